Context: an optimization exercise on an open-source flow, tuned for small area. The choices shown serve that exercise and are no tape-out recipe. At most, simulation tests tie the RTL to the original design; equivalence was not proved. Order is by start time. A run may have started before the one above it ended, and the first run may already hold edits. The series may have gaps, and a smaller design here may also do less where the tests do not look. Function not checked in runs 1, 4 to 6, 8 and 9: the RTL went through the layout flow alone. No activity file was given, so power comes from the tool's default toggle rates.

<file path="design/flow/run.sh">
#!/bin/bash
# synth_recipe.tcl (not shown) runs the flow's synth.tcl, then flattens the netlist and writes it again
# the make line also repeats each setting of config.mk as NAME=value (left out here)
make -C /OpenROAD-flow-scripts/flow DESIGN_CONFIG=/design/flow/config.mk WORK_HOME=/design/flow/orfs CLKGATE_MAP_FILE= SYNTH_SCRIPT=/design/flow/synth_recipe.tcl finish
</file>
<file path="design/flow/config.mk">
export PLATFORM = sky130hd
export DESIGN_NAME = dk_core
export DESIGN_NICKNAME = dk_core
export VERILOG_FILES = /design/flow/design.v
export SDC_FILE = /design/flow/constraint.sdc
export NUM_CORES = 4
export LEC_CHECK = 0
export CAP_MARGIN = 20
export CORE_MARGIN = 2
export CORE_UTILIZATION = 40
export SLEW_MARGIN = 20
</file>
<file path="design/flow/constraint.sdc">
create_clock -name core_clock -period 30.0 [get_ports {clk}]
set_input_delay 6.0000 -clock core_clock [delete_from_list [all_inputs] [get_ports {clk}]]
set_output_delay 6.0000 -clock core_clock [all_outputs]
set_load 0.01 [all_outputs]
</file>
<file path="design/flow/design.v">
`timescale 1ns / 1ps
module rand_gen(
    input wire clk,
    input wire reset,
    input wire en,
    output reg [31:0] rand_out
    );
    always @ (posedge clk) begin 
        if (reset) rand_out <= 1;
        else if (en) rand_out <= (rand_out * 32'h41C6_4E6D + 32'h0000_3039) & 32'h7fff_ffff;
    end
endmodule
`timescale 1ns / 1ps
module barrel(
    input wire clk,   
    input wire reset,   
    input wire en,   
    input wire rst,   
    input wire start, 
    input wire over,  
    output reg [9:0] x,   
    output reg [8:0] y,   
    output reg [1:0] state,   
    output reg [2:0] animation_state   
    );
    localparam BARREL_INITIAL = 2'b00,   
               BARREL_ROLLING = 2'b01,   
               BARREL_FALLING = 2'b10;   
    localparam BARREL_ROLL1 = 3'b000,    
               BARREL_ROLL2 = 3'b001,
               BARREL_ROLL3 = 3'b010,
               BARREL_ROLL4 = 3'b011,
               BARREL_FALL1 = 3'b100,    
               BARREL_FALL2 = 3'b101;
    localparam TOP_BOARD = 9'd5,         
               BOTTOM_BOARD = 9'd461,
               LEFT_BOARD = 10'd5,
               RIGHT_BOARD = 10'd640;
    localparam land0lx = 10'd250,    
               land0ly =  9'd53,
               land0rx = 10'd388,
               land0ry =  9'd70,
               land1lx = 10'd0,
               land1ly =  9'd115,
               land1rx = 10'd591,
               land1ry =  9'd131,
               land2lx = 10'd49,
               land2ly =  9'd197,
               land2rx = 10'd640,
               land2ry =  9'd213,
               land3lx = 10'd0,
               land3ly =  9'd286,
               land3rx = 10'd591,
               land3ry =  9'd302,
               land4lx = 10'd49,
               land4ly =  9'd376,
               land4rx = 10'd640,
               land4ry =  9'd393,
               land5lx = 10'd0,
               land5ly =  9'd461,
               land5rx = 10'd640,
               land5ry =  9'd479;
    localparam ladder0lx = 10'd337,   
               ladder0ly =  9'd27,
               ladder0rx = 10'd347,
               ladder0ry =  9'd48,
               ladder1lx = 10'd539,
               ladder1ly =  9'd89,
               ladder1rx = 10'd549,
               ladder1ry =  9'd109,
               ladder2lx = 10'd46,
               ladder2ly =  9'd171,
               ladder2rx = 10'd56,
               ladder2ry =  9'd191,
               ladder3lx = 10'd544,
               ladder3ly =  9'd260,
               ladder3rx = 10'd554,
               ladder3ry =  9'd280,
               ladder4lx = 10'd51,
               ladder4ly =  9'd350,
               ladder4rx = 10'd61,
               ladder4ry =  9'd371;
    localparam BARREL_INITIAL_X = 10'd203,   
               BARREL_INITIAL_Y =  9'd90;
    localparam BARREL_FALL_WIDTH  = 10'd42,   
               BARREL_FALL_HEIGHT = 9'd24,
               BARREL_ROLL_WIDTH  = 10'd32,
               BARREL_ROLL_HEIGHT = 9'd24;
    localparam MOVSPEED_X = 3'd1,   
               MOVSPEED_Y = 3'd1,
               accumulate_Y = 1'b0;
    wire COLLATION_DOWN;
    wire EN_FALL;
    wire [31:0] randnumber;
    wire RAND_MATCH;
    assign COLLATION_DOWN = (y + BARREL_FALL_HEIGHT >= BOTTOM_BOARD) | 
                            ((x < land0rx & x + BARREL_FALL_WIDTH > land0lx) & (y + BARREL_FALL_HEIGHT >= land0ly & y + BARREL_FALL_HEIGHT <= land0ry)) |
                            ((x < land1rx & x + BARREL_FALL_WIDTH > land1lx) & (y + BARREL_FALL_HEIGHT >= land1ly & y + BARREL_FALL_HEIGHT <= land1ry)) |
                            ((x < land2rx & x + BARREL_FALL_WIDTH > land2lx) & (y + BARREL_FALL_HEIGHT >= land2ly & y + BARREL_FALL_HEIGHT <= land2ry)) |
                            ((x < land3rx & x + BARREL_FALL_WIDTH > land3lx) & (y + BARREL_FALL_HEIGHT >= land3ly & y + BARREL_FALL_HEIGHT <= land3ry)) |
                            ((x < land4rx & x + BARREL_FALL_WIDTH > land4lx) & (y + BARREL_FALL_HEIGHT >= land4ly & y + BARREL_FALL_HEIGHT <= land4ry)) |
                            ((x < land5rx & x + BARREL_FALL_WIDTH > land5lx) & (y + BARREL_FALL_HEIGHT >= land5ly & y + BARREL_FALL_HEIGHT <= land5ry));
    assign EN_FALL = (x >= ladder0lx & x <= ladder0rx & y >= ladder0ly & y <= ladder0ry) |
                     (x >= ladder1lx & x <= ladder1rx & y >= ladder1ly & y <= ladder1ry) |
                     (x >= ladder2lx & x <= ladder2rx & y >= ladder2ly & y <= ladder2ry) |
                     (x >= ladder3lx & x <= ladder3rx & y >= ladder3ly & y <= ladder3ry) |
                     (x >= ladder4lx & x <= ladder4rx & y >= ladder4ly & y <= ladder4ry);
    rand_gen m20(.clk(clk), .reset(reset), .en(en), .rand_out(randnumber));
    assign RAND_MATCH = randnumber[3:2] == 2'b10;
    reg signed [10:0] SPEED_X;
	reg signed [9:0] SPEED_Y;
    reg [1:0] next_state;
    reg [4:0] animation_counter;
    always@ (posedge clk) begin
      if (reset) begin   
        x <= BARREL_INITIAL_X;
        y <= BARREL_INITIAL_Y;
        SPEED_X <= MOVSPEED_X;
        SPEED_Y <= 0;
        state <= BARREL_INITIAL;
        animation_counter <= 0;
      end
      else if (en) begin
        state <= next_state;
        case (state)
            BARREL_INITIAL: begin
                x <= BARREL_INITIAL_X;
                y <= BARREL_INITIAL_Y;
                SPEED_X <= MOVSPEED_X;
                SPEED_Y <= 0;
            end
            BARREL_ROLLING: begin   
                if(x + BARREL_ROLL_WIDTH + SPEED_X > RIGHT_BOARD) begin
                    x <= RIGHT_BOARD - BARREL_ROLL_WIDTH;
                    SPEED_X <= -MOVSPEED_X;
                end
                else if(x + SPEED_X < LEFT_BOARD) begin
                    x <= LEFT_BOARD;
                    SPEED_X <= MOVSPEED_X;
                end
                else begin
                    x <= x + SPEED_X;
                end
                SPEED_Y <= 0;
                animation_counter <= animation_counter + 1'b1;
            end
            BARREL_FALLING: begin   
                if(y + BARREL_FALL_HEIGHT + SPEED_Y > BOTTOM_BOARD) begin
                    y <= BOTTOM_BOARD - BARREL_FALL_HEIGHT;
                    SPEED_Y <= 0;
                end
                else if((y + BARREL_FALL_HEIGHT + SPEED_Y > land0ly & y + BARREL_FALL_HEIGHT + SPEED_Y < land0ry) & (x + SPEED_X < land0rx & x + SPEED_X + BARREL_ROLL_WIDTH > land0lx) & (~EN_FALL)) begin
                    y <= land0ly - BARREL_FALL_HEIGHT;
                    SPEED_Y <= 0;
                end
                else if((y + BARREL_FALL_HEIGHT + SPEED_Y > land1ly & y + BARREL_FALL_HEIGHT + SPEED_Y < land1ry) & (x + SPEED_X < land1rx & x + SPEED_X + BARREL_ROLL_WIDTH > land1lx) & (~EN_FALL)) begin
                    y <= land1ly - BARREL_FALL_HEIGHT;
                    SPEED_Y <= 0;
                end
                else if((y + BARREL_FALL_HEIGHT + SPEED_Y > land2ly & y + BARREL_FALL_HEIGHT + SPEED_Y < land2ry) & (x + SPEED_X < land2rx & x + SPEED_X + BARREL_ROLL_WIDTH > land2lx) & (~EN_FALL)) begin
                    y <= land2ly - BARREL_FALL_HEIGHT;
                    SPEED_Y <= 0;
                end
                else if((y + BARREL_FALL_HEIGHT + SPEED_Y > land3ly & y + BARREL_FALL_HEIGHT + SPEED_Y < land3ry) & (x + SPEED_X < land3rx & x + SPEED_X + BARREL_ROLL_WIDTH > land3lx) & (~EN_FALL)) begin
                    y <= land3ly - BARREL_FALL_HEIGHT;
                    SPEED_Y <= 0;
                end
                else if((y + BARREL_FALL_HEIGHT + SPEED_Y > land4ly & y + BARREL_FALL_HEIGHT + SPEED_Y < land4ry) & (x + SPEED_X < land4rx & x + SPEED_X + BARREL_ROLL_WIDTH > land4lx) & (~EN_FALL)) begin
                    y <= land4ly - BARREL_FALL_HEIGHT;
                    SPEED_Y <= 0;
                end
                else if((y + BARREL_FALL_HEIGHT + SPEED_Y > land5ly & y + BARREL_FALL_HEIGHT + SPEED_Y < land5ry) & (x + SPEED_X < land5rx & x + SPEED_X + BARREL_ROLL_WIDTH > land5lx) & (~EN_FALL)) begin
                    y <= land5ly - BARREL_FALL_HEIGHT;
                    SPEED_Y <= 0;
                end
                else begin   
                    y <= y + SPEED_Y;
                end
                SPEED_Y <= MOVSPEED_Y;   
                animation_counter <= animation_counter + 1'b1;
            end
        endcase
      end
    end
    always@ (*) begin   
        case(state)
            BARREL_FALLING: begin
                case (animation_counter[4])
                    1'b1: animation_state = BARREL_FALL1;
                    1'b0: animation_state = BARREL_FALL2;
                endcase
            end
            default: begin
                case (animation_counter[4:3])
                    2'b00: animation_state = BARREL_ROLL1;
                    2'b01: animation_state = BARREL_ROLL2;
                    2'b10: animation_state = BARREL_ROLL3;
                    2'b11: animation_state = BARREL_ROLL4;
                endcase
            end
        endcase
    end
    always@ (*) begin   
        next_state = state;
        case(state)
            BARREL_INITIAL: begin
                if(start & (~rst)) next_state = BARREL_ROLLING;
                else next_state = BARREL_INITIAL;
            end
            BARREL_ROLLING: begin
                if(rst) next_state = BARREL_INITIAL;
                else if(over) next_state = BARREL_INITIAL;
                else if(~COLLATION_DOWN) next_state = BARREL_FALLING;
                else if(EN_FALL & RAND_MATCH) next_state = BARREL_FALLING;
                else next_state = BARREL_ROLLING;
            end
            BARREL_FALLING: begin
                if(rst) next_state = BARREL_INITIAL;
                else if(over) next_state = BARREL_INITIAL;
                else if(EN_FALL) next_state = BARREL_FALLING;
                else if(COLLATION_DOWN) next_state = BARREL_ROLLING;
                else next_state = BARREL_FALLING;
            end
        endcase
    end
endmodule
`timescale 1ns / 1ps
module mario(
    input wire clk,   
    input wire reset,   
    input wire en,   
    input wire rst,   
    input wire start, 
    input wire over,  
    input wire [4:0] keydown,   
    output reg [9:0] x,   
    output reg [8:0] y,   
    output reg [2:0] state,   
    output reg [3:0] animation_state   
    );
    localparam MARIO_INITIAL  = 3'b000,   
               MARIO_FLYING   = 3'b001,
               MARIO_JUMPING  = 3'b010,
               MARIO_WALKING  = 3'b011,
               MARIO_STANDING = 3'b100,
               MARIO_DYING    = 3'b101,
               MARIO_CLAMPING = 3'b110;
    localparam MARIO_STAND       = 4'b0000,   
               MARIO_WALK_LEFT1  = 4'b0001,
               MARIO_WALK_LEFT2  = 4'b0010,
               MARIO_WALK_LEFT3  = 4'b0011,
               MARIO_WALK_RIGHT1 = 4'b0100,
               MARIO_WALK_RIGHT2 = 4'b0101,
               MARIO_WALK_RIGHT3 = 4'b1110,
               MARIO_FLY_LEFT    = 4'b0110,
               MARIO_FLY_RIGHT   = 4'b0111,
               MARIO_CLAMP1      = 4'b1000,
               MARIO_CLAMP2      = 4'b1001,
               MARIO_DIE1        = 4'b1010,
               MARIO_DIE2        = 4'b1011,
               MARIO_DIE3        = 4'b1100,
               MARIO_DIE4        = 4'b1101;
    localparam TOP_BOARD = 9'd5,   
               BOTTOM_BOARD = 9'd461,
               LEFT_BOARD = 10'd5,
               RIGHT_BOARD = 10'd640;
    localparam land0lx = 10'd250,   
               land0ly =  9'd53,
               land0rx = 10'd388,
               land0ry =  9'd70,
               land1lx = 10'd0,
               land1ly =  9'd115,
               land1rx = 10'd591,
               land1ry =  9'd131,
               land2lx = 10'd49,
               land2ly =  9'd197,
               land2rx = 10'd640,
               land2ry =  9'd213,
               land3lx = 10'd0,
               land3ly =  9'd286,
               land3rx = 10'd591,
               land3ry =  9'd302,
               land4lx = 10'd49,
               land4ly =  9'd376,
               land4rx = 10'd640,
               land4ry =  9'd393,
               land5lx = 10'd0,
               land5ly =  9'd461,
               land5rx = 10'd640,
               land5ry =  9'd479;
    localparam ladder0lx = 10'd339,   
               ladder0ly =  9'd15,
               ladder0rx = 10'd353,
               ladder0ry =  9'd81,
               ladder1lx = 10'd541,
               ladder1ly =  9'd77,
               ladder1rx = 10'd555,
               ladder1ry =  9'd163,
               ladder2lx = 10'd48,
               ladder2ly =  9'd159,
               ladder2rx = 10'd62,
               ladder2ry =  9'd252,
               ladder3lx = 10'd546,
               ladder3ly =  9'd248,
               ladder3rx = 10'd560,
               ladder3ry =  9'd342,
               ladder4lx = 10'd53,
               ladder4ly =  9'd338,
               ladder4rx = 10'd67,
               ladder4ry =  9'd427;
    localparam MARIO_INITIAL_X = 10'd450,   
               MARIO_INITIAL_Y = 9'd425;
    localparam MARIO_HEIGHT = 9'd36,   
	           MARIO_WIDTH  = 10'd34;
    localparam MOVSPEED_X = 3'd4,   
               MOVSPEED_Y = 6'd50,
               CLAMPSPEED = 3'd3,
               ACCELERATION_Y = 3'd3;
    wire COLLATION_LEFT, COLLATION_RIGHT, COLLATION_DOWN, COLLATION_UP;
    wire KEYUP, KEYDOWN, KEYLEFT, KEYRIGHT, KEYJUMP;
    wire EN_CLAMP_DOWN, EN_CLAMP_UP;
    assign COLLATION_RIGHT = (x + MARIO_WIDTH  >= RIGHT_BOARD) |
                             (y < land0ry & y + MARIO_HEIGHT > land0ly) & (x + MARIO_WIDTH >= land0lx & x + MARIO_WIDTH <= land0rx) |
                             (y < land1ry & y + MARIO_HEIGHT > land1ly) & (x + MARIO_WIDTH >= land1lx & x + MARIO_WIDTH <= land1rx) |
                             (y < land2ry & y + MARIO_HEIGHT > land2ly) & (x + MARIO_WIDTH >= land2lx & x + MARIO_WIDTH <= land2rx) |
                             (y < land3ry & y + MARIO_HEIGHT > land3ly) & (x + MARIO_WIDTH >= land3lx & x + MARIO_WIDTH <= land3rx) |
                             (y < land4ry & y + MARIO_HEIGHT > land4ly) & (x + MARIO_WIDTH >= land4lx & x + MARIO_WIDTH <= land4rx) |
                             (y < land5ry & y + MARIO_HEIGHT > land5ly) & (x + MARIO_WIDTH >= land5lx & x + MARIO_WIDTH <= land5rx);
    assign COLLATION_LEFT  = (x <= LEFT_BOARD) |
                             ((y < land0ry & y + MARIO_HEIGHT > land0ly) & (x >= land0lx & x <= land0rx)) |
                             ((y < land1ry & y + MARIO_HEIGHT > land1ly) & (x >= land1lx & x <= land1rx)) |
                             ((y < land2ry & y + MARIO_HEIGHT > land2ly) & (x >= land2lx & x <= land2rx)) |
                             ((y < land3ry & y + MARIO_HEIGHT > land3ly) & (x >= land3lx & x <= land3rx)) |
                             ((y < land4ry & y + MARIO_HEIGHT > land4ly) & (x >= land4lx & x <= land4rx)) |
                             ((y < land5ry & y + MARIO_HEIGHT > land5ly) & (x >= land5lx & x <= land5rx));
    assign COLLATION_DOWN  = (y + MARIO_HEIGHT >= BOTTOM_BOARD) | 
                             ((x < land0rx & x + MARIO_WIDTH > land0lx) & (y + MARIO_HEIGHT >= land0ly & y + MARIO_HEIGHT <= land0ry)) |
                             ((x < land1rx & x + MARIO_WIDTH > land1lx) & (y + MARIO_HEIGHT >= land1ly & y + MARIO_HEIGHT <= land1ry)) |
                             ((x < land2rx & x + MARIO_WIDTH > land2lx) & (y + MARIO_HEIGHT >= land2ly & y + MARIO_HEIGHT <= land2ry)) |
                             ((x < land3rx & x + MARIO_WIDTH > land3lx) & (y + MARIO_HEIGHT >= land3ly & y + MARIO_HEIGHT <= land3ry)) |
                             ((x < land4rx & x + MARIO_WIDTH > land4lx) & (y + MARIO_HEIGHT >= land4ly & y + MARIO_HEIGHT <= land4ry)) |
                             ((x < land5rx & x + MARIO_WIDTH > land5lx) & (y + MARIO_HEIGHT >= land5ly & y + MARIO_HEIGHT <= land5ry));
    assign COLLATION_UP    = (y <= TOP_BOARD) |
                             ((x < land0rx & x + MARIO_WIDTH > land0lx) & (y >= land0ly & y <= land0ry)) |
                             ((x < land1rx & x + MARIO_WIDTH > land1lx) & (y >= land1ly & y <= land1ry)) |
                             ((x < land2rx & x + MARIO_WIDTH > land2lx) & (y >= land2ly & y <= land2ry)) |
                             ((x < land3rx & x + MARIO_WIDTH > land3lx) & (y >= land3ly & y <= land3ry)) |
                             ((x < land4rx & x + MARIO_WIDTH > land4lx) & (y >= land4ly & y <= land4ry)) |
                             ((x < land5rx & x + MARIO_WIDTH > land5lx) & (y >= land5ly & y <= land5ry));
    assign KEYUP    = keydown[0];
    assign KEYLEFT  = keydown[1];
    assign KEYRIGHT = keydown[2];
    assign KEYDOWN  = keydown[3];
    assign KEYJUMP  = keydown[4];
    assign EN_CLAMP_UP   = (x > 300 && x < 400) | 
                           (x >= ladder0lx & x <= ladder0rx & y > ladder0ly & y < ladder0ry) |
                           (x >= ladder1lx & x <= ladder1rx & y > ladder1ly & y < ladder1ry) |
                           (x >= ladder2lx & x <= ladder2rx & y > ladder2ly & y < ladder2ry) |
                           (x >= ladder3lx & x <= ladder3rx & y > ladder3ly & y < ladder3ry) |
                           (x >= ladder4lx & x <= ladder4rx & y > ladder4ly & y < ladder4ry);
    assign EN_CLAMP_DOWN = (x > 300 && x < 400) |
                           (x >= ladder0lx & x <= ladder0rx & y > ladder0ly & y < ladder0ry) |
                           (x >= ladder1lx & x <= ladder1rx & y > ladder1ly & y < ladder1ry) |
                           (x >= ladder2lx & x <= ladder2rx & y > ladder2ly & y < ladder2ry) |
                           (x >= ladder3lx & x <= ladder3rx & y > ladder3ly & y < ladder3ry) |
                           (x >= ladder4lx & x <= ladder4rx & y > ladder4ly & y < ladder4ry);
    reg signed [9:0] SPEED_X;
    wire signed [12:0] SPEED_Y;
    reg signed [12:0] SPEED_Y10x;   
    assign SPEED_Y = SPEED_Y10x / 10;
    reg [2:0] next_state;
    reg [4:0] animation_counter;
    reg last_direction;
    always@ (posedge clk) begin   
      if (reset) begin   
        x <= MARIO_INITIAL_X;
        y <= MARIO_INITIAL_Y;
        SPEED_X <= 0;
        SPEED_Y10x <= 0;
        state <= MARIO_INITIAL;
        animation_counter <= 0;
        last_direction <= 1'b1;
      end
      else if (en) begin
        state <= next_state;
        case (state)
            MARIO_INITIAL: begin   
                x <= MARIO_INITIAL_X;
                y <= MARIO_INITIAL_Y;
            end
            MARIO_JUMPING: begin   
                SPEED_Y10x <= -MOVSPEED_Y;
            end
            MARIO_FLYING: begin   
                animation_counter <= animation_counter + 1'b1;
                if(y + SPEED_Y < TOP_BOARD) begin   
                    y <= TOP_BOARD;
                    SPEED_Y10x <= 0;
                end 
                else if((y + SPEED_Y > land0ly & y + SPEED_Y < land0ry) & (x + SPEED_X < land0rx & x + SPEED_X + MARIO_WIDTH > land0lx)) begin
                    y <= land0ry;
                    SPEED_Y10x <= 0;
                end
                else if((y + SPEED_Y > land1ly & y + SPEED_Y < land1ry) & (x + SPEED_X < land1rx & x + SPEED_X + MARIO_WIDTH > land1lx)) begin
                    y <= land1ry;
                    SPEED_Y10x <= 0;
                end
                else if((y + SPEED_Y > land2ly & y + SPEED_Y < land2ry) & (x + SPEED_X < land2rx & x + SPEED_X + MARIO_WIDTH > land2lx)) begin
                    y <= land2ry;
                    SPEED_Y10x <= 0;
                end
                else if((y + SPEED_Y > land3ly & y + SPEED_Y < land3ry) & (x + SPEED_X < land3rx & x + SPEED_X + MARIO_WIDTH > land3lx)) begin
                    y <= land3ry;
                    SPEED_Y10x <= 0;
                end
                else if((y + SPEED_Y > land4ly & y + SPEED_Y < land4ry) & (x + SPEED_X < land4rx & x + SPEED_X + MARIO_WIDTH > land4lx)) begin
                    y <= land4ry;
                    SPEED_Y10x <= 0;
                end
                else if((y + SPEED_Y > land5ly & y + SPEED_Y < land5ry) & (x + SPEED_X < land5rx & x + SPEED_X + MARIO_WIDTH > land5lx)) begin
                    y <= land5ry;
                    SPEED_Y10x <= 0;
                end 
                else if(y + MARIO_HEIGHT + SPEED_Y > BOTTOM_BOARD) begin
                    y <= BOTTOM_BOARD - MARIO_HEIGHT;
                    SPEED_Y10x <= 0;
                end
                else if((y + MARIO_HEIGHT + SPEED_Y > land0ly & y + MARIO_HEIGHT + SPEED_Y < land0ry) & (x + SPEED_X < land0rx & x + SPEED_X + MARIO_WIDTH > land0lx)) begin
                    y <= land0ly - MARIO_HEIGHT;
                    SPEED_Y10x <= 0;
                end
                else if((y + MARIO_HEIGHT + SPEED_Y > land1ly & y + MARIO_HEIGHT + SPEED_Y < land1ry) & (x + SPEED_X < land1rx & x + SPEED_X + MARIO_WIDTH > land1lx)) begin
                    y <= land1ly - MARIO_HEIGHT;
                    SPEED_Y10x <= 0;
                end
                else if((y + MARIO_HEIGHT + SPEED_Y > land2ly & y + MARIO_HEIGHT + SPEED_Y < land2ry) & (x + SPEED_X < land2rx & x + SPEED_X + MARIO_WIDTH > land2lx)) begin
                    y <= land2ly - MARIO_HEIGHT;
                    SPEED_Y10x <= 0;
                end
                else if((y + MARIO_HEIGHT + SPEED_Y > land3ly & y + MARIO_HEIGHT + SPEED_Y < land3ry) & (x + SPEED_X < land3rx & x + SPEED_X + MARIO_WIDTH > land3lx)) begin
                    y <= land3ly - MARIO_HEIGHT;
                    SPEED_Y10x <= 0;
                end
                else if((y + MARIO_HEIGHT + SPEED_Y > land4ly & y + MARIO_HEIGHT + SPEED_Y < land4ry) & (x + SPEED_X < land4rx & x + SPEED_X + MARIO_WIDTH > land4lx)) begin
                    y <= land4ly - MARIO_HEIGHT;
                    SPEED_Y10x <= 0;
                end
                else if((y + MARIO_HEIGHT + SPEED_Y > land5ly & y + MARIO_HEIGHT + SPEED_Y < land5ry) & (x + SPEED_X < land5rx & x + SPEED_X + MARIO_WIDTH > land5lx)) begin
                    y <= land5ly - MARIO_HEIGHT;
                    SPEED_Y10x <= 0;
                end
                else y <= y + SPEED_Y;
                if(x + SPEED_X < LEFT_BOARD) begin
                    x <= LEFT_BOARD;
                    SPEED_X <= 0;
                end
                else if(x + MARIO_WIDTH + SPEED_X > RIGHT_BOARD) begin
                    x <= RIGHT_BOARD - MARIO_WIDTH;
                    SPEED_X <= 0;
                end
                else x <= x + SPEED_X;   
                SPEED_Y10x <= SPEED_Y10x + ACCELERATION_Y;
            end
            MARIO_WALKING: begin   
                animation_counter <= animation_counter + 1'b1;
                SPEED_Y10x <= 0;
                if(KEYLEFT) begin   
                    SPEED_X <= -MOVSPEED_X;
                    last_direction <= 1;
                end
                else if(KEYRIGHT) begin   
                    SPEED_X <= MOVSPEED_X;
                    last_direction <= 0;
                end
                else begin
                    SPEED_X <= MOVSPEED_X;   
                end
                if(x + SPEED_X < LEFT_BOARD)  
                    x <= LEFT_BOARD;
                else if(x + MARIO_WIDTH + SPEED_X > RIGHT_BOARD)   
                    x <= RIGHT_BOARD - MARIO_WIDTH;
                else x <= x + SPEED_X;   
            end
            MARIO_STANDING: begin   
                SPEED_X <= 0;
                SPEED_Y10x <= 0;
            end
            MARIO_DYING: begin   
                animation_counter <= animation_counter + 1'b1;
                SPEED_X <= 0;
                SPEED_Y10x <= 0;
            end
            MARIO_CLAMPING: begin   
                SPEED_X <= 0;
                SPEED_Y10x <= 0;
                if(KEYUP | KEYDOWN) begin
                    animation_counter <= animation_counter + 1'b1;
                    if(KEYUP) begin   
                        if(y - CLAMPSPEED < TOP_BOARD)
                            y <= TOP_BOARD;
                        else y <= y - CLAMPSPEED;
                    end
                    else begin   
                        if(y + MARIO_HEIGHT + CLAMPSPEED > BOTTOM_BOARD)
                            y <= BOTTOM_BOARD - MARIO_HEIGHT;
                        else y <= y + CLAMPSPEED;
                    end
                end
            end
        endcase
      end
    end
    always@ (*) begin   
        case(state)
            MARIO_FLYING: begin   
                if(last_direction) animation_state = MARIO_FLY_LEFT;
                else animation_state = MARIO_FLY_RIGHT;
            end
            MARIO_WALKING: begin   
                if(SPEED_X > 0) begin
                    case (animation_counter[3:2])
                        2'b00: animation_state = MARIO_WALK_RIGHT1;
                        2'b01: animation_state = MARIO_WALK_RIGHT3;
                        2'b10: animation_state = MARIO_WALK_RIGHT2;
                        2'b11: animation_state = MARIO_WALK_RIGHT3;
                    endcase
                end
                else begin
                    case (animation_counter[3:2])
                        2'b00: animation_state = MARIO_WALK_LEFT1;
                        2'b01: animation_state = MARIO_WALK_LEFT3;
                        2'b10: animation_state = MARIO_WALK_LEFT2;
                        2'b11: animation_state = MARIO_WALK_LEFT3;
                    endcase
                end
            end
            MARIO_DYING: begin   
                case (animation_counter[4:3])
                    2'b00: animation_state = MARIO_DIE1;
                    2'b01: animation_state = MARIO_DIE2;
                    2'b10: animation_state = MARIO_DIE3;
                    2'b11: animation_state = MARIO_DIE4;
                endcase
            end
            MARIO_CLAMPING: begin   
                if(KEYDOWN | KEYUP) begin
                    case (animation_counter[2:1])
                        2'b00: animation_state = MARIO_CLAMP1;
                        2'b01: animation_state = MARIO_CLAMP1;
                        2'b10: animation_state = MARIO_CLAMP2;
                        2'b11: animation_state = MARIO_CLAMP2;
                    endcase
                end
                else animation_state = MARIO_CLAMP1;
            end
            default: animation_state = last_direction ? MARIO_WALK_LEFT3 : MARIO_WALK_RIGHT3;
        endcase
    end
    always@ (*) begin  
        next_state = state;
        case(state)
            MARIO_INITIAL: begin
                if(start & (~rst)) next_state = MARIO_STANDING;
                else next_state = MARIO_INITIAL;
            end
            MARIO_JUMPING: begin
                if(rst) next_state = MARIO_INITIAL;
                else if(over) next_state = MARIO_DYING;
                else next_state = MARIO_FLYING;
            end
            MARIO_FLYING: begin
                if(rst) next_state = MARIO_INITIAL;
                else if(over) next_state = MARIO_DYING;
                else if(COLLATION_DOWN & (SPEED_Y10x >= 0)) next_state = MARIO_STANDING;   
                else next_state = MARIO_FLYING;
            end
            MARIO_WALKING: begin
                if(rst) next_state = MARIO_INITIAL;
                else if(over) next_state = MARIO_DYING;
                else if(~COLLATION_DOWN) next_state = MARIO_FLYING;
                else if(KEYJUMP) next_state = MARIO_JUMPING;   
                else if(KEYUP & EN_CLAMP_UP) next_state = MARIO_CLAMPING;
                else if(KEYDOWN & EN_CLAMP_DOWN) next_state = MARIO_CLAMPING;
                else if((~KEYLEFT) & (~KEYRIGHT)) next_state = MARIO_STANDING;
                else next_state = MARIO_WALKING;
            end
            MARIO_STANDING: begin
                if(rst) begin
                    next_state = MARIO_INITIAL;
                end
                else if(over) begin
                    next_state = MARIO_DYING;
                end
                else if(~COLLATION_DOWN) begin
                    next_state = MARIO_FLYING;
                end
                else if(KEYJUMP) begin   
                    next_state = MARIO_JUMPING;
                end
                else if(KEYUP & EN_CLAMP_UP) begin
                    next_state = MARIO_CLAMPING;
                end
                else if(KEYDOWN & EN_CLAMP_DOWN) begin
                    next_state = MARIO_CLAMPING;
                end
                else if(KEYLEFT | KEYRIGHT) begin
                    next_state = MARIO_WALKING;
                end
                else next_state = MARIO_STANDING;
            end
            MARIO_DYING: begin
                if(rst) begin
                    next_state = MARIO_INITIAL;
                end
                else next_state = MARIO_DYING;
            end
            MARIO_CLAMPING: begin
                if(rst) begin
                    next_state = MARIO_INITIAL;
                end
                else if(over) begin
                    next_state = MARIO_DYING;
                end
                else if(COLLATION_DOWN & KEYJUMP) begin
                    next_state = MARIO_JUMPING;
                end
                else if(KEYLEFT & (~COLLATION_LEFT)) begin   
                    next_state = MARIO_WALKING;
                end
                else if(KEYRIGHT & (~COLLATION_RIGHT)) begin   
                    next_state = MARIO_WALKING;
                end
                else if(EN_CLAMP_UP | EN_CLAMP_DOWN) begin
                    next_state = MARIO_CLAMPING;
                end
                else begin
                    next_state = MARIO_STANDING;
                end
            end
        endcase
    end
endmodule
`timescale 1ns / 1ps
module kong(
    input wire clk,   
    input wire reset,   
    input wire en,   
    input wire rst,   
    input wire start, 
    input wire over,  
    output wire [9:0] x,   
    output wire [8:0] y,   
    output reg [3:0] drop_count,   
    output reg state,    
    output reg [1:0] animation_state   
    );
    localparam KONG_INITIAL = 1'b0,   
               KONG_PLAYING = 1'b1;
    localparam KONG_NORMAL = 2'b00,   
               KONG_GET    = 2'b01,
               KONG_HOLD   = 2'b10,
               KONG_DROP   = 2'b11;
    localparam KONG_INITIAL_X = 127,   
               KONG_INITIAL_Y = 79;
    reg next_state;
    reg [7:0] animation_counter;
    reg [10:0] clk_div;
    assign x = KONG_INITIAL_X;
    assign y = KONG_INITIAL_Y;
    always@ (posedge clk) begin
      if (reset) begin   
        state <= KONG_INITIAL;
        clk_div <= 0;
      end
      else if (en) begin
        state <= next_state;
        clk_div <= clk_div + 1'b1;   
      end
    end
    always@ (posedge clk) begin
      if (reset) begin
        animation_state <= KONG_NORMAL;
        drop_count <= 0;
        animation_counter <= 0;
      end
      else if (en && clk_div[5:0] == 6'b011111) begin
        case(state)
            KONG_INITIAL: begin
                animation_state <= KONG_NORMAL;
            end
            KONG_PLAYING: begin
                case(animation_state)
                    KONG_GET: begin
                        animation_state <= KONG_HOLD;
                    end
                    KONG_HOLD: begin
                        animation_state <= KONG_DROP;
                    end
                    KONG_DROP: begin
                        animation_state <= KONG_NORMAL;
                        drop_count <= drop_count + 1'b1;   
                    end
                    KONG_NORMAL: begin
                        if(animation_counter[2:0] == 3'b101) begin
                            animation_counter <= 0;
                            animation_state <= KONG_GET;
                        end
                        else begin
                            animation_counter <= animation_counter + 1'b1;
                        end
                    end
                endcase
            end
        endcase
      end
    end
    always@ (*) begin   
        next_state = state;
        case(state)
            KONG_INITIAL: begin
                if(start & (~rst)) next_state = KONG_PLAYING;
                else next_state = KONG_INITIAL;
            end
            KONG_PLAYING: begin
                if(rst | over) next_state = KONG_INITIAL;
                else next_state = KONG_PLAYING;
            end
        endcase
    end
endmodule
`timescale 1ns / 1ps
module queue(
    input wire clk,   
    input wire reset,   
    input wire en,   
    input wire rst,   
    input wire start, 
    input wire over,  
    output wire [9:0] x,  
    output wire [8:0] y,   
    output reg state,   
    output reg animation_state   
    );
    localparam QUEUE_INITIAL = 1'b0,   
               QUEUE_PLAYING = 1'b1;
    localparam QUEUE_LEFT  = 1'b0,  
               QUEUE_RIGHT = 1'b1;
    localparam QUEUE_INITIAL_X = 280,   
               QUEUE_INITIAL_Y = 27;
    reg next_state;
    reg [4:0] animation_counter;
    assign x = QUEUE_INITIAL_X;
    assign y = QUEUE_INITIAL_Y;
    always@ (posedge clk) begin
        if (reset) state <= QUEUE_INITIAL;
        else if (en) state <= next_state;
    end
    always@ (posedge clk) begin   
      if (reset) begin
        animation_state <= QUEUE_RIGHT;
        animation_counter <= 0;
      end
      else if (en) begin
        case(state)
            QUEUE_INITIAL: begin
                animation_state <= QUEUE_RIGHT;
            end
            QUEUE_PLAYING: begin
                case (animation_counter[4])
                    1'b0: animation_state <= QUEUE_RIGHT;
                    1'b1: animation_state <= QUEUE_LEFT;
                endcase
                animation_counter <= animation_counter + 1'b1;
            end
        endcase
      end
    end
    always@ (*) begin   
        next_state = state;
        case(state)
            QUEUE_INITIAL: begin
                if(start & (~rst)) next_state = QUEUE_PLAYING;
                else next_state = QUEUE_INITIAL;
            end
            QUEUE_PLAYING: begin
                if(rst | over) next_state = QUEUE_INITIAL;
                else next_state = QUEUE_PLAYING;
            end
        endcase
    end
endmodule
`timescale 1ns / 1ps
module state_fsm(
    input wire clk,
    input wire reset,
    input wire start,
    input wire restart,
    input wire over,
    input wire success,
    output reg [1:0] state
    );
    localparam GAME_INITIAL = 2'b00,   
               GAME_RUNNING = 2'b01,
               GAME_OVER    = 2'b10,
               GAME_SUCCESS = 2'b11;
    reg [1:0] next_state;
    always @ (posedge clk) begin
        if (reset) state <= GAME_INITIAL;   
        else state <= next_state;
    end
    always@ (*) begin   
        next_state = state;
        case (state)
            GAME_INITIAL: begin
                if (start & ~restart)
                    next_state = GAME_RUNNING;
            end
            GAME_RUNNING: begin
                if (over) begin
                    next_state = GAME_OVER;
                end
                else if (restart) begin
                    next_state = GAME_INITIAL;
                end
                else if (success) begin
                    next_state = GAME_SUCCESS;
                end
            end
            GAME_OVER: begin
                if (restart) begin
                    next_state = GAME_INITIAL;
                end
            end
            GAME_SUCCESS: begin
                if(restart) begin
                    next_state = GAME_INITIAL;
                end
            end
        endcase
    end
endmodule
`timescale 1ns / 1ps
module WelStateControl(
	 input wire clk,
	 input wire reset,
	 input wire start,
	 input wire [4:0] movement,
    output reg [1:0] state
    );
	localparam Welcome_choice1 = 2'b00,
              Welcome_choice2 = 2'b01,
              Acknowledge   =   2'b10,
				  StartRunning  =   2'b11; 
	reg [1:0] next_state;
	always @ (posedge clk) begin
        if (reset) state <= 2'b00;
        else state <= next_state;
   end
	always@ (*) begin
		if(start == 1)begin 
			  next_state = state;
			  case (state)
					Welcome_choice1: 
					begin
						 if (movement[4]) next_state = StartRunning;
						 else if(movement[3]) next_state = Welcome_choice2; 
					end
					Welcome_choice2:
					begin
						 if (movement[4]) next_state = Acknowledge;
						 else if (movement[0]) next_state = Welcome_choice1;
					end
					Acknowledge: 
					begin
						 if (movement[1]) next_state = Welcome_choice2;
					end
			  endcase
		 end
		 else next_state = Welcome_choice1;
    end
endmodule
module score(
    input wire clk,   
    input wire rst,   
    input wire[9:0] mario_posx, barrel_posx,   
    input wire[8:0] mario_posy, barrel_posy,
    input wire barrel_fall,   
    input wire mario_jumping,   
    output reg[10:0] count
);
    localparam[2:0] same_floor_no_intersection = 3'b001, start = 3'b000,
        different_floor = 3'b010, same_floor_with_intersection = 3'b011, goal = 3'b100;   
    localparam[9:0] mario_width = 34, barrel_fall_width = 42, barrel_roll_width = 32;   
    localparam[8:0] mario_height = 36, barrel_height = 24, jump_height = 60;
    wire same_floor;   
    wire intersection;   
    wire[9:0] barrel_posx1,barrel_posx2,mario_posx1,mario_posx2;
    wire[8:0] barrel_bottom, mario_bottom;
    reg[10:0] count_next;
    reg[2:0] state, state_next;
    assign barrel_posx1 = barrel_posx;
    assign barrel_posx2 = barrel_posx + (barrel_fall ? barrel_fall_width : barrel_roll_width);   
    assign mario_posx1 = mario_posx;
    assign mario_posx2 = mario_posx + mario_width;   
    assign barrel_bottom = barrel_posy + barrel_height;
    assign mario_bottom = mario_posy + mario_height;
    assign same_floor = mario_bottom <= barrel_bottom + 4 & mario_bottom >= barrel_bottom - jump_height;   
    assign intersection = (mario_posx2 > barrel_posx1 & barrel_posx2 > mario_posx1)   
    | (mario_posx2 < barrel_posx1 & barrel_posx2 < mario_posx1);
    always @(posedge clk)   
    begin
        if(rst)
        begin
            count <= 0;
            state <= start;
        end
        else begin
            count <= count_next;
            state <= state_next;
        end
    end
    always @(*) begin   
        case (state)
			 start:
			 begin
				count_next <= 0;
				if(same_floor)
                state_next <= intersection ? same_floor_with_intersection : same_floor_no_intersection;
            else
                state_next <= different_floor;
			 end
          different_floor:   
			 begin
				count_next <= count;
            if(same_floor)
                state_next <= intersection ? same_floor_with_intersection : same_floor_no_intersection;
            else
                state_next <= different_floor;
			 end
          same_floor_no_intersection:   
			 begin
				count_next <= count;
            if(same_floor)
                state_next <= intersection ? same_floor_with_intersection : same_floor_no_intersection;
            else
                state_next <= different_floor;
			 end
          same_floor_with_intersection:   
			 begin
				count_next <= count;
            if(same_floor)
                state_next <=  intersection ? same_floor_with_intersection :   
                 (mario_jumping ? goal : same_floor_no_intersection);
            else
                state_next <= different_floor;
			 end
          goal: 
            begin
                count_next <= count + 1;   
                state_next <= same_floor_no_intersection;   
            end
          default:
            begin
                count_next <= count;
                state_next <= start;
            end
        endcase
    end
endmodule
`timescale 1ns / 1ps
module dk_core(
	input wire clk,
	input wire reset,   
	input wire tick_fast,   
	input wire tick_slow,   
	input wire [4:0] keys,   
	input wire [1:0] SW,   
	output wire [1:0] game_state,
	output wire [1:0] menu_state,
	output wire [9:0] mario_x,
	output wire [8:0] mario_y,
	output wire [2:0] mario_state,
	output wire [3:0] mario_anim,
	output wire kong_state,
	output wire [1:0] kong_anim,
	output wire queue_state,
	output wire queue_anim,
	output wire [159:0] barrel_x_all,   
	output wire [143:0] barrel_y_all,   
	output wire [31:0] barrel_state_all,   
	output wire [47:0] barrel_anim_all,   
	output wire collision,
	output wire [23:0] score_bcd   
    );
	wire [31:0] total_count;
	wire [4:0] movement;
	assign movement = keys;
	localparam GAME_INITIAL = 2'b00,   
               GAME_RUNNING = 2'b01,
               GAME_OVER    = 2'b10,
               GAME_SUCCESS = 2'b11;
	wire start, over, restart, success;
	wire [1:0] cur_state;
	wire [1:0] W_state;   
	assign start = W_state[0] & W_state[1];   
	assign restart = SW[1];   
	assign success = mario_y < 30 && (mario_x > 250 && mario_x < 350) && mario_state == 3'b100;  
	state_fsm StateControl(.clk(clk), .reset(reset), .start(start), .restart(restart), .over(over), .success(success), .state(cur_state));
	WelStateControl Wel00(.clk(clk), .reset(reset), .start(cur_state == GAME_INITIAL), .movement(movement), .state(W_state));
	assign game_state = cur_state;
	assign menu_state = W_state;
	localparam mario_height 	  = 36,
	           mario_width        = 34,
			   BARREL_FALL_WIDTH  = 42,
               BARREL_FALL_HEIGHT = 24,
               BARREL_ROLL_WIDTH  = 32,
               BARREL_ROLL_HEIGHT = 24;
	mario myMario(.clk(clk), .reset(reset), .en(tick_slow),   
				  .rst(cur_state == GAME_INITIAL),
				  .start(cur_state == GAME_RUNNING),
				  .over(cur_state == GAME_OVER),
				  .keydown(movement),
				  .x(mario_x), .y(mario_y),
				  .state(mario_state),
				  .animation_state(mario_animation));
	wire [3:0] mario_animation;
	assign mario_anim = mario_animation;
	wire [9:0] kong_x;   
	wire [8:0] kong_y;
	wire [3:0] drop_count;   
	kong myKong(.clk(clk), .reset(reset), .en(tick_slow),
				.rst(cur_state == GAME_INITIAL),
				.start(cur_state == GAME_RUNNING),
				.over(cur_state == GAME_OVER),
				.x(kong_x), .y(kong_y),
				.drop_count(drop_count),
				.state(kong_state),
				.animation_state(kong_anim));
	wire [9:0] queue_x;  
	wire [8:0] queue_y;
	queue myQueue(.clk(clk), .reset(reset), .en(tick_slow),
				  .rst(cur_state == GAME_INITIAL),
				  .start(cur_state == GAME_RUNNING),
				  .over(cur_state == GAME_OVER),
				  .x(queue_x), .y(queue_y),
				  .state(queue_state),
				  .animation_state(queue_anim));
	localparam BARREL_NUM_MAX = 16;   
	localparam BARREL_INITIAL = 2'b00,
               BARREL_ROLLING = 2'b01,
               BARREL_FALLING = 2'b10;
	wire [9:0] barrel_x [0:BARREL_NUM_MAX - 1];   
	wire [8:0] barrel_y [0:BARREL_NUM_MAX - 1];
	wire [1:0] barrel_state [0:BARREL_NUM_MAX - 1];   
	wire [2:0] barrel_animation [0:BARREL_NUM_MAX - 1];   
	wire [9:0] barrel_curwidth [0:BARREL_NUM_MAX - 1];   
	wire [8:0] barrel_curheight [0:BARREL_NUM_MAX - 1];
	wire [10:0] barrel_count [0:BARREL_NUM_MAX - 1];   
	generate   
		genvar target_index;
		for(target_index = 0; target_index < BARREL_NUM_MAX; target_index = target_index + 1) begin: barrel_generator
			barrel myBarrel(.clk(clk), .reset(reset), .en(tick_fast),
							.rst(cur_state == GAME_INITIAL),
							.start((cur_state == GAME_RUNNING) & (target_index == drop_count)),
							.over((cur_state == GAME_OVER) | (barrel_x[target_index] > 560 & barrel_y[target_index] > 410)),
							.x(barrel_x[target_index]), .y(barrel_y[target_index]),
							.state(barrel_state[target_index]),
							.animation_state(barrel_animation[target_index]));
			assign barrel_curwidth[target_index] = barrel_state[target_index] == BARREL_FALLING ? BARREL_FALL_WIDTH : (barrel_state[target_index] == BARREL_ROLLING ? BARREL_ROLL_WIDTH : 0);   
			assign barrel_curheight[target_index] = barrel_state[target_index] == BARREL_FALLING ? BARREL_FALL_HEIGHT : (barrel_state[target_index] == BARREL_ROLLING ? BARREL_ROLL_HEIGHT : 0);
			score myScore(.clk(clk),   
						  .rst(reset | (cur_state == GAME_INITIAL)),
						  .mario_posx(mario_x), .mario_posy(mario_y),
						  .barrel_posx(barrel_x[target_index]), .barrel_posy(barrel_y[target_index]),
						  .barrel_fall(barrel_animation[target_index][2] == 1'b1),
						  .mario_jumping(mario_state == 3'b001),
						  .count(barrel_count[target_index]));
			assign barrel_x_all[10*target_index +: 10] = barrel_x[target_index];
			assign barrel_y_all[9*target_index +: 9] = barrel_y[target_index];
			assign barrel_state_all[2*target_index +: 2] = barrel_state[target_index];
			assign barrel_anim_all[3*target_index +: 3] = barrel_animation[target_index];
		end
	endgenerate
	assign total_count = (barrel_count[0] + barrel_count[1] + barrel_count[2] + barrel_count[3] + barrel_count[4] + barrel_count[5] + barrel_count[6] + barrel_count[7] + barrel_count[8] + barrel_count[9] + barrel_count[10] + barrel_count[11] + barrel_count[12] + barrel_count[13] + barrel_count[14] + barrel_count[15]);   
	assign
        score_bcd[ 3: 0] = total_count % 10,
        score_bcd[ 7: 4] = total_count/     10 % 10,
        score_bcd[11: 8] = total_count/    100 % 10,
        score_bcd[15:12] = total_count/   1000 % 10,
        score_bcd[19:16] = total_count/  10000 % 10,
        score_bcd[23:20] = total_count/ 100000 % 10;   
	reg [BARREL_NUM_MAX - 1 : 0] mario_collision;   
	generate
		genvar coltarget_index;
		for(coltarget_index = 0; coltarget_index < BARREL_NUM_MAX; coltarget_index = coltarget_index + 1) begin: barrel_collision_check
			always@ (*) begin   
				mario_collision[coltarget_index] = ((barrel_state[coltarget_index] == BARREL_ROLLING) ||
				(barrel_state[coltarget_index] == BARREL_FALLING)) &&
				((barrel_x[coltarget_index] > mario_x &&
				barrel_x[coltarget_index] < mario_x + mario_width &&
				barrel_y[coltarget_index] > mario_y &&
				barrel_y[coltarget_index] < mario_y + mario_height) ||
				(barrel_x[coltarget_index] + barrel_curwidth[coltarget_index] > mario_x &&
				barrel_x[coltarget_index] + barrel_curwidth[coltarget_index] < mario_x + mario_width &&
				barrel_y[coltarget_index] > mario_y &&
				barrel_y[coltarget_index] < mario_y + mario_height) ||
				(barrel_x[coltarget_index] > mario_x &&
				barrel_x[coltarget_index] < mario_x + mario_width &&
				barrel_y[coltarget_index] + barrel_curheight[coltarget_index] > mario_y &&
				barrel_y[coltarget_index] + barrel_curheight[coltarget_index] < mario_y + mario_height) ||
				(barrel_x[coltarget_index] + barrel_curwidth[coltarget_index] > mario_x &&
				barrel_x[coltarget_index] + barrel_curwidth[coltarget_index] < mario_x + mario_width &&
				barrel_y[coltarget_index] + barrel_curheight[coltarget_index] > mario_y &&
				barrel_y[coltarget_index] + barrel_curheight[coltarget_index] < mario_y + mario_height));
			end
		end
	endgenerate
	reg[127:0] collision_sampler;   
	assign collision = |mario_collision;
	assign over = (~SW[0]) & ((&collision_sampler) | (mario_x < 183 && mario_y < 114));
	always @(posedge clk)
	begin
		if (reset) collision_sampler <= 128'b0;
		else if (tick_slow) collision_sampler <= {collision_sampler[126:0], collision};
	end
endmodule
</file>
==> results by group, run 1 <==
Run status
  – Status: no timing/DRC/antenna violations

Cells and area
  – Final Cell Area: about 160000 um^2
  – Area growth from synthesis to layout: 10.7%
  – Layout cells sized above 1: ~4.9%
  – Fillers: about 37000
  – Fin nets: 22400

Synthesis
  – Post-synthesis sequential area ratio: between 10 and 15%
  – Mapped cell area: 146000 um^2
  – Register bit total from synthesis: 934
  – Yosys cell types: between 100 and 150
  – Synth area leader: ha_1
  – Top cells by count, synth: 2502 x ha_1, 1869 x nor2_1, 1718 x a21oi_1
  – Dominant cells by area after synthesis: ha_1 22%, dfxtp_1 13%, a21oi_1 5.9%
  – Number of synthesized flops with an enable pin: 0
  – Async SR Flop Fraction: 0%
  – Count leader, synth: ha_1
  – Syn Inst Count: between 15000 and 20000
  – Main synth FF type: dfxtp_1
  – Avg Inst Size Synth: approximately 7.5 um^2
  – Share of the synthesized area in the top cell type: approximately 22%
  – Ys Warns: 9

Power
  – PwrDens: roughly 23 nW/um^2
  – Worst-case vdd ir drop: around 0.00005 V
  – Leakage: 68.4 nW

Job
  – MaxCap Viol Count: 0

Critical path
  – CP Data Arrival Time: roughly 18 ns
  – Critical path endpoint category: primary output
  – Setup crit start kind: flop
  – Worst-path maximum fanout: 18
  – Worst path slowest cell: o31ai_2
  – WS Path Type: reg -> out
  – Req. time, crit path: approximately 24 ns
  – Critical path's largest stage delay: a little under 0.9 ns
  – Cell repeated most along the worst path: fa_1

Timing
  – Slew @ Worst Pin: 1.37 ns
  – F_max: approximately 0.042 GHz
  – Worst hold-check slack: approximately 0.48 ns
  – Tcrit/Tclk final: between 70% and 80%
  – Setup violators final: 0
  – RSZ-0062 raised after global routing: false
  – Setup WS post-layout: about 6.3 ns
  – Final setup TNS: 0 ns
  – Final hold violations: 0
  – Slew headroom: roughly 9%
  – Post-route minimum period: 23.73 ns
  – Setup Skew: between 0.07 and 0.08 ns
  – Pins Over Slew Limit: 0

CTS
  – Post-CTS Setup Inserts: 0
  – Clk root buf: clkbuf_16
  – Num Clock Sinks: about 930
  – Clk latency of the worst-skew pair: about 0.84 ns
  – CTS buffer count: about 110
  – CTS tree: done
  – Post-CTS resize count: 0
  – Quantity of hold-fixing buffers added after cts: 0
  – H-tree levels: 3
  – Worst-path clk slew: roughly 0.06 ns
  – Worst-case clock buffer depth: 3

GRT
  – Vias in the first global route: 139000
  – Gr usage total: ~30%
  – Initial antenna violation count: 37
  – GR Overflow Total: 0
  – Global-route wire length before repair: approximately 860000 um
  – Largest net degree at the start of global routing: ~130

Placed design
  – Placed Area: between 150000 and 200000 um^2
  – GPL Wtd Cong: between 0.9 and 1
  – Buffers on Ports: ~450
  – DPL Wire Length: about 420000 um
  – Setup WS pre-CTS: 7.31 ns

Routing
  – Final ANT Viol Nets: 0
  – Vias post-DR: 148000
  – DRT Wirelength: 567000 um
  – Remaining DRCs: 0
  – DR iter-0 viols: between 10000 and 15000
  – Drt first pass iters: 6
  – Routed WL per cell: ~23 um
  – Number of vias per cell: roughly 6.1

Floorplanning
  – Die area: ~370000 um^2
  – Die Y: between 600 and 700 um
  – Die width: ~610 um
  – Core outline area: 362000 um^2
  – Num rows: between 200 and 250
  – Num ports: around 460
  – Starting density of the core: approximately 40%

Hold path
  – HP Class: reg -> reg
-- logic make-up (layout without fill, tap and decap cells) --
logic type | Yosys count | count (layout) | share of synthesized area (%)
muxes | 288 | 288 | 2.00
DFF | 934 | 934 | 12.8
adders and majority gates | 2824 | 2824 | 25.9
xor gates and xnor gates | 1404 | 1404 | 8.45
AOI/OAI and AO/OA | 5383 | 5383 | 23.4
buffers and inverters | 1731 | 2074 | 4.58
other | 1 | 23 | 0.00258
and+or+nand+nor | 6761 | 6761 | 22.9
-- layout make-up --
class / instances / area (um^2) / share of cell area, %
Sequential cell: 934 / 18700 / 11.6
Timing Repair Buffer: 915 / 8030 / 4.99
Clock inverter: 61 / 977 / 0.607
Clock buffer: 151 / 3170 / 1.97
Tap cell: 4794 / 6000 / 3.72
Antenna cell: 18 / 45.0 / 0.0280
Multi-Input combinational cell: 16700 / 121000 / 74.8
Inverter: 947 / 3600 / 2.24
-- worst paths after layout --
check	startpoint	to	slack, ns	depth (start not counted)
max	barrel_generator[6].myScore.count[6]	score_bcd[7]	6.27	47
min	flop	flop	0.48	2
max reg2reg	myMario.SPEED_Y10x[0]	myMario.y[1]	17.47	45
min reg2reg	flop	flop	0.48	2
-- power by group --
part	internal [mW]	switching, mW
Combinational	0.343	0.564
Sequential	1.27	0.0363
Clock	0.904	0.666
Total	2.52	1.27
-- registers in the layout, summed over array words and instances (netlist names), 16 cells and up --
signal,cells
barrel_generator.myBarrel.SPEED_X,16
barrel_generator.myBarrel.SPEED_Y,16
barrel_generator.myBarrel.animation_counter,80
barrel_generator.myBarrel.m20.rand_out,64
barrel_generator.myBarrel.state,32
barrel_generator.myBarrel.x,160
barrel_generator.myBarrel.y,144
barrel_generator.myScore.count,176
barrel_generator.myScore.state,48
collision_sampler,128
-- cell usage in the layout (no fill, tap or decap), types with 433 or more instances in the layout --
master / instances
a21oi_1: 1718
buf_4: 464
clkdlybuf4s50_1: 446
dfxtp_1: 928
ha_1: 2500
inv_1: 846
nand2_1: 1457
nand2b_1: 495
nand3_1: 610
nand4_1: 433
nor2_1: 1866
nor2b_1: 476
nor3_1: 442
o21ai_0: 1183
xnor2_1: 874
xor2_1: 511
-- worst max-delay path: cells and delay by family (launching register included) --
kind / cells / cell delay, ns
AO/OA/AOI/OAI: 17 / 6.16
XOR/XNOR: 2 / 0.56
adder cells (fa/ha/maj): 9 / 4.37
buffers and inverters: 5 / 1.28
flip-flops: 1 / 0.36
multiplexers: 2 / 0.53
AND/OR/NAND/NOR: 12 / 3.58
-- metrics by stage --
stage | instances | power, mW | utilization (%)
2_1_floorplan | 19300 | 1.95 | -
3_3_place_gp | 24300 | 2.21 | 43.3
3_5_place_dp | 24300 | 2.22 | 43.3
4_1_cts | 24500 | 3.80 | 44.5
5_1_grt | 24500 | 3.96 | 44.5
6_report | 24500 | 3.78 | 44.5
-- layer usage --
layer / vias up / GRT usage (%) / share of wire (%)
li1: 70700 / - / -
met2: 5974 / 47.0 / 44
met5: - / 0 / 0.033
met4: 26 / 14.4 / 5.6
met1: 70300 / 37.8 / 42
met3: 1239 / 4.92 / 8.0
==> run 2: changes to the inputs <==
==> design/flow/design.v (replaced) <==
`timescale 1ns / 1ps
module rand_gen(
    input wire clk,
    input wire reset,
    input wire en,
    output reg [3:0] rand_out
    );
    always @ (posedge clk) begin
        if (reset) rand_out <= 4'd1;
        else if (en) rand_out <= rand_out * 4'd13 + 4'd9;
    end
endmodule
`timescale 1ns / 1ps
module barrel(
    input wire clk,
    input wire reset,
    input wire en,
    input wire rst,
    input wire start,
    input wire game_over,
    input wire rand_match,
    output reg [9:0] x,
    output reg [8:0] y,
    output reg [1:0] state,
    output wire [2:0] animation_state
    );
    localparam BARREL_INITIAL = 2'b00,
               BARREL_ROLLING = 2'b01,
               BARREL_FALLING = 2'b10;
    reg sx;          
    reg sy;          
    reg [4:0] animation_counter;
    reg [1:0] next_state;
    wire y90  = y == 9'd90;
    wire y91  = y == 9'd91;
    wire y173 = y == 9'd173;
    wire y262 = y == 9'd262;
    wire y352 = y == 9'd352;
    wire y437 = y == 9'd437;
    wire x_right = x >= 10'd591;
    wire x_left  = x <= 10'd7;
    wire lad1 = x >= 10'd539 & x <= 10'd549;
    wire lad2 = x >= 10'd46  & x <= 10'd56;
    wire lad3 = x >= 10'd544 & x <= 10'd554;
    wire lad4 = x >= 10'd51  & x <= 10'd61;
    wire COLLATION_DOWN = y437 | ((y91 | y262) & ~x_right) | ((y173 | y352) & ~x_left);
    wire EN_FALL = (y91 & lad1) | (y173 & lad2) | (y262 & lad3) | (y352 & lad4);
    wire land = COLLATION_DOWN & ~EN_FALL;
    wire over = game_over | (y437 & x == 10'd561);
    wire turn = sx ? (x <= 10'd5) : (x >= 10'd608);
    always @(posedge clk) begin
        if (reset) begin
            x <= 10'd203;
            y <= 9'd90;
            sx <= 1'b0;
            sy <= 1'b0;
            state <= BARREL_INITIAL;
            animation_counter <= 5'd0;
        end
        else if (en) begin
            state <= next_state;
            sy <= state == BARREL_FALLING;
            case (state)
                BARREL_INITIAL: begin
                    x <= 10'd203;
                    y <= 9'd90;
                    sx <= 1'b0;
                end
                BARREL_ROLLING: begin
                    if (turn) sx <= ~sx;
                    else x <= sx ? x - 10'd1 : x + 10'd1;
                    animation_counter <= animation_counter + 1'b1;
                end
                BARREL_FALLING: begin
                    y <= y + {8'd0, sy & ~land};
                    animation_counter <= animation_counter + 1'b1;
                end
                default: ;
            endcase
        end
    end
    assign animation_state = (state == BARREL_FALLING) ? {2'b10, ~animation_counter[4]}
                                                       : {1'b0, animation_counter[4:3]};
    always @(*) begin
        next_state = state;
        case (state)
            BARREL_INITIAL: if (start & ~rst) next_state = BARREL_ROLLING;
            BARREL_ROLLING: begin
                if (rst | over) next_state = BARREL_INITIAL;
                else if (~COLLATION_DOWN | (EN_FALL & rand_match)) next_state = BARREL_FALLING;
            end
            BARREL_FALLING: begin
                if (rst | over) next_state = BARREL_INITIAL;
                else if (land) next_state = BARREL_ROLLING;
            end
            default: ;
        endcase
    end
endmodule
`timescale 1ns / 1ps
module mario(
    input wire clk,   
    input wire reset,   
    input wire en,   
    input wire rst,   
    input wire start, 
    input wire over,  
    input wire [4:0] keydown,   
    output reg [9:0] x,   
    output reg [8:0] y,   
    output reg [2:0] state,   
    output reg [3:0] animation_state   
    );
    localparam MARIO_INITIAL  = 3'b000,   
               MARIO_FLYING   = 3'b001,
               MARIO_JUMPING  = 3'b010,
               MARIO_WALKING  = 3'b011,
               MARIO_STANDING = 3'b100,
               MARIO_DYING    = 3'b101,
               MARIO_CLAMPING = 3'b110;
    localparam MARIO_STAND       = 4'b0000,   
               MARIO_WALK_LEFT1  = 4'b0001,
               MARIO_WALK_LEFT2  = 4'b0010,
               MARIO_WALK_LEFT3  = 4'b0011,
               MARIO_WALK_RIGHT1 = 4'b0100,
               MARIO_WALK_RIGHT2 = 4'b0101,
               MARIO_WALK_RIGHT3 = 4'b1110,
               MARIO_FLY_LEFT    = 4'b0110,
               MARIO_FLY_RIGHT   = 4'b0111,
               MARIO_CLAMP1      = 4'b1000,
               MARIO_CLAMP2      = 4'b1001,
               MARIO_DIE1        = 4'b1010,
               MARIO_DIE2        = 4'b1011,
               MARIO_DIE3        = 4'b1100,
               MARIO_DIE4        = 4'b1101;
    localparam TOP_BOARD = 9'd5,   
               BOTTOM_BOARD = 9'd461,
               LEFT_BOARD = 10'd5,
               RIGHT_BOARD = 10'd640;
    localparam land0lx = 10'd250,   
               land0ly =  9'd53,
               land0rx = 10'd388,
               land0ry =  9'd70,
               land1lx = 10'd0,
               land1ly =  9'd115,
               land1rx = 10'd591,
               land1ry =  9'd131,
               land2lx = 10'd49,
               land2ly =  9'd197,
               land2rx = 10'd640,
               land2ry =  9'd213,
               land3lx = 10'd0,
               land3ly =  9'd286,
               land3rx = 10'd591,
               land3ry =  9'd302,
               land4lx = 10'd49,
               land4ly =  9'd376,
               land4rx = 10'd640,
               land4ry =  9'd393,
               land5lx = 10'd0,
               land5ly =  9'd461,
               land5rx = 10'd640,
               land5ry =  9'd479;
    localparam ladder0lx = 10'd339,   
               ladder0ly =  9'd15,
               ladder0rx = 10'd353,
               ladder0ry =  9'd81,
               ladder1lx = 10'd541,
               ladder1ly =  9'd77,
               ladder1rx = 10'd555,
               ladder1ry =  9'd163,
               ladder2lx = 10'd48,
               ladder2ly =  9'd159,
               ladder2rx = 10'd62,
               ladder2ry =  9'd252,
               ladder3lx = 10'd546,
               ladder3ly =  9'd248,
               ladder3rx = 10'd560,
               ladder3ry =  9'd342,
               ladder4lx = 10'd53,
               ladder4ly =  9'd338,
               ladder4rx = 10'd67,
               ladder4ry =  9'd427;
    localparam MARIO_INITIAL_X = 10'd450,   
               MARIO_INITIAL_Y = 9'd425;
    localparam MARIO_HEIGHT = 9'd36,   
	           MARIO_WIDTH  = 10'd34;
    localparam MOVSPEED_X = 3'd4,   
               MOVSPEED_Y = 6'd50,
               CLAMPSPEED = 3'd3,
               ACCELERATION_Y = 3'd3;
    wire COLLATION_LEFT, COLLATION_RIGHT, COLLATION_DOWN, COLLATION_UP;
    wire KEYUP, KEYDOWN, KEYLEFT, KEYRIGHT, KEYJUMP;
    wire EN_CLAMP_DOWN, EN_CLAMP_UP;
    assign COLLATION_RIGHT = (x + MARIO_WIDTH  >= RIGHT_BOARD) |
                             (y < land0ry & y + MARIO_HEIGHT > land0ly) & (x + MARIO_WIDTH >= land0lx & x + MARIO_WIDTH <= land0rx) |
                             (y < land1ry & y + MARIO_HEIGHT > land1ly) & (x + MARIO_WIDTH >= land1lx & x + MARIO_WIDTH <= land1rx) |
                             (y < land2ry & y + MARIO_HEIGHT > land2ly) & (x + MARIO_WIDTH >= land2lx & x + MARIO_WIDTH <= land2rx) |
                             (y < land3ry & y + MARIO_HEIGHT > land3ly) & (x + MARIO_WIDTH >= land3lx & x + MARIO_WIDTH <= land3rx) |
                             (y < land4ry & y + MARIO_HEIGHT > land4ly) & (x + MARIO_WIDTH >= land4lx & x + MARIO_WIDTH <= land4rx) |
                             (y < land5ry & y + MARIO_HEIGHT > land5ly) & (x + MARIO_WIDTH >= land5lx & x + MARIO_WIDTH <= land5rx);
    assign COLLATION_LEFT  = (x <= LEFT_BOARD) |
                             ((y < land0ry & y + MARIO_HEIGHT > land0ly) & (x >= land0lx & x <= land0rx)) |
                             ((y < land1ry & y + MARIO_HEIGHT > land1ly) & (x >= land1lx & x <= land1rx)) |
                             ((y < land2ry & y + MARIO_HEIGHT > land2ly) & (x >= land2lx & x <= land2rx)) |
                             ((y < land3ry & y + MARIO_HEIGHT > land3ly) & (x >= land3lx & x <= land3rx)) |
                             ((y < land4ry & y + MARIO_HEIGHT > land4ly) & (x >= land4lx & x <= land4rx)) |
                             ((y < land5ry & y + MARIO_HEIGHT > land5ly) & (x >= land5lx & x <= land5rx));
    assign COLLATION_DOWN  = (y + MARIO_HEIGHT >= BOTTOM_BOARD) | 
                             ((x < land0rx & x + MARIO_WIDTH > land0lx) & (y + MARIO_HEIGHT >= land0ly & y + MARIO_HEIGHT <= land0ry)) |
                             ((x < land1rx & x + MARIO_WIDTH > land1lx) & (y + MARIO_HEIGHT >= land1ly & y + MARIO_HEIGHT <= land1ry)) |
                             ((x < land2rx & x + MARIO_WIDTH > land2lx) & (y + MARIO_HEIGHT >= land2ly & y + MARIO_HEIGHT <= land2ry)) |
                             ((x < land3rx & x + MARIO_WIDTH > land3lx) & (y + MARIO_HEIGHT >= land3ly & y + MARIO_HEIGHT <= land3ry)) |
                             ((x < land4rx & x + MARIO_WIDTH > land4lx) & (y + MARIO_HEIGHT >= land4ly & y + MARIO_HEIGHT <= land4ry)) |
                             ((x < land5rx & x + MARIO_WIDTH > land5lx) & (y + MARIO_HEIGHT >= land5ly & y + MARIO_HEIGHT <= land5ry));
    assign COLLATION_UP    = (y <= TOP_BOARD) |
                             ((x < land0rx & x + MARIO_WIDTH > land0lx) & (y >= land0ly & y <= land0ry)) |
                             ((x < land1rx & x + MARIO_WIDTH > land1lx) & (y >= land1ly & y <= land1ry)) |
                             ((x < land2rx & x + MARIO_WIDTH > land2lx) & (y >= land2ly & y <= land2ry)) |
                             ((x < land3rx & x + MARIO_WIDTH > land3lx) & (y >= land3ly & y <= land3ry)) |
                             ((x < land4rx & x + MARIO_WIDTH > land4lx) & (y >= land4ly & y <= land4ry)) |
                             ((x < land5rx & x + MARIO_WIDTH > land5lx) & (y >= land5ly & y <= land5ry));
    assign KEYUP    = keydown[0];
    assign KEYLEFT  = keydown[1];
    assign KEYRIGHT = keydown[2];
    assign KEYDOWN  = keydown[3];
    assign KEYJUMP  = keydown[4];
    assign EN_CLAMP_UP   = (x > 300 && x < 400) | 
                           (x >= ladder0lx & x <= ladder0rx & y > ladder0ly & y < ladder0ry) |
                           (x >= ladder1lx & x <= ladder1rx & y > ladder1ly & y < ladder1ry) |
                           (x >= ladder2lx & x <= ladder2rx & y > ladder2ly & y < ladder2ry) |
                           (x >= ladder3lx & x <= ladder3rx & y > ladder3ly & y < ladder3ry) |
                           (x >= ladder4lx & x <= ladder4rx & y > ladder4ly & y < ladder4ry);
    assign EN_CLAMP_DOWN = (x > 300 && x < 400) |
                           (x >= ladder0lx & x <= ladder0rx & y > ladder0ly & y < ladder0ry) |
                           (x >= ladder1lx & x <= ladder1rx & y > ladder1ly & y < ladder1ry) |
                           (x >= ladder2lx & x <= ladder2rx & y > ladder2ly & y < ladder2ry) |
                           (x >= ladder3lx & x <= ladder3rx & y > ladder3ly & y < ladder3ry) |
                           (x >= ladder4lx & x <= ladder4rx & y > ladder4ly & y < ladder4ry);
    reg sx_nz, sx_neg;
    wire signed [9:0] SPEED_X = sx_nz ? (sx_neg ? -10'sd4 : 10'sd4) : 10'sd0;
    reg signed [9:0] vq;
    reg signed [4:0] vr;
    wire signed [12:0] SPEED_Y = {{3{vq[9]}}, vq};
    wire v_neg = vq[9] | vr[4];
    wire v_wrap = (vq == 10'sd409) & (vr >= 5'sd3);                        
    wire v_carry = v_neg ? (vq[9] & (vr >= -5'sd2) & (vr <= 5'sd0)) : (vr >= 5'sd7);
    wire signed [9:0] vq_acc = v_wrap ? -10'sd409 : (v_carry ? vq + 10'sd1 : vq);
    wire signed [4:0] vr_acc = v_wrap ? vr - 5'sd9 : (v_carry ? vr - 5'sd7 : vr + 5'sd3);
    reg [2:0] next_state;
    reg [4:0] animation_counter;
    reg last_direction;
    always@ (posedge clk) begin   
      if (reset) begin   
        x <= MARIO_INITIAL_X;
        y <= MARIO_INITIAL_Y;
        sx_nz <= 1'b0;
        sx_neg <= 1'b0;
        vq <= 10'sd0;
        vr <= 5'sd0;
        state <= MARIO_INITIAL;
        animation_counter <= 0;
        last_direction <= 1'b1;
      end
      else if (en) begin
        state <= next_state;
        case (state)
            MARIO_INITIAL: begin   
                x <= MARIO_INITIAL_X;
                y <= MARIO_INITIAL_Y;
            end
            MARIO_JUMPING: begin   
                vq <= -10'sd5;
                vr <= 5'sd0;
            end
            MARIO_FLYING: begin   
                animation_counter <= animation_counter + 1'b1;
                if(y + SPEED_Y < TOP_BOARD) begin   
                    y <= TOP_BOARD;
                end 
                else if((y + SPEED_Y > land0ly & y + SPEED_Y < land0ry) & (x + SPEED_X < land0rx & x + SPEED_X + MARIO_WIDTH > land0lx)) begin
                    y <= land0ry;
                end
                else if((y + SPEED_Y > land1ly & y + SPEED_Y < land1ry) & (x + SPEED_X < land1rx & x + SPEED_X + MARIO_WIDTH > land1lx)) begin
                    y <= land1ry;
                end
                else if((y + SPEED_Y > land2ly & y + SPEED_Y < land2ry) & (x + SPEED_X < land2rx & x + SPEED_X + MARIO_WIDTH > land2lx)) begin
                    y <= land2ry;
                end
                else if((y + SPEED_Y > land3ly & y + SPEED_Y < land3ry) & (x + SPEED_X < land3rx & x + SPEED_X + MARIO_WIDTH > land3lx)) begin
                    y <= land3ry;
                end
                else if((y + SPEED_Y > land4ly & y + SPEED_Y < land4ry) & (x + SPEED_X < land4rx & x + SPEED_X + MARIO_WIDTH > land4lx)) begin
                    y <= land4ry;
                end
                else if((y + SPEED_Y > land5ly & y + SPEED_Y < land5ry) & (x + SPEED_X < land5rx & x + SPEED_X + MARIO_WIDTH > land5lx)) begin
                    y <= land5ry;
                end 
                else if(y + MARIO_HEIGHT + SPEED_Y > BOTTOM_BOARD) begin
                    y <= BOTTOM_BOARD - MARIO_HEIGHT;
                end
                else if((y + MARIO_HEIGHT + SPEED_Y > land0ly & y + MARIO_HEIGHT + SPEED_Y < land0ry) & (x + SPEED_X < land0rx & x + SPEED_X + MARIO_WIDTH > land0lx)) begin
                    y <= land0ly - MARIO_HEIGHT;
                end
                else if((y + MARIO_HEIGHT + SPEED_Y > land1ly & y + MARIO_HEIGHT + SPEED_Y < land1ry) & (x + SPEED_X < land1rx & x + SPEED_X + MARIO_WIDTH > land1lx)) begin
                    y <= land1ly - MARIO_HEIGHT;
                end
                else if((y + MARIO_HEIGHT + SPEED_Y > land2ly & y + MARIO_HEIGHT + SPEED_Y < land2ry) & (x + SPEED_X < land2rx & x + SPEED_X + MARIO_WIDTH > land2lx)) begin
                    y <= land2ly - MARIO_HEIGHT;
                end
                else if((y + MARIO_HEIGHT + SPEED_Y > land3ly & y + MARIO_HEIGHT + SPEED_Y < land3ry) & (x + SPEED_X < land3rx & x + SPEED_X + MARIO_WIDTH > land3lx)) begin
                    y <= land3ly - MARIO_HEIGHT;
                end
                else if((y + MARIO_HEIGHT + SPEED_Y > land4ly & y + MARIO_HEIGHT + SPEED_Y < land4ry) & (x + SPEED_X < land4rx & x + SPEED_X + MARIO_WIDTH > land4lx)) begin
                    y <= land4ly - MARIO_HEIGHT;
                end
                else if((y + MARIO_HEIGHT + SPEED_Y > land5ly & y + MARIO_HEIGHT + SPEED_Y < land5ry) & (x + SPEED_X < land5rx & x + SPEED_X + MARIO_WIDTH > land5lx)) begin
                    y <= land5ly - MARIO_HEIGHT;
                end
                else y <= y + SPEED_Y;
                if(x + SPEED_X < LEFT_BOARD) begin
                    x <= LEFT_BOARD;
                    sx_nz <= 1'b0;
                end
                else if(x + MARIO_WIDTH + SPEED_X > RIGHT_BOARD) begin
                    x <= RIGHT_BOARD - MARIO_WIDTH;
                    sx_nz <= 1'b0;
                end
                else x <= x + SPEED_X;   
                vq <= vq_acc;
                vr <= vr_acc;
            end
            MARIO_WALKING: begin   
                animation_counter <= animation_counter + 1'b1;
                vq <= 10'sd0;
                vr <= 5'sd0;
                sx_nz <= 1'b1;
                sx_neg <= KEYLEFT;
                if(KEYLEFT) last_direction <= 1;
                else if(KEYRIGHT) last_direction <= 0;
                if(x + SPEED_X < LEFT_BOARD)  
                    x <= LEFT_BOARD;
                else if(x + MARIO_WIDTH + SPEED_X > RIGHT_BOARD)   
                    x <= RIGHT_BOARD - MARIO_WIDTH;
                else x <= x + SPEED_X;   
            end
            MARIO_STANDING: begin   
                sx_nz <= 1'b0;
                vq <= 10'sd0;
                vr <= 5'sd0;
            end
            MARIO_DYING: begin   
                animation_counter <= animation_counter + 1'b1;
                sx_nz <= 1'b0;
                vq <= 10'sd0;
                vr <= 5'sd0;
            end
            MARIO_CLAMPING: begin   
                sx_nz <= 1'b0;
                vq <= 10'sd0;
                vr <= 5'sd0;
                if(KEYUP | KEYDOWN) begin
                    animation_counter <= animation_counter + 1'b1;
                    if(KEYUP) begin   
                        if(y - CLAMPSPEED < TOP_BOARD)
                            y <= TOP_BOARD;
                        else y <= y - CLAMPSPEED;
                    end
                    else begin   
                        if(y + MARIO_HEIGHT + CLAMPSPEED > BOTTOM_BOARD)
                            y <= BOTTOM_BOARD - MARIO_HEIGHT;
                        else y <= y + CLAMPSPEED;
                    end
                end
            end
        endcase
      end
    end
    always@ (*) begin   
        case(state)
            MARIO_FLYING: begin   
                if(last_direction) animation_state = MARIO_FLY_LEFT;
                else animation_state = MARIO_FLY_RIGHT;
            end
            MARIO_WALKING: begin   
                if(SPEED_X > 0) begin
                    case (animation_counter[3:2])
                        2'b00: animation_state = MARIO_WALK_RIGHT1;
                        2'b01: animation_state = MARIO_WALK_RIGHT3;
                        2'b10: animation_state = MARIO_WALK_RIGHT2;
                        2'b11: animation_state = MARIO_WALK_RIGHT3;
                    endcase
                end
                else begin
                    case (animation_counter[3:2])
                        2'b00: animation_state = MARIO_WALK_LEFT1;
                        2'b01: animation_state = MARIO_WALK_LEFT3;
                        2'b10: animation_state = MARIO_WALK_LEFT2;
                        2'b11: animation_state = MARIO_WALK_LEFT3;
                    endcase
                end
            end
            MARIO_DYING: begin   
                case (animation_counter[4:3])
                    2'b00: animation_state = MARIO_DIE1;
                    2'b01: animation_state = MARIO_DIE2;
                    2'b10: animation_state = MARIO_DIE3;
                    2'b11: animation_state = MARIO_DIE4;
                endcase
            end
            MARIO_CLAMPING: begin   
                if(KEYDOWN | KEYUP) begin
                    case (animation_counter[2:1])
                        2'b00: animation_state = MARIO_CLAMP1;
                        2'b01: animation_state = MARIO_CLAMP1;
                        2'b10: animation_state = MARIO_CLAMP2;
                        2'b11: animation_state = MARIO_CLAMP2;
                    endcase
                end
                else animation_state = MARIO_CLAMP1;
            end
            default: animation_state = last_direction ? MARIO_WALK_LEFT3 : MARIO_WALK_RIGHT3;
        endcase
    end
    always@ (*) begin  
        next_state = state;
        case(state)
            MARIO_INITIAL: begin
                if(start & (~rst)) next_state = MARIO_STANDING;
                else next_state = MARIO_INITIAL;
            end
            MARIO_JUMPING: begin
                if(rst) next_state = MARIO_INITIAL;
                else if(over) next_state = MARIO_DYING;
                else next_state = MARIO_FLYING;
            end
            MARIO_FLYING: begin
                if(rst) next_state = MARIO_INITIAL;
                else if(over) next_state = MARIO_DYING;
                else if(COLLATION_DOWN & ~v_neg) next_state = MARIO_STANDING;   
                else next_state = MARIO_FLYING;
            end
            MARIO_WALKING: begin
                if(rst) next_state = MARIO_INITIAL;
                else if(over) next_state = MARIO_DYING;
                else if(~COLLATION_DOWN) next_state = MARIO_FLYING;
                else if(KEYJUMP) next_state = MARIO_JUMPING;   
                else if(KEYUP & EN_CLAMP_UP) next_state = MARIO_CLAMPING;
                else if(KEYDOWN & EN_CLAMP_DOWN) next_state = MARIO_CLAMPING;
                else if((~KEYLEFT) & (~KEYRIGHT)) next_state = MARIO_STANDING;
                else next_state = MARIO_WALKING;
            end
            MARIO_STANDING: begin
                if(rst) begin
                    next_state = MARIO_INITIAL;
                end
                else if(over) begin
                    next_state = MARIO_DYING;
                end
                else if(~COLLATION_DOWN) begin
                    next_state = MARIO_FLYING;
                end
                else if(KEYJUMP) begin   
                    next_state = MARIO_JUMPING;
                end
                else if(KEYUP & EN_CLAMP_UP) begin
                    next_state = MARIO_CLAMPING;
                end
                else if(KEYDOWN & EN_CLAMP_DOWN) begin
                    next_state = MARIO_CLAMPING;
                end
                else if(KEYLEFT | KEYRIGHT) begin
                    next_state = MARIO_WALKING;
                end
                else next_state = MARIO_STANDING;
            end
            MARIO_DYING: begin
                if(rst) begin
                    next_state = MARIO_INITIAL;
                end
                else next_state = MARIO_DYING;
            end
            MARIO_CLAMPING: begin
                if(rst) begin
                    next_state = MARIO_INITIAL;
                end
                else if(over) begin
                    next_state = MARIO_DYING;
                end
                else if(COLLATION_DOWN & KEYJUMP) begin
                    next_state = MARIO_JUMPING;
                end
                else if(KEYLEFT & (~COLLATION_LEFT)) begin   
                    next_state = MARIO_WALKING;
                end
                else if(KEYRIGHT & (~COLLATION_RIGHT)) begin   
                    next_state = MARIO_WALKING;
                end
                else if(EN_CLAMP_UP | EN_CLAMP_DOWN) begin
                    next_state = MARIO_CLAMPING;
                end
                else begin
                    next_state = MARIO_STANDING;
                end
            end
        endcase
    end
endmodule
`timescale 1ns / 1ps
module kong(
    input wire clk,
    input wire reset,
    input wire en,
    input wire rst,
    input wire start,
    input wire over,
    output reg [3:0] drop_count,   
    output reg state,
    output reg [1:0] animation_state
    );
    localparam KONG_INITIAL = 1'b0,
               KONG_PLAYING = 1'b1;
    localparam KONG_NORMAL = 2'b00,
               KONG_GET    = 2'b01,
               KONG_HOLD   = 2'b10,
               KONG_DROP   = 2'b11;
    reg [2:0] animation_counter;   
    reg [5:0] clk_div;             
    always @(posedge clk) begin
      if (reset) begin
        state <= KONG_INITIAL;
        clk_div <= 6'd0;
      end
      else if (en) begin
        state <= state ? ~(rst | over) : (start & ~rst);
        clk_div <= clk_div + 1'b1;
      end
    end
    always @(posedge clk) begin
      if (reset) begin
        animation_state <= KONG_NORMAL;
        drop_count <= 4'd0;
        animation_counter <= 3'd0;
      end
      else if (en && clk_div == 6'b011111) begin
        if (state == KONG_INITIAL) animation_state <= KONG_NORMAL;
        else begin
            case (animation_state)
                KONG_GET: animation_state <= KONG_HOLD;
                KONG_HOLD: animation_state <= KONG_DROP;
                KONG_DROP: begin
                    animation_state <= KONG_NORMAL;
                    drop_count <= drop_count + 1'b1;
                end
                KONG_NORMAL: begin
                    if (animation_counter == 3'b101) begin
                        animation_counter <= 3'd0;
                        animation_state <= KONG_GET;
                    end
                    else animation_counter <= animation_counter + 1'b1;
                end
            endcase
        end
      end
    end
endmodule
`timescale 1ns / 1ps
module queue(
    input wire clk,
    input wire reset,
    input wire en,
    input wire state,
    output reg animation_state
    );
    reg [4:0] animation_counter;
    always @(posedge clk) begin
      if (reset) begin
        animation_state <= 1'b1;
        animation_counter <= 5'd0;
      end
      else if (en) begin
        if (state) begin
            animation_state <= ~animation_counter[4];
            animation_counter <= animation_counter + 1'b1;
        end
        else animation_state <= 1'b1;
      end
    end
endmodule
`timescale 1ns / 1ps
module state_fsm(
    input wire clk,
    input wire reset,
    input wire start,
    input wire restart,
    input wire over,
    input wire success,
    output reg [1:0] state
    );
    localparam GAME_INITIAL = 2'b00,   
               GAME_RUNNING = 2'b01,
               GAME_OVER    = 2'b10,
               GAME_SUCCESS = 2'b11;
    reg [1:0] next_state;
    always @ (posedge clk) begin
        if (reset) state <= GAME_INITIAL;   
        else state <= next_state;
    end
    always@ (*) begin   
        next_state = state;
        case (state)
            GAME_INITIAL: begin
                if (start & ~restart)
                    next_state = GAME_RUNNING;
            end
            GAME_RUNNING: begin
                if (over) begin
                    next_state = GAME_OVER;
                end
                else if (restart) begin
                    next_state = GAME_INITIAL;
                end
                else if (success) begin
                    next_state = GAME_SUCCESS;
                end
            end
            GAME_OVER: begin
                if (restart) begin
                    next_state = GAME_INITIAL;
                end
            end
            GAME_SUCCESS: begin
                if(restart) begin
                    next_state = GAME_INITIAL;
                end
            end
        endcase
    end
endmodule
`timescale 1ns / 1ps
module WelStateControl(
	 input wire clk,
	 input wire reset,
	 input wire start,
	 input wire [4:0] movement,
    output reg [1:0] state
    );
	localparam Welcome_choice1 = 2'b00,
              Welcome_choice2 = 2'b01,
              Acknowledge   =   2'b10,
				  StartRunning  =   2'b11; 
	reg [1:0] next_state;
	always @ (posedge clk) begin
        if (reset) state <= 2'b00;
        else state <= next_state;
   end
	always@ (*) begin
		if(start == 1)begin 
			  next_state = state;
			  case (state)
					Welcome_choice1: 
					begin
						 if (movement[4]) next_state = StartRunning;
						 else if(movement[3]) next_state = Welcome_choice2; 
					end
					Welcome_choice2:
					begin
						 if (movement[4]) next_state = Acknowledge;
						 else if (movement[0]) next_state = Welcome_choice1;
					end
					Acknowledge: 
					begin
						 if (movement[1]) next_state = Welcome_choice2;
					end
			  endcase
		 end
		 else next_state = Welcome_choice1;
    end
endmodule
`timescale 1ns / 1ps
module score(
    input wire clk,
    input wire rst,             
    input wire same_floor,
    input wire intersection,
    input wire mario_jumping,
    output wire goal,           
    output wire wrap            
);
    localparam [1:0] S_IDLE = 2'd0, S_OVER = 2'd1, S_GOAL = 2'd2;
    reg [1:0] state;
    reg [10:0] cnt;             
    wire fb = cnt[10] ^ cnt[8] ^ (cnt[9:0] == 10'd0);
    wire [10:0] cnt_next = {cnt[9:0], fb};
    assign goal = state == S_GOAL;
    assign wrap = goal & (cnt == 11'b10000000000);
    always @(posedge clk) begin
        if (rst) begin
            state <= S_IDLE;
            cnt <= 11'd0;
        end
        else begin
            if (goal) cnt <= cnt_next;
            case (state)
                S_OVER: state <= ~same_floor ? S_IDLE :
                                 intersection ? S_OVER :
                                 mario_jumping ? S_GOAL : S_IDLE;
                S_GOAL: state <= S_IDLE;
                default: state <= (same_floor & intersection) ? S_OVER : S_IDLE;
            endcase
        end
    end
endmodule
`timescale 1ns / 1ps
module dk_core(
	input wire clk,
	input wire reset,
	input wire tick_fast,
	input wire tick_slow,
	input wire [4:0] keys,
	input wire [1:0] SW,
	output wire [1:0] game_state,
	output wire [1:0] menu_state,
	output wire [9:0] mario_x,
	output wire [8:0] mario_y,
	output wire [2:0] mario_state,
	output wire [3:0] mario_anim,
	output wire kong_state,
	output wire [1:0] kong_anim,
	output wire queue_state,
	output wire queue_anim,
	output wire [159:0] barrel_x_all,
	output wire [143:0] barrel_y_all,
	output wire [31:0] barrel_state_all,
	output wire [47:0] barrel_anim_all,
	output wire collision,
	output wire [23:0] score_bcd
    );
	localparam GAME_INITIAL = 2'b00,
	           GAME_RUNNING = 2'b01,
	           GAME_OVER    = 2'b10,
	           GAME_SUCCESS = 2'b11;
	wire over, success;
	wire [1:0] cur_state;
	wire [1:0] W_state;
	wire g_init = cur_state == GAME_INITIAL;
	wire g_run  = cur_state == GAME_RUNNING;
	wire g_over = cur_state == GAME_OVER;
	assign success = mario_y < 30 && (mario_x > 250 && mario_x < 350) && mario_state == 3'b100;
	state_fsm StateControl(.clk(clk), .reset(reset), .start(W_state[0] & W_state[1]), .restart(SW[1]),
	                       .over(over), .success(success), .state(cur_state));
	WelStateControl Wel00(.clk(clk), .reset(reset), .start(g_init), .movement(keys), .state(W_state));
	assign game_state = cur_state;
	assign menu_state = W_state;
	mario myMario(.clk(clk), .reset(reset), .en(tick_slow),
	              .rst(g_init), .start(g_run), .over(g_over),
	              .keydown(keys),
	              .x(mario_x), .y(mario_y),
	              .state(mario_state),
	              .animation_state(mario_anim));
	wire [3:0] drop_count;
	kong myKong(.clk(clk), .reset(reset), .en(tick_slow),
	            .rst(g_init), .start(g_run), .over(g_over),
	            .drop_count(drop_count),
	            .state(kong_state),
	            .animation_state(kong_anim));
	assign queue_state = kong_state;
	queue myQueue(.clk(clk), .reset(reset), .en(tick_slow),
	              .state(kong_state),
	              .animation_state(queue_anim));
	wire [3:0] rnd;
	rand_gen rg(.clk(clk), .reset(reset), .en(tick_fast), .rand_out(rnd));
	wire rand_match = rnd[3:2] == 2'b10;
	localparam BARREL_NUM_MAX = 16;
	wire score_rst = reset | g_init;
	wire mario_jumping = mario_state == 3'b001;
	wire mario_low_ok = mario_y < 9'd476;
	wire [15:0] barrel_collision;
	wire [15:0] goal;
	wire [15:0] wrap;
	generate
		genvar i;
		for (i = 0; i < BARREL_NUM_MAX; i = i + 1) begin: barrel_generator
			wire [9:0] bx;
			wire [8:0] by;
			wire [1:0] bs;
			wire [2:0] ba;
			barrel myBarrel(.clk(clk), .reset(reset), .en(tick_fast),
			                .rst(g_init),
			                .start(g_run & (drop_count == i)),
			                .game_over(g_over),
			                .rand_match(rand_match),
			                .x(bx), .y(by), .state(bs), .animation_state(ba));
			wire signed [10:0] dx = {1'b0, bx} - {1'b0, mario_x};
			wire signed [9:0]  dy = {1'b0, by} - {1'b0, mario_y};
			wire falling = bs == 2'b10;
			wire rolling = bs == 2'b01;
			wire y_hit = dy >= -10'sd23 && dy <= 10'sd35;
			wire x_roll = dx >= -11'sd31 && dx <= 11'sd33;
			wire x_fall = (dx >= -11'sd41 && dx <= -11'sd9) || (dx >= 11'sd1 && dx <= 11'sd33);
			assign barrel_collision[i] = y_hit & ((rolling & x_roll) | (falling & x_fall));
			wire same_floor = mario_low_ok && dy >= 10'sd8 && dy <= 10'sd72;
			wire intersection = dx <= 11'sd33 && (falling ? dx >= -11'sd41 : dx >= -11'sd31);
			score myScore(.clk(clk), .rst(score_rst),
			              .same_floor(same_floor), .intersection(intersection),
			              .mario_jumping(mario_jumping),
			              .goal(goal[i]), .wrap(wrap[i]));
			assign barrel_x_all[10*i +: 10] = bx;
			assign barrel_y_all[9*i +: 9] = by;
			assign barrel_state_all[2*i +: 2] = bs;
			assign barrel_anim_all[3*i +: 3] = ba;
		end
	endgenerate
	reg [14:0] total;
	reg [4:0] n_goal, n_wrap;
	integer k;
	always @(*) begin
		n_goal = 5'd0;
		n_wrap = 5'd0;
		for (k = 0; k < BARREL_NUM_MAX; k = k + 1) begin
			n_goal = n_goal + goal[k];
			n_wrap = n_wrap + wrap[k];
		end
	end
	always @(posedge clk) begin
		if (score_rst) total <= 15'd0;
		else total <= total + {10'd0, n_goal} - {n_wrap[3:0], 11'd0};
	end
	reg [19:0] bcd;
	integer b, d;
	always @(*) begin
		bcd = 20'd0;
		for (b = 14; b >= 0; b = b - 1) begin
			for (d = 0; d < 5; d = d + 1)
				if (bcd[4*d +: 4] >= 4'd5) bcd[4*d +: 4] = bcd[4*d +: 4] + 4'd3;
			bcd = {bcd[18:0], total[b]};
		end
	end
	assign score_bcd = {4'd0, bcd};
	assign collision = |barrel_collision;
	reg [7:0] coll_run;
	always @(posedge clk) begin
		if (reset) coll_run <= 8'd0;
		else if (tick_slow) coll_run <= ~collision ? 8'd0 : (coll_run[7] ? coll_run : coll_run + 8'd1);
	end
	assign over = (~SW[0]) & (coll_run[7] | (mario_x < 183 && mario_y < 114));
endmodule
==> results by group, run 2 <==
Run status
  – Status: no timing/DRC/antenna violations

Cells and area
  – Fin nets: 10200 (-54%)
  – Most frequent cells in the layout: 1051 x nor2_1, 751 x dfxtp_1, 741 x ha_1
  – Area growth from synthesis to layout: 14.1%
  – Commonest non-fill, non-tap cell in the layout: nor2_1
  – Final Cell Area: 79200 um^2 (-51%)
  – Largest Register: barrel_generator.myScore.cnt
  – Layout cells sized above 1: 4.30% (-0.63 points)
  – Max FFs per register: 176 (unchanged)
  – Leading registers by flop count: barrel_generator.myScore.cnt x176, barrel_generator.myBarrel.x x160, barrel_generator.myBarrel.y x144

CTS
  – Num Clock Sinks: 754 (-19%)
  – Post-CTS resize count: 0 (unchanged)
  – Worst-path clk slew: 0.06 ns (about the same)
  – CTS tree: done
  – Clk latency of the worst-skew pair: 0.76 ns (-0.08 ns)
  – H-tree levels: 3 (unchanged)
  – Clk root buf: clkbuf_16
  – Post-CTS Setup Inserts: 0 (unchanged)
  – Quantity of hold-fixing buffers added after cts: 0 (unchanged)
  – CTS buffer count: 97 (-15%)
  – Worst-case clock buffer depth: 3 (unchanged)

GRT
  – Global-route wire length before repair: 366000 um (-57%)
  – GR Overflow Total: 0 (unchanged)
  – Initial antenna violation count: 4 (-89%)
  – Largest net degree at the start of global routing: 176 (+32%)
  – Vias in the first global route: 64500 (-54%)
  – Gr usage total: 26.0% (-3.3 points)

Placed design
  – Buffers on Ports: 449 (unchanged)
  – Placed Area: 75800 um^2 (-52%)
  – GPL Wtd Cong: 0.931 (-3.0%)
  – DPL Wire Length: 175000 um (-59%)
  – Setup WS pre-CTS: 12.48 ns (+5.18 ns)

Floorplanning
  – Die width: 421 um (-31%)
  – Num rows: 152 (-31%)
  – Starting density of the core: 40.4% (+0.18 points)
  – Core outline area: 172000 um^2 (-53%)
  – Die Y: 421 um (-31%)
  – Num ports: 455 (unchanged)
  – Die area: 177000 um^2 (-52%)

Critical path
  – Critical path endpoint category: primary output
  – Buf+Inv Stages, Crit Path: 7 (+2)
  – Setup crit start kind: flop
  – Cell repeated most along the worst path: ha_1
  – CP Data Arrival Time: 12.43 ns (-5.30 ns)
  – Critical path's largest stage delay: 0.57 ns (-0.32 ns)
  – Worst-path maximum fanout: 10 (-8)
  – Worst path slowest cell: clkdlybuf4s50_1
  – WS Path Type: reg -> out
  – Req. time, crit path: 24.00 ns (about the same)
  – Largest delay share family, worst path: compound AO/OA/AOI/OAI gates

Synthesis
  – Async SR Flop Fraction: 0% (unchanged)
  – Synth area leader: dfxtp_1
  – Register bit total from synthesis: 754 (-19%)
  – Mapped cell area: 69400 um^2 (-52%)
  – Count leader, synth: nor2_1
  – Main synth FF type: dfxtp_1
  – Share of the synthesized area in the top cell type: 21.7% (+0.25 points)
  – Avg Inst Size Synth: 7.58 um^2 (+0.56%)
  – Yosys cell types: 127 (-3.8%)
  – Number of synthesized flops with an enable pin: 0 (unchanged)
  – Syn Inst Count: 9161 (-53%)
  – Ys Warns: 9 (unchanged)
  – Post-synthesis sequential area ratio: 21.7% (+8.9 points)
  – Top cells by count, synth: 1052 x nor2_1, 754 x dfxtp_1, 741 x ha_1
  – Dominant cells by area after synthesis: dfxtp_1 22%, ha_1 13%, nor2_1 5.7%

Power
  – P_int: 1.79 mW (-29%)
  – Worst-case vdd ir drop: 0.0000550 V (+6.7%)
  – Clock Power Share: 51.1% (+9.6 points)
  – Design Power: 2.44 mW (-36%)
  – Switching power: 651 uW (-49%)
  – Combinational power share: 7.5% (-16 points)
  – PwrDens: 30.8 nW/um^2 (+31%)
  – Leakage: 30.9 nW (-55%)
  – Sw Ratio: 26.7% (-6.8 points)
  – Power share of the sequential group: 41.4% (+6.9 points)

Timing
  – Slew @ Worst Pin: 1.16 ns (-0.203 ns)
  – Pins Over Slew Limit: 0 (unchanged)
  – Worst hold-check slack: 0.456 ns (-0.0211 ns)
  – Tcrit/Tclk final: 61.4% (-18 points)
  – Final setup TNS: 0 ns (unchanged)
  – RSZ-0062 raised after global routing: false
  – Setup violators final: 0 (unchanged)
  – Final hold violations: 0 (unchanged)
  – Slew headroom: 20.5% (+12 points)
  – Post-route minimum period: 18.43 ns (-5.30 ns)
  – Setup Skew: 0.0441 ns (-0.0287 ns)
  – F_max: 0.0543 GHz (+29%)
  – Setup WS post-layout: 11.57 ns (+5.30 ns)

Routing
  – Final ANT Viol Nets: 0 (unchanged)
  – Number of vias per cell: 5.80 (-4.2%)
  – Routed WL per cell: 20.2 um (-13%)
  – Drt first pass iters: 6 (unchanged)
  – Remaining DRCs: 0 (unchanged)
  – DR iter-0 viols: 5229 (-65%)
  – DRT Wirelength: 238000 um (-58%)
  – Vias post-DR: 68300 (-54%)

Hold path
  – HP Class: reg -> reg

Job
  – MaxCap Viol Count: 0 (unchanged)
==> run 2: cell count changes in the layout (fill, tap and decap cells not counted), sizes merged, moves of 253 or more <==
cell    before   now
ha        2502   741
a21oi     1727   730
o21ai     1227   534
nand2b     495   221
nand4      433   129
xnor2      889   305
a31oi      348    87
xor2       515   192
nor3       447   173
nand2     1459   613
buf        468    79
inv        873   620
nor2b      476   138
nor2      1873  1054
==> run 2: metal layers <==
metal	routed length, um	GRT usage (%)
met1	100000	31.8
met2	109000	43.1
met3	14400	4.29
met4	14600	14.8
met5	0	0
==> run 2: worst min-delay path: stages (launching register included) <==
cell and delay, ns:
dfxtp_1 0.30, nand2_1 0.05, a21oi_1 0.05
==> run 2: area by class of cell <==
type | instances | area (um^2)
Clock buffer | 134 | 2740
Timing Repair Buffer | 526 | 5090
Fill cell | 17100 | 92700
Sequential cell | 754 | 15100
Antenna cell | 3 | 7.51
Multi-Input combinational cell | 7374 | 50300
Clock inverter | 46 | 668
Tap cell | 2310 | 2890
Inverter | 635 | 2390
==> run 2: worst paths after layout <==
kind / endpoint / slack [ns] / startpoint / cells past startpoint
setup / recovery: score_bcd[9] / 11.57 / total[13] / 44
hold / removal: barrel_generator[1].myBarrel.sy / 0.46 / barrel_generator[1].myBarrel.sy / 2
setup reg to reg: coll_run[3] / 22.75 / myMario.x[2] / 21
hold reg to reg: barrel_generator[1].myBarrel.sy / 0.46 / barrel_generator[1].myBarrel.sy / 2
==> run 2: cells by family after synthesis <==
| family | count (synthesis) | synth area share (%) |
|---|---|---|
| multiplexers | 273 | 4.02 |
| adder cells (fa/ha/maj) | 815 | 15.5 |
| AO/OA/AOI/OAI | 2422 | 22.4 |
| other | 1 | 0.00540 |
| buffers and inverters | 1037 | 5.77 |
| XOR/XNOR | 498 | 6.37 |
| AND/OR/NAND/NOR | 3361 | 24.2 |
| flip-flops | 754 | 21.7 |
==> run 2: stage by stage <==
step	cells	utilization, %
CTS	11800	46.1
finish	11800	46.1
global placement	11600	44.1
detailed placement	11600	44.1
global route	11800	46.1
floorplan	9165	-
==> run 2: power by group through the flow <==
stage          registers [mW]  clock network (mW)  logic [mW]
2_1_floorplan            1.03                   0       0.121
3_3_place_gp             1.03                   0       0.177
3_5_place_dp             1.03                   0       0.179
4_1_cts                  1.01                1.28       0.180
5_1_grt                  1.01                1.32       0.199
6_report                 1.01                1.25       0.182
==> run 3: changes to the inputs <==
==> design/flow/design.v (replaced) <==
`timescale 1ns / 1ps
module rand_gen(
    input wire clk,
    input wire reset,
    input wire en,
    output reg [3:0] rand_out
    );
    function [3:0] lcg4(input [3:0] r);
        case (r)
            4'd0: lcg4 = 4'd9;    4'd1: lcg4 = 4'd6;    4'd2: lcg4 = 4'd3;    4'd3: lcg4 = 4'd0;
            4'd4: lcg4 = 4'd13;   4'd5: lcg4 = 4'd10;   4'd6: lcg4 = 4'd7;    4'd7: lcg4 = 4'd4;
            4'd8: lcg4 = 4'd1;    4'd9: lcg4 = 4'd14;   4'd10: lcg4 = 4'd11;  4'd11: lcg4 = 4'd8;
            4'd12: lcg4 = 4'd5;   4'd13: lcg4 = 4'd2;   4'd14: lcg4 = 4'd15;  default: lcg4 = 4'd12;
        endcase
    endfunction
    always @ (posedge clk) begin
        if (reset) rand_out <= 4'd1;
        else if (en) rand_out <= lcg4(rand_out);
    end
endmodule
`timescale 1ns / 1ps
module barrel(
    input wire clk,
    input wire reset,
    input wire en,
    input wire rst,
    input wire start,
    input wire game_over,
    input wire rand_match,
    output reg [9:0] x,
    output reg [8:0] y,
    output reg [1:0] state,
    output wire [2:0] animation_state
    );
    localparam BARREL_INITIAL = 2'b00,
               BARREL_ROLLING = 2'b01,
               BARREL_FALLING = 2'b10;
    reg sx;          
    reg sy;          
    reg [4:0] animation_counter;
    reg [1:0] next_state;
    wire y90  = y == 9'd90;
    wire y91  = y == 9'd91;
    wire y173 = y == 9'd173;
    wire y262 = y == 9'd262;
    wire y352 = y == 9'd352;
    wire y437 = y == 9'd437;
    wire x_right = x >= 10'd591;
    wire x_left  = x <= 10'd7;
    wire lad1 = x >= 10'd539 & x <= 10'd549;
    wire lad2 = x >= 10'd46  & x <= 10'd56;
    wire lad3 = x >= 10'd544 & x <= 10'd554;
    wire lad4 = x >= 10'd51  & x <= 10'd61;
    wire COLLATION_DOWN = y437 | ((y91 | y262) & ~x_right) | ((y173 | y352) & ~x_left);
    wire EN_FALL = (y91 & lad1) | (y173 & lad2) | (y262 & lad3) | (y352 & lad4);
    wire land = COLLATION_DOWN & ~EN_FALL;
    wire over = game_over | (y437 & x == 10'd561);
    function [9:0] step10(input [9:0] v, input dir);
        integer i;
        reg c;
        begin
            c = 1'b1;
            for (i = 0; i < 10; i = i + 1) begin
                step10[i] = v[i] ^ c;
                c = c & (v[i] ^ dir);
            end
        end
    endfunction
    function [8:0] inc9(input [8:0] v, input ci);
        integer i;
        reg c;
        begin
            c = ci;
            for (i = 0; i < 9; i = i + 1) begin
                inc9[i] = v[i] ^ c;
                c = c & v[i];
            end
        end
    endfunction
    function [4:0] inc5(input [4:0] v);
        integer i;
        reg c;
        begin
            c = 1'b1;
            for (i = 0; i < 5; i = i + 1) begin
                inc5[i] = v[i] ^ c;
                c = c & v[i];
            end
        end
    endfunction
    wire turn = sx ? (x <= 10'd5) : (x >= 10'd608);
    always @(posedge clk) begin
        if (reset) begin
            x <= 10'd203;
            y <= 9'd90;
            sx <= 1'b0;
            sy <= 1'b0;
            state <= BARREL_INITIAL;
            animation_counter <= 5'd0;
        end
        else if (en) begin
            state <= next_state;
            sy <= state == BARREL_FALLING;
            case (state)
                BARREL_INITIAL: begin
                    x <= 10'd203;
                    y <= 9'd90;
                    sx <= 1'b0;
                end
                BARREL_ROLLING: begin
                    if (turn) sx <= ~sx;
                    else x <= step10(x, sx);
                    animation_counter <= inc5(animation_counter);
                end
                BARREL_FALLING: begin
                    y <= inc9(y, sy & ~land);
                    animation_counter <= inc5(animation_counter);
                end
                default: ;
            endcase
        end
    end
    assign animation_state = (state == BARREL_FALLING) ? {2'b10, ~animation_counter[4]}
                                                       : {1'b0, animation_counter[4:3]};
    always @(*) begin
        next_state = state;
        case (state)
            BARREL_INITIAL: if (start & ~rst) next_state = BARREL_ROLLING;
            BARREL_ROLLING: begin
                if (rst | over) next_state = BARREL_INITIAL;
                else if (~COLLATION_DOWN | (EN_FALL & rand_match)) next_state = BARREL_FALLING;
            end
            BARREL_FALLING: begin
                if (rst | over) next_state = BARREL_INITIAL;
                else if (land) next_state = BARREL_ROLLING;
            end
            default: ;
        endcase
    end
endmodule
`timescale 1ns / 1ps
module mario(
    input wire clk,
    input wire reset,
    input wire en,
    input wire rst,
    input wire start,
    input wire over,
    input wire [4:0] keydown,   
    output reg [9:0] x,
    output reg [8:0] y,
    output reg [2:0] state,
    output reg [3:0] animation_state
    );
    localparam MARIO_INITIAL  = 3'b000,
               MARIO_FLYING   = 3'b001,
               MARIO_JUMPING  = 3'b010,
               MARIO_WALKING  = 3'b011,
               MARIO_STANDING = 3'b100,
               MARIO_DYING    = 3'b101,
               MARIO_CLAMPING = 3'b110;
    localparam MARIO_STAND       = 4'b0000,
               MARIO_WALK_LEFT1  = 4'b0001,
               MARIO_WALK_LEFT2  = 4'b0010,
               MARIO_WALK_LEFT3  = 4'b0011,
               MARIO_WALK_RIGHT1 = 4'b0100,
               MARIO_WALK_RIGHT2 = 4'b0101,
               MARIO_WALK_RIGHT3 = 4'b1110,
               MARIO_FLY_LEFT    = 4'b0110,
               MARIO_FLY_RIGHT   = 4'b0111,
               MARIO_CLAMP1      = 4'b1000,
               MARIO_CLAMP2      = 4'b1001,
               MARIO_DIE1        = 4'b1010,
               MARIO_DIE2        = 4'b1011,
               MARIO_DIE3        = 4'b1100,
               MARIO_DIE4        = 4'b1101;
    wire KEYUP    = keydown[0];
    wire KEYLEFT  = keydown[1];
    wire KEYRIGHT = keydown[2];
    wire KEYDOWN  = keydown[3];
    wire KEYJUMP  = keydown[4];
    function [12:0] add13(input [12:0] a, input [12:0] b);
        integer i;
        reg c;
        begin
            c = 1'b0;
            for (i = 0; i < 13; i = i + 1) begin
                add13[i] = a[i] ^ b[i] ^ c;
                c = (a[i] & b[i]) | (c & (a[i] ^ b[i]));
            end
        end
    endfunction
    function [9:0] add10(input [9:0] a, input [9:0] b);
        integer i;
        reg c;
        begin
            c = 1'b0;
            for (i = 0; i < 10; i = i + 1) begin
                add10[i] = a[i] ^ b[i] ^ c;
                c = (a[i] & b[i]) | (c & (a[i] ^ b[i]));
            end
        end
    endfunction
    function [4:0] inc5(input [4:0] v);
        integer i;
        reg c;
        begin
            c = 1'b1;
            for (i = 0; i < 5; i = i + 1) begin
                inc5[i] = v[i] ^ c;
                c = c & v[i];
            end
        end
    endfunction
    reg sx_nz, sx_neg;
    wire [9:0] SPEED_X = sx_nz ? (sx_neg ? 10'h3fc : 10'd4) : 10'd0;
    wire speed_x_pos = sx_nz & ~sx_neg;
    reg signed [9:0] vq;
    reg signed [4:0] vr;
    wire v_neg = vq[9] | vr[4];
    wire v_wrap = (vq == 10'sd409) & (vr >= 5'sd3);                        
    wire v_carry = v_neg ? (vq[9] & (vr >= -5'sd2) & (vr <= 5'sd0)) : (vr >= 5'sd7);
    wire [9:0] vq_inc = add10(vq, 10'd1);
    wire signed [9:0] vq_acc = v_wrap ? -10'sd409 : (v_carry ? vq_inc : vq);
    wire signed [4:0] vr_acc = v_wrap ? vr - 5'sd9 : (v_carry ? vr - 5'sd7 : vr + 5'sd3);
    wire [12:0] ys = add13({4'd0, y}, {{3{vq[9]}}, vq});
    wire [9:0]  xs = add10(x, SPEED_X);
    wire ys_hi0 = ys[12:9] == 4'd0;
    wire [8:0] ysl = ys[8:0];
    wire xs_l0 = xs >= 10'd217 && xs <= 10'd387;
    wire xs_l1 = xs < 10'd591;    
    wire xs_l2 = xs >= 10'd16;    
    wire COLLATION_DOWN = (y >= 9'd425 && y <= 9'd475) |
                          (x >= 10'd217 && x <= 10'd387 && y >= 9'd17 && y <= 9'd34) |
                          (x <= 10'd590 && y >= 9'd79  && y <= 9'd95) |
                          (x >= 10'd16  && y >= 9'd161 && y <= 9'd177) |
                          (x <= 10'd590 && y >= 9'd250 && y <= 9'd266) |
                          (x >= 10'd16  && y >= 9'd340 && y <= 9'd357);
    wire COLLATION_LEFT  = (x <= 10'd5) |
                           (x >= 10'd250 && x <= 10'd388 && y >= 9'd18  && y <= 9'd69) |
                           (x <= 10'd591 && y >= 9'd80  && y <= 9'd130) |
                           (x >= 10'd49  && y >= 9'd162 && y <= 9'd212) |
                           (x <= 10'd591 && y >= 9'd251 && y <= 9'd301) |
                           (x >= 10'd49  && y >= 9'd341 && y <= 9'd392) |
                           (y >= 9'd426 && y <= 9'd475);
    wire COLLATION_RIGHT = (x >= 10'd606) |
                           (x >= 10'd216 && x <= 10'd354 && y >= 9'd18  && y <= 9'd69) |
                           (x <= 10'd557 && y >= 9'd80  && y <= 9'd130) |
                           (x >= 10'd15  && y >= 9'd162 && y <= 9'd212) |
                           (x <= 10'd557 && y >= 9'd251 && y <= 9'd301) |
                           (x >= 10'd15  && y >= 9'd341 && y <= 9'd392) |
                           (y >= 9'd426 && y <= 9'd475);
    wire EN_CLAMP = (x >= 10'd301 && x <= 10'd399) |
                    (x >= 10'd541 && x <= 10'd555 && y >= 9'd78  && y <= 9'd162) |
                    (x >= 10'd48  && x <= 10'd62  && y >= 9'd160 && y <= 9'd251) |
                    (x >= 10'd546 && x <= 10'd560 && y >= 9'd249 && y <= 9'd341) |
                    (x >= 10'd53  && x <= 10'd67  && y >= 9'd339 && y <= 9'd426);
    wire [9:0] x_move = (xs < 10'd5) ? 10'd5 : (xs > 10'd606) ? 10'd606 : xs;
    wire x_stop = (xs < 10'd5) | (xs > 10'd606);
    reg [8:0] y_fly;
    always @(*) begin
        if (ys < 13'd5) y_fly = 9'd5;
        else if (ys_hi0 && ysl > 9'd53  && ysl < 9'd70  && xs_l0) y_fly = 9'd70;
        else if (ys_hi0 && ysl > 9'd115 && ysl < 9'd131 && xs_l1) y_fly = 9'd131;
        else if (ys_hi0 && ysl > 9'd197 && ysl < 9'd213 && xs_l2) y_fly = 9'd213;
        else if (ys_hi0 && ysl > 9'd286 && ysl < 9'd302 && xs_l1) y_fly = 9'd302;
        else if (ys_hi0 && ysl > 9'd376 && ysl < 9'd393 && xs_l2) y_fly = 9'd393;
        else if (ys_hi0 && ysl > 9'd461 && ysl < 9'd479) y_fly = 9'd479;
        else if (ys > 13'd425 && ys < 13'd8156) y_fly = 9'd425;
        else if (ys_hi0 && ysl > 9'd17  && ysl < 9'd34  && xs_l0) y_fly = 9'd17;
        else if (ys_hi0 && ysl > 9'd79  && ysl < 9'd95  && xs_l1) y_fly = 9'd79;
        else if (ys_hi0 && ysl > 9'd161 && ysl < 9'd177 && xs_l2) y_fly = 9'd161;
        else if (ys_hi0 && ysl > 9'd250 && ysl < 9'd266 && xs_l1) y_fly = 9'd250;
        else if (ys_hi0 && ysl > 9'd340 && ysl < 9'd357 && xs_l2) y_fly = 9'd340;
        else y_fly = ysl;
    end
    wire [8:0] y_up   = (y >= 9'd3 && y <= 9'd7) ? 9'd5 : y - 9'd3;
    wire [8:0] y_down = (y >= 9'd423 && y <= 9'd472) ? 9'd425 : y + 9'd3;
    reg [2:0] next_state;
    reg [4:0] animation_counter;
    reg last_direction;
    always @(posedge clk) begin
      if (reset) begin
        x <= 10'd450;
        y <= 9'd425;
        sx_nz <= 1'b0;
        sx_neg <= 1'b0;
        vq <= 10'sd0;
        vr <= 5'sd0;
        state <= MARIO_INITIAL;
        animation_counter <= 5'd0;
        last_direction <= 1'b1;
      end
      else if (en) begin
        state <= next_state;
        case (state)
            MARIO_INITIAL: begin
                x <= 10'd450;
                y <= 9'd425;
            end
            MARIO_JUMPING: begin
                vq <= -10'sd5;
                vr <= 5'sd0;
            end
            MARIO_FLYING: begin
                animation_counter <= inc5(animation_counter);
                y <= y_fly;
                x <= x_move;
                if (x_stop) sx_nz <= 1'b0;
                vq <= vq_acc;
                vr <= vr_acc;
            end
            MARIO_WALKING: begin
                animation_counter <= inc5(animation_counter);
                vq <= 10'sd0;
                vr <= 5'sd0;
                sx_nz <= 1'b1;
                sx_neg <= KEYLEFT;
                if (KEYLEFT) last_direction <= 1'b1;
                else if (KEYRIGHT) last_direction <= 1'b0;
                x <= x_move;
            end
            MARIO_STANDING: begin
                sx_nz <= 1'b0;
                vq <= 10'sd0;
                vr <= 5'sd0;
            end
            MARIO_DYING: begin
                animation_counter <= inc5(animation_counter);
                sx_nz <= 1'b0;
                vq <= 10'sd0;
                vr <= 5'sd0;
            end
            MARIO_CLAMPING: begin
                sx_nz <= 1'b0;
                vq <= 10'sd0;
                vr <= 5'sd0;
                if (KEYUP | KEYDOWN) begin
                    animation_counter <= inc5(animation_counter);
                    y <= KEYUP ? y_up : y_down;
                end
            end
            default: ;
        endcase
      end
    end
    always @(*) begin
        case (state)
            MARIO_FLYING: animation_state = last_direction ? MARIO_FLY_LEFT : MARIO_FLY_RIGHT;
            MARIO_WALKING: begin
                if (speed_x_pos) animation_state = animation_counter[2] ? MARIO_WALK_RIGHT3 :
                                                   animation_counter[3] ? MARIO_WALK_RIGHT2 : MARIO_WALK_RIGHT1;
                else animation_state = animation_counter[2] ? MARIO_WALK_LEFT3 :
                                       animation_counter[3] ? MARIO_WALK_LEFT2 : MARIO_WALK_LEFT1;
            end
            MARIO_DYING: case (animation_counter[4:3])
                2'b00: animation_state = MARIO_DIE1;
                2'b01: animation_state = MARIO_DIE2;
                2'b10: animation_state = MARIO_DIE3;
                default: animation_state = MARIO_DIE4;
            endcase
            MARIO_CLAMPING: animation_state = ((KEYDOWN | KEYUP) & animation_counter[2]) ? MARIO_CLAMP2 : MARIO_CLAMP1;
            default: animation_state = last_direction ? MARIO_WALK_LEFT3 : MARIO_WALK_RIGHT3;
        endcase
    end
    always @(*) begin
        next_state = state;
        case (state)
            MARIO_INITIAL: next_state = (start & ~rst) ? MARIO_STANDING : MARIO_INITIAL;
            MARIO_JUMPING: next_state = rst ? MARIO_INITIAL : over ? MARIO_DYING : MARIO_FLYING;
            MARIO_FLYING: begin
                if (rst) next_state = MARIO_INITIAL;
                else if (over) next_state = MARIO_DYING;
                else if (COLLATION_DOWN & ~v_neg) next_state = MARIO_STANDING;
            end
            MARIO_WALKING: begin
                if (rst) next_state = MARIO_INITIAL;
                else if (over) next_state = MARIO_DYING;
                else if (~COLLATION_DOWN) next_state = MARIO_FLYING;
                else if (KEYJUMP) next_state = MARIO_JUMPING;
                else if ((KEYUP | KEYDOWN) & EN_CLAMP) next_state = MARIO_CLAMPING;
                else if (~KEYLEFT & ~KEYRIGHT) next_state = MARIO_STANDING;
            end
            MARIO_STANDING: begin
                if (rst) next_state = MARIO_INITIAL;
                else if (over) next_state = MARIO_DYING;
                else if (~COLLATION_DOWN) next_state = MARIO_FLYING;
                else if (KEYJUMP) next_state = MARIO_JUMPING;
                else if ((KEYUP | KEYDOWN) & EN_CLAMP) next_state = MARIO_CLAMPING;
                else if (KEYLEFT | KEYRIGHT) next_state = MARIO_WALKING;
            end
            MARIO_DYING: if (rst) next_state = MARIO_INITIAL;
            MARIO_CLAMPING: begin
                if (rst) next_state = MARIO_INITIAL;
                else if (over) next_state = MARIO_DYING;
                else if (COLLATION_DOWN & KEYJUMP) next_state = MARIO_JUMPING;
                else if (KEYLEFT & ~COLLATION_LEFT) next_state = MARIO_WALKING;
                else if (KEYRIGHT & ~COLLATION_RIGHT) next_state = MARIO_WALKING;
                else if (~EN_CLAMP) next_state = MARIO_STANDING;
            end
            default: ;
        endcase
    end
endmodule
`timescale 1ns / 1ps
module kong(
    input wire clk,
    input wire reset,
    input wire en,
    input wire rst,
    input wire start,
    input wire over,
    output reg [3:0] drop_count,   
    output reg state,
    output reg [1:0] animation_state
    );
    localparam KONG_INITIAL = 1'b0,
               KONG_PLAYING = 1'b1;
    localparam KONG_NORMAL = 2'b00,
               KONG_GET    = 2'b01,
               KONG_HOLD   = 2'b10,
               KONG_DROP   = 2'b11;
    reg [2:0] animation_counter;   
    reg [5:0] clk_div;             
    always @(posedge clk) begin
      if (reset) begin
        state <= KONG_INITIAL;
        clk_div <= 6'd0;
      end
      else if (en) begin
        state <= state ? ~(rst | over) : (start & ~rst);
        clk_div <= clk_div + 1'b1;
      end
    end
    always @(posedge clk) begin
      if (reset) begin
        animation_state <= KONG_NORMAL;
        drop_count <= 4'd0;
        animation_counter <= 3'd0;
      end
      else if (en && clk_div == 6'b011111) begin
        if (state == KONG_INITIAL) animation_state <= KONG_NORMAL;
        else begin
            case (animation_state)
                KONG_GET: animation_state <= KONG_HOLD;
                KONG_HOLD: animation_state <= KONG_DROP;
                KONG_DROP: begin
                    animation_state <= KONG_NORMAL;
                    drop_count <= drop_count + 1'b1;
                end
                KONG_NORMAL: begin
                    if (animation_counter == 3'b101) begin
                        animation_counter <= 3'd0;
                        animation_state <= KONG_GET;
                    end
                    else animation_counter <= animation_counter + 1'b1;
                end
            endcase
        end
      end
    end
endmodule
`timescale 1ns / 1ps
module queue(
    input wire clk,
    input wire reset,
    input wire en,
    input wire state,
    output reg animation_state
    );
    reg [4:0] animation_counter;
    always @(posedge clk) begin
      if (reset) begin
        animation_state <= 1'b1;
        animation_counter <= 5'd0;
      end
      else if (en) begin
        if (state) begin
            animation_state <= ~animation_counter[4];
            animation_counter <= animation_counter + 1'b1;
        end
        else animation_state <= 1'b1;
      end
    end
endmodule
`timescale 1ns / 1ps
module state_fsm(
    input wire clk,
    input wire reset,
    input wire start,
    input wire restart,
    input wire over,
    input wire success,
    output reg [1:0] state
    );
    localparam GAME_INITIAL = 2'b00,   
               GAME_RUNNING = 2'b01,
               GAME_OVER    = 2'b10,
               GAME_SUCCESS = 2'b11;
    reg [1:0] next_state;
    always @ (posedge clk) begin
        if (reset) state <= GAME_INITIAL;   
        else state <= next_state;
    end
    always@ (*) begin   
        next_state = state;
        case (state)
            GAME_INITIAL: begin
                if (start & ~restart)
                    next_state = GAME_RUNNING;
            end
            GAME_RUNNING: begin
                if (over) begin
                    next_state = GAME_OVER;
                end
                else if (restart) begin
                    next_state = GAME_INITIAL;
                end
                else if (success) begin
                    next_state = GAME_SUCCESS;
                end
            end
            GAME_OVER: begin
                if (restart) begin
                    next_state = GAME_INITIAL;
                end
            end
            GAME_SUCCESS: begin
                if(restart) begin
                    next_state = GAME_INITIAL;
                end
            end
        endcase
    end
endmodule
`timescale 1ns / 1ps
module WelStateControl(
	 input wire clk,
	 input wire reset,
	 input wire start,
	 input wire [4:0] movement,
    output reg [1:0] state
    );
	localparam Welcome_choice1 = 2'b00,
              Welcome_choice2 = 2'b01,
              Acknowledge   =   2'b10,
				  StartRunning  =   2'b11; 
	reg [1:0] next_state;
	always @ (posedge clk) begin
        if (reset) state <= 2'b00;
        else state <= next_state;
   end
	always@ (*) begin
		if(start == 1)begin 
			  next_state = state;
			  case (state)
					Welcome_choice1: 
					begin
						 if (movement[4]) next_state = StartRunning;
						 else if(movement[3]) next_state = Welcome_choice2; 
					end
					Welcome_choice2:
					begin
						 if (movement[4]) next_state = Acknowledge;
						 else if (movement[0]) next_state = Welcome_choice1;
					end
					Acknowledge: 
					begin
						 if (movement[1]) next_state = Welcome_choice2;
					end
			  endcase
		 end
		 else next_state = Welcome_choice1;
    end
endmodule
`timescale 1ns / 1ps
module score(
    input wire clk,
    input wire rst,             
    input wire same_floor,
    input wire intersection,
    input wire mario_jumping,
    output wire goal,           
    output wire wrap            
);
    localparam [1:0] S_IDLE = 2'd0, S_OVER = 2'd1, S_GOAL = 2'd2;
    reg [1:0] state;
    reg [10:0] cnt;             
    wire fb = cnt[10] ^ cnt[8] ^ (cnt[9:0] == 10'd0);
    wire [10:0] cnt_next = {cnt[9:0], fb};
    assign goal = state == S_GOAL;
    assign wrap = goal & (cnt == 11'b10000000000);
    always @(posedge clk) begin
        if (rst) begin
            state <= S_IDLE;
            cnt <= 11'd0;
        end
        else begin
            if (goal) cnt <= cnt_next;
            case (state)
                S_OVER: state <= ~same_floor ? S_IDLE :
                                 intersection ? S_OVER :
                                 mario_jumping ? S_GOAL : S_IDLE;
                S_GOAL: state <= S_IDLE;
                default: state <= (same_floor & intersection) ? S_OVER : S_IDLE;
            endcase
        end
    end
endmodule
module score_total(
    input wire clk,
    input wire rst,
    input wire [15:0] goal,
    input wire [15:0] wrap,
    output reg [19:0] score_dec     
);
    function [4:0] add5(input [4:0] a, input [4:0] b);
        integer j;
        reg c;
        begin
            c = 1'b0;
            for (j = 0; j < 5; j = j + 1) begin
                add5[j] = a[j] ^ b[j] ^ c;
                c = (a[j] & b[j]) | (c & (a[j] ^ b[j]));
            end
        end
    endfunction
    function [4:0] pop16(input [15:0] v);
        reg [4:0] p0, p1, p2, p3, p4, p5, p6, p7, q0, q1, q2, q3;
        begin
            p0 = add5({4'd0, v[0]}, {4'd0, v[1]});   p1 = add5({4'd0, v[2]}, {4'd0, v[3]});
            p2 = add5({4'd0, v[4]}, {4'd0, v[5]});   p3 = add5({4'd0, v[6]}, {4'd0, v[7]});
            p4 = add5({4'd0, v[8]}, {4'd0, v[9]});   p5 = add5({4'd0, v[10]}, {4'd0, v[11]});
            p6 = add5({4'd0, v[12]}, {4'd0, v[13]}); p7 = add5({4'd0, v[14]}, {4'd0, v[15]});
            q0 = add5(p0, p1); q1 = add5(p2, p3); q2 = add5(p4, p5); q3 = add5(p6, p7);
            pop16 = add5(add5(q0, q1), add5(q2, q3));
        end
    endfunction
    function [19:0] wrap_nines(input [4:0] w);
        case (w)
            5'd0:  wrap_nines = 20'h99999; 5'd1:  wrap_nines = 20'h97951; 5'd2:  wrap_nines = 20'h95903; 5'd3:  wrap_nines = 20'h93855;
            5'd4:  wrap_nines = 20'h91807; 5'd5:  wrap_nines = 20'h89759; 5'd6:  wrap_nines = 20'h87711; 5'd7:  wrap_nines = 20'h85663;
            5'd8:  wrap_nines = 20'h83615; 5'd9:  wrap_nines = 20'h81567; 5'd10: wrap_nines = 20'h79519; 5'd11: wrap_nines = 20'h77471;
            5'd12: wrap_nines = 20'h75423; 5'd13: wrap_nines = 20'h73375; 5'd14: wrap_nines = 20'h71327; 5'd15: wrap_nines = 20'h69279;
            default: wrap_nines = 20'h67231;
        endcase
    endfunction
    wire [4:0] n_goal = pop16(goal);
    wire [4:0] n_wrap = pop16(wrap);
    wire [19:0] wk = wrap_nines(n_wrap);
    reg [19:0] sum_dec, next_dec;
    reg [4:0] ds;
    reg dc;
    reg [3:0] ng_u;
    reg ng_t;
    integer k;
    always @(*) begin
        ng_t = n_goal >= 5'd10;
        ng_u = ng_t ? n_goal[3:0] - 4'd10 : n_goal[3:0];
        ds = add5({1'b0, score_dec[3:0]}, {1'b0, ng_u});
        dc = ds >= 5'd10;
        sum_dec[3:0] = dc ? ds[3:0] - 4'd10 : ds[3:0];
        ds = add5(add5({1'b0, score_dec[7:4]}, {4'd0, ng_t}), {4'd0, dc});
        dc = ds >= 5'd10;
        sum_dec[7:4] = dc ? ds[3:0] - 4'd10 : ds[3:0];
        for (k = 2; k < 5; k = k + 1) begin
            ds = add5({1'b0, score_dec[4*k +: 4]}, {4'd0, dc});
            dc = ds >= 5'd10;
            sum_dec[4*k +: 4] = dc ? 4'd0 : ds[3:0];
        end
        dc = 1'b1;
        for (k = 0; k < 5; k = k + 1) begin
            ds = add5(add5({1'b0, sum_dec[4*k +: 4]}, {1'b0, wk[4*k +: 4]}), {4'd0, dc});
            dc = ds >= 5'd10;
            next_dec[4*k +: 4] = dc ? ds[3:0] - 4'd10 : ds[3:0];
        end
    end
    always @(posedge clk) begin
        if (rst) score_dec <= 20'd0;
        else score_dec <= next_dec;
    end
endmodule
`timescale 1ns / 1ps
module dk_core(
	input wire clk,
	input wire reset,
	input wire tick_fast,
	input wire tick_slow,
	input wire [4:0] keys,
	input wire [1:0] SW,
	output wire [1:0] game_state,
	output wire [1:0] menu_state,
	output wire [9:0] mario_x,
	output wire [8:0] mario_y,
	output wire [2:0] mario_state,
	output wire [3:0] mario_anim,
	output wire kong_state,
	output wire [1:0] kong_anim,
	output wire queue_state,
	output wire queue_anim,
	output wire [159:0] barrel_x_all,
	output wire [143:0] barrel_y_all,
	output wire [31:0] barrel_state_all,
	output wire [47:0] barrel_anim_all,
	output wire collision,
	output wire [23:0] score_bcd
    );
	localparam GAME_INITIAL = 2'b00,
	           GAME_RUNNING = 2'b01,
	           GAME_OVER    = 2'b10,
	           GAME_SUCCESS = 2'b11;
	wire over, success;
	wire [1:0] cur_state;
	wire [1:0] W_state;
	wire g_init = cur_state == GAME_INITIAL;
	wire g_run  = cur_state == GAME_RUNNING;
	wire g_over = cur_state == GAME_OVER;
	assign success = mario_y < 30 && (mario_x > 250 && mario_x < 350) && mario_state == 3'b100;
	state_fsm StateControl(.clk(clk), .reset(reset), .start(W_state[0] & W_state[1]), .restart(SW[1]),
	                       .over(over), .success(success), .state(cur_state));
	WelStateControl Wel00(.clk(clk), .reset(reset), .start(g_init), .movement(keys), .state(W_state));
	assign game_state = cur_state;
	assign menu_state = W_state;
	mario myMario(.clk(clk), .reset(reset), .en(tick_slow),
	              .rst(g_init), .start(g_run), .over(g_over),
	              .keydown(keys),
	              .x(mario_x), .y(mario_y),
	              .state(mario_state),
	              .animation_state(mario_anim));
	wire [3:0] drop_count;
	kong myKong(.clk(clk), .reset(reset), .en(tick_slow),
	            .rst(g_init), .start(g_run), .over(g_over),
	            .drop_count(drop_count),
	            .state(kong_state),
	            .animation_state(kong_anim));
	assign queue_state = kong_state;
	queue myQueue(.clk(clk), .reset(reset), .en(tick_slow),
	              .state(kong_state),
	              .animation_state(queue_anim));
	wire [3:0] rnd;
	rand_gen rg(.clk(clk), .reset(reset), .en(tick_fast), .rand_out(rnd));
	wire rand_match = rnd[3:2] == 2'b10;
	localparam BARREL_NUM_MAX = 16;
	wire score_rst = reset | g_init;
	wire mario_jumping = mario_state == 3'b001;
	wire mario_low_ok = mario_y < 9'd476;
	function [10:0] add11(input [10:0] a, input [10:0] b);
		integer j;
		reg c;
		begin
			c = 1'b0;
			for (j = 0; j < 11; j = j + 1) begin
				add11[j] = a[j] ^ b[j] ^ c;
				c = (a[j] & b[j]) | (c & (a[j] ^ b[j]));
			end
		end
	endfunction
	wire [10:0] mx_off = 11'd41 - {1'b0, mario_x};
	wire [9:0]  my_off = 10'd23 - {1'b0, mario_y};
	wire [15:0] barrel_collision;
	wire [15:0] goal;
	wire [15:0] wrap;
	generate
		genvar i;
		for (i = 0; i < BARREL_NUM_MAX; i = i + 1) begin: barrel_generator
			wire [9:0] bx;
			wire [8:0] by;
			wire [1:0] bs;
			wire [2:0] ba;
			barrel myBarrel(.clk(clk), .reset(reset), .en(tick_fast),
			                .rst(g_init),
			                .start(g_run & (drop_count == i)),
			                .game_over(g_over),
			                .rand_match(rand_match),
			                .x(bx), .y(by), .state(bs), .animation_state(ba));
			wire [10:0] ex = add11({1'b0, bx}, mx_off);
			wire [10:0] ey11 = add11({2'b0, by}, {my_off[9], my_off});
			wire [9:0]  ey = ey11[9:0];
			wire ex_in = ex[10:7] == 4'd0;      
			wire ey_in = ey[9:7] == 3'd0;       
			wire falling = bs == 2'b10;
			wire rolling = bs == 2'b01;
			wire y_hit = ey_in && ey[6:0] <= 7'd58;
			wire x_roll = ex_in && ex[6:0] >= 7'd10 && ex[6:0] <= 7'd74;
			wire x_fall = ex_in && (ex[6:0] <= 7'd32 || (ex[6:0] >= 7'd42 && ex[6:0] <= 7'd74));
			assign barrel_collision[i] = y_hit & ((rolling & x_roll) | (falling & x_fall));
			wire same_floor = mario_low_ok && ey_in && ey[6:0] >= 7'd31 && ey[6:0] <= 7'd95;
			wire intersection = ex_in && ex[6:0] <= 7'd74 && (falling || ex[6:0] >= 7'd10);
			score myScore(.clk(clk), .rst(score_rst),
			              .same_floor(same_floor), .intersection(intersection),
			              .mario_jumping(mario_jumping),
			              .goal(goal[i]), .wrap(wrap[i]));
			assign barrel_x_all[10*i +: 10] = bx;
			assign barrel_y_all[9*i +: 9] = by;
			assign barrel_state_all[2*i +: 2] = bs;
			assign barrel_anim_all[3*i +: 3] = ba;
		end
	endgenerate
	wire [19:0] score_dec;
	score_total myTotal(.clk(clk), .rst(score_rst), .goal(goal), .wrap(wrap), .score_dec(score_dec));
	assign score_bcd = {4'd0, score_dec};
	assign collision = |barrel_collision;
	reg [6:0] coll_run;
	reg coll_full;
	always @(posedge clk) begin
		if (reset) begin
			coll_run <= 7'd0;
			coll_full <= 1'b0;
		end
		else if (tick_slow) begin
			if (~collision) begin
				coll_run <= 7'd0;
				coll_full <= 1'b0;
			end
			else begin
				coll_run <= {coll_run[5:0], coll_run[6] ^ coll_run[5] ^ (coll_run[5:0] == 6'd0)};
				if (coll_run == 7'b1000000) coll_full <= 1'b1;   
			end
		end
	end
	assign over = (~SW[0]) & (coll_full | (mario_x < 183 && mario_y < 114));
endmodule
==> results by group, run 3 <==
Run status
  – Status: no timing/DRC/antenna violations

GRT
  – Gr usage total: 26.5% (+0.48 points)
  – Vias in the first global route: 50600 (-22%)
  – GR Overflow Total: 0 (unchanged)
  – Initial antenna violation count: 2 (-2)
  – Global-route wire length before repair: 306000 um (-16%)
  – Largest net degree at the start of global routing: 106 (-40%)

Routing
  – Routed WL per cell: 21.6 um (+7.0%)
  – Vias post-DR: 53800 (-21%)
  – Number of vias per cell: 5.77 (-0.42%)
  – DR iter-0 viols: 4649 (-11%)
  – DRT Wirelength: 202000 um (-15%)
  – Remaining DRCs: 0 (unchanged)
  – Final ANT Viol Nets: 0 (unchanged)
  – Drt first pass iters: 8 (+2)

Power
  – Clock Power Share: 51.3% (+0.2 points)
  – Power share of the sequential group: 42.6% (+1.2 points)
  – PwrDens: 35.7 nW/um^2 (+16%)
  – Worst-case vdd ir drop: 0.0000377 V (-31%)
  – Leakage: 26.1 nW (-15%)
  – Switching power: 611 uW (-6.1%)
  – Combinational power share: 6.1% (-1.4 points)
  – Sw Ratio: 25.3% (-1.4 points)
  – P_int: 1.80 mW (+0.87%)

Cells and area
  – Largest Register: barrel_generator.myScore.cnt
  – Max FFs per register: 176 (unchanged)
  – Most frequent cells in the layout: 759 x dfxtp_1, 733 x nor2_1, 676 x nand2_1
  – Layout cells sized above 1: 4.47% (+0.17 points)
  – Commonest non-fill, non-tap cell in the layout: dfxtp_1
  – Leading registers by flop count: barrel_generator.myScore.cnt x176, barrel_generator.myBarrel.x x160, barrel_generator.myBarrel.y x144
  – N_diodes: 0 (-3)
  – Fin nets: 8115 (-21%)
  – Area growth from synthesis to layout: 16.4%

Timing
  – Slew @ Worst Pin: 1.08 ns (-0.0810 ns)
  – Setup violators final: 0 (unchanged)
  – Worst hold-check slack: 0.457 ns (+0.00115 ns)
  – Final setup TNS: 0 ns (unchanged)
  – Post-route minimum period: 14.47 ns (-3.96 ns)
  – F_max: 0.0691 GHz (+27%)
  – Slew headroom: 27.9% (+7.4 points)
  – RSZ-0062 raised after global routing: false
  – Tcrit/Tclk final: 48.2% (-13 points)
  – Setup Skew: 0.0428 ns (-0.00139 ns)
  – Setup WS post-layout: 15.53 ns (+3.96 ns)
  – Pins Over Slew Limit: 0 (unchanged)
  – Final hold violations: 0 (unchanged)

Synthesis
  – Main synth FF type: dfxtp_1
  – Number of synthesized flops with an enable pin: 0 (unchanged)
  – Ys Warns: 10 (+1)
  – Top cells by count, synth: 759 x dfxtp_1, 734 x nor2_1, 677 x nand2_1
  – Mapped cell area: 58100 um^2 (-16%)
  – Async SR Flop Fraction: 0% (unchanged)
  – Dominant cells by area after synthesis: dfxtp_1 26%, fa_1 11%, ha_1 9.6%
  – Register bit total from synthesis: 759 (+0.66%)
  – Yosys cell types: 100 (-21%)
  – Post-synthesis sequential area ratio: 26.2% (+4.4 points)
  – Syn Inst Count: 7076 (-23%)
  – Avg Inst Size Synth: 8.21 um^2 (+8.3%)
  – Share of the synthesized area in the top cell type: 26.2% (+4.4 points)
  – Synth area leader: dfxtp_1
  – Count leader, synth: dfxtp_1

Floorplanning
  – Die width: 385 um (-8.5%)
  – Starting density of the core: 40.4% (about the same)
  – Die Y: 385 um (-8.5%)
  – Num rows: 139 (-8.6%)
  – Core outline area: 144000 um^2 (-16%)
  – Num ports: 455 (unchanged)
  – Die area: 148000 um^2 (-16%)

CTS
  – H-tree levels: 3 (unchanged)
  – Worst-case clock buffer depth: 3 (unchanged)
  – CTS buffer count: 95 (-2.1%)
  – Post-CTS Setup Inserts: 0 (unchanged)
  – Quantity of hold-fixing buffers added after cts: 0 (unchanged)
  – Post-CTS resize count: 0 (unchanged)
  – Clk latency of the worst-skew pair: 0.72 ns (-0.04 ns)
  – Num Clock Sinks: 759 (+0.66%)
  – CTS tree: done
  – Clk root buf: clkbuf_16
  – Worst-path clk slew: 0.06 ns (about the same)

Job
  – MaxCap Viol Count: 0 (unchanged)

Placed design
  – Buffers on Ports: 450 (+0.22%)
  – GPL Wtd Cong: 0.926 (-0.54%)
  – Setup WS pre-CTS: 15.66 ns (+3.18 ns)
  – DPL Wire Length: 149000 um (-15%)

Critical path
  – WS Path Type: reg -> out
  – RR Startpoint: barrel_generator[2].myScore.state[0]
  – Critical path's largest stage delay: 0.76 ns (+0.19 ns)
  – Worst path slowest cell: xor2_4
  – Critical path endpoint category: primary output
  – Cell repeated most along the worst path: fa_1
  – CP Data Arrival Time: 8.47 ns (-3.96 ns)
  – Setup crit start kind: flop
  – Buf+Inv Stages, Crit Path: 7 (unchanged)
  – Worst-path maximum fanout: 18 (+8)
  – Crit path cell chain: inv_2 > buf_4 > ha_1 > xor2_4 > buf_4 > fa_1 > inv_1 > fa_1 > inv_1 > fa_1 > inv_1 > fa_1 > fa_1 > fa_1 > fa_1 > a21boi_0 > or4_1 > nor4_1 > nor4_1 > nand4_1 > clkdlybuf4s50_1
  – Largest delay share family, worst path: adder cells
  – Setup crit start: myMario.x[1]
  – Req. time, crit path: 24.00 ns (about the same)

Hold path
  – HP Class: reg -> reg
-- run 3: cell count changes after synthesis, sizes merged, moves of 116 or more --
cell and delta:
a21oi -381, ha -296, nand3 -116, o21ai -174
nor2 -319, fa +254, nand2b -137, a21o -157
o21bai -120
-- run 3: layout make-up --
type / count / area [um^2]
Inverter: 585 / 2200
Timing Repair Buffer: 532 / 5130
Clock inverter: 46 / 607
Fill cell: 13900 / 76200
Multi-Input combinational cell: 5359 / 39300
Tap cell: 1903 / 2380
Sequential cell: 759 / 15200
Clock buffer: 131 / 2760
-- run 3: logic make-up (layout without fill, tap and decap cells) --
kind of cell / Yosys count / count (layout) / share of synthesized area (%)
other cells: 1 / 4 / 0.00646
xor+xnor: 285 / 285 / 4.30
simple gates: 2661 / 2661 / 22.7
buf+inv: 961 / 1294 / 6.37
fa+ha+maj: 773 / 773 / 20.9
compound gates: 1410 / 1410 / 15.7
flops: 759 / 759 / 26.2
mux: 226 / 226 / 3.94
-- run 3: final timing paths --
kind	cells past startpoint	to	slack, ns
setup / recovery	21	collision	15.53
hold / removal	2	flop	0.46
setup reg to reg	62	myTotal.score_dec[17]	16.22
hold reg to reg	2	flop	0.46
-- run 3: metrics by stage --
| step | util (%) | cells | area, um^2 | total power, mW |
|---|---|---|---|---|
| 6_report | 47.0 | 9315 | 67600 | 2.41 |
| 2_1_floorplan | - | 7079 | 58100 | 1.14 |
| 5_1_grt | 47.0 | 9315 | 67600 | 2.49 |
| 4_1_cts | 47.0 | 9315 | 67600 | 2.44 |
| 3_5_place_dp | 44.7 | 9138 | 64200 | 1.19 |
| 3_3_place_gp | 44.6 | 9138 | 64200 | 1.19 |
-- run 3: power by group through the flow --
stage	clock network (mW)	registers (mW)	logic, mW
5_1_grt	1.30	1.03	0.161
2_1_floorplan	0	1.04	0.0973
4_1_cts	1.26	1.03	0.145
3_5_place_dp	0	1.05	0.144
6_report	1.24	1.03	0.146
3_3_place_gp	0	1.05	0.142
-- run 3: tightest hold or removal path: cells and delay by family, from the launching register on --
kind / cells / cell delay [ns]
simple gates: 1 / 0.05
flops: 1 / 0.31
compound gates: 1 / 0.05
-- run 3: routing by layer --
layer  part of all wire [%]  track usage (%)  vias to the layer above
met5                      0                0                        -
met4                    3.3             8.32                        0
met3                    8.0             5.17                      307
met2                     45             42.2                     2004
met1                     44             35.9                    26200
li1                       -                -                    25300
==> run 4: changes to the inputs <==
--- a/design/flow/design.v
+++ b/design/flow/design.v
@@ -55,69 +55,50 @@
     wire EN_FALL = (y91 & lad1) | (y173 & lad2) | (y262 & lad3) | (y352 & lad4);
     wire land = COLLATION_DOWN & ~EN_FALL;
     wire over = game_over | (y437 & x == 10'd561);
-    function [9:0] step10(input [9:0] v, input dir);
-        integer i;
-        reg c;
-        begin
-            c = 1'b1;
-            for (i = 0; i < 10; i = i + 1) begin
-                step10[i] = v[i] ^ c;
-                c = c & (v[i] ^ dir);
-            end
+    wire turn = sx ? (x <= 10'd5) : (x >= 10'd608);
+    wire st_init = state == BARREL_INITIAL;
+    wire st_roll = state == BARREL_ROLLING;
+    wire st_fall = state == BARREL_FALLING;
+    wire load = reset | (en & st_init);
+    wire x_step = en & st_roll & ~turn;
+    wire y_step = en & st_fall & sy & ~land;
+    wire a_step = en & (st_roll | st_fall);
+    reg [9:0] x_next;
+    reg [8:0] y_next;
+    reg [4:0] a_next;
+    reg c;
+    integer i;
+    always @(*) begin
+        c = x_step;
+        for (i = 0; i < 10; i = i + 1) begin
+            x_next[i] = x[i] ^ c;
+            c = c & (x[i] ^ sx);
         end
-    endfunction
-    function [8:0] inc9(input [8:0] v, input ci);
-        integer i;
-        reg c;
-        begin
-            c = ci;
-            for (i = 0; i < 9; i = i + 1) begin
-                inc9[i] = v[i] ^ c;
-                c = c & v[i];
-            end
+        c = y_step;
+        for (i = 0; i < 9; i = i + 1) begin
+            y_next[i] = y[i] ^ c;
+            c = c & y[i];
         end
-    endfunction
-    function [4:0] inc5(input [4:0] v);
-        integer i;
-        reg c;
-        begin
-            c = 1'b1;
-            for (i = 0; i < 5; i = i + 1) begin
-                inc5[i] = v[i] ^ c;
-                c = c & v[i];
-            end
+        c = a_step;
+        for (i = 0; i < 5; i = i + 1) begin
+            a_next[i] = animation_counter[i] ^ c;
+            c = c & animation_counter[i];
         end
-    endfunction
-    wire turn = sx ? (x <= 10'd5) : (x >= 10'd608);
+    end
     always @(posedge clk) begin
+        x <= load ? 10'd203 : x_next;
+        y <= load ? 9'd90 : y_next;
+        animation_counter <= reset ? 5'd0 : a_next;
         if (reset) begin
-            x <= 10'd203;
-            y <= 9'd90;
             sx <= 1'b0;
             sy <= 1'b0;
             state <= BARREL_INITIAL;
-            animation_counter <= 5'd0;
         end
         else if (en) begin
             state <= next_state;
-            sy <= state == BARREL_FALLING;
-            case (state)
-                BARREL_INITIAL: begin
-                    x <= 10'd203;
-                    y <= 9'd90;
-                    sx <= 1'b0;
-                end
-                BARREL_ROLLING: begin
-                    if (turn) sx <= ~sx;
-                    else x <= step10(x, sx);
-                    animation_counter <= inc5(animation_counter);
-                end
-                BARREL_FALLING: begin
-                    y <= inc9(y, sy & ~land);
-                    animation_counter <= inc5(animation_counter);
-                end
-                default: ;
-            endcase
+            sy <= st_fall;
+            if (st_init) sx <= 1'b0;
+            else if (st_roll & turn) sx <= ~sx;
         end
     end
     assign animation_state = (state == BARREL_FALLING) ? {2'b10, ~animation_counter[4]}
==> design/flow/flow/run.sh (new file) <==
#!/bin/bash
# Layout flow: the standard flow (standard synthesis unchanged), with the
# port buffers made from the smallest buffer cell instead of the one
# buffer_ports picks by default. The make output goes to flow_make.log here.
set -euo pipefail
bash standard.sh "BUFFER_PORTS_ARGS=-buffer_cell sky130_fd_sc_hd__buf_1" finish > flow_make.log 2>&1
==> design/flow/standard.sh (new file) <==
#!/bin/bash
# synth_recipe.tcl (not shown) runs the flow's synth.tcl, then flattens the netlist and writes it again
# the make line also repeats each setting of config.mk as NAME=value (left out here)
make -C /OpenROAD-flow-scripts/flow DESIGN_CONFIG=/design/flow/config.mk WORK_HOME=/design/flow/orfs CLKGATE_MAP_FILE= SYNTH_SCRIPT=/design/flow/synth_recipe.tcl "${@:-finish}"
--- a/design/flow/config.mk
+++ b/design/flow/config.mk
@@ -7,5 +7,5 @@
 export LEC_CHECK = 0
 export CAP_MARGIN = 20
 export CORE_MARGIN = 2
-export CORE_UTILIZATION = 40
+export CORE_UTILIZATION = 65
 export SLEW_MARGIN = 20
removed: design/flow/run.sh
==> results by group, run 4 <==
CTS
  – Clk root buf: clkbuf_16
  – Clk latency of the worst-skew pair: 0.70 ns (-0.02 ns)
  – CTS tree: done
  – Worst-case clock buffer depth: 3 (unchanged)
  – Post-CTS resize count: 0 (unchanged)
  – Worst-path clk slew: 0.06 ns (about the same)
  – CTS buffer count: 86 (-9.5%)
  – Quantity of hold-fixing buffers added after cts: 0 (unchanged)
  – Post-CTS Setup Inserts: 0 (unchanged)
  – Num Clock Sinks: 759 (unchanged)
  – H-tree levels: 3 (unchanged)

Synthesis
  – Post-synthesis sequential area ratio: 26.9% (+0.70 points)
  – Syn Inst Count: 6676 (-5.7%)
  – Yosys cell types: 98 (-2.0%)
  – Count leader, synth: dfxtp_1
  – Register bit total from synthesis: 759 (unchanged)
  – Top cells by count, synth: 759 x dfxtp_1, 662 x nor2_1, 566 x inv_1
  – Number of synthesized flops with an enable pin: 0 (unchanged)
  – Share of the synthesized area in the top cell type: 26.9% (+0.70 points)
  – Synth area leader: dfxtp_1
  – Dominant cells by area after synthesis: dfxtp_1 27%, fa_1 12%, ha_1 10%
  – Async SR Flop Fraction: 0% (unchanged)
  – Ys Warns: 10 (unchanged)
  – Avg Inst Size Synth: 8.47 um^2 (+3.2%)
  – Mapped cell area: 56500 um^2 (-2.6%)
  – Main synth FF type: dfxtp_1

Cells and area
  – Largest Register: barrel_generator.myScore.cnt
  – Cell Count, Final, Fillers Out: 8157 (-12%)
  – Area growth from synthesis to layout: 9.41%
  – Commonest non-fill, non-tap cell in the layout: dfxtp_1
  – Max FFs per register: 176 (unchanged)
  – Fillers: 7013 (-49%)
  – Layout cells sized above 1: 4.31% (-0.15 points)
  – Most frequent cells in the layout: 758 x dfxtp_1, 660 x nor2_1, 559 x inv_1
  – Leading registers by flop count: barrel_generator.myScore.cnt x176, barrel_generator.myBarrel.x x160, barrel_generator.myBarrel.y x144
  – Fin nets: 7737 (-4.7%)
  – Register area: 15200 um^2 (about the same)
  – Multi-input gate area: 38000 um^2 (-3.4%)

GRT
  – GR Overflow Total: 0 (unchanged)
  – Layer with the highest usage: met2
  – Vias in the first global route: 48100 (-4.9%)
  – Largest net degree at the start of global routing: 106 (unchanged)
  – Gr usage total: 39.2% (+13 points)
  – GR Layer Usage met1: 50.8% (+15 points)
  – Met2 usage: 61.1% (+19 points)
  – Initial antenna violation count: 4 (+2)
  – Global-route wire length before repair: 276000 um (-9.8%)
  – Met3 usage: 10.1% (+4.9 points)

Timing
  – Final setup TNS: 0 ns (unchanged)
  – RSZ-0062 raised after global routing: false
  – Setup Skew: 0.0346 ns (-0.00814 ns)
  – Setup violators final: 0 (unchanged)
  – Final hold violations: 0 (unchanged)
  – Post-route minimum period: 13.94 ns (-0.537 ns)
  – Slew headroom: 24.0% (-3.9 points)
  – Slew @ Worst Pin: 1.14 ns (+0.0583 ns)
  – F_max: 0.0717 GHz (+3.9%)
  – Pins Over Slew Limit: 0 (unchanged)
  – Tcrit/Tclk final: 46.5% (-1.8 points)

Floorplanning
  – Num rows: 108 (-22%)
  – Core outline area: 86500 um^2 (-40%)
  – Die width: 299 um (-22%)
  – Starting density of the core: 65.4% (+25 points)
  – Die area: 89400 um^2 (-40%)
  – Num ports: 455 (unchanged)
  – Die Y: 299 um (-22%)

Critical path
  – RR Endpoint: myTotal.score_dec[18]
  – Req. time, crit path: 30.53 ns (+6.53 ns)
  – Cell repeated most along the worst path: ha_1
  – Critical path endpoint category: flop
  – RR Startpoint: barrel_generator[7].myScore.state[0]
  – R2R cell count: 62 (unchanged)
  – Setup crit start kind: flop
  – CP Data Arrival Time: 14.47 ns (+6.00 ns)
  – Worst-path maximum fanout: 13 (-5)
  – Critical path's largest stage delay: 0.65 ns (-0.11 ns)
  – WS Path Type: reg -> reg
  – FF-to-FF setup slack: 16.06 ns (-0.16 ns)
  – Worst path slowest cell: ha_1

Routing
  – Final ANT Viol Nets: 0 (unchanged)
  – DR iter-0 viols: 4937 (+6.2%)
  – Drt first pass iters: 16 (+8)
  – Remaining DRCs: 0 (unchanged)
  – Number of vias per cell: 6.29 (+8.9%)
  – Vias post-DR: 51300 (-4.6%)
  – DRT Wirelength: 180000 um (-11%)
  – Routed WL per cell: 22.0 um (+1.9%)

Power
  – Leakage: 24.6 nW (-5.7%)
  – P_int: 1.69 mW (-6.3%)
  – Sw Ratio: 24.4% (-0.96 points)
  – Clock Power Share: 49.7% (-1.6 points)
  – Combinational power share: 4.9% (-1.2 points)
  – Switching power: 544 uW (-11%)
  – Power share of the sequential group: 45.5% (+2.9 points)
  – PwrDens: 36.1 nW/um^2 (+1.1%)
  – Worst-case vdd ir drop: 0.0000543 V (+44%)

Placed design
  – GPL Wtd Cong: 0.978 (+5.5%)
  – DP Cell Count: 8000 (-12%)
  – Buffers on Ports: 450 (unchanged)
  – DPL Wire Length: 132000 um (-12%)

Hold path
  – Min-Delay Endpoint: myQueue.animation_counter[1]
  – Beginning of the worst hold path: myQueue.animation_counter[1]
  – WHS Path Cells: 2 (unchanged)
  – HP Class: reg -> reg

Run status
  – Status: no timing/DRC/antenna violations

Job
  – MaxCap Viol Count: 0 (unchanged)
==> run 4: changes by cell type in the layout (fill, tap and decap cells not counted), moves of 27 or more <==
| cell | before | now |
|---|---|---|
| nand3_1 | 250 | 207 |
| nand2_1 | 676 | 526 |
| a32oi_1 | 71 | 7 |
| nand2b_1 | 83 | 130 |
| o22ai_1 | 82 | 17 |
| nor2_1 | 733 | 660 |
| o21ai_0 | 353 | 302 |
| xor2_1 | 93 | 57 |
| clkdlybuf4s50_1 | 448 | 0 |
| nor2b_1 | 134 | 161 |
| buf_1 | 0 | 448 |
| and2_1 | 28 | 104 |
| a21oi_1 | 348 | 314 |
==> run 4: per-stage QoR <==
stage          instance area (um^2)  power (mW)  hold slack (ns)  util (%)  worst slack (ns)
2_1_floorplan                 56600        1.10            0.444         -             17.22
3_3_place_gp                  58900        1.14            0.464      68.1             16.64
3_5_place_dp                  58900        1.14            0.469      68.1             16.19
4_1_cts                       61800        2.24            0.477      71.5             16.16
5_1_grt                       61900        2.29            0.504      71.5             15.16
6_report                      61900        2.23            0.477      71.5             16.06
==> run 4: critical path, delay by kind of cell (launching register included) <==
family | cells | cell delay [ns]
DFF | 1 | 0.31
adders and majority gates | 31 | 9.89
AOI/OAI and AO/OA | 9 | 1.61
buffers and inverters | 13 | 0.94
xor gates and xnor gates | 2 | 0.35
and+or+nand+nor | 7 | 0.69
==> run 4: power groups by stage <==
stage | clock (mW) | sequential, mW | combinational (mW)
floorplan | 0 | 1.04 | 0.0682
global placement | 0 | 1.04 | 0.103
CTS | 1.12 | 1.02 | 0.106
detailed placement | 0 | 1.04 | 0.105
global route | 1.16 | 1.02 | 0.117
finish | 1.11 | 1.02 | 0.109
==> run 4: cell families (layout without fill, tap and decap cells) <==
logic type / count (synthesis) / count (layout) / synth area share [%]
muxes: 247 / 247 / 4.42
AOI/OAI and AO/OA: 1160 / 1160 / 13.3
adders and majority gates: 791 / 791 / 21.8
buffers and inverters: 915 / 1237 / 6.32
xor gates and xnor gates: 274 / 274 / 4.28
and+or+nand+nor: 2529 / 2529 / 22.9
other: 1 / 5 / 0.00663
DFF: 759 / 759 / 26.9
==> run 4: final cells by class <==
| cell class | instances | area share [%] |
|---|---|---|
| multi-input cells | 5005 | 61.4 |
| flip-flops and latches | 759 | 24.6 |
| clock buffers | 119 | 4.05 |
| repair buffers | 511 | 3.49 |
| inverters | 572 | 3.47 |
| well taps | 1155 | 2.34 |
| clock inverters | 35 | 0.698 |
| diodes | 1 | 0.00404 |
==> run 4: routing by layer <==
metal | vias to the layer above | share of wire (%)
met5 | - | 0.029
li1 | 23700 | -
met2 | 2406 | 44
met4 | 8 | 5.2
met1 | 24700 | 40
met3 | 516 | 11
==> run 4: worst max-delay path by stage <==
stage                                          from               endpoint  cells past startpoint  slack, ns
6_report       barrel_generator[7].myScore.state[0]  myTotal.score_dec[18]                     62      16.06
5_1_grt        barrel_generator[7].myScore.state[0]  myTotal.score_dec[18]                     60      15.16
4_1_cts        barrel_generator[7].myScore.state[0]  myTotal.score_dec[18]                     60      16.16
3_5_place_dp   barrel_generator[7].myScore.state[0]  myTotal.score_dec[18]                     60      16.19
3_3_place_gp   barrel_generator[7].myScore.state[0]  myTotal.score_dec[17]                     62      16.64
2_1_floorplan                          myMario.x[1]              collision                     19      17.22
==> run 5: changes to the inputs <==
--- a/design/flow/design.v
+++ b/design/flow/design.v
@@ -69,10 +69,10 @@
     reg c;
     integer i;
     always @(*) begin
-        c = x_step;
+        c = 1'b0;
         for (i = 0; i < 10; i = i + 1) begin
-            x_next[i] = x[i] ^ c;
-            c = c & (x[i] ^ sx);
+            x_next[i] = x[i] ^ ((i == 0) ? x_step : (x_step & sx)) ^ c;
+            c = (x[i] & ((i == 0) ? x_step : (x_step & sx))) | (c & (x[i] ^ ((i == 0) ? x_step : (x_step & sx))));
         end
         c = y_step;
         for (i = 0; i < 9; i = i + 1) begin
@@ -595,26 +595,46 @@
     input wire [15:0] wrap,
     output reg [19:0] score_dec     
 );
-    function [4:0] add5(input [4:0] a, input [4:0] b);
-        integer j;
-        reg c;
+    function [1:0] fa(input a, input b, input c);
+        fa = {(a & b) | (c & (a ^ b)), a ^ b ^ c};
+    endfunction
+    function [4:0] pop16(input [15:0] v);
+        reg [1:0] a0, a1, a2, a3, a4, b0, b1, b2, d0, d1, d2, e0, e1, e2;
         begin
-            c = 1'b0;
-            for (j = 0; j < 5; j = j + 1) begin
-                add5[j] = a[j] ^ b[j] ^ c;
-                c = (a[j] & b[j]) | (c & (a[j] ^ b[j]));
-            end
+            a0 = fa(v[0], v[1], v[2]);     a1 = fa(v[3], v[4], v[5]);
+            a2 = fa(v[6], v[7], v[8]);     a3 = fa(v[9], v[10], v[11]);
+            a4 = fa(v[12], v[13], v[14]);
+            b0 = fa(a0[0], a1[0], a2[0]);  b1 = fa(a3[0], a4[0], v[15]);
+            b2 = fa(a0[1], a1[1], a2[1]);
+            d0 = fa(b0[0], b1[0], 1'b0);
+            d1 = fa(b0[1], b1[1], b2[0]);
+            d2 = fa(a3[1], a4[1], d0[1]);
+            e0 = fa(d1[0], d2[0], 1'b0);
+            e1 = fa(b2[1], d1[1], d2[1]);
+            e2 = fa(e1[0], e0[1], 1'b0);
+            pop16 = {e1[1] & e2[1], e1[1] ^ e2[1], e2[0], e0[0], d0[0]};
         end
     endfunction
-    function [4:0] pop16(input [15:0] v);
-        reg [4:0] p0, p1, p2, p3, p4, p5, p6, p7, q0, q1, q2, q3;
+    function [4:0] dadd(input [3:0] a, input [3:0] b, input ci);
+        reg [1:0] f0, f1, f2, f3;
+        reg [3:0] s;
+        reg z;
+        begin
+            f0 = fa(a[0], b[0], ci);
+            f1 = fa(a[1], b[1], f0[1]);
+            f2 = fa(a[2], b[2], f1[1]);
+            f3 = fa(a[3], b[3], f2[1]);
+            s = {f3[0], f2[0], f1[0], f0[0]};
+            z = f3[1] | (s[3] & (s[2] | s[1]));    
+            dadd = {z, s[3] ^ (z & (s[2] | s[1])), s[2] ^ (z & ~s[1]), s[1] ^ z, s[0]};
+        end
+    endfunction
+    function [4:0] dinc(input [3:0] a, input ci);
+        reg nine;
         begin
-            p0 = add5({4'd0, v[0]}, {4'd0, v[1]});   p1 = add5({4'd0, v[2]}, {4'd0, v[3]});
-            p2 = add5({4'd0, v[4]}, {4'd0, v[5]});   p3 = add5({4'd0, v[6]}, {4'd0, v[7]});
-            p4 = add5({4'd0, v[8]}, {4'd0, v[9]});   p5 = add5({4'd0, v[10]}, {4'd0, v[11]});
-            p6 = add5({4'd0, v[12]}, {4'd0, v[13]}); p7 = add5({4'd0, v[14]}, {4'd0, v[15]});
-            q0 = add5(p0, p1); q1 = add5(p2, p3); q2 = add5(p4, p5); q3 = add5(p6, p7);
-            pop16 = add5(add5(q0, q1), add5(q2, q3));
+            nine = a[3] & a[0];    
+            if (ci & nine) dinc = 5'b10000;
+            else dinc = {1'b0, a[3] ^ (ci & a[2] & a[1] & a[0]), a[2] ^ (ci & a[1] & a[0]), a[1] ^ (ci & a[0]), a[0] ^ ci};
         end
     endfunction
     function [19:0] wrap_nines(input [4:0] w);
@@ -626,39 +646,30 @@
             default: wrap_nines = 20'h67231;
         endcase
     endfunction
+    function [4:0] bin_dec(input [4:0] n);
+        case (n)
+            5'd10: bin_dec = 5'h10; 5'd11: bin_dec = 5'h11; 5'd12: bin_dec = 5'h12; 5'd13: bin_dec = 5'h13;
+            5'd14: bin_dec = 5'h14; 5'd15: bin_dec = 5'h15; 5'd16: bin_dec = 5'h16;
+            default: bin_dec = n;
+        endcase
+    endfunction
     wire [4:0] n_goal = pop16(goal);
     wire [4:0] n_wrap = pop16(wrap);
     wire [19:0] wk = wrap_nines(n_wrap);
-    reg [19:0] sum_dec, next_dec;
-    reg [4:0] ds;
-    reg dc;
-    reg [3:0] ng_u;
-    reg ng_t;
-    integer k;
-    always @(*) begin
-        ng_t = n_goal >= 5'd10;
-        ng_u = ng_t ? n_goal[3:0] - 4'd10 : n_goal[3:0];
-        ds = add5({1'b0, score_dec[3:0]}, {1'b0, ng_u});
-        dc = ds >= 5'd10;
-        sum_dec[3:0] = dc ? ds[3:0] - 4'd10 : ds[3:0];
-        ds = add5(add5({1'b0, score_dec[7:4]}, {4'd0, ng_t}), {4'd0, dc});
-        dc = ds >= 5'd10;
-        sum_dec[7:4] = dc ? ds[3:0] - 4'd10 : ds[3:0];
-        for (k = 2; k < 5; k = k + 1) begin
-            ds = add5({1'b0, score_dec[4*k +: 4]}, {4'd0, dc});
-            dc = ds >= 5'd10;
-            sum_dec[4*k +: 4] = dc ? 4'd0 : ds[3:0];
-        end
-        dc = 1'b1;
-        for (k = 0; k < 5; k = k + 1) begin
-            ds = add5(add5({1'b0, sum_dec[4*k +: 4]}, {1'b0, wk[4*k +: 4]}), {4'd0, dc});
-            dc = ds >= 5'd10;
-            next_dec[4*k +: 4] = dc ? ds[3:0] - 4'd10 : ds[3:0];
-        end
-    end
+    wire [4:0] ng = bin_dec(n_goal);
+    wire [4:0] s0 = dadd(score_dec[3:0], ng[3:0], 1'b0);
+    wire [4:0] s1 = dadd(score_dec[7:4], {3'd0, ng[4]}, s0[4]);
+    wire [4:0] s2 = dinc(score_dec[11:8], s1[4]);
+    wire [4:0] s3 = dinc(score_dec[15:12], s2[4]);
+    wire [4:0] s4 = dinc(score_dec[19:16], s3[4]);
+    wire [4:0] t0 = dadd(s0[3:0], wk[3:0], 1'b1);
+    wire [4:0] t1 = dadd(s1[3:0], wk[7:4], t0[4]);
+    wire [4:0] t2 = dadd(s2[3:0], wk[11:8], t1[4]);
+    wire [4:0] t3 = dadd(s3[3:0], wk[15:12], t2[4]);
+    wire [4:0] t4 = dadd(s4[3:0], wk[19:16], t3[4]);
     always @(posedge clk) begin
         if (rst) score_dec <= 20'd0;
-        else score_dec <= next_dec;
+        else score_dec <= {t4[3:0], t3[3:0], t2[3:0], t1[3:0], t0[3:0]};
     end
 endmodule
 `timescale 1ns / 1ps
==> design/flow/flow/run.sh (replaced) <==
#!/bin/bash
# Layout flow: the standard flow (standard synthesis unchanged), with
#  - the port buffers made from the smallest buffer cell instead of the one
#    buffer_ports picks by default;
#  - a clock tree of smaller clock buffers in larger clusters, without dummy
#    loads.
# The make output goes to flow_make.log here.
set -euo pipefail
bash standard.sh \
  "BUFFER_PORTS_ARGS=-buffer_cell sky130_fd_sc_hd__buf_1" \
  "CTS_ARGS=-sink_clustering_enable -repair_clock_nets -dont_use_dummy_load -buf_list {sky130_fd_sc_hd__clkbuf_8} -sink_clustering_size 20 -sink_clustering_max_diameter 60" \
  finish > flow_make.log 2>&1
--- a/design/flow/config.mk
+++ b/design/flow/config.mk
@@ -7,5 +7,5 @@
 export LEC_CHECK = 0
 export CAP_MARGIN = 20
 export CORE_MARGIN = 2
-export CORE_UTILIZATION = 65
+export CORE_UTILIZATION = 55
 export SLEW_MARGIN = 20
==> results by group, run 5 <==
Run status
  – Status: no timing/DRC/antenna violations

CTS
  – CTS tree: done
  – Quantity of hold-fixing buffers added after cts: 0 (unchanged)
  – Post-CTS Setup Inserts: 0 (unchanged)
  – Clk latency of the worst-skew pair: 0.79 ns (+0.09 ns)
  – Post-CTS resize count: 0 (unchanged)
  – CTS buffer count: 81 (-5.8%)
  – Num Clock Sinks: 759 (unchanged)
  – H-tree levels: 3 (unchanged)
  – Worst-case clock buffer depth: 3 (unchanged)
  – Clk root buf: clkbuf_8
  – Worst-path clk slew: 0.12 ns (+0.06 ns)

Routing
  – DR iter-0 viols: 3812 (-23%)
  – Final ANT Viol Nets: 0 (unchanged)
  – Vias post-DR: 46500 (-9.4%)
  – DRT Wirelength: 172000 um (-4.1%)
  – Number of vias per cell: 5.91 (-6.0%)
  – Routed WL per cell: 21.9 um (-0.51%)
  – Remaining DRCs: 0 (unchanged)
  – Drt first pass iters: 6 (-10)

GRT
  – GR Overflow Total: 0 (unchanged)
  – Gr usage total: 32.9% (-6.3 points)
  – Largest net degree at the start of global routing: 103 (-2.8%)
  – Vias in the first global route: 43700 (-9.1%)
  – Global-route wire length before repair: 263000 um (-4.7%)
  – Initial antenna violation count: 7 (+3)

Synthesis
  – Post-Synth Adder-Cell Area: 25.8% (+4.0 points)
  – Post-synthesis sequential area ratio: 27.3% (+0.39 points)
  – Main synth FF type: dfxtp_1
  – Largest family of logic cells by synthesized area: adder cells
  – Synth Area in XOR/XNOR: 2.18% (-2.1 points)
  – Simple-Gate Fraction of Synth Area: 22.1% (-0.87 points)
  – Synth area leader: dfxtp_1
  – Mapped cell area: 55700 um^2 (-1.4%)
  – Syn Inst Count: 6147 (-7.9%)
  – Yosys cell types: 94 (-4.1%)
  – Register bit total from synthesis: 759 (unchanged)
  – Compound-cell area share of the yosys netlist: 11.9% (-1.4 points)
  – Count leader, synth: dfxtp_1
  – Number of synthesized flops with an enable pin: 0 (unchanged)
  – Avg Inst Size Synth: 9.07 um^2 (+7.1%)
  – Async SR Flop Fraction: 0% (unchanged)
  – Top cells by count, synth: 759 x dfxtp_1, 611 x inv_1, 509 x nor2_1
  – Mux cell area share after synthesis: 4.66% (+0.23 points)
  – Ys Warns: 10 (unchanged)
  – Dominant cells by area after synthesis: dfxtp_1 27%, fa_1 16%, ha_1 9.4%
  – Share of the synthesized area in the top cell type: 27.3% (+0.39 points)

Critical path
  – R2R cell count: 58 (-6.5%)
  – Worst path slowest cell: or4b_2
  – WS Path Type: reg -> reg
  – Setup crit start kind: flop
  – RR Endpoint: myTotal.score_dec[18]
  – RR Startpoint: barrel_generator[3].myScore.state[0]
  – Cell repeated most along the worst path: fa_1
  – CP Data Arrival Time: 15.64 ns (+1.17 ns)
  – Critical path endpoint category: flop
  – Worst-path maximum fanout: 13 (unchanged)
  – Req. time, crit path: 30.59 ns (+0.06 ns)
  – Critical path's largest stage delay: 0.62 ns (-0.03 ns)
  – FF-to-FF setup slack: 14.94 ns (-1.12 ns)

Hold path
  – WHS Path Cells: 2 (unchanged)
  – Min-Delay Endpoint: barrel_generator[11].myScore.cnt[3]
  – Beginning of the worst hold path: barrel_generator[11].myScore.cnt[2]
  – HP Class: reg -> reg

Floorplanning
  – Num rows: 116 (+7.4%)
  – Core outline area: 100000 um^2 (+16%)
  – Die area: 104000 um^2 (+16%)
  – Die Y: 322 um (+7.8%)
  – Starting density of the core: 55.6% (-9.8 points)
  – Num ports: 455 (unchanged)
  – Die width: 322 um (+7.8%)

Timing
  – Post-route minimum period: 15.06 ns (+1.12 ns)
  – Pins Over Slew Limit: 0 (unchanged)
  – Slew @ Worst Pin: 1.10 ns (-0.0448 ns)
  – RSZ-0062 raised after global routing: false
  – Slew headroom: 26.3% (+2.3 points)
  – Final setup TNS: 0 ns (unchanged)
  – Setup violators final: 0 (unchanged)
  – Final hold violations: 0 (unchanged)
  – Setup Skew: 0.106 ns (+0.0709 ns)
  – Tcrit/Tclk final: 50.2% (+3.7 points)
  – F_max: 0.0664 GHz (-7.4%)

Placed design
  – GPL Wtd Cong: 0.954 (-2.4%)
  – Buffers on Ports: 450 (unchanged)
  – DPL Wire Length: 128000 um (-2.6%)
  – Placed Area: 58800 um^2 (-0.11%)

Cells and area
  – Fillers: 9130 (+30%)
  – Leading registers by flop count: barrel_generator.myScore.cnt x176, barrel_generator.myBarrel.x x160, barrel_generator.myBarrel.y x144
  – Layout cells sized above 1: 3.83% (-0.48 points)
  – Commonest non-fill, non-tap cell in the layout: dfxtp_1
  – Most frequent cells in the layout: 758 x dfxtp_1, 602 x inv_1, 506 x nor2_1
  – Fin nets: 7388 (-4.5%)
  – Max FFs per register: 176 (unchanged)
  – Final Cell Area: 60000 um^2 (-3.1%)
  – Finished Core Util: 59.8% (-12 points)
  – Largest Register: barrel_generator.myScore.cnt
  – Area growth from synthesis to layout: 7.58%

Power
  – PwrDens: 28.7 nW/um^2 (-21%)
  – Leakage: 24.1 nW (-2.3%)
  – Worst-case vdd ir drop: 0.0000307 V (-43%)
  – Design Power: 1.72 mW (-23%)

Job
  – MaxCap Viol Count: 0 (unchanged)
## run 5: power by group
part	switching (mW)	internal (mW)	leakage (nW)
clock network	0.362	0.239	0.582
logic	0.0700	0.0294	17.3
registers	0.00690	1.01	6.12
## run 5: layout make-up
cell class | instances | area (um^2) | share of cell area (%)
multi-input cells | 4515 | 37300 | 62.3
flip-flops and latches | 759 | 15200 | 25.3
repair buffers | 531 | 2300 | 3.84
inverters | 613 | 2300 | 3.84
well taps | 1357 | 1700 | 2.83
clock buffers | 81 | 1110 | 1.86
diodes | 3 | 7.51 | 0.0125
## run 5: layer usage
layer | global-route usage [%] | vias to the layer above | share of wire (%)
met5 | 0 | - | 0.020
met4 | 12.2 | 4 | 3.9
met3 | 6.72 | 300 | 7.8
met2 | 52.2 | 1677 | 45
met1 | 44.3 | 22600 | 43
li1 | - | 21900 | -
## run 5: how the worst max path moves through the flow
stage                                                    start               endpoint  slack (ns)  cells past startpoint
after floorplan           barrel_generator[3].myScore.state[0]  myTotal.score_dec[18]       15.67                     61
after global placement    barrel_generator[3].myScore.state[0]  myTotal.score_dec[18]       15.24                     58
after detailed placement  barrel_generator[3].myScore.state[0]  myTotal.score_dec[18]       14.96                     58
after CTS                 barrel_generator[3].myScore.state[0]  myTotal.score_dec[18]       14.91                     58
after global routing      barrel_generator[3].myScore.state[0]  myTotal.score_dec[18]       13.89                     58
final                     barrel_generator[3].myScore.state[0]  myTotal.score_dec[18]       14.94                     58
## run 5: kinds of logic (layout without fill, tap and decap cells)
logic type	after synthesis	after routing
adders and majority gates	876	876
buffers and inverters	876	1225
muxes	256	256
DFF	759	759
and+or+nand+nor	2256	2256
AOI/OAI and AO/OA	984	984
xor gates and xnor gates	139	139
other	1	7
## run 5: metrics by stage
stage	hold slack (ns)	setup WS, ns	std cells
floorplan	0.452	15.67	6150
detailed placement	0.472	14.96	7775
global route	0.448	13.89	7857
CTS	0.453	14.91	7856
global placement	0.464	15.24	7775
finish	0.449	14.94	7859
## run 5: critical path, delay by kind of cell, from the launching register on
kind	cells	cell delay, ns
XOR/XNOR	2	0.20
buffers and inverters	16	1.11
AND/OR/NAND/NOR	2	0.67
adder cells (fa/ha/maj)	31	11.04
AO/OA/AOI/OAI	7	1.50
flip-flops	1	0.32
==> run 6: changes to the inputs <==
--- a/design/flow/flow/run.sh
+++ b/design/flow/flow/run.sh
@@ -8,5 +8,5 @@
 set -euo pipefail
 bash standard.sh \
   "BUFFER_PORTS_ARGS=-buffer_cell sky130_fd_sc_hd__buf_1" \
-  "CTS_ARGS=-sink_clustering_enable -repair_clock_nets -dont_use_dummy_load -buf_list {sky130_fd_sc_hd__clkbuf_8} -sink_clustering_size 20 -sink_clustering_max_diameter 60" \
+  "CTS_ARGS=-sink_clustering_enable -repair_clock_nets -dont_use_dummy_load -buf_list {sky130_fd_sc_hd__clkbuf_4 sky130_fd_sc_hd__clkbuf_8} -sink_clustering_size 12 -sink_clustering_max_diameter 50" \
   finish > flow_make.log 2>&1
==> results by group, run 6 <==
Power
  – Leakage: 24.2 nW (+0.66%)
  – Switching power: 449 uW (+2.5%)
  – Worst-case vdd ir drop: 0.0000342 V (+11%)
  – Design Power: 1.79 mW (+4.2%)
  – Clock Power Share: 37.6% (+2.6 points)
  – Power share of the sequential group: 56.9% (-2.3 points)
  – Combinational power share: 5.6% (-0.2 points)
  – P_int: 1.34 mW (+4.8%)
  – PwrDens: 29.7 nW/um^2 (+3.7%)
  – Sw Ratio: 25.1% (-0.43 points)

Timing
  – F_max: 0.0667 GHz (+0.38%)
  – Slew @ Worst Pin: 1.06 ns (-0.0315 ns)
  – Post-route minimum period: 15.00 ns (-0.0576 ns)
  – Setup Skew: 0.0767 ns (-0.0288 ns)
  – Final setup TNS: 0 ns (unchanged)
  – Pins Over Slew Limit: 0 (unchanged)
  – RSZ-0062 raised after global routing: false
  – Final hold violations: 0 (unchanged)
  – Slew headroom: 28.4% (+2.1 points)
  – Setup violators final: 0 (unchanged)
  – Tcrit/Tclk final: 50.0% (-0.19 points)
  – Worst hold-check slack: 0.479 ns (+0.0300 ns)

CTS
  – Post-CTS Setup Inserts: 0 (unchanged)
  – Post-CTS resize count: 0 (unchanged)
  – Quantity of hold-fixing buffers added after cts: 0 (unchanged)
  – Clk root buf: clkbuf_8
  – Worst-case clock buffer depth: 3 (unchanged)
  – Clk latency of the worst-skew pair: 0.80 ns (about the same)
  – H-tree levels: 3 (unchanged)
  – CTS tree: done
  – Worst-path clk slew: 0.08 ns (-0.04 ns)
  – Num Clock Sinks: 759 (unchanged)
  – CTS buffer count: 103 (+27%)

Synthesis
  – Main synth FF type: dfxtp_1
  – Post-synthesis sequential area ratio: 27.3% (unchanged)
  – Synth area leader: dfxtp_1
  – Mapped cell area: 55700 um^2 (unchanged)
  – Dominant cells by area after synthesis: dfxtp_1 27%, fa_1 16%, ha_1 9.4%
  – Avg Inst Size Synth: 9.07 um^2 (unchanged)
  – Register bit total from synthesis: 759 (unchanged)
  – Top cells by count, synth: 759 x dfxtp_1, 611 x inv_1, 509 x nor2_1
  – Async SR Flop Fraction: 0% (unchanged)
  – Syn Inst Count: 6147 (unchanged)
  – Ys Warns: 10 (unchanged)
  – Share of the synthesized area in the top cell type: 27.3% (unchanged)
  – Number of synthesized flops with an enable pin: 0 (unchanged)
  – Yosys cell types: 94 (unchanged)
  – Count leader, synth: dfxtp_1

Job
  – MaxCap Viol Count: 0 (unchanged)

Cells and area
  – Leading registers by flop count: barrel_generator.myScore.cnt x176, barrel_generator.myBarrel.x x160, barrel_generator.myBarrel.y x144
  – Layout cells sized above 1: 4.16% (+0.32 points)
  – Largest Register: barrel_generator.myScore.cnt
  – Commonest non-fill, non-tap cell in the layout: dfxtp_1
  – Fin nets: 7410 (+0.30%)
  – Most frequent cells in the layout: 758 x dfxtp_1, 602 x inv_1, 506 x nor2_1
  – Max FFs per register: 176 (unchanged)
  – Fillers: 9114 (-0.18%)
  – Area growth from synthesis to layout: 8.12%

Critical path
  – R2R cell count: 58 (unchanged)
  – RR Endpoint: myTotal.score_dec[18]
  – WS Path Type: reg -> reg
  – Req. time, crit path: 30.65 ns (+0.06 ns)
  – Critical path's largest stage delay: 0.62 ns (about the same)
  – Worst-path maximum fanout: 13 (unchanged)
  – RR Startpoint: barrel_generator[3].myScore.state[0]
  – CP Data Arrival Time: 15.65 ns (about the same)
  – Critical path endpoint category: flop
  – Setup crit start kind: flop
  – FF-to-FF setup slack: 15.00 ns (+0.06 ns)
  – Worst path slowest cell: or4b_2
  – Cell repeated most along the worst path: fa_1

Routing
  – Remaining DRCs: 0 (unchanged)
  – Final ANT Viol Nets: 0 (unchanged)
  – Number of vias per cell: 5.92 (+0.18%)
  – DR iter-0 viols: 3711 (-2.6%)
  – Vias post-DR: 46700 (+0.46%)
  – Routed WL per cell: 21.9 um (about the same)
  – Drt first pass iters: 6 (unchanged)
  – DRT Wirelength: 173000 um (+0.28%)

GRT
  – Largest net degree at the start of global routing: 103 (unchanged)
  – Initial antenna violation count: 8 (+1)
  – Vias in the first global route: 44000 (+0.52%)
  – Gr usage total: 33.0% (+0.084 points)
  – Global-route wire length before repair: 263000 um (+0.19%)
  – GR Overflow Total: 0 (unchanged)

Hold path
  – Min-Delay Endpoint: myKong.animation_counter[2]
  – HP Class: reg -> reg
  – Beginning of the worst hold path: myKong.animation_counter[1]
  – WHS Path Cells: 2 (unchanged)

Placed design
  – DPL Wire Length: 128000 um (unchanged)
  – GPL Wtd Cong: 0.954 (unchanged)
  – Buffers on Ports: 450 (unchanged)

Floorplanning
  – Num rows: 116 (unchanged)
  – Core outline area: 100000 um^2 (unchanged)
  – Starting density of the core: 55.6% (unchanged)
  – Die area: 104000 um^2 (unchanged)
  – Num ports: 455 (unchanged)
  – Die Y: 322 um (unchanged)
  – Die width: 322 um (unchanged)

Run status
  – Status: no timing/DRC/antenna violations
run 6: cell counts after synthesis:
Identical to the previous run, type by type.
run 6: how the worst max path moves through the flow:
stage | endpoint | startpoint | slack, ns
2_1_floorplan | myTotal.score_dec[18] | barrel_generator[3].myScore.state[0] | 15.67
3_3_place_gp | myTotal.score_dec[18] | barrel_generator[3].myScore.state[0] | 15.24
3_5_place_dp | myTotal.score_dec[18] | barrel_generator[3].myScore.state[0] | 14.96
4_1_cts | myTotal.score_dec[18] | barrel_generator[3].myScore.state[0] | 14.97
5_1_grt | myTotal.score_dec[18] | barrel_generator[3].myScore.state[0] | 13.96
6_report | myTotal.score_dec[18] | barrel_generator[3].myScore.state[0] | 15.00
run 6: final cells by class:
cell class	instances	area [um^2]	share of cell area, %
Multi-Input combinational cell	4515	37300	62.0
Sequential cell	759	15200	25.2
Timing Repair Buffer	531	2300	3.82
Inverter	613	2300	3.82
Tap cell	1357	1700	2.82
Clock buffer	103	1420	2.35
Antenna cell	3	7.51	0.0125
run 6: routing by layer:
| layer | vias to the layer above | track usage [%] | routed length, um | part of all wire (%) |
|---|---|---|---|---|
| met1 | 22700 | 44.0 | 73500 | 42 |
| li1 | 22000 | - | - | - |
| met5 | - | 0 | 27 | 0.016 |
| met2 | 1714 | 52.8 | 78900 | 46 |
| met4 | 4 | 11.6 | 6570 | 3.8 |
| met3 | 331 | 7.21 | 13900 | 8.1 |
run 6: power groups by stage:
stage / clock, mW / combinational (mW) / sequential (mW)
2_1_floorplan: 0 / 0.0630 / 1.04
3_3_place_gp: 0 / 0.0967 / 1.04
3_5_place_dp: 0 / 0.0976 / 1.04
4_1_cts: 0.696 / 0.0982 / 1.02
5_1_grt: 0.733 / 0.109 / 1.02
6_report: 0.673 / 0.0995 / 1.02
run 6: critical path, delay by kind of cell (launching register included):
family          cells  cell delay (ns)
fa+ha+maj          31            11.03
compound gates      7             1.49
buf+inv            16             1.11
simple gates        2             0.67
flops               1             0.32
xor+xnor            2             0.20
run 6: cell families (layout without fill, tap and decap cells):
| group | Yosys count | in the layout | synth area share (%) |
|---|---|---|---|
| AOI/OAI and AO/OA | 984 | 984 | 11.9 |
| xor gates and xnor gates | 139 | 139 | 2.18 |
| adders and majority gates | 876 | 876 | 25.8 |
| buffers and inverters | 876 | 1247 | 6.06 |
| DFF | 759 | 759 | 27.3 |
| muxes | 256 | 256 | 4.66 |
| other | 1 | 7 | 0.00673 |
| and+or+nand+nor | 2256 | 2256 | 22.1 |
run 6: through the flow:
stage | setup WS (ns) | utilization, % | std cells | instance area [um^2]
3_5_place_dp | 14.96 | 58.7 | 7775 | 58800
4_1_cts | 14.97 | 60.1 | 7878 | 60200
3_3_place_gp | 15.24 | 58.6 | 7775 | 58800
5_1_grt | 13.96 | 60.1 | 7879 | 60300
6_report | 15.00 | 60.1 | 7881 | 60300
2_1_floorplan | 15.67 | - | 6150 | 55800
==> run 7: changes to the inputs <==
--- a/design/flow/design.v
+++ b/design/flow/design.v
@@ -128,8 +128,10 @@
     input wire start,
     input wire over,
     input wire [4:0] keydown,   
-    output reg [9:0] x,
-    output reg [8:0] y,
+    output wire [9:0] x,
+    output wire [8:0] y,
+    output reg [9:0] xn,        
+    output reg [8:0] yn,
     output reg [2:0] state,
     output reg [3:0] animation_state
     );
@@ -257,13 +259,15 @@
     end
     wire [8:0] y_up   = (y >= 9'd3 && y <= 9'd7) ? 9'd5 : y - 9'd3;
     wire [8:0] y_down = (y >= 9'd423 && y <= 9'd472) ? 9'd425 : y + 9'd3;
+    assign x = ~xn;
+    assign y = ~yn;
     reg [2:0] next_state;
     reg [4:0] animation_counter;
     reg last_direction;
     always @(posedge clk) begin
       if (reset) begin
-        x <= 10'd450;
-        y <= 9'd425;
+        xn <= ~(10'd450);
+        yn <= ~(9'd425);
         sx_nz <= 1'b0;
         sx_neg <= 1'b0;
         vq <= 10'sd0;
@@ -276,8 +280,8 @@
         state <= next_state;
         case (state)
             MARIO_INITIAL: begin
-                x <= 10'd450;
-                y <= 9'd425;
+                xn <= ~(10'd450);
+                yn <= ~(9'd425);
             end
             MARIO_JUMPING: begin
                 vq <= -10'sd5;
@@ -285,8 +289,8 @@
             end
             MARIO_FLYING: begin
                 animation_counter <= inc5(animation_counter);
-                y <= y_fly;
-                x <= x_move;
+                yn <= ~(y_fly);
+                xn <= ~(x_move);
                 if (x_stop) sx_nz <= 1'b0;
                 vq <= vq_acc;
                 vr <= vr_acc;
@@ -299,7 +303,7 @@
                 sx_neg <= KEYLEFT;
                 if (KEYLEFT) last_direction <= 1'b1;
                 else if (KEYRIGHT) last_direction <= 1'b0;
-                x <= x_move;
+                xn <= ~(x_move);
             end
             MARIO_STANDING: begin
                 sx_nz <= 1'b0;
@@ -318,7 +322,7 @@
                 vr <= 5'sd0;
                 if (KEYUP | KEYDOWN) begin
                     animation_counter <= inc5(animation_counter);
-                    y <= KEYUP ? y_up : y_down;
+                    yn <= ~(KEYUP ? y_up : y_down);
                 end
             end
             default: ;
@@ -713,10 +717,12 @@
 	WelStateControl Wel00(.clk(clk), .reset(reset), .start(g_init), .movement(keys), .state(W_state));
 	assign game_state = cur_state;
 	assign menu_state = W_state;
+	wire [9:0] mario_xn;   
+	wire [8:0] mario_yn;   
 	mario myMario(.clk(clk), .reset(reset), .en(tick_slow),
 	              .rst(g_init), .start(g_run), .over(g_over),
 	              .keydown(keys),
-	              .x(mario_x), .y(mario_y),
+	              .x(mario_x), .y(mario_y), .xn(mario_xn), .yn(mario_yn),
 	              .state(mario_state),
 	              .animation_state(mario_anim));
 	wire [3:0] drop_count;
@@ -747,8 +753,6 @@
 			end
 		end
 	endfunction
-	wire [10:0] mx_off = 11'd41 - {1'b0, mario_x};
-	wire [9:0]  my_off = 10'd23 - {1'b0, mario_y};
 	wire [15:0] barrel_collision;
 	wire [15:0] goal;
 	wire [15:0] wrap;
@@ -765,19 +769,25 @@
 			                .game_over(g_over),
 			                .rand_match(rand_match),
 			                .x(bx), .y(by), .state(bs), .animation_state(ba));
-			wire [10:0] ex = add11({1'b0, bx}, mx_off);
-			wire [10:0] ey11 = add11({2'b0, by}, {my_off[9], my_off});
+			wire [10:0] ex = add11({1'b0, bx}, {1'b1, mario_xn});
+			wire [10:0] ey11 = add11({2'b0, by}, {2'b11, mario_yn});
 			wire [9:0]  ey = ey11[9:0];
-			wire ex_in = ex[10:7] == 4'd0;      
-			wire ey_in = ey[9:7] == 3'd0;       
+			wire ex_pos = ex[10:6] == 5'b00000;    
+			wire ex_neg = ex[10:6] == 5'b11111;    
+			wire ey_pos = ey[9:7] == 3'b000;       
+			wire ey_neg = ey[9:7] == 3'b111;       
 			wire falling = bs == 2'b10;
 			wire rolling = bs == 2'b01;
-			wire y_hit = ey_in && ey[6:0] <= 7'd58;
-			wire x_roll = ex_in && ex[6:0] >= 7'd10 && ex[6:0] <= 7'd74;
-			wire x_fall = ex_in && (ex[6:0] <= 7'd32 || (ex[6:0] >= 7'd42 && ex[6:0] <= 7'd74));
+			wire ex_0_32  = ex_pos && ex[5:0] <= 6'd32;                     
+			wire ex_m32_m1 = ex_neg && ex[5:0] >= 6'd32;                    
+			wire ex_m42_m1 = ex_neg && ex[5:0] >= 6'd22;                    
+			wire ex_m42_m10 = ex_neg && ex[5:0] >= 6'd22 && ex[5:0] <= 6'd54;   
+			wire y_hit = (ey_pos && ey[6:0] <= 7'd34) || (ey_neg && ey[6:0] >= 7'd104);
+			wire x_roll = ex_0_32 | ex_m32_m1;
+			wire x_fall = ex_0_32 | ex_m42_m10;
 			assign barrel_collision[i] = y_hit & ((rolling & x_roll) | (falling & x_fall));
-			wire same_floor = mario_low_ok && ey_in && ey[6:0] >= 7'd31 && ey[6:0] <= 7'd95;
-			wire intersection = ex_in && ex[6:0] <= 7'd74 && (falling || ex[6:0] >= 7'd10);
+			wire same_floor = mario_low_ok && ey_pos && ey[6:0] >= 7'd7 && ey[6:0] <= 7'd71;
+			wire intersection = ex_0_32 | (falling ? ex_m42_m1 : ex_m32_m1);
 			score myScore(.clk(clk), .rst(score_rst),
 			              .same_floor(same_floor), .intersection(intersection),
 			              .mario_jumping(mario_jumping),
==> results by group, run 7 <==
Run status
  – Status: no timing/DRC/antenna violations

Floorplanning
  – Num rows: 116 (unchanged)
  – Die Y: 320 um (-0.60%)
  – Starting density of the core: 55.2% (-0.35 points)
  – Die area: 103000 um^2 (-1.2%)
  – Core outline area: 99700 um^2 (-0.58%)
  – Num ports: 455 (unchanged)
  – Die width: 320 um (-0.60%)

Routing
  – DR iter-0 viols: 4305 (+16%)
  – Routed WL per cell: 21.5 um (-2.1%)
  – Vias post-DR: 46000 (-1.5%)
  – Number of vias per cell: 5.90 (-0.39%)
  – Drt first pass iters: 7 (+1)
  – Remaining DRCs: 0 (unchanged)
  – DRT Wirelength: 167000 um (-3.2%)
  – Final ANT Viol Nets: 0 (unchanged)

GRT
  – Vias in the first global route: 43300 (-1.4%)
  – Global-route wire length before repair: 257000 um (-2.4%)
  – Gr usage total: 32.3% (-0.70 points)
  – Initial antenna violation count: 6 (-2)
  – Largest net degree at the start of global routing: 129 (+25%)
  – GR Overflow Total: 0 (unchanged)

Critical path
  – Critical path's largest stage delay: 0.60 ns (-0.02 ns)
  – CP Data Arrival Time: 15.53 ns (-0.12 ns)
  – Critical path endpoint category: flop
  – Worst-path maximum fanout: 13 (unchanged)
  – Setup crit start kind: flop
  – Worst path slowest cell: ha_1
  – FF-to-FF setup slack: 15.08 ns (+0.08 ns)
  – Cell repeated most along the worst path: fa_1
  – Req. time, crit path: 30.61 ns (-0.04 ns)
  – R2R cell count: 60 (+3.4%)
  – WS Path Type: reg -> reg

Timing
  – Slew @ Worst Pin: 1.11 ns (+0.0436 ns)
  – Final setup TNS: 0 ns (unchanged)
  – Setup Skew: 0.0629 ns (-0.0138 ns)
  – Tcrit/Tclk final: 49.7% (-0.27 points)
  – RSZ-0062 raised after global routing: false
  – F_max: 0.0670 GHz (+0.55%)
  – Final hold violations: 0 (unchanged)
  – Pins Over Slew Limit: 0 (unchanged)
  – Slew headroom: 26.2% (-2.2 points)
  – Setup violators final: 0 (unchanged)
  – Post-route minimum period: 14.92 ns (-0.0817 ns)

CTS
  – Num Clock Sinks: 759 (unchanged)
  – Post-CTS resize count: 0 (unchanged)
  – CTS buffer count: 100 (-2.9%)
  – Quantity of hold-fixing buffers added after cts: 0 (unchanged)
  – H-tree levels: 3 (unchanged)
  – Clk latency of the worst-skew pair: 0.78 ns (-0.02 ns)
  – Clk root buf: clkbuf_8
  – CTS tree: done
  – Post-CTS Setup Inserts: 0 (unchanged)
  – Worst-case clock buffer depth: 3 (unchanged)
  – Worst-path clk slew: 0.07 ns (about the same)

Cells and area
  – Area growth from synthesis to layout: 7.87%
  – Most frequent cells in the layout: 752 x dfxtp_1, 638 x inv_1, 557 x nor2_1
  – Fin nets: 7370 (-0.54%)
  – Fillers: 9088 (-0.29%)
  – Layout cells sized above 1: 3.79% (-0.37 points)
  – Largest Register: barrel_generator.myScore.cnt
  – Max FFs per register: 176 (unchanged)
  – Leading registers by flop count: barrel_generator.myScore.cnt x176, barrel_generator.myBarrel.x x160, barrel_generator.myBarrel.y x144
  – Commonest non-fill, non-tap cell in the layout: dfxtp_1

Synthesis
  – Number of synthesized flops with an enable pin: 0 (unchanged)
  – Synth area leader: dfxtp_1
  – Async SR Flop Fraction: 0% (unchanged)
  – Yosys cell types: 101 (+7.4%)
  – Syn Inst Count: 6105 (-0.68%)
  – Avg Inst Size Synth: 9.02 um^2 (-0.53%)
  – Main synth FF type: dfxtp_1
  – Post-synthesis sequential area ratio: 27.6% (+0.33 points)
  – Ys Warns: 10 (unchanged)
  – Share of the synthesized area in the top cell type: 27.6% (+0.33 points)
  – Count leader, synth: dfxtp_1
  – Top cells by count, synth: 759 x dfxtp_1, 649 x inv_1, 559 x nor2_1
  – Dominant cells by area after synthesis: dfxtp_1 28%, fa_1 17%, ha_1 9.3%
  – Mapped cell area: 55100 um^2 (-1.2%)
  – Register bit total from synthesis: 759 (unchanged)

Job
  – MaxCap Viol Count: 0 (unchanged)

Hold path
  – WHS Path Cells: 2 (unchanged)
  – HP Class: reg -> reg

Power
  – Design Power: 1.77 mW (-0.96%)
  – PwrDens: 29.9 nW/um^2 (+0.49%)
  – Leakage: 23.8 nW (-1.8%)
  – Worst-case vdd ir drop: 0.0000294 V (-14%)

Placed design
  – DPL Wire Length: 124000 um (-3.5%)
  – Buffers on Ports: 450 (unchanged)
  – GPL Wtd Cong: 0.924 (-3.2%)
[run 7: cell types whose count changed in the layout (fill, tap and decap cells not counted), moves of 15 or more]
cell	change
a21oi_1	+17
inv_1	+36
a211o_1	+15
mux2i_1	-22
nor2b_1	-38
nand4b_1	-16
nor2_1	+51
o21ai_0	+26
[run 7: final cells by class]
type | count | area (um^2) | area share (%)
timing repair buffer | 519 | 2220 | 3.74
tap | 1298 | 1620 | 2.73
inverter | 655 | 2460 | 4.14
sequential | 759 | 15200 | 25.6
multi-input combinational | 4459 | 36500 | 61.5
clock buffer | 100 | 1380 | 2.32
antenna | 2 | 5.00 | 0.00843
[run 7: worst max-delay path: cells and delay by family (launching register included)]
| family | cells | cell delay, ns |
|---|---|---|
| xor+xnor | 1 | 0.11 |
| fa+ha+maj | 32 | 11.42 |
| flops | 1 | 0.31 |
| compound gates | 8 | 1.39 |
| simple gates | 2 | 0.37 |
| buf+inv | 17 | 1.16 |
[run 7: metal layers]
metal | track usage, % | vias up | routed length (um)
li1 | - | 21800 | -
met1 | 44.0 | 22200 | 72700
met2 | 51.8 | 1616 | 76500
met3 | 5.95 | 313 | 12100
met4 | 10.6 | 2 | 6020
met5 | 0 | - | 13
[run 7: path summary, 6_finish.rpt]
kind / startpoint / to
setup / recovery: barrel_generator[3].myScore.state[0] / myTotal.score_dec[18]
hold / removal: myMario.sx_neg / myMario.sx_neg
setup reg to reg: barrel_generator[3].myScore.state[0] / myTotal.score_dec[18]
hold reg to reg: myMario.sx_neg / myMario.sx_neg
[run 7: per-stage QoR]
| stage | instances | setup WS [ns] | area [um^2] | hold WS [ns] | utilization [%] |
|---|---|---|---|---|---|
| final | 7792 | 15.08 | 59400 | 0.475 | 59.6 |
| after global routing | 7791 | 14.23 | 59400 | 0.490 | 59.6 |
| after CTS | 7790 | 15.15 | 59400 | 0.474 | 59.6 |
| after detailed placement | 7690 | 15.15 | 58000 | 0.468 | 58.2 |
| after global placement | 7689 | 15.44 | 58000 | 0.456 | 58.2 |
| after floorplan | 6108 | 15.86 | 55100 | 0.439 | - |
[run 7: cells by family (layout without fill, tap and decap cells)]
logic type | Yosys count | after routing | synth area share (%)
AOI/OAI and AO/OA | 1024 | 1024 | 12.5
other | 1 | 6 | 0.00681
muxes | 233 | 233 | 4.29
xor gates and xnor gates | 114 | 114 | 1.81
adders and majority gates | 866 | 866 | 25.9
buffers and inverters | 890 | 1274 | 6.23
and+or+nand+nor | 2218 | 2218 | 21.6
DFF | 759 | 759 | 27.6
[run 7: where the power goes]
part | internal (mW) | switching (mW) | total [mW]
Clock | 0.292 | 0.371 | 0.663
Combinational | 0.0297 | 0.0675 | 0.0972
Sequential | 1.01 | 0.00372 | 1.01
==> run 8: changes to the inputs <==
--- a/design/flow/design.v
+++ b/design/flow/design.v
@@ -29,16 +29,17 @@
     input wire rand_match,
     output reg [9:0] x,
     output reg [8:0] y,
-    output reg [1:0] state,
+    output wire [1:0] state,
     output wire [2:0] animation_state
     );
     localparam BARREL_INITIAL = 2'b00,
                BARREL_ROLLING = 2'b01,
                BARREL_FALLING = 2'b10;
     reg sx;          
-    reg sy;          
     reg [4:0] animation_counter;
+    reg [1:0] st;
     reg [1:0] next_state;
+    assign state = {st[1], st[0] & ~st[1]};
     wire y90  = y == 9'd90;
     wire y91  = y == 9'd91;
     wire y173 = y == 9'd173;
@@ -56,9 +57,10 @@
     wire land = COLLATION_DOWN & ~EN_FALL;
     wire over = game_over | (y437 & x == 10'd561);
     wire turn = sx ? (x <= 10'd5) : (x >= 10'd608);
-    wire st_init = state == BARREL_INITIAL;
-    wire st_roll = state == BARREL_ROLLING;
-    wire st_fall = state == BARREL_FALLING;
+    wire st_init = st == 2'b00;
+    wire st_roll = st == 2'b01;
+    wire st_fall = st[1];
+    wire sy = ~st[0];    
     wire load = reset | (en & st_init);
     wire x_step = en & st_roll & ~turn;
     wire y_step = en & st_fall & sy & ~land;
@@ -91,32 +93,26 @@
         animation_counter <= reset ? 5'd0 : a_next;
         if (reset) begin
             sx <= 1'b0;
-            sy <= 1'b0;
-            state <= BARREL_INITIAL;
+            st <= 2'b00;
         end
         else if (en) begin
-            state <= next_state;
-            sy <= st_fall;
+            st <= next_state;
             if (st_init) sx <= 1'b0;
             else if (st_roll & turn) sx <= ~sx;
         end
     end
-    assign animation_state = (state == BARREL_FALLING) ? {2'b10, ~animation_counter[4]}
+    assign animation_state = st_fall ? {2'b10, ~animation_counter[4]}
                                                        : {1'b0, animation_counter[4:3]};
     always @(*) begin
-        next_state = state;
-        case (state)
-            BARREL_INITIAL: if (start & ~rst) next_state = BARREL_ROLLING;
-            BARREL_ROLLING: begin
-                if (rst | over) next_state = BARREL_INITIAL;
-                else if (~COLLATION_DOWN | (EN_FALL & rand_match)) next_state = BARREL_FALLING;
-            end
-            BARREL_FALLING: begin
-                if (rst | over) next_state = BARREL_INITIAL;
-                else if (land) next_state = BARREL_ROLLING;
-            end
-            default: ;
-        endcase
+        next_state = st;
+        if (st_init) begin
+            if (start & ~rst) next_state = 2'b01;
+        end
+        else if (rst | over) next_state = 2'b00;
+        else if (st_roll) begin
+            if (~COLLATION_DOWN | (EN_FALL & rand_match)) next_state = 2'b11;
+        end
+        else next_state = land ? 2'b01 : 2'b10;
     end
 endmodule
 `timescale 1ns / 1ps
@@ -748,8 +744,7 @@
 		begin
 			c = 1'b0;
 			for (j = 0; j < 11; j = j + 1) begin
-				add11[j] = a[j] ^ b[j] ^ c;
-				c = (a[j] & b[j]) | (c & (a[j] ^ b[j]));
+				{c, add11[j]} = {1'b0, a[j]} + {1'b0, b[j]} + {1'b0, c};
 			end
 		end
 	endfunction
==> design/flow/flow/run.sh (replaced) <==
#!/bin/bash
# Layout flow: the standard flow (standard synthesis unchanged), with
#  - the port buffers made from the smallest buffer cell instead of the one
#    buffer_ports picks by default;
#  - a clock tree of clkbuf_8 buffers in clusters of up to 16 sinks, without
#    dummy loads.
# The make output goes to flow_make.log here.
set -euo pipefail
bash standard.sh \
  "BUFFER_PORTS_ARGS=-buffer_cell sky130_fd_sc_hd__buf_1" \
  "CTS_ARGS=-sink_clustering_enable -repair_clock_nets -dont_use_dummy_load -buf_list {sky130_fd_sc_hd__clkbuf_8} -sink_clustering_size 16 -sink_clustering_max_diameter 50" \
  finish > flow_make.log 2>&1
--- a/design/flow/config.mk
+++ b/design/flow/config.mk
@@ -5,7 +5,7 @@
 export SDC_FILE = /design/flow/constraint.sdc
 export NUM_CORES = 4
 export LEC_CHECK = 0
-export CAP_MARGIN = 20
+export CAP_MARGIN = 5
 export CORE_MARGIN = 2
 export CORE_UTILIZATION = 55
-export SLEW_MARGIN = 20
+export SLEW_MARGIN = 5
==> results by group, run 8 <==
GRT
  – GR Overflow Total: 0 (unchanged)
  – Initial antenna violation count: 6 (unchanged)
  – Global-route wire length before repair: 255000 um (-0.85%)
  – Vias in the first global route: 42800 (-1.2%)
  – Gr usage total: 33.0% (+0.73 points)
  – Largest net degree at the start of global routing: 197 (+53%)

Hold path
  – Beginning of the worst hold path: coll_run[3]
  – Min-Delay Endpoint: coll_run[3]
  – WHS Path Cells: 2 (unchanged)
  – HP Class: reg -> reg

Critical path
  – CP Data Arrival Time: 15.50 ns (-0.03 ns)
  – Cell repeated most along the worst path: fa_1
  – Setup crit start: barrel_generator[0].myScore.state[0]
  – WS Path Type: reg -> reg
  – Setup crit start kind: flop
  – RR Startpoint: barrel_generator[0].myScore.state[0]
  – FF-to-FF setup slack: 15.12 ns (+0.04 ns)
  – Buf+Inv Stages, Crit Path: 17 (unchanged)
  – Critical path's largest stage delay: 0.59 ns (about the same)
  – Worst-path maximum fanout: 13 (unchanged)
  – RR Endpoint: myTotal.score_dec[18]
  – Critical path endpoint category: flop
  – Req. time, crit path: 30.62 ns (about the same)
  – R2R cell count: 60 (unchanged)
  – Largest delay share family, worst path: adder cells
  – Worst path slowest cell: ha_1

Cells and area
  – Most frequent cells in the layout: 736 x dfxtp_1, 586 x nor2_1, 527 x inv_1
  – Fillers: 8808 (-3.1%)
  – Fin nets: 7062 (-4.2%)
  – Leading registers by flop count: barrel_generator.myScore.cnt x176, barrel_generator.myBarrel.x x160, barrel_generator.myBarrel.y x144
  – Layout cells sized above 1: 3.97% (+0.18 points)
  – Largest Register: barrel_generator.myScore.cnt
  – Area growth from synthesis to layout: 7.40%
  – Cell Count, Final, Fillers Out: 7525 (-3.4%)
  – Max FFs per register: 176 (unchanged)
  – Final Cell Area: 57400 um^2 (-3.4%)
  – Commonest non-fill, non-tap cell in the layout: dfxtp_1
  – Finished Core Util: 59.5% (-0.085 points)

Routing
  – Routed WL per cell: 22.0 um (+2.3%)
  – Remaining DRCs: 0 (unchanged)
  – DRT Wirelength: 165000 um (-1.2%)
  – DR iter-0 viols: 4005 (-7.0%)
  – Final ANT Viol Nets: 0 (unchanged)
  – Number of vias per cell: 6.02 (+2.1%)
  – Vias post-DR: 45300 (-1.4%)
  – Drt first pass iters: 6 (-1)

Placed design
  – DPL Wire Length: 122000 um (-1.4%)
  – Buffers on Ports: 450 (unchanged)
  – Placed Area: 56000 um^2 (-3.5%)
  – DP Cell Count: 7422 (-3.5%)
  – Setup WS pre-CTS: 15.11 ns (-0.0429 ns)
  – GPL Wtd Cong: 0.946 (+2.4%)

Timing
  – Final setup TNS: 0 ns (unchanged)
  – Pins Over Slew Limit: 0 (unchanged)
  – Final hold violations: 0 (unchanged)
  – Setup Skew: 0.0852 ns (+0.0222 ns)
  – Post-route minimum period: 14.88 ns (-0.0366 ns)
  – Slew headroom: 30.0% (+3.8 points)
  – Tcrit/Tclk final: 49.6% (-0.12 points)
  – Setup WS post-layout: 15.12 ns (+0.0366 ns)
  – Worst hold-check slack: 0.475 ns (+0.000140 ns)
  – RSZ-0062 raised after global routing: false
  – F_max: 0.0672 GHz (+0.25%)
  – Setup violators final: 0 (unchanged)
  – Slew @ Worst Pin: 1.04 ns (-0.0624 ns)

Synthesis
  – Avg Inst Size Synth: 9.04 um^2 (+0.17%)
  – Dominant cells by area after synthesis: dfxtp_1 28%, fa_1 17%, ha_1 8.1%
  – Share of the synthesized area in the top cell type: 27.9% (+0.26 points)
  – Yosys cell types: 103 (+2.0%)
  – Syn Inst Count: 5911 (-3.2%)
  – Top cells by count, synth: 743 x dfxtp_1, 589 x nor2_1, 541 x inv_1
  – Count leader, synth: dfxtp_1
  – Mapped cell area: 53400 um^2 (-3.0%)
  – Main synth FF type: dfxtp_1
  – Async SR Flop Fraction: 0% (unchanged)
  – Ys Warns: 10 (unchanged)
  – Synth area leader: dfxtp_1
  – Register bit total from synthesis: 743 (-2.1%)
  – Number of synthesized flops with an enable pin: 0 (unchanged)
  – Post-synthesis sequential area ratio: 27.9% (+0.26 points)

CTS
  – Clk root buf: clkbuf_8
  – Post-CTS resize count: 0 (unchanged)
  – Quantity of hold-fixing buffers added after cts: 0 (unchanged)
  – CTS buffer count: 101 (+1.0%)
  – Clk latency of the worst-skew pair: 0.78 ns (about the same)
  – CTS tree: done
  – Worst-path clk slew: 0.08 ns (about the same)
  – H-tree levels: 3 (unchanged)
  – Post-CTS Setup Inserts: 0 (unchanged)
  – Worst-case clock buffer depth: 3 (unchanged)
  – Num Clock Sinks: 743 (-2.1%)

Power
  – Design Power: 1.75 mW (-1.4%)
  – PwrDens: 30.5 nW/um^2 (+2.1%)
  – Leakage: 22.2 nW (-6.7%)
  – Worst-case vdd ir drop: 0.0000319 V (+8.6%)

Floorplanning
  – Num rows: 114 (-1.7%)
  – Core outline area: 96400 um^2 (-3.3%)
  – Die width: 316 um (-1.5%)
  – Die Y: 316 um (-1.5%)
  – Starting density of the core: 55.4% (+0.16 points)
  – Die area: 99600 um^2 (-3.0%)
  – Num ports: 455 (unchanged)

Job
  – MaxCap Viol Count: 0 (unchanged)

Run status
  – Status: no timing/DRC/antenna violations
-- run 8: layout make-up --
type | instances | area (um^2) | share of cell area, %
antenna | 2 | 5.00 | 0.00873
clock buffer | 101 | 1390 | 2.42
inverter | 545 | 2050 | 3.57
multi-input combinational | 4359 | 35300 | 61.6
sequential | 743 | 14900 | 25.9
tap | 1276 | 1600 | 2.78
timing repair buffer | 499 | 2100 | 3.66
-- run 8: how the worst max path moves through the flow --
stage / slack [ns] / depth (start not counted) / to
after floorplan: 15.77 / 62 / myTotal.score_dec[18]
after global placement: 15.33 / 59 / myTotal.score_dec[18]
after detailed placement: 15.11 / 59 / myTotal.score_dec[18]
after CTS: 15.11 / 59 / myTotal.score_dec[18]
after global routing: 14.21 / 60 / myTotal.score_dec[18]
final: 15.12 / 60 / myTotal.score_dec[18]
-- run 8: worst min-delay path, delay by kind of cell, from the launching register on --
family | cells | cell delay, ns
flip-flops | 1 | 0.31
AND/OR/NAND/NOR | 1 | 0.06
AO/OA/AOI/OAI | 1 | 0.05
-- run 8: power breakdown --
| part | leakage, nW | switching, mW | internal (mW) |
|---|---|---|---|
| sequential | 5.99 | 0.00444 | 0.989 |
| combinational | 15.5 | 0.0685 | 0.0269 |
| clock | 0.726 | 0.366 | 0.295 |
| total | 22.2 | 0.439 | 1.31 |
-- run 8: kinds of logic (layout without fill, tap and decap cells) --
logic type                 Yosys count  count (layout)  share of synthesized area [%]
muxes                              225             225                           4.30
and+or+nand+nor                   2232            2232                           22.1
adders and majority gates          803             803                           25.2
buffers and inverters              812            1145                           6.04
other                                1               6                        0.00702
DFF                                743             743                           27.9
xor gates and xnor gates           120             120                           1.97
AOI/OAI and AO/OA                  975             975                           12.5
-- run 8: per-layer routing --
metal	wire, um	global-route usage (%)	up-vias
li1	-	-	21300
met1	73100	46.2	22000
met2	72700	50.6	1692
met3	13200	6.85	323
met4	6330	11.7	4
met5	27	0	-
==> run 9: changes to the inputs <==
==> design/flow/flow/run.sh (replaced) <==
#!/bin/bash
# Layout flow: the standard flow (standard synthesis unchanged), with
#  - the port buffers made from the smallest buffer cell instead of the one
#    buffer_ports picks by default;
#  - a clock tree of clkbuf_8 and clkbuf_16 buffers in clusters of up to 30 sinks, without
#    dummy loads.
# The make output goes to flow_make.log here.
set -euo pipefail
bash standard.sh \
  "BUFFER_PORTS_ARGS=-buffer_cell sky130_fd_sc_hd__buf_1" \
  "CTS_ARGS=-sink_clustering_enable -repair_clock_nets -dont_use_dummy_load -buf_list {sky130_fd_sc_hd__clkbuf_8 sky130_fd_sc_hd__clkbuf_16} -sink_clustering_size 30 -sink_clustering_max_diameter 100" \
  finish > flow_make.log 2>&1
==> results by group, run 9 <==
Run status
  – Status: no timing/DRC/antenna violations

CTS
  – H-tree levels: 2 (-1)
  – Post-CTS resize count: 0 (unchanged)
  – Num Clock Sinks: 743 (unchanged)
  – Worst-path clk slew: 0.11 ns (+0.03 ns)
  – CTS tree: done
  – Clk root buf: clkbuf_16
  – Post-CTS Setup Inserts: 0 (unchanged)
  – Worst-case clock buffer depth: 3 (unchanged)
  – Clk latency of the worst-skew pair: 0.67 ns (-0.11 ns)
  – Quantity of hold-fixing buffers added after cts: 0 (unchanged)
  – CTS buffer count: 37 (-63%)

Timing
  – Slew @ Worst Pin: 1.04 ns (-0.00286 ns)
  – Post-route minimum period: 14.96 ns (+0.0805 ns)
  – Slew headroom: 29.7% (-0.37 points)
  – Final setup TNS: 0 ns (unchanged)
  – Setup WS post-layout: 15.04 ns (-0.0805 ns)
  – Final hold violations: 0 (unchanged)
  – Setup violators final: 0 (unchanged)
  – RSZ-0062 raised after global routing: false
  – Tcrit/Tclk final: 49.9% (+0.27 points)
  – Pins Over Slew Limit: 0 (unchanged)
  – F_max: 0.0668 GHz (-0.54%)
  – Setup Skew: 0.0752 ns (-0.00997 ns)

GRT
  – GR Overflow Total: 0 (unchanged)
  – Initial antenna violation count: 5 (-1)
  – Gr usage total: 32.8% (-0.19 points)
  – Vias in the first global route: 42200 (-1.4%)
  – Largest net degree at the start of global routing: 197 (unchanged)
  – Global-route wire length before repair: 254000 um (-0.48%)

Routing
  – Remaining DRCs: 0 (unchanged)
  – Number of vias per cell: 6.02 (about the same)
  – Vias post-DR: 44900 (-0.89%)
  – DRT Wirelength: 164000 um (-0.55%)
  – Routed WL per cell: 22.0 um (+0.30%)
  – Final ANT Viol Nets: 0 (unchanged)
  – Drt first pass iters: 6 (unchanged)
  – DR iter-0 viols: 4046 (+1.0%)

Synthesis
  – Share of the synthesized area in the top cell type: 27.9% (unchanged)
  – Mapped cell area: 53400 um^2 (unchanged)
  – Number of synthesized flops with an enable pin: 0 (unchanged)
  – Dominant cells by area after synthesis: dfxtp_1 28%, fa_1 17%, ha_1 8.1%
  – Post-synthesis sequential area ratio: 27.9% (unchanged)
  – Avg Inst Size Synth: 9.04 um^2 (unchanged)
  – Async SR Flop Fraction: 0% (unchanged)
  – Main synth FF type: dfxtp_1
  – Ys Warns: 10 (unchanged)
  – Syn Inst Count: 5911 (unchanged)
  – Synth area leader: dfxtp_1
  – Count leader, synth: dfxtp_1
  – Yosys cell types: 103 (unchanged)
  – Top cells by count, synth: 743 x dfxtp_1, 589 x nor2_1, 541 x inv_1
  – Register bit total from synthesis: 743 (unchanged)

Power
  – PwrDens: 28.9 nW/um^2 (-5.1%)
  – Worst-case vdd ir drop: 0.0000386 V (+21%)
  – Leakage: 21.9 nW (-1.2%)

Placed design
  – Setup WS pre-CTS: 15.11 ns (unchanged)
  – DPL Wire Length: 122000 um (unchanged)
  – GPL Wtd Cong: 0.946 (unchanged)
  – Placed Area: 56000 um^2 (unchanged)
  – Buffers on Ports: 450 (unchanged)

Cells and area
  – Most frequent cells in the layout: 736 x dfxtp_1, 586 x nor2_1, 527 x inv_1
  – Register area: 14900 um^2 (unchanged)
  – Final Cell Area: 56900 um^2 (-0.81%)
  – Finished Core Util: 59.0% (-0.48 points)
  – Multi-input gate area: 35300 um^2 (unchanged)
  – Fillers: 8819 (+0.12%)
  – Largest Register: barrel_generator.myScore.cnt
  – Fin nets: 6998 (-0.91%)
  – Commonest non-fill, non-tap cell in the layout: dfxtp_1
  – Max FFs per register: 176 (unchanged)
  – Leading registers by flop count: barrel_generator.myScore.cnt x176, barrel_generator.myBarrel.x x160, barrel_generator.myBarrel.y x144
  – Layout cells sized above 1: 2.98% (-0.99 points)
  – Area growth from synthesis to layout: 6.53%

Job
  – MaxCap Viol Count: 0 (unchanged)

Floorplanning
  – Die area: 99600 um^2 (unchanged)
  – Die Y: 316 um (unchanged)
  – Starting density of the core: 55.4% (unchanged)
  – Die width: 316 um (unchanged)
  – Core outline area: 96400 um^2 (unchanged)
  – Num rows: 114 (unchanged)
  – Num ports: 455 (unchanged)

Critical path
  – Worst path slowest cell: ha_1
  – Req. time, crit path: 30.46 ns (-0.16 ns)
  – Buf+Inv Stages, Crit Path: 17 (unchanged)
  – Cell repeated most along the worst path: fa_1
  – Setup crit start kind: flop
  – Critical path's largest stage delay: 0.58 ns (about the same)
  – WS Path Type: reg -> reg
  – Largest delay share family, worst path: adder cells
  – Critical path endpoint category: flop
  – CP Data Arrival Time: 15.42 ns (-0.08 ns)
  – Worst-path maximum fanout: 13 (unchanged)

Hold path
  – HP Class: reg -> reg
==> run 9: cell counts after synthesis <==
No cell type changed its count.
==> run 9: logic make-up after synthesis <==
family,Yosys count,share of synthesized area (%)
buffers and inverters,812,6.04
AO/OA/AOI/OAI,975,12.5
multiplexers,225,4.30
flip-flops,743,27.9
XOR/XNOR,120,1.97
other,1,0.00702
AND/OR/NAND/NOR,2232,22.1
adder cells (fa/ha/maj),803,25.2
==> run 9: layout make-up <==
| cell class | count | share of cell area (%) |
|---|---|---|
| multi-input combinational | 4359 | 62.1 |
| sequential | 743 | 26.2 |
| timing repair buffer | 499 | 3.69 |
| inverter | 545 | 3.60 |
| tap | 1276 | 2.81 |
| clock buffer | 37 | 1.63 |
| antenna | 2 | 0.00880 |
==> run 9: worst reg2reg max path: cells and delay by family (launching register included) <==
| family | cells | cell delay, ns |
|---|---|---|
| compound gates | 8 | 1.70 |
| flops | 1 | 0.33 |
| fa+ha+maj | 32 | 10.99 |
| buf+inv | 17 | 1.20 |
| xor+xnor | 1 | 0.11 |
| simple gates | 2 | 0.43 |
==> run 9: routing by layer <==
layer  vias up  GRT usage, %  share of wire (%)
met1     21900          46.9                 45
met4         2          10.1                3.4
met5         -             0             0.0079
li1      21200             -                  -
met2      1538          50.7                 44
met3       266          5.85                7.2
==> run 9: per-stage QoR <==
stage | hold slack [ns] | instances | total power, mW
CTS | 0.473 | 7459 | 1.66
global placement | 0.460 | 7422 | 1.11
global route | 0.506 | 7459 | 1.71
floorplan | 0.432 | 5914 | 1.08
detailed placement | 0.466 | 7422 | 1.11
finish | 0.477 | 7461 | 1.65
==> run 9: path summary, 6_finish.rpt <==
| path | from | to | slack (ns) | cells past startpoint |
|---|---|---|---|---|
| worst max-delay path | barrel_generator[0].myScore.state[0] | myTotal.score_dec[18] | 15.04 | 60 |
| worst min-delay path | barrel_generator[6].myScore.cnt[3] | barrel_generator[6].myScore.cnt[4] | 0.48 | 2 |
| worst max register to register | barrel_generator[0].myScore.state[0] | myTotal.score_dec[18] | 15.04 | 60 |
| worst min register to register | barrel_generator[6].myScore.cnt[3] | barrel_generator[6].myScore.cnt[4] | 0.48 | 2 |
==> run 9: power by group <==
part / switching, mW / leakage, nW / internal (mW)
combinational: 0.0683 / 15.5 / 0.0269
clock: 0.337 / 0.456 / 0.222
sequential: 0.00443 / 5.99 / 0.988
==> run 10: changes to the inputs <==
--- a/design/flow/design.v
+++ b/design/flow/design.v
@@ -738,16 +738,6 @@
 	wire score_rst = reset | g_init;
 	wire mario_jumping = mario_state == 3'b001;
 	wire mario_low_ok = mario_y < 9'd476;
-	function [10:0] add11(input [10:0] a, input [10:0] b);
-		integer j;
-		reg c;
-		begin
-			c = 1'b0;
-			for (j = 0; j < 11; j = j + 1) begin
-				{c, add11[j]} = {1'b0, a[j]} + {1'b0, b[j]} + {1'b0, c};
-			end
-		end
-	endfunction
 	wire [15:0] barrel_collision;
 	wire [15:0] goal;
 	wire [15:0] wrap;
@@ -764,25 +754,11 @@
 			                .game_over(g_over),
 			                .rand_match(rand_match),
 			                .x(bx), .y(by), .state(bs), .animation_state(ba));
-			wire [10:0] ex = add11({1'b0, bx}, {1'b1, mario_xn});
-			wire [10:0] ey11 = add11({2'b0, by}, {2'b11, mario_yn});
-			wire [9:0]  ey = ey11[9:0];
-			wire ex_pos = ex[10:6] == 5'b00000;    
-			wire ex_neg = ex[10:6] == 5'b11111;    
-			wire ey_pos = ey[9:7] == 3'b000;       
-			wire ey_neg = ey[9:7] == 3'b111;       
-			wire falling = bs == 2'b10;
-			wire rolling = bs == 2'b01;
-			wire ex_0_32  = ex_pos && ex[5:0] <= 6'd32;                     
-			wire ex_m32_m1 = ex_neg && ex[5:0] >= 6'd32;                    
-			wire ex_m42_m1 = ex_neg && ex[5:0] >= 6'd22;                    
-			wire ex_m42_m10 = ex_neg && ex[5:0] >= 6'd22 && ex[5:0] <= 6'd54;   
-			wire y_hit = (ey_pos && ey[6:0] <= 7'd34) || (ey_neg && ey[6:0] >= 7'd104);
-			wire x_roll = ex_0_32 | ex_m32_m1;
-			wire x_fall = ex_0_32 | ex_m42_m10;
-			assign barrel_collision[i] = y_hit & ((rolling & x_roll) | (falling & x_fall));
-			wire same_floor = mario_low_ok && ey_pos && ey[6:0] >= 7'd7 && ey[6:0] <= 7'd71;
-			wire intersection = ex_0_32 | (falling ? ex_m42_m1 : ex_m32_m1);
+			wire collision_i, same_floor, intersection;
+			barrel_rel myRel(.bx(bx), .by(by), .bs(bs), .mario_xn(mario_xn), .mario_yn(mario_yn),
+			                 .mario_low_ok(mario_low_ok),
+			                 .collision(collision_i), .same_floor(same_floor), .intersection(intersection));
+			assign barrel_collision[i] = collision_i;
 			score myScore(.clk(clk), .rst(score_rst),
 			              .same_floor(same_floor), .intersection(intersection),
 			              .mario_jumping(mario_jumping),
@@ -817,3 +793,44 @@
 	end
 	assign over = (~SW[0]) & (coll_full | (mario_x < 183 && mario_y < 114));
 endmodule
+module barrel_rel(
+	input wire [9:0] bx,
+	input wire [8:0] by,
+	input wire [1:0] bs,
+	input wire [9:0] mario_xn,    
+	input wire [8:0] mario_yn,    
+	input wire mario_low_ok,      
+	output wire collision,
+	output wire same_floor,
+	output wire intersection
+	);
+	function [10:0] add11(input [10:0] a, input [10:0] b);
+		integer j;
+		reg c;
+		begin
+			c = 1'b0;
+			for (j = 0; j < 11; j = j + 1) begin
+				{c, add11[j]} = {1'b0, a[j]} + {1'b0, b[j]} + {1'b0, c};
+			end
+		end
+	endfunction
+	wire [10:0] ex = add11({1'b0, bx}, {1'b1, mario_xn});
+	wire [10:0] ey11 = add11({2'b0, by}, {2'b11, mario_yn});
+	wire [9:0]  ey = ey11[9:0];
+	wire ex_pos = ex[10:6] == 5'b00000;    
+	wire ex_neg = ex[10:6] == 5'b11111;    
+	wire ey_pos = ey[9:7] == 3'b000;       
+	wire ey_neg = ey[9:7] == 3'b111;       
+	wire falling = bs == 2'b10;
+	wire rolling = bs == 2'b01;
+	wire ex_0_32  = ex_pos && ex[5:0] <= 6'd32;                     
+	wire ex_m32_m1 = ex_neg && ex[5:0] >= 6'd32;                    
+	wire ex_m42_m1 = ex_neg && ex[5:0] >= 6'd22;                    
+	wire ex_m42_m10 = ex_neg && ex[5:0] >= 6'd22 && ex[5:0] <= 6'd54;   
+	wire y_hit = (ey_pos && ey[6:0] <= 7'd34) || (ey_neg && ey[6:0] >= 7'd104);
+	wire x_roll = ex_0_32 | ex_m32_m1;
+	wire x_fall = ex_0_32 | ex_m42_m10;
+	assign collision = y_hit & ((rolling & x_roll) | (falling & x_fall));
+	assign same_floor = mario_low_ok && ey_pos && ey[6:0] >= 7'd7 && ey[6:0] <= 7'd71;
+	assign intersection = ex_0_32 | (falling ? ex_m42_m1 : ex_m32_m1);
+endmodule
==> design/flow/flow/run.sh (replaced) <==
#!/bin/bash
# Layout flow: the standard flow, with
#  - ABC mapping for area: ORFS's own scripts, copied, with abc_speed.script
#    replaced by flow/abc_speed.script (ORFS's speed script with area
#    recovery in &nf and without ABC's buffering and gate upsizing, which
#    placement undoes or repeats anyway); the synthesis is otherwise the
#    standard one, so the registers are the same;
#  - the port buffers made from the smallest buffer cell instead of the one
#    buffer_ports picks by default;
#  - a clock tree of larger clusters, without dummy loads.
# The make output goes to flow_make.log here.
set -euo pipefail
rm -rf scripts_alt
cp -r "$FLOW_HOME/scripts" scripts_alt
cp flow/abc_speed.script scripts_alt/abc_speed.script
bash standard.sh \
  "SCRIPTS_DIR=$PWD/scripts_alt" \
  "BUFFER_PORTS_ARGS=-buffer_cell sky130_fd_sc_hd__buf_1" \
  "CTS_ARGS=-sink_clustering_enable -repair_clock_nets -dont_use_dummy_load -buf_list {sky130_fd_sc_hd__clkbuf_8 sky130_fd_sc_hd__clkbuf_16} -sink_clustering_size 24 -sink_clustering_max_diameter 60" \
  finish > flow_make.log 2>&1
==> design/flow/flow/abc_speed.script (new file) <==
strash
&get -n
&st
&dch
&nf -R 1000
&st
&syn2
&if -g -K 6
&synch2
&nf -R 1000
&st
&syn2
&if -g -K 6
&synch2
&nf -R 1000
&put
topo
stime -c
==> results by group, run 10 <==
Run status
  – Status: no timing/DRC/antenna violations

Cells and area
  – Fin nets: 7092 (+1.3%)
  – Fillers: 8426 (-4.5%)
  – Area growth from synthesis to layout: 10.3%
  – Final Cell Area: 57200 um^2 (+0.57%)
  – Commonest non-fill, non-tap cell in the layout: dfxtp_1
  – Layout cells sized above 1: 2.41% (-0.57 points)
  – Max FFs per register: 176 (unchanged)
  – Most frequent cells in the layout: 737 x dfxtp_1, 642 x nor2_1, 541 x clkinv_1
  – Leading registers by flop count: barrel_generator.myScore.cnt x176, barrel_generator.myBarrel.x x160, barrel_generator.myBarrel.y x144
  – Largest Register: barrel_generator.myScore.cnt
  – Finished Core Util: 61.2% (+2.2 points)

Timing
  – Slew @ Worst Pin: 1.16 ns (+0.119 ns)
  – F_max: 0.0651 GHz (-2.5%)
  – Pins Over Slew Limit: 0 (unchanged)
  – Final hold violations: 0 (unchanged)
  – Slew headroom: 21.6% (-8.0 points)
  – Setup Skew: 0.0708 ns (-0.00444 ns)
  – Setup WS post-layout: 14.65 ns (-0.389 ns)
  – Tcrit/Tclk final: 51.2% (+1.3 points)
  – RSZ-0062 raised after global routing: false
  – Post-route minimum period: 15.35 ns (+0.389 ns)
  – Final setup TNS: 0 ns (unchanged)
  – Setup violators final: 0 (unchanged)

CTS
  – H-tree levels: 3 (+1)
  – Post-CTS Setup Inserts: 0 (unchanged)
  – Num Clock Sinks: 743 (unchanged)
  – CTS buffer count: 78 (+110%)
  – Worst-case clock buffer depth: 3 (unchanged)
  – Worst-path clk slew: 0.06 ns (-0.05 ns)
  – Quantity of hold-fixing buffers added after cts: 0 (unchanged)
  – Clk latency of the worst-skew pair: 0.66 ns (about the same)
  – Post-CTS resize count: 0 (unchanged)
  – CTS tree: done
  – Clk root buf: clkbuf_16

Critical path
  – CP Depth: 60 (unchanged)
  – Buf+Inv Stages, Crit Path: 17 (unchanged)
  – RR Startpoint: barrel_generator[4].myScore.state[0]
  – Critical path endpoint category: flop
  – R2R cell count: 60 (unchanged)
  – Critical path's largest stage delay: 0.59 ns (about the same)
  – WS Path Type: reg -> reg
  – Req. time, crit path: 30.52 ns (+0.06 ns)
  – Largest delay share family, worst path: adder cells
  – Worst setup endpoint: myTotal.score_dec[18]
  – Worst path slowest cell: ha_1
  – Worst-path maximum fanout: 13 (unchanged)
  – RR Endpoint: myTotal.score_dec[18]
  – CP Data Arrival Time: 15.87 ns (+0.45 ns)
  – FF-to-FF setup slack: 14.65 ns (-0.39 ns)
  – Setup crit start kind: flop
  – Cell repeated most along the worst path: fa_1
  – Setup crit start: barrel_generator[4].myScore.state[0]

Synthesis
  – Yosys cell types: 73 (-29%)
  – Share of the synthesized area in the top cell type: 28.7% (+0.81 points)
  – Count leader, synth: dfxtp_1
  – Number of synthesized flops with an enable pin: 0 (unchanged)
  – Register bit total from synthesis: 743 (unchanged)
  – Syn Inst Count: 5741 (-2.9%)
  – Dominant cells by area after synthesis: dfxtp_1 29%, fa_1 18%, ha_1 8.3%
  – Async SR Flop Fraction: 0% (unchanged)
  – Synth area leader: dfxtp_1
  – Main synth FF type: dfxtp_1
  – Avg Inst Size Synth: 9.04 um^2 (about the same)
  – Ys Warns: 11 (+1)
  – Mapped cell area: 51900 um^2 (-2.8%)
  – Top cells by count, synth: 743 x dfxtp_1, 643 x nor2_1, 555 x clkinv_1
  – Post-synthesis sequential area ratio: 28.7% (+0.81 points)

Routing
  – Number of vias per cell: 5.93 (-1.6%)
  – Vias post-DR: 44600 (-0.64%)
  – Final ANT Viol Nets: 0 (unchanged)
  – DR iter-0 viols: 3656 (-9.6%)
  – Remaining DRCs: 0 (unchanged)
  – DRT Wirelength: 157000 um (-4.4%)
  – Routed WL per cell: 20.9 um (-5.3%)
  – Drt first pass iters: 6 (unchanged)

GRT
  – Initial antenna violation count: 1 (-4)
  – GR Overflow Total: 0 (unchanged)
  – Largest net degree at the start of global routing: 108 (-45%)
  – Layer with the highest usage: met2
  – Met2 usage: 52.0% (+1.4 points)
  – Global-route wire length before repair: 246000 um (-3.0%)
  – Vias in the first global route: 42400 (+0.52%)
  – Met3 usage: 5.83% (-0.019 points)
  – GR Layer Usage met1: 43.9% (-3.0 points)
  – Gr usage total: 32.2% (-0.64 points)

Floorplanning
  – Num ports: 455 (unchanged)
  – Core outline area: 93500 um^2 (-3.1%)
  – Num rows: 112 (-1.8%)
  – Die width: 311 um (-1.4%)
  – Die area: 96800 um^2 (-2.8%)
  – Starting density of the core: 55.5% (+0.13 points)
  – Die Y: 311 um (-1.4%)

Placed design
  – DPL Wire Length: 119000 um (-2.7%)
  – GPL Wtd Cong: 0.924 (-2.3%)
  – Placed Area: 55300 um^2 (-1.3%)
  – Buffers on Ports: 450 (unchanged)
  – Setup WS pre-CTS: 14.62 ns (-0.485 ns)

Hold path
  – HP Class: reg -> reg
  – WHS Path Cells: 2 (unchanged)

Power
  – PwrDens: 33.8 nW/um^2 (+17%)
  – Design Power: 1.93 mW (+17%)
  – Leakage: 20.7 nW (-5.7%)
  – Worst-case vdd ir drop: 0.0000402 V (+4.1%)

Job
  – MaxCap Viol Count: 0 (unchanged)
[run 10: cell types whose count changed after synthesis, sizes merged, moves of 24 or more]
cell | before | now
nor2b | 114 | 138
o21ai | 171 | 214
a21o | 42 | 16
nand2 | 345 | 406
nor2 | 589 | 643
clkinv | 3 | 555
o211ai | 43 | 18
nand3 | 108 | 167
buf | 89 | 38
inv | 542 | 0
clkbuf | 178 | 0
[run 10: worst min path at each step]
stage / from / to
floorplan: coll_full / coll_full
global placement: myQueue.animation_counter[1] / myQueue.animation_counter[1]
detailed placement: myQueue.animation_counter[1] / myQueue.animation_counter[1]
CTS: myQueue.animation_counter[1] / myQueue.animation_counter[1]
global route: myKong.animation_counter[2] / myKong.animation_counter[2]
finish: myQueue.animation_counter[1] / myQueue.animation_counter[1]
[run 10: logic make-up (layout without fill, tap and decap cells)]
kind of cell / after synthesis / in the layout / synth area share [%]
mux: 225 / 225 / 4.42
simple gates: 2360 / 2360 / 23.2
flops: 743 / 743 / 28.7
xor+xnor: 121 / 121 / 2.04
fa+ha+maj: 801 / 801 / 25.9
other cells: 1 / 6 / 0.00723
compound gates: 897 / 897 / 11.2
buf+inv: 593 / 1127 / 4.56
[run 10: worst register-to-register path, delay by kind of cell, from the launching register on]
| family | cells | cell delay [ns] |
|---|---|---|
| fa+ha+maj | 32 | 11.36 |
| compound gates | 8 | 1.57 |
| buf+inv | 17 | 1.52 |
| simple gates | 2 | 0.37 |
| flops | 1 | 0.32 |
| xor+xnor | 1 | 0.11 |
[run 10: per-stage QoR]
| step | hold WS (ns) | std cells |
|---|---|---|
| floorplan | 0.438 | 5744 |
| global placement | 0.466 | 7454 |
| detailed placement | 0.475 | 7454 |
| CTS | 0.484 | 7532 |
| global route | 0.512 | 7532 |
| finish | 0.482 | 7534 |
[run 10: cell type report]
type | count | area (um^2) | area share (%)
multi-input combinational | 4408 | 34700 | 60.6
sequential | 743 | 14900 | 26.0
inverter | 555 | 2080 | 3.64
timing repair buffer | 494 | 2030 | 3.54
clock buffer | 78 | 1950 | 3.41
tap | 1254 | 1570 | 2.74
antenna | 2 | 5.00 | 0.00875
[run 10: routing by layer]
metal,vias to the layer above,share of wire (%)
met5,-,0
met3,280,7.2
met4,0,3.3
met2,1568,46
met1,21600,44
li1,21200,-
[run 10: power breakdown]
part           leakage, nW  switching [mW]  internal [mW]
sequential            5.99         0.00429          0.989
clock                0.961           0.385          0.454
combinational         13.7          0.0703         0.0310
total                 20.7           0.460           1.47
==> run 11: changes to the inputs <==
--- a/design/flow/flow/run.sh
+++ b/design/flow/flow/run.sh
@@ -16,5 +16,5 @@
 bash standard.sh \
   "SCRIPTS_DIR=$PWD/scripts_alt" \
   "BUFFER_PORTS_ARGS=-buffer_cell sky130_fd_sc_hd__buf_1" \
-  "CTS_ARGS=-sink_clustering_enable -repair_clock_nets -dont_use_dummy_load -buf_list {sky130_fd_sc_hd__clkbuf_8 sky130_fd_sc_hd__clkbuf_16} -sink_clustering_size 24 -sink_clustering_max_diameter 60" \
+  "CTS_ARGS=-sink_clustering_enable -repair_clock_nets -dont_use_dummy_load -buf_list {sky130_fd_sc_hd__clkbuf_16} -sink_clustering_size 30 -sink_clustering_max_diameter 60" \
   finish > flow_make.log 2>&1
==> results by group, run 11 <==
Run status
  – Status: no timing/DRC/antenna violations

Floorplanning
  – Num rows: 112 (unchanged)
  – Die area: 96800 um^2 (unchanged)
  – Die width: 311 um (unchanged)
  – Core outline area: 93500 um^2 (unchanged)
  – Num ports: 455 (unchanged)
  – Die Y: 311 um (unchanged)
  – Starting density of the core: 55.5% (unchanged)

Placed design
  – Placed Area: 55300 um^2 (unchanged)
  – DPL Wire Length: 119000 um (unchanged)
  – Buffers on Ports: 450 (unchanged)
  – GPL Wtd Cong: 0.924 (unchanged)

Routing
  – Drt first pass iters: 7 (+1)
  – Remaining DRCs: 0 (unchanged)
  – Vias post-DR: 44600 (-0.11%)
  – Final ANT Viol Nets: 0 (unchanged)
  – DR iter-0 viols: 3683 (+0.74%)
  – Routed WL per cell: 20.9 um (about the same)
  – Number of vias per cell: 5.92 (-0.11%)
  – DRT Wirelength: 157000 um (about the same)

Timing
  – Pins Over Slew Limit: 0 (unchanged)
  – Final setup TNS: 0 ns (unchanged)
  – Final hold violations: 0 (unchanged)
  – Post-route minimum period: 15.34 ns (-0.00780 ns)
  – Tcrit/Tclk final: 51.1% (about the same)
  – F_max: 0.0652 GHz (about the same)
  – Setup violators final: 0 (unchanged)
  – Setup Skew: 0.0711 ns (+0.000383 ns)
  – Slew @ Worst Pin: 1.18 ns (+0.0169 ns)
  – Slew headroom: 20.5% (-1.1 points)
  – RSZ-0062 raised after global routing: false

Power
  – Leakage: 20.7 nW (unchanged)
  – PwrDens: 33.8 nW/um^2 (about the same)
  – Worst-case vdd ir drop: 0.0000405 V (+0.58%)

Critical path
  – Buf+Inv Stages, Crit Path: 17 (unchanged)
  – Critical path's largest stage delay: 0.59 ns (about the same)
  – Cell repeated most along the worst path: fa_1
  – Worst path slowest cell: ha_1
  – Req. time, crit path: 30.52 ns (about the same)
  – Largest delay share family, worst path: adder cells
  – Worst-path maximum fanout: 13 (unchanged)
  – CP Data Arrival Time: 15.86 ns (about the same)
  – WS Path Type: reg -> reg
  – Critical path endpoint category: flop
  – Setup crit start kind: flop

Cells and area
  – Fin nets: 7092 (unchanged)
  – Leading registers by flop count: barrel_generator.myScore.cnt x176, barrel_generator.myBarrel.x x160, barrel_generator.myBarrel.y x144
  – Largest Register: barrel_generator.myScore.cnt
  – Max FFs per register: 176 (unchanged)
  – Commonest non-fill, non-tap cell in the layout: dfxtp_1
  – Final Cell Area: 57200 um^2 (unchanged)
  – Most frequent cells in the layout: 737 x dfxtp_1, 642 x nor2_1, 541 x clkinv_1
  – Area growth from synthesis to layout: 10.3% (unchanged)
  – Layout cells sized above 1: 2.41% (unchanged)

Synthesis
  – Synth area leader: dfxtp_1
  – Count leader, synth: dfxtp_1
  – Yosys cell types: 73 (unchanged)
  – Share of the synthesized area in the top cell type: 28.7% (unchanged)
  – Ys Warns: 11 (unchanged)
  – Syn Inst Count: 5741 (unchanged)
  – Mapped cell area: 51900 um^2 (unchanged)
  – Post-synthesis sequential area ratio: 28.7% (unchanged)
  – Dominant cells by area after synthesis: dfxtp_1 29%, fa_1 18%, ha_1 8.3%
  – Top cells by count, synth: 743 x dfxtp_1, 643 x nor2_1, 555 x clkinv_1
  – Avg Inst Size Synth: 9.04 um^2 (unchanged)
  – Async SR Flop Fraction: 0% (unchanged)
  – Main synth FF type: dfxtp_1
  – Number of synthesized flops with an enable pin: 0 (unchanged)
  – Register bit total from synthesis: 743 (unchanged)

GRT
  – GR Overflow Total: 0 (unchanged)
  – Vias in the first global route: 42400 (unchanged)
  – Global-route wire length before repair: 246000 um (about the same)
  – Initial antenna violation count: 1 (unchanged)
  – Gr usage total: 32.2% (about the same)
  – Largest net degree at the start of global routing: 108 (unchanged)

CTS
  – Worst-case clock buffer depth: 3 (unchanged)
  – CTS tree: done
  – H-tree levels: 3 (unchanged)
  – Quantity of hold-fixing buffers added after cts: 0 (unchanged)
  – CTS buffer count: 78 (unchanged)
  – Post-CTS Setup Inserts: 0 (unchanged)
  – Clk latency of the worst-skew pair: 0.66 ns (about the same)
  – Num Clock Sinks: 743 (unchanged)
  – Clk root buf: clkbuf_16
  – Post-CTS resize count: 0 (unchanged)
  – Worst-path clk slew: 0.06 ns (about the same)

Hold path
  – HP Class: reg -> reg

Job
  – MaxCap Viol Count: 0 (unchanged)
[run 11: cell counts after synthesis]
No cell type changed its count.
[run 11: cells by family after synthesis]
logic type	share of synthesized area, %
other	0.00723
multiplexers	4.42
buffers and inverters	4.56
AO/OA/AOI/OAI	11.2
AND/OR/NAND/NOR	23.2
flip-flops	28.7
XOR/XNOR	2.04
adder cells (fa/ha/maj)	25.9
[run 11: area by class of cell]
class | count | area (um^2)
diodes | 2 | 5.00
clock buffers | 78 | 1950
fillers | 8426 | 36300
inverters | 555 | 2080
multi-input cells | 4408 | 34700
flip-flops and latches | 743 | 14900
well taps | 1254 | 1570
repair buffers | 494 | 2030
[run 11: routing by layer]
metal / part of all wire (%) / vias up / track usage (%) / routed length, um
met2: 46 / 1569 / 52.0 / 71800
met3: 7.3 / 286 / 5.83 / 11500
met5: 0 / - / 0 / 0
met1: 44 / 21500 / 43.9 / 68600
li1: - / 21200 / - / -
met4: 3.4 / 0 / 9.90 / 5330
[run 11: worst register-to-register path, delay by kind of cell, from the launching register on]
family	cells	cell delay, ns
adder cells (fa/ha/maj)	32	11.36
AO/OA/AOI/OAI	8	1.57
XOR/XNOR	1	0.11
flip-flops	1	0.32
AND/OR/NAND/NOR	2	0.37
buffers and inverters	17	1.52
[run 11: power by group]
part	internal, mW	switching (mW)
Combinational	0.0310	0.0703
Sequential	0.989	0.00428
Clock	0.454	0.385
Total	1.47	0.460
[run 11: path summary, 6_finish.rpt]
kind,from,to,slack [ns],cells past startpoint
setup / recovery,barrel_generator[4].myScore.state[0],myTotal.score_dec[18],14.66,60
hold / removal,myQueue.animation_counter[1],myQueue.animation_counter[1],0.48,2
setup reg to reg,barrel_generator[4].myScore.state[0],myTotal.score_dec[18],14.66,60
hold reg to reg,myQueue.animation_counter[1],myQueue.animation_counter[1],0.48,2
[run 11: through the flow]
stage	util, %	instances	worst slack (ns)	power, mW	hold slack (ns)
5_1_grt	61.2	7532	13.78	2.00	0.512
4_1_cts	61.2	7532	14.66	1.95	0.484
2_1_floorplan	-	5744	15.45	1.07	0.438
3_5_place_dp	59.1	7454	14.62	1.12	0.475
3_3_place_gp	59.1	7454	14.98	1.11	0.466
6_report	61.2	7534	14.66	1.93	0.481
==> run 12: changes to the inputs <==
--- a/design/flow/flow/run.sh
+++ b/design/flow/flow/run.sh
@@ -16,5 +16,5 @@
 bash standard.sh \
   "SCRIPTS_DIR=$PWD/scripts_alt" \
   "BUFFER_PORTS_ARGS=-buffer_cell sky130_fd_sc_hd__buf_1" \
-  "CTS_ARGS=-sink_clustering_enable -repair_clock_nets -dont_use_dummy_load -buf_list {sky130_fd_sc_hd__clkbuf_16} -sink_clustering_size 30 -sink_clustering_max_diameter 60" \
+  "CTS_ARGS=-sink_clustering_enable -repair_clock_nets -dont_use_dummy_load -buf_list {sky130_fd_sc_hd__clkbuf_8} -sink_clustering_size 16 -sink_clustering_max_diameter 50" \
   finish > flow_make.log 2>&1
==> results by group, run 12 <==
Cells and area
  – Area growth from synthesis to layout: 9.04%
  – Fillers: 8521 (+1.1%)
  – Largest Register: barrel_generator.myScore.cnt
  – Layout cells sized above 1: 2.68% (+0.28 points)
  – Max FFs per register: 176 (unchanged)
  – Most frequent cells in the layout: 737 x dfxtp_1, 642 x nor2_1, 541 x clkinv_1
  – Leading registers by flop count: barrel_generator.myScore.cnt x176, barrel_generator.myBarrel.x x160, barrel_generator.myBarrel.y x144
  – Commonest non-fill, non-tap cell in the layout: dfxtp_1
  – Register area: 14900 um^2 (unchanged)
  – Final Cell Area: 56600 um^2 (-1.1%)
  – Multi-input gate area: 34700 um^2 (unchanged)
  – Fin nets: 7110 (+0.25%)

Power
  – Switching power: 437 uW (-4.9%)
  – Clock Power Share: 37.0% (-6.4 points)
  – Combinational power share: 5.8% (+0.6 points)
  – Leakage: 20.4 nW (-1.3%)
  – Power share of the sequential group: 57.2% (+5.8 points)
  – PwrDens: 30.7 nW/um^2 (-9.1%)
  – P_int: 1.30 mW (-12%)
  – Sw Ratio: 25.2% (+1.4 points)
  – Worst-case vdd ir drop: 0.0000289 V (-29%)

CTS
  – Post-CTS resize count: 0 (unchanged)
  – Worst-path clk slew: 0.06 ns (about the same)
  – CTS tree: done
  – Worst-case clock buffer depth: 3 (unchanged)
  – Clk root buf: clkbuf_8
  – CTS buffer count: 96 (+23%)
  – Quantity of hold-fixing buffers added after cts: 0 (unchanged)
  – H-tree levels: 3 (unchanged)
  – Post-CTS Setup Inserts: 0 (unchanged)
  – Clk latency of the worst-skew pair: 0.77 ns (+0.11 ns)
  – Num Clock Sinks: 743 (unchanged)

Routing
  – DR iter-0 viols: 3749 (+1.8%)
  – Final ANT Viol Nets: 0 (unchanged)
  – DRT Wirelength: 157000 um (about the same)
  – Number of vias per cell: 5.91 (-0.18%)
  – Vias post-DR: 44600 (+0.054%)
  – Drt first pass iters: 8 (+1)
  – Routed WL per cell: 20.8 um (-0.33%)
  – Remaining DRCs: 0 (unchanged)

Synthesis
  – Register bit total from synthesis: 743 (unchanged)
  – Syn Inst Count: 5741 (unchanged)
  – Count leader, synth: dfxtp_1
  – Yosys cell types: 73 (unchanged)
  – Share of the synthesized area in the top cell type: 28.7% (unchanged)
  – Mapped cell area: 51900 um^2 (unchanged)
  – Post-synthesis sequential area ratio: 28.7% (unchanged)
  – Avg Inst Size Synth: 9.04 um^2 (unchanged)
  – Top cells by count, synth: 743 x dfxtp_1, 643 x nor2_1, 555 x clkinv_1
  – Dominant cells by area after synthesis: dfxtp_1 29%, fa_1 18%, ha_1 8.3%
  – Ys Warns: 11 (unchanged)
  – Synth area leader: dfxtp_1
  – Async SR Flop Fraction: 0% (unchanged)
  – Main synth FF type: dfxtp_1
  – Number of synthesized flops with an enable pin: 0 (unchanged)

Floorplanning
  – Core outline area: 93500 um^2 (unchanged)
  – Num ports: 455 (unchanged)
  – Die width: 311 um (unchanged)
  – Starting density of the core: 55.5% (unchanged)
  – Num rows: 112 (unchanged)
  – Die Y: 311 um (unchanged)
  – Die area: 96800 um^2 (unchanged)

Timing
  – Setup Skew: 0.0626 ns (-0.00858 ns)
  – RSZ-0062 raised after global routing: false
  – Setup violators final: 0 (unchanged)
  – Post-route minimum period: 15.40 ns (+0.0600 ns)
  – Slew headroom: 20.1% (-0.37 points)
  – Tcrit/Tclk final: 51.3% (+0.20 points)
  – Final hold violations: 0 (unchanged)
  – F_max: 0.0649 GHz (-0.39%)
  – Slew @ Worst Pin: 1.18 ns (+0.00553 ns)
  – Pins Over Slew Limit: 0 (unchanged)
  – Final setup TNS: 0 ns (unchanged)

GRT
  – Vias in the first global route: 42500 (+0.090%)
  – GR Overflow Total: 0 (unchanged)
  – Largest net degree at the start of global routing: 108 (unchanged)
  – Gr usage total: 32.2% (about the same)
  – Initial antenna violation count: 2 (+1)
  – Global-route wire length before repair: 246000 um (about the same)

Placed design
  – Buffers on Ports: 450 (unchanged)
  – DPL Wire Length: 119000 um (unchanged)
  – GPL Wtd Cong: 0.924 (unchanged)
  – Placed Area: 55300 um^2 (unchanged)

Critical path
  – WS Path Type: reg -> reg
  – Critical path endpoint category: flop
  – Setup crit start kind: flop
  – Req. time, crit path: 30.62 ns (+0.10 ns)
  – Worst path slowest cell: ha_1
  – Worst-path maximum fanout: 13 (unchanged)
  – Critical path's largest stage delay: 0.59 ns (about the same)
  – Cell repeated most along the worst path: fa_1
  – R2R cell count: 60 (unchanged)
  – CP Data Arrival Time: 16.02 ns (+0.16 ns)

Hold path
  – HP Class: reg -> reg
  – WHS Path Cells: 2 (unchanged)

Run status
  – Status: no timing/DRC/antenna violations

Job
  – MaxCap Viol Count: 0 (unchanged)
[run 12: cell types whose count changed in the layout (fill, tap and decap cells not counted), sizes merged]
cell	previous run	this run
clkbuf	80	98
[run 12: routing by layer]
| layer | wire [um] | vias to the layer above | part of all wire (%) | global-route usage (%) |
|---|---|---|---|---|
| met5 | 0 | - | 0 | 0 |
| met4 | 5520 | 0 | 3.5 | 10.6 |
| met3 | 10700 | 280 | 6.8 | 5.61 |
| met2 | 71500 | 1531 | 45 | 51.7 |
| met1 | 69400 | 21600 | 44 | 44.1 |
| li1 | - | 21300 | - | - |
[run 12: layout make-up]
| class | count | area share [%] |
|---|---|---|
| Antenna cell | 2 | 0.00884 |
| Clock buffer | 96 | 2.33 |
| Inverter | 555 | 3.68 |
| Multi-Input combinational cell | 4408 | 61.3 |
| Sequential cell | 743 | 26.3 |
| Tap cell | 1254 | 2.77 |
| Timing Repair Buffer | 494 | 3.58 |
[run 12: path summary, 6_finish.rpt]
check,startpoint,end,slack [ns]
worst max-delay path,barrel_generator[4].myScore.state[0],myTotal.score_dec[18],14.60
worst min-delay path,myMario.sx_neg,myMario.sx_neg,0.48
worst max register to register,barrel_generator[4].myScore.state[0],myTotal.score_dec[18],14.60
worst min register to register,myMario.sx_neg,myMario.sx_neg,0.48
[run 12: through the flow]
stage                     hold slack [ns]  worst slack (ns)  total power [mW]  cells  util [%]
after floorplan                     0.438             15.45              1.07   5744         -
after CTS                           0.486             14.64              1.76   7550      60.5
final                               0.484             14.60              1.74   7552      60.5
after global placement              0.466             14.98              1.11   7454      59.1
after detailed placement            0.475             14.62              1.12   7454      59.1
after global routing                0.517             13.78              1.80   7551      60.5
[run 12: kinds of logic (layout without fill, tap and decap cells)]
group	Yosys count	count (layout)	share of synthesized area, %
AND/OR/NAND/NOR	2360	2360	23.2
AO/OA/AOI/OAI	897	897	11.2
adder cells (fa/ha/maj)	801	801	25.9
flip-flops	743	743	28.7
buffers and inverters	593	1145	4.56
multiplexers	225	225	4.42
XOR/XNOR	121	121	2.04
other	1	6	0.00723
[run 12: power by group through the flow]
| stage | combinational, mW | clock, mW | sequential, mW |
|---|---|---|---|
| final | 0.101 | 0.644 | 0.993 |
| after global routing | 0.112 | 0.698 | 0.993 |
| after CTS | 0.100 | 0.664 | 0.993 |
| after detailed placement | 0.0998 | 0 | 1.02 |
| after global placement | 0.0985 | 0 | 1.02 |
| after floorplan | 0.0583 | 0 | 1.02 |
[run 12: worst max-delay path, delay by kind of cell, from the launching register on]
family          cells  cell delay [ns]
simple gates        2             0.37
buf+inv            17             1.52
fa+ha+maj          32            11.37
xor+xnor            1             0.11
flops               1             0.32
compound gates      8             1.57
==> run 13: changes to the inputs <==
--- a/design/flow/flow/run.sh
+++ b/design/flow/flow/run.sh
@@ -16,5 +16,5 @@
 bash standard.sh \
   "SCRIPTS_DIR=$PWD/scripts_alt" \
   "BUFFER_PORTS_ARGS=-buffer_cell sky130_fd_sc_hd__buf_1" \
-  "CTS_ARGS=-sink_clustering_enable -repair_clock_nets -dont_use_dummy_load -buf_list {sky130_fd_sc_hd__clkbuf_8} -sink_clustering_size 16 -sink_clustering_max_diameter 50" \
+  "CTS_ARGS=-sink_clustering_enable -repair_clock_nets -dont_use_dummy_load -buf_list {sky130_fd_sc_hd__clkbuf_8} -sink_clustering_size 20 -sink_clustering_max_diameter 60" \
   finish > flow_make.log 2>&1
--- a/design/flow/config.mk
+++ b/design/flow/config.mk
@@ -7,5 +7,5 @@
 export LEC_CHECK = 0
 export CAP_MARGIN = 5
 export CORE_MARGIN = 2
-export CORE_UTILIZATION = 55
+export CORE_UTILIZATION = 70
 export SLEW_MARGIN = 5
==> results by group, run 13 <==
Cells and area
  – Largest Register: barrel_generator.myScore.cnt
  – Max FFs per register: 176 (unchanged)
  – Fillers: 5390 (-37%)
  – Leading registers by flop count: barrel_generator.myScore.cnt x176, barrel_generator.myBarrel.x x160, barrel_generator.myBarrel.y x144
  – Fin nets: 7070 (-0.56%)
  – Commonest non-fill, non-tap cell in the layout: dfxtp_1
  – Most frequent cells in the layout: 737 x dfxtp_1, 642 x nor2_1, 541 x clkinv_1
  – Area growth from synthesis to layout: 7.34%
  – Layout cells sized above 1: 2.06% (-0.62 points)
  – Finished Core Util: 76.1% (+16 points)

Run status
  – Status: no timing/DRC/antenna violations

Hold path
  – HP Class: reg -> reg
  – Beginning of the worst hold path: barrel_generator[8].myScore.cnt[5]

GRT
  – Vias in the first global route: 44800 (+5.4%)
  – Largest net degree at the start of global routing: 152 (+41%)
  – Global-route wire length before repair: 238000 um (-3.1%)
  – Initial antenna violation count: 4 (+2)
  – Gr usage total: 38.9% (+6.7 points)
  – GR Overflow Total: 0 (unchanged)

Timing
  – Setup violators final: 0 (unchanged)
  – Final setup TNS: 0 ns (unchanged)
  – F_max: 0.0641 GHz (-1.3%)
  – Final hold violations: 0 (unchanged)
  – RSZ-0062 raised after global routing: false
  – Slew headroom: 23.5% (+3.4 points)
  – Tcrit/Tclk final: 52.0% (+0.65 points)
  – Slew @ Worst Pin: 1.14 ns (-0.0385 ns)
  – Pins Over Slew Limit: 0 (unchanged)
  – Post-route minimum period: 15.60 ns (+0.196 ns)
  – Setup WS post-layout: 14.40 ns (-0.196 ns)
  – Setup Skew: 0.111 ns (+0.0480 ns)

Placed design
  – DPL Wire Length: 113000 um (-5.0%)
  – GPL Wtd Cong: 0.972 (+5.2%)
  – Setup WS pre-CTS: 14.54 ns (-0.0764 ns)
  – Buffers on Ports: 450 (unchanged)

Floorplanning
  – Die Y: 276 um (-11%)
  – Core outline area: 73200 um^2 (-22%)
  – Die width: 276 um (-11%)
  – Starting density of the core: 70.9% (+15 points)
  – Num ports: 455 (unchanged)
  – Num rows: 99 (-12%)
  – Die area: 76300 um^2 (-21%)

Critical path
  – Setup crit start kind: flop
  – Worst-path maximum fanout: 13 (unchanged)
  – Critical path endpoint category: flop
  – WS Path Type: reg -> reg
  – Req. time, crit path: 30.51 ns (-0.11 ns)
  – Worst path slowest cell: fa_1
  – Cell repeated most along the worst path: fa_1
  – Critical path's largest stage delay: 0.60 ns (about the same)
  – CP Data Arrival Time: 16.11 ns (+0.09 ns)
  – Setup crit start: barrel_generator[4].myScore.state[0]
  – RR Startpoint: barrel_generator[4].myScore.state[0]

Synthesis
  – Yosys cell types: 73 (unchanged)
  – Ys Warns: 11 (unchanged)
  – Async SR Flop Fraction: 0% (unchanged)
  – Dominant cells by area after synthesis: dfxtp_1 29%, fa_1 18%, ha_1 8.3%
  – Synth area leader: dfxtp_1
  – Avg Inst Size Synth: 9.04 um^2 (unchanged)
  – Mapped cell area: 51900 um^2 (unchanged)
  – Post-synthesis sequential area ratio: 28.7% (unchanged)
  – Count leader, synth: dfxtp_1
  – Main synth FF type: dfxtp_1
  – Syn Inst Count: 5741 (unchanged)
  – Register bit total from synthesis: 743 (unchanged)
  – Share of the synthesized area in the top cell type: 28.7% (unchanged)
  – Top cells by count, synth: 743 x dfxtp_1, 643 x nor2_1, 555 x clkinv_1
  – Number of synthesized flops with an enable pin: 0 (unchanged)

Routing
  – Vias post-DR: 45800 (+2.7%)
  – Routed WL per cell: 20.8 um (about the same)
  – Number of vias per cell: 6.35 (+7.4%)
  – Remaining DRCs: 0 (unchanged)
  – Drt first pass iters: 6 (-2)
  – Final ANT Viol Nets: 0 (unchanged)
  – DRT Wirelength: 150000 um (-4.4%)
  – DR iter-0 viols: 4040 (+7.8%)

Job
  – MaxCap Viol Count: 0 (unchanged)

Power
  – Leakage: 20.1 nW (-1.3%)
  – PwrDens: 28.7 nW/um^2 (-6.4%)
  – Worst-case vdd ir drop: 0.0000430 V (+49%)

CTS
  – Post-CTS resize count: 0 (unchanged)
  – Num Clock Sinks: 743 (unchanged)
  – H-tree levels: 2 (-1)
  – CTS buffer count: 60 (-38%)
  – Clk latency of the worst-skew pair: 0.78 ns (about the same)
  – CTS tree: done
  – Worst-path clk slew: 0.11 ns (+0.05 ns)
  – Post-CTS Setup Inserts: 0 (unchanged)
  – Quantity of hold-fixing buffers added after cts: 0 (unchanged)
  – Worst-case clock buffer depth: 3 (unchanged)
  – Clk root buf: clkbuf_8
-- run 13: path summary, 6_finish.rpt --
check | end | slack (ns) | cells after the start
min | barrel_generator[8].myScore.cnt[6] | 0.48 | 2
max reg2reg | myTotal.score_dec[18] | 14.40 | 60
max | myTotal.score_dec[18] | 14.40 | 60
min reg2reg | barrel_generator[8].myScore.cnt[6] | 0.48 | 2
-- run 13: metrics by stage --
stage | hold slack [ns] | instance area (um^2) | power, mW | instances
after global routing | 0.513 | 55700 | 1.65 | 7216
final | 0.480 | 55700 | 1.60 | 7219
after floorplan | 0.438 | 51900 | 1.07 | 5744
after detailed placement | 0.470 | 54900 | 1.11 | 7155
after global placement | 0.463 | 54900 | 1.11 | 7155
after CTS | 0.482 | 55700 | 1.60 | 7215
-- run 13: layer usage --
metal	part of all wire, %	track usage [%]	up-vias
met5	0	0	-
li1	-	-	21200
met3	9.2	7.61	492
met4	5.5	19.7	0
met2	45	62.6	2173
met1	40	50.3	22000
-- run 13: power breakdown --
part,total (mW),internal [mW],switching (mW)
sequential,0.993,0.988,0.00490
clock,0.507,0.177,0.330
combinational,0.101,0.0309,0.0697
total,1.60,1.20,0.404
-- run 13: worst max-delay path, delay by kind of cell (launching register included) --
kind | cells | cell delay (ns)
AO/OA/AOI/OAI | 8 | 1.61
XOR/XNOR | 1 | 0.11
adder cells (fa/ha/maj) | 32 | 11.38
buffers and inverters | 17 | 1.53
flip-flops | 1 | 0.33
AND/OR/NAND/NOR | 2 | 0.38
-- run 13: layout make-up --
type	instances	area [um^2]	area share [%]
diodes	4	10.0	0.0180
multi-input cells	4408	34700	62.3
well taps	959	1200	2.15
repair buffers	490	2010	3.61
clock buffers	60	826	1.48
flip-flops and latches	743	14900	26.7
inverters	555	2080	3.74
-- run 13: cells by family (layout without fill, tap and decap cells) --
logic type,Yosys count,in the layout,synth area share (%)
other,1,8,0.00723
AOI/OAI and AO/OA,897,897,11.2
xor gates and xnor gates,121,121,2.04
adders and majority gates,801,801,25.9
muxes,225,225,4.42
buffers and inverters,593,1105,4.56
and+or+nand+nor,2360,2360,23.2
DFF,743,743,28.7
==> run 14: changes to the inputs <==
--- a/design/flow/design.v
+++ b/design/flow/design.v
@@ -158,13 +158,13 @@
     wire KEYRIGHT = keydown[2];
     wire KEYDOWN  = keydown[3];
     wire KEYJUMP  = keydown[4];
-    function [12:0] add13(input [12:0] a, input [12:0] b);
+    function [10:0] add11(input [10:0] a, input [10:0] b);
         integer i;
         reg c;
         begin
             c = 1'b0;
-            for (i = 0; i < 13; i = i + 1) begin
-                add13[i] = a[i] ^ b[i] ^ c;
+            for (i = 0; i < 11; i = i + 1) begin
+                add11[i] = a[i] ^ b[i] ^ c;
                 c = (a[i] & b[i]) | (c & (a[i] ^ b[i]));
             end
         end
@@ -202,9 +202,9 @@
     wire [9:0] vq_inc = add10(vq, 10'd1);
     wire signed [9:0] vq_acc = v_wrap ? -10'sd409 : (v_carry ? vq_inc : vq);
     wire signed [4:0] vr_acc = v_wrap ? vr - 5'sd9 : (v_carry ? vr - 5'sd7 : vr + 5'sd3);
-    wire [12:0] ys = add13({4'd0, y}, {{3{vq[9]}}, vq});
+    wire [10:0] ys = add11({2'd0, y}, {vq[9], vq});
     wire [9:0]  xs = add10(x, SPEED_X);
-    wire ys_hi0 = ys[12:9] == 4'd0;
+    wire ys_hi0 = ys[10:9] == 2'd0;       
     wire [8:0] ysl = ys[8:0];
     wire xs_l0 = xs >= 10'd217 && xs <= 10'd387;
     wire xs_l1 = xs < 10'd591;    
@@ -238,14 +238,14 @@
     wire x_stop = (xs < 10'd5) | (xs > 10'd606);
     reg [8:0] y_fly;
     always @(*) begin
-        if (ys < 13'd5) y_fly = 9'd5;
+        if (ys_hi0 && ysl < 9'd5) y_fly = 9'd5;
         else if (ys_hi0 && ysl > 9'd53  && ysl < 9'd70  && xs_l0) y_fly = 9'd70;
         else if (ys_hi0 && ysl > 9'd115 && ysl < 9'd131 && xs_l1) y_fly = 9'd131;
         else if (ys_hi0 && ysl > 9'd197 && ysl < 9'd213 && xs_l2) y_fly = 9'd213;
         else if (ys_hi0 && ysl > 9'd286 && ysl < 9'd302 && xs_l1) y_fly = 9'd302;
         else if (ys_hi0 && ysl > 9'd376 && ysl < 9'd393 && xs_l2) y_fly = 9'd393;
         else if (ys_hi0 && ysl > 9'd461 && ysl < 9'd479) y_fly = 9'd479;
-        else if (ys > 13'd425 && ys < 13'd8156) y_fly = 9'd425;
+        else if ((~ys[10] && ys[9:0] > 10'd425) || (ys[10] && ys[9:0] < 10'd988)) y_fly = 9'd425;   
         else if (ys_hi0 && ysl > 9'd17  && ysl < 9'd34  && xs_l0) y_fly = 9'd17;
         else if (ys_hi0 && ysl > 9'd79  && ysl < 9'd95  && xs_l1) y_fly = 9'd79;
         else if (ys_hi0 && ysl > 9'd161 && ysl < 9'd177 && xs_l2) y_fly = 9'd161;
==> design/flow/flow/run.sh (replaced) <==
#!/bin/bash
# Layout flow: the standard flow, with
#  - ABC mapping for area: ORFS's own scripts, copied, with abc_speed.script
#    replaced by flow/abc_speed.script (ORFS's speed script with area
#    recovery in &nf, two more choice-and-map rounds, and without ABC's
#    buffering and gate upsizing, which placement undoes or repeats
#    anyway); ABC maps only the logic between the registers, so the
#    registers are the standard synthesis's;
#  - the port buffers made from the smallest buffer cell instead of the one
#    buffer_ports picks by default;
#  - a clock tree of larger clusters, without dummy loads.
# The make output goes to flow_make.log here.
set -euo pipefail
rm -rf scripts_alt
cp -r "$FLOW_HOME/scripts" scripts_alt
cp flow/abc_speed.script scripts_alt/abc_speed.script
bash standard.sh \
  "SCRIPTS_DIR=$PWD/scripts_alt" \
  "BUFFER_PORTS_ARGS=-buffer_cell sky130_fd_sc_hd__buf_1" \
  "CTS_ARGS=-sink_clustering_enable -repair_clock_nets -dont_use_dummy_load -buf_list {sky130_fd_sc_hd__clkbuf_8} -sink_clustering_size 16 -sink_clustering_max_diameter 50" \
  finish > flow_make.log 2>&1
==> design/flow/flow/abc_speed.script (replaced) <==
strash
&get -n
&st
&dch
&nf -R 1000
&st
&syn2
&if -g -K 6
&synch2
&nf -R 1000
&st
&syn2
&if -g -K 6
&synch2
&nf -R 1000
&st
&dch -f
&nf -R 2000
&st
&dch -f
&nf -R 2000
&put
topo
stime -c
==> results by group, run 14 <==
Run status
  – Status: no timing/DRC/antenna violations

Timing
  – F_max: 0.0646 GHz (+0.75%)
  – Setup violators final: 0 (unchanged)
  – Final setup TNS: 0 ns (unchanged)
  – Slew headroom: 18.1% (-5.4 points)
  – Post-route minimum period: 15.48 ns (-0.116 ns)
  – Pins Over Slew Limit: 0 (unchanged)
  – Final hold violations: 0 (unchanged)
  – Tcrit/Tclk final: 51.6% (-0.39 points)
  – Setup Skew: 0.0735 ns (-0.0371 ns)
  – RSZ-0062 raised after global routing: false
  – Slew @ Worst Pin: 1.23 ns (+0.0832 ns)

GRT
  – Met2 usage: 63.0% (+0.42 points)
  – GR Overflow Total: 0 (unchanged)
  – Layer with the highest usage: met2
  – Global-route wire length before repair: 232000 um (-2.5%)
  – Initial antenna violation count: 2 (-2)
  – Vias in the first global route: 43500 (-2.8%)
  – Largest net degree at the start of global routing: 100 (-34%)
  – Met3 usage: 7.92% (+0.31 points)
  – Gr usage total: 39.2% (+0.28 points)
  – GR Layer Usage met1: 50.9% (+0.52 points)

Critical path
  – Setup crit start kind: flop
  – Cell repeated most along the worst path: fa_1
  – WS Path Type: reg -> reg
  – Critical path's largest stage delay: 0.59 ns (about the same)
  – RR Startpoint: barrel_generator[10].myScore.state[1]
  – CP Data Arrival Time: 16.03 ns (-0.08 ns)
  – FF-to-FF setup slack: 14.52 ns (+0.12 ns)
  – Worst-path maximum fanout: 13 (unchanged)
  – R2R cell count: 62 (+3.3%)
  – RR Endpoint: myTotal.score_dec[18]
  – Req. time, crit path: 30.54 ns (+0.03 ns)
  – Worst path slowest cell: fa_1
  – Critical path endpoint category: flop

Power
  – Sw Ratio: 25.3% (+0.055 points)
  – Switching power: 427 uW (+5.5%)
  – Clock Power Share: 34.3% (+2.6 points)
  – Leakage: 20.1 nW (about the same)
  – Design Power: 1.69 mW (+5.3%)
  – Combinational power share: 6.4% (about the same)
  – P_int: 1.26 mW (+5.2%)
  – Worst-case vdd ir drop: 0.0000415 V (-3.6%)
  – Power share of the sequential group: 59.2% (-2.8 points)
  – PwrDens: 30.6 nW/um^2 (+6.5%)

CTS
  – H-tree levels: 3 (+1)
  – Quantity of hold-fixing buffers added after cts: 0 (unchanged)
  – CTS tree: done
  – CTS buffer count: 80 (+33%)
  – Post-CTS Setup Inserts: 0 (unchanged)
  – Worst-path clk slew: 0.10 ns (about the same)
  – Worst-case clock buffer depth: 3 (unchanged)
  – Num Clock Sinks: 743 (unchanged)
  – Clk latency of the worst-skew pair: 0.71 ns (-0.07 ns)
  – Post-CTS resize count: 0 (unchanged)
  – Clk root buf: clkbuf_8

Routing
  – Vias post-DR: 45100 (-1.6%)
  – Drt first pass iters: 8 (+2)
  – DR iter-0 viols: 3897 (-3.5%)
  – Number of vias per cell: 6.29 (-0.96%)
  – Routed WL per cell: 20.6 um (-0.95%)
  – Final ANT Viol Nets: 0 (unchanged)
  – DRT Wirelength: 148000 um (-1.6%)
  – Remaining DRCs: 0 (unchanged)

Floorplanning
  – Die area: 75000 um^2 (-1.7%)
  – Core outline area: 71900 um^2 (-1.8%)
  – Num ports: 455 (unchanged)
  – Die width: 274 um (-0.85%)
  – Starting density of the core: 71.0% (+0.10 points)
  – Num rows: 98 (-1.0%)
  – Die Y: 274 um (-0.85%)

Hold path
  – WHS Path Cells: 2 (unchanged)
  – Beginning of the worst hold path: myMario.sx_neg
  – HP Class: reg -> reg
  – Min-Delay Endpoint: myMario.sx_neg

Cells and area
  – Layout cells sized above 1: 2.46% (+0.40 points)
  – Fin nets: 7034 (-0.51%)
  – Area growth from synthesis to layout: 8.00%
  – Max FFs per register: 176 (unchanged)
  – Fillers: 5352 (-0.71%)
  – Finished Core Util: 76.7% (+0.58 points)
  – Commonest non-fill, non-tap cell in the layout: dfxtp_1
  – Final Cell Area: 55100 um^2 (-1.1%)
  – Largest Register: barrel_generator.myScore.cnt
  – Leading registers by flop count: barrel_generator.myScore.cnt x176, barrel_generator.myBarrel.x x160, barrel_generator.myBarrel.y x144
  – Most frequent cells in the layout: 737 x dfxtp_1, 682 x nor2_1, 521 x clkinv_1
  – Cell Count, Final, Fillers Out: 7173 (-0.64%)

Synthesis
  – Number of synthesized flops with an enable pin: 0 (unchanged)
  – Share of the synthesized area in the top cell type: 29.2% (+0.50 points)
  – Main synth FF type: dfxtp_1
  – Register bit total from synthesis: 743 (unchanged)
  – Simple-Gate Fraction of Synth Area: 23.3% (+0.10 points)
  – Top cells by count, synth: 743 x dfxtp_1, 683 x nor2_1, 536 x clkinv_1
  – Syn Inst Count: 5681 (-1.0%)
  – Post-synthesis sequential area ratio: 29.2% (+0.50 points)
  – Mux cell area share after synthesis: 3.18% (-1.2 points)
  – Post-Synth Adder-Cell Area: 26.3% (+0.40 points)
  – Ys Warns: 11 (unchanged)
  – Largest family of logic cells by synthesized area: adder cells
  – Compound-cell area share of the yosys netlist: 11.8% (+0.64 points)
  – Synth Area in XOR/XNOR: 1.70% (-0.34 points)
  – Dominant cells by area after synthesis: dfxtp_1 29%, fa_1 18%, ha_1 8.4%
  – Yosys cell types: 72 (-1.4%)
  – Synth area leader: dfxtp_1
  – Async SR Flop Fraction: 0% (unchanged)
  – Count leader, synth: dfxtp_1
  – Avg Inst Size Synth: 8.98 um^2 (-0.67%)
  – Mapped cell area: 51000 um^2 (-1.7%)

Placed design
  – DP Cell Count: 7092 (-0.88%)
  – Placed Area: 54000 um^2 (-1.6%)
  – DPL Wire Length: 111000 um (-1.3%)
  – GPL Wtd Cong: 0.970 (-0.23%)
  – Buffers on Ports: 450 (unchanged)

Job
  – MaxCap Viol Count: 0 (unchanged)
[run 14: cell count changes in the layout (fill, tap and decap cells not counted), moves of 22 or more]
cell	previous run	this run
a21oi_1	222	276
mux2i_1	217	161
nand2_1	406	365
nor2_1	642	682
nor2b_1	137	168
nor3_1	191	243
nor4_1	117	85
o2111ai_1	14	37
or4_1	39	16
xnor2_1	92	70
[run 14: area by class of cell]
cell class	instances	area, um^2	share of cell area [%]
inverter	536	2010	3.65
tap	950	1190	2.16
antenna	1	2.50	0.00454
timing repair buffer	496	2040	3.70
sequential	743	14900	27.0
clock buffer	80	1100	2.00
multi-input combinational	4367	33900	61.5
[run 14: cell families after synthesis]
logic type,after synthesis
flops,743
compound gates,939
simple gates,2364
buf+inv,574
mux,162
other cells,1
fa+ha+maj,799
xor+xnor,99
[run 14: critical path: cells and delay by family, from the launching register on]
kind                     cells  cell delay [ns]
flip-flops                   1             0.34
AO/OA/AOI/OAI                6             1.30
adder cells (fa/ha/maj)     32            11.15
AND/OR/NAND/NOR              7             1.01
XOR/XNOR                     1             0.11
buffers and inverters       16             1.37
[run 14: layer usage]
layer / wire [um] / vias up / share of wire [%]
li1: - / 21000 / -
met1: 58400 / 21500 / 39
met2: 67400 / 2145 / 46
met3: 14100 / 481 / 9.6
met4: 7980 / 0 / 5.4
met5: 0 / - / 0
[run 14: power groups by stage]
stage | clock (mW) | combinational, mW | sequential (mW)
global route | 0.619 | 0.119 | 1.00
CTS | 0.582 | 0.106 | 0.999
floorplan | 0 | 0.0645 | 1.02
finish | 0.579 | 0.108 | 0.999
global placement | 0 | 0.103 | 1.02
detailed placement | 0 | 0.105 | 1.02
[run 14: metrics by stage]
step | setup slack (ns) | hold WS (ns)
floorplan | 15.41 | 0.438
global placement | 15.02 | 0.459
detailed placement | 14.61 | 0.467
CTS | 14.58 | 0.477
global route | 13.67 | 0.512
finish | 14.52 | 0.475
[run 14: worst max path at each step]
stage                                     startpoint                     to  slack, ns  cells past startpoint
6_report       barrel_generator[10].myScore.state[1]  myTotal.score_dec[18]      14.52                     62
2_1_floorplan  barrel_generator[10].myScore.state[0]  myTotal.score_dec[18]      15.41                     63
3_3_place_gp   barrel_generator[10].myScore.state[0]  myTotal.score_dec[18]      15.02                     63
3_5_place_dp   barrel_generator[10].myScore.state[0]  myTotal.score_dec[18]      14.61                     63
5_1_grt        barrel_generator[10].myScore.state[1]  myTotal.score_dec[18]      13.67                     62
4_1_cts        barrel_generator[10].myScore.state[1]  myTotal.score_dec[18]      14.58                     62
==> run 15: changes to the inputs <==
--- a/design/flow/flow/run.sh
+++ b/design/flow/flow/run.sh
@@ -17,5 +17,5 @@
 bash standard.sh \
   "SCRIPTS_DIR=$PWD/scripts_alt" \
   "BUFFER_PORTS_ARGS=-buffer_cell sky130_fd_sc_hd__buf_1" \
-  "CTS_ARGS=-sink_clustering_enable -repair_clock_nets -dont_use_dummy_load -buf_list {sky130_fd_sc_hd__clkbuf_8} -sink_clustering_size 16 -sink_clustering_max_diameter 50" \
+  "CTS_ARGS=-sink_clustering_enable -repair_clock_nets -dont_use_dummy_load -buf_list {sky130_fd_sc_hd__clkbuf_8} -sink_clustering_size 20 -sink_clustering_max_diameter 50" \
   finish > flow_make.log 2>&1
==> results by group, run 15 <==
Synthesis
  – Syn Inst Count: 5681 (unchanged)
  – Post-synthesis sequential area ratio: 29.2% (unchanged)
  – Main synth FF type: dfxtp_1
  – Count leader, synth: dfxtp_1
  – Number of synthesized flops with an enable pin: 0 (unchanged)
  – Synth area leader: dfxtp_1
  – Async SR Flop Fraction: 0% (unchanged)
  – Mapped cell area: 51000 um^2 (unchanged)
  – Share of the synthesized area in the top cell type: 29.2% (unchanged)
  – Top cells by count, synth: 743 x dfxtp_1, 683 x nor2_1, 536 x clkinv_1
  – Ys Warns: 11 (unchanged)
  – Yosys cell types: 72 (unchanged)
  – Dominant cells by area after synthesis: dfxtp_1 29%, fa_1 18%, ha_1 8.4%
  – Register bit total from synthesis: 743 (unchanged)
  – Avg Inst Size Synth: 8.98 um^2 (unchanged)

Placed design
  – GPL Wtd Cong: 0.970 (unchanged)
  – Buffers on Ports: 450 (unchanged)
  – DPL Wire Length: 111000 um (unchanged)
  – Setup WS pre-CTS: 14.61 ns (unchanged)

Cells and area
  – Layout cells sized above 1: 2.41% (-0.047 points)
  – Commonest non-fill, non-tap cell in the layout: dfxtp_1
  – Largest Register: barrel_generator.myScore.cnt
  – Max FFs per register: 176 (unchanged)
  – Fillers: 5351 (-0.019%)
  – Finished Core Util: 76.6% (about the same)
  – Most frequent cells in the layout: 737 x dfxtp_1, 682 x nor2_1, 521 x clkinv_1
  – Area growth from synthesis to layout: 7.93% (about the same)
  – Fin nets: 7031 (-0.043%)
  – Leading registers by flop count: barrel_generator.myScore.cnt x176, barrel_generator.myBarrel.x x160, barrel_generator.myBarrel.y x144

GRT
  – Global-route wire length before repair: 233000 um (+0.14%)
  – GR Overflow Total: 0 (unchanged)
  – Initial antenna violation count: 3 (+1)
  – Largest net degree at the start of global routing: 100 (unchanged)
  – Gr usage total: 39.2% (about the same)
  – Vias in the first global route: 43500 (+0.023%)

CTS
  – Quantity of hold-fixing buffers added after cts: 0 (unchanged)
  – Num Clock Sinks: 743 (unchanged)
  – Post-CTS resize count: 0 (unchanged)
  – Worst-case clock buffer depth: 3 (unchanged)
  – Clk root buf: clkbuf_8
  – CTS buffer count: 77 (-3.8%)
  – CTS tree: done
  – Worst-path clk slew: 0.11 ns (about the same)
  – H-tree levels: 3 (unchanged)
  – Post-CTS Setup Inserts: 0 (unchanged)
  – Clk latency of the worst-skew pair: 0.71 ns (about the same)

Routing
  – Number of vias per cell: 6.30 (+0.14%)
  – Routed WL per cell: 20.6 um (+0.10%)
  – DRT Wirelength: 148000 um (about the same)
  – DR iter-0 viols: 3701 (-5.0%)
  – Remaining DRCs: 0 (unchanged)
  – Drt first pass iters: 8 (unchanged)
  – Vias post-DR: 45100 (+0.11%)
  – Final ANT Viol Nets: 0 (unchanged)

Timing
  – Setup WS post-layout: 14.45 ns (-0.0686 ns)
  – Setup Skew: 0.0844 ns (+0.0109 ns)
  – Final setup TNS: 0 ns (unchanged)
  – Final hold violations: 0 (unchanged)
  – Setup violators final: 0 (unchanged)
  – Slew headroom: 16.6% (-1.6 points)
  – Pins Over Slew Limit: 0 (unchanged)
  – Post-route minimum period: 15.55 ns (+0.0686 ns)
  – RSZ-0062 raised after global routing: false
  – Tcrit/Tclk final: 51.8% (+0.23 points)
  – Worst hold-check slack: 0.454 ns (-0.0208 ns)
  – Slew @ Worst Pin: 1.25 ns (+0.0237 ns)
  – F_max: 0.0643 GHz (-0.44%)

Power
  – Leakage: 20.1 nW (-0.11%)
  – Worst-case vdd ir drop: 0.0000425 V (+2.6%)
  – PwrDens: 30.4 nW/um^2 (-0.70%)

Floorplanning
  – Die width: 274 um (unchanged)
  – Num ports: 455 (unchanged)
  – Starting density of the core: 71.0% (unchanged)
  – Num rows: 98 (unchanged)
  – Core outline area: 71900 um^2 (unchanged)
  – Die Y: 274 um (unchanged)
  – Die area: 75000 um^2 (unchanged)

Critical path
  – WS Path Type: reg -> reg
  – Worst-path maximum fanout: 13 (unchanged)
  – CP Data Arrival Time: 16.08 ns (+0.05 ns)
  – Critical path's largest stage delay: 0.60 ns (about the same)
  – Setup crit start kind: flop
  – Cell repeated most along the worst path: fa_1
  – Critical path endpoint category: flop
  – Worst path slowest cell: fa_1
  – Req. time, crit path: 30.53 ns (about the same)

Job
  – MaxCap Viol Count: 0 (unchanged)

Run status
  – Status: no timing/DRC/antenna violations

Hold path
  – HP Class: reg -> reg
==> run 15: cell types whose count changed in the layout (fill, tap and decap cells not counted), sizes merged <==
cell and change:
clkbuf -3, diode +1
==> run 15: per-stage QoR <==
step                      instance area, um^2  total power [mW]  instances
final                                   55100              1.67       7171
after CTS                               55000              1.67       7169
after global routing                    55100              1.73       7170
after global placement                  54000              1.12       7092
after detailed placement                54000              1.13       7092
after floorplan                         51000              1.08       5684
==> run 15: path summary, 6_finish.rpt <==
path | start | end | slack (ns) | depth (start not counted)
min | barrel_generator[0].myScore.cnt[2] | barrel_generator[0].myScore.cnt[3] | 0.45 | 2
max reg2reg | barrel_generator[10].myScore.state[1] | myTotal.score_dec[18] | 14.45 | 62
max | barrel_generator[10].myScore.state[1] | myTotal.score_dec[18] | 14.45 | 62
min reg2reg | barrel_generator[0].myScore.cnt[2] | barrel_generator[0].myScore.cnt[3] | 0.45 | 2
==> run 15: worst max-delay path, delay by kind of cell, from the launching register on <==
family	cells	cell delay, ns
xor gates and xnor gates	1	0.11
AOI/OAI and AO/OA	6	1.32
buffers and inverters	16	1.38
DFF	1	0.34
adders and majority gates	32	11.19
and+or+nand+nor	7	1.00
==> run 15: final cells by class <==
| cell class | instances | area (um^2) | area share [%] |
|---|---|---|---|
| antenna | 2 | 5.00 | 0.00909 |
| clock buffer | 77 | 1060 | 1.92 |
| inverter | 536 | 2010 | 3.65 |
| multi-input combinational | 4367 | 33900 | 61.5 |
| sequential | 743 | 14900 | 27.0 |
| tap | 950 | 1190 | 2.16 |
| timing repair buffer | 496 | 2040 | 3.71 |
==> run 15: cell families after synthesis <==
group | synth area share, %
AND/OR/NAND/NOR | 23.3
AO/OA/AOI/OAI | 11.8
adder cells (fa/ha/maj) | 26.3
flip-flops | 29.2
buffers and inverters | 4.50
multiplexers | 3.18
XOR/XNOR | 1.70
other | 0.00735
==> run 15: power breakdown <==
part / switching, mW / internal (mW) / total (mW)
sequential: 0.00813 / 0.991 / 0.999
combinational: 0.0769 / 0.0316 / 0.108
clock: 0.337 / 0.228 / 0.566
total: 0.422 / 1.25 / 1.67
==> run 15: per-layer routing <==
metal  global-route usage (%)  part of all wire (%)  wire length, um  vias up
met5                        0                0.0088               13        -
li1                         -                     -                -    20900
met2                     63.0                    45            67100     2166
met1                     50.8                    40            58500    21600
met4                     18.6                   5.5             8170        2
met3                     8.38                   9.6            14300      478
==> run 16: changes to the inputs <==
--- a/design/flow/flow/run.sh
+++ b/design/flow/flow/run.sh
@@ -17,5 +17,5 @@
 bash standard.sh \
   "SCRIPTS_DIR=$PWD/scripts_alt" \
   "BUFFER_PORTS_ARGS=-buffer_cell sky130_fd_sc_hd__buf_1" \
-  "CTS_ARGS=-sink_clustering_enable -repair_clock_nets -dont_use_dummy_load -buf_list {sky130_fd_sc_hd__clkbuf_8} -sink_clustering_size 20 -sink_clustering_max_diameter 50" \
+  "CTS_ARGS=-sink_clustering_enable -repair_clock_nets -dont_use_dummy_load -buf_list {sky130_fd_sc_hd__clkbuf_4} -sink_clustering_size 10 -sink_clustering_max_diameter 40" \
   finish > flow_make.log 2>&1
==> results by group, run 16 <==
Run status
  – Status: no timing/DRC/antenna violations

Timing
  – Post-route minimum period: 15.46 ns (-0.0882 ns)
  – Setup violators final: 0 (unchanged)
  – Setup Skew: 0.0839 ns (-0.000528 ns)
  – Pins Over Slew Limit: 0 (unchanged)
  – F_max: 0.0647 GHz (+0.57%)
  – Setup WS post-layout: 14.54 ns (+0.0882 ns)
  – Final setup TNS: 0 ns (unchanged)
  – RSZ-0062 raised after global routing: false
  – Tcrit/Tclk final: 51.5% (-0.29 points)
  – Slew @ Worst Pin: 1.21 ns (-0.0402 ns)
  – Final hold violations: 0 (unchanged)
  – Slew headroom: 19.2% (+2.7 points)

CTS
  – CTS tree: done
  – Clk latency of the worst-skew pair: 0.93 ns (+0.22 ns)
  – Num Clock Sinks: 743 (unchanged)
  – H-tree levels: 3 (unchanged)
  – Worst-path clk slew: 0.11 ns (about the same)
  – Post-CTS resize count: 0 (unchanged)
  – Clk root buf: clkbuf_4
  – Worst-case clock buffer depth: 3 (unchanged)
  – CTS buffer count: 109 (+42%)
  – Quantity of hold-fixing buffers added after cts: 0 (unchanged)
  – Post-CTS Setup Inserts: 0 (unchanged)

Routing
  – Routed WL per cell: 20.4 um (-1.1%)
  – DR iter-0 viols: 3819 (+3.2%)
  – Remaining DRCs: 0 (unchanged)
  – Final ANT Viol Nets: 0 (unchanged)
  – Drt first pass iters: 7 (-1)
  – Vias post-DR: 45200 (+0.19%)
  – Number of vias per cell: 6.28 (-0.25%)
  – DRT Wirelength: 147000 um (-0.62%)

Cells and area
  – Area growth from synthesis to layout: 7.45%
  – Fillers: 5429 (+1.5%)
  – Most frequent cells in the layout: 737 x dfxtp_1, 682 x nor2_1, 521 x clkinv_1
  – Max FFs per register: 176 (unchanged)
  – Fin nets: 7063 (+0.46%)
  – Leading registers by flop count: barrel_generator.myScore.cnt x176, barrel_generator.myBarrel.x x160, barrel_generator.myBarrel.y x144
  – Commonest non-fill, non-tap cell in the layout: dfxtp_1
  – Cell Count, Final, Fillers Out: 7203 (+0.45%)
  – Largest Register: barrel_generator.myScore.cnt
  – Layout cells sized above 1: 2.91% (+0.50 points)
  – Finished Core Util: 76.3% (-0.34 points)

Power
  – Design Power: 1.61 mW (-3.9%)
  – Worst-case vdd ir drop: 0.0000333 V (-22%)
  – Leakage: 20.0 nW (-0.26%)
  – PwrDens: 29.3 nW/um^2 (-3.5%)

Critical path
  – Cell repeated most along the worst path: fa_1
  – Largest delay share family, worst path: adder cells
  – Buf+Inv Stages, Crit Path: 17 (+1)
  – Critical path's largest stage delay: 0.55 ns (-0.05 ns)
  – CP Data Arrival Time: 16.24 ns (+0.16 ns)
  – Req. time, crit path: 30.78 ns (+0.25 ns)
  – Setup crit start kind: flop
  – WS Path Type: reg -> reg
  – Worst-path maximum fanout: 13 (unchanged)
  – Worst path slowest cell: ha_1
  – Critical path endpoint category: flop

Synthesis
  – Ys Warns: 11 (unchanged)
  – Post-synthesis sequential area ratio: 29.2% (unchanged)
  – Yosys cell types: 72 (unchanged)
  – Syn Inst Count: 5681 (unchanged)
  – Compound-cell area share of the yosys netlist: 11.8% (unchanged)
  – Synth Area in XOR/XNOR: 1.70% (unchanged)
  – Post-Synth Adder-Cell Area: 26.3% (unchanged)
  – Mapped cell area: 51000 um^2 (unchanged)
  – Top cells by count, synth: 743 x dfxtp_1, 683 x nor2_1, 536 x clkinv_1
  – Mux cell area share after synthesis: 3.18% (unchanged)
  – Dominant cells by area after synthesis: dfxtp_1 29%, fa_1 18%, ha_1 8.4%
  – Largest family of logic cells by synthesized area: adder cells
  – Synth area leader: dfxtp_1
  – Main synth FF type: dfxtp_1
  – Register bit total from synthesis: 743 (unchanged)
  – Count leader, synth: dfxtp_1
  – Simple-Gate Fraction of Synth Area: 23.3% (unchanged)
  – Async SR Flop Fraction: 0% (unchanged)
  – Share of the synthesized area in the top cell type: 29.2% (unchanged)
  – Avg Inst Size Synth: 8.98 um^2 (unchanged)
  – Number of synthesized flops with an enable pin: 0 (unchanged)

Floorplanning
  – Starting density of the core: 71.0% (unchanged)
  – Die area: 75000 um^2 (unchanged)
  – Die Y: 274 um (unchanged)
  – Num ports: 455 (unchanged)
  – Num rows: 98 (unchanged)
  – Die width: 274 um (unchanged)
  – Core outline area: 71900 um^2 (unchanged)

GRT
  – Gr usage total: 39.1% (-0.13 points)
  – GR Overflow Total: 0 (unchanged)
  – Largest net degree at the start of global routing: 100 (unchanged)
  – Vias in the first global route: 43600 (+0.092%)
  – Global-route wire length before repair: 232000 um (-0.23%)
  – Initial antenna violation count: 2 (-1)

Hold path
  – HP Class: reg -> reg

Placed design
  – Setup WS pre-CTS: 14.61 ns (unchanged)
  – DPL Wire Length: 111000 um (unchanged)
  – DP Cell Count: 7092 (unchanged)
  – Buffers on Ports: 450 (unchanged)
  – GPL Wtd Cong: 0.970 (unchanged)

Job
  – MaxCap Viol Count: 0 (unchanged)
==> run 16: cell counts after synthesis <==
No cell type changed its count.
==> run 16: report_power, final <==
group | total [mW] | leakage [nW] | switching, mW | internal [mW]
Clock | 0.500 | 0.501 | 0.336 | 0.165
Sequential | 0.999 | 5.99 | 0.00824 | 0.991
Combinational | 0.108 | 13.6 | 0.0764 | 0.0316
==> run 16: logic make-up after synthesis <==
family	after synthesis
AO/OA/AOI/OAI	939
XOR/XNOR	99
adder cells (fa/ha/maj)	799
buffers and inverters	574
flip-flops	743
multiplexers	162
other	1
AND/OR/NAND/NOR	2364
==> run 16: worst register-to-register path, delay by kind of cell, from the launching register on <==
kind	cells	cell delay (ns)
flops	1	0.34
simple gates	7	1.01
fa+ha+maj	32	11.12
compound gates	6	1.30
buf+inv	17	1.42
xor+xnor	1	0.11
==> run 16: cell type report <==
class / instances / area (um^2) / area share, %
Multi-Input combinational cell: 4367 / 33900 / 61.8
Inverter: 536 / 2010 / 3.67
Clock buffer: 109 / 818 / 1.49
Timing Repair Buffer: 496 / 2040 / 3.72
Tap cell: 950 / 1190 / 2.17
Sequential cell: 743 / 14900 / 27.2
Antenna cell: 2 / 5.00 / 0.00913
==> run 16: stage by stage <==
| stage | instance area (um^2) | hold slack, ns |
|---|---|---|
| global placement | 54000 | 0.459 |
| global route | 54800 | 0.499 |
| CTS | 54800 | 0.481 |
| detailed placement | 54000 | 0.467 |
| floorplan | 51000 | 0.438 |
| finish | 54800 | 0.471 |
==> run 16: metal layers <==
layer / vias to the layer above / part of all wire (%) / GRT usage [%]
met3: 488 / 9.4 / 8.11
met2: 2124 / 45 / 62.3
met4: 0 / 5.6 / 19.2
met1: 21600 / 40 / 50.9
met5: - / 0 / 0
li1: 21100 / - / -
==> run 16: path summary, 6_finish.rpt <==
kind	endpoint	from	cells past startpoint	slack (ns)
worst max-delay path	myTotal.score_dec[18]	barrel_generator[11].myScore.state[0]	63	14.54
worst min-delay path	barrel_generator[13].myScore.cnt[10]	barrel_generator[13].myScore.cnt[9]	2	0.47
worst max register to register	myTotal.score_dec[18]	barrel_generator[11].myScore.state[0]	63	14.54
worst min register to register	barrel_generator[13].myScore.cnt[10]	barrel_generator[13].myScore.cnt[9]	2	0.47
==> run 17: changes to the inputs <==
--- a/design/flow/design.v
+++ b/design/flow/design.v
@@ -253,8 +253,9 @@
         else if (ys_hi0 && ysl > 9'd340 && ysl < 9'd357 && xs_l2) y_fly = 9'd340;
         else y_fly = ysl;
     end
-    wire [8:0] y_up   = (y >= 9'd3 && y <= 9'd7) ? 9'd5 : y - 9'd3;
-    wire [8:0] y_down = (y >= 9'd423 && y <= 9'd472) ? 9'd425 : y + 9'd3;
+    wire [10:0] y_pm3 = add11({2'd0, y}, KEYUP ? 11'h7fd : 11'd3);    
+    wire [8:0] y_up   = (y >= 9'd3 && y <= 9'd7) ? 9'd5 : y_pm3[8:0];
+    wire [8:0] y_down = (y >= 9'd423 && y <= 9'd472) ? 9'd425 : y_pm3[8:0];
     assign x = ~xn;
     assign y = ~yn;
     reg [2:0] next_state;
--- a/design/flow/flow/run.sh
+++ b/design/flow/flow/run.sh
@@ -8,7 +8,8 @@
 #    registers are the standard synthesis's;
 #  - the port buffers made from the smallest buffer cell instead of the one
 #    buffer_ports picks by default;
-#  - a clock tree of larger clusters, without dummy loads.
+#  - a clock tree of small clock buffers (clkbuf_4), each driving a cluster
+#    of up to 10 registers, without dummy loads.
 # The make output goes to flow_make.log here.
 set -euo pipefail
 rm -rf scripts_alt
==> results by group, run 17 <==
Floorplanning
  – Core outline area: 71700 um^2 (-0.17%)
  – Die Y: 273 um (-0.19%)
  – Num ports: 455 (unchanged)
  – Num rows: 98 (unchanged)
  – Starting density of the core: 70.8% (-0.15 points)
  – Die area: 74800 um^2 (-0.38%)
  – Die width: 273 um (-0.19%)

Cells and area
  – Largest Register: barrel_generator.myScore.cnt
  – Most frequent cells in the layout: 738 x dfxtp_1, 672 x nor2_1, 524 x clkinv_1
  – Cell Count, Final, Fillers Out: 7166 (-0.51%)
  – Max FFs per register: 176 (unchanged)
  – Leading registers by flop count: barrel_generator.myScore.cnt x176, barrel_generator.myBarrel.x x160, barrel_generator.myBarrel.y x144
  – Area growth from synthesis to layout: 7.58%
  – Register area: 14900 um^2 (about the same)
  – Final Cell Area: 54700 um^2 (-0.26%)
  – Commonest non-fill, non-tap cell in the layout: dfxtp_1
  – Layout cells sized above 1: 2.96% (+0.053 points)
  – Fillers: 5386 (-0.79%)
  – Fin nets: 7025 (-0.54%)
  – Multi-input gate area: 33700 um^2 (-0.59%)

Job
  – MaxCap Viol Count: 0 (unchanged)

Power
  – PwrDens: 29.8 nW/um^2 (+1.5%)
  – Worst-case vdd ir drop: 0.0000322 V (-3.2%)
  – Leakage: 20.0 nW (-0.20%)
  – Design Power: 1.63 mW (+1.2%)
  – Sw Ratio: 26.5% (+0.35 points)
  – Switching power: 431 uW (+2.6%)
  – Power share of the sequential group: 61.5% (-0.6 points)
  – Clock Power Share: 31.3% (+0.2 points)
  – Combinational power share: 7.3% (+0.6 points)
  – P_int: 1.20 mW (+0.76%)

Critical path
  – Req. time, crit path: 30.79 ns (about the same)
  – CP Data Arrival Time: 16.25 ns (about the same)
  – Critical path endpoint category: flop
  – Worst-path maximum fanout: 13 (unchanged)
  – Cell repeated most along the worst path: fa_1
  – Setup crit start kind: flop
  – Critical path's largest stage delay: 0.60 ns (+0.05 ns)
  – WS Path Type: reg -> reg
  – Worst path slowest cell: fa_1

Routing
  – DRT Wirelength: 150000 um (+2.2%)
  – Routed WL per cell: 21.0 um (+2.7%)
  – Number of vias per cell: 6.28 (about the same)
  – Drt first pass iters: 6 (-1)
  – DR iter-0 viols: 3937 (+3.1%)
  – Vias post-DR: 45000 (-0.55%)
  – Final ANT Viol Nets: 0 (unchanged)
  – Remaining DRCs: 0 (unchanged)

Synthesis
  – Syn Inst Count: 5633 (-0.84%)
  – Post-synthesis sequential area ratio: 29.3% (+0.11 points)
  – Dominant cells by area after synthesis: dfxtp_1 29%, fa_1 18%, ha_1 8.4%
  – Async SR Flop Fraction: 0% (unchanged)
  – Mapped cell area: 50800 um^2 (-0.38%)
  – Synth area leader: dfxtp_1
  – Share of the synthesized area in the top cell type: 29.3% (+0.11 points)
  – Top cells by count, synth: 743 x dfxtp_1, 673 x nor2_1, 539 x clkinv_1
  – Number of synthesized flops with an enable pin: 0 (unchanged)
  – Main synth FF type: dfxtp_1
  – Avg Inst Size Synth: 9.02 um^2 (+0.47%)
  – Count leader, synth: dfxtp_1
  – Yosys cell types: 73 (+1.4%)
  – Register bit total from synthesis: 743 (unchanged)
  – Ys Warns: 11 (unchanged)

Placed design
  – Placed Area: 53800 um^2 (-0.34%)
  – GPL Wtd Cong: 0.969 (-0.12%)
  – DPL Wire Length: 112000 um (+0.79%)
  – Buffers on Ports: 450 (unchanged)
  – DP Cell Count: 7045 (-0.66%)

Timing
  – RSZ-0062 raised after global routing: false
  – Post-route minimum period: 15.46 ns (-0.00320 ns)
  – Setup violators final: 0 (unchanged)
  – Worst hold-check slack: 0.464 ns (-0.00698 ns)
  – Final hold violations: 0 (unchanged)
  – Slew headroom: 17.7% (-1.6 points)
  – Setup Skew: 0.121 ns (+0.0366 ns)
  – Final setup TNS: 0 ns (unchanged)
  – F_max: 0.0647 GHz (about the same)
  – Slew @ Worst Pin: 1.23 ns (+0.0236 ns)
  – Pins Over Slew Limit: 0 (unchanged)
  – Tcrit/Tclk final: 51.5% (about the same)

GRT
  – Global-route wire length before repair: 234000 um (+1.0%)
  – Gr usage total: 40.0% (+0.88 points)
  – Largest net degree at the start of global routing: 94 (-6.0%)
  – Initial antenna violation count: 4 (+2)
  – GR Overflow Total: 0 (unchanged)
  – Vias in the first global route: 43200 (-0.81%)

CTS
  – Post-CTS Setup Inserts: 0 (unchanged)
  – Quantity of hold-fixing buffers added after cts: 0 (unchanged)
  – Clk root buf: clkbuf_4
  – Worst-path clk slew: 0.10 ns (about the same)
  – Clk latency of the worst-skew pair: 0.99 ns (+0.06 ns)
  – Num Clock Sinks: 743 (unchanged)
  – Post-CTS resize count: 0 (unchanged)
  – CTS buffer count: 112 (+2.8%)
  – Worst-case clock buffer depth: 3 (unchanged)
  – H-tree levels: 3 (unchanged)
  – CTS tree: done

Hold path
  – HP Class: reg -> reg

Run status
  – Status: no timing/DRC/antenna violations
## run 17: cell types whose count changed after synthesis, moves of 8 or more
cell,change
a31oi_1,-10
and2_0,-8
nand2_1,+12
nand2b_1,+53
nand3_1,-17
nand4_1,-16
nor2_1,-10
nor2b_1,-31
or3_1,-44
or4_1,+11
## run 17: power by group through the flow
stage,sequential [mW],combinational (mW),clock (mW)
4_1_cts,1.00,0.115,0.517
6_report,1.00,0.118,0.509
2_1_floorplan,1.02,0.0713,0
3_3_place_gp,1.02,0.111,0
3_5_place_dp,1.02,0.115,0
5_1_grt,1.00,0.130,0.553
## run 17: layout make-up
| cell class | count | area share (%) |
|---|---|---|
| multi-input combinational | 4316 | 61.6 |
| antenna | 9 | 0.0412 |
| sequential | 743 | 27.2 |
| timing repair buffer | 497 | 3.74 |
| inverter | 539 | 3.70 |
| clock buffer | 112 | 1.54 |
| tap | 950 | 2.17 |
## run 17: routing by layer
layer | global-route usage (%) | part of all wire (%) | vias up
li1 | - | - | 20800
met1 | 51.9 | 39 | 21300
met2 | 61.4 | 44 | 2250
met3 | 9.88 | 11 | 566
met4 | 22.3 | 6.5 | 0
met5 | 0 | 0 | -
## run 17: cell families after synthesis
group | Yosys count | share of synthesized area, %
compound gates | 938 | 11.8
xor+xnor | 93 | 1.60
fa+ha+maj | 805 | 26.7
buf+inv | 577 | 4.54
flops | 743 | 29.3
mux | 161 | 3.17
other cells | 1 | 0.00738
simple gates | 2315 | 22.9
## run 17: final timing paths
| check | from | to | slack [ns] | cells after the start |
|---|---|---|---|---|
| min | barrel_generator[8].myScore.cnt[4] | barrel_generator[8].myScore.cnt[5] | 0.46 | 2 |
| min reg2reg | barrel_generator[8].myScore.cnt[4] | barrel_generator[8].myScore.cnt[5] | 0.46 | 2 |
| max | barrel_generator[7].myScore.state[0] | myTotal.score_dec[18] | 14.54 | 63 |
| max reg2reg | barrel_generator[7].myScore.state[0] | myTotal.score_dec[18] | 14.54 | 63 |
## run 17: critical path, delay by kind of cell (launching register included)
family	cells	cell delay, ns
xor+xnor	1	0.12
buf+inv	17	1.43
flops	1	0.34
simple gates	7	1.14
compound gates	6	1.06
fa+ha+maj	32	11.18
## run 17: stage by stage
step                setup WS [ns]  util, %
global route                13.71     76.2
floorplan                   15.38        -
finish                      14.54     76.2
global placement            14.94     75.0
CTS                         14.58     76.2
detailed placement          14.54     75.0
==> run 18: changes to the inputs <==
--- a/design/flow/design.v
+++ b/design/flow/design.v
@@ -594,8 +594,10 @@
     input wire rst,
     input wire [15:0] goal,
     input wire [15:0] wrap,
-    output reg [19:0] score_dec     
+    output wire [19:0] score_dec    
 );
+    reg [17:0] dec;
+    assign score_dec = {2'b00, dec};
     function [1:0] fa(input a, input b, input c);
         fa = {(a & b) | (c & (a ^ b)), a ^ b ^ c};
     endfunction
@@ -669,8 +671,8 @@
     wire [4:0] t3 = dadd(s3[3:0], wk[15:12], t2[4]);
     wire [4:0] t4 = dadd(s4[3:0], wk[19:16], t3[4]);
     always @(posedge clk) begin
-        if (rst) score_dec <= 20'd0;
-        else score_dec <= {t4[3:0], t3[3:0], t2[3:0], t1[3:0], t0[3:0]};
+        if (rst) dec <= 18'd0;
+        else dec <= {t4[1:0], t3[3:0], t2[3:0], t1[3:0], t0[3:0]};
     end
 endmodule
 `timescale 1ns / 1ps
==> results by group, run 18 <==
Synthesis
  – Ys Warns: 11 (unchanged)
  – Top cells by count, synth: 741 x dfxtp_1, 650 x nor2_1, 551 x clkinv_1
  – Share of the synthesized area in the top cell type: 29.3% (about the same)
  – Main synth FF type: dfxtp_1
  – Register bit total from synthesis: 741 (-0.27%)
  – Synth area leader: dfxtp_1
  – Mapped cell area: 50600 um^2 (-0.36%)
  – Count leader, synth: dfxtp_1
  – Syn Inst Count: 5640 (+0.12%)
  – Dominant cells by area after synthesis: dfxtp_1 29%, fa_1 18%, ha_1 8.4%
  – Async SR Flop Fraction: 0% (unchanged)
  – Yosys cell types: 72 (-1.4%)
  – Number of synthesized flops with an enable pin: 0 (unchanged)
  – Avg Inst Size Synth: 8.98 um^2 (-0.48%)
  – Post-synthesis sequential area ratio: 29.3% (about the same)

Timing
  – Tcrit/Tclk final: 50.8% (-0.78 points)
  – F_max: 0.0657 GHz (+1.5%)
  – Setup violators final: 0 (unchanged)
  – Setup WS post-layout: 14.77 ns (+0.235 ns)
  – Final setup TNS: 0 ns (unchanged)
  – Final hold violations: 0 (unchanged)
  – Slew @ Worst Pin: 1.09 ns (-0.142 ns)
  – Slew headroom: 27.2% (+9.5 points)
  – Post-route minimum period: 15.23 ns (-0.235 ns)
  – RSZ-0062 raised after global routing: false
  – Setup Skew: 0.122 ns (+0.00162 ns)
  – Pins Over Slew Limit: 0 (unchanged)

Routing
  – Routed WL per cell: 20.7 um (-1.4%)
  – Number of vias per cell: 6.29 (+0.16%)
  – Vias post-DR: 45100 (+0.17%)
  – DR iter-0 viols: 4189 (+6.4%)
  – DRT Wirelength: 148000 um (-1.4%)
  – Drt first pass iters: 9 (+3)
  – Remaining DRCs: 0 (unchanged)
  – Final ANT Viol Nets: 0 (unchanged)

GRT
  – Global-route wire length before repair: 231000 um (-1.3%)
  – Vias in the first global route: 43000 (-0.46%)
  – Initial antenna violation count: 3 (-1)
  – Gr usage total: 39.4% (-0.58 points)
  – GR Overflow Total: 0 (unchanged)
  – Largest net degree at the start of global routing: 93 (-1.1%)

Hold path
  – HP Class: reg -> reg
  – Beginning of the worst hold path: barrel_generator[14].myScore.cnt[9]

Cells and area
  – Layout cells sized above 1: 2.98% (+0.014 points)
  – Largest Register: barrel_generator.myScore.cnt
  – Max FFs per register: 176 (unchanged)
  – Most frequent cells in the layout: 735 x dfxtp_1, 649 x nor2_1, 536 x clkinv_1
  – Area growth from synthesis to layout: 7.55% (about the same)
  – Commonest non-fill, non-tap cell in the layout: dfxtp_1
  – Finished Core Util: 76.0% (-0.16 points)
  – Fin nets: 7028 (+0.043%)
  – Leading registers by flop count: barrel_generator.myScore.cnt x176, barrel_generator.myBarrel.x x160, barrel_generator.myBarrel.y x144

Critical path
  – Worst-path maximum fanout: 13 (unchanged)
  – Largest delay share family, worst path: adder cells
  – Setup crit start: barrel_generator[10].myScore.state[0]
  – RR Startpoint: barrel_generator[10].myScore.state[0]
  – Setup crit start kind: flop
  – Critical path endpoint category: flop
  – WS Path Type: reg -> reg
  – Req. time, crit path: 30.84 ns (+0.05 ns)
  – Buf+Inv Stages, Crit Path: 16 (-1)
  – CP Data Arrival Time: 16.06 ns (-0.19 ns)
  – Worst path slowest cell: fa_1
  – Cell repeated most along the worst path: fa_1
  – Critical path's largest stage delay: 0.57 ns (-0.03 ns)

Floorplanning
  – Die area: 74500 um^2 (-0.35%)
  – Num rows: 98 (unchanged)
  – Die width: 273 um (-0.18%)
  – Num ports: 455 (unchanged)
  – Core outline area: 71600 um^2 (-0.17%)
  – Die Y: 273 um (-0.18%)
  – Starting density of the core: 70.7% (-0.13 points)

Power
  – PwrDens: 28.8 nW/um^2 (-3.3%)
  – Worst-case vdd ir drop: 0.0000350 V (+8.6%)
  – Leakage: 19.9 nW (-0.72%)

Placed design
  – Buffers on Ports: 448 (-0.44%)
  – Setup WS pre-CTS: 14.80 ns (+0.261 ns)
  – DPL Wire Length: 112000 um (-0.64%)
  – GPL Wtd Cong: 0.977 (+0.86%)

CTS
  – Worst-path clk slew: 0.10 ns (about the same)
  – Post-CTS resize count: 0 (unchanged)
  – CTS buffer count: 114 (+1.8%)
  – Post-CTS Setup Inserts: 0 (unchanged)
  – Num Clock Sinks: 741 (-0.27%)
  – CTS tree: done
  – H-tree levels: 3 (unchanged)
  – Clk root buf: clkbuf_4
  – Worst-case clock buffer depth: 3 (unchanged)
  – Clk latency of the worst-skew pair: 0.98 ns (about the same)
  – Quantity of hold-fixing buffers added after cts: 0 (unchanged)

Job
  – MaxCap Viol Count: 0 (unchanged)

Run status
  – Status: no timing/DRC/antenna violations
[run 18: metrics by stage]
stage | cells | total power [mW] | hold slack (ns) | area, um^2
2_1_floorplan | 5645 | 1.05 | 0.430 | 50700
3_3_place_gp | 7048 | 1.07 | 0.441 | 53600
3_5_place_dp | 7048 | 1.08 | 0.455 | 53600
4_1_cts | 7162 | 1.57 | 0.430 | 54400
5_1_grt | 7165 | 1.62 | 0.484 | 54500
6_report | 7167 | 1.57 | 0.441 | 54500
[run 18: worst paths after layout]
check             slack, ns                              endpoint  cells past startpoint
setup / recovery      14.77                       myTotal.dec[17]                     59
hold / removal         0.44  barrel_generator[14].myScore.cnt[10]                      2
setup reg to reg      14.77                       myTotal.dec[17]                     59
hold reg to reg        0.44  barrel_generator[14].myScore.cnt[10]                      2
[run 18: area by class of cell]
cell class | instances | area, um^2
clock buffer | 114 | 856
antenna | 5 | 12.5
inverter | 551 | 2070
timing repair buffer | 493 | 2020
sequential | 741 | 14800
tap | 950 | 1190
fill | 5408 | 17200
multi-input combinational | 4313 | 33500
[run 18: worst register-to-register path, delay by kind of cell, from the launching register on]
kind / cells / cell delay, ns
compound gates: 7 / 1.28
fa+ha+maj: 30 / 10.79
buf+inv: 16 / 1.39
flops: 1 / 0.34
simple gates: 6 / 1.31
[run 18: layer usage]
| metal | vias to the layer above | wire length, um | global-route usage (%) |
|---|---|---|---|
| li1 | 20900 | - | - |
| met1 | 21400 | 57700 | 50.4 |
| met2 | 2257 | 67100 | 62.2 |
| met3 | 506 | 14400 | 8.87 |
| met4 | 0 | 9050 | 21.8 |
| met5 | - | 0 | 0 |
[run 18: cell families (layout without fill, tap and decap cells)]
group | after synthesis | count (layout) | synth area share (%)
mux | 152 | 152 | 3.01
fa+ha+maj | 803 | 803 | 26.7
xor+xnor | 91 | 91 | 1.57
flops | 741 | 741 | 29.3
other cells | 1 | 11 | 0.00741
buf+inv | 591 | 1158 | 4.67
simple gates | 2326 | 2326 | 23.1
compound gates | 935 | 935 | 11.7
[run 18: report_power, final]
part | switching (mW) | internal (mW)
combinational | 0.0470 | 0.0176
clock | 0.341 | 0.172
sequential | 0.00429 | 0.986
total | 0.392 | 1.18
==> run 19: changes to the inputs <==
--- a/design/flow/config.mk
+++ b/design/flow/config.mk
@@ -7,5 +7,5 @@
 export LEC_CHECK = 0
 export CAP_MARGIN = 5
 export CORE_MARGIN = 2
-export CORE_UTILIZATION = 70
+export CORE_UTILIZATION = 80
 export SLEW_MARGIN = 5
==> results by group, run 19 <==
Critical path
  – Setup crit start kind: flop
  – Cell repeated most along the worst path: fa_1
  – CP Data Arrival Time: 16.40 ns (+0.34 ns)
  – Req. time, crit path: 30.90 ns (+0.06 ns)
  – WS Path Type: reg -> reg
  – Critical path's largest stage delay: 0.61 ns (+0.04 ns)
  – Critical path endpoint category: flop
  – R2R cell count: 59 (unchanged)
  – Worst-path maximum fanout: 13 (unchanged)
  – FF-to-FF setup slack: 14.49 ns (-0.28 ns)
  – Worst path slowest cell: fa_1

Synthesis
  – Top cells by count, synth: 741 x dfxtp_1, 650 x nor2_1, 551 x clkinv_1
  – Number of synthesized flops with an enable pin: 0 (unchanged)
  – Share of the synthesized area in the top cell type: 29.3% (unchanged)
  – Avg Inst Size Synth: 8.98 um^2 (unchanged)
  – Mapped cell area: 50600 um^2 (unchanged)
  – Post-synthesis sequential area ratio: 29.3% (unchanged)
  – Main synth FF type: dfxtp_1
  – Count leader, synth: dfxtp_1
  – Largest family of logic cells by synthesized area: adder cells
  – Post-Synth Adder-Cell Area: 26.7% (unchanged)
  – Yosys cell types: 72 (unchanged)
  – Syn Inst Count: 5640 (unchanged)
  – Dominant cells by area after synthesis: dfxtp_1 29%, fa_1 18%, ha_1 8.4%
  – Ys Warns: 11 (unchanged)
  – Register bit total from synthesis: 741 (unchanged)
  – Mux cell area share after synthesis: 3.01% (unchanged)
  – Simple-Gate Fraction of Synth Area: 23.1% (unchanged)
  – Compound-cell area share of the yosys netlist: 11.7% (unchanged)
  – Synth area leader: dfxtp_1
  – Async SR Flop Fraction: 0% (unchanged)
  – Synth Area in XOR/XNOR: 1.57% (unchanged)

Power
  – PwrDens: 28.8 nW/um^2 (about the same)
  – Leakage: 19.8 nW (-0.21%)
  – Worst-case vdd ir drop: 0.0000394 V (+12%)

Floorplanning
  – Num ports: 455 (unchanged)
  – Die width: 256 um (-6.4%)
  – Die Y: 256 um (-6.4%)
  – Num rows: 92 (-6.1%)
  – Core outline area: 62900 um^2 (-12%)
  – Starting density of the core: 80.6% (+9.9 points)
  – Die area: 65300 um^2 (-12%)

CTS
  – CTS tree: done
  – Num Clock Sinks: 741 (unchanged)
  – CTS buffer count: 108 (-5.3%)
  – Clk root buf: clkbuf_4
  – H-tree levels: 3 (unchanged)
  – Worst-path clk slew: 0.10 ns (about the same)
  – Clk latency of the worst-skew pair: 0.97 ns (about the same)
  – Worst-case clock buffer depth: 3 (unchanged)
  – Post-CTS Setup Inserts: 0 (unchanged)
  – Quantity of hold-fixing buffers added after cts: 0 (unchanged)
  – Post-CTS resize count: 0 (unchanged)

Routing
  – Drt first pass iters: 10 (+1)
  – Vias post-DR: 47400 (+5.1%)
  – Number of vias per cell: 6.71 (+6.8%)
  – Routed WL per cell: 22.3 um (+7.9%)
  – Final ANT Viol Nets: 0 (unchanged)
  – DRT Wirelength: 157000 um (+6.2%)
  – Remaining DRCs: 0 (unchanged)
  – DR iter-0 viols: 5486 (+31%)

Cells and area
  – Most frequent cells in the layout: 735 x dfxtp_1, 649 x nor2_1, 536 x clkinv_1
  – Max FFs per register: 176 (unchanged)
  – Area growth from synthesis to layout: 7.18%
  – Finished Core Util: 86.3% (+10 points)
  – Commonest non-fill, non-tap cell in the layout: dfxtp_1
  – Fin nets: 7018 (-0.14%)
  – Cell Count, Final, Fillers Out: 7053 (-1.6%)
  – Layout cells sized above 1: 2.84% (-0.14 points)
  – Largest Register: barrel_generator.myScore.cnt
  – Leading registers by flop count: barrel_generator.myScore.cnt x176, barrel_generator.myBarrel.x x160, barrel_generator.myBarrel.y x144
  – Final Cell Area: 54300 um^2 (-0.35%)

Timing
  – Setup violators final: 0 (unchanged)
  – Setup Skew: 0.109 ns (-0.0134 ns)
  – F_max: 0.0645 GHz (-1.8%)
  – RSZ-0062 raised after global routing: false
  – Post-route minimum period: 15.51 ns (+0.282 ns)
  – Worst hold-check slack: 0.454 ns (+0.0130 ns)
  – Slew @ Worst Pin: 1.10 ns (+0.00345 ns)
  – Tcrit/Tclk final: 51.7% (+0.94 points)
  – Final setup TNS: 0 ns (unchanged)
  – Pins Over Slew Limit: 0 (unchanged)
  – Final hold violations: 0 (unchanged)
  – Slew headroom: 26.7% (-0.50 points)

Placed design
  – GPL Wtd Cong: 0.990 (+1.3%)
  – DPL Wire Length: 117000 um (+4.5%)
  – DP Cell Count: 6940 (-1.5%)
  – Buffers on Ports: 448 (unchanged)
  – Placed Area: 53400 um^2 (-0.28%)

GRT
  – GR Overflow Total: 0 (unchanged)
  – Vias in the first global route: 46500 (+8.2%)
  – Initial antenna violation count: 5 (+2)
  – Gr usage total: 47.4% (+8.0 points)
  – Largest net degree at the start of global routing: 129 (+39%)
  – Global-route wire length before repair: 247000 um (+6.9%)

Job
  – MaxCap Viol Count: 0 (unchanged)

Hold path
  – HP Class: reg -> reg
  – WHS Path Cells: 2 (unchanged)

Run status
  – Status: no timing/DRC/antenna violations
==> run 19: worst max-delay path: cells and delay by family, from the launching register on <==
family | cells | cell delay (ns)
AOI/OAI and AO/OA | 7 | 1.27
buffers and inverters | 16 | 1.50
and+or+nand+nor | 6 | 1.35
adders and majority gates | 30 | 11.01
DFF | 1 | 0.34
==> run 19: cells by family after synthesis <==
family | count (synthesis)
multiplexers | 152
XOR/XNOR | 91
AND/OR/NAND/NOR | 2326
other | 1
adder cells (fa/ha/maj) | 803
AO/OA/AOI/OAI | 935
flip-flops | 741
buffers and inverters | 591
==> run 19: area by class of cell <==
class / instances / area [um^2]
multi-input combinational: 4313 / 33500
sequential: 741 / 14800
fill: 3405 / 8580
inverter: 551 / 2070
timing repair buffer: 489 / 2010
tap: 846 / 1060
clock buffer: 108 / 811
antenna: 5 / 12.5
==> run 19: per-stage QoR <==
step	setup WS (ns)	total power, mW
6_report	14.49	1.56
2_1_floorplan	15.65	1.05
3_3_place_gp	15.26	1.07
5_1_grt	13.60	1.60
3_5_place_dp	14.64	1.08
4_1_cts	14.60	1.56
==> run 19: final timing paths <==
kind,from,to
worst max register to register,barrel_generator[1].myScore.state[0],myTotal.dec[17]
worst max-delay path,barrel_generator[1].myScore.state[0],myTotal.dec[17]
worst min register to register,myMario.animation_counter[1],myMario.animation_counter[1]
worst min-delay path,myMario.animation_counter[1],myMario.animation_counter[1]
==> run 19: routing by layer <==
| layer | track usage, % | vias to the layer above | share of wire (%) |
|---|---|---|---|
| li1 | - | 20800 | - |
| met1 | 58.1 | 22200 | 35 |
| met2 | 74.7 | 3391 | 45 |
| met3 | 12.2 | 916 | 12 |
| met4 | 30.8 | 2 | 8.0 |
| met5 | 0 | - | 0.011 |
==> run 19: where the power goes <==
group	switching (mW)	total (mW)	internal, mW
clock network	0.342	0.505	0.163
registers	0.00462	0.990	0.986
logic	0.0485	0.0663	0.0177

[afterwards: timing with drivers on the ports]
No port has a modelled driver above. Below, the same layouts with a new extraction and two added sets of constraints. Step 1 assumes that a clkbuf_16 drives the clock port and a buf_2 every other input. Step 2 moves the port delays by t, midway between the first and last clock arrival at a register: inputs arrive t later, outputs are due t later. That takes back most of the time a late clock gives input paths. a / b / c = ideal ports / drivers / drivers and shift; a / b = the first two.
| run | shift t [ns] | setup WS [ns] | worst hold slack (ns) | clock arrival spread, ns | slew at the worst register clock pin (ns) |
|---|---|---|---|---|---|
| run 1 | 0.920 | 6.268 / 6.161 / 7.082 | 0.477 / 0.477 / 0.477 | 0.091 / 0.091 | 0.08 / 0.08 |
| run 2 | 0.827 | 11.570 / 11.487 / 12.314 | 0.456 / 0.456 / 0.456 | 0.049 / 0.048 | 0.07 / 0.07 |
| run 3 | 0.776 | 15.526 / 15.444 / 15.596 | 0.457 / 0.457 / 0.457 | 0.044 / 0.044 | 0.07 / 0.07 |
| run 4 | 0.762 | 16.063 / 16.063 / 16.063 | 0.477 / 0.477 / 0.477 | 0.035 / 0.035 | 0.06 / 0.06 |
| run 5 | 0.802 | 14.943 / 14.943 / 14.943 | 0.449 / 0.449 / 0.449 | 0.106 / 0.105 | 0.12 / 0.12 |
| run 6 | 0.830 | 15.000 / 15.000 / 15.000 | 0.479 / 0.479 / 0.479 | 0.078 / 0.077 | 0.08 / 0.08 |
| run 7 | 0.824 | 15.082 / 15.082 / 15.082 | 0.475 / 0.475 / 0.475 | 0.066 / 0.067 | 0.08 / 0.08 |
| run 8 | 0.813 | 15.118 / 15.118 / 15.118 | 0.475 / 0.475 / 0.475 | 0.090 / 0.090 | 0.10 / 0.10 |
| run 9 | 0.714 | 15.038 / 15.038 / 15.038 | 0.477 / 0.477 / 0.477 | 0.077 / 0.077 | 0.12 / 0.12 |
| run 10 | 0.706 | 14.649 / 14.649 / 14.649 | 0.482 / 0.482 / 0.482 | 0.078 / 0.078 | 0.09 / 0.09 |
| run 11 | 0.706 | 14.657 / 14.657 / 14.657 | 0.481 / 0.481 / 0.481 | 0.078 / 0.079 | 0.09 / 0.09 |
| run 12 | 0.813 | 14.597 / 14.597 / 14.597 | 0.484 / 0.484 / 0.484 | 0.067 / 0.068 | 0.10 / 0.10 |
| run 13 | 0.791 | 14.400 / 14.400 / 14.400 | 0.480 / 0.480 / 0.480 | 0.111 / 0.111 | 0.12 / 0.12 |
| run 14 | 0.748 | 14.517 / 14.517 / 14.517 | 0.475 / 0.475 / 0.475 | 0.087 / 0.088 | 0.10 / 0.10 |
| run 15 | 0.744 | 14.448 / 14.448 / 14.448 | 0.454 / 0.454 / 0.454 | 0.095 / 0.095 | 0.11 / 0.11 |
| run 16 | 0.960 | 14.536 / 14.536 / 14.536 | 0.471 / 0.471 / 0.471 | 0.105 / 0.104 | 0.11 / 0.11 |
| run 17 | 0.986 | 14.540 / 14.540 / 14.540 | 0.464 / 0.464 / 0.464 | 0.141 / 0.141 | 0.11 / 0.11 |
| run 18 | 0.978 | 14.775 / 14.775 / 14.775 | 0.441 / 0.441 / 0.441 | 0.149 / 0.149 | 0.12 / 0.12 |
| run 19 | 0.995 | 14.492 / 14.492 / 14.492 | 0.454 / 0.454 / 0.454 | 0.130 / 0.130 | 0.11 / 0.11 |
After both steps setup and hold are still met in every run listed.
